Background: an optimization exercise with open tools, aiming at small area and a short achievable clock period. Do not read the settings as production practice. At most, simulation tests tie the RTL to the original design; equivalence was not proved. Runs are listed by start time; runs that overlapped did not see each other's results, and the first one shown may already differ from the original design. The series may have gaps, and a smaller design here may also do less where the tests do not look. No functional check of the RTL was part of runs 2 to 9, 13 to 15, 18, 25 to 27, 29 to 32 and 38. Power is estimated from default activity; no workload was simulated.

===== design.v =====
`timescale 1ns / 1ps
module fadd_align (a,b,sub,s_is_nan,s_is_inf,inf_nan_frac,sign,temp_exp,
op_sub,large_frac24,small_frac27);  
	input [31:0] a,b;
	input sub;
	output [26:0] small_frac27;
	output [23:0] large_frac24;
	output [22:0] inf_nan_frac;
	output [7:0] temp_exp;
	output s_is_nan;
	output s_is_inf;
	output sign;
	output op_sub;
	wire exchange = (b[30:0] > a[30:0]);
	wire [31:0] fp_large = exchange? b : a;
	wire [31:0] fp_small = exchange? a : b;
	wire fp_large_hidden_bit = |fp_large[30:23];
	wire fp_small_hidden_bit = |fp_small[30:23];
	wire [23:0] large_frac24 = {fp_large_hidden_bit,fp_large[22:0]};
	wire [23:0] small_frac24 = {fp_small_hidden_bit,fp_small[22:0]};
	assign temp_exp = fp_large[30:23];
	assign sign = exchange? sub^b[31] : a[31];
	assign op_sub = sub ^ fp_large[31] ^ fp_small[31];
	wire fp_large_expo_is_ff = &fp_large[30:23];  
	wire fp_small_expo_is_ff = &fp_small[30:23];
	wire fp_large_frac_is_00 = ~|fp_large[22:0];  
	wire fp_small_frac_is_00 = ~|fp_small[22:0];
	wire fp_large_is_inf=fp_large_expo_is_ff & fp_large_frac_is_00;
	wire fp_small_is_inf=fp_small_expo_is_ff & fp_small_frac_is_00;
	wire fp_large_is_nan=fp_large_expo_is_ff & ~fp_large_frac_is_00;
	wire fp_small_is_nan=fp_small_expo_is_ff & ~fp_small_frac_is_00;
	assign s_is_inf = fp_large_is_inf | fp_small_is_inf;
	wire s_is_nan = fp_large_is_nan | fp_small_is_nan | ((sub ^ fp_small[31] ^ fp_large[31]) & fp_large_is_inf & fp_small_is_inf);
	wire [22:0] nan_frac = (a[21:0] > b[21:0])?	{1'b1,a[21:0]} : {1'b1,b[21:0]};
	assign inf_nan_frac = s_is_nan? nan_frac : 23'h0;
	wire [7:0] exp_diff = fp_large[30:23] - fp_small[30:23];
	wire small_den_only = (fp_large[30:23] != 0) & (fp_small[30:23] == 0);
	wire [7:0] shift_amount = small_den_only? exp_diff - 8'h1 : exp_diff;
	wire [49:0] small_frac50 = (shift_amount >= 26)? {26'h0,small_frac24} : {small_frac24,26'h0} >> shift_amount;
	assign small_frac27 = {small_frac50[49:24],|small_frac50[23:0]};
endmodule
`timescale 1ns / 1ps
module reg_align_cal (a_rm,a_is_nan,a_is_inf,a_inf_nan_frac,a_sign,a_exp,
a_op_sub,a_large_frac,a_small_frac,clk,clrn,e,c_rm,
c_is_nan,c_is_inf,c_inf_nan_frac,c_sign,c_exp,
c_op_sub,c_large_frac,c_small_frac);  
	input [26:0] a_small_frac;
	input [23:0] a_large_frac;
	input [22:0] a_inf_nan_frac;
	input [7:0] a_exp;
	input [1:0] a_rm;
	input a_is_nan, a_is_inf, a_sign, a_op_sub;
	input e;  
	input clk, clrn;  
	output reg [26:0] c_small_frac;
	output reg [23:0] c_large_frac;
	output reg [22:0] c_inf_nan_frac;
	output reg [7:0] c_exp;
	output reg [1:0] c_rm;
	output reg c_is_nan,c_is_inf,c_sign,c_op_sub;
	always @ (posedge clk or negedge clrn) begin
		if (!clrn) begin
			c_rm <= 0;
			c_is_nan <= 0;
			c_is_inf <= 0;
			c_inf_nan_frac <= 0;
			c_sign <= 0;
			c_exp <= 0;
			c_op_sub <= 0;
			c_large_frac <= 0;
			c_small_frac <= 0;
		end else if (e) begin
			c_rm <= a_rm;
			c_is_nan <= a_is_nan;
			c_is_inf <= a_is_inf;
			c_inf_nan_frac <= a_inf_nan_frac;
			c_sign <= a_sign;
			c_exp <= a_exp;
			c_op_sub <= a_op_sub;
			c_large_frac <= a_large_frac;
			c_small_frac <= a_small_frac;
		end
	end
endmodule
`timescale 1ns / 1ps
module fadd_cal (op_sub,large_frac24,small_frac27, cal_frac);  
	input [23:0] large_frac24;
	input op_sub;
	input [26:0] small_frac27;
	output [27:0] cal_frac;
	wire [27:0] aligned_large_frac = {1'b0,large_frac24,3'b000};
	wire [27:0] aligned_small_frac = {1'b0,small_frac27};
	assign cal_frac = op_sub?
	aligned_large_frac - aligned_small_frac :
	aligned_large_frac + aligned_small_frac;
endmodule
`timescale 1ns / 1ps
module reg_cal_norm (c_rm,c_is_nan,c_is_inf,c_inf_nan_frac,c_sign,c_exp,
c_frac,clk,clrn,e,n_rm,n_is_nan,n_is_inf,
n_inf_nan_frac,n_sign,n_exp,n_frac);  
	input [27:0] c_frac;
	input [22:0] c_inf_nan_frac;
	input [7:0] c_exp;
	input [1:0] c_rm;
	input c_is_nan, c_is_inf, c_sign;
	input e;  
	input clk, clrn;  
	output reg [27:0] n_frac;
	output reg [22:0] n_inf_nan_frac;
	output reg [7:0] n_exp;
	output reg [1:0] n_rm;
	output reg n_is_nan,n_is_inf,n_sign;
	always @ (posedge clk or negedge clrn) begin
		if (!clrn) begin
			n_rm <= 0;
			n_is_nan <= 0;
			n_is_inf <= 0;
			n_inf_nan_frac <= 0;
			n_sign <= 0;
			n_exp <= 0;
			n_frac <= 0;
		end else if (e) begin
			n_rm <= c_rm;
			n_is_nan <= c_is_nan;
			n_is_inf <= c_is_inf;
			n_inf_nan_frac <= c_inf_nan_frac;
			n_sign <= c_sign;
			n_exp <= c_exp;
			n_frac <= c_frac;
		end
	end
endmodule
`timescale 1ns / 1ps
module fadd_norm (rm,is_nan,is_inf,inf_nan_frac,sign,temp_exp,cal_frac,s);
	input [27:0] cal_frac;
	input [22:0] inf_nan_frac;
	input [7:0] temp_exp;
	input [1:0] rm;
	input is_nan,is_inf;
	input sign;
	output [31:0] s;
	wire [26:0] f4,f3,f2,f1,f0;
	wire [4:0] zeros;
	assign zeros[4] = ~|cal_frac[26:11];  
	assign f4 = zeros[4]? {cal_frac[10:0],16'b0} : cal_frac[26:0];
	assign zeros[3] = ~|f4[26:19];  
	assign f3 = zeros[3]? {f4[18:0], 8'b0} : f4;
	assign zeros[2] = ~|f3[26:23];  
	assign f2 = zeros[2]? {f3[22:0], 4'b0} : f3;
	assign zeros[1] = ~|f2[26:25];  
	assign f1 = zeros[1]? {f2[24:0], 2'b0} : f2;
	assign zeros[0] = ~f1[26];  
	assign f0 = zeros[0]? {f1[25:0], 1'b0} : f1;
	reg [26:0] frac0;
	reg [7:0] exp0;
	always @ * begin
		if (cal_frac[27]) begin
			frac0 = cal_frac[27:1];  
			exp0 = temp_exp + 8'h1;  
		end 
		else begin
			if ((temp_exp > zeros) && (f0[26])) begin  
				exp0 = temp_exp - zeros;
				frac0 = f0;  
			end
			else begin  
				exp0 = 0;
				if (temp_exp != 0)  
					frac0 = cal_frac[26:0] << (temp_exp - 8'h1);
				else frac0 = cal_frac[26:0];
			end
		end
	end
	wire frac_plus_1 =  
	~rm[1] & ~rm[0] & frac0[2] & (frac0[1] | frac0[0]) |
	~rm[1] & ~rm[0] & frac0[2] & ~frac0[1] & ~frac0[0] & frac0[3] |
	~rm[1] & rm[0] & (frac0[2] | frac0[1] | frac0[0]) & sign |
	rm[1] & ~rm[0] & (frac0[2] | frac0[1] | frac0[0]) & ~sign;
	wire [24:0] frac_round = {1'b0,frac0[26:3]} + frac_plus_1;
	wire [7:0] exponent = frac_round[24]? exp0 + 8'h1 : exp0;
	wire overflow = &exp0 | &exponent;
	assign s = final_result(overflow, rm, sign, is_nan, is_inf, exponent, frac_round[22:0], inf_nan_frac);
	function [31:0] final_result;
		input overflow;
		input [1:0] rm;
		input sign, is_nan, is_inf;
		input [7:0] exponent;
		input [22:0] fraction, inf_nan_frac;
		casex ({overflow, rm, sign, is_nan, is_inf})
			6'b1_00_x_0_x : final_result = {sign,8'hff,23'h000000};  
			6'b1_01_0_0_x : final_result = {sign,8'hfe,23'h7fffff};  
			6'b1_01_1_0_x : final_result = {sign,8'hff,23'h000000};  
			6'b1_10_0_0_x : final_result = {sign,8'hff,23'h000000};  
			6'b1_10_1_0_x : final_result = {sign,8'hfe,23'h7fffff};  
			6'b1_11_x_0_x : final_result = {sign,8'hfe,23'h7fffff};  
			6'b0_xx_x_0_0 : final_result = {sign,exponent,fraction};  
			6'bx_xx_x_1_x : final_result = {1'b1,8'hff,inf_nan_frac};  
			6'bx_xx_x_0_1 : final_result = {sign,8'hff,inf_nan_frac};  
			default : final_result = {sign,8'h00,23'h000000};  
		endcase
	endfunction
endmodule
`timescale 1ns / 1ps
module pipelined_fpadder (a,b,sub,rm,s,clk,clrn,e);  
	input clk, clrn;  
	input [31:0] a, b;  
	input [1:0] rm;  
	input sub;  
	input e;  
	output [31:0] s;  
	wire [26:0] a_small_frac;
	wire [23:0] a_large_frac;
	wire [22:0] a_inf_nan_frac; 
	wire [7:0] a_exp; 
	wire a_is_nan,a_is_inf;
	wire a_sign;
	wire a_op_sub;
	fadd_align alignment (a,b,sub,a_is_nan,a_is_inf,a_inf_nan_frac,a_sign,
	a_exp,a_op_sub,a_large_frac,a_small_frac);
	wire [26:0] c_small_frac;
	wire [23:0] c_large_frac;
	wire [22:0] c_inf_nan_frac;
	wire [7:0] c_exp;
	wire [1:0] c_rm;
	wire c_is_nan,c_is_inf;
	wire c_sign;
	wire c_op_sub;
	reg_align_cal reg_ac (rm,a_is_nan,a_is_inf,a_inf_nan_frac,a_sign,a_exp,
	a_op_sub,a_large_frac,a_small_frac,clk,clrn,e,
	c_rm,c_is_nan,c_is_inf,c_inf_nan_frac,c_sign,
	c_exp,c_op_sub,c_large_frac,c_small_frac);
	wire [27:0] c_frac;
	fadd_cal calculation (c_op_sub,c_large_frac,c_small_frac,c_frac);
	wire [27:0] n_frac;
	wire [22:0] n_inf_nan_frac;
	wire [7:0] n_exp;
	wire [1:0] n_rm;
	wire n_is_nan,n_is_inf;
	wire n_sign;
	reg_cal_norm reg_cn (c_rm,c_is_nan,c_is_inf,c_inf_nan_frac,c_sign,c_exp,
	c_frac,clk,clrn,e,n_rm,n_is_nan,n_is_inf,
	n_inf_nan_frac,n_sign,n_exp,n_frac);
	fadd_norm normalization (n_rm,n_is_nan,n_is_inf,n_inf_nan_frac,n_sign,
	n_exp,n_frac,s);
endmodule

===== run.sh =====
#!/bin/bash
# synth_recipe.tcl (not shown) runs the flow's synth.tcl, then flattens the netlist and writes it again
# the make line also repeats each setting of config.mk as NAME=value (left out here)
make -C /OpenROAD-flow-scripts/flow DESIGN_CONFIG=/design/flow/config.mk WORK_HOME=/design/flow/orfs CLKGATE_MAP_FILE= SYNTH_SCRIPT=/design/flow/synth_recipe.tcl finish

===== config.mk =====
export PLATFORM = sky130hd
export DESIGN_NAME = pipelined_fpadder
export DESIGN_NICKNAME = pipelined_fpadder
export VERILOG_FILES = /design/flow/design.v
export SDC_FILE = /design/flow/constraint.sdc
export NUM_CORES = 4
export LEC_CHECK = 0
export CAP_MARGIN = 20
export CORE_MARGIN = 2
export CORE_UTILIZATION = 40
export SETUP_SLACK_MARGIN = 0.3
export SLEW_MARGIN = 20

===== constraint.sdc =====
create_clock -name core_clock -period 10.0 [get_ports {clk}]
set_input_delay 2.0000 -clock core_clock [delete_from_list [all_inputs] [get_ports {clk}]]
set_output_delay 2.0000 -clock core_clock [all_outputs]
set_load 0.01 [all_outputs]

==> impl_metrics.yaml, run 1 <==
die:
  rows: 78
  die_y_um: 218.5
  die-area_mm2: 0.04776
  num_io_pins: 102
  initial_core_util_pct: 40.57
  coreArea_mm2: 0.04538
  die_w_um: 218.5
synth:
  synth_ff_type: "dfrtp_1"
  synth-edff-count: 0
  syn_area_per_cell_um2: 7.640
  synth_cells: 2410
  yosysSeqAreaShare_pct: 20.39
  ys_ff_latch: 150
  yosysMostFrequentCell: "nand2_1"
  yosysUniqueCellTypes: 100
  synth_area_mm2: 0.01841
  yosysTopAreaCellShare_pct: 20.39
  async_reset_ff_share_pct: 100.0
  synth_commonest_cells: "nand2_1 (285), nor2_1 (180), a21oi_1 (152), dfrtp_1 (150), inv_1 (146)"
  synthTopCellsByArea: "dfrtp_1 (20%), ha_1 (7.8%), mux2i_1 (7.4%), nand2_1 (5.8%), a21oi_1 (4.1%)"
  ys_warn_count: 3
  yosysTopAreaCell: "dfrtp_1"
setup_path:
  startpoint_type: "flop"
  worstPathMaxFanout: 24
  crit_required_ns: 8.00
  critPathCaptureType: "output pin"
  path_common_cell: "buf_4"
  cp_slowest_cell: "or4_4"
  reg2reg_depth: 16
  worstSetupStartpoint: "reg_cn.n_frac[25]"
  cp_num_buf_inv: 8
  cp-endpoint: "s[15]"
  r2r_start: "reg_ac.c_large_frac[0]"
  r2r_setup_slack_ns: 5.32
  cp_top_family: "simple AND/OR/NAND/NOR gates"
  slowest_delay_ns: 0.61
  cp_num_cells: 31
  cp.arrival_ns: 7.44
  r2r-end: "reg_cn.n_frac[26]"
  worstSetupPathType: "flop to output pin"
clock_network:
  path_clk_slew_ns: 0.08
  clock_latency_ns: 0.46
  clock_sinks: 150
  cts_root_buffer: "clkbuf_16"
  cts.path.max_buffers: 2
  cts_tree: "built"
  htree_levels: 4
  cts_made_buffers: 17
timing:
  maxSlewViolCount: 0
  hold_ws_ns: 0.4852
  finClkSkew_ns: 0.01653
  finalSetupTns_ns: 0
  finalHoldViolations: 0
  finalSetupViolations: 0
  max_slew_margin_pct: 19.56
  grt_setup_unrepaired: "false"
  finalCriticalPeriod_ns: 9.438
  fmax_mhz: 106.0
  fin_crit_sh_pct: 94.38
  tightestPinTransition_ns: 1.207
drt:
  wl_um: 79990
  wl_per_cell_um: 26.02
  postRouteAntennaNets: 0
  dr.pass1.iters: 7
  drtIter0Drc: 2361
  vias: 19660
  route.detailed.drc: 0
  avgViaCountPerCell: 6.395
power_and_ir_drop:
  ir_drop_v: 0.0001345
  power_density_mw_per_mm2: 208.9
  cellLeakagePower_nw: 9.101
grt:
  antenna_found_initial: 1
  grt_max_degree: 99
  grt_usage_pct: 33.36
  gr-total-overflow: 0
  grt_pass1_vias: 18900
  grt_pass1_wl_um: 120000
min_path:
  hp-class: "flop to flop"
  hold_path.startpoint: "reg_ac.c_is_inf"
placement:
  gp_congestion: 1.027
  place_hpwl_um: 61290
  io_buffer_count: 101
run:
  cap_violations: 0
finish:
  nets: 2647
  drive_gt1_share_pct: 13.02
  areaGrowthSynthToFinish_pct: 14.11
status:
  status: "finished clean"
==> cells by family (layout without fill, tap and decap cells) <==
family / count (synthesis) / in the layout / synth area share [%]
AO/OA/AOI/OAI: 686 / 686 / 25.50
adder cells (fa/ha/maj): 117 / 117 / 8.033
AND/OR/NAND/NOR: 838 / 838 / 21.97
XOR/XNOR: 77 / 77 / 3.663
buffers and inverters: 324 / 387 / 7.068
other: 0 / 1 / 0
flip-flops: 150 / 150 / 20.39
multiplexers: 218 / 218 / 13.38
==> area by class of cell <==
| type | count | area (µm²) |
|---|---|---|
| clock buffer | 17 | 425.4 |
| fill | 4595 | 24370 |
| antenna | 1 | 2.502 |
| timing repair buffer | 203 | 1804 |
| sequential | 150 | 3756 |
| tap | 600 | 750.7 |
| inverter | 152 | 573.1 |
| clock inverter | 15 | 171.4 |
| multi-input combinational | 1936 | 13530 |
==> through the flow <==
stage,setup slack (ns),power [mW],utilization (%),cell area (µm²),instances
5_1_grt,0.2893,4.623,46.29,21010,3073
6_report,0.5619,4.389,46.29,21010,3074
4_1_cts,0.3213,4.320,45.99,20870,3067
3_5_place_dp,0.3498,3.646,44.48,20180,3028
2_1_floorplan,0.8863,2.602,-,18410,2410
3_3_place_gp,0.4582,3.671,44.48,20180,3028
==> layer usage <==
metal	up-vias	wire [µm]	GRT usage [%]
li1	8990	-	-
met4	2	4832	18.53
met5	-	12	0
met3	236	5340	4.830
met2	976	37800	55.57
met1	9453	32000	41.32
==> how the worst min path moves through the flow <==
stage	end	slack [ns]	cells past startpoint
after floorplan	reg_ac.c_is_inf	0.45	1
after global placement	reg_ac.c_is_inf	0.48	1
after detailed placement	reg_ac.c_is_inf	0.47	1
after CTS	reg_ac.c_is_inf	0.49	1
after global routing	reg_cn.n_inf_nan_frac[0]	0.52	1
final	reg_ac.c_is_inf	0.49	1
==> cells in the final DEF, fill, tap and decap left out, types with 33 or more instances in the layout <==
cell type        Yosys  layout
buf_4                3      98
nand2_1            285     283
nor3_1              60      59
mux2_2              64      64
o21ai_0            129     125
mux2i_1            137     137
xnor2_1             48      42
a21oi_1            152     149
inv_1              146     146
ha_1               115     113
nor2_1             180     179
dfrtp_1            150     148
a31oi_1             50      50
nand3_1            102     101
nand4_1             33      33
clkdlybuf4s50_1      0      74
==> power by group <==
part | switching (mW) | leakage [nW] | internal [mW] | total, mW
Clock | 0.325 | 0.292 | 0.337 | 0.662
Combinational | 1.83 | 6.93 | 1.08 | 2.91
Sequential | 0.115 | 1.87 | 0.705 | 0.820
Total | 2.27 | 9.10 | 2.12 | 4.39
==> worst register-to-register path, cell delays in order, from the launching register on <==
cell       delay [ns]
dfrtp_1          0.45
ha_1             0.37
and3b_1          0.20
o21a_1           0.15
o21ai_0          0.13
a21oi_1          0.18
o21ai_0          0.18
a2111oi_0        0.69
nor3_1           0.18
o41ai_1          0.61
a31o_2           0.26
a41o_1           0.22
a21oi_1          0.08
o21ai_0          0.23
a31oi_1          0.14
xnor2_1          0.21
mux2_2           0.29
==> timing repair <==
| action | 4_1_cts | 5_1_grt |
|---|---|---|
| pin swaps | 6 | 8 |
| hold buffers | 0 | 0 |
| setup buffers | 7 | 5 |
| setup endpoints to repair | 31 | 31 |
| gates resized for setup | 29 | 44 |
| gates cloned | 0 | 0 |
==> sequential cells by signal, summed over array words and instances, names as in the netlist <==
name / flops
reg_cn.n_frac: 28
reg_ac.c_small_frac: 27
reg_ac.c_large_frac: 24
reg_cn.n_inf_nan_frac: 23
reg_ac.c_inf_nan_frac: 22
reg_ac.c_exp: 8
reg_cn.n_exp: 8
reg_ac.c_rm: 2
reg_cn.n_rm: 2
reg_ac.c_is_inf: 1
reg_ac.c_is_nan: 1
reg_ac.c_op_sub: 1
reg_ac.c_sign: 1
reg_cn.n_is_inf: 1
reg_cn.n_sign: 1
==> inputs of run 2 (changes only) <==
==> design.v (replaced) <==
`timescale 1ns / 1ps
module fadd_align #(parameter J = 3) (a,b,sub,s_is_nan,s_is_inf,sign,temp_exp,
op_sub,large_frac23,small_win,small_sticky,shift_lo);
	input [31:0] a,b;
	input sub;
	output s_is_nan, s_is_inf, sign, op_sub;
	output [7:0] temp_exp;
	output [22:0] large_frac23;
	output [25:0] small_win;      
	output small_sticky;          
	output [J-1:0] shift_lo;      
	wire [7:0] ea = a[30:23], eb = b[30:23];
	wire a_ff = &ea, b_ff = &eb;
	wire a_f0 = ~|a[22:0], b_f0 = ~|b[22:0];
	wire a_inf = a_ff & a_f0, b_inf = b_ff & b_f0;
	wire a_nan = a_ff & ~a_f0, b_nan = b_ff & ~b_f0;
	assign op_sub = sub ^ a[31] ^ b[31];
	assign s_is_inf = a_inf | b_inf;
	assign s_is_nan = a_nan | b_nan | (op_sub & a_inf & b_inf);
	wire exchange = b[30:0] > a[30:0];
	wire pay_b = b[21:0] > a[21:0];
	wire x = s_is_nan ? pay_b : exchange;
	wire [30:0] fp_large = x ? b[30:0] : a[30:0];
	wire [30:0] fp_small = x ? a[30:0] : b[30:0];
	assign sign = x ? sub ^ b[31] : a[31];
	assign temp_exp = s_is_nan ? 8'd1 : fp_large[30:23];
	assign large_frac23 = fp_large[22:0];
	wire [23:0] small24 = s_is_nan ? 24'h0 : {|fp_small[30:23], fp_small[22:0]};
	wire [7:0] fa = {ea[7:1], ea[0] | ~|ea};
	wire [7:0] fb = {eb[7:1], eb[0] | ~|eb};
	wire [7:0] d = (fa >= fb) ? fa - fb : fb - fa;
	wire [4:0] k = (d >= 8'd26) ? 5'd26 : d[4:0];
	wire [4:0] k_hi = k & ~((5'd1 << J) - 5'd1);
	wire [49:0] y = {small24, 26'h0} >> k_hi;
	assign small_win = y[49:24];
	assign small_sticky = |y[23:0];
	assign shift_lo = k[J-1:0];
endmodule
`timescale 1ns / 1ps
module reg_align_cal #(parameter J = 3) (a_rm,a_is_nan,a_is_inf,a_sign,a_exp,
a_op_sub,a_large_frac,a_small_win,a_small_sticky,a_shift_lo,clk,clrn,e,
c_rm,c_is_nan,c_is_inf,c_sign,c_exp,c_op_sub,c_large_frac,c_small_win,
c_small_sticky,c_shift_lo);  
	input [25:0] a_small_win;
	input [22:0] a_large_frac;
	input [7:0] a_exp;
	input [1:0] a_rm;
	input [J-1:0] a_shift_lo;
	input a_is_nan, a_is_inf, a_sign, a_op_sub, a_small_sticky;
	input e;  
	input clk, clrn;  
	output reg [25:0] c_small_win;
	output reg [22:0] c_large_frac;
	output reg [7:0] c_exp;
	output reg [1:0] c_rm;
	output reg [J-1:0] c_shift_lo;
	output reg c_is_nan,c_is_inf,c_sign,c_op_sub,c_small_sticky;
	always @ (posedge clk or negedge clrn) begin
		if (!clrn) begin
			c_rm <= 0;
			c_is_nan <= 0;
			c_is_inf <= 0;
			c_sign <= 0;
			c_exp <= 0;
			c_op_sub <= 0;
			c_large_frac <= 0;
			c_small_win <= 0;
			c_small_sticky <= 0;
			c_shift_lo <= 0;
		end else if (e) begin
			c_rm <= a_rm;
			c_is_nan <= a_is_nan;
			c_is_inf <= a_is_inf;
			c_sign <= a_sign;
			c_exp <= a_exp;
			c_op_sub <= a_op_sub;
			c_large_frac <= a_large_frac;
			c_small_win <= a_small_win;
			c_small_sticky <= a_small_sticky;
			c_shift_lo <= a_shift_lo;
		end
	end
endmodule
`timescale 1ns / 1ps
module fadd_cal #(parameter J = 3) (op_sub,temp_exp,large_frac23,small_win,
small_sticky,shift_lo,frac,grs,exp0);
	input op_sub;
	input [7:0] temp_exp;
	input [22:0] large_frac23;
	input [25:0] small_win;
	input small_sticky;
	input [J-1:0] shift_lo;
	output [23:0] frac;     
	output [1:0] grs;       
	output [7:0] exp0;      
	wire [25:0] win = small_win >> shift_lo;
	wire [25:0] lost = small_win & ~({26{1'b1}} << shift_lo);
	wire [26:0] small27 = {win, small_sticky | (|lost)};
	wire [27:0] large28 = {1'b0, |temp_exp, large_frac23, 3'b000};
	wire [27:0] cal = op_sub ? large28 - {1'b0, small27} : large28 + {1'b0, small27};
	wire [7:0] ee = {temp_exp[7:1], temp_exp[0] | ~|temp_exp};
	wire [27:0] marker = (ee <= 8'd27) ? (28'h8000000 >> ee) : 28'h0;
	wire [27:0] m = cal | marker;
	reg [4:0] sh;
	integer i;
	always @* begin
		sh = 5'd0;
		for (i = 0; i < 28; i = i + 1)
			if (m[i]) sh = 5'd27 - i;
	end
	wire [27:0] nrm = cal << sh;
	assign frac = nrm[27:4];
	assign grs = {nrm[3], |nrm[2:1]};
	assign exp0 = temp_exp + 8'd1 - {3'b0, sh};
endmodule
`timescale 1ns / 1ps
module reg_cal_norm (c_rm,c_is_nan,c_is_inf,c_sign,c_exp,c_frac,c_grs,
clk,clrn,e,n_rm,n_is_nan,n_is_inf,n_sign,n_exp,n_frac,n_grs);  
	input [23:0] c_frac;
	input [1:0] c_grs;
	input [7:0] c_exp;
	input [1:0] c_rm;
	input c_is_nan, c_is_inf, c_sign;
	input e;  
	input clk, clrn;  
	output reg [23:0] n_frac;
	output reg [1:0] n_grs;
	output reg [7:0] n_exp;
	output reg [1:0] n_rm;
	output reg n_is_nan,n_is_inf,n_sign;
	always @ (posedge clk or negedge clrn) begin
		if (!clrn) begin
			n_rm <= 0;
			n_is_nan <= 0;
			n_is_inf <= 0;
			n_sign <= 0;
			n_exp <= 0;
			n_frac <= 0;
			n_grs <= 0;
		end else if (e) begin
			n_rm <= c_rm;
			n_is_nan <= c_is_nan;
			n_is_inf <= c_is_inf;
			n_sign <= c_sign;
			n_exp <= c_exp;
			n_frac <= c_frac;
			n_grs <= c_grs;
		end
	end
endmodule
`timescale 1ns / 1ps
module fadd_norm (rm,is_nan,is_inf,sign,exp0,frac,grs,s);
	input [1:0] rm;
	input is_nan, is_inf, sign;
	input [7:0] exp0;
	input [23:0] frac;
	input [1:0] grs;
	output [31:0] s;
	wire g = grs[1], st = grs[0];
	wire frac_plus_1 =
		~rm[1] & ~rm[0] & g & (st | frac[0]) |
		~rm[1] &  rm[0] & (g | st) & sign |
		 rm[1] & ~rm[0] & (g | st) & ~sign;
	wire [30:0] inc = {exp0, frac[22:0]} + {30'h0, frac_plus_1};
	wire [7:0] exponent = frac[23] ? inc[30:23] : 8'h00;
	wire overflow = frac[23] & (&exp0 | &inc[30:23]);
	wire to_max = rm[1] & rm[0] | ~rm[1] & rm[0] & ~sign | rm[1] & ~rm[0] & sign;
	assign s = is_nan   ? {1'b1, 8'hff, 1'b1, inc[21:0]} :
	           overflow ? (to_max ? {sign, 8'hfe, 23'h7fffff} : {sign, 8'hff, 23'h0}) :
	           is_inf   ? {sign, 8'hff, 23'h0} :
	                      {sign, exponent, inc[22:0]};
endmodule
`timescale 1ns / 1ps
module pipelined_fpadder (a,b,sub,rm,s,clk,clrn,e);  
	input clk, clrn;  
	input [31:0] a, b;  
	input [1:0] rm;  
	input sub;  
	input e;  
	output [31:0] s;  
	localparam J = 3;  
	wire a_is_nan, a_is_inf, a_sign, a_op_sub, a_small_sticky;
	wire [7:0] a_exp;
	wire [22:0] a_large_frac;
	wire [25:0] a_small_win;
	wire [J-1:0] a_shift_lo;
	fadd_align #(J) alignment (a,b,sub,a_is_nan,a_is_inf,a_sign,a_exp,a_op_sub,
	a_large_frac,a_small_win,a_small_sticky,a_shift_lo);
	wire c_is_nan, c_is_inf, c_sign, c_op_sub, c_small_sticky;
	wire [7:0] c_exp;
	wire [1:0] c_rm;
	wire [22:0] c_large_frac;
	wire [25:0] c_small_win;
	wire [J-1:0] c_shift_lo;
	reg_align_cal #(J) reg_ac (rm,a_is_nan,a_is_inf,a_sign,a_exp,a_op_sub,
	a_large_frac,a_small_win,a_small_sticky,a_shift_lo,clk,clrn,e,
	c_rm,c_is_nan,c_is_inf,c_sign,c_exp,c_op_sub,c_large_frac,c_small_win,
	c_small_sticky,c_shift_lo);
	wire [23:0] c_frac;
	wire [1:0] c_grs;
	wire [7:0] c_exp0;
	fadd_cal #(J) calculation (c_op_sub,c_exp,c_large_frac,c_small_win,
	c_small_sticky,c_shift_lo,c_frac,c_grs,c_exp0);
	wire [23:0] n_frac;
	wire [1:0] n_grs;
	wire [7:0] n_exp;
	wire [1:0] n_rm;
	wire n_is_nan, n_is_inf, n_sign;
	reg_cal_norm reg_cn (c_rm,c_is_nan,c_is_inf,c_sign,c_exp0,c_frac,c_grs,
	clk,clrn,e,n_rm,n_is_nan,n_is_inf,n_sign,n_exp,n_frac,n_grs);
	fadd_norm normalization (n_rm,n_is_nan,n_is_inf,n_sign,n_exp,n_frac,n_grs,s);
endmodule
==> run 2 against run 1 <==
Synthesized cell count fell by 24%. Non-clock buffer count down 88. Via count down 28%. Die area shrank 23%. Synthesized area is 24% lower. Combinational power is 26% lower. Final area decreased by 25%. Maximum frequency increased by 14%. First-iteration DRC count decreased by 43%. Critical path depth down 7. Largest cell class unchanged.
==> impl_metrics.yaml, run 2 <==
status:
  status: "finished clean"
timing:
  setup_ws_ns: 1.702
  maxSlewViolCount: 0
  fin_crit_sh_pct: 82.98
  finalCriticalPeriod_ns: 8.298
  fmax_mhz: 120.5
  finClkSkew_ns: 0.01068
  hold_ws_ns: 0.4773
  tightestPinTransition_ns: 0.9697
  finalSetupTns_ns: 0
  max_slew_margin_pct: 34.85
  finalSetupViolations: 0
  grt_setup_unrepaired: "false"
  finalHoldViolations: 0
setup_path:
  startpoint_type: "flop"
  reg2reg_depth: 24
  cp.arrival_ns: 8.55
  worstPathMaxFanout: 25
  worstSetupPathType: "flop to flop"
  crit_required_ns: 10.25
  critPathCaptureType: "flop"
placement:
  dp_slack_ns: 1.880
  gp_congestion: 0.9584
  place_hpwl_um: 37690
  io_buffer_count: 101
power_and_ir_drop:
  cellLeakagePower_nw: 6.748
  finalPower_mw: 3.204
  pwr-share-comb_pct: 67.1
  p_clk_share_pct: 12.2
  switching_share_pct: 48.70
  p_seq_share_pct: 20.7
  power_density_mw_per_mm2: 204.7
  internal-power_mw: 1.644
  ir_drop_v: 0.00009009
  p_sw_mw: 1.561
die:
  num_io_pins: 102
  coreArea_mm2: 0.03454
  die_w_um: 191.3
  rows: 68
  die_y_um: 191.3
  initial_core_util_pct: 40.63
  die-area_mm2: 0.03660
clock_network:
  clock_latency_ns: 0.37
  cts_tree: "built"
  cts_made_buffers: 9
  post_cts_resized: 0
  cts_hold_buf: 0
  htree_levels: 3
  clock_sinks: 106
  path_clk_slew_ns: 0.08
  cts_root_buffer: "clkbuf_16"
  cts.path.max_buffers: 2
  cts_post_setup_buffers_inserted: 0
synth:
  async_reset_ff_share_pct: 100.0
  synth_commonest_cells: "nor2_1 (173), a21oi_1 (150), nand2_1 (140), inv_1 (118), mux2i_1 (108)"
  yosysMostFrequentCell: "nor2_1"
  syn_area_per_cell_um2: 7.706
  yosysSeqAreaShare_pct: 18.90
  synth_cells: 1821
  synthTopCellsByArea: "dfrtp_1 (19%), ha_1 (9.3%), mux2i_1 (7.7%), a21oi_1 (5.3%), nor2_1 (4.6%)"
  yosysUniqueCellTypes: 96
  ys_warn_count: 3
  yosysTopAreaCellShare_pct: 18.90
  synth_area_mm2: 0.01403
  yosysTopAreaCell: "dfrtp_1"
  ys_ff_latch: 106
  synth_ff_type: "dfrtp_1"
  synth-edff-count: 0
finish:
  largest_register_ffs: 26
  areaGrowthSynthToFinish_pct: 11.55
  drive_gt1_share_pct: 6.774
  diodes: 0
  top_register: "reg_ac.c_small_win"
  final_util_pct: 45.32
  final_common_cell: "nor2_1"
  nets: 2033
  largest_registers: "reg_ac.c_small_win (26), reg_cn.n_frac (24), reg_ac.c_large_frac (23)"
  layout_common_cells: "nor2_1 (173), a21oi_1 (150), nand2_1 (140)"
drt:
  met3_length_um: 2762
  met2_length_um: 19440
  vias: 14070
  met1_length_um: 23060
  drtIter0Drc: 1345
  postRouteAntennaNets: 0
  wl_per_cell_um: 20.16
  top_layer: "met4"
  wl_um: 46670
  dr.pass1.iters: 7
  route.detailed.drc: 0
  avgViaCountPerCell: 6.076
min_path:
  hold_depth: 1
  hp-class: "flop to flop"
grt:
  grt_usage_pct: 25.48
  grt_pass1_wl_um: 73700
  antenna_found_initial: 0
  grt_max_degree: 72
  grt_pass1_vias: 13120
  gr-total-overflow: 0
run:
  cap_violations: 0
run 2: worst paths after layout:
kind | startpoint | endpoint | slack (ns)
setup / recovery | reg_ac.c_shift_lo[0] | reg_cn.n_exp[6] | 1.70
hold / removal | reg_ac.c_is_nan | reg_ac.c_is_nan | 0.48
setup reg to reg | reg_ac.c_shift_lo[0] | reg_cn.n_exp[6] | 1.70
hold reg to reg | reg_ac.c_is_nan | reg_ac.c_is_nan | 0.48
max in group asynchronous | clrn | reg_cn.n_frac[8] | 7.11
min in group asynchronous | clrn | reg_ac.c_large_frac[0] | 1.59
run 2: logic make-up after synthesis:
| group | share of synthesized area (%) |
|---|---|
| XOR/XNOR | 3.620 |
| adder cells (fa/ha/maj) | 9.843 |
| AND/OR/NAND/NOR | 20.88 |
| buffers and inverters | 6.045 |
| flip-flops | 18.90 |
| multiplexers | 13.35 |
| AO/OA/AOI/OAI | 27.36 |
run 2: worst max-delay path, cell delays in order, from the launching register on:
cell and delay (ns):
dfrtp_1 0.89, inv_1 0.48, and2_1 0.27, a211oi_1 0.20, a21oi_1 0.10, ha_1 0.44, and2_1 0.27, o32ai_1 0.18
or4_1 0.53, and3_1 0.25, or2_1 0.30, o21a_1 0.21, o21a_1 0.19, a311o_1 0.42, nor4_1 0.59, o31a_1 0.74
inv_2 0.38, ha_1 0.41, ha_1 0.30, a21o_1 0.15, a21o_1 0.19, a21o_1 0.17, a21oi_1 0.17, xnor2_1 0.08
mux2_2 0.26
run 2: area by class of cell:
type | instances | area [µm²]
clock inverters | 7 | 100.1
well taps | 455 | 569.3
inverters | 120 | 450.4
clock buffers | 9 | 225.2
multi-input cells | 1503 | 10550
fillers | 3563 | 18890
flip-flops and latches | 106 | 2653
repair buffers | 115 | 1111
run 2: stage by stage:
step / area [µm²] / std cells
detailed placement: 15330 / 2299
global route: 15650 / 2315
finish: 15650 / 2315
CTS: 15650 / 2315
global placement: 15330 / 2299
floorplan: 14030 / 1821
run 2: power groups by stage:
stage          registers, mW  clock network [mW]  logic [mW]
6_report               0.662               0.392        2.15
3_5_place_dp           0.667                   0        2.10
5_1_grt                0.678               0.414        2.34
2_1_floorplan          0.615                   0        1.50
3_3_place_gp           0.665                   0        2.10
4_1_cts                0.659               0.396        2.12
run 2: layer usage:
metal	vias up	global-route usage, %
met5	-	0
met4	0	8.254
met3	60	3.084
met2	482	37.67
met1	6714	38.06
li1	6810	-
==> inputs of run 3 (changes only) <==
--- a/config.mk
+++ b/config.mk
@@ -8,5 +8,5 @@
 export CAP_MARGIN = 20
 export CORE_MARGIN = 2
 export CORE_UTILIZATION = 40
-export SETUP_SLACK_MARGIN = 0.3
+export SETUP_SLACK_MARGIN = 5
 export SLEW_MARGIN = 20
==> run 3 against run 2 <==
Register-to-register slack improved by 2.1 ns. Via count increased by 13%. Final area increased by 31%. Die area unchanged. Largest cell class unchanged. Critical endpoint is now reg_cn.n_frac[20]. Synthesized area unchanged. Still clean.
==> impl_metrics.yaml, run 3 <==
finish:
  final_util_pct: 59.58
  stdcell_count: 2541
  final_common_cell: "nor2_1"
  largest_register_ffs: 26
  drive_gt1_share_pct: 35.71
  nets: 2260
  layout_common_cells: "nor2_1 (153), buf_4 (149), nand2_1 (128)"
  largest_registers: "reg_ac.c_small_win (26), reg_cn.n_frac (24), reg_ac.c_large_frac (23)"
  areaGrowthSynthToFinish_pct: 46.65
  top_register: "reg_ac.c_small_win"
  diodes: 0
setup_path:
  crit_required_ns: 10.25
  r2r_start: "reg_ac.c_shift_lo[1]"
  reg2reg_depth: 24
  cp_slowest_cell: "or4b_4"
  worstPathMaxFanout: 8
  r2r_setup_slack_ns: 3.80
  r2r-end: "reg_cn.n_frac[20]"
  worstSetupPathType: "flop to flop"
  path_common_cell: "mux2_4"
  cp.arrival_ns: 6.45
  critPathCaptureType: "flop"
  slowest_delay_ns: 0.58
  crit_chain: "buf_6 > buf_16 > mux2_4 > o21ai_1 > o21a_2 > inv_1 > ha_4 > o211ai_1 > nand2_1 > a41oi_2 > mux2_4 > a31o_4 > or4b_4 > a21o_1 > o31ai_4 > o31ai_4 > o311a_1 > buf_12 > buf_12 > mux2_4 > mux2_4 > mux2_4 > mux2_4 > a211o_1"
  startpoint_type: "flop"
drt:
  wl_per_cell_um: 21.89
  met2_length_um: 25310
  route.detailed.drc: 0
  postRouteAntennaNets: 0
  wl_um: 55640
  top_layer: "met4"
  vias: 15920
  met1_length_um: 24250
  avgViaCountPerCell: 6.264
  drtIter0Drc: 1469
  dr.pass1.iters: 6
  met3_length_um: 3856
die:
  coreArea_mm2: 0.03454
  die_y_um: 191.3
  initial_core_util_pct: 40.63
  die_w_um: 191.3
  die-area_mm2: 0.03660
  num_io_pins: 102
  rows: 68
power_and_ir_drop:
  internal-power_mw: 2.244
  cellLeakagePower_nw: 8.692
  p_clk_share_pct: 8.1
  finalPower_mw: 4.251
  p_sw_mw: 2.008
  switching_share_pct: 47.22
  ir_drop_v: 0.0001328
  power_density_mw_per_mm2: 206.6
  p_seq_share_pct: 15.9
  pwr-share-comb_pct: 76.1
timing:
  finalSetupTns_ns: 0
  tightestPinTransition_ns: 1.082
  fmax_mhz: 161.3
  maxSlewViolCount: 0
  max_slew_margin_pct: 27.79
  grt_setup_unrepaired: "true"
  fin_crit_sh_pct: 62.02
  finClkSkew_ns: 0.01784
  finalSetupViolations: 0
  finalCriticalPeriod_ns: 6.202
  finalHoldViolations: 0
placement:
  place_hpwl_um: 37150
  io_buffer_count: 101
  gp_congestion: 0.9472
  dp_cells: 2298
clock_network:
  cts_tree: "built"
  path_clk_slew_ns: 0.07
  htree_levels: 3
  cts_root_buffer: "clkbuf_16"
  cts.path.max_buffers: 2
  cts_hold_buf: 0
  cts_made_buffers: 9
  clock_sinks: 106
  clock_latency_ns: 0.37
synth:
  yosysTopAreaCell: "dfrtp_1"
  synth_ff_type: "dfrtp_1"
  synthTopCellsByArea: "dfrtp_1 (19%), ha_1 (9.3%), mux2i_1 (7.7%), a21oi_1 (5.3%), nor2_1 (4.6%)"
  yosysMostFrequentCell: "nor2_1"
  synth_area_mm2: 0.01403
  yosysUniqueCellTypes: 96
  yosysTopAreaCellShare_pct: 18.90
  yosysSeqAreaShare_pct: 18.90
  ys_ff_latch: 106
  synth-edff-count: 0
  synth_commonest_cells: "nor2_1 (173), a21oi_1 (150), nand2_1 (140), inv_1 (118), mux2i_1 (108)"
  syn_area_per_cell_um2: 7.706
  synth_cells: 1821
  ys_warn_count: 3
  async_reset_ff_share_pct: 100.0
grt:
  gr-total-overflow: 0
  antenna_found_initial: 0
  grt_pass1_vias: 14950
  grt_usage_pct: 28.65
  grt_max_degree: 71
  grt_pass1_wl_um: 83060
status:
  status: "finished clean"
min_path:
  hold_path.startpoint: "reg_ac.c_is_nan"
  hp-class: "flop to flop"
  hold_depth: 1
  hold_end: "reg_ac.c_is_nan"
run:
  cap_violations: 0
## run 3: cell counts after synthesis
No cell type changed its count.
## run 3: how the worst max path moves through the flow
| stage | start | end | slack (ns) | cells past startpoint |
|---|---|---|---|---|
| 2_1_floorplan | reg_ac.c_shift_lo[1] | reg_cn.n_exp[7] | 3.84 | 32 |
| 3_3_place_gp | b[27] | reg_ac.c_small_sticky | 2.91 | 21 |
| 3_5_place_dp | reg_ac.c_shift_lo[0] | reg_cn.n_exp[6] | 2.77 | 23 |
| 4_1_cts | reg_ac.c_shift_lo[0] | reg_cn.n_exp[7] | 3.91 | 27 |
| 5_1_grt | reg_ac.c_shift_lo[0] | reg_cn.n_exp[7] | 3.68 | 28 |
| 6_report | reg_ac.c_shift_lo[1] | reg_cn.n_frac[20] | 3.80 | 24 |
## run 3: metal layers
layer	vias to the layer above	GRT usage (%)
met5	-	0
met4	0	10.71
met3	126	2.974
met2	756	44.93
met1	7734	40.50
li1	7301	-
## run 3: per-stage QoR
step           setup slack [ns]  area [µm²]  hold WS, ns
2_1_floorplan             3.844       14680       0.4456
3_3_place_gp              2.910       15780       0.4627
3_5_place_dp              2.766       15780       0.4695
4_1_cts                   3.912       18890       0.4860
5_1_grt                   3.681       20580       0.5047
6_report                  3.798       20580       0.4810
## run 3: logic make-up after synthesis
kind of cell,after synthesis,share of synthesized area [%]
adders and majority gates,108,9.843
and+or+nand+nor,601,20.88
buffers and inverters,212,6.045
xor gates and xnor gates,58,3.620
AOI/OAI and AO/OA,564,27.36
muxes,172,13.35
DFF,106,18.90
## run 3: worst max-delay path: cells and delay by family (launching register included)
| family | cells | cell delay, ns |
|---|---|---|
| DFF | 1 | 0.45 |
| and+or+nand+nor | 2 | 0.75 |
| muxes | 6 | 1.85 |
| AOI/OAI and AO/OA | 10 | 2.18 |
| buffers and inverters | 5 | 0.64 |
| adders and majority gates | 1 | 0.24 |
## run 3: repair_timing
action,CTS,global route
gates resized for setup,509,225
cloned,17,4
pin swaps,94,109
setup endpoints to repair,127,127
setup buffers,135,72
## run 3: final cells by class
cell class              instances  area, µm²
inverters                     120      496.7
flip-flops and latches        106       2654
well taps                     455      569.3
repair buffers                334       3392
clock buffers                  11      242.7
multi-input cells            1511      13200
fillers                      2974      13960
clock inverters                 4      27.53
## run 3: power by group through the flow
stage	combinational [mW]	clock, mW	sequential (mW)
floorplan	1.63	0	0.618
global placement	2.20	0	0.661
detailed placement	2.20	0	0.664
CTS	2.81	0.348	0.666
global route	3.41	0.364	0.690
finish	3.23	0.342	0.675
==> inputs of run 4 (changes only) <==
--- a/config.mk
+++ b/config.mk
@@ -5,8 +5,9 @@
 export SDC_FILE = /design/flow/constraint.sdc
 export NUM_CORES = 4
 export LEC_CHECK = 0
+export ABC_AREA = 1
 export CAP_MARGIN = 20
 export CORE_MARGIN = 2
 export CORE_UTILIZATION = 40
-export SETUP_SLACK_MARGIN = 5
+export SETUP_SLACK_MARGIN = 3
 export SLEW_MARGIN = 20
==> run 4 against run 3 <==
Non-clock buffer count decreased by 194. Combinational power decreased by about 30%. Clock power is 21% higher. Largest cell class unchanged. Cell count rose by 6.9%. Largest power group unchanged. Synthesized cell count grew 21%.
==> impl_metrics.yaml, run 4 <==
clock_network:
  clock_latency_ns: 0.37
  htree_levels: 3
  cts_made_buffers: 9
  clock_sinks: 106
  cts_hold_buf: 0
  path_clk_slew_ns: 0.08
  cts_root_buffer: "clkbuf_16"
  cts.path.max_buffers: 2
  cts_tree: "built"
drt:
  drtIter0Drc: 1314
  postRouteAntennaNets: 0
  wl_per_cell_um: 17.83
  avgViaCountPerCell: 5.653
  wl_um: 48440
  dr.pass1.iters: 6
  route.detailed.drc: 0
  vias: 15360
placement:
  io_buffer_count: 101
  place_hpwl_um: 38170
  gp_congestion: 0.9810
die:
  initial_core_util_pct: 40.39
  rows: 67
  die_y_um: 187.3
  num_io_pins: 102
  die-area_mm2: 0.03509
  coreArea_mm2: 0.03328
  die_w_um: 187.3
setup_path:
  path_common_cell: "nor2_4"
  worstPathMaxFanout: 5
  startpoint_type: "flop"
  crit_required_ns: 8.00
  critPathCaptureType: "output pin"
  worstSetupPathType: "flop to output pin"
  slowest_delay_ns: 0.46
  cp.arrival_ns: 4.95
  cp_slowest_cell: "dfrtp_2"
power_and_ir_drop:
  cellLeakagePower_nw: 7.625
  ir_drop_v: 0.0001174
  finalPower_mw: 3.345
  power_density_mw_per_mm2: 214.9
synth:
  ys_ff_latch: 106
  ys_warn_count: 3
  yosysMostFrequentCell: "nand2_1"
  synthTopCellsByArea: "dfrtp_1 (20%), nand2_1 (14%), ha_1 (9.7%), nand3_1 (9.5%), o21ai_0 (8.2%)"
  yosysTopAreaCellShare_pct: 19.73
  yosysUniqueCellTypes: 65
  synth_area_mm2: 0.01344
  yosysTopAreaCell: "dfrtp_1"
  yosysSeqAreaShare_pct: 19.73
  async_reset_ff_share_pct: 100.0
  synth_cells: 2195
  synth_ff_type: "dfrtp_1"
  synth_commonest_cells: "nand2_1 (514), inv_1 (265), nand3_1 (255), o21ai_0 (221), nor2_1 (173)"
  syn_area_per_cell_um2: 6.124
  synth-edff-count: 0
run:
  cap_violations: 0
timing:
  finalSetupViolations: 0
  finalHoldViolations: 0
  finalSetupTns_ns: 0
  fmax_mhz: 143.9
  finalCriticalPeriod_ns: 6.948
  grt_setup_unrepaired: "true"
  fin_crit_sh_pct: 69.48
  finClkSkew_ns: 0.01301
  maxSlewViolCount: 0
  max_slew_margin_pct: 37.99
  tightestPinTransition_ns: 0.9302
finish:
  layout_common_cells: "nand2_1 (506), inv_1 (259), nand3_1 (250)"
  largest_registers: "reg_ac.c_small_win (26), reg_cn.n_frac (24), reg_ac.c_large_frac (23)"
  largest_register_ffs: 26
  top_register: "reg_ac.c_small_win"
  final_common_cell: "nand2_1"
  nets: 2442
  drive_gt1_share_pct: 9.740
  areaGrowthSynthToFinish_pct: 15.77
  diodes: 0
grt:
  grt_pass1_wl_um: 76970
  grt_usage_pct: 27.07
  gr-total-overflow: 0
  grt_pass1_vias: 14480
  antenna_found_initial: 0
  grt_max_degree: 70
min_path:
  hp-class: "flop to flop"
status:
  status: "finished clean"
run 4: repair_timing:
action,4_1_cts,5_1_grt
setup buffers,6,19
resized for setup,55,155
hold endpoints to repair,0,0
setup endpoints to repair,37,75
pin swaps,4,29
gates cloned,4,3
run 4: path summary, 6_finish.rpt:
check	start	end	slack, ns	cells after the start
max	reg_cn.n_sign	s[13]	3.05	34
min	reg_ac.c_rm[0]	reg_ac.c_rm[0]	0.48	2
max reg2reg	reg_ac.c_shift_lo[2]	reg_cn.n_exp[7]	3.57	41
min reg2reg	reg_ac.c_rm[0]	reg_ac.c_rm[0]	0.48	2
max in group asynchronous	clrn	reg_ac.c_small_win[8]	7.06	2
min in group asynchronous	clrn	reg_cn.n_frac[11]	1.59	1
run 4: worst max-delay path: cells and delay by family (launching register included):
family          cells  cell delay (ns)
compound gates      4             0.62
xor+xnor            1             0.16
fa+ha+maj           1             0.22
buf+inv             7             0.65
flops               1             0.46
simple gates       21             2.47
run 4: logic make-up (layout without fill, tap and decap cells):
family	after synthesis	count (layout)	synth area share, %
AO/OA/AOI/OAI	459	460	18.84
buffers and inverters	367	437	11.05
multiplexers	11	11	0.8285
flip-flops	106	106	19.73
adder cells (fa/ha/maj)	108	108	10.28
AND/OR/NAND/NOR	1107	1110	36.86
XOR/XNOR	37	37	2.411
run 4: through the flow:
stage	worst slack, ns	hold WS (ns)	cells	utilization [%]	instance area (µm²)
after global placement	2.547	0.4599	2669	44.13	14690
final	3.052	0.4777	2717	46.76	15560
after global routing	2.684	0.5092	2717	46.76	15560
after floorplan	4.064	0.4422	2195	-	13440
after CTS	2.826	0.4806	2695	45.68	15200
after detailed placement	2.493	0.4613	2669	44.13	14690
run 4: area by class of cell:
cell class / count / area (µm²)
clock buffer: 9 / 225.2
clock inverter: 7 / 107.6
fill: 3555 / 17720
inverter: 278 / 1090
multi-input combinational: 1726 / 9673
sequential: 106 / 2654
tap: 448 / 560.5
timing repair buffer: 140 / 1234
timing repair inverter: 3 / 17.52
run 4: metal layers:
metal / vias up / track usage (%) / wire [µm]
li1: 7545 / - / -
met1: 7174 / 38.14 / 22450
met2: 571 / 43.91 / 21970
met3: 70 / 3.265 / 2904
met4: 0 / 6.868 / 1119
met5: - / 0 / 0
run 4: report_power, final:
group | switching [mW] | internal (mW)
logic | 1.49 | 0.784
registers | 0.130 | 0.530
clock network | 0.188 | 0.225
total | 1.81 | 1.54
==> inputs of run 5 (changes only) <==
--- a/config.mk
+++ b/config.mk
@@ -9,5 +9,5 @@
 export CAP_MARGIN = 20
 export CORE_MARGIN = 2
 export CORE_UTILIZATION = 40
-export SETUP_SLACK_MARGIN = 3
+export SETUP_SLACK_MARGIN = 0.3
 export SLEW_MARGIN = 20
==> run 5 against run 4 <==
Maximum frequency down 8.9%. Sequential cell count unchanged. Sequential power down 2%. Power down 1.8%. First-iteration DRC count down 0.68%. Still clean on timing, DRC and antenna. Clock-buffer cell count unchanged. Hold slack about the same. Clock skew down 0.0012 ns. Worst setup slack worse by 0.68 ns. Sequential share of layout area up 0.61 points. Largest cell class unchanged. Global-route usage down 0.41 points. Combinational power down 2%.
==> impl_metrics.yaml, run 5 <==
timing:
  maxSlewViolCount: 0
  finalSetupViolations: 0
  fmax_mhz: 131.1
  finClkSkew_ns: 0.01180
  setup_ws_ns: 2.373
  tightestPinTransition_ns: 0.9673
  fin_crit_sh_pct: 76.27
  finalHoldViolations: 0
  max_slew_margin_pct: 35.36
  grt_setup_unrepaired: "false"
  finalCriticalPeriod_ns: 7.627
  finalSetupTns_ns: 0
finish:
  diodes: 0
  ff_latch_area_mm2: 0.002653
  layout_common_cells: "nand2_1 (514), inv_1 (264), nand3_1 (255)"
  largest_register_ffs: 26
  drive_gt1_share_pct: 4.873
  stdcell_count: 2685
  multiInputGateArea_mm2: 0.009318
  final_util_pct: 45.13
  areaGrowthSynthToFinish_pct: 11.75
  top_register: "reg_ac.c_small_win"
  nets: 2410
  largest_registers: "reg_ac.c_small_win (26), reg_cn.n_frac (24), reg_ac.c_large_frac (23)"
  fill_cells: 3623
  final_common_cell: "nand2_1"
setup_path:
  critPathCaptureType: "output pin"
  path_common_cell: "inv_1"
  worstSetupPathType: "flop to output pin"
  crit_required_ns: 8.00
  reg2reg_depth: 37
  startpoint_type: "flop"
  slowest_delay_ns: 0.60
  cp.arrival_ns: 5.63
  worstPathMaxFanout: 22
  cp_slowest_cell: "clkdlybuf4s50_1"
drt:
  vias: 15100
  postRouteAntennaNets: 0
  wl_per_cell_um: 17.47
  dr.pass1.iters: 6
  avgViaCountPerCell: 5.623
  drtIter0Drc: 1305
  wl_um: 46890
  route.detailed.drc: 0
clock_network:
  cts_root_buffer: "clkbuf_16"
  cts.path.max_buffers: 2
  post_cts_resized: 0
  htree_levels: 3
  path_clk_slew_ns: 0.08
  clock_latency_ns: 0.37
  clock_sinks: 106
  cts_made_buffers: 9
  cts_tree: "built"
  cts_hold_buf: 0
  cts_post_setup_buffers_inserted: 0
die:
  die-area_mm2: 0.03509
  rows: 67
  num_io_pins: 102
  die_y_um: 187.3
  die_w_um: 187.3
  initial_core_util_pct: 40.39
  coreArea_mm2: 0.03328
synth:
  async_reset_ff_share_pct: 100.0
  yosysTopAreaCell: "dfrtp_1"
  synth_ff_type: "dfrtp_1"
  yosysTopAreaCellShare_pct: 19.73
  synth_commonest_cells: "nand2_1 (514), inv_1 (265), nand3_1 (255), o21ai_0 (221), nor2_1 (173)"
  synthTopCellsByArea: "dfrtp_1 (20%), nand2_1 (14%), ha_1 (9.7%), nand3_1 (9.5%), o21ai_0 (8.2%)"
  ys_warn_count: 3
  syn_area_per_cell_um2: 6.124
  yosysMostFrequentCell: "nand2_1"
  ys_ff_latch: 106
  synth_cells: 2195
  yosysSeqAreaShare_pct: 19.73
  synth-edff-count: 0
  yosysUniqueCellTypes: 65
  synth_area_mm2: 0.01344
status:
  status: "finished clean"
placement:
  io_buffer_count: 101
  dp_slack_ns: 2.493
  dp_cells: 2669
  gp_congestion: 0.9810
  place_hpwl_um: 38170
grt:
  gr-total-overflow: 0
  grt_pass1_vias: 14310
  antenna_found_initial: 0
  grt_max_degree: 70
  grt_usage_pct: 26.66
  grt_pass1_wl_um: 75890
power_and_ir_drop:
  ir_drop_v: 0.0001195
  power_density_mw_per_mm2: 218.6
  cellLeakagePower_nw: 7.326
  finalPower_mw: 3.284
min_path:
  hold_depth: 2
  hp-class: "flop to flop"
run:
  cap_violations: 0
run 5: cell counts after synthesis:
Identical to the previous run, type by type.
run 5: final timing paths:
check,from,to,slack [ns]
worst max-delay path,reg_cn.n_sign,s[13],2.37
worst min-delay path,reg_ac.c_rm[0],reg_ac.c_rm[0],0.48
worst max register to register,reg_ac.c_shift_lo[2],reg_cn.n_exp[7],2.45
worst min register to register,reg_ac.c_rm[0],reg_ac.c_rm[0],0.48
max in group asynchronous,clrn,reg_ac.c_small_win[3],7.07
min in group asynchronous,clrn,reg_cn.n_frac[11],1.59
run 5: worst max-delay path, delay by kind of cell (launching register included):
family                   cells  cell delay (ns)
buffers and inverters        8             1.31
flip-flops                   1             0.44
XOR/XNOR                     1             0.15
adder cells (fa/ha/maj)      2             0.36
AND/OR/NAND/NOR             16             2.38
AO/OA/AOI/OAI                4             0.59
run 5: cells by family (layout without fill, tap and decap cells):
| group | Yosys count | count (layout) | synth area share (%) |
|---|---|---|---|
| AOI/OAI and AO/OA | 459 | 459 | 18.84 |
| xor gates and xnor gates | 37 | 37 | 2.411 |
| adders and majority gates | 108 | 108 | 10.28 |
| buffers and inverters | 367 | 409 | 11.05 |
| DFF | 106 | 106 | 19.73 |
| muxes | 11 | 11 | 0.8285 |
| and+or+nand+nor | 1107 | 1107 | 36.86 |
run 5: final cells by class:
class	instances	share of cell area, %
Tap cell	448	3.732
Clock inverter	7	0.7164
Inverter	278	6.980
Clock buffer	9	1.499
Timing Repair Buffer	115	7.380
Sequential cell	106	17.66
Multi-Input combinational cell	1722	62.03
run 5: per-layer routing:
metal  wire length [µm]  global-route usage (%)  vias to the layer above
met3               2748                   3.152                       62
li1                   -                       -                     7460
met4               1062                   6.807                        0
met2              20990                   43.19                      536
met5                  0                       0                        -
met1              22090                   37.63                     7039
run 5: report_power, final:
group	switching, mW	total (mW)	internal, mW	leakage (nW)
clock network	0.188	0.413	0.225	0.160
logic	1.43	2.22	0.793	5.84
registers	0.118	0.649	0.531	1.33
total	1.74	3.28	1.55	7.33
run 5: per-stage QoR:
step | area [µm²] | hold slack, ns
finish | 15020 | 0.4780
global route | 15020 | 0.5091
floorplan | 13440 | 0.4422
CTS | 15020 | 0.4806
detailed placement | 14690 | 0.4613
global placement | 14690 | 0.4599
==> inputs of run 6 (changes only) <==
--- a/config.mk
+++ b/config.mk
@@ -9,5 +9,5 @@
 export CAP_MARGIN = 20
 export CORE_MARGIN = 2
 export CORE_UTILIZATION = 40
-export SETUP_SLACK_MARGIN = 0.3
+export SETUP_SLACK_MARGIN = 4
 export SLEW_MARGIN = 20
==> run 6 against run 5 <==
Final area rose by 22%. Cell count rose by 9.0%. Still clean. Wire length rose by 18%. Sequential power rose by 3.9%. Synthesized cell count did not move.
==> impl_metrics.yaml, run 6 <==
setup_path:
  r2r_start: "reg_ac.c_shift_lo[0]"
  cp.arrival_ns: 4.97
  critPathCaptureType: "output pin"
  crit_required_ns: 8.00
  r2r-end: "reg_cn.n_exp[7]"
  cp_top_family: "buffers and inverters"
  worstSetupPathType: "flop to output pin"
  startpoint_type: "flop"
  worstPathMaxFanout: 5
  r2r_setup_slack_ns: 4.02
  reg2reg_depth: 42
  path_common_cell: "buf_4"
  cp_num_buf_inv: 22
  slowest_delay_ns: 0.47
  cp_slowest_cell: "dfrtp_2"
placement:
  place_hpwl_um: 38170
  place_area_mm2: 0.01469
  io_buffer_count: 101
  gp_congestion: 0.9810
timing:
  fin_crit_sh_pct: 69.66
  tightestPinTransition_ns: 0.9299
  finalCriticalPeriod_ns: 6.966
  finalSetupViolations: 0
  maxSlewViolCount: 0
  finalHoldViolations: 0
  finalSetupTns_ns: 0
  grt_setup_unrepaired: "true"
  fmax_mhz: 143.6
  finClkSkew_ns: 0.01727
  max_slew_margin_pct: 38.00
die:
  coreArea_mm2: 0.03328
  initial_core_util_pct: 40.39
  die_y_um: 187.3
  die-area_mm2: 0.03509
  num_io_pins: 102
  rows: 67
  die_w_um: 187.3
synth:
  synthAdderAreaFrac_pct: 10.28
  ys_warn_count: 3
  yosysMostFrequentCell: "nand2_1"
  synth_commonest_cells: "nand2_1 (514), inv_1 (265), nand3_1 (255), o21ai_0 (221), nor2_1 (173)"
  async_reset_ff_share_pct: 100.0
  synthXorXnorAreaFrac_pct: 2.411
  synth_cells: 2195
  yosysUniqueCellTypes: 65
  synth-edff-count: 0
  synth_area_mm2: 0.01344
  yosys.area_share.simple_pct: 36.86
  synth_compound_area_share_pct: 18.84
  synthTopCellsByArea: "dfrtp_1 (20%), nand2_1 (14%), ha_1 (9.7%), nand3_1 (9.5%), o21ai_0 (8.2%)"
  yosysTopAreaCell: "dfrtp_1"
  synth_ff_type: "dfrtp_1"
  ys_ff_latch: 106
  synth_top_family_by_area: "simple AND/OR/NAND/NOR gates"
  synthMuxAreaShare_pct: 0.8284
  syn_area_per_cell_um2: 6.124
  yosysSeqAreaShare_pct: 19.73
  yosysTopAreaCellShare_pct: 19.73
grt:
  grt_pass1_wl_um: 84410
  grt_max_degree: 70
  grt_pass1_vias: 15800
  gr-total-overflow: 0
  grt_usage_pct: 29.81
  antenna_found_initial: 0
power_and_ir_drop:
  cellLeakagePower_nw: 8.847
  ir_drop_v: 0.0001256
  power_density_mw_per_mm2: 215.0
finish:
  areaGrowthSynthToFinish_pct: 36.35
  final_area_mm2: 0.01833
  largest_register_ffs: 26
  drive_gt1_share_pct: 25.50
  final_util_pct: 55.07
  final_common_cell: "nand2_1"
  layout_common_cells: "nand2_1 (470), inv_1 (231), nand3_1 (229)"
  nets: 2651
  fill_cells: 3214
  largest_registers: "reg_ac.c_small_win (26), reg_cn.n_frac (24), reg_ac.c_large_frac (23)"
  diodes: 0
  top_register: "reg_ac.c_small_win"
clock_network:
  clock_latency_ns: 0.38
  htree_levels: 3
  cts_tree: "built"
  cts_root_buffer: "clkbuf_16"
  cts.path.max_buffers: 2
  clock_sinks: 106
  cts_made_buffers: 9
  path_clk_slew_ns: 0.08
min_path:
  hold_path.startpoint: "reg_ac.c_rm[0]"
  hp-class: "flop to flop"
  hold_depth: 2
  hold_end: "reg_ac.c_rm[0]"
drt:
  vias: 16790
  route.detailed.drc: 0
  wl_um: 55380
  wl_per_cell_um: 18.93
  avgViaCountPerCell: 5.737
  postRouteAntennaNets: 0
  drtIter0Drc: 1487
  dr.pass1.iters: 6
status:
  status: "finished clean"
run:
  cap_violations: 0
-- run 6: per-layer routing --
layer,routed length (µm),vias to the layer above,global-route usage (%)
li1,-,7975,-
met1,23530,7858,40.37
met2,25430,779,49.26
met3,4046,173,3.565
met4,2373,0,9.951
met5,0,-,0
-- run 6: worst max-delay path by stage --
stage / depth (start not counted) / end / from
final: 34 / s[14] / reg_cn.n_sign
after CTS: 32 / s[20] / reg_cn.n_sign
after global routing: 34 / s[9] / reg_cn.n_sign
after global placement: 37 / reg_cn.n_exp[7] / reg_ac.c_shift_lo[2]
after floorplan: 31 / s[13] / reg_cn.n_sign
after detailed placement: 30 / s[17] / reg_cn.n_sign
-- run 6: worst reg2reg max path, delay by kind of cell (launching register included) --
kind | cells | cell delay [ns]
simple gates | 14 | 1.68
compound gates | 12 | 1.39
fa+ha+maj | 4 | 0.98
buf+inv | 10 | 0.94
flops | 1 | 0.52
mux | 1 | 0.19
xor+xnor | 1 | 0.14
-- run 6: logic make-up (layout without fill, tap and decap cells) --
logic type,Yosys count,in the layout
simple gates,1107,1113
compound gates,459,460
buf+inv,367,643
fa+ha+maj,108,108
flops,106,106
xor+xnor,37,37
mux,11,11
-- run 6: final cells by class --
class	count	area, µm²	area share, %
multi-input cells	1729	10650	58.08
clock buffers	9	225.2	1.229
repair buffers	344	2978	16.25
clock inverters	7	107.6	0.5871
inverters	278	1121	6.117
flip-flops and latches	106	2656	14.49
well taps	448	560.5	3.058
repair inverters	5	33.78	0.1843
-- run 6: metrics by stage --
step / hold slack, ns / std cells / worst slack [ns] / total power [mW]
2_1_floorplan: 0.4422 / 2195 / 4.064 / 2.202
4_1_cts: 0.4806 / 2856 / 3.038 / 3.500
3_3_place_gp: 0.4599 / 2669 / 2.547 / 2.825
6_report: 0.4798 / 2926 / 3.034 / 3.940
3_5_place_dp: 0.4613 / 2669 / 2.493 / 2.841
5_1_grt: 0.5094 / 2926 / 2.729 / 4.241
-- run 6: power by group --
group          switching [mW]  internal (mW)
Clock                   0.193          0.225
Sequential              0.143          0.530
Combinational            1.74           1.11
Total                    2.08           1.86
-- run 6: timing repair --
action | 4_1_cts | 5_1_grt
gates resized for setup | 281 | 292
setup buffers | 157 | 66
hold buffers | 0 | 0
pin swaps | 66 | 116
endpoints found under the setup margin | 92 | 82
gates cloned | 14 | 4
==> inputs of run 7 (changes only) <==
--- a/config.mk
+++ b/config.mk
@@ -9,5 +9,5 @@
 export CAP_MARGIN = 20
 export CORE_MARGIN = 2
 export CORE_UTILIZATION = 40
-export SETUP_SLACK_MARGIN = 4
+export SETUP_SLACK_MARGIN = 4.5
 export SLEW_MARGIN = 20
==> run 7 against run 6 <==
Worst setup slack got worse by 0.17 ns. Critical path depth rose by 2. Sequential power barely moved. First-iteration DRC count up 15%. Global-route usage rose by 0.92 points. Power is 7.1% higher. Final area up 8.3%. Sequential share of layout area down 1.1 points. Maximum frequency is 2.4% lower. Wire length increased by 2.5%.
==> impl_metrics.yaml, run 7 <==
status:
  status: "finished clean"
power_and_ir_drop:
  power_density_mw_per_mm2: 212.7
  ir_drop_v: 0.0001257
  cellLeakagePower_nw: 9.449
synth:
  yosysUniqueCellTypes: 65
  synth_cells: 2195
  ys_warn_count: 3
  async_reset_ff_share_pct: 100.0
  synth_area_mm2: 0.01344
  yosysTopAreaCell: "dfrtp_1"
  syn_area_per_cell_um2: 6.124
  synthMuxAreaShare_pct: 0.8284
  ys_ff_latch: 106
  yosys.area_share.simple_pct: 36.86
  yosysMostFrequentCell: "nand2_1"
  synth_ff_type: "dfrtp_1"
  synth_commonest_cells: "nand2_1 (514), inv_1 (265), nand3_1 (255), o21ai_0 (221), nor2_1 (173)"
  synthAdderAreaFrac_pct: 10.28
  synthTopCellsByArea: "dfrtp_1 (20%), nand2_1 (14%), ha_1 (9.7%), nand3_1 (9.5%), o21ai_0 (8.2%)"
  synth_compound_area_share_pct: 18.84
  yosysSeqAreaShare_pct: 19.73
  synth-edff-count: 0
  yosysTopAreaCellShare_pct: 19.73
  synthXorXnorAreaFrac_pct: 2.411
  synth_top_family_by_area: "simple AND/OR/NAND/NOR gates"
placement:
  dp_cells: 2671
  dp_slack_ns: 2.106
  gp_congestion: 0.9804
  io_buffer_count: 101
  place_hpwl_um: 38450
setup_path:
  slowest_delay_ns: 0.45
  worstSetupPathType: "flop to output pin"
  cp_slowest_cell: "dfrtp_1"
  cp_num_buf_inv: 10
  startpoint_type: "flop"
  cp.arrival_ns: 5.13
  worstPathMaxFanout: 5
  path_common_cell: "nor2_4"
  cp_top_family: "simple AND/OR/NAND/NOR gates"
  critPathCaptureType: "output pin"
  crit_required_ns: 8.00
finish:
  layout_common_cells: "nand2_1 (438), buf_4 (232), nand3_1 (228)"
  nets: 2708
  areaGrowthSynthToFinish_pct: 47.61
  diodes: 0
  final_common_cell: "nand2_1"
  ff_latch_area_mm2: 0.002655
  drive_gt1_share_pct: 32.50
  multiInputGateArea_mm2: 0.01138
  fill_cells: 3075
  largest_register_ffs: 26
  largest_registers: "reg_ac.c_small_win (26), reg_cn.n_frac (24), reg_ac.c_large_frac (23)"
  stdcell_count: 2983
  top_register: "reg_ac.c_small_win"
die:
  die_w_um: 187.3
  rows: 67
  num_io_pins: 102
  initial_core_util_pct: 40.39
  die-area_mm2: 0.03509
  coreArea_mm2: 0.03328
  die_y_um: 187.3
timing:
  hold_ws_ns: 0.4811
  maxSlewViolCount: 0
  finalCriticalPeriod_ns: 7.133
  setup_ws_ns: 2.867
  fin_crit_sh_pct: 71.33
  fmax_mhz: 140.2
  tightestPinTransition_ns: 0.9266
  finalSetupTns_ns: 0
  grt_setup_unrepaired: "true"
  max_slew_margin_pct: 38.22
  finalHoldViolations: 0
  finClkSkew_ns: 0.01301
  finalSetupViolations: 0
clock_network:
  cts_made_buffers: 9
  htree_levels: 3
  cts.path.max_buffers: 2
  path_clk_slew_ns: 0.07
  cts_hold_buf: 0
  cts_root_buffer: "clkbuf_16"
  clock_latency_ns: 0.39
  clock_sinks: 106
  cts_tree: "built"
grt:
  grt_usage_pct: 30.73
  grt_max_degree: 72
  grt_pass1_vias: 15800
  gr-total-overflow: 0
  antenna_found_initial: 0
  grt_pass1_wl_um: 86040
drt:
  wl_per_cell_um: 19.03
  met1_length_um: 25350
  top_layer: "met4"
  route.detailed.drc: 0
  dr.pass1.iters: 7
  wl_um: 56770
  vias: 16920
  met2_length_um: 25800
  met3_length_um: 3989
  avgViaCountPerCell: 5.672
  drtIter0Drc: 1714
  postRouteAntennaNets: 0
run:
  cap_violations: 0
min_path:
  hp-class: "flop to flop"
run 7: final timing paths:
kind                                 startpoint                 endpoint  slack (ns)  depth (start not counted)
min reg2reg                       reg_ac.c_sign            reg_ac.c_sign        0.48                          2
min                               reg_ac.c_sign            reg_ac.c_sign        0.48                          2
max reg2reg                reg_ac.c_shift_lo[0]          reg_cn.n_exp[7]        4.24                         44
max                              reg_cn.n_rm[1]                    s[13]        2.87                         36
max in group asynchronous                  clrn            reg_cn.n_sign        7.07                          2
min in group asynchronous                  clrn  reg_ac.c_large_frac[16]        1.60                          1
run 7: through the flow:
stage	power [mW]	util, %	area, µm²
CTS	3.716	53.72	17880
finish	4.220	59.62	19840
detailed placement	2.924	45.11	15010
global route	4.529	59.62	19840
global placement	2.909	45.11	15010
floorplan	2.283	-	13810
run 7: area by class of cell:
type / instances / area share (%)
tap: 448 / 2.825
inverter: 278 / 5.820
multi-input combinational: 1728 / 57.34
timing repair buffer: 400 / 18.80
timing repair inverter: 7 / 0.2712
sequential: 106 / 13.38
clock buffer: 9 / 1.135
clock inverter: 7 / 0.4225
run 7: cell families (layout without fill, tap and decap cells):
group,after synthesis,in the layout
xor gates and xnor gates,37,37
DFF,106,106
muxes,11,11
AOI/OAI and AO/OA,459,460
and+or+nand+nor,1107,1112
adders and majority gates,108,108
buffers and inverters,367,701
run 7: power breakdown:
group | internal [mW] | total [mW] | switching (mW)
combinational | 1.31 | 3.16 | 1.85
clock | 0.199 | 0.383 | 0.185
sequential | 0.530 | 0.675 | 0.145
run 7: timing repair:
item	CTS	global route
cloned	18	7
buffers inserted	185	86
setup endpoints to repair	94	87
gates resized for setup	429	382
endpoints found under the hold margin	0	0
pin swaps	96	133
run 7: layer usage:
layer / GRT usage [%] / vias up
met1: 43.82 / 7950
met2: 48.66 / 753
met4: 8.700 / 0
met3: 3.846 / 125
li1: - / 8091
met5: 0 / -
run 7: worst reg2reg max path, delay by kind of cell, from the launching register on:
family                   cells  cell delay [ns]
buffers and inverters        7             0.61
flip-flops                   1             0.51
AND/OR/NAND/NOR             21             2.17
AO/OA/AOI/OAI               10             1.05
XOR/XNOR                     2             0.29
adder cells (fa/ha/maj)      4             0.99
==> inputs of run 8 (changes only) <==
--- a/design.v
+++ b/design.v
@@ -28,7 +28,9 @@
 	wire [23:0] small24 = s_is_nan ? 24'h0 : {|fp_small[30:23], fp_small[22:0]};
 	wire [7:0] fa = {ea[7:1], ea[0] | ~|ea};
 	wire [7:0] fb = {eb[7:1], eb[0] | ~|eb};
-	wire [7:0] d = (fa >= fb) ? fa - fb : fb - fa;
+	wire [8:0] d1 = {1'b0, fa} - {1'b0, fb};
+	wire [7:0] d2 = fb - fa;
+	wire [7:0] d = d1[8] ? d2 : d1[7:0];
 	wire [4:0] k = (d >= 8'd26) ? 5'd26 : d[4:0];
 	wire [4:0] k_hi = k & ~((5'd1 << J) - 5'd1);
 	wire [49:0] y = {small24, 26'h0} >> k_hi;
@@ -111,7 +113,10 @@
 	wire [27:0] nrm = cal << sh;
 	assign frac = nrm[27:4];
 	assign grs = {nrm[3], |nrm[2:1]};
-	assign exp0 = temp_exp + 8'd1 - {3'b0, sh};
+	wire [7:0] e1 = temp_exp + 8'd1;
+	wire [5:0] lo = {1'b0, e1[4:0]} - {1'b0, sh};
+	wire [2:0] hi_m1 = e1[7:5] - 3'd1;
+	assign exp0 = {lo[5] ? hi_m1 : e1[7:5], lo[4:0]};
 endmodule
 `timescale 1ns / 1ps
 module reg_cal_norm (c_rm,c_is_nan,c_is_inf,c_sign,c_exp,c_frac,c_grs,
@@ -161,14 +166,40 @@
 		~rm[1] & ~rm[0] & g & (st | frac[0]) |
 		~rm[1] &  rm[0] & (g | st) & sign |
 		 rm[1] & ~rm[0] & (g | st) & ~sign;
-	wire [30:0] inc = {exp0, frac[22:0]} + {30'h0, frac_plus_1};
-	wire [7:0] exponent = frac[23] ? inc[30:23] : 8'h00;
-	wire overflow = frac[23] & (&exp0 | &inc[30:23]);
+	wire [31:0] pa [0:5];
+	assign pa[0] = {9'h0, frac[22:0]};
+	genvar l, i;
+	generate
+		for (l = 0; l < 5; l = l + 1) begin : lv
+			for (i = 0; i < 32; i = i + 1) begin : nd
+				if ((i >> l) & 1) begin : c
+					assign pa[l+1][i] = pa[l][i] & pa[l][((i >> l) << l) - 1];
+				end else begin : p
+					assign pa[l+1][i] = pa[l][i];
+				end
+			end
+		end
+	endgenerate
+	wire [22:0] ones = pa[5][22:0];
+	wire [22:0] fr_inc = frac[22:0] ^ ({ones[21:0], 1'b1} & {23{frac_plus_1}});
+	wire carry = frac_plus_1 & ones[22];
+	wire e_ff = &exp0;
+	wire e_fe = &exp0[7:1] & ~exp0[0];
+	wire [7:0] eo;   
+	assign eo[0] = 1'b1;
+	generate
+		for (i = 1; i < 8; i = i + 1) begin : eon
+			assign eo[i] = &exp0[i-1:0];
+		end
+	endgenerate
+	wire [7:0] exp_inc = exp0 ^ (eo & {8{carry}});
+	wire [7:0] exponent = frac[23] ? exp_inc : 8'h00;
+	wire overflow = frac[23] & (e_ff | e_fe & carry);
 	wire to_max = rm[1] & rm[0] | ~rm[1] & rm[0] & ~sign | rm[1] & ~rm[0] & sign;
-	assign s = is_nan   ? {1'b1, 8'hff, 1'b1, inc[21:0]} :
+	assign s = is_nan   ? {1'b1, 8'hff, 1'b1, fr_inc[21:0]} :
 	           overflow ? (to_max ? {sign, 8'hfe, 23'h7fffff} : {sign, 8'hff, 23'h0}) :
 	           is_inf   ? {sign, 8'hff, 23'h0} :
-	                      {sign, exponent, inc[22:0]};
+	                      {sign, exponent, fr_inc};
 endmodule
 `timescale 1ns / 1ps
 module pipelined_fpadder (a,b,sub,rm,s,clk,clrn,e);  
--- a/config.mk
+++ b/config.mk
@@ -9,5 +9,5 @@
 export CAP_MARGIN = 20
 export CORE_MARGIN = 2
 export CORE_UTILIZATION = 40
-export SETUP_SLACK_MARGIN = 4.5
+export SETUP_SLACK_MARGIN = 3
 export SLEW_MARGIN = 20
==> run 8 against run 7 <==
Still clean. First-iteration DRC count shrank 14%. Global-route usage shrank 4.8 points. Worst setup slack gained 0.45 ns. Clock power shrank 5%. Sequential share of layout area grew 4.0 points. Die area grew 0.39%. Non-clock buffer count shrank 278. Sequential cell count is the same. Wire length shrank 19%. Combinational power shrank 27%. Utilization shrank 14 points. Highest routed layer unchanged.
==> impl_metrics.yaml, run 8 <==
grt:
  grt_max_degree: 79
  met3_usage_pct: 2.302
  busiest_layer: "met1"
  gr-total-overflow: 0
  grt_pass1_wl_um: 73860
  met2_usage_pct: 38.62
  grtUsageMet1_pct: 39.53
  grt_pass1_vias: 13890
  grt_usage_pct: 25.92
  antenna_found_initial: 0
run:
  cap_violations: 0
finish:
  final_area_mm2: 0.01527
  top_register: "reg_ac.c_small_win"
  layout_common_cells: "nand2_1 (538), nand3_1 (292), inv_1 (287)"
  final_util_pct: 45.75
  nets: 2434
  drive_gt1_share_pct: 5.293
  areaGrowthSynthToFinish_pct: 13.12
  diodes: 0
  largest_registers: "reg_ac.c_small_win (26), reg_cn.n_frac (24), reg_ac.c_large_frac (23)"
  stdcell_count: 2715
  final_common_cell: "nand2_1"
  largest_register_ffs: 26
setup_path:
  worstPathMaxFanout: 22
  cp_slowest_cell: "clkdlybuf4s50_1"
  worstSetupPathType: "flop to output pin"
  critPathCaptureType: "output pin"
  slowest_delay_ns: 0.54
  cp_num_cells: 29
  path_common_cell: "nor2_4"
  cp_num_buf_inv: 2
  crit_required_ns: 8.00
  reg2reg_depth: 37
  cp.arrival_ns: 4.68
  startpoint_type: "flop"
  cp_top_family: "simple AND/OR/NAND/NOR gates"
clock_network:
  cts_tree: "built"
  clock_sinks: 106
  cts_hold_buf: 0
  cts.path.max_buffers: 2
  cts_made_buffers: 9
  htree_levels: 3
  cts_root_buffer: "clkbuf_16"
  clock_latency_ns: 0.37
  path_clk_slew_ns: 0.08
die:
  num_io_pins: 102
  initial_core_util_pct: 40.45
  die_y_um: 187.7
  coreArea_mm2: 0.03336
  die-area_mm2: 0.03522
  rows: 67
  die_w_um: 187.7
synth:
  synth_cells: 2227
  synthTopCellsByArea: "dfrtp_1 (20%), nand2_1 (15%), nand3_1 (11%), ha_1 (9.1%), inv_1 (8.0%)"
  yosysUniqueCellTypes: 60
  ys_ff_latch: 106
  yosysTopAreaCell: "dfrtp_1"
  synth_commonest_cells: "nand2_1 (543), nand3_1 (292), inv_1 (288), o21ai_0 (198), nor2_1 (168)"
  yosysMostFrequentCell: "nand2_1"
  synth-edff-count: 0
  async_reset_ff_share_pct: 100.0
  synth_ff_type: "dfrtp_1"
  yosysSeqAreaShare_pct: 19.66
  synth_area_mm2: 0.01350
  ys_warn_count: 4
  yosysTopAreaCellShare_pct: 19.66
  syn_area_per_cell_um2: 6.060
power_and_ir_drop:
  p_seq_share_pct: 19.9
  p_clk_share_pct: 11.0
  cellLeakagePower_nw: 7.757
  switching_share_pct: 54.99
  internal-power_mw: 1.499
  ir_drop_v: 0.0001032
  pwr-share-comb_pct: 69.1
  power_density_mw_per_mm2: 218.1
  p_sw_mw: 1.831
  finalPower_mw: 3.330
drt:
  vias: 14970
  route.detailed.drc: 0
  dr.pass1.iters: 5
  drtIter0Drc: 1477
  wl_um: 45810
  avgViaCountPerCell: 5.514
  wl_per_cell_um: 16.87
  postRouteAntennaNets: 0
placement:
  dp_slack_ns: 2.592
  gp_congestion: 0.9259
  place_hpwl_um: 37100
  dp_cells: 2687
  place_area_mm2: 0.01470
  io_buffer_count: 101
timing:
  max_slew_margin_pct: 37.85
  grt_setup_unrepaired: "true"
  finalCriticalPeriod_ns: 6.681
  maxSlewViolCount: 0
  hold_ws_ns: 0.4806
  finalSetupViolations: 0
  setup_ws_ns: 3.319
  finalSetupTns_ns: 0
  fin_crit_sh_pct: 66.81
  tightestPinTransition_ns: 0.9323
  finClkSkew_ns: 0.01098
  fmax_mhz: 149.7
  finalHoldViolations: 0
min_path:
  hold_depth: 2
  hp-class: "flop to flop"
status:
  status: "finished clean"
run 8: changes by cell type in the layout (fill, tap and decap cells not counted), moves of 44 or more:
cell,change
buf_4,-215
buf_6,-54
inv_1,+73
nand2_1,+100
nand2_2,-61
nand3_1,+64
o21ai_0,+76
o21ai_1,-44
run 8: worst min-delay path, delay by kind of cell (launching register included):
| kind | cells | cell delay, ns |
|---|---|---|
| DFF | 1 | 0.35 |
| and+or+nand+nor | 2 | 0.11 |
run 8: what timing repair did:
| item | 4_1_cts | 5_1_grt |
|---|---|---|
| buffers inserted | 0 | 9 |
| pin swaps | 2 | 5 |
| gates resized for setup | 4 | 51 |
| endpoints found under the setup margin | 49 | 82 |
| gates cloned | 1 | 2 |
| endpoints found under the hold margin | 0 | 0 |
run 8: power groups by stage:
stage | registers (mW) | clock network (mW) | logic (mW)
5_1_grt | 0.679 | 0.391 | 2.60
3_3_place_gp | 0.663 | 0 | 2.23
4_1_cts | 0.658 | 0.371 | 2.26
3_5_place_dp | 0.664 | 0 | 2.24
6_report | 0.662 | 0.365 | 2.30
2_1_floorplan | 0.609 | 0 | 1.61
run 8: worst paths after layout:
path | start | to | slack, ns
setup / recovery | reg_cn.n_grs[1] | s[4] | 3.32
hold reg to reg | reg_ac.c_rm[0] | reg_ac.c_rm[0] | 0.48
setup reg to reg | reg_ac.c_shift_lo[1] | reg_cn.n_exp[6] | 3.74
min in group asynchronous | clrn | reg_ac.c_large_frac[0] | 1.60
hold / removal | reg_ac.c_rm[0] | reg_ac.c_rm[0] | 0.48
max in group asynchronous | clrn | reg_ac.c_shift_lo[1] | 7.12
run 8: logic make-up after synthesis:
group / share of synthesized area, %
AOI/OAI and AO/OA: 18.17
xor gates and xnor gates: 3.310
muxes: 0.5934
and+or+nand+nor: 37.05
buffers and inverters: 11.54
DFF: 19.66
adders and majority gates: 9.679
run 8: routing by layer:
metal / share of wire [%] / vias to the layer above
met5: 0 / -
li1: - / 7463
met4: 2.5 / 0
met3: 6.1 / 46
met2: 41 / 477
met1: 50 / 6985
run 8: layout make-up:
type                       count  area (µm²)
fill                        3648       18100
multi-input combinational   1725        9373
sequential                   106        2654
timing repair buffer         122        1246
inverter                     298        1137
tap                          448       560.5
clock buffer                  10       239.0
clock inverter                 6       56.30
==> inputs of run 9 (changes only) <==
--- a/config.mk
+++ b/config.mk
@@ -9,5 +9,5 @@
 export CAP_MARGIN = 20
 export CORE_MARGIN = 2
 export CORE_UTILIZATION = 40
-export SETUP_SLACK_MARGIN = 3
+export SETUP_SLACK_MARGIN = 3.5
 export SLEW_MARGIN = 20
==> run 9 against run 8 <==
Via count grew 1.5%. Combinational power about the same. Hold slack worse by 0.0016 ns.
==> impl_metrics.yaml, run 9 <==
die:
  initial_core_util_pct: 40.45
  die_y_um: 187.7
  coreArea_mm2: 0.03336
  die_w_um: 187.7
  die-area_mm2: 0.03522
  rows: 67
  num_io_pins: 102
power_and_ir_drop:
  internal-power_mw: 1.488
  power_density_mw_per_mm2: 216.1
  p_clk_share_pct: 10.9
  cellLeakagePower_nw: 7.723
  pwr-share-comb_pct: 69.3
  p_seq_share_pct: 19.9
  switching_share_pct: 55.67
  p_sw_mw: 1.869
  finalPower_mw: 3.357
  ir_drop_v: 0.0001031
timing:
  finalSetupTns_ns: 0
  finClkSkew_ns: 0.007882
  maxSlewViolCount: 0
  fmax_mhz: 151.9
  tightestPinTransition_ns: 0.9213
  finalSetupViolations: 0
  fin_crit_sh_pct: 65.85
  max_slew_margin_pct: 38.58
  grt_setup_unrepaired: "true"
  finalHoldViolations: 0
  finalCriticalPeriod_ns: 6.585
finish:
  layout_common_cells: "nand2_1 (535), nand3_1 (291), inv_1 (283)"
  drive_gt1_share_pct: 8.718
  final_common_cell: "nand2_1"
  fill_cells: 3634
  largest_registers: "reg_ac.c_small_win (26), reg_cn.n_frac (24), reg_ac.c_large_frac (23)"
  areaGrowthSynthToFinish_pct: 15.10
  top_register: "reg_ac.c_small_win"
  diodes: 0
  nets: 2461
  largest_register_ffs: 26
grt:
  gr-total-overflow: 0
  grt_usage_pct: 26.09
  grt_pass1_vias: 13990
  grt_pass1_wl_um: 74400
  grt_max_degree: 79
  antenna_found_initial: 0
setup_path:
  crit_required_ns: 8.00
  cp.arrival_ns: 4.59
  r2r-end: "reg_cn.n_exp[4]"
  worstPathMaxFanout: 6
  cp_top_family: "simple AND/OR/NAND/NOR gates"
  r2r_setup_slack_ns: 4.10
  path_common_cell: "nor2_4"
  cp_slowest_cell: "dfrtp_1"
  critPathCaptureType: "output pin"
  slowest_delay_ns: 0.43
  startpoint_type: "flop"
  r2r_start: "reg_ac.c_shift_lo[0]"
  reg2reg_depth: 44
  cp_num_buf_inv: 3
  worstSetupPathType: "flop to output pin"
synth:
  synth_compound_area_share_pct: 18.17
  synth_commonest_cells: "nand2_1 (543), nand3_1 (292), inv_1 (288), o21ai_0 (198), nor2_1 (168)"
  async_reset_ff_share_pct: 100.0
  synth_cells: 2227
  ys_warn_count: 4
  yosysUniqueCellTypes: 60
  synthXorXnorAreaFrac_pct: 3.310
  synth_ff_type: "dfrtp_1"
  synthMuxAreaShare_pct: 0.5934
  synthTopCellsByArea: "dfrtp_1 (20%), nand2_1 (15%), nand3_1 (11%), ha_1 (9.1%), inv_1 (8.0%)"
  synth_area_mm2: 0.01350
  yosys.area_share.simple_pct: 37.05
  syn_area_per_cell_um2: 6.060
  synth_top_family_by_area: "simple AND/OR/NAND/NOR gates"
  yosysTopAreaCellShare_pct: 19.66
  synth-edff-count: 0
  yosysTopAreaCell: "dfrtp_1"
  yosysSeqAreaShare_pct: 19.66
  ys_ff_latch: 106
  yosysMostFrequentCell: "nand2_1"
  synthAdderAreaFrac_pct: 9.679
status:
  status: "finished clean"
drt:
  wl_um: 47100
  top_layer: "met4"
  drtIter0Drc: 1578
  route.detailed.drc: 0
  met3_length_um: 3226
  dr.pass1.iters: 6
  met2_length_um: 19550
  wl_per_cell_um: 17.18
  postRouteAntennaNets: 0
  met1_length_um: 23160
  vias: 15190
  avgViaCountPerCell: 5.539
placement:
  gp_congestion: 0.9259
  place_hpwl_um: 37100
  io_buffer_count: 101
clock_network:
  cts.path.max_buffers: 2
  path_clk_slew_ns: 0.08
  htree_levels: 3
  clock_sinks: 106
  cts_tree: "built"
  cts_root_buffer: "clkbuf_16"
  cts_made_buffers: 9
  cts_hold_buf: 0
  clock_latency_ns: 0.36
min_path:
  hold_depth: 2
  hp-class: "flop to flop"
  hold_end: "reg_ac.c_rm[0]"
  hold_path.startpoint: "reg_ac.c_rm[0]"
run:
  cap_violations: 0
## run 9: stage by stage
step	area [µm²]	util (%)	cells	setup WS (ns)	hold slack (ns)
finish	15530	46.56	2742	3.415	0.4790
global route	15530	46.56	2742	3.123	0.5168
CTS	15100	45.25	2710	3.311	0.4848
detailed placement	14700	44.07	2687	2.592	0.4643
global placement	14700	44.07	2687	2.840	0.4617
floorplan	13500	-	2227	4.180	0.4417
## run 9: metal layers
layer  vias up  GRT usage, %
met3        51         2.340
li1       7520             -
met5         -             0
met2       508         38.95
met1      7110         39.69
met4         0         7.480
## run 9: worst max path at each step
stage | from | endpoint | cells past startpoint
after floorplan | b[24] | reg_ac.c_small_sticky | 24
after global placement | b[24] | reg_ac.c_small_sticky | 25
after detailed placement | reg_ac.c_shift_lo[2] | reg_cn.n_exp[4] | 39
after CTS | reg_cn.n_grs[1] | s[16] | 29
after global routing | reg_cn.n_sign | s[3] | 32
final | reg_cn.n_frac[0] | s[18] | 29
## run 9: cells by family after synthesis
family	after synthesis
mux	8
xor+xnor	51
fa+ha+maj	102
flops	106
buf+inv	398
simple gates	1135
compound gates	427
## run 9: power groups by stage
stage | logic (mW) | clock network (mW) | registers, mW
after floorplan | 1.61 | 0 | 0.609
after global placement | 2.23 | 0 | 0.663
after detailed placement | 2.24 | 0 | 0.664
after CTS | 2.24 | 0.371 | 0.659
after global routing | 2.61 | 0.391 | 0.682
final | 2.32 | 0.365 | 0.667
## run 9: cell type report
cell class	count	area, µm²	share of cell area, %
timing repair buffer	144	1300	8.369
clock inverter	6	56.30	0.3625
sequential	106	2655	17.09
clock buffer	10	239.0	1.538
tap	448	560.5	3.609
timing repair inverter	4	43.79	0.2819
inverter	298	1151	7.410
multi-input combinational	1726	9528	61.34
## run 9: repair_timing
action,in CTS,in global routing
endpoints found under the setup margin,82,92
resized for setup,43,143
pin swaps,2,23
gates cloned,3,7
setup buffers,4,25
## run 9: worst min-delay path, stage by stage (launching register included)
cell	delay, ns
dfrtp_1	0.35
nand2_1	0.06
nand2_1	0.05
==> inputs of run 10 (changes only) <==
--- a/design.v
+++ b/design.v
@@ -17,8 +17,8 @@
 	assign op_sub = sub ^ a[31] ^ b[31];
 	assign s_is_inf = a_inf | b_inf;
 	assign s_is_nan = a_nan | b_nan | (op_sub & a_inf & b_inf);
-	wire exchange = b[30:0] > a[30:0];
 	wire pay_b = b[21:0] > a[21:0];
+	wire exchange = (b[30:22] > a[30:22]) | (b[30:22] == a[30:22]) & pay_b;
 	wire x = s_is_nan ? pay_b : exchange;
 	wire [30:0] fp_large = x ? b[30:0] : a[30:0];
 	wire [30:0] fp_small = x ? a[30:0] : b[30:0];
--- a/config.mk
+++ b/config.mk
@@ -5,7 +5,7 @@
 export SDC_FILE = /design/flow/constraint.sdc
 export NUM_CORES = 4
 export LEC_CHECK = 0
-export ABC_AREA = 1
+export ABC_AREA = 0
 export CAP_MARGIN = 20
 export CORE_MARGIN = 2
 export CORE_UTILIZATION = 40
==> run 10 against run 9 <==
Sequential power grew 4.0%. Register-to-register slack lost 0.45 ns. Non-clock buffer count grew 28. Clock power shrank 4%. Sequential cell count is the same. Wire length grew 13%. Utilization grew 1.6 points. Maximum frequency grew 3.1%. Clock skew grew 0.0048 ns. Critical path depth shrank 13. Hold slack lost 0.0017 ns. Largest power group unchanged. Highest routed layer is now met5.
==> impl_metrics.yaml, run 10 <==
status:
  status: "finished clean"
timing:
  tightestPinTransition_ns: 1.076
  hold_ws_ns: 0.4772
  fin_crit_sh_pct: 63.86
  finalHoldViolations: 0
  setup_ws_ns: 3.614
  maxSlewViolCount: 0
  finalSetupViolations: 0
  max_slew_margin_pct: 27.81
  finalSetupTns_ns: 0
  finClkSkew_ns: 0.01267
  grt_setup_unrepaired: "true"
  finalCriticalPeriod_ns: 6.386
  fmax_mhz: 156.6
power_and_ir_drop:
  finalPower_mw: 3.259
  power_density_mw_per_mm2: 189.8
  ir_drop_v: 0.00007844
  cellLeakagePower_nw: 7.421
synth:
  yosysTopAreaCell: "dfrtp_1"
  synth_ff_type: "dfrtp_1"
  synth-edff-count: 0
  ys_ff_latch: 106
  async_reset_ff_share_pct: 100.0
  yosysTopAreaCellShare_pct: 18.30
  synth_area_mm2: 0.01449
  yosysMostFrequentCell: "nor2_1"
  yosysSeqAreaShare_pct: 18.30
  ys_warn_count: 4
  synth_cells: 1841
  synth_commonest_cells: "nor2_1 (182), a21oi_1 (150), nand2_1 (135), inv_1 (120), dfrtp_1 (106)"
  yosysUniqueCellTypes: 113
  syn_area_per_cell_um2: 7.873
  synthTopCellsByArea: "dfrtp_1 (18%), ha_1 (8.5%), mux2i_1 (7.2%), a21oi_1 (5.2%), nor2_1 (4.7%)"
placement:
  gp_congestion: 0.9154
  place_area_mm2: 0.01566
  place_hpwl_um: 40200
  dp_slack_ns: 2.013
  io_buffer_count: 101
die:
  num_io_pins: 102
  rows: 69
  die_y_um: 194.4
  coreArea_mm2: 0.03566
  initial_core_util_pct: 40.65
  die_w_um: 194.4
  die-area_mm2: 0.03777
drt:
  dr.pass1.iters: 6
  wl_um: 53160
  avgViaCountPerCell: 6.332
  vias: 15190
  route.detailed.drc: 0
  wl_per_cell_um: 22.16
  postRouteAntennaNets: 0
  drtIter0Drc: 1494
grt:
  gr-total-overflow: 0
  grt_max_degree: 85
  grt_usage_pct: 26.91
  antenna_found_initial: 2
  grt_pass1_wl_um: 81080
  grt_pass1_vias: 13920
setup_path:
  worstSetupPathType: "input pin to flop"
  worstSetupStartpoint: "b[10]"
  startpoint_type: "input pin"
  critPathCaptureType: "flop"
  crit_required_ns: 10.24
  worstPathMaxFanout: 24
  cp.arrival_ns: 6.63
  r2r_setup_slack_ns: 3.65
  cp-endpoint: "reg_ac.c_small_sticky"
  r2r-end: "reg_cn.n_exp[7]"
  reg2reg_depth: 23
  r2r_start: "reg_ac.c_shift_lo[0]"
finish:
  top_register: "reg_ac.c_small_win"
  largest_register_ffs: 26
  layout_common_cells: "nor2_1 (177), a21oi_1 (137), nand2_1 (132)"
  drive_gt1_share_pct: 16.51
  diodes: 0
  areaGrowthSynthToFinish_pct: 18.47
  final_area_mm2: 0.01717
  nets: 2106
  largest_registers: "reg_ac.c_small_win (26), reg_cn.n_frac (24), reg_ac.c_large_frac (23)"
  final_common_cell: "nor2_1"
run:
  cap_violations: 0
clock_network:
  clock_sinks: 106
  htree_levels: 3
  cts_made_buffers: 9
  cts_root_buffer: "clkbuf_16"
  path_clk_slew_ns: 0.07
  cts_tree: "built"
  clock_latency_ns: 0.37
  cts.path.max_buffers: 2
min_path:
  hp-class: "flop to flop"
==> run 10: changes by cell type after synthesis, sizes merged, moves of 24 or more <==
| cell | before | now |
|---|---|---|
| nand2 | 552 | 137 |
| nand3 | 292 | 62 |
| inv | 295 | 124 |
| o21ai | 226 | 105 |
| mux2i | 8 | 106 |
| mux2 | 0 | 48 |
| a21oi | 112 | 151 |
| o21a | 0 | 31 |
| o2bb2ai | 0 | 29 |
| a211oi | 6 | 32 |
| a21o | 7 | 31 |
==> run 10: critical path, stage by stage <==
cell	delay, ns
clkdlybuf4s50_1	0.53
or4_1	0.57
nor4_1	0.28
nand4_1	0.21
a21oi_1	0.20
o22ai_1	0.10
buf_4	0.21
a41oi_2	0.35
nor3_1	0.21
a21o_4	0.37
mux2i_4	0.31
nor3_1	0.09
nor2_2	0.21
or4b_1	0.48
a2111oi_2	0.36
a31oi_1	0.12
==> run 10: stage by stage <==
stage	cells	util (%)
final	2399	48.16
after global routing	2399	48.16
after CTS	2363	46.13
after detailed placement	2319	43.92
after global placement	2319	43.92
after floorplan	1841	-
==> run 10: timing repair <==
| action | in CTS | in global routing |
|---|---|---|
| hold buffers | 0 | 0 |
| gates cloned | 5 | 5 |
| setup endpoints to repair | 91 | 86 |
| pin swaps | 18 | 32 |
| gates resized for setup | 71 | 127 |
| setup buffers | 23 | 31 |
==> run 10: per-layer routing <==
metal | GRT usage, % | part of all wire, % | vias to the layer above
li1 | - | - | 7096
met1 | 39.69 | 46 | 7364
met2 | 41.58 | 44 | 648
met3 | 2.915 | 7.0 | 80
met4 | 7.265 | 2.5 | 2
met5 | 0 | 0.024 | -
==> run 10: how the worst min path moves through the flow <==
stage	slack (ns)	end	startpoint	cells after the start
3_3_place_gp	0.46	reg_ac.c_is_nan	reg_ac.c_is_nan	1
5_1_grt	0.52	reg_ac.c_is_nan	reg_ac.c_is_nan	1
2_1_floorplan	0.45	reg_ac.c_is_nan	reg_ac.c_is_nan	1
3_5_place_dp	0.46	reg_ac.c_is_nan	reg_ac.c_is_nan	1
6_report	0.48	reg_ac.c_is_nan	reg_ac.c_is_nan	1
4_1_cts	0.48	reg_ac.c_is_nan	reg_ac.c_is_nan	1
==> run 10: cell type report <==
class                      instances  area, µm²
fill                            3524      18480
multi-input combinational       1518      11450
sequential                       106       2663
timing repair buffer             172       1709
tap                              461      576.8
inverter                         125      484.2
clock buffer                      10      239.0
clock inverter                     6      47.55
timing repair inverter             1      5.005
==> run 10: kinds of logic after synthesis <==
family          Yosys count  synth area share (%)
buf+inv                 224                 7.035
fa+ha+maj               103                 9.099
mux                     169                 13.56
simple gates            606                 20.90
xor+xnor                 58                 3.505
compound gates          575                 27.60
flops                   106                 18.30
==> run 10: power breakdown <==
part,switching (mW),internal (mW)
Combinational,1.29,0.920
Clock,0.173,0.179
Sequential,0.167,0.527
==> inputs of run 11 (changes only) <==
--- a/config.mk
+++ b/config.mk
@@ -5,9 +5,9 @@
 export SDC_FILE = /design/flow/constraint.sdc
 export NUM_CORES = 4
 export LEC_CHECK = 0
-export ABC_AREA = 0
+export ABC_AREA = 1
 export CAP_MARGIN = 20
 export CORE_MARGIN = 2
 export CORE_UTILIZATION = 40
-export SETUP_SLACK_MARGIN = 3.5
+export SETUP_SLACK_MARGIN = 4
 export SLEW_MARGIN = 20
==> run 11 against run 10 <==
Sequential share of layout area up 1.2 points. Global-route usage is 1.0 points higher. Combinational power rose by 7%. Cell count up 13%. Worst setup slack improved by 0.32 ns. Power grew 3.6%. Critical path depth rose by 14. Die area is 8.5% lower. Clock power increased by 4%. Still clean. Register-to-register slack better by 0.74 ns. Critical endpoint is now s[19]. Sequential cell count did not move. Hold slack gained 0.0071 ns.
==> impl_metrics.yaml, run 11 <==
status:
  status: "finished clean"
synth:
  synth_ff_type: "dfrtp_1"
  synthAdderAreaFrac_pct: 9.966
  synth_area_mm2: 0.01323
  synth-edff-count: 0
  synth_commonest_cells: "nand2_1 (531), inv_1 (262), nand3_1 (223), o21ai_0 (219), nor2_1 (163)"
  synth_top_family_by_area: "simple AND/OR/NAND/NOR gates"
  synth_cells: 2150
  yosysMostFrequentCell: "nand2_1"
  yosysTopAreaCell: "dfrtp_1"
  syn_area_per_cell_um2: 6.155
  yosysSeqAreaShare_pct: 20.05
  synth_compound_area_share_pct: 20.58
  yosysUniqueCellTypes: 61
  ys_ff_latch: 106
  synthTopCellsByArea: "dfrtp_1 (20%), nand2_1 (15%), ha_1 (9.4%), nand3_1 (8.4%), o21ai_0 (8.3%)"
  synthXorXnorAreaFrac_pct: 1.976
  yosysTopAreaCellShare_pct: 20.05
  yosys.area_share.simple_pct: 35.32
  ys_warn_count: 4
  synthMuxAreaShare_pct: 0.7753
  async_reset_ff_share_pct: 100.0
setup_path:
  path_common_cell: "nor2_4"
  cp.arrival_ns: 4.06
  critPathCaptureType: "output pin"
  crit_required_ns: 8.00
  cp_slowest_cell: "dfrtp_1"
  slowest_delay_ns: 0.40
  worstSetupPathType: "flop to output pin"
  worstPathMaxFanout: 11
  startpoint_type: "flop"
drt:
  postRouteAntennaNets: 0
  vias: 15200
  route.detailed.drc: 0
  dr.pass1.iters: 6
  avgViaCountPerCell: 5.588
  wl_per_cell_um: 17.81
  wl_um: 48450
  drtIter0Drc: 1440
grt:
  grt_max_degree: 74
  grt_usage_pct: 27.93
  grt_pass1_vias: 13980
  gr-total-overflow: 0
  antenna_found_initial: 0
  grt_pass1_wl_um: 76020
clock_network:
  path_clk_slew_ns: 0.07
  cts.path.max_buffers: 2
  htree_levels: 3
  cts_made_buffers: 9
  clock_sinks: 106
  cts_hold_buf: 0
  cts_tree: "built"
  cts_root_buffer: "clkbuf_16"
  clock_latency_ns: 0.38
timing:
  finalSetupViolations: 0
  finalSetupTns_ns: 0
  tightestPinTransition_ns: 0.9478
  fmax_mhz: 164.9
  finClkSkew_ns: 0.01548
  hold_ws_ns: 0.4843
  finalHoldViolations: 0
  grt_setup_unrepaired: "true"
  maxSlewViolCount: 0
  fin_crit_sh_pct: 60.64
  max_slew_margin_pct: 36.81
  finalCriticalPeriod_ns: 6.064
finish:
  final_common_cell: "nand2_1"
  drive_gt1_share_pct: 14.93
  diodes: 0
  nets: 2446
  largest_registers: "reg_ac.c_small_win (26), reg_cn.n_frac (24), reg_ac.c_large_frac (23)"
  layout_common_cells: "nand2_1 (519), inv_1 (248), nand3_1 (223)"
  stdcell_count: 2720
  final_area_mm2: 0.01586
  top_register: "reg_ac.c_small_win"
  final_util_pct: 48.73
  largest_register_ffs: 26
  areaGrowthSynthToFinish_pct: 19.82
power_and_ir_drop:
  cellLeakagePower_nw: 7.878
  power_density_mw_per_mm2: 213.0
  ir_drop_v: 0.00008178
die:
  die_w_um: 185.9
  initial_core_util_pct: 40.67
  num_io_pins: 102
  coreArea_mm2: 0.03254
  rows: 66
  die-area_mm2: 0.03455
  die_y_um: 185.9
placement:
  io_buffer_count: 101
  place_hpwl_um: 36090
  gp_congestion: 0.8978
  place_area_mm2: 0.01442
  dp_cells: 2614
min_path:
  hp-class: "flop to flop"
run:
  cap_violations: 0
## run 11: changes by cell type in the layout (fill, tap and decap cells not counted), sizes merged, moves of 20 or more
cell / previous run / this run
o2bb2ai: 29 / 0
o21ai: 105 / 253
a21o: 33 / 7
mux2i: 106 / 8
o21a: 31 / 2
nand3: 63 / 230
a21oi: 151 / 129
inv: 124 / 273
buf: 71 / 119
dlymetal6s2s: 33 / 13
mux2: 48 / 2
nand2: 137 / 554
a211oi: 32 / 7
## run 11: per-stage QoR
stage | setup WS (ns) | total power [mW]
4_1_cts | 3.733 | 3.205
5_1_grt | 3.706 | 3.693
6_report | 3.936 | 3.377
2_1_floorplan | 4.240 | 2.197
3_3_place_gp | 2.356 | 2.770
3_5_place_dp | 2.345 | 2.792
## run 11: repair_timing
action                                  4_1_cts  5_1_grt
cloned                                        8        3
setup buffers                                41       38
pin swaps                                    29       48
endpoints found under the setup margin       92       90
gates resized for setup                     199      115
## run 11: kinds of logic after synthesis
kind of cell,count (synthesis)
AOI/OAI and AO/OA,478
xor gates and xnor gates,29
adders and majority gates,103
buffers and inverters,367
DFF,106
muxes,10
and+or+nand+nor,1057
## run 11: worst paths after layout
| path | startpoint | to | slack, ns | cells after the start |
|---|---|---|---|---|
| min in group asynchronous | clrn | reg_ac.c_small_win[21] | 1.60 | 1 |
| max | reg_cn.n_sign | s[19] | 3.94 | 30 |
| max in group asynchronous | clrn | reg_cn.n_rm[0] | 6.98 | 2 |
| max reg2reg | reg_ac.c_shift_lo[1] | reg_cn.n_frac[16] | 4.39 | 34 |
| min | reg_ac.c_rm[1] | reg_ac.c_rm[1] | 0.48 | 2 |
| min reg2reg | reg_ac.c_rm[1] | reg_ac.c_rm[1] | 0.48 | 2 |
## run 11: critical path: cells and delay by family (launching register included)
kind / cells / cell delay, ns
buffers and inverters: 5 / 0.59
flip-flops: 1 / 0.40
AO/OA/AOI/OAI: 3 / 0.40
AND/OR/NAND/NOR: 22 / 2.29
## run 11: layer usage
| metal | up-vias | share of wire, % | global-route usage, % |
|---|---|---|---|
| met5 | - | 0 | 0 |
| met4 | 0 | 2.9 | 8.756 |
| met1 | 7092 | 48 | 41.07 |
| met2 | 583 | 43 | 42.63 |
| met3 | 87 | 6.2 | 2.915 |
| li1 | 7437 | - | - |
## run 11: cell type report
cell class / instances / area [µm²]
multi-input combinational: 1683 / 9553
clock inverter: 4 / 35.03
fill: 3466 / 16680
clock buffer: 12 / 256.5
tap: 442 / 553.0
timing repair buffer: 191 / 1688
timing repair inverter: 4 / 31.28
sequential: 106 / 2655
inverter: 278 / 1084
## run 11: power by group
group          leakage [nW]  switching [mW]  internal [mW]
Clock                 0.143           0.180          0.185
Combinational          6.41            1.51          0.842
Sequential             1.32           0.124          0.532
==> inputs of run 12 (changes only) <==
--- a/config.mk
+++ b/config.mk
@@ -11,3 +11,4 @@
 export CORE_UTILIZATION = 40
 export SETUP_SLACK_MARGIN = 4
 export SLEW_MARGIN = 20
+export SYNTH_HIERARCHICAL = 1
==> run 12 against run 11 <==
Hold slack got worse by 0.0073 ns. Largest power group unchanged. Power is 15% higher. Die area increased by 14%. Synthesized cell count is 22% higher. Still clean. Non-clock buffer count shrank 44. Synthesized area increased by 14%. First-iteration DRC count shrank 18%. Maximum frequency increased by 7.5%. Wire length up 2.8%. Clock skew grew 0.0011 ns.
==> impl_metrics.yaml, run 12 <==
synth:
  async_reset_ff_share_pct: 100.0
  yosysSeqAreaShare_pct: 17.56
  ys_warn_count: 10
  synthTopCellsByArea: "nand2_1 (25%), dfrtp_1 (18%), nand3_1 (9.1%), ha_1 (8.2%), inv_1 (7.1%)"
  synth-edff-count: 0
  yosysTopAreaCellShare_pct: 25.47
  ys_ff_latch: 106
  yosysTopAreaCell: "nand2_1"
  yosysMostFrequentCell: "nand2_1"
  synth_ff_type: "dfrtp_1"
  synth_cells: 2624
  synth_commonest_cells: "nand2_1 (1025), inv_1 (284), nand3_1 (274), nor2_1 (197), o21ai_0 (129)"
  syn_area_per_cell_um2: 5.757
  synth_area_mm2: 0.01511
  yosysUniqueCellTypes: 60
finish:
  areaGrowthSynthToFinish_pct: 13.86
  final_common_cell: "nand2_1"
  top_register: "reg_ac.c_small_win"
  drive_gt1_share_pct: 8.531
  largest_register_ffs: 26
  layout_common_cells: "nand2_1 (1019), inv_1 (281), nand3_1 (274)"
  diodes: 0
  nets: 2864
  fill_cells: 4089
  largest_registers: "reg_ac.c_small_win (26), reg_cn.n_frac (24), reg_ac.c_large_frac (23)"
power_and_ir_drop:
  internal-power_mw: 1.740
  power_density_mw_per_mm2: 226.6
  switching_share_pct: 55.35
  pwr-share-comb_pct: 72.9
  p_seq_share_pct: 17.3
  p_clk_share_pct: 9.8
  p_sw_mw: 2.157
  ir_drop_v: 0.0001066
  cellLeakagePower_nw: 9.356
grt:
  busiest_layer: "met2"
  antenna_found_initial: 0
  grt_usage_pct: 25.36
  met2_usage_pct: 44.60
  grt_pass1_vias: 15910
  grt_max_degree: 89
  met3_usage_pct: 2.521
  grtUsageMet1_pct: 33.22
  grt_pass1_wl_um: 80450
  gr-total-overflow: 0
status:
  status: "finished clean"
clock_network:
  cts_tree: "built"
  cts.path.max_buffers: 2
  clock_sinks: 106
  htree_levels: 3
  path_clk_slew_ns: 0.09
  clock_latency_ns: 0.38
  cts_root_buffer: "clkbuf_16"
  cts_made_buffers: 9
die:
  initial_core_util_pct: 40.39
  rows: 71
  die_y_um: 198.3
  die_w_um: 198.3
  die-area_mm2: 0.03934
  coreArea_mm2: 0.03740
  num_io_pins: 102
drt:
  wl_um: 49790
  postRouteAntennaNets: 0
  dr.pass1.iters: 5
  drtIter0Drc: 1182
  wl_per_cell_um: 15.53
  route.detailed.drc: 0
  vias: 16800
  avgViaCountPerCell: 5.239
timing:
  hold_ws_ns: 0.4770
  finalSetupTns_ns: 0
  grt_setup_unrepaired: "true"
  finClkSkew_ns: 0.01662
  fin_crit_sh_pct: 56.40
  tightestPinTransition_ns: 0.9309
  fmax_mhz: 177.3
  finalSetupViolations: 0
  max_slew_margin_pct: 37.94
  maxSlewViolCount: 0
  finalCriticalPeriod_ns: 5.640
  finalHoldViolations: 0
placement:
  place_hpwl_um: 39400
  io_buffer_count: 101
  gp_congestion: 0.9270
setup_path:
  path_common_cell: "nand2_1"
  worstPathMaxFanout: 7
  critPathCaptureType: "flop"
  cp_slowest_cell: "dfrtp_4"
  worstSetupPathType: "flop to flop"
  cp.arrival_ns: 5.91
  slowest_delay_ns: 0.56
  startpoint_type: "flop"
  crit_required_ns: 10.27
run:
  cap_violations: 0
min_path:
  hp-class: "flop to flop"
[run 12: cell count changes after synthesis, sizes merged, moves of 28 or more]
cell,delta
inv,+28
buf,+33
nor2,+35
o21ai,-91
nand2,+503
a21oi,-28
nand3,+66
[run 12: repair_timing]
action,CTS,global route
gates resized for setup,20,75
hold buffers,0,0
setup endpoints to repair,35,35
buffers inserted,9,28
pin swaps,3,16
cloned,6,5
[run 12: critical path, delay by kind of cell (launching register included)]
kind            cells  cell delay, ns
flops               1            0.56
buf+inv             8            0.93
fa+ha+maj           2            0.58
xor+xnor            2            0.30
simple gates       15            1.33
compound gates     10            1.81
[run 12: layout make-up]
type                    count  area (µm²)  share of cell area [%]
repair inverters            4       28.78                  0.1673
clock buffers               9       225.2                   1.309
inverters                 306        1190                   6.918
repair buffers            147        1380                   8.024
clock inverters             7       91.34                  0.5310
multi-input cells        2117       10990                   63.87
well taps                 511       639.4                   3.717
flip-flops and latches    106        2660                   15.47
[run 12: stage by stage]
step | cell area [µm²] | setup slack, ns | utilization, % | instances | power (mW)
6_report | 17200 | 4.360 | 45.99 | 3207 | 3.897
5_1_grt | 17200 | 3.916 | 45.99 | 3207 | 4.312
4_1_cts | 16670 | 3.993 | 44.59 | 3174 | 3.745
3_5_place_dp | 16180 | 2.486 | 43.27 | 3143 | 3.305
3_3_place_gp | 16180 | 2.653 | 43.27 | 3143 | 3.291
2_1_floorplan | 15110 | 4.321 | - | 2624 | 2.621
[run 12: per-layer routing]
metal / part of all wire, % / vias up
met5: 0 / -
met4: 2.0 / 0
met3: 4.5 / 59
met2: 48 / 440
met1: 45 / 7756
li1: - / 8545
[run 12: logic make-up (layout without fill, tap and decap cells)]
logic type,Yosys count,in the layout,share of synthesized area (%)
and+or+nand+nor,1660,1665,47.70
buffers and inverters,407,473,11.81
AOI/OAI and AO/OA,302,303,11.51
DFF,106,106,17.56
adders and majority gates,103,103,8.730
xor gates and xnor gates,43,43,2.493
muxes,3,3,0.1988
[run 12: path summary, 6_finish.rpt]
kind | slack, ns | startpoint | cells past startpoint | to
worst max-delay path | 4.36 | reg_ac.c_shift_lo[0] | 37 | reg_cn.n_exp[7]
worst min-delay path | 0.48 | reg_ac.c_rm[1] | 2 | reg_ac.c_rm[1]
worst max register to register | 4.36 | reg_ac.c_shift_lo[0] | 37 | reg_cn.n_exp[7]
worst min register to register | 0.48 | reg_ac.c_rm[1] | 2 | reg_ac.c_rm[1]
max in group asynchronous | 7.16 | clrn | 2 | reg_cn.n_frac[20]
min in group asynchronous | 1.63 | clrn | 1 | reg_ac.c_large_frac[16]
[run 12: Yosys stat by module (local to each module, per instance), a selection]
module / copies in the design / area [µm²]
fadd_norm: 1 / 1404
reg_cal_norm: 1 / 1466
[run 12: power by group through the flow]
stage / logic, mW / clock network [mW] / registers (mW)
finish: 2.84 / 0.381 / 0.674
global placement: 2.61 / 0 / 0.680
floorplan: 2.01 / 0 / 0.616
detailed placement: 2.62 / 0 / 0.681
global route: 3.21 / 0.410 / 0.690
CTS: 2.68 / 0.392 / 0.673
==> inputs of run 13 (changes only) <==
--- a/design.v
+++ b/design.v
@@ -1,6 +1,6 @@
 `timescale 1ns / 1ps
-module fadd_align #(parameter J = 3) (a,b,sub,s_is_nan,s_is_inf,sign,temp_exp,
-op_sub,large_frac23,small_win,small_sticky,shift_lo);
+module fadd_align (a,b,sub,s_is_nan,s_is_inf,sign,temp_exp,
+op_sub,large_frac23,small_win,small_sticky);
 	input [31:0] a,b;
 	input sub;
 	output s_is_nan, s_is_inf, sign, op_sub;
@@ -8,7 +8,6 @@
 	output [22:0] large_frac23;
 	output [25:0] small_win;      
 	output small_sticky;          
-	output [J-1:0] shift_lo;      
 	wire [7:0] ea = a[30:23], eb = b[30:23];
 	wire a_ff = &ea, b_ff = &eb;
 	wire a_f0 = ~|a[22:0], b_f0 = ~|b[22:0];
@@ -31,23 +30,27 @@
 	wire [8:0] d1 = {1'b0, fa} - {1'b0, fb};
 	wire [7:0] d2 = fb - fa;
 	wire [7:0] d = d1[8] ? d2 : d1[7:0];
-	wire [4:0] k = (d >= 8'd26) ? 5'd26 : d[4:0];
-	wire [4:0] k_hi = k & ~((5'd1 << J) - 5'd1);
-	wire [49:0] y = {small24, 26'h0} >> k_hi;
-	assign small_win = y[49:24];
-	assign small_sticky = |y[23:0];
-	assign shift_lo = k[J-1:0];
-endmodule
-`timescale 1ns / 1ps
-module reg_align_cal #(parameter J = 3) (a_rm,a_is_nan,a_is_inf,a_sign,a_exp,
-a_op_sub,a_large_frac,a_small_win,a_small_sticky,a_shift_lo,clk,clrn,e,
+	wire sat = |d[7:5] | d[4] & d[3] & (d[2] | d[1]);
+	wire [49:0] y = {small24, 26'h0} >> d[4:0];
+	assign small_win = sat ? 26'h0 : y[49:24];
+	wire [23:0] below;
+	genvar i;
+	generate
+		for (i = 0; i < 24; i = i + 1) begin : stk
+			assign below[i] = d[4:0] > i + 2;
+		end
+	endgenerate
+	assign small_sticky = sat ? |small24 : |(small24 & below);
+endmodule
+`timescale 1ns / 1ps
+module reg_align_cal (a_rm,a_is_nan,a_is_inf,a_sign,a_exp,
+a_op_sub,a_large_frac,a_small_win,a_small_sticky,clk,clrn,e,
 c_rm,c_is_nan,c_is_inf,c_sign,c_exp,c_op_sub,c_large_frac,c_small_win,
-c_small_sticky,c_shift_lo);  
+c_small_sticky);  
 	input [25:0] a_small_win;
 	input [22:0] a_large_frac;
 	input [7:0] a_exp;
 	input [1:0] a_rm;
-	input [J-1:0] a_shift_lo;
 	input a_is_nan, a_is_inf, a_sign, a_op_sub, a_small_sticky;
 	input e;  
 	input clk, clrn;  
@@ -55,7 +58,6 @@
 	output reg [22:0] c_large_frac;
 	output reg [7:0] c_exp;
 	output reg [1:0] c_rm;
-	output reg [J-1:0] c_shift_lo;
 	output reg c_is_nan,c_is_inf,c_sign,c_op_sub,c_small_sticky;
 	always @ (posedge clk or negedge clrn) begin
 		if (!clrn) begin
@@ -68,7 +70,6 @@
 			c_large_frac <= 0;
 			c_small_win <= 0;
 			c_small_sticky <= 0;
-			c_shift_lo <= 0;
 		end else if (e) begin
 			c_rm <= a_rm;
 			c_is_nan <= a_is_nan;
@@ -79,25 +80,21 @@
 			c_large_frac <= a_large_frac;
 			c_small_win <= a_small_win;
 			c_small_sticky <= a_small_sticky;
-			c_shift_lo <= a_shift_lo;
 		end
 	end
 endmodule
 `timescale 1ns / 1ps
-module fadd_cal #(parameter J = 3) (op_sub,temp_exp,large_frac23,small_win,
-small_sticky,shift_lo,frac,grs,exp0);
+module fadd_cal (op_sub,temp_exp,large_frac23,small_win,
+small_sticky,frac,grs,exp0);
 	input op_sub;
 	input [7:0] temp_exp;
 	input [22:0] large_frac23;
 	input [25:0] small_win;
 	input small_sticky;
-	input [J-1:0] shift_lo;
 	output [23:0] frac;     
 	output [1:0] grs;       
 	output [7:0] exp0;      
-	wire [25:0] win = small_win >> shift_lo;
-	wire [25:0] lost = small_win & ~({26{1'b1}} << shift_lo);
-	wire [26:0] small27 = {win, small_sticky | (|lost)};
+	wire [26:0] small27 = {small_win, small_sticky};
 	wire [27:0] large28 = {1'b0, |temp_exp, large_frac23, 3'b000};
 	wire [27:0] cal = op_sub ? large28 - {1'b0, small27} : large28 + {1'b0, small27};
 	wire [7:0] ee = {temp_exp[7:1], temp_exp[0] | ~|temp_exp};
@@ -209,29 +206,26 @@
 	input sub;  
 	input e;  
 	output [31:0] s;  
-	localparam J = 3;  
 	wire a_is_nan, a_is_inf, a_sign, a_op_sub, a_small_sticky;
 	wire [7:0] a_exp;
 	wire [22:0] a_large_frac;
 	wire [25:0] a_small_win;
-	wire [J-1:0] a_shift_lo;
-	fadd_align #(J) alignment (a,b,sub,a_is_nan,a_is_inf,a_sign,a_exp,a_op_sub,
-	a_large_frac,a_small_win,a_small_sticky,a_shift_lo);
+	fadd_align alignment (a,b,sub,a_is_nan,a_is_inf,a_sign,a_exp,a_op_sub,
+	a_large_frac,a_small_win,a_small_sticky);
 	wire c_is_nan, c_is_inf, c_sign, c_op_sub, c_small_sticky;
 	wire [7:0] c_exp;
 	wire [1:0] c_rm;
 	wire [22:0] c_large_frac;
 	wire [25:0] c_small_win;
-	wire [J-1:0] c_shift_lo;
-	reg_align_cal #(J) reg_ac (rm,a_is_nan,a_is_inf,a_sign,a_exp,a_op_sub,
-	a_large_frac,a_small_win,a_small_sticky,a_shift_lo,clk,clrn,e,
+	reg_align_cal reg_ac (rm,a_is_nan,a_is_inf,a_sign,a_exp,a_op_sub,
+	a_large_frac,a_small_win,a_small_sticky,clk,clrn,e,
 	c_rm,c_is_nan,c_is_inf,c_sign,c_exp,c_op_sub,c_large_frac,c_small_win,
-	c_small_sticky,c_shift_lo);
+	c_small_sticky);
 	wire [23:0] c_frac;
 	wire [1:0] c_grs;
 	wire [7:0] c_exp0;
-	fadd_cal #(J) calculation (c_op_sub,c_exp,c_large_frac,c_small_win,
-	c_small_sticky,c_shift_lo,c_frac,c_grs,c_exp0);
+	fadd_cal calculation (c_op_sub,c_exp,c_large_frac,c_small_win,
+	c_small_sticky,c_frac,c_grs,c_exp0);
 	wire [23:0] n_frac;
 	wire [1:0] n_grs;
 	wire [7:0] n_exp;
--- a/config.mk
+++ b/config.mk
@@ -9,6 +9,6 @@
 export CAP_MARGIN = 20
 export CORE_MARGIN = 2
 export CORE_UTILIZATION = 40
-export SETUP_SLACK_MARGIN = 4
+export SETUP_SLACK_MARGIN = 4.5
 export SLEW_MARGIN = 20
 export SYNTH_HIERARCHICAL = 1
==> run 13 against run 12 <==
Wire length rose by 13%. Utilization did not move. Sequential share of layout area fell by 0.47 points. Register-to-register slack improved by 0.57 ns. Non-clock buffer count fell by 3. Via count rose by 1.9%. Clock-buffer cell count rose by 1. Synthesized area barely moved. Power fell by 18%.
==> impl_metrics.yaml, run 13 <==
clock_network:
  clock_sinks: 103
  cts_made_buffers: 9
  cts_tree: "built"
  cts.path.max_buffers: 2
  cts_hold_buf: 0
  cts_root_buffer: "clkbuf_16"
  path_clk_slew_ns: 0.08
  htree_levels: 3
  clock_latency_ns: 0.36
timing:
  finalSetupViolations: 0
  finClkSkew_ns: 0.01642
  maxSlewViolCount: 0
  fmax_mhz: 187.9
  finalCriticalPeriod_ns: 5.321
  grt_setup_unrepaired: "true"
  setup_ws_ns: 4.679
  finalHoldViolations: 0
  finalSetupTns_ns: 0
  fin_crit_sh_pct: 53.21
  max_slew_margin_pct: 33.94
  tightestPinTransition_ns: 0.9899
synth:
  synth_ff_type: "dfrtp_1"
  synth_area_mm2: 0.01511
  yosysSeqAreaShare_pct: 17.05
  synth_cells: 2594
  yosysUniqueCellTypes: 67
  ys_ff_latch: 103
  yosysTopAreaCellShare_pct: 24.64
  ys_warn_count: 10
  synth_commonest_cells: "nand2_1 (992), nand3_1 (293), inv_1 (245), nor2_1 (191), a21oi_1 (109)"
  yosysMostFrequentCell: "nand2_1"
  synthTopCellsByArea: "nand2_1 (25%), dfrtp_1 (17%), nand3_1 (9.7%), ha_1 (8.2%), inv_1 (6.1%)"
  async_reset_ff_share_pct: 100.0
  yosysTopAreaCell: "nand2_1"
  syn_area_per_cell_um2: 5.827
  synth-edff-count: 0
die:
  die-area_mm2: 0.03936
  num_io_pins: 102
  die_y_um: 198.4
  die_w_um: 198.4
  coreArea_mm2: 0.03740
  rows: 71
  initial_core_util_pct: 40.41
setup_path:
  critPathCaptureType: "flop"
  slowest_delay_ns: 0.53
  cp_slowest_cell: "clkdlybuf4s50_1"
  path_common_cell: "nand2_1"
  worstPathMaxFanout: 24
  startpoint_type: "input pin"
  worstSetupPathType: "input pin to flop"
  cp_top_family: "simple AND/OR/NAND/NOR gates"
  r2r_setup_slack_ns: 4.93
  crit_required_ns: 10.25
  cp.arrival_ns: 5.57
  cp_num_buf_inv: 5
grt:
  antenna_found_initial: 0
  grt_usage_pct: 28.67
  gr-total-overflow: 0
  grt_max_degree: 65
  grt_pass1_vias: 16310
  grt_pass1_wl_um: 88700
finish:
  nets: 2829
  drive_gt1_share_pct: 9.320
  largest_register_ffs: 26
  areaGrowthSynthToFinish_pct: 13.80
  final_common_cell: "nand2_1"
  fill_cells: 4086
  largest_registers: "reg_ac.c_small_win (26), reg_cn.n_frac (24), reg_ac.c_large_frac (23)"
  top_register: "reg_ac.c_small_win"
  diodes: 0
  stdcell_count: 3172
  layout_common_cells: "nand2_1 (988), nand3_1 (293), inv_1 (239)"
placement:
  dp_slack_ns: 3.366
  place_hpwl_um: 43910
  dp_cells: 3112
  gp_congestion: 0.9827
  io_buffer_count: 101
power_and_ir_drop:
  pwr-share-comb_pct: 68.8
  internal-power_mw: 1.477
  switching_share_pct: 53.98
  cellLeakagePower_nw: 9.160
  p_clk_share_pct: 11.1
  finalPower_mw: 3.208
  p_sw_mw: 1.732
  power_density_mw_per_mm2: 186.5
  p_seq_share_pct: 20.1
  ir_drop_v: 0.00008571
drt:
  met3_length_um: 2343
  postRouteAntennaNets: 0
  avgViaCountPerCell: 5.397
  drtIter0Drc: 1317
  vias: 17120
  wl_per_cell_um: 17.72
  wl_um: 56210
  met1_length_um: 24310
  route.detailed.drc: 0
  met2_length_um: 27160
  dr.pass1.iters: 5
  top_layer: "met4"
min_path:
  hp-class: "flop to flop"
status:
  status: "finished clean"
run:
  cap_violations: 0
## run 13: layout make-up
class	count	area, µm²	area share [%]
clock inverters	6	57.56	0.3346
multi-input cells	2116	11120	64.68
well taps	511	639.4	3.717
flip-flops and latches	103	2579	14.99
inverters	282	1104	6.416
clock buffers	10	239.0	1.389
repair buffers	144	1458	8.475
## run 13: kinds of logic (layout without fill, tap and decap cells)
kind of cell,after synthesis,in the layout,synth area share [%]
compound gates,288,289,11.28
flops,103,103,17.05
mux,2,2,0.1325
simple gates,1670,1677,48.98
fa+ha+maj,103,103,8.725
buf+inv,383,442,11.22
xor+xnor,45,45,2.608
## run 13: through the flow
step           hold slack (ns)  utilization, %  cell area (µm²)
2_1_floorplan           0.4366               -            15110
3_3_place_gp            0.4539           43.27            16180
3_5_place_dp            0.4590           43.27            16180
4_1_cts                 0.4781           44.77            16740
5_1_grt                 0.5050           45.99            17200
6_report                0.4761           45.99            17200
## run 13: per-layer routing
metal	vias up	track usage, %
li1	8511	-
met1	7987	36.15
met2	517	50.44
met3	103	2.458
met4	0	11.47
met5	-	0
## run 13: worst min-delay path, stage by stage (launching register included)
cell and delay, ns:
dfrtp_1 0.35, nand2_1 0.05, nand2_1 0.05
## run 13: what timing repair did
action                     4_1_cts  5_1_grt
gates cloned                     5        5
buffers inserted                 9       25
pin swaps                        9       16
resized for setup               28       49
setup endpoints to repair       30       57
## run 13: modules after synthesis, one instance, submodules excluded, excerpt
module         times used  cell area [µm²]
fadd_cal                1             5186
fadd_align              1             4612
reg_align_cal           1             2446
reg_cal_norm            1             1466
fadd_norm               1             1404
## run 13: power groups by stage
stage	combinational, mW	sequential [mW]	clock, mW
2_1_floorplan	1.50	0.591	0
3_3_place_gp	2.05	0.651	0
3_5_place_dp	2.06	0.652	0
4_1_cts	2.12	0.645	0.371
5_1_grt	2.47	0.658	0.385
6_report	2.21	0.644	0.358
## run 13: final timing paths
kind	from	cells after the start	endpoint
max	a[27]	25	reg_ac.c_small_sticky
min	reg_ac.c_is_inf	2	reg_ac.c_is_inf
max reg2reg	reg_ac.c_small_win[4]	38	reg_cn.n_frac[9]
min reg2reg	reg_ac.c_is_inf	2	reg_ac.c_is_inf
max in group asynchronous	clrn	2	reg_ac.c_small_sticky
min in group asynchronous	clrn	1	reg_cn.n_frac[3]
==> inputs of run 14 (changes only) <==
--- a/config.mk
+++ b/config.mk
@@ -9,6 +9,6 @@
 export CAP_MARGIN = 20
 export CORE_MARGIN = 2
 export CORE_UTILIZATION = 40
-export SETUP_SLACK_MARGIN = 4.5
+export SETUP_SLACK_MARGIN = 5
 export SLEW_MARGIN = 20
 export SYNTH_HIERARCHICAL = 1
==> run 14 against run 13 <==
Hold slack lost 0.0013 ns. Critical path type unchanged. Worst setup slack better by 0.27 ns. Via count is 2.7% higher. Critical path depth is 1 higher. Clock-buffer cell count unchanged. Largest power group unchanged. Die area did not move. Critical endpoint unchanged. Still clean. Wire length grew 4.2%. Power grew 7.0%.
==> impl_metrics.yaml, run 14 <==
status:
  status: "finished clean"
setup_path:
  r2r_start: "reg_ac.c_small_win[3]"
  r2r_setup_slack_ns: 5.29
  startpoint_type: "input pin"
  worstSetupPathType: "input pin to flop"
  cp.arrival_ns: 5.30
  reg2reg_depth: 38
  r2r-end: "reg_cn.n_exp[7]"
  crit_required_ns: 10.25
  worstPathMaxFanout: 8
  critPathCaptureType: "flop"
timing:
  finalHoldViolations: 0
  finClkSkew_ns: 0.01543
  grt_setup_unrepaired: "true"
  fmax_mhz: 198.1
  tightestPinTransition_ns: 0.9241
  finalSetupTns_ns: 0
  maxSlewViolCount: 0
  fin_crit_sh_pct: 50.49
  max_slew_margin_pct: 38.39
  finalSetupViolations: 0
  finalCriticalPeriod_ns: 5.049
clock_network:
  clock_sinks: 103
  cts_tree: "built"
  cts_made_buffers: 9
  cts_root_buffer: "clkbuf_16"
  cts.path.max_buffers: 2
  clock_latency_ns: 0.36
  htree_levels: 3
  path_clk_slew_ns: 0.08
placement:
  io_buffer_count: 101
  gp_congestion: 0.9827
  dp_cells: 3112
  place_hpwl_um: 43910
finish:
  largest_register_ffs: 26
  fill_cells: 3970
  layout_common_cells: "nand2_1 (967), nand3_1 (271), inv_1 (226)"
  largest_registers: "reg_ac.c_small_win (26), reg_cn.n_frac (24), reg_ac.c_large_frac (23)"
  final_common_cell: "nand2_1"
  top_register: "reg_ac.c_small_win"
  drive_gt1_share_pct: 16.05
  areaGrowthSynthToFinish_pct: 22.99
  nets: 2890
  ff_latch_area_mm2: 0.002582
  diodes: 0
  multiInputGateArea_mm2: 0.01186
  stdcell_count: 3233
min_path:
  hold_end: "reg_ac.c_is_inf"
  hp-class: "flop to flop"
  hold_depth: 2
  hold_path.startpoint: "reg_ac.c_is_inf"
grt:
  antenna_found_initial: 0
  gr-total-overflow: 0
  grt_pass1_wl_um: 90400
  grt_max_degree: 65
  grt_pass1_vias: 16580
  grt_usage_pct: 29.30
drt:
  drtIter0Drc: 1472
  postRouteAntennaNets: 0
  wl_um: 58580
  avgViaCountPerCell: 5.439
  route.detailed.drc: 0
  wl_per_cell_um: 18.12
  dr.pass1.iters: 8
  vias: 17580
synth:
  async_reset_ff_share_pct: 100.0
  syn_area_per_cell_um2: 5.827
  ys_ff_latch: 103
  synth_commonest_cells: "nand2_1 (992), nand3_1 (293), inv_1 (245), nor2_1 (191), a21oi_1 (109)"
  synth_ff_type: "dfrtp_1"
  yosysTopAreaCell: "nand2_1"
  synth_cells: 2594
  yosysTopAreaCellShare_pct: 24.64
  synth_area_mm2: 0.01511
  yosysSeqAreaShare_pct: 17.05
  synth-edff-count: 0
  yosysUniqueCellTypes: 67
  yosysMostFrequentCell: "nand2_1"
  synthTopCellsByArea: "nand2_1 (25%), dfrtp_1 (17%), nand3_1 (9.7%), ha_1 (8.2%), inv_1 (6.1%)"
  ys_warn_count: 10
power_and_ir_drop:
  cellLeakagePower_nw: 9.603
  ir_drop_v: 0.00008791
  power_density_mw_per_mm2: 184.6
die:
  initial_core_util_pct: 40.41
  die-area_mm2: 0.03936
  die_w_um: 198.4
  coreArea_mm2: 0.03740
  die_y_um: 198.4
  rows: 71
  num_io_pins: 102
run:
  cap_violations: 0
-- run 14: layout make-up --
cell class / count / share of cell area [%]
Tap cell: 511 / 3.439
Clock inverter: 6 / 0.3096
Sequential cell: 103 / 13.89
Inverter: 282 / 6.293
Multi-Input combinational cell: 2119 / 63.77
Timing Repair Buffer: 199 / 10.87
Timing Repair inverter: 3 / 0.1346
Clock buffer: 10 / 1.286
-- run 14: kinds of logic after synthesis --
kind of cell,share of synthesized area (%)
flops,17.05
mux,0.1325
fa+ha+maj,8.725
simple gates,48.98
compound gates,11.28
xor+xnor,2.608
buf+inv,11.22
-- run 14: where the power goes --
group          total, mW  switching (mW)  internal (mW)
Combinational       2.42            1.54          0.889
Clock              0.359           0.177          0.183
Sequential         0.649           0.135          0.513
-- run 14: worst max-delay path by stage --
stage	start	endpoint	depth (start not counted)
floorplan	b[27]	reg_ac.c_small_sticky	26
global placement	b[28]	reg_ac.c_small_win[7]	24
detailed placement	b[27]	reg_ac.c_small_win[7]	24
CTS	b[29]	reg_ac.c_small_win[7]	26
global route	b[28]	reg_ac.c_small_sticky	27
finish	b[28]	reg_ac.c_small_sticky	26
-- run 14: critical path, cell delays in order --
cell and delay [ns]:
buf_8 0.10, nor4_4 0.25, nand4_1 0.16, inv_1 0.10
nor2_2 0.05, inv_1 0.06, ha_2 0.16, inv_2 0.04
fa_2 0.36, a21oi_4 0.16, o21ai_4 0.08, nand2_4 0.11
nand2_8 0.13, inv_6 0.10, nor2_2 0.04, o22ai_2 0.16
xor2_1 0.20, nand3_2 0.17, nor2_4 0.19, buf_12 0.15
clkinvlp_4 0.13, buf_4 0.16, nand2_1 0.07, nand2_1 0.05
nand2_1 0.06, nand2_1 0.05
-- run 14: modules after synthesis, one instance, submodules excluded, excerpt --
module / copies in the design / flip-flops and latches
reg_align_cal: 1 / 64
fadd_align: 1 / 0
fadd_norm: 1 / 0
fadd_cal: 1 / 0
reg_cal_norm: 1 / 39
-- run 14: metrics by stage --
stage	setup WS, ns	cell area (µm²)	utilization (%)	power, mW	hold WS, ns
2_1_floorplan	5.121	15110	-	2.090	0.4366
3_3_place_gp	3.483	16180	43.27	2.698	0.4539
3_5_place_dp	3.366	16180	43.27	2.710	0.4590
4_1_cts	4.937	17350	46.40	3.215	0.4781
5_1_grt	4.765	18590	49.70	3.730	0.5050
6_report	4.951	18590	49.70	3.432	0.4747
-- run 14: repair_timing --
action	in CTS	in global routing
setup buffers	39	48
cloned	11	7
setup endpoints to repair	89	86
gates resized for setup	117	192
hold buffers	0	0
hold endpoints to repair	0	0
pin swaps	29	94
-- run 14: metal layers --
metal	vias up	track usage (%)	part of all wire [%]
met5	-	0	0
met1	8246	36.71	43
met2	577	50.99	48
met3	128	2.967	4.6
met4	0	12.75	4.6
li1	8632	-	-
==> inputs of run 15 (changes only) <==
==> flow/run.sh (new file) <==
#!/bin/bash
# The standard layout, with plain buffers on the ports in place of the
# delay cells buffer_ports picks by default. Every port still gets a buffer.
set -euo pipefail
export BUFFER_PORTS_ARGS="-buffer_cell sky130_fd_sc_hd__buf_2"
bash standard.sh finish > standard_make.log 2>&1
==> standard.sh (new file) <==
#!/bin/bash
# synth_recipe.tcl (not shown) runs the flow's synth.tcl, then flattens the netlist and writes it again
# the make line also repeats each setting of config.mk as NAME=value (left out here)
make -C /OpenROAD-flow-scripts/flow DESIGN_CONFIG=/design/flow/config.mk WORK_HOME=/design/flow/orfs CLKGATE_MAP_FILE= SYNTH_SCRIPT=/design/flow/synth_recipe.tcl "${@:-finish}"
--- a/config.mk
+++ b/config.mk
@@ -9,6 +9,6 @@
 export CAP_MARGIN = 20
 export CORE_MARGIN = 2
 export CORE_UTILIZATION = 40
-export SETUP_SLACK_MARGIN = 5
+export SETUP_SLACK_MARGIN = 4.5
 export SLEW_MARGIN = 20
 export SYNTH_HIERARCHICAL = 1
removed: run.sh
==> run 15 against run 14 <==
Via count is 3.4% lower. Die area unchanged. Sequential share of layout area rose by 1.7 points. Hold slack improved by 0.0058 ns. Utilization fell by 5.6 points. Register-to-register slack got worse by 0.42 ns. Synthesized area unchanged. First-iteration DRC count decreased by 23%. Clock-buffer cell count is 1 higher. Power is 10% lower. Critical path type unchanged. Largest cell class unchanged.
==> impl_metrics.yaml, run 15 <==
setup_path:
  reg2reg_depth: 27
  path_common_cell: "nand2_1"
  cp_num_buf_inv: 6
  slowest_delay_ns: 0.41
  r2r-end: "reg_cn.n_exp[7]"
  worstSetupPathType: "input pin to flop"
  cp_slowest_cell: "fa_1"
  startpoint_type: "input pin"
  r2r_start: "reg_ac.c_exp[1]"
  worstPathMaxFanout: 13
  critPathCaptureType: "flop"
  r2r_setup_slack_ns: 4.87
  cp.arrival_ns: 5.65
  crit_required_ns: 10.30
  cp_top_family: "simple AND/OR/NAND/NOR gates"
placement:
  place_hpwl_um: 42740
  gp_congestion: 0.9478
  dp_cells: 3112
  io_buffer_count: 101
  place_area_mm2: 0.01569
  dp_slack_ns: 3.831
finish:
  multiInputGateArea_mm2: 0.01101
  largest_register_ffs: 26
  final_common_cell: "nand2_1"
  fill_cells: 4168
  final_util_pct: 44.08
  diodes: 0
  layout_common_cells: "nand2_1 (990), nand3_1 (292), inv_1 (243)"
  areaGrowthSynthToFinish_pct: 9.065
  drive_gt1_share_pct: 12.47
  top_register: "reg_ac.c_small_win"
  final_area_mm2: 0.01648
  stdcell_count: 3166
  largest_registers: "reg_ac.c_small_win (26), reg_cn.n_frac (24), reg_ac.c_large_frac (23)"
  nets: 2823
  ff_latch_area_mm2: 0.002577
grt:
  gr-total-overflow: 0
  grt_pass1_wl_um: 83970
  grt_usage_pct: 26.96
  grt_max_degree: 87
  grt_pass1_vias: 15890
  antenna_found_initial: 0
synth:
  synth_area_mm2: 0.01511
  ys_ff_latch: 103
  yosysUniqueCellTypes: 67
  synth-edff-count: 0
  synthTopCellsByArea: "nand2_1 (25%), dfrtp_1 (17%), nand3_1 (9.7%), ha_1 (8.2%), inv_1 (6.1%)"
  yosysTopAreaCell: "nand2_1"
  syn_area_per_cell_um2: 5.827
  synth_cells: 2594
  yosysSeqAreaShare_pct: 17.05
  synth_commonest_cells: "nand2_1 (992), nand3_1 (293), inv_1 (245), nor2_1 (191), a21oi_1 (109)"
  async_reset_ff_share_pct: 100.0
  synth_ff_type: "dfrtp_1"
  yosysMostFrequentCell: "nand2_1"
  yosysTopAreaCellShare_pct: 24.64
  ys_warn_count: 10
die:
  coreArea_mm2: 0.03740
  die_w_um: 198.4
  initial_core_util_pct: 40.41
  num_io_pins: 102
  rows: 71
  die_y_um: 198.4
  die-area_mm2: 0.03936
run:
  cap_violations: 0
drt:
  vias: 16990
  route.detailed.drc: 0
  postRouteAntennaNets: 0
  dr.pass1.iters: 6
  drtIter0Drc: 1128
  wl_um: 53930
  wl_per_cell_um: 17.03
  avgViaCountPerCell: 5.366
clock_network:
  path_clk_slew_ns: 0.07
  cts_made_buffers: 9
  cts_tree: "built"
  clock_latency_ns: 0.36
  clock_sinks: 103
  htree_levels: 3
  cts.path.max_buffers: 2
  cts_root_buffer: "clkbuf_16"
timing:
  max_slew_margin_pct: 35.78
  finalCriticalPeriod_ns: 5.359
  tightestPinTransition_ns: 0.9632
  finalHoldViolations: 0
  grt_setup_unrepaired: "true"
  finalSetupViolations: 0
  setup_ws_ns: 4.641
  finClkSkew_ns: 0.01025
  fmax_mhz: 186.6
  maxSlewViolCount: 0
  fin_crit_sh_pct: 53.59
  finalSetupTns_ns: 0
power_and_ir_drop:
  power_density_mw_per_mm2: 186.6
  cellLeakagePower_nw: 9.032
  ir_drop_v: 0.00008472
min_path:
  hold_path.startpoint: "reg_ac.c_rm[1]"
  hold_end: "reg_ac.c_rm[1]"
  hp-class: "flop to flop"
  hold_depth: 2
status:
  status: "finished clean"
run 15: cell counts after synthesis:
Identical to the previous run, type by type.
run 15: where the power goes:
| part | leakage, nW | switching [mW] | internal [mW] |
|---|---|---|---|
| Sequential | 1.31 | 0.114 | 0.513 |
| Combinational | 7.59 | 1.40 | 0.707 |
| Clock | 0.128 | 0.167 | 0.172 |
run 15: through the flow:
step / hold WS, ns / power [mW]
2_1_floorplan: 0.4366 / 2.090
3_3_place_gp: 0.4604 / 2.598
3_5_place_dp: 0.4655 / 2.611
4_1_cts: 0.4825 / 2.967
5_1_grt: 0.5069 / 3.372
6_report: 0.4805 / 3.076
run 15: tightest hold or removal path, delay by kind of cell (launching register included):
kind / cells / cell delay (ns)
and+or+nand+nor: 2 / 0.09
DFF: 1 / 0.35
run 15: kinds of logic (layout without fill, tap and decap cells):
logic type                 Yosys count  count (layout)  share of synthesized area [%]
AOI/OAI and AO/OA                  288             289                          11.28
muxes                                2               2                         0.1325
DFF                                103             103                          17.05
buffers and inverters              383             439                          11.22
and+or+nand+nor                   1670            1674                          48.98
adders and majority gates          103             103                          8.725
xor gates and xnor gates            45              45                          2.608
run 15: modules after synthesis (local to each module, per instance), excerpt:
module	flops+latches	cell area (µm²)	cells
reg_align_cal	64	2446	270
fadd_cal	0	5186	995
reg_cal_norm	39	1466	165
fadd_align	0	4612	883
fadd_norm	0	1404	281
run 15: what timing repair did:
action	in CTS	in global routing
hold endpoints to repair	0	0
gates cloned	1	5
setup endpoints to repair	28	38
gates resized for setup	4	41
buffers inserted	0	32
pin swaps	1	9
hold buffers	0	0
run 15: how the worst max path moves through the flow:
| stage | depth (start not counted) | from | endpoint |
|---|---|---|---|
| after floorplan | 26 | b[27] | reg_ac.c_small_sticky |
| after global placement | 29 | b[27] | reg_ac.c_small_sticky |
| after detailed placement | 29 | b[27] | reg_ac.c_small_sticky |
| after CTS | 30 | b[27] | reg_ac.c_small_sticky |
| after global routing | 30 | b[27] | reg_ac.c_small_sticky |
| final | 27 | b[27] | reg_ac.c_small_win[5] |
run 15: cell type report:
class	count	share of cell area, %
well taps	511	3.879
repair buffers	141	5.442
clock buffers	11	1.412
inverters	282	6.588
multi-input cells	2113	66.78
flip-flops and latches	103	15.64
clock inverters	5	0.2657
run 15: metal layers:
metal,routed length (µm),global-route usage (%),vias up
met5,0,0,-
met3,2435,2.408,128
met1,23070,33.39,7894
li1,-,-,8479
met4,2663,12.42,0
met2,25760,47.36,488
==> inputs of run 16 (changes only) <==
--- a/design.v
+++ b/design.v
@@ -96,7 +96,8 @@
 	output [7:0] exp0;      
 	wire [26:0] small27 = {small_win, small_sticky};
 	wire [27:0] large28 = {1'b0, |temp_exp, large_frac23, 3'b000};
-	wire [27:0] cal = op_sub ? large28 - {1'b0, small27} : large28 + {1'b0, small27};
+	wire [28:0] sum29 = {large28, 1'b1} + {{1'b0, small27} ^ {28{op_sub}}, op_sub};
+	wire [27:0] cal = sum29[28:1];
 	wire [7:0] ee = {temp_exp[7:1], temp_exp[0] | ~|temp_exp};
 	wire [27:0] marker = (ee <= 8'd27) ? (28'h8000000 >> ee) : 28'h0;
 	wire [27:0] m = cal | marker;
==> run.sh (new file) <==
#!/bin/bash
# synth_recipe.tcl (not shown) runs the flow's synth.tcl, then flattens the netlist and writes it again
# the make line also repeats each setting of config.mk as NAME=value (left out here)
make -C /OpenROAD-flow-scripts/flow DESIGN_CONFIG=/design/flow/config.mk WORK_HOME=/design/flow/orfs CLKGATE_MAP_FILE= SYNTH_SCRIPT=/design/flow/synth_recipe.tcl finish
removed: flow/run.sh
removed: standard.sh
==> run 16 against run 15 <==
Still clean on timing, DRC and antenna. Global-route usage about the same. Synthesized cell count decreased by 7.9%. Utilization increased by 2.3 points. Critical path depth decreased by 1. Critical endpoint is now reg_ac.c_small_sticky. Largest cell class unchanged. Largest power group unchanged.
==> impl_metrics.yaml, run 16 <==
die:
  die_w_um: 191.5
  rows: 68
  coreArea_mm2: 0.03454
  initial_core_util_pct: 40.69
  num_io_pins: 102
  die_y_um: 191.5
  die-area_mm2: 0.03665
grt:
  gr-total-overflow: 0
  grt_max_degree: 79
  grt_pass1_wl_um: 78270
  antenna_found_initial: 0
  grt_usage_pct: 26.93
  grt_pass1_vias: 14790
timing:
  tightestPinTransition_ns: 1.035
  fmax_mhz: 188.4
  finalCriticalPeriod_ns: 5.308
  grt_setup_unrepaired: "false"
  max_slew_margin_pct: 31.02
  fin_crit_sh_pct: 53.08
  finalHoldViolations: 0
  maxSlewViolCount: 0
  setup_ws_ns: 4.692
  finalSetupTns_ns: 0
  finalSetupViolations: 0
  finClkSkew_ns: 0.01185
finish:
  diodes: 0
  fill_cells: 3780
  multiInputGateArea_mm2: 0.01026
  areaGrowthSynthToFinish_pct: 13.94
  top_register: "reg_ac.c_small_win"
  final_util_pct: 46.36
  largest_registers: "reg_ac.c_small_win (26), reg_cn.n_frac (24), reg_ac.c_large_frac (23)"
  ff_latch_area_mm2: 0.002577
  largest_register_ffs: 26
  final_common_cell: "nand2_1"
  final_area_mm2: 0.01601
  layout_common_cells: "nand2_1 (926), nand3_1 (302), inv_1 (197)"
  nets: 2600
  drive_gt1_share_pct: 9.239
synth:
  syn_area_per_cell_um2: 5.881
  yosysUniqueCellTypes: 59
  yosysSeqAreaShare_pct: 18.34
  yosysTopAreaCellShare_pct: 24.84
  synth_commonest_cells: "nand2_1 (930), nand3_1 (304), inv_1 (202), nor2_1 (167), dfrtp_1 (103)"
  yosys.area_share.simple_pct: 49.03
  synthAdderAreaFrac_pct: 7.104
  synth-edff-count: 0
  synthXorXnorAreaFrac_pct: 5.101
  synth_compound_area_share_pct: 9.721
  synthTopCellsByArea: "nand2_1 (25%), dfrtp_1 (18%), nand3_1 (11%), ha_1 (6.7%), inv_1 (5.4%)"
  synth_cells: 2390
  yosysMostFrequentCell: "nand2_1"
  synth_ff_type: "dfrtp_1"
  synth_top_family_by_area: "simple AND/OR/NAND/NOR gates"
  ys_ff_latch: 103
  yosysTopAreaCell: "nand2_1"
  ys_warn_count: 10
  async_reset_ff_share_pct: 100.0
  synthMuxAreaShare_pct: 0.07122
  synth_area_mm2: 0.01405
clock_network:
  clock_latency_ns: 0.36
  cts_made_buffers: 9
  cts_tree: "built"
  clock_sinks: 103
  path_clk_slew_ns: 0.08
  htree_levels: 3
  cts.path.max_buffers: 2
  cts_root_buffer: "clkbuf_16"
placement:
  place_area_mm2: 0.01505
  gp_congestion: 0.9768
  place_hpwl_um: 38170
  io_buffer_count: 101
  dp_slack_ns: 3.241
drt:
  wl_um: 49370
  wl_per_cell_um: 16.96
  avgViaCountPerCell: 5.434
  postRouteAntennaNets: 0
  drtIter0Drc: 1450
  dr.pass1.iters: 6
  route.detailed.drc: 0
  vias: 15820
setup_path:
  crit_required_ns: 10.25
  critPathCaptureType: "flop"
  startpoint_type: "input pin"
  worstSetupPathType: "input pin to flop"
  path_common_cell: "nand2_1"
  cp.arrival_ns: 5.56
  cp_slowest_cell: "clkdlybuf4s50_1"
  worstPathMaxFanout: 19
  slowest_delay_ns: 0.52
power_and_ir_drop:
  power_density_mw_per_mm2: 240.4
  ir_drop_v: 0.0001239
  cellLeakagePower_nw: 8.597
status:
  status: "finished clean"
run:
  cap_violations: 0
min_path:
  hp-class: "flop to flop"
[run 16: cell types whose count changed in the layout (fill, tap and decap cells not counted), moves of 10 or more]
| cell | before | now |
|---|---|---|
| xor2_1 | 34 | 58 |
| ha_1 | 98 | 73 |
| nand2_1 | 990 | 926 |
| clkdlybuf4s50_1 | 0 | 92 |
| nand3_1 | 292 | 302 |
| o21ai_1 | 32 | 21 |
| buf_2 | 99 | 0 |
| nor2_1 | 190 | 160 |
| inv_1 | 243 | 197 |
[run 16: path summary, 6_finish.rpt]
check                           startpoint                      end  slack, ns  cells past startpoint
setup / recovery                     a[28]    reg_ac.c_small_sticky       4.69                     26
hold / removal             reg_ac.c_is_inf          reg_ac.c_is_inf       0.48                      2
setup reg to reg           reg_ac.c_op_sub          reg_cn.n_exp[7]       4.91                     25
hold reg to reg            reg_ac.c_is_inf          reg_ac.c_is_inf       0.48                      2
max in group asynchronous             clrn  reg_ac.c_large_frac[10]       7.18                      2
min in group asynchronous             clrn         reg_cn.n_frac[5]       1.61                      1
[run 16: cell type report]
type,instances,share of cell area [%]
Sequential cell,103,16.10
Inverter,230,5.586
Tap cell,455,3.555
Multi-Input combinational cell,1969,64.08
Timing Repair Buffer,138,8.634
Clock inverter,7,0.5938
Clock buffer,9,1.406
Timing Repair inverter,1,0.04688
[run 16: what timing repair did]
action / CTS / global route
hold buffers: 0 / 0
gates cloned: 7 / 4
setup endpoints to repair: 42 / 58
pin swaps: 8 / 11
gates resized for setup: 33 / 47
setup buffers: 11 / 18
[run 16: per-stage QoR]
stage                     hold WS [ns]  cells  power [mW]
after floorplan                 0.4366   2390       2.575
after global routing            0.5032   2912       4.223
final                           0.4782   2912       3.850
after global placement          0.4569   2856       3.278
after CTS                       0.4815   2890       3.763
after detailed placement        0.4620   2856       3.286
[run 16: logic make-up (layout without fill, tap and decap cells)]
kind of cell / Yosys count / after routing
AO/OA/AOI/OAI: 238 / 240
XOR/XNOR: 78 / 78
adder cells (fa/ha/maj): 78 / 78
buffers and inverters: 326 / 385
flip-flops: 103 / 103
multiplexers: 1 / 1
AND/OR/NAND/NOR: 1566 / 1572
[run 16: layer usage]
layer  part of all wire (%)  vias up  global-route usage, %
met4                    4.4        0                  10.95
li1                       -     7852                      -
met3                    4.9      135                  2.846
met2                     48      597                  46.64
met1                     43     7239                  34.03
met5                      0        -                      0
[run 16: report_power, final]
group	total [mW]	switching, mW	internal, mW
logic	2.82	1.84	0.979
clock network	0.387	0.184	0.203
registers	0.648	0.128	0.520
[run 16: worst max-delay path, delay by kind of cell]
family	cells	cell delay, ns
compound gates	3	0.32
fa+ha+maj	2	0.54
buf+inv	6	1.07
simple gates	15	1.61
[run 16: Yosys stat by module, one instance, submodules excluded, excerpt]
module	cells inside	times used	area (µm²)
fadd_cal	797	1	4213
reg_align_cal	270	1	2446
reg_cal_norm	165	1	1466
fadd_align	877	1	4526
fadd_norm	281	1	1404
==> inputs of run 17 (changes only) <==
==> flow/run.sh (new file) <==
#!/bin/bash
# The standard layout, with plain buffers on the ports in place of the
# delay cells buffer_ports picks by default. Every port still gets a buffer.
set -euo pipefail
export BUFFER_PORTS_ARGS="-buffer_cell sky130_fd_sc_hd__buf_2"
bash standard.sh finish > standard_make.log 2>&1
==> standard.sh (new file) <==
#!/bin/bash
# synth_recipe.tcl (not shown) runs the flow's synth.tcl, then flattens the netlist and writes it again
# the make line also repeats each setting of config.mk as NAME=value (left out here)
make -C /OpenROAD-flow-scripts/flow DESIGN_CONFIG=/design/flow/config.mk WORK_HOME=/design/flow/orfs CLKGATE_MAP_FILE= SYNTH_SCRIPT=/design/flow/synth_recipe.tcl "${@:-finish}"
removed: run.sh
==> run 17 against run 16 <==
Global-route usage grew 0.056 points. Clock skew rose by 0.0023 ns. Critical path depth down 3. Synthesized area did not move. Worst setup slack improved by 0.027 ns. Sequential share of layout area increased by 0.79 points. Wire length fell by 0.64%. Utilization shrank 2.2 points. Via count shrank 1.5%. Highest routed layer unchanged.
==> impl_metrics.yaml, run 17 <==
finish:
  layout_common_cells: "nand2_1 (927), nand3_1 (302), inv_1 (199)"
  areaGrowthSynthToFinish_pct: 8.626
  final_common_cell: "nand2_1"
  largest_register_ffs: 26
  fill_cells: 3852
  largest_registers: "reg_ac.c_small_win (26), reg_cn.n_frac (24), reg_ac.c_large_frac (23)"
  top_register: "reg_ac.c_small_win"
  drive_gt1_share_pct: 12.12
  diodes: 0
  nets: 2585
min_path:
  hp-class: "flop to flop"
synth:
  ys_warn_count: 10
  synthTopCellsByArea: "nand2_1 (25%), dfrtp_1 (18%), nand3_1 (11%), ha_1 (6.7%), inv_1 (5.4%)"
  syn_area_per_cell_um2: 5.881
  yosysMostFrequentCell: "nand2_1"
  yosysSeqAreaShare_pct: 18.34
  synth_area_mm2: 0.01405
  ys_ff_latch: 103
  synth_commonest_cells: "nand2_1 (930), nand3_1 (304), inv_1 (202), nor2_1 (167), dfrtp_1 (103)"
  synth-edff-count: 0
  yosysUniqueCellTypes: 59
  synth_ff_type: "dfrtp_1"
  synth_cells: 2390
  yosysTopAreaCell: "nand2_1"
  yosysTopAreaCellShare_pct: 24.84
  async_reset_ff_share_pct: 100.0
setup_path:
  worstPathMaxFanout: 12
  startpoint_type: "input pin"
  crit_required_ns: 10.30
  critPathCaptureType: "flop"
  cp.arrival_ns: 5.58
  path_common_cell: "inv_1"
  cp_num_buf_inv: 7
  slowest_delay_ns: 0.39
  worstSetupPathType: "input pin to flop"
  cp_top_family: "simple AND/OR/NAND/NOR gates"
  crit_chain: "buf_2 > nor4_2 > nand4_1 > inv_1 > nor2_1 > inv_1 > ha_1 > inv_1 > fa_1 > inv_1 > o21ai_2 > nand2_1 > nand3_4 > inv_2 > nor2_1 > o22ai_1 > xor2_1 > nand3_4 > inv_2 > nand2_2 > a21oi_1 > nand2_1 > nand2_1"
  cp_slowest_cell: "fa_1"
clock_network:
  cts_made_buffers: 9
  cts_root_buffer: "clkbuf_16"
  clock_latency_ns: 0.37
  cts_hold_buf: 0
  htree_levels: 3
  path_clk_slew_ns: 0.08
  cts_tree: "built"
  cts.path.max_buffers: 2
  clock_sinks: 103
drt:
  vias: 15590
  avgViaCountPerCell: 5.380
  wl_per_cell_um: 16.93
  drtIter0Drc: 1224
  route.detailed.drc: 0
  dr.pass1.iters: 6
  wl_um: 49060
  postRouteAntennaNets: 0
timing:
  finalSetupTns_ns: 0
  finalCriticalPeriod_ns: 5.281
  tightestPinTransition_ns: 0.9450
  max_slew_margin_pct: 36.91
  fmax_mhz: 189.4
  finalSetupViolations: 0
  finalHoldViolations: 0
  fin_crit_sh_pct: 52.81
  finClkSkew_ns: 0.01419
  maxSlewViolCount: 0
  grt_setup_unrepaired: "false"
  setup_ws_ns: 4.719
die:
  die-area_mm2: 0.03665
  die_y_um: 191.5
  rows: 68
  die_w_um: 191.5
  num_io_pins: 102
  initial_core_util_pct: 40.69
  coreArea_mm2: 0.03454
placement:
  gp_congestion: 0.9479
  place_hpwl_um: 38790
  io_buffer_count: 101
  dp_slack_ns: 3.311
grt:
  grt_pass1_wl_um: 77910
  antenna_found_initial: 0
  grt_pass1_vias: 14480
  gr-total-overflow: 0
  grt_usage_pct: 26.98
  grt_max_degree: 87
power_and_ir_drop:
  power_density_mw_per_mm2: 244.0
  cellLeakagePower_nw: 8.485
  ir_drop_v: 0.0001272
status:
  status: "finished clean"
run:
  cap_violations: 0
[run 17: Yosys stat by module, one instance, submodules excluded, excerpt]
module | flops+latches | cell area [µm²] | times used
fadd_align | 0 | 4526 | 1
fadd_cal | 0 | 4213 | 1
reg_align_cal | 64 | 2446 | 1
reg_cal_norm | 39 | 1466 | 1
fadd_norm | 0 | 1404 | 1
[run 17: final timing paths]
kind,slack (ns),start,cells past startpoint,to
min in group asynchronous,1.57,clrn,1,reg_cn.n_frac[8]
max in group asynchronous,7.14,clrn,2,reg_ac.c_small_win[23]
setup / recovery,4.72,b[27],23,reg_ac.c_small_win[17]
setup reg to reg,4.86,reg_ac.c_op_sub,27,reg_cn.n_exp[4]
hold reg to reg,0.48,reg_ac.c_exp[7],2,reg_ac.c_exp[7]
hold / removal,0.48,reg_ac.c_exp[7],2,reg_ac.c_exp[7]
[run 17: what timing repair did]
action | CTS | global route
pin swaps | 3 | 5
cloned | 4 | 1
setup endpoints to repair | 41 | 40
gates resized for setup | 16 | 27
setup buffers | 2 | 17
[run 17: worst min-delay path: cells and delay by family, from the launching register on]
| kind | cells | cell delay [ns] |
|---|---|---|
| flops | 1 | 0.35 |
| simple gates | 2 | 0.09 |
[run 17: cell families (layout without fill, tap and decap cells)]
group                    count (synthesis)  in the layout  synth area share (%)
flip-flops                             103            103                 18.34
buffers and inverters                  326            374                 10.64
adder cells (fa/ha/maj)                 78             78                 7.104
XOR/XNOR                                78             78                 5.101
AND/OR/NAND/NOR                       1566           1567                 49.03
multiplexers                             1              1               0.07122
AO/OA/AOI/OAI                          238            241                 9.721
[run 17: cell type report]
class | count | area, µm² | area share, %
clock buffers | 10 | 239.0 | 1.565
clock inverters | 6 | 82.58 | 0.5409
inverters | 230 | 882.1 | 5.778
multi-input cells | 1965 | 10150 | 66.51
flip-flops and latches | 103 | 2577 | 16.88
well taps | 455 | 569.3 | 3.729
repair buffers | 127 | 754.5 | 4.942
repair inverters | 1 | 7.507 | 0.04917
[run 17: report_power, final]
group	switching, mW	internal, mW
clock network	0.180	0.207
logic	1.81	0.877
registers	0.126	0.520
[run 17: metrics by stage]
step	instances	power (mW)	utilization, %	cell area (µm²)	hold WS [ns]
after detailed placement	2855	3.215	42.10	14540	0.4606
after floorplan	2390	2.575	-	14050	0.4366
after global routing	2897	4.098	44.20	15270	0.5040
after CTS	2877	3.656	43.39	14990	0.4806
after global placement	2855	3.219	42.10	14540	0.4572
final	2897	3.725	44.20	15270	0.4802
[run 17: metal layers]
metal,vias to the layer above,wire length (µm),track usage (%)
li1,7817,-,-
met1,7145,20960,34.21
met3,110,2515,2.901
met5,-,0,0
met2,514,23510,46.45
met4,0,2074,11.24
==> inputs of run 18 (changes only) <==
--- a/design.v
+++ b/design.v
@@ -1,6 +1,6 @@
 `timescale 1ns / 1ps
-module fadd_align (a,b,sub,s_is_nan,s_is_inf,sign,temp_exp,
-op_sub,large_frac23,small_win,small_sticky);
+module fadd_align #(parameter J = 3) (a,b,sub,s_is_nan,s_is_inf,sign,temp_exp,
+op_sub,large_frac23,small_win,small_sticky,shift_lo);
 	input [31:0] a,b;
 	input sub;
 	output s_is_nan, s_is_inf, sign, op_sub;
@@ -8,6 +8,7 @@
 	output [22:0] large_frac23;
 	output [25:0] small_win;      
 	output small_sticky;          
+	output [J-1:0] shift_lo;      
 	wire [7:0] ea = a[30:23], eb = b[30:23];
 	wire a_ff = &ea, b_ff = &eb;
 	wire a_f0 = ~|a[22:0], b_f0 = ~|b[22:0];
@@ -31,8 +32,10 @@
 	wire [7:0] d2 = fb - fa;
 	wire [7:0] d = d1[8] ? d2 : d1[7:0];
 	wire sat = |d[7:5] | d[4] & d[3] & (d[2] | d[1]);
-	wire [49:0] y = {small24, 26'h0} >> d[4:0];
+	wire [4:0] k_hi = d[4:0] & ~((5'd1 << J) - 5'd1);
+	wire [49:0] y = {small24, 26'h0} >> k_hi;
 	assign small_win = sat ? 26'h0 : y[49:24];
+	assign shift_lo = d[J-1:0];
 	wire [23:0] below;
 	genvar i;
 	generate
@@ -43,14 +46,15 @@
 	assign small_sticky = sat ? |small24 : |(small24 & below);
 endmodule
 `timescale 1ns / 1ps
-module reg_align_cal (a_rm,a_is_nan,a_is_inf,a_sign,a_exp,
-a_op_sub,a_large_frac,a_small_win,a_small_sticky,clk,clrn,e,
+module reg_align_cal #(parameter J = 3) (a_rm,a_is_nan,a_is_inf,a_sign,a_exp,
+a_op_sub,a_large_frac,a_small_win,a_small_sticky,a_shift_lo,clk,clrn,e,
 c_rm,c_is_nan,c_is_inf,c_sign,c_exp,c_op_sub,c_large_frac,c_small_win,
-c_small_sticky);  
+c_small_sticky,c_shift_lo);  
 	input [25:0] a_small_win;
 	input [22:0] a_large_frac;
 	input [7:0] a_exp;
 	input [1:0] a_rm;
+	input [J-1:0] a_shift_lo;
 	input a_is_nan, a_is_inf, a_sign, a_op_sub, a_small_sticky;
 	input e;  
 	input clk, clrn;  
@@ -58,6 +62,7 @@
 	output reg [22:0] c_large_frac;
 	output reg [7:0] c_exp;
 	output reg [1:0] c_rm;
+	output reg [J-1:0] c_shift_lo;
 	output reg c_is_nan,c_is_inf,c_sign,c_op_sub,c_small_sticky;
 	always @ (posedge clk or negedge clrn) begin
 		if (!clrn) begin
@@ -70,6 +75,7 @@
 			c_large_frac <= 0;
 			c_small_win <= 0;
 			c_small_sticky <= 0;
+			c_shift_lo <= 0;
 		end else if (e) begin
 			c_rm <= a_rm;
 			c_is_nan <= a_is_nan;
@@ -80,28 +86,30 @@
 			c_large_frac <= a_large_frac;
 			c_small_win <= a_small_win;
 			c_small_sticky <= a_small_sticky;
+			c_shift_lo <= a_shift_lo;
 		end
 	end
 endmodule
 `timescale 1ns / 1ps
-module fadd_cal (op_sub,temp_exp,large_frac23,small_win,
-small_sticky,frac,grs,exp0);
+module fadd_cal #(parameter J = 3) (op_sub,temp_exp,large_frac23,small_win,
+small_sticky,shift_lo,frac,grs,sh);
 	input op_sub;
 	input [7:0] temp_exp;
 	input [22:0] large_frac23;
 	input [25:0] small_win;
 	input small_sticky;
+	input [J-1:0] shift_lo;
 	output [23:0] frac;     
 	output [1:0] grs;       
-	output [7:0] exp0;      
-	wire [26:0] small27 = {small_win, small_sticky};
+	output reg [4:0] sh;    
+	wire [25:0] win = small_win >> shift_lo;
+	wire [26:0] small27 = {win, small_sticky};
 	wire [27:0] large28 = {1'b0, |temp_exp, large_frac23, 3'b000};
 	wire [28:0] sum29 = {large28, 1'b1} + {{1'b0, small27} ^ {28{op_sub}}, op_sub};
 	wire [27:0] cal = sum29[28:1];
 	wire [7:0] ee = {temp_exp[7:1], temp_exp[0] | ~|temp_exp};
 	wire [27:0] marker = (ee <= 8'd27) ? (28'h8000000 >> ee) : 28'h0;
 	wire [27:0] m = cal | marker;
-	reg [4:0] sh;
 	integer i;
 	always @* begin
 		sh = 5'd0;
@@ -111,17 +119,14 @@
 	wire [27:0] nrm = cal << sh;
 	assign frac = nrm[27:4];
 	assign grs = {nrm[3], |nrm[2:1]};
-	wire [7:0] e1 = temp_exp + 8'd1;
-	wire [5:0] lo = {1'b0, e1[4:0]} - {1'b0, sh};
-	wire [2:0] hi_m1 = e1[7:5] - 3'd1;
-	assign exp0 = {lo[5] ? hi_m1 : e1[7:5], lo[4:0]};
-endmodule
-`timescale 1ns / 1ps
-module reg_cal_norm (c_rm,c_is_nan,c_is_inf,c_sign,c_exp,c_frac,c_grs,
-clk,clrn,e,n_rm,n_is_nan,n_is_inf,n_sign,n_exp,n_frac,n_grs);  
+endmodule
+`timescale 1ns / 1ps
+module reg_cal_norm (c_rm,c_is_nan,c_is_inf,c_sign,c_exp,c_sh,c_frac,c_grs,
+clk,clrn,e,n_rm,n_is_nan,n_is_inf,n_sign,n_exp,n_sh,n_frac,n_grs);  
 	input [23:0] c_frac;
 	input [1:0] c_grs;
 	input [7:0] c_exp;
+	input [4:0] c_sh;
 	input [1:0] c_rm;
 	input c_is_nan, c_is_inf, c_sign;
 	input e;  
@@ -129,6 +134,7 @@
 	output reg [23:0] n_frac;
 	output reg [1:0] n_grs;
 	output reg [7:0] n_exp;
+	output reg [4:0] n_sh;
 	output reg [1:0] n_rm;
 	output reg n_is_nan,n_is_inf,n_sign;
 	always @ (posedge clk or negedge clrn) begin
@@ -138,6 +144,7 @@
 			n_is_inf <= 0;
 			n_sign <= 0;
 			n_exp <= 0;
+			n_sh <= 0;
 			n_frac <= 0;
 			n_grs <= 0;
 		end else if (e) begin
@@ -146,20 +153,23 @@
 			n_is_inf <= c_is_inf;
 			n_sign <= c_sign;
 			n_exp <= c_exp;
+			n_sh <= c_sh;
 			n_frac <= c_frac;
 			n_grs <= c_grs;
 		end
 	end
 endmodule
 `timescale 1ns / 1ps
-module fadd_norm (rm,is_nan,is_inf,sign,exp0,frac,grs,s);
+module fadd_norm (rm,is_nan,is_inf,sign,temp_exp,sh,frac,grs,s);
 	input [1:0] rm;
 	input is_nan, is_inf, sign;
-	input [7:0] exp0;
+	input [7:0] temp_exp;
+	input [4:0] sh;
 	input [23:0] frac;
 	input [1:0] grs;
 	output [31:0] s;
 	wire g = grs[1], st = grs[0];
+	wire [7:0] exp0 = temp_exp + 8'd1 - {3'b0, sh};  
 	wire frac_plus_1 =
 		~rm[1] & ~rm[0] & g & (st | frac[0]) |
 		~rm[1] &  rm[0] & (g | st) & sign |
@@ -207,32 +217,36 @@
 	input sub;  
 	input e;  
 	output [31:0] s;  
+	localparam J = 1;  
 	wire a_is_nan, a_is_inf, a_sign, a_op_sub, a_small_sticky;
 	wire [7:0] a_exp;
 	wire [22:0] a_large_frac;
 	wire [25:0] a_small_win;
-	fadd_align alignment (a,b,sub,a_is_nan,a_is_inf,a_sign,a_exp,a_op_sub,
-	a_large_frac,a_small_win,a_small_sticky);
+	wire [J-1:0] a_shift_lo;
+	fadd_align #(J) alignment (a,b,sub,a_is_nan,a_is_inf,a_sign,a_exp,a_op_sub,
+	a_large_frac,a_small_win,a_small_sticky,a_shift_lo);
 	wire c_is_nan, c_is_inf, c_sign, c_op_sub, c_small_sticky;
 	wire [7:0] c_exp;
 	wire [1:0] c_rm;
 	wire [22:0] c_large_frac;
 	wire [25:0] c_small_win;
-	reg_align_cal reg_ac (rm,a_is_nan,a_is_inf,a_sign,a_exp,a_op_sub,
-	a_large_frac,a_small_win,a_small_sticky,clk,clrn,e,
+	wire [J-1:0] c_shift_lo;
+	reg_align_cal #(J) reg_ac (rm,a_is_nan,a_is_inf,a_sign,a_exp,a_op_sub,
+	a_large_frac,a_small_win,a_small_sticky,a_shift_lo,clk,clrn,e,
 	c_rm,c_is_nan,c_is_inf,c_sign,c_exp,c_op_sub,c_large_frac,c_small_win,
-	c_small_sticky);
+	c_small_sticky,c_shift_lo);
 	wire [23:0] c_frac;
 	wire [1:0] c_grs;
-	wire [7:0] c_exp0;
-	fadd_cal calculation (c_op_sub,c_exp,c_large_frac,c_small_win,
-	c_small_sticky,c_frac,c_grs,c_exp0);
+	wire [4:0] c_sh;
+	fadd_cal #(J) calculation (c_op_sub,c_exp,c_large_frac,c_small_win,
+	c_small_sticky,c_shift_lo,c_frac,c_grs,c_sh);
 	wire [23:0] n_frac;
 	wire [1:0] n_grs;
 	wire [7:0] n_exp;
+	wire [4:0] n_sh;
 	wire [1:0] n_rm;
 	wire n_is_nan, n_is_inf, n_sign;
-	reg_cal_norm reg_cn (c_rm,c_is_nan,c_is_inf,c_sign,c_exp0,c_frac,c_grs,
-	clk,clrn,e,n_rm,n_is_nan,n_is_inf,n_sign,n_exp,n_frac,n_grs);
-	fadd_norm normalization (n_rm,n_is_nan,n_is_inf,n_sign,n_exp,n_frac,n_grs,s);
-endmodule
+	reg_cal_norm reg_cn (c_rm,c_is_nan,c_is_inf,c_sign,c_exp,c_sh,c_frac,c_grs,
+	clk,clrn,e,n_rm,n_is_nan,n_is_inf,n_sign,n_exp,n_sh,n_frac,n_grs);
+	fadd_norm normalization (n_rm,n_is_nan,n_is_inf,n_sign,n_exp,n_sh,n_frac,n_grs,s);
+endmodule
==> run 18 against run 17 <==
Synthesized area grew 4.8%. Critical path depth grew 2. Still clean on timing, DRC and antenna. Non-clock buffer count grew 6. Utilization shrank 0.22 points. Largest power group unchanged. Global-route usage grew 0.97 points. Wire length grew 9.5%. Sequential cell count grew 6. Synthesized cell count grew 7.0%. Power grew 3.7%.
==> impl_metrics.yaml, run 18 <==
die:
  num_io_pins: 102
  rows: 70
  coreArea_mm2: 0.03643
  die_w_um: 195.9
  die-area_mm2: 0.03837
  initial_core_util_pct: 40.43
  die_y_um: 195.9
timing:
  hold_ws_ns: 0.4745
  maxSlewViolCount: 0
  max_slew_margin_pct: 32.82
  finalSetupViolations: 0
  fin_crit_sh_pct: 52.77
  finClkSkew_ns: 0.009114
  finalHoldViolations: 0
  finalSetupTns_ns: 0
  fmax_mhz: 189.5
  setup_ws_ns: 4.723
  tightestPinTransition_ns: 1.008
  grt_setup_unrepaired: "true"
  finalCriticalPeriod_ns: 5.277
clock_network:
  cts_root_buffer: "clkbuf_16"
  clock_sinks: 109
  clock_latency_ns: 0.37
  path_clk_slew_ns: 0.09
  cts_made_buffers: 9
  cts.path.max_buffers: 2
  cts_tree: "built"
  htree_levels: 3
  cts_hold_buf: 0
grt:
  antenna_found_initial: 2
  gr-total-overflow: 0
  grt_pass1_vias: 15720
  grt_usage_pct: 27.95
  grt_max_degree: 96
  grt_pass1_wl_um: 84810
finish:
  drive_gt1_share_pct: 11.51
  final_common_cell: "nand2_1"
  layout_common_cells: "nand2_1 (1018), nand3_1 (315), inv_1 (251)"
  largest_register_ffs: 26
  top_register: "reg_ac.c_small_win"
  areaGrowthSynthToFinish_pct: 8.784
  final_area_mm2: 0.01602
  fill_cells: 4144
  largest_registers: "reg_ac.c_small_win (26), reg_cn.n_frac (24), reg_ac.c_large_frac (23)"
  nets: 2753
  diodes: 0
synth:
  yosysTopAreaCellShare_pct: 26.07
  synth_commonest_cells: "nand2_1 (1023), nand3_1 (315), inv_1 (252), nor2_1 (186), dfrtp_1 (109)"
  synth-edff-count: 0
  yosysUniqueCellTypes: 59
  synth_cells: 2558
  synthTopCellsByArea: "nand2_1 (26%), dfrtp_1 (19%), nand3_1 (11%), ha_1 (6.6%), inv_1 (6.4%)"
  async_reset_ff_share_pct: 100.0
  ys_warn_count: 10
  yosysTopAreaCell: "nand2_1"
  synth_ff_type: "dfrtp_1"
  yosysMostFrequentCell: "nand2_1"
  yosysSeqAreaShare_pct: 18.52
  synth_area_mm2: 0.01473
  ys_ff_latch: 109
  syn_area_per_cell_um2: 5.758
setup_path:
  crit_required_ns: 10.26
  cp_slowest_cell: "fa_1"
  cp_top_family: "simple AND/OR/NAND/NOR gates"
  cp_num_buf_inv: 4
  cp.arrival_ns: 5.54
  slowest_delay_ns: 0.46
  startpoint_type: "input pin"
  path_common_cell: "nand2_1"
  worstSetupPathType: "input pin to flop"
  worstPathMaxFanout: 19
  critPathCaptureType: "flop"
placement:
  dp_slack_ns: 3.555
  io_buffer_count: 101
  place_hpwl_um: 42060
  place_area_mm2: 0.01518
  gp_congestion: 0.9563
drt:
  drtIter0Drc: 1207
  avgViaCountPerCell: 5.393
  route.detailed.drc: 0
  wl_per_cell_um: 17.47
  wl_um: 53730
  dr.pass1.iters: 5
  vias: 16580
  postRouteAntennaNets: 0
power_and_ir_drop:
  ir_drop_v: 0.0001090
  p_seq_share_pct: 17.2
  pwr-share-comb_pct: 72.7
  finalPower_mw: 3.864
  internal-power_mw: 1.641
  p_sw_mw: 2.223
  power_density_mw_per_mm2: 241.1
  cellLeakagePower_nw: 9.036
  p_clk_share_pct: 10.1
  switching_share_pct: 57.52
status:
  status: "finished clean"
run:
  cap_violations: 0
min_path:
  hp-class: "flop to flop"
-- run 18: Yosys stat by module (local to each module, per instance), excerpt --
module        times used  flops+latches
reg_cal_norm           1             44
fadd_norm              1              0
-- run 18: cell type report --
type | count | area [µm²] | share of cell area [%]
inverter | 277 | 1075 | 6.708
clock buffer | 9 | 225.2 | 1.406
multi-input combinational | 2071 | 10530 | 65.69
timing repair inverter | 1 | 5.005 | 0.03124
tap | 468 | 585.6 | 3.655
sequential | 109 | 2728 | 17.02
clock inverter | 7 | 96.34 | 0.6013
timing repair buffer | 133 | 783.3 | 4.888
-- run 18: repair_timing --
action	CTS	global route
setup buffers	7	19
gates cloned	4	1
resized for setup	20	34
pin swaps	6	12
endpoints found under the setup margin	53	64
-- run 18: cell families after synthesis --
family	Yosys count	share of synthesized area (%)
simple gates	1721	50.97
buf+inv	382	11.90
compound gates	207	8.028
flops	109	18.52
fa+ha+maj	81	7.034
xor+xnor	58	3.551
-- run 18: per-stage QoR --
step	cells	utilization, %
finish	3075	43.98
global route	3075	43.98
detailed placement	3028	41.66
global placement	3028	41.64
CTS	3055	43.01
floorplan	2558	-
-- run 18: power groups by stage --
stage	registers (mW)	clock network, mW	logic, mW
2_1_floorplan	0.616	0	2.07
3_3_place_gp	0.672	0	2.65
3_5_place_dp	0.672	0	2.67
4_1_cts	0.666	0.400	2.72
5_1_grt	0.678	0.417	3.16
6_report	0.666	0.389	2.81
-- run 18: worst reg2reg max path: cells and delay by family (launching register included) --
family | cells | cell delay (ns)
simple gates | 25 | 2.79
buf+inv | 4 | 0.79
compound gates | 3 | 0.54
fa+ha+maj | 1 | 0.38
flops | 1 | 0.35
xor+xnor | 1 | 0.14
-- run 18: per-layer routing --
layer | GRT usage (%) | share of wire, % | vias to the layer above
li1 | - | - | 8287
met1 | 34.47 | 43 | 7678
met2 | 49.18 | 48 | 496
met3 | 3.043 | 4.4 | 117
met4 | 12.40 | 4.7 | 4
met5 | 0 | 0.052 | -
-- run 18: worst paths after layout --
| path | startpoint | endpoint | slack, ns | depth (start not counted) |
|---|---|---|---|---|
| min in group asynchronous | clrn | reg_cn.n_rm[0] | 1.65 | 1 |
| setup / recovery | a[24] | reg_ac.c_small_sticky | 4.72 | 25 |
| hold / removal | reg_ac.c_is_inf | reg_cn.n_is_inf | 0.47 | 2 |
| hold reg to reg | reg_ac.c_is_inf | reg_cn.n_is_inf | 0.47 | 2 |
| max in group asynchronous | clrn | reg_ac.c_large_frac[0] | 7.13 | 2 |
| setup reg to reg | reg_ac.c_shift_lo | reg_cn.n_frac[22] | 4.96 | 34 |
==> inputs of run 19 (changes only) <==
==> design.v (replaced) <==
`timescale 1ns / 1ps
module fadd_align (a,b,sub,s_is_nan,s_is_inf,sign,temp_exp,
op_sub,large_frac23,small_win,small_sticky);
	input [31:0] a,b;
	input sub;
	output s_is_nan, s_is_inf, sign, op_sub;
	output [7:0] temp_exp;
	output [22:0] large_frac23;
	output [25:0] small_win;      
	output small_sticky;          
	wire [7:0] ea = a[30:23], eb = b[30:23];
	wire a_ff = &ea, b_ff = &eb;
	wire a_f0 = ~|a[22:0], b_f0 = ~|b[22:0];
	wire a_inf = a_ff & a_f0, b_inf = b_ff & b_f0;
	wire a_nan = a_ff & ~a_f0, b_nan = b_ff & ~b_f0;
	assign op_sub = sub ^ a[31] ^ b[31];
	assign s_is_inf = a_inf | b_inf;
	assign s_is_nan = a_nan | b_nan | (op_sub & a_inf & b_inf);
	wire pay_b = b[21:0] > a[21:0];
	wire exchange = (b[30:22] > a[30:22]) | (b[30:22] == a[30:22]) & pay_b;
	wire x = s_is_nan ? pay_b : exchange;
	wire [30:0] fp_large = x ? b[30:0] : a[30:0];
	wire [30:0] fp_small = x ? a[30:0] : b[30:0];
	assign sign = x ? sub ^ b[31] : a[31];
	assign temp_exp = s_is_nan ? 8'd1 : fp_large[30:23];
	assign large_frac23 = fp_large[22:0];
	wire [23:0] small24 = s_is_nan ? 24'h0 : {|fp_small[30:23], fp_small[22:0]};
	wire [7:0] fa = {ea[7:1], ea[0] | ~|ea};
	wire [7:0] fb = {eb[7:1], eb[0] | ~|eb};
	wire [8:0] d1 = {1'b0, fa} - {1'b0, fb};
	wire [7:0] d2 = fb - fa;
	wire [7:0] d = d1[8] ? d2 : d1[7:0];
	wire sat = |d[7:5] | d[4] & d[3] & (d[2] | d[1]);
	wire [49:0] y = {small24, 26'h0} >> d[4:0];
	assign small_win = sat ? 26'h0 : y[49:24];
	wire [23:0] below;
	genvar i;
	generate
		for (i = 0; i < 24; i = i + 1) begin : stk
			assign below[i] = d[4:0] > i + 2;
		end
	endgenerate
	assign small_sticky = sat ? |small24 : |(small24 & below);
endmodule
`timescale 1ns / 1ps
module reg_align_cal (a_rm,a_is_nan,a_is_inf,a_sign,a_exp,
a_op_sub,a_large_frac,a_small_win,a_small_sticky,clk,clrn,e,
c_rm,c_is_nan,c_is_inf,c_sign,c_exp,c_op_sub,c_large_frac,c_small_win,
c_small_sticky,c_valid);  
	input [25:0] a_small_win;
	input [22:0] a_large_frac;
	input [7:0] a_exp;
	input [1:0] a_rm;
	input a_is_nan, a_is_inf, a_sign, a_op_sub, a_small_sticky;
	input e;  
	input clk, clrn;  
	output reg [25:0] c_small_win;
	output reg [22:0] c_large_frac;
	output reg [7:0] c_exp;
	output reg [1:0] c_rm;
	output reg c_is_nan,c_is_inf,c_sign,c_op_sub,c_small_sticky;
	output reg c_valid;
	always @ (posedge clk or negedge clrn) begin
		if (!clrn) c_valid <= 0;
		else if (e) c_valid <= 1'b1;
	end
	always @ (posedge clk) begin
		if (e) begin
			c_rm <= a_rm;
			c_is_nan <= a_is_nan;
			c_is_inf <= a_is_inf;
			c_sign <= a_sign;
			c_exp <= a_exp;
			c_op_sub <= a_op_sub;
			c_large_frac <= a_large_frac;
			c_small_win <= a_small_win;
			c_small_sticky <= a_small_sticky;
		end
	end
endmodule
`timescale 1ns / 1ps
module fadd_cal (op_sub,temp_exp,large_frac23,small_win,
small_sticky,valid,frac,grs,exp0);
	input op_sub;
	input [7:0] temp_exp;
	input [22:0] large_frac23;
	input [25:0] small_win;
	input small_sticky;
	input valid;            
	output [23:0] frac;     
	output [1:0] grs;       
	output [7:0] exp0;      
	wire [26:0] small27 = {small_win, small_sticky};
	wire [27:0] large28 = {1'b0, |temp_exp, large_frac23, 3'b000};
	wire [28:0] sum29 = {large28, 1'b1} + {{1'b0, small27} ^ {28{op_sub}}, op_sub};
	wire [27:0] cal = sum29[28:1];
	wire [7:0] ee = {temp_exp[7:1], temp_exp[0] | ~|temp_exp};
	wire [27:0] marker = (ee <= 8'd27) ? (28'h8000000 >> ee) : 28'h0;
	wire [27:0] m = cal | marker;
	reg [4:0] lz;
	integer i;
	always @* begin
		lz = 5'd0;
		for (i = 0; i < 28; i = i + 1)
			if (m[i]) lz = 5'd27 - i;
	end
	wire [4:0] sh = valid ? lz : 5'd31;
	wire [27:0] nrm = cal << sh;
	assign frac = nrm[27:4];
	assign grs = {nrm[3], |nrm[2:1]};
	wire [7:0] e1 = temp_exp + 8'd1;
	wire [5:0] lo = {1'b0, e1[4:0]} - {1'b0, sh};
	wire [2:0] hi_m1 = e1[7:5] - 3'd1;
	assign exp0 = {lo[5] ? hi_m1 : e1[7:5], lo[4:0]};
endmodule
`timescale 1ns / 1ps
module reg_cal_norm (c_rm,c_is_nan,c_is_inf,c_sign,c_exp,c_frac,c_grs,c_valid,
clk,clrn,e,n_rm,n_is_nan,n_is_inf,n_sign,n_exp,n_frac,n_grs);  
	input [23:0] c_frac;
	input [1:0] c_grs;
	input [7:0] c_exp;
	input [1:0] c_rm;
	input c_is_nan, c_is_inf, c_sign, c_valid;
	input e;  
	input clk, clrn;  
	output reg [23:0] n_frac;
	output reg [1:0] n_grs;
	output reg [7:0] n_exp;
	output reg [1:0] n_rm;
	output reg n_is_nan,n_is_inf,n_sign;
	always @ (posedge clk or negedge clrn) begin
		if (!clrn) begin
			n_is_nan <= 0;
			n_is_inf <= 0;
			n_sign <= 0;
			n_frac <= 0;
			n_grs <= 0;
		end else if (e) begin
			n_is_nan <= c_is_nan & c_valid;
			n_is_inf <= c_is_inf & c_valid;
			n_sign <= c_sign & c_valid;
			n_frac <= c_frac;
			n_grs <= c_grs;
		end
	end
	always @ (posedge clk) begin
		if (e) begin
			n_rm <= c_rm;
			n_exp <= c_exp;
		end
	end
endmodule
`timescale 1ns / 1ps
module fadd_norm (rm,is_nan,is_inf,sign,exp0,frac,grs,s);
	input [1:0] rm;
	input is_nan, is_inf, sign;
	input [7:0] exp0;
	input [23:0] frac;
	input [1:0] grs;
	output [31:0] s;
	wire g = grs[1], st = grs[0];
	wire frac_plus_1 =
		~rm[1] & ~rm[0] & g & (st | frac[0]) |
		~rm[1] &  rm[0] & (g | st) & sign |
		 rm[1] & ~rm[0] & (g | st) & ~sign;
	wire [31:0] pa [0:5];
	assign pa[0] = {9'h0, frac[22:0]};
	genvar l, i;
	generate
		for (l = 0; l < 5; l = l + 1) begin : lv
			for (i = 0; i < 32; i = i + 1) begin : nd
				if ((i >> l) & 1) begin : c
					assign pa[l+1][i] = pa[l][i] & pa[l][((i >> l) << l) - 1];
				end else begin : p
					assign pa[l+1][i] = pa[l][i];
				end
			end
		end
	endgenerate
	wire [22:0] ones = pa[5][22:0];
	wire [22:0] fr_inc = frac[22:0] ^ ({ones[21:0], 1'b1} & {23{frac_plus_1}});
	wire carry = frac_plus_1 & ones[22];
	wire e_ff = &exp0;
	wire e_fe = &exp0[7:1] & ~exp0[0];
	wire [7:0] eo;   
	assign eo[0] = 1'b1;
	generate
		for (i = 1; i < 8; i = i + 1) begin : eon
			assign eo[i] = &exp0[i-1:0];
		end
	endgenerate
	wire [7:0] exp_inc = exp0 ^ (eo & {8{carry}});
	wire [7:0] exponent = frac[23] ? exp_inc : 8'h00;
	wire overflow = frac[23] & (e_ff | e_fe & carry);
	wire to_max = rm[1] & rm[0] | ~rm[1] & rm[0] & ~sign | rm[1] & ~rm[0] & sign;
	assign s = is_nan   ? {1'b1, 8'hff, 1'b1, fr_inc[21:0]} :
	           overflow ? (to_max ? {sign, 8'hfe, 23'h7fffff} : {sign, 8'hff, 23'h0}) :
	           is_inf   ? {sign, 8'hff, 23'h0} :
	                      {sign, exponent, fr_inc};
endmodule
`timescale 1ns / 1ps
module pipelined_fpadder (a,b,sub,rm,s,clk,clrn,e);  
	input clk, clrn;  
	input [31:0] a, b;  
	input [1:0] rm;  
	input sub;  
	input e;  
	output [31:0] s;  
	wire a_is_nan, a_is_inf, a_sign, a_op_sub, a_small_sticky;
	wire [7:0] a_exp;
	wire [22:0] a_large_frac;
	wire [25:0] a_small_win;
	fadd_align alignment (a,b,sub,a_is_nan,a_is_inf,a_sign,a_exp,a_op_sub,
	a_large_frac,a_small_win,a_small_sticky);
	wire c_is_nan, c_is_inf, c_sign, c_op_sub, c_small_sticky;
	wire [7:0] c_exp;
	wire c_valid;
	wire [1:0] c_rm;
	wire [22:0] c_large_frac;
	wire [25:0] c_small_win;
	reg_align_cal reg_ac (rm,a_is_nan,a_is_inf,a_sign,a_exp,a_op_sub,
	a_large_frac,a_small_win,a_small_sticky,clk,clrn,e,
	c_rm,c_is_nan,c_is_inf,c_sign,c_exp,c_op_sub,c_large_frac,c_small_win,
	c_small_sticky,c_valid);
	wire [23:0] c_frac;
	wire [1:0] c_grs;
	wire [7:0] c_exp0;
	fadd_cal calculation (c_op_sub,c_exp,c_large_frac,c_small_win,
	c_small_sticky,c_valid,c_frac,c_grs,c_exp0);
	wire [23:0] n_frac;
	wire [1:0] n_grs;
	wire [7:0] n_exp;
	wire [1:0] n_rm;
	wire n_is_nan, n_is_inf, n_sign;
	reg_cal_norm reg_cn (c_rm,c_is_nan,c_is_inf,c_sign,c_exp0,c_frac,c_grs,c_valid,
	clk,clrn,e,n_rm,n_is_nan,n_is_inf,n_sign,n_exp,n_frac,n_grs);
	fadd_norm normalization (n_rm,n_is_nan,n_is_inf,n_sign,n_exp,n_frac,n_grs,s);
endmodule
==> run 19 against run 18 <==
Critical path depth increased by 1. Highest routed layer is now met4. Synthesized area decreased by 6.6%. Power decreased by 4.0%. Worst setup slack improved by 0.041 ns. Register-to-register slack got worse by 0.16 ns. First-iteration DRC count increased by 19%. Largest cell class unchanged. Sequential power increased by 4.7%.
==> impl_metrics.yaml, run 19 <==
status:
  status: "finished clean"
synth:
  synth_ff_type: "edfxtp_1"
  yosysTopAreaCellShare_pct: 19.43
  yosysMostFrequentCell: "nand2_1"
  yosysUniqueCellTypes: 61
  ys_ff_latch: 104
  async_reset_ff_share_pct: 28.85
  yosysTopAreaCell: "nand2_1"
  synth_cells: 2187
  syn_area_per_cell_um2: 6.288
  synth_area_mm2: 0.01375
  synth-edff-count: 74
  ys_warn_count: 10
  yosysSeqAreaShare_pct: 21.62
  synth_commonest_cells: "nand2_1 (712), nand3_1 (320), inv_1 (205), nor2_1 (171), a21oi_1 (88)"
  synthTopCellsByArea: "nand2_1 (19%), edfxtp_1 (16%), nand3_1 (12%), ha_1 (6.8%), inv_1 (5.6%)"
setup_path:
  worstSetupStartpoint: "b[27]"
  worstPathMaxFanout: 15
  worstSetupPathType: "input pin to flop"
  reg2reg_depth: 31
  critPathCaptureType: "flop"
  crit_required_ns: 10.13
  startpoint_type: "input pin"
  r2r_start: "reg_ac.c_op_sub"
  r2r_setup_slack_ns: 4.80
  cp.arrival_ns: 5.36
timing:
  finalSetupViolations: 0
  finalCriticalPeriod_ns: 5.236
  tightestPinTransition_ns: 0.9871
  grt_setup_unrepaired: "false"
  finClkSkew_ns: 0.01237
  finalHoldViolations: 0
  fin_crit_sh_pct: 52.36
  finalSetupTns_ns: 0
  fmax_mhz: 191.0
  maxSlewViolCount: 0
  max_slew_margin_pct: 34.10
drt:
  route.detailed.drc: 0
  dr.pass1.iters: 6
  wl_um: 47270
  drtIter0Drc: 1437
  postRouteAntennaNets: 0
  wl_per_cell_um: 17.63
  vias: 14750
  avgViaCountPerCell: 5.499
placement:
  io_buffer_count: 101
  place_area_mm2: 0.01430
  gp_congestion: 0.9569
  place_hpwl_um: 37280
die:
  die_y_um: 189.4
  die-area_mm2: 0.03588
  initial_core_util_pct: 40.81
  rows: 67
  coreArea_mm2: 0.03370
  num_io_pins: 102
  die_w_um: 189.4
run:
  cap_violations: 0
finish:
  top_register: "reg_ac.c_small_win"
  layout_common_cells: "nand2_1 (707), nand3_1 (318), inv_1 (202)"
  largest_register_ffs: 26
  areaGrowthSynthToFinish_pct: 9.417
  diodes: 0
  largest_registers: "reg_ac.c_small_win (26), reg_cn.n_frac (24), reg_ac.c_large_frac (23)"
  final_area_mm2: 0.01505
  nets: 2377
  drive_gt1_share_pct: 13.29
  final_common_cell: "nand2_1"
grt:
  grt_max_degree: 87
  antenna_found_initial: 0
  gr-total-overflow: 0
  grt_pass1_wl_um: 74030
  grt_usage_pct: 26.02
  grt_pass1_vias: 13920
power_and_ir_drop:
  finalPower_mw: 3.707
  ir_drop_v: 0.0001090
  cellLeakagePower_nw: 7.643
  power_density_mw_per_mm2: 246.4
min_path:
  hold_depth: 0
  hold_path.startpoint: "reg_ac.c_rm[0]"
  hp-class: "flop to flop"
clock_network:
  cts_made_buffers: 9
  htree_levels: 3
  cts_tree: "built"
  cts_root_buffer: "clkbuf_16"
  clock_sinks: 104
  clock_latency_ns: 0.37
  cts_hold_buf: 0
  path_clk_slew_ns: 0.07
  cts.path.max_buffers: 2
==> run 19: cells by family after synthesis <==
logic type	count (synthesis)	synth area share (%)
xor+xnor	76	5.004
compound gates	218	9.490
buf+inv	321	10.46
mux	1	0.07279
fa+ha+maj	78	7.261
flops	104	21.62
simple gates	1389	46.09
==> run 19: power by group <==
group / switching, mW / internal [mW] / total (mW)
Sequential: 0.116 / 0.582 / 0.697
Combinational: 1.78 / 0.860 / 2.64
Clock: 0.173 / 0.201 / 0.374
Total: 2.06 / 1.64 / 3.71
==> run 19: layout make-up <==
type                       count  area, µm²
clock buffer                  12      279.0
clock inverter                 4      30.03
fill                        3621      18650
inverter                     230      898.4
multi-input combinational   1764       9583
sequential                   104       2973
tap                          448      560.5
timing repair buffer         119      715.7
timing repair inverter         1      7.507
==> run 19: critical path: stages <==
cell and delay (ns):
buf_2 0.13, nor4_2 0.29, nand4_1 0.14, inv_1 0.08, nor2_1 0.05, inv_1 0.06
ha_1 0.16, inv_1 0.05, fa_1 0.39, inv_1 0.11, o21ai_2 0.08, nand2_1 0.13
nand3_4 0.18, o21ai_4 0.24, buf_12 0.18, nand2_1 0.12, inv_2 0.14, nand2_1 0.10
a21oi_1 0.21, o22ai_1 0.10, nor2_1 0.09, nand2_1 0.07, nor2_1 0.08, nand2_1 0.06
nand2_1 0.06, nand2_1 0.04
==> run 19: path summary, 6_finish.rpt <==
path / end
max in group asynchronous: reg_ac.c_valid
hold reg to reg: reg_cn.n_rm[0]
setup / recovery: reg_ac.c_small_sticky
hold / removal: reg_cn.n_rm[0]
min in group asynchronous: reg_cn.n_frac[12]
setup reg to reg: reg_cn.n_exp[7]
==> run 19: modules after synthesis, one instance, submodules excluded, excerpt <==
module / cells inside / flops+latches / copies in the design
fadd_norm: 281 / 0 / 1
reg_cal_norm: 133 / 39 / 1
fadd_align: 877 / 0 / 1
fadd_cal: 828 / 0 / 1
reg_align_cal: 68 / 65 / 1
==> run 19: routing by layer <==
| layer | up-vias | track usage [%] | wire (µm) |
|---|---|---|---|
| li1 | 7275 | - | - |
| met3 | 93 | 2.243 | 2351 |
| met1 | 6872 | 32.21 | 19690 |
| met5 | - | 0 | 0 |
| met4 | 0 | 10.94 | 2064 |
| met2 | 507 | 46.29 | 23170 |
==> run 19: metrics by stage <==
step           setup slack (ns)  cells  hold WS (ns)  util, %
2_1_floorplan             4.916   2187        0.4003        -
3_3_place_gp              3.504   2652        0.4023    42.44
3_5_place_dp              3.363   2652        0.4080    42.44
4_1_cts                   4.503   2670        0.4239    43.66
5_1_grt                   4.499   2682        0.4324    44.65
6_report                  4.764   2682        0.4219    44.65
==> run 19: repair_timing <==
action,4_1_cts,5_1_grt
hold endpoints to repair,0,0
gates resized for setup,19,45
cloned,2,3
setup endpoints to repair,33,60
buffers inserted,0,9
pin swaps,1,8
==> inputs of run 20 (changes only) <==
--- a/config.mk
+++ b/config.mk
@@ -8,7 +8,7 @@
 export ABC_AREA = 1
 export CAP_MARGIN = 20
 export CORE_MARGIN = 2
-export CORE_UTILIZATION = 40
+export CORE_UTILIZATION = 60
 export SETUP_SLACK_MARGIN = 4.5
 export SLEW_MARGIN = 20
 export SYNTH_HIERARCHICAL = 1
==> run 20 against run 19 <==
Utilization increased by 22 points. Cell count decreased by 5.6%. Maximum frequency fell by 0.61%. Combinational power is essentially flat. Sequential power fell by 2%. Non-clock buffer count is 11 higher. Final area shrank 0.76%. Hold slack improved by 0.0014 ns. Synthesized area did not move. Still clean. Largest power group unchanged. Clock-buffer cell count fell by 3. First-iteration DRC count grew 26%.
==> impl_metrics.yaml, run 20 <==
status:
  status: "finished clean"
synth:
  synth_cells: 2187
  synth_ff_type: "edfxtp_1"
  synthTopCellsByArea: "nand2_1 (19%), edfxtp_1 (16%), nand3_1 (12%), ha_1 (6.8%), inv_1 (5.6%)"
  yosysTopAreaCell: "nand2_1"
  synth_area_mm2: 0.01375
  yosysSeqAreaShare_pct: 21.62
  synth-edff-count: 74
  synth_commonest_cells: "nand2_1 (712), nand3_1 (320), inv_1 (205), nor2_1 (171), a21oi_1 (88)"
  syn_area_per_cell_um2: 6.288
  async_reset_ff_share_pct: 28.85
  ys_warn_count: 10
  yosysTopAreaCellShare_pct: 19.43
  yosysUniqueCellTypes: 61
  ys_ff_latch: 104
  yosysMostFrequentCell: "nand2_1"
setup_path:
  worstPathMaxFanout: 22
  cp.arrival_ns: 5.40
  reg2reg_depth: 36
  worstSetupPathType: "input pin to flop"
  crit_required_ns: 10.13
  critPathCaptureType: "flop"
  startpoint_type: "input pin"
grt:
  grt_max_degree: 87
  grt_pass1_vias: 14230
  gr-total-overflow: 0
  antenna_found_initial: 1
  grt_pass1_wl_um: 71140
  grt_usage_pct: 36.82
die:
  die_w_um: 155.4
  coreArea_mm2: 0.02257
  die-area_mm2: 0.02415
  die_y_um: 155.4
  num_io_pins: 102
  rows: 55
  initial_core_util_pct: 60.93
clock_network:
  htree_levels: 3
  cts_root_buffer: "clkbuf_16"
  cts.path.max_buffers: 2
  clock_sinks: 104
  cts_tree: "built"
  path_clk_slew_ns: 0.08
  cts_made_buffers: 9
  cts_hold_buf: 0
  clock_latency_ns: 0.37
timing:
  finalSetupTns_ns: 0
  fmax_mhz: 189.8
  finClkSkew_ns: 0.008775
  tightestPinTransition_ns: 1.002
  finalHoldViolations: 0
  grt_setup_unrepaired: "false"
  setup_ws_ns: 4.732
  finalCriticalPeriod_ns: 5.268
  finalSetupViolations: 0
  max_slew_margin_pct: 33.13
  fin_crit_sh_pct: 52.68
  maxSlewViolCount: 0
finish:
  largest_registers: "reg_ac.c_small_win (26), reg_cn.n_frac (24), reg_ac.c_large_frac (23)"
  areaGrowthSynthToFinish_pct: 8.580
  multiInputGateArea_mm2: 0.009583
  fill_cells: 2094
  largest_register_ffs: 26
  ff_latch_area_mm2: 0.002973
  top_register: "reg_ac.c_small_win"
  layout_common_cells: "nand2_1 (702), nand3_1 (317), inv_1 (201)"
  drive_gt1_share_pct: 13.97
  final_common_cell: "nand2_1"
  nets: 2390
placement:
  dp_slack_ns: 3.619
  gp_congestion: 1.066
  io_buffer_count: 101
  place_hpwl_um: 35000
drt:
  wl_per_cell_um: 17.86
  route.detailed.drc: 0
  dr.pass1.iters: 10
  wl_um: 45230
  vias: 15340
  postRouteAntennaNets: 0
  drtIter0Drc: 1817
  avgViaCountPerCell: 6.058
power_and_ir_drop:
  ir_drop_v: 0.0001382
  power_density_mw_per_mm2: 247.4
  cellLeakagePower_nw: 7.717
min_path:
  hp-class: "flop to flop"
  hold_depth: 0
run:
  cap_violations: 0
[run 20: cell counts after synthesis]
Identical to the previous run, type by type.
[run 20: layout make-up]
class / count / share of cell area, %
antenna: 1 / 0.01676
timing repair buffer: 130 / 5.313
timing repair inverter: 1 / 0.03352
tap: 285 / 2.388
clock inverter: 7 / 0.5614
inverter: 230 / 6.092
sequential: 104 / 19.91
clock buffer: 9 / 1.508
multi-input combinational: 1766 / 64.18
[run 20: metrics by stage]
step,power (mW),util [%],hold slack (ns),std cells,area (µm²)
finish,3.695,66.15,0.4233,2533,14930
global route,4.010,66.14,0.4337,2532,14930
CTS,3.537,64.11,0.4254,2506,14470
detailed placement,3.146,62.42,0.4054,2488,14090
global placement,3.110,62.42,0.4010,2488,14090
floorplan,2.584,-,0.4003,2187,13750
[run 20: cells by family after synthesis]
family,after synthesis,share of synthesized area [%]
and+or+nand+nor,1389,46.09
buffers and inverters,321,10.46
AOI/OAI and AO/OA,218,9.490
DFF,104,21.62
adders and majority gates,78,7.261
xor gates and xnor gates,76,5.004
muxes,1,0.07279
[run 20: path summary, 6_finish.rpt]
kind                                 start               endpoint  slack (ns)
min in group asynchronous             clrn      reg_cn.n_frac[23]        1.65
max reg2reg                reg_ac.c_op_sub        reg_cn.n_exp[7]        4.84
min reg2reg                 reg_ac.c_rm[1]         reg_cn.n_rm[1]        0.42
max                                  b[27]  reg_ac.c_small_win[8]        4.73
max in group asynchronous             clrn        reg_cn.n_is_inf        7.91
min                         reg_ac.c_rm[1]         reg_cn.n_rm[1]        0.42
[run 20: worst max-delay path, stage by stage]
cell	delay, ns
buf_2	0.14
nor4_2	0.28
nand4_1	0.13
inv_1	0.08
nor2_1	0.05
inv_1	0.06
ha_1	0.18
inv_1	0.06
fa_1	0.39
inv_1	0.10
o21ai_2	0.09
nand2_2	0.11
nand3_4	0.14
o21ai_4	0.23
buf_12	0.19
clkinvlp_4	0.40
nand3_1	0.28
nand3_1	0.14
a21oi_1	0.29
nor3_2	0.05
[run 20: per-layer routing]
layer	GRT usage, %	up-vias	share of wire, %
li1	-	7310	-
met1	44.99	6957	39
met2	63.30	888	47
met3	4.513	189	8.2
met4	19.92	0	6.4
met5	0	-	0
[run 20: where the power goes]
group | switching, mW | leakage, nW | internal [mW] | total [mW]
registers | 0.101 | 1.08 | 0.581 | 0.683
logic | 1.78 | 6.49 | 0.858 | 2.64
clock network | 0.191 | 0.152 | 0.182 | 0.373
[run 20: Yosys stat by module, one instance, submodules excluded, a selection]
module,cells,times used,area [µm²],flops+latches
reg_cal_norm,133,1,1408,39
fadd_norm,281,1,1404,0
reg_align_cal,68,1,1958,65
fadd_cal,828,1,4457,0
fadd_align,877,1,4526,0
[run 20: what timing repair did]
action                     4_1_cts  5_1_grt
setup buffers                    1       20
setup endpoints to repair       39       59
pin swaps                        0        8
gates cloned                     1        6
gates resized for setup         15       54
==> inputs of run 21 (changes only) <==
==> flow/run.sh (replaced) <==
#!/bin/bash
# The standard layout (standard.sh, its own synthesis script and
# registers), with two changes to how the layout is made:
# - plain buffers on the ports in place of the delay cells buffer_ports picks
#   by default (every port still gets its buffer);
# - no full/half adder cells in synthesis (ADDER_MAP_FILE empty), so abc maps
#   the arithmetic as plain logic and can restructure it.
set -euo pipefail
export BUFFER_PORTS_ARGS="-buffer_cell sky130_fd_sc_hd__buf_2"
bash standard.sh ADDER_MAP_FILE= finish > standard_make.log 2>&1
--- a/config.mk
+++ b/config.mk
@@ -8,7 +8,7 @@
 export ABC_AREA = 1
 export CAP_MARGIN = 20
 export CORE_MARGIN = 2
-export CORE_UTILIZATION = 60
+export CORE_UTILIZATION = 40
 export SETUP_SLACK_MARGIN = 4.5
 export SLEW_MARGIN = 20
 export SYNTH_HIERARCHICAL = 1
==> run 21 against run 20 <==
Synthesized area grew 2.0%. Die area grew 52%. Utilization shrank 23 points. Maximum frequency grew 3.8%. Sequential share of layout area is essentially flat. Global-route usage shrank 11 points. Sequential cell count is the same. Clock power shrank 3%.
==> impl_metrics.yaml, run 21 <==
synth:
  synth-edff-count: 74
  ys_warn_count: 10
  synth_ff_type: "edfxtp_1"
  syn_area_per_cell_um2: 5.838
  async_reset_ff_share_pct: 28.85
  yosysTopAreaCellShare_pct: 22.55
  yosysUniqueCellTypes: 60
  synth_cells: 2404
  yosysTopAreaCell: "nand2_1"
  synth_commonest_cells: "nand2_1 (843), nand3_1 (332), inv_1 (259), nor2_1 (257), edfxtp_1 (74)"
  yosysMostFrequentCell: "nand2_1"
  synth_area_mm2: 0.01403
  synthTopCellsByArea: "nand2_1 (23%), edfxtp_1 (16%), nand3_1 (12%), inv_1 (6.9%), nor2_1 (6.9%)"
  ys_ff_latch: 104
  yosysSeqAreaShare_pct: 21.18
grt:
  grt_usage_pct: 26.19
  grt_pass1_wl_um: 74910
  grt_pass1_vias: 14130
  antenna_found_initial: 0
  grt_max_degree: 88
  gr-total-overflow: 0
timing:
  finalHoldViolations: 0
  fmax_mhz: 197.1
  finClkSkew_ns: 0.02358
  tightestPinTransition_ns: 0.9876
  hold_ws_ns: 0.4263
  finalSetupViolations: 0
  maxSlewViolCount: 0
  fin_crit_sh_pct: 50.75
  grt_setup_unrepaired: "true"
  max_slew_margin_pct: 34.09
  finalSetupTns_ns: 0
  finalCriticalPeriod_ns: 5.075
die:
  die_y_um: 191.3
  coreArea_mm2: 0.03454
  die-area_mm2: 0.03660
  rows: 68
  num_io_pins: 102
  die_w_um: 191.3
  initial_core_util_pct: 40.63
finish:
  diodes: 0
  largest_registers: "reg_ac.c_small_win (26), reg_cn.n_frac (24), reg_ac.c_large_frac (23)"
  top_register: "reg_ac.c_small_win"
  nets: 2515
  areaGrowthSynthToFinish_pct: 6.464
  layout_common_cells: "nand2_1 (843), nand3_1 (332), inv_1 (259)"
  stdcell_count: 2905
  final_common_cell: "nand2_1"
  largest_register_ffs: 26
  drive_gt1_share_pct: 13.39
  final_area_mm2: 0.01494
placement:
  place_hpwl_um: 39070
  dp_cells: 2887
  gp_congestion: 0.9486
  place_area_mm2: 0.01460
  io_buffer_count: 101
drt:
  dr.pass1.iters: 6
  avgViaCountPerCell: 5.283
  wl_per_cell_um: 16.69
  vias: 15350
  wl_um: 48490
  drtIter0Drc: 1195
  postRouteAntennaNets: 0
  route.detailed.drc: 0
setup_path:
  cp.arrival_ns: 5.32
  crit_required_ns: 10.25
  startpoint_type: "input pin"
  worstSetupPathType: "input pin to flop"
  worstPathMaxFanout: 44
  critPathCaptureType: "flop"
clock_network:
  clock_sinks: 104
  cts_tree: "built"
  cts.path.max_buffers: 2
  cts_root_buffer: "clkbuf_16"
  path_clk_slew_ns: 0.09
  cts_made_buffers: 9
  cts_post_setup_buffers_inserted: 0
  cts_hold_buf: 0
  clock_latency_ns: 0.38
  htree_levels: 3
power_and_ir_drop:
  cellLeakagePower_nw: 7.709
  finalPower_mw: 3.193
  ir_drop_v: 0.00009789
  power_density_mw_per_mm2: 213.7
run:
  cap_violations: 0
min_path:
  hp-class: "flop to flop"
status:
  status: "finished clean"
run 21: metal layers:
metal | routed length [µm] | up-vias | share of wire (%) | GRT usage, %
met4 | 2353 | 0 | 4.9 | 12.60
met5 | 0 | - | 0 | 0
met1 | 20370 | 6932 | 42 | 31.50
met2 | 23350 | 512 | 48 | 46.36
met3 | 2419 | 103 | 5.0 | 2.846
li1 | - | 7801 | - | -
run 21: per-module statistics from Yosys, one instance, submodules excluded, excerpt:
module / times used / cell area, µm² / flops+latches / cells
reg_align_cal: 1 / 1958 / 65 / 68
fadd_align: 1 / 4672 / 0 / 1000
fadd_norm: 1 / 1369 / 0 / 277
reg_cal_norm: 1 / 1408 / 39 / 133
fadd_cal: 1 / 4627 / 0 / 926
run 21: logic make-up after synthesis:
family	share of synthesized area [%]
flops	21.18
simple gates	54.98
xor+xnor	4.458
compound gates	7.356
mux	0.08024
buf+inv	11.94
run 21: path summary, 6_finish.rpt:
path | start | end | slack, ns | cells past startpoint
max | b[23] | reg_ac.c_small_win[3] | 4.93 | 17
min | reg_ac.c_rm[0] | reg_cn.n_rm[0] | 0.43 | 0
max reg2reg | reg_ac.c_op_sub | reg_cn.n_frac[3] | 4.94 | 40
min reg2reg | reg_ac.c_rm[0] | reg_cn.n_rm[0] | 0.43 | 0
max in group asynchronous | clrn | reg_cn.n_grs[0] | 7.90 | 1
min in group asynchronous | clrn | reg_cn.n_frac[18] | 1.65 | 1
run 21: critical path: stages:
cell     delay [ns]
buf_2          0.15
nand4_1        0.09
nor2_1         0.35
nand2_1        0.21
o31ai_2        0.20
nand2_4        0.36
nand3_4        0.39
nand2_8        0.27
nand2_1        0.16
nand3_2        0.17
nor2_1         0.25
nand2_1        0.11
nand3_1        0.13
nand3_1        0.17
nand2_1        0.12
inv_1          0.07
nor2_1         0.11
run 21: per-stage QoR:
stage | setup slack (ns) | utilization [%]
floorplan | 5.969 | -
global placement | 3.523 | 42.26
detailed placement | 3.565 | 42.26
CTS | 4.580 | 43.15
global route | 4.462 | 43.25
finish | 4.925 | 43.25
run 21: power breakdown:
group          internal [mW]  leakage [nW]  switching (mW)  total, mW
Clock                  0.174         0.137           0.187      0.362
Combinational          0.691          6.49            1.48       2.17
Sequential             0.570          1.08          0.0909      0.661
Total                   1.44          7.71            1.76       3.19
run 21: cell type report:
| type | instances | area, µm² |
|---|---|---|
| Fill cell | 3776 | 19600 |
| Multi-Input combinational cell | 1929 | 9432 |
| Sequential cell | 104 | 2973 |
| Inverter | 292 | 1104 |
| Timing Repair Buffer | 109 | 571.8 |
| Tap cell | 455 | 569.3 |
| Clock buffer | 9 | 225.2 |
| Clock inverter | 7 | 66.31 |
run 21: timing repair:
item	4_1_cts	5_1_grt
pin swaps	0	2
gates cloned	0	2
endpoints found under the setup margin	30	53
resized for setup	3	5
==> inputs of run 22 (changes only) <==
--- a/config.mk
+++ b/config.mk
@@ -9,6 +9,6 @@
 export CAP_MARGIN = 20
 export CORE_MARGIN = 2
 export CORE_UTILIZATION = 40
-export SETUP_SLACK_MARGIN = 4.5
+export SETUP_SLACK_MARGIN = 5
 export SLEW_MARGIN = 20
 export SYNTH_HIERARCHICAL = 1
==> run 22 against run 21 <==
Sequential power is essentially flat. Via count grew 0.83%. Worst setup slack gained 0.30 ns. Final area grew 1.2%. Global-route usage grew 0.31 points. Wire length grew 1.9%. Clock-buffer cell count is the same. Hold slack is essentially flat. Cell count grew 0.24%. Non-clock buffer count grew 1. First-iteration DRC count grew 2.4%. Synthesized area is the same.
==> impl_metrics.yaml, run 22 <==
status:
  status: "finished clean"
setup_path:
  r2r-end: "reg_cn.n_frac[7]"
  startpoint_type: "input pin"
  slowest_delay_ns: 0.26
  reg2reg_depth: 39
  cp_top_family: "simple AND/OR/NAND/NOR gates"
  worstSetupPathType: "input pin to flop"
  crit_chain: "buf_2 > inv_1 > nand3_1 > nor2_1 > nand3_1 > nand2_1 > o31ai_2 > nand2_4 > nand3_4 > nand2_8 > nand2_1 > nand3_2 > nand2_1 > nand2_1 > nand2_1 > nand3_1 > nand2_1 > o21ai_0 > nor2_1"
  crit_required_ns: 10.14
  critPathCaptureType: "flop"
  cp_slowest_cell: "nand2_4"
  path_common_cell: "nand2_1"
  cp_num_buf_inv: 2
  r2r_setup_slack_ns: 5.35
  r2r_start: "reg_ac.c_op_sub"
  cp.arrival_ns: 4.91
  worstPathMaxFanout: 22
clock_network:
  clock_latency_ns: 0.38
  cts_tree: "built"
  cts_hold_buf: 0
  cts_root_buffer: "clkbuf_16"
  htree_levels: 3
  path_clk_slew_ns: 0.09
  cts_made_buffers: 9
  cts.path.max_buffers: 2
  clock_sinks: 104
grt:
  grt_usage_pct: 26.49
  gr-total-overflow: 0
  grt_pass1_wl_um: 75710
  grt_pass1_vias: 14210
  grt_max_degree: 45
  antenna_found_initial: 0
finish:
  layout_common_cells: "nand2_1 (841), nand3_1 (331), inv_1 (259)"
  largest_registers: "reg_ac.c_small_win (26), reg_cn.n_frac (24), reg_ac.c_large_frac (23)"
  final_common_cell: "nand2_1"
  top_register: "reg_ac.c_small_win"
  stdcell_count: 2912
  nets: 2522
  ff_latch_area_mm2: 0.002973
  diodes: 0
  multiInputGateArea_mm2: 0.009575
  drive_gt1_share_pct: 13.92
  fill_cells: 3754
  largest_register_ffs: 26
  areaGrowthSynthToFinish_pct: 7.766
synth:
  synth_cells: 2404
  yosysTopAreaCell: "nand2_1"
  synth_area_mm2: 0.01403
  synth-edff-count: 74
  async_reset_ff_share_pct: 28.85
  yosysTopAreaCellShare_pct: 22.55
  yosysMostFrequentCell: "nand2_1"
  ys_ff_latch: 104
  yosysSeqAreaShare_pct: 21.18
  syn_area_per_cell_um2: 5.838
  synth_ff_type: "edfxtp_1"
  synth_commonest_cells: "nand2_1 (843), nand3_1 (332), inv_1 (259), nor2_1 (257), edfxtp_1 (74)"
  yosysUniqueCellTypes: 60
  synthTopCellsByArea: "nand2_1 (23%), edfxtp_1 (16%), nand3_1 (12%), inv_1 (6.9%), nor2_1 (6.9%)"
  ys_warn_count: 10
placement:
  place_hpwl_um: 39070
  dp_slack_ns: 3.565
  dp_cells: 2887
  io_buffer_count: 101
  gp_congestion: 0.9486
min_path:
  hp-class: "flop to flop"
  hold_path.startpoint: "reg_ac.c_rm[0]"
  hold_end: "reg_cn.n_rm[0]"
  hold_depth: 0
timing:
  finClkSkew_ns: 0.02494
  grt_setup_unrepaired: "true"
  fin_crit_sh_pct: 47.71
  setup_ws_ns: 5.229
  max_slew_margin_pct: 33.45
  finalCriticalPeriod_ns: 4.771
  finalSetupTns_ns: 0
  finalSetupViolations: 0
  fmax_mhz: 209.6
  maxSlewViolCount: 0
  tightestPinTransition_ns: 0.9971
  finalHoldViolations: 0
die:
  rows: 68
  die_w_um: 191.3
  num_io_pins: 102
  coreArea_mm2: 0.03454
  die-area_mm2: 0.03660
  initial_core_util_pct: 40.63
  die_y_um: 191.3
run:
  cap_violations: 0
power_and_ir_drop:
  p_clk_share_pct: 11.1
  p_sw_mw: 1.788
  switching_share_pct: 55.15
  pwr-share-comb_pct: 68.5
  p_seq_share_pct: 20.4
  power_density_mw_per_mm2: 214.4
  cellLeakagePower_nw: 7.759
  ir_drop_v: 0.0001127
  internal-power_mw: 1.454
drt:
  wl_um: 49410
  postRouteAntennaNets: 0
  dr.pass1.iters: 6
  vias: 15480
  wl_per_cell_um: 16.97
  avgViaCountPerCell: 5.315
  drtIter0Drc: 1224
  route.detailed.drc: 0
==> run 22: Yosys stat by module (local to each module, per instance), excerpt <==
module,cells inside,area [µm²],flip-flops and latches,times used
fadd_align,1000,4672,0,1
fadd_norm,277,1369,0,1
reg_cal_norm,133,1408,39,1
fadd_cal,926,4627,0,1
reg_align_cal,68,1958,65,1
==> run 22: how the worst max path moves through the flow <==
| stage | startpoint | to | slack [ns] | depth (start not counted) |
|---|---|---|---|---|
| after floorplan | a[21] | reg_ac.c_small_sticky | 5.97 | 19 |
| after global placement | b[22] | reg_ac.c_small_win[6] | 3.52 | 19 |
| after detailed placement | b[22] | reg_ac.c_small_win[6] | 3.56 | 19 |
| after CTS | reg_ac.c_op_sub | reg_cn.n_frac[3] | 5.03 | 40 |
| after global routing | reg_ac.c_op_sub | reg_cn.n_frac[3] | 4.96 | 40 |
| final | b[22] | reg_ac.c_small_win[6] | 5.23 | 19 |
==> run 22: stage by stage <==
step | hold slack, ns | total power, mW | utilization, % | cell area, µm²
6_report | 0.4262 | 3.243 | 43.78 | 15120
5_1_grt | 0.4286 | 3.548 | 43.78 | 15120
4_1_cts | 0.4268 | 3.183 | 43.29 | 14950
3_5_place_dp | 0.4081 | 2.807 | 42.26 | 14600
3_3_place_gp | 0.4036 | 2.807 | 42.26 | 14600
2_1_floorplan | 0.4003 | 2.345 | - | 14030
==> run 22: power groups by stage <==
stage                     clock, mW  sequential [mW]  combinational [mW]
after floorplan                   0            0.634                1.71
after global placement            0            0.668                2.14
after detailed placement          0            0.668                2.14
after CTS                     0.370            0.659                2.15
after global routing          0.385            0.673                2.49
final                         0.361            0.661                2.22
==> run 22: final cells by class <==
cell class	instances	area share (%)
sequential	104	19.66
multi-input combinational	1935	63.32
clock inverter	7	0.4385
tap	455	3.764
inverter	292	7.429
clock buffer	9	1.489
timing repair buffer	110	3.905
==> run 22: cells by family (layout without fill, tap and decap cells) <==
| kind of cell | count (synthesis) | after routing | synth area share [%] |
|---|---|---|---|
| AND/OR/NAND/NOR | 1682 | 1690 | 54.98 |
| buffers and inverters | 373 | 418 | 11.94 |
| AO/OA/AOI/OAI | 176 | 176 | 7.356 |
| flip-flops | 104 | 104 | 21.18 |
| XOR/XNOR | 68 | 68 | 4.458 |
| multiplexers | 1 | 1 | 0.08024 |
==> run 22: routing by layer <==
layer / GRT usage (%) / share of wire (%) / up-vias
met5: 0 / 0 / -
met4: 12.87 / 5.1 / 0
met3: 2.864 / 5.5 / 120
met2: 47.00 / 49 / 590
met1: 31.75 / 41 / 6948
li1: - / - / 7818
==> run 22: repair_timing <==
item | 4_1_cts | 5_1_grt
gates cloned | 3 | 5
endpoints found under the setup margin | 93 | 55
buffers inserted | 0 | 1
resized for setup | 8 | 27
pin swaps | 3 | 6
==> inputs of run 23 (changes only) <==
==> flow/run.sh (replaced) <==
#!/bin/bash
# The standard layout (standard.sh, its own synthesis script and
# registers), with two changes to how the layout is made:
# - plain buffers on the ports in place of the delay cells buffer_ports picks
#   by default (every port still gets its buffer);
# - no full/half adder cells in synthesis (ADDER_MAP_FILE empty), so abc maps
#   the arithmetic as plain logic and can restructure it;
# - timing repair aims at 5.5 ns of setup slack.
set -euo pipefail
export BUFFER_PORTS_ARGS="-buffer_cell sky130_fd_sc_hd__buf_2"
bash standard.sh ADDER_MAP_FILE= SETUP_SLACK_MARGIN=5.5 finish > standard_make.log 2>&1
--- a/config.mk
+++ b/config.mk
@@ -9,6 +9,5 @@
 export CAP_MARGIN = 20
 export CORE_MARGIN = 2
 export CORE_UTILIZATION = 40
-export SETUP_SLACK_MARGIN = 5
 export SLEW_MARGIN = 20
 export SYNTH_HIERARCHICAL = 1
==> run 23 against run 22 <==
Power rose by 19%. Via count rose by 6.5%. Synthesized area is the same. Synthesized cell count unchanged. Clock-buffer cell count stayed put. Worst setup slack better by 0.34 ns. Utilization grew 7.3 points. Sequential power about the same. Highest routed layer unchanged.
==> impl_metrics.yaml, run 23 <==
power_and_ir_drop:
  ir_drop_v: 0.0001098
  power_density_mw_per_mm2: 218.5
  cellLeakagePower_nw: 8.766
setup_path:
  startpoint_type: "flop"
  r2r-end: "reg_cn.n_frac[12]"
  reg2reg_depth: 34
  path_common_cell: "nand2_1"
  worstSetupPathType: "flop to flop"
  r2r_setup_slack_ns: 5.57
  r2r_start: "reg_ac.c_op_sub"
  worstSetupStartpoint: "reg_ac.c_op_sub"
  crit_required_ns: 10.26
  cp.arrival_ns: 4.69
  cp_slowest_cell: "edfxtp_1"
  critPathCaptureType: "flop"
  worstPathMaxFanout: 7
  slowest_delay_ns: 0.47
synth:
  yosysUniqueCellTypes: 60
  synth-edff-count: 74
  synth_cells: 2404
  ys_ff_latch: 104
  yosysSeqAreaShare_pct: 21.18
  yosysTopAreaCellShare_pct: 22.55
  yosysTopAreaCell: "nand2_1"
  synth_area_mm2: 0.01403
  synth_ff_type: "edfxtp_1"
  synthTopCellsByArea: "nand2_1 (23%), edfxtp_1 (16%), nand3_1 (12%), inv_1 (6.9%), nor2_1 (6.9%)"
  synth_commonest_cells: "nand2_1 (843), nand3_1 (332), inv_1 (259), nor2_1 (257), edfxtp_1 (74)"
  ys_warn_count: 10
  async_reset_ff_share_pct: 28.85
  yosysMostFrequentCell: "nand2_1"
  syn_area_per_cell_um2: 5.838
placement:
  io_buffer_count: 101
  gp_congestion: 0.9486
  dp_slack_ns: 3.565
  place_hpwl_um: 39070
  place_area_mm2: 0.01460
drt:
  route.detailed.drc: 0
  wl_um: 54300
  drtIter0Drc: 1550
  dr.pass1.iters: 6
  wl_per_cell_um: 17.88
  vias: 16480
  avgViaCountPerCell: 5.425
  postRouteAntennaNets: 0
clock_network:
  path_clk_slew_ns: 0.09
  cts_hold_buf: 0
  clock_sinks: 104
  cts_tree: "built"
  cts_root_buffer: "clkbuf_16"
  cts.path.max_buffers: 2
  clock_latency_ns: 0.38
  cts_made_buffers: 9
  htree_levels: 3
die:
  coreArea_mm2: 0.03454
  initial_core_util_pct: 40.63
  die-area_mm2: 0.03660
  die_y_um: 191.3
  rows: 68
  die_w_um: 191.3
  num_io_pins: 102
timing:
  setup_ws_ns: 5.567
  finalCriticalPeriod_ns: 4.433
  finalSetupTns_ns: 0
  maxSlewViolCount: 0
  finalHoldViolations: 0
  tightestPinTransition_ns: 0.9078
  grt_setup_unrepaired: "true"
  fmax_mhz: 225.6
  fin_crit_sh_pct: 44.33
  max_slew_margin_pct: 39.48
  finClkSkew_ns: 0.02364
  finalSetupViolations: 0
status:
  status: "finished clean"
min_path:
  hold_depth: 0
  hold_path.startpoint: "reg_ac.c_rm[0]"
  hold_end: "reg_cn.n_rm[0]"
  hp-class: "flop to flop"
finish:
  drive_gt1_share_pct: 26.53
  largest_registers: "reg_ac.c_small_win (26), reg_cn.n_frac (24), reg_ac.c_large_frac (23)"
  top_register: "reg_ac.c_small_win"
  nets: 2647
  diodes: 0
  areaGrowthSynthToFinish_pct: 25.78
  largest_register_ffs: 26
  final_area_mm2: 0.01765
  final_common_cell: "nand2_1"
  layout_common_cells: "nand2_1 (768), nand3_1 (267), inv_1 (250)"
grt:
  grt_pass1_wl_um: 77060
  grt_max_degree: 44
  grt_usage_pct: 26.99
  gr-total-overflow: 0
  grt_pass1_vias: 14480
  antenna_found_initial: 0
run:
  cap_violations: 0
==> run 23: cell families (layout without fill, tap and decap cells) <==
logic type                count (synthesis)  count (layout)  synth area share, %
and+or+nand+nor                        1682            1700                54.98
DFF                                     104             104                21.18
buffers and inverters                   373             533                11.94
AOI/OAI and AO/OA                       176             176                7.356
xor gates and xnor gates                 68              68                4.458
muxes                                     1               1              0.08024
==> run 23: cell type report <==
cell class	count	area (µm²)
inverters	292	1182
multi-input cells	1945	10950
clock inverters	7	66.31
repair buffers	223	1665
clock buffers	9	225.2
well taps	455	569.3
fillers	3527	16890
repair inverters	2	18.77
flip-flops and latches	104	2974
==> run 23: how the worst max path moves through the flow <==
| stage | to | slack [ns] | depth (start not counted) |
|---|---|---|---|
| 6_report | reg_cn.n_frac[12] | 5.57 | 34 |
| 5_1_grt | reg_cn.n_frac[12] | 5.32 | 40 |
| 4_1_cts | reg_cn.n_frac[3] | 5.50 | 40 |
| 3_5_place_dp | reg_ac.c_small_win[6] | 3.56 | 19 |
| 3_3_place_gp | reg_ac.c_small_win[6] | 3.52 | 19 |
| 2_1_floorplan | reg_ac.c_small_sticky | 5.97 | 19 |
==> run 23: power by group <==
| group | internal [mW] | total [mW] | leakage (nW) | switching, mW |
|---|---|---|---|---|
| clock | 0.174 | 0.364 | 0.137 | 0.190 |
| combinational | 1.03 | 2.83 | 7.55 | 1.80 |
| sequential | 0.570 | 0.663 | 1.08 | 0.0921 |
==> run 23: layer usage <==
layer / GRT usage, % / wire length (µm) / vias up
li1: - / - / 8077
met1: 31.80 / 21200 / 7463
met2: 47.63 / 26330 / 730
met3: 2.901 / 2952 / 207
met4: 15.15 / 3813 / 0
met5: 0 / 0 / -
==> run 23: critical path, delay by kind of cell (launching register included) <==
kind	cells	cell delay, ns
xor gates and xnor gates	2	0.39
buffers and inverters	6	0.90
DFF	1	0.47
AOI/OAI and AO/OA	5	0.66
and+or+nand+nor	21	1.88
==> run 23: repair_timing <==
item / 4_1_cts / 5_1_grt
setup endpoints to repair: 100 / 85
pin swaps: 8 / 80
gates resized for setup: 51 / 316
gates cloned: 10 / 15
buffers inserted: 12 / 97
==> run 23: modules after synthesis, one instance, submodules excluded, excerpt <==
module,copies in the design,cells inside
fadd_cal,1,926
reg_align_cal,1,68
fadd_align,1,1000
fadd_norm,1,277
reg_cal_norm,1,133
==> run 23: metrics by stage <==
| step | util [%] | hold WS, ns | total power, mW | cells |
|---|---|---|---|---|
| global route | 51.10 | 0.4286 | 4.142 | 3037 |
| CTS | 44.33 | 0.4268 | 3.254 | 2925 |
| global placement | 42.26 | 0.4036 | 2.807 | 2887 |
| finish | 51.10 | 0.4262 | 3.857 | 3037 |
| detailed placement | 42.26 | 0.4081 | 2.807 | 2887 |
| floorplan | - | 0.4003 | 2.345 | 2404 |
==> inputs of run 24 (changes only) <==
--- a/flow/run.sh
+++ b/flow/run.sh
@@ -5,7 +5,7 @@
 #   by default (every port still gets its buffer);
 # - no full/half adder cells in synthesis (ADDER_MAP_FILE empty), so abc maps
 #   the arithmetic as plain logic and can restructure it;
-# - timing repair aims at 5.5 ns of setup slack.
+# - timing repair aims at 6 ns of setup slack.
 set -euo pipefail
 export BUFFER_PORTS_ARGS="-buffer_cell sky130_fd_sc_hd__buf_2"
-bash standard.sh ADDER_MAP_FILE= SETUP_SLACK_MARGIN=5.5 finish > standard_make.log 2>&1
+bash standard.sh ADDER_MAP_FILE= SETUP_SLACK_MARGIN=6 finish > standard_make.log 2>&1
==> run 24 against run 23 <==
Synthesized cell count unchanged. Utilization increased by 13 points. Largest power group unchanged. Via count increased by 12%. Sequential cell count unchanged. Non-clock buffer count increased by 119. Clock skew decreased by 0.0046 ns. Critical path type unchanged. Sequential share of layout area decreased by 3.4 points. Largest cell class unchanged.
==> impl_metrics.yaml, run 24 <==
synth:
  synth-edff-count: 74
  ys_warn_count: 10
  synth_cells: 2404
  yosysUniqueCellTypes: 60
  synth_area_mm2: 0.01403
  async_reset_ff_share_pct: 28.85
  synth_ff_type: "edfxtp_1"
  yosysSeqAreaShare_pct: 21.18
  yosysMostFrequentCell: "nand2_1"
  ys_ff_latch: 104
  syn_area_per_cell_um2: 5.838
  synthTopCellsByArea: "nand2_1 (23%), edfxtp_1 (16%), nand3_1 (12%), inv_1 (6.9%), nor2_1 (6.9%)"
  yosysTopAreaCell: "nand2_1"
  synth_commonest_cells: "nand2_1 (843), nand3_1 (332), inv_1 (259), nor2_1 (257), edfxtp_1 (74)"
  yosysTopAreaCellShare_pct: 22.55
finish:
  nets: 2782
  top_register: "reg_ac.c_small_win"
  largest_register_ffs: 26
  drive_gt1_share_pct: 46.04
  diodes: 0
  areaGrowthSynthToFinish_pct: 57.77
  layout_common_cells: "nand2_1 (586), inv_1 (227), nand2_2 (208)"
  final_common_cell: "nand2_1"
  largest_registers: "reg_ac.c_small_win (26), reg_cn.n_frac (24), reg_ac.c_large_frac (23)"
clock_network:
  cts_tree: "built"
  path_clk_slew_ns: 0.08
  htree_levels: 3
  cts_root_buffer: "clkbuf_16"
  cts_made_buffers: 9
  cts.path.max_buffers: 2
  clock_latency_ns: 0.37
  clock_sinks: 104
grt:
  grt_usage_pct: 30.98
  gr-total-overflow: 0
  grt_max_degree: 61
  grt_pass1_wl_um: 89380
  antenna_found_initial: 1
  grt_pass1_vias: 17040
setup_path:
  critPathCaptureType: "flop"
  worstPathMaxFanout: 8
  cp_num_buf_inv: 5
  worstSetupStartpoint: "reg_ac.c_op_sub"
  slowest_delay_ns: 0.42
  cp_top_family: "simple AND/OR/NAND/NOR gates"
  path_common_cell: "nand2_1"
  cp_slowest_cell: "edfxtp_1"
  cp.arrival_ns: 4.76
  r2r_setup_slack_ns: 5.53
  startpoint_type: "flop"
  worstSetupPathType: "flop to flop"
  reg2reg_depth: 32
  crit_required_ns: 10.29
  r2r-end: "reg_cn.n_frac[16]"
  r2r_start: "reg_ac.c_op_sub"
min_path:
  hp-class: "flop to flop"
  hold_depth: 0
  hold_path.startpoint: "reg_ac.c_rm[1]"
  hold_end: "reg_cn.n_rm[1]"
die:
  initial_core_util_pct: 40.63
  die-area_mm2: 0.03660
  die_w_um: 191.3
  coreArea_mm2: 0.03454
  num_io_pins: 102
  rows: 68
  die_y_um: 191.3
power_and_ir_drop:
  p_seq_share_pct: 14.0
  cellLeakagePower_nw: 10.34
  pwr-share-comb_pct: 78.5
  p_clk_share_pct: 7.5
  internal-power_mw: 2.152
  switching_share_pct: 54.58
  power_density_mw_per_mm2: 214.0
  p_sw_mw: 2.585
  ir_drop_v: 0.0001330
timing:
  finalSetupTns_ns: 0
  tightestPinTransition_ns: 0.9860
  setup_ws_ns: 5.530
  fmax_mhz: 223.7
  fin_crit_sh_pct: 44.70
  grt_setup_unrepaired: "true"
  finalSetupViolations: 0
  max_slew_margin_pct: 34.27
  maxSlewViolCount: 0
  finalHoldViolations: 0
  finClkSkew_ns: 0.01904
  finalCriticalPeriod_ns: 4.470
drt:
  dr.pass1.iters: 6
  avgViaCountPerCell: 5.812
  vias: 18440
  wl_um: 62750
  wl_per_cell_um: 19.78
  drtIter0Drc: 1890
  postRouteAntennaNets: 0
  route.detailed.drc: 0
placement:
  dp_slack_ns: 3.502
  io_buffer_count: 101
  gp_congestion: 0.9419
  place_hpwl_um: 36690
status:
  status: "finished clean"
run:
  cap_violations: 0
==> run 24: cell types whose count changed in the layout (fill, tap and decap cells not counted), sizes merged <==
cell      change
buf         +123
bufbuf        +1
clkbuf        -4
clkinvlp      +4
inv           -1
nand2         +8
nand3         +2
nand4         +1
nor2          +1
==> run 24: how the worst max path moves through the flow <==
| stage | endpoint | slack [ns] | cells past startpoint |
|---|---|---|---|
| 2_1_floorplan | reg_ac.c_small_sticky | 6.00 | 19 |
| 3_3_place_gp | reg_ac.c_small_win[0] | 3.54 | 19 |
| 3_5_place_dp | reg_ac.c_small_win[0] | 3.50 | 19 |
| 4_1_cts | reg_cn.n_grs[0] | 5.76 | 33 |
| 5_1_grt | reg_cn.n_frac[16] | 5.28 | 37 |
| 6_report | reg_cn.n_frac[16] | 5.53 | 32 |
==> run 24: through the flow <==
| stage | hold slack, ns | cells | util, % | total power, mW | cell area, µm² |
|---|---|---|---|---|---|
| after global placement | 0.4013 | 2885 | 42.23 | 2.761 | 14590 |
| after floorplan | 0.4003 | 2404 | - | 2.345 | 14040 |
| after CTS | 0.4233 | 3095 | 56.87 | 4.107 | 19640 |
| after detailed placement | 0.4054 | 2885 | 42.23 | 2.779 | 14590 |
| after global routing | 0.4307 | 3172 | 64.09 | 5.023 | 22140 |
| final | 0.4235 | 3172 | 64.09 | 4.737 | 22140 |
==> run 24: layer usage <==
| layer | track usage (%) | vias to the layer above | wire [µm] |
|---|---|---|---|
| met5 | 0 | - | 13 |
| met4 | 20.38 | 2 | 5868 |
| met3 | 2.827 | 406 | 4840 |
| met2 | 55.46 | 1121 | 30270 |
| met1 | 35.02 | 8518 | 21760 |
| li1 | - | 8388 | - |
==> run 24: final cells by class <==
| class | count | area, µm² |
|---|---|---|
| repair buffers | 342 | 3152 |
| multi-input cells | 1957 | 13890 |
| clock buffers | 10 | 229.0 |
| well taps | 455 | 569.3 |
| repair inverters | 6 | 51.30 |
| clock inverters | 6 | 51.30 |
| flip-flops and latches | 104 | 2975 |
| inverters | 292 | 1222 |
| fillers | 2888 | 12400 |
==> run 24: cell families (layout without fill, tap and decap cells) <==
kind of cell | count (synthesis) | after routing | synth area share, %
AO/OA/AOI/OAI | 176 | 176 | 7.356
XOR/XNOR | 68 | 68 | 4.458
buffers and inverters | 373 | 656 | 11.94
flip-flops | 104 | 104 | 21.18
multiplexers | 1 | 1 | 0.08024
AND/OR/NAND/NOR | 1682 | 1712 | 54.98
==> run 24: timing repair <==
action | 4_1_cts | 5_1_grt
setup buffers | 156 | 71
setup endpoints to repair | 125 | 122
gates resized for setup | 691 | 437
gates cloned | 38 | 6
hold buffers | 0 | 0
pin swaps | 255 | 251
==> run 24: power groups by stage <==
stage	Clock (mW)	Combinational (mW)	Sequential, mW
2_1_floorplan	0	1.71	0.634
3_3_place_gp	0	2.10	0.665
3_5_place_dp	0	2.11	0.667
4_1_cts	0.356	3.09	0.660
5_1_grt	0.375	3.97	0.675
6_report	0.355	3.72	0.664
==> run 24: per-module statistics from Yosys, one instance, submodules excluded, excerpt <==
module         cell area (µm²)  cells inside  copies in the design  flip-flops and latches
fadd_norm                 1369           277                     1                       0
fadd_cal                  4627           926                     1                       0
reg_cal_norm              1408           133                     1                      39
reg_align_cal             1958            68                     1                      65
fadd_align                4672          1000                     1                       0
==> inputs of run 25 (changes only) <==
--- a/design.v
+++ b/design.v
@@ -92,8 +92,8 @@
 	output [7:0] exp0;      
 	wire [26:0] small27 = {small_win, small_sticky};
 	wire [27:0] large28 = {1'b0, |temp_exp, large_frac23, 3'b000};
-	wire [28:0] sum29 = {large28, 1'b1} + {{1'b0, small27} ^ {28{op_sub}}, op_sub};
-	wire [27:0] cal = sum29[28:1];
+	wire [27:0] cal;
+	fadd_add28 adder (large28, {1'b0, small27} ^ {28{op_sub}}, op_sub, cal);
 	wire [7:0] ee = {temp_exp[7:1], temp_exp[0] | ~|temp_exp};
 	wire [27:0] marker = (ee <= 8'd27) ? (28'h8000000 >> ee) : 28'h0;
 	wire [27:0] m = cal | marker;
@@ -112,6 +112,30 @@
 	wire [5:0] lo = {1'b0, e1[4:0]} - {1'b0, sh};
 	wire [2:0] hi_m1 = e1[7:5] - 3'd1;
 	assign exp0 = {lo[5] ? hi_m1 : e1[7:5], lo[4:0]};
+endmodule
+module fadd_add28 (x, y, ci, sum);
+	input [27:0] x, y;
+	input ci;
+	output [27:0] sum;
+	wire [31:0] g [0:5];
+	wire [31:0] p [0:5];
+	assign g[0] = {3'b0, x & y, ci};
+	assign p[0] = {3'b0, x ^ y, 1'b0};
+	genvar l, i;
+	generate
+		for (l = 0; l < 5; l = l + 1) begin : lv
+			for (i = 0; i < 32; i = i + 1) begin : nd
+				if ((i >> l) & 1) begin : c
+					assign g[l+1][i] = g[l][i] | p[l][i] & g[l][((i >> l) << l) - 1];
+					assign p[l+1][i] = p[l][i] & p[l][((i >> l) << l) - 1];
+				end else begin : k
+					assign g[l+1][i] = g[l][i];
+					assign p[l+1][i] = p[l][i];
+				end
+			end
+		end
+	endgenerate
+	assign sum = (x ^ y) ^ g[5][27:0];
 endmodule
 `timescale 1ns / 1ps
 module reg_cal_norm (c_rm,c_is_nan,c_is_inf,c_sign,c_exp,c_frac,c_grs,c_valid,
==> flow/run.sh (replaced) <==
#!/bin/bash
# The standard layout (standard.sh, its own synthesis script and
# registers), with two changes to how the layout is made:
# - plain buffers on the ports in place of the delay cells buffer_ports picks
#   by default (every port still gets its buffer);
# - no full/half adder cells in synthesis (ADDER_MAP_FILE empty), so abc maps
#   the arithmetic as plain logic and can restructure it.
set -euo pipefail
export BUFFER_PORTS_ARGS="-buffer_cell sky130_fd_sc_hd__buf_2"
bash standard.sh ADDER_MAP_FILE= finish > standard_make.log 2>&1
--- a/config.mk
+++ b/config.mk
@@ -9,5 +9,6 @@
 export CAP_MARGIN = 20
 export CORE_MARGIN = 2
 export CORE_UTILIZATION = 40
+export SETUP_SLACK_MARGIN = 5
 export SLEW_MARGIN = 20
 export SYNTH_HIERARCHICAL = 1
==> run 25 against run 24 <==
Still clean on timing, DRC and antenna. Hold slack lost 0.0046 ns. First-iteration DRC count is 35% lower. Sequential share of layout area increased by 6.3 points. Wire length is 24% lower. Maximum frequency is 7.3% lower. Critical path type is now input pin to flop. Critical endpoint is now reg_ac.c_small_win[6]. Highest routed layer is now met4.
==> impl_metrics.yaml, run 25 <==
synth:
  synthTopCellsByArea: "nand2_1 (23%), edfxtp_1 (16%), nand3_1 (13%), inv_1 (7.0%), nor2_1 (6.4%)"
  ys_ff_latch: 104
  synth-edff-count: 74
  synth_commonest_cells: "nand2_1 (841), nand3_1 (360), inv_1 (255), nor2_1 (233), a21oi_1 (89)"
  syn_area_per_cell_um2: 5.738
  synth_area_mm2: 0.01375
  yosysSeqAreaShare_pct: 21.62
  yosysUniqueCellTypes: 52
  ys_warn_count: 11
  async_reset_ff_share_pct: 28.85
  synth_cells: 2396
  yosysTopAreaCell: "nand2_1"
  yosysTopAreaCellShare_pct: 22.96
  synth_ff_type: "edfxtp_1"
  yosysMostFrequentCell: "nand2_1"
setup_path:
  critPathCaptureType: "flop"
  r2r_start: "reg_ac.c_op_sub"
  reg2reg_depth: 30
  crit_required_ns: 10.20
  worstPathMaxFanout: 22
  worstSetupPathType: "input pin to flop"
  r2r-end: "reg_cn.n_exp[7]"
  r2r_setup_slack_ns: 5.36
  cp.arrival_ns: 5.02
  startpoint_type: "input pin"
min_path:
  hp-class: "flop to flop"
  hold_depth: 0
  hold_end: "reg_cn.n_rm[0]"
  hold_path.startpoint: "reg_ac.c_rm[0]"
finish:
  layout_common_cells: "nand2_1 (838), nand3_1 (359), inv_1 (253)"
  diodes: 0
  multiInputGateArea_mm2: 0.009435
  ff_latch_area_mm2: 0.002973
  final_util_pct: 44.67
  drive_gt1_share_pct: 13.20
  largest_register_ffs: 26
  fill_cells: 3771
  largest_registers: "reg_ac.c_small_win (26), reg_cn.n_frac (24), reg_ac.c_large_frac (23)"
  top_register: "reg_ac.c_small_win"
  nets: 2534
  final_common_cell: "nand2_1"
  areaGrowthSynthToFinish_pct: 9.501
power_and_ir_drop:
  p_sw_mw: 1.760
  ir_drop_v: 0.0001006
  pwr-share-comb_pct: 69.3
  cellLeakagePower_nw: 7.953
  p_clk_share_pct: 10.1
  switching_share_pct: 54.51
  internal-power_mw: 1.469
  p_seq_share_pct: 20.6
  power_density_mw_per_mm2: 214.5
die:
  initial_core_util_pct: 40.80
  die_y_um: 189.4
  coreArea_mm2: 0.03370
  die_w_um: 189.4
  rows: 67
  die-area_mm2: 0.03587
  num_io_pins: 102
drt:
  wl_um: 47410
  vias: 15320
  postRouteAntennaNets: 0
  drtIter0Drc: 1228
  wl_per_cell_um: 16.25
  avgViaCountPerCell: 5.252
  dr.pass1.iters: 6
  route.detailed.drc: 0
clock_network:
  cts_tree: "built"
  htree_levels: 3
  path_clk_slew_ns: 0.06
  clock_latency_ns: 0.37
  clock_sinks: 104
  cts_made_buffers: 9
  cts.path.max_buffers: 2
  cts_root_buffer: "clkbuf_16"
timing:
  tightestPinTransition_ns: 0.7026
  finClkSkew_ns: 0.01398
  grt_setup_unrepaired: "false"
  finalSetupTns_ns: 0
  finalHoldViolations: 0
  fin_crit_sh_pct: 48.23
  setup_ws_ns: 5.177
  max_slew_margin_pct: 53.16
  finalCriticalPeriod_ns: 4.823
  fmax_mhz: 207.3
  finalSetupViolations: 0
  maxSlewViolCount: 0
grt:
  grt_max_degree: 64
  antenna_found_initial: 0
  grt_usage_pct: 26.23
  grt_pass1_wl_um: 74640
  gr-total-overflow: 0
  grt_pass1_vias: 14230
placement:
  dp_slack_ns: 4.134
  gp_congestion: 0.9438
  place_hpwl_um: 37200
  io_buffer_count: 101
status:
  status: "finished clean"
run:
  cap_violations: 0
run 25: cell count changes after synthesis, moves of 8 or more:
cell      change
a21oi_1      +26
buf_1         +8
buf_4         -8
clkbuf_1     +13
nand3_1      +28
nand3_2      -23
nand4_1      -13
nor2_1       -24
o21ai_0      +17
o21ai_1      -13
xnor2_1      -22
xor2_1       +35
run 25: stage by stage:
stage               hold slack [ns]  cells  cell area, µm²  total power [mW]
floorplan                    0.4003   2403           13770             2.320
global placement             0.4016   2880           14430             2.814
detailed placement           0.4057   2880           14430             2.821
CTS                          0.4208   2901           14780             3.173
global route                 0.4308   2917           15050             3.578
finish                       0.4189   2917           15050             3.229
run 25: worst max path at each step:
stage	from	to	slack [ns]
final	b[23]	reg_ac.c_small_win[6]	5.18
after detailed placement	reg_ac.c_op_sub	reg_cn.n_exp[7]	4.13
after global placement	sub	reg_ac.c_small_win[9]	4.16
after floorplan	reg_ac.c_op_sub	reg_cn.n_exp[7]	5.48
after global routing	reg_ac.c_op_sub	reg_cn.n_exp[4]	4.98
after CTS	b[29]	reg_ac.c_small_sticky	5.01
run 25: modules after synthesis (local to each module, per instance), a selection:
module         times used  cells  cell area (µm²)
reg_align_cal           1     68             1958
fadd_align              1    987             4603
fadd_norm               1    277             1369
reg_cal_norm            1    133             1408
fadd_add28              1    319             1478
fadd_cal                1    612             2933
run 25: logic make-up after synthesis:
kind of cell              after synthesis  synth area share [%]
and+or+nand+nor                      1638                 53.98
buffers and inverters                 370                 11.35
AOI/OAI and AO/OA                     206                 8.118
DFF                                   104                 21.62
xor gates and xnor gates               77                 4.905
other                                   1               0.02728
run 25: cell type report:
cell class / count / area share, %
multi-input cells: 1934 / 62.67
flip-flops and latches: 104 / 19.75
repair inverters: 1 / 0.04987
repair buffers: 124 / 4.712
well taps: 448 / 3.723
clock inverters: 4 / 0.1496
clock buffers: 12 / 1.571
inverters: 290 / 7.372
run 25: power by group through the flow:
stage	registers (mW)	clock network, mW	logic, mW
2_1_floorplan	0.639	0	1.68
3_3_place_gp	0.671	0	2.14
3_5_place_dp	0.673	0	2.15
4_1_cts	0.665	0.338	2.17
5_1_grt	0.682	0.352	2.54
6_report	0.665	0.327	2.24
run 25: timing repair:
| action | 4_1_cts | 5_1_grt |
|---|---|---|
| resized for setup | 10 | 31 |
| hold endpoints to repair | 0 | 0 |
| hold buffers | 0 | 0 |
| setup endpoints to repair | 58 | 60 |
| pin swaps | 1 | 5 |
| gates cloned | 4 | 2 |
| buffers inserted | 1 | 14 |
run 25: critical path: stages:
cell	delay (ns)
buf_2	0.16
nand4_1	0.11
nor2_1	0.47
inv_1	0.12
nor2_1	0.13
nand3_1	0.16
nand2_4	0.17
inv_2	0.10
nand3_4	0.21
nand2_8	0.19
nand2_1	0.10
nand3_1	0.19
nand2_1	0.16
nand2_1	0.08
nand2_1	0.10
nand3_1	0.17
a21oi_1	0.17
nand2_1	0.07
nor2_1	0.14
run 25: metal layers:
| layer | vias up | routed length, µm | GRT usage (%) |
|---|---|---|---|
| li1 | 7806 | - | - |
| met5 | - | 0 | 0 |
| met4 | 0 | 2195 | 11.87 |
| met1 | 6911 | 20140 | 32.49 |
| met2 | 506 | 22950 | 46.38 |
| met3 | 98 | 2123 | 2.095 |
==> inputs of run 26 (changes only) <==
--- a/design.v
+++ b/design.v
@@ -30,17 +30,19 @@
 	wire [8:0] d1 = {1'b0, fa} - {1'b0, fb};
 	wire [7:0] d2 = fb - fa;
 	wire [7:0] d = d1[8] ? d2 : d1[7:0];
-	wire sat = |d[7:5] | d[4] & d[3] & (d[2] | d[1]);
+	wire sat = |d[7:5];
 	wire [49:0] y = {small24, 26'h0} >> d[4:0];
 	assign small_win = sat ? 26'h0 : y[49:24];
-	wire [23:0] below;
+	wire [23:0] po;
+	assign po[0] = small24[0];
 	genvar i;
 	generate
-		for (i = 0; i < 24; i = i + 1) begin : stk
-			assign below[i] = d[4:0] > i + 2;
-		end
-	endgenerate
-	assign small_sticky = sat ? |small24 : |(small24 & below);
+		for (i = 1; i < 24; i = i + 1) begin : por
+			assign po[i] = po[i-1] | small24[i];
+		end
+	endgenerate
+	wire [31:0] q = {{6{po[23]}}, po[22:0], 3'b000};
+	assign small_sticky = sat ? po[23] : q[d[4:0]];
 endmodule
 `timescale 1ns / 1ps
 module reg_align_cal (a_rm,a_is_nan,a_is_inf,a_sign,a_exp,
@@ -97,13 +99,8 @@
 	wire [7:0] ee = {temp_exp[7:1], temp_exp[0] | ~|temp_exp};
 	wire [27:0] marker = (ee <= 8'd27) ? (28'h8000000 >> ee) : 28'h0;
 	wire [27:0] m = cal | marker;
-	reg [4:0] lz;
-	integer i;
-	always @* begin
-		lz = 5'd0;
-		for (i = 0; i < 28; i = i + 1)
-			if (m[i]) lz = 5'd27 - i;
-	end
+	wire [4:0] lz;
+	fadd_lzc32 lzc ({m, 4'h0}, lz);
 	wire [4:0] sh = valid ? lz : 5'd31;
 	wire [27:0] nrm = cal << sh;
 	assign frac = nrm[27:4];
@@ -136,6 +133,31 @@
 		end
 	endgenerate
 	assign sum = (x ^ y) ^ g[5][27:0];
+endmodule
+module fadd_lzc32 (x, lz);
+	input [31:0] x;
+	output [4:0] lz;
+	wire [31:0] v [0:5];
+	wire [4:0] c [0:5][0:31];
+	genvar l, i;
+	generate
+		for (i = 0; i < 32; i = i + 1) begin : leaf
+			assign v[0][i] = x[i];
+			assign c[0][i] = 5'd0;
+		end
+		for (l = 1; l <= 5; l = l + 1) begin : lv
+			for (i = 0; i < (32 >> l); i = i + 1) begin : nd
+				wire hv = v[l-1][2*i+1];
+				assign v[l][i] = hv | v[l-1][2*i];
+				assign c[l][i] = hv ? c[l-1][2*i+1] : (c[l-1][2*i] | (5'd1 << (l-1)));
+			end
+			for (i = (32 >> l); i < 32; i = i + 1) begin : pad
+				assign v[l][i] = 1'b0;
+				assign c[l][i] = 5'd0;
+			end
+		end
+	endgenerate
+	assign lz = c[5][0];
 endmodule
 `timescale 1ns / 1ps
 module reg_cal_norm (c_rm,c_is_nan,c_is_inf,c_sign,c_exp,c_frac,c_grs,c_valid,
==> run 26 against run 25 <==
Worst setup slack got worse by 0.055 ns. Synthesized cell count decreased by 5.4%. Via count shrank 5.0%. Synthesized area is 3.4% lower. Clock skew shrank 0.0016 ns. Clock power increased by 18%. Global-route usage fell by 2.1 points.
==> impl_metrics.yaml, run 26 <==
timing:
  finalCriticalPeriod_ns: 4.878
  fmax_mhz: 205.0
  max_slew_margin_pct: 52.17
  finalSetupTns_ns: 0
  grt_setup_unrepaired: "true"
  fin_crit_sh_pct: 48.78
  finClkSkew_ns: 0.01236
  tightestPinTransition_ns: 0.7174
  maxSlewViolCount: 0
  finalSetupViolations: 0
  finalHoldViolations: 0
setup_path:
  r2r-end: "reg_cn.n_exp[5]"
  r2r_setup_slack_ns: 5.41
  worstPathMaxFanout: 8
  startpoint_type: "input pin"
  crit_required_ns: 10.19
  critPathCaptureType: "flop"
  cp.arrival_ns: 5.06
  reg2reg_depth: 35
  r2r_start: "reg_ac.c_op_sub"
  worstSetupPathType: "input pin to flop"
run:
  cap_violations: 0
synth:
  syn_area_per_cell_um2: 5.859
  synth_compound_area_share_pct: 12.85
  synthTopCellsByArea: "nand2_1 (23%), edfxtp_1 (17%), nand3_1 (7.3%), inv_1 (7.2%), nor2_1 (6.1%)"
  yosys.area_share.simple_pct: 46.48
  ys_warn_count: 11
  synth_area_mm2: 0.01328
  synthXorXnorAreaFrac_pct: 5.417
  yosysTopAreaCellShare_pct: 22.84
  synth_ff_type: "edfxtp_1"
  synth-edff-count: 74
  synthMuxAreaShare_pct: 0.4522
  yosysSeqAreaShare_pct: 22.38
  async_reset_ff_share_pct: 28.85
  yosysUniqueCellTypes: 62
  ys_ff_latch: 104
  yosysMostFrequentCell: "nand2_1"
  synthAdderAreaFrac_pct: 0
  yosysTopAreaCell: "nand2_1"
  synth_top_family_by_area: "simple AND/OR/NAND/NOR gates"
  synth_cells: 2267
  synth_commonest_cells: "nand2_1 (808), inv_1 (256), nor2_1 (217), nand3_1 (195), o21ai_0 (117)"
placement:
  place_hpwl_um: 32750
  io_buffer_count: 101
  place_area_mm2: 0.01396
  gp_congestion: 0.9396
drt:
  drtIter0Drc: 1097
  vias: 14550
  avgViaCountPerCell: 5.189
  postRouteAntennaNets: 0
  dr.pass1.iters: 8
  route.detailed.drc: 0
  wl_per_cell_um: 14.85
  wl_um: 41640
finish:
  top_register: "reg_ac.c_small_win"
  fill_cells: 3514
  final_common_cell: "nand2_1"
  drive_gt1_share_pct: 15.71
  nets: 2427
  layout_common_cells: "nand2_1 (803), inv_1 (249), nor2_1 (213)"
  largest_register_ffs: 26
  areaGrowthSynthToFinish_pct: 12.24
  largest_registers: "reg_ac.c_small_win (26), reg_cn.n_frac (24), reg_ac.c_large_frac (23)"
  final_area_mm2: 0.01491
  diodes: 0
power_and_ir_drop:
  ir_drop_v: 0.0001172
  cellLeakagePower_nw: 7.669
  power_density_mw_per_mm2: 219.7
clock_network:
  cts.path.max_buffers: 2
  cts_made_buffers: 9
  cts_tree: "built"
  cts_hold_buf: 0
  clock_latency_ns: 0.37
  htree_levels: 3
  cts_root_buffer: "clkbuf_16"
  clock_sinks: 104
  path_clk_slew_ns: 0.08
grt:
  grt_pass1_vias: 12960
  grt_pass1_wl_um: 66190
  grt_max_degree: 62
  grt_usage_pct: 24.11
  antenna_found_initial: 0
  gr-total-overflow: 0
die:
  initial_core_util_pct: 40.72
  die-area_mm2: 0.03468
  num_io_pins: 102
  die_y_um: 186.2
  coreArea_mm2: 0.03262
  die_w_um: 186.2
  rows: 66
min_path:
  hold_depth: 0
  hold_path.startpoint: "reg_ac.c_rm[0]"
  hp-class: "flop to flop"
  hold_end: "reg_cn.n_rm[0]"
status:
  status: "finished clean"
## run 26: cell count changes in the layout (fill, tap and decap cells not counted), moves of 12 or more
cell / change
nor2_1: -19
buf_4: +12
o21ai_2: +17
nand3_1: -166
nand2_1: -35
o21ai_1: +58
nand4_1: -15
a21oi_1: -30
inv_2: +12
nand2_2: -17
o21ai_0: +20
## run 26: logic make-up after synthesis
| kind of cell | Yosys count |
|---|---|
| xor+xnor | 80 |
| simple gates | 1386 |
| compound gates | 303 |
| other cells | 1 |
| buf+inv | 387 |
| flops | 104 |
| mux | 6 |
## run 26: what timing repair did
| item | in CTS | in global routing |
|---|---|---|
| resized for setup | 21 | 71 |
| setup buffers | 3 | 25 |
| pin swaps | 2 | 10 |
| setup endpoints to repair | 59 | 56 |
| cloned | 5 | 5 |
## run 26: cell type report
cell class | instances | area, µm² | share of cell area, %
Clock buffer | 9 | 225.2 | 1.511
Clock inverter | 7 | 95.09 | 0.6379
Inverter | 309 | 1211 | 8.125
Multi-Input combinational cell | 1796 | 9057 | 60.76
Sequential cell | 104 | 2973 | 19.94
Tap cell | 442 | 553.0 | 3.710
Timing Repair Buffer | 135 | 779.5 | 5.229
Timing Repair inverter | 2 | 12.51 | 0.08393
## run 26: per-layer routing
metal,track usage (%),vias up,part of all wire [%]
li1,-,7393,-
met1,33.30,6624,46
met2,39.39,478,45
met3,2.940,55,6.1
met4,7.307,0,3.1
met5,0,-,0
## run 26: worst max-delay path by stage
stage / startpoint / endpoint / slack (ns) / cells after the start
2_1_floorplan: a[21] / reg_ac.c_small_sticky / 5.63 / 25
3_3_place_gp: b[25] / reg_ac.c_small_win[1] / 3.51 / 22
3_5_place_dp: b[25] / reg_ac.c_small_win[1] / 3.56 / 22
4_1_cts: b[25] / reg_ac.c_small_win[1] / 5.00 / 22
5_1_grt: b[24] / reg_ac.c_small_win[14] / 4.96 / 21
6_report: b[25] / reg_ac.c_small_win[1] / 5.12 / 23
## run 26: power breakdown
group | internal [mW] | switching (mW)
Sequential | 0.572 | 0.0925
Clock | 0.202 | 0.183
Combinational | 0.730 | 1.50
Total | 1.50 | 1.77
## run 26: per-stage QoR
stage               cells  utilization [%]  setup WS (ns)  power [mW]  hold WS, ns
finish               2804            45.70          5.122       3.276       0.4234
CTS                  2774            44.28          4.996       3.154       0.4261
floorplan            2279                -          5.633       2.268       0.4003
global route         2804            45.70          4.958       3.618       0.4503
detailed placement   2750            42.80          3.565       2.738       0.4056
global placement     2750            42.80          3.511       2.721       0.4005
## run 26: worst max-delay path, cell delays in order
cell and delay [ns]:
buf_2 0.12, inv_1 0.11, nand4_1 0.16, nor4_4 0.32, nor2_1 0.11, inv_2 0.08, nand2_2 0.09, nand2_1 0.09
nand2_2 0.08, nand2_2 0.09, nand2_4 0.06, nand2_4 0.08, nand2_8 0.08, inv_4 0.13, nand2_2 0.19, nand2_8 0.18
clkinvlp_4 0.10, buf_4 0.16, nand2_2 0.13, o22ai_1 0.11, o21ai_1 0.21, o21ai_0 0.15, o22ai_1 0.22
## run 26: per-module statistics from Yosys, one instance, submodules excluded, excerpt
module	cells	copies in the design	cell area (µm²)	flip-flops and latches
fadd_cal	539	1	2564	0
fadd_align	831	1	4033	0
fadd_add28	319	1	1478	0
fadd_norm	277	1	1369	0
reg_align_cal	68	1	1958	65
fadd_lzc32	100	1	473.0	0
reg_cal_norm	133	1	1408	39
==> inputs of run 27 (changes only) <==
--- a/design.v
+++ b/design.v
@@ -33,16 +33,14 @@
 	wire sat = |d[7:5];
 	wire [49:0] y = {small24, 26'h0} >> d[4:0];
 	assign small_win = sat ? 26'h0 : y[49:24];
-	wire [23:0] po;
-	assign po[0] = small24[0];
+	wire [23:0] below;
 	genvar i;
 	generate
-		for (i = 1; i < 24; i = i + 1) begin : por
-			assign po[i] = po[i-1] | small24[i];
-		end
-	endgenerate
-	wire [31:0] q = {{6{po[23]}}, po[22:0], 3'b000};
-	assign small_sticky = sat ? po[23] : q[d[4:0]];
+		for (i = 0; i < 24; i = i + 1) begin : stk
+			assign below[i] = d[4:0] > i + 2;
+		end
+	endgenerate
+	assign small_sticky = sat ? |small24 : |(small24 & below);
 endmodule
 `timescale 1ns / 1ps
 module reg_align_cal (a_rm,a_is_nan,a_is_inf,a_sign,a_exp,
==> run 27 against run 26 <==
Still clean. Synthesized cell count is 7.6% higher. Clock-buffer cell count stayed put. Final area is 1.7% higher. Register-to-register slack worse by 0.07 ns. Wire length is 16% higher. Sequential power hardly changed. Power is 0.90% higher. Via count is 8.0% higher. Cell count is 5.5% higher. Clock skew is 0.0021 ns higher. Global-route usage is 2.3 points higher. Critical path type unchanged. Critical endpoint is now reg_ac.c_small_win[13].
==> impl_metrics.yaml, run 27 <==
status:
  status: "finished clean"
finish:
  largest_registers: "reg_ac.c_small_win (26), reg_cn.n_frac (24), reg_ac.c_large_frac (23)"
  top_register: "reg_ac.c_small_win"
  final_util_pct: 43.99
  areaGrowthSynthToFinish_pct: 8.791
  final_area_mm2: 0.01516
  drive_gt1_share_pct: 13.43
  nets: 2567
  final_common_cell: "nand2_1"
  largest_register_ffs: 26
  stdcell_count: 2958
  layout_common_cells: "nand2_1 (901), nand3_1 (304), inv_1 (257)"
drt:
  dr.pass1.iters: 6
  drtIter0Drc: 1375
  vias: 15710
  postRouteAntennaNets: 0
  avgViaCountPerCell: 5.311
  wl_per_cell_um: 16.37
  route.detailed.drc: 0
  wl_um: 48430
timing:
  tightestPinTransition_ns: 0.8451
  maxSlewViolCount: 0
  fmax_mhz: 206.2
  hold_ws_ns: 0.4268
  finalSetupViolations: 0
  finalCriticalPeriod_ns: 4.850
  finalHoldViolations: 0
  finClkSkew_ns: 0.01443
  grt_setup_unrepaired: "true"
  max_slew_margin_pct: 43.66
  fin_crit_sh_pct: 48.50
  finalSetupTns_ns: 0
  setup_ws_ns: 5.150
setup_path:
  worstPathMaxFanout: 49
  crit_required_ns: 10.17
  startpoint_type: "input pin"
  reg2reg_depth: 32
  worstSetupPathType: "input pin to flop"
  r2r_setup_slack_ns: 5.34
  r2r-end: "reg_cn.n_frac[23]"
  critPathCaptureType: "flop"
  cp.arrival_ns: 5.02
  r2r_start: "reg_ac.c_op_sub"
die:
  die_w_um: 190.6
  num_io_pins: 102
  die_y_um: 190.6
  rows: 68
  initial_core_util_pct: 40.44
  coreArea_mm2: 0.03446
  die-area_mm2: 0.03634
grt:
  gr-total-overflow: 0
  grt_max_degree: 73
  grt_pass1_vias: 14340
  antenna_found_initial: 0
  grt_pass1_wl_um: 75790
  grt_usage_pct: 26.42
power_and_ir_drop:
  p_sw_mw: 1.851
  internal-power_mw: 1.454
  p_clk_share_pct: 10.9
  switching_share_pct: 56.01
  power_density_mw_per_mm2: 218.0
  pwr-share-comb_pct: 69.0
  cellLeakagePower_nw: 8.004
  ir_drop_v: 0.0001060
  p_seq_share_pct: 20.1
  finalPower_mw: 3.305
clock_network:
  cts_tree: "built"
  path_clk_slew_ns: 0.09
  htree_levels: 3
  cts.path.max_buffers: 2
  cts_hold_buf: 0
  clock_latency_ns: 0.37
  clock_sinks: 104
  cts_root_buffer: "clkbuf_16"
  cts_made_buffers: 9
run:
  cap_violations: 0
placement:
  place_hpwl_um: 38770
  gp_congestion: 0.9714
  place_area_mm2: 0.01458
  dp_cells: 2934
  io_buffer_count: 101
  dp_slack_ns: 4.225
synth:
  async_reset_ff_share_pct: 28.85
  ys_warn_count: 11
  yosysUniqueCellTypes: 61
  syn_area_per_cell_um2: 5.710
  synth-edff-count: 74
  yosysSeqAreaShare_pct: 21.34
  yosysMostFrequentCell: "nand2_1"
  synth_commonest_cells: "nand2_1 (902), nand3_1 (305), inv_1 (259), nor2_1 (236), o21ai_0 (106)"
  synth_cells: 2440
  ys_ff_latch: 104
  synth_area_mm2: 0.01393
  yosysTopAreaCellShare_pct: 24.30
  synthTopCellsByArea: "nand2_1 (24%), edfxtp_1 (16%), nand3_1 (11%), inv_1 (7.0%), nor2_1 (6.4%)"
  yosysTopAreaCell: "nand2_1"
  synth_ff_type: "edfxtp_1"
min_path:
  hold_end: "reg_cn.n_rm[1]"
  hold_path.startpoint: "reg_ac.c_rm[1]"
  hold_depth: 0
  hp-class: "flop to flop"
run 27: power by group through the flow:
stage	clock, mW	combinational (mW)	sequential (mW)
final	0.361	2.28	0.663
after detailed placement	0	2.16	0.672
after floorplan	0	1.67	0.634
after global placement	0	2.15	0.670
after CTS	0.366	2.18	0.663
after global routing	0.380	2.56	0.677
run 27: area by class of cell:
cell class                 count  area, µm²
antenna                        1      2.502
clock inverter                 7      72.57
fill                        3806      19300
timing repair inverter         1      5.005
sequential                   104       2973
multi-input combinational   1963       9550
tap                          455      569.3
clock buffer                   9      225.2
timing repair buffer         108      576.8
inverter                     310       1184
run 27: kinds of logic (layout without fill, tap and decap cells):
kind of cell / count (synthesis) / in the layout / share of synthesized area (%)
other: 1 / 14 / 0.02691
buffers and inverters: 390 / 435 / 12.18
multiplexers: 1 / 1 / 0.08081
AO/OA/AOI/OAI: 234 / 234 / 9.339
AND/OR/NAND/NOR: 1638 / 1643 / 52.51
flip-flops: 104 / 104 / 21.34
XOR/XNOR: 72 / 72 / 4.526
run 27: critical path, cell delays in order:
cell and delay [ns]:
buf_2 0.10, inv_1 0.15, nand3_1 0.15, nor2_1 0.25, nand3_1 0.18, nand2_1 0.09, nand2_1 0.06, inv_2 0.06
nand2_1 0.23, inv_1 0.11, buf_4 0.44, nand3_1 0.29, nand2_1 0.17, nand3_1 0.11, nand3_1 0.13, nand3_1 0.13
a21oi_1 0.33
run 27: routing by layer:
layer	GRT usage (%)	part of all wire, %	wire [µm]	vias to the layer above
met1	35.37	45	21880	7260
met4	7.513	2.5	1219	0
li1	-	-	-	7857
met5	0	0	0	-
met3	3.589	5.9	2860	76
met2	44.34	46	22460	516
run 27: Yosys stat by module, one instance, submodules excluded, excerpt:
module | flip-flops and latches | cells | copies in the design | area, µm²
fadd_lzc32 | 0 | 100 | 1 | 473.0
reg_cal_norm | 39 | 133 | 1 | 1408
fadd_add28 | 0 | 319 | 1 | 1478
fadd_align | 0 | 1004 | 1 | 4684
reg_align_cal | 65 | 68 | 1 | 1958
fadd_norm | 0 | 277 | 1 | 1369
fadd_cal | 0 | 539 | 1 | 2564
run 27: what timing repair did:
action	4_1_cts	5_1_grt
endpoints found under the setup margin	59	48
buffers inserted	1	0
gates cloned	2	4
gates resized for setup	8	51
endpoints found under the hold margin	0	0
pin swaps	2	1
run 27: how the worst max path moves through the flow:
stage	from	end	slack (ns)	depth (start not counted)
floorplan	b[25]	reg_ac.c_small_sticky	5.92	22
global placement	a[7]	reg_ac.c_small_win[1]	4.29	19
detailed placement	a[6]	reg_ac.c_small_win[3]	4.23	19
CTS	reg_ac.c_op_sub	reg_cn.n_frac[23]	5.05	30
global route	a[9]	reg_ac.c_small_win[2]	4.99	22
finish	a[6]	reg_ac.c_small_win[13]	5.15	17
==> inputs of run 28 (changes only) <==
==> design.v: back to that of run 19 <==
==> flow/run.sh (replaced) <==
#!/bin/bash
# The standard layout (standard.sh, its own synthesis script and
# registers), with two changes to how the layout is made:
# - plain buffers on the ports in place of the delay cells buffer_ports picks
#   by default (every port still gets its buffer);
# - no full/half adder cells in synthesis (ADDER_MAP_FILE empty), so abc maps
#   the arithmetic as plain logic and can restructure it;
# - timing repair aims at 5.2 ns of setup slack.
set -euo pipefail
export BUFFER_PORTS_ARGS="-buffer_cell sky130_fd_sc_hd__buf_2"
bash standard.sh ADDER_MAP_FILE= SETUP_SLACK_MARGIN=5.2 finish > standard_make.log 2>&1
--- a/config.mk
+++ b/config.mk
@@ -9,6 +9,5 @@
 export CAP_MARGIN = 20
 export CORE_MARGIN = 2
 export CORE_UTILIZATION = 40
-export SETUP_SLACK_MARGIN = 5
 export SLEW_MARGIN = 20
 export SYNTH_HIERARCHICAL = 1
==> run 28 against run 27 <==
Register-to-register slack better by 0.13 ns. Largest power group unchanged. Sequential share of layout area shrank 0.38 points. Critical endpoint is now reg_ac.c_small_sticky. Global-route usage up 0.21 points. Sequential power barely moved. Non-clock buffer count up 22. Clock skew is 0.0061 ns higher. Hold slack hardly changed. Wire length grew 3.5%. Highest routed layer unchanged. Final area grew 2.0%. First-iteration DRC count fell by 1.6%. Worst setup slack improved by 0.24 ns.
==> impl_metrics.yaml, run 28 <==
grt:
  antenna_found_initial: 0
  grt_usage_pct: 26.63
  met2_usage_pct: 46.95
  grt_pass1_wl_um: 76020
  busiest_layer: "met2"
  grt_max_degree: 44
  grt_pass1_vias: 14270
  grtUsageMet1_pct: 31.72
  gr-total-overflow: 0
  met3_usage_pct: 2.992
die:
  die_w_um: 191.3
  coreArea_mm2: 0.03454
  initial_core_util_pct: 40.63
  die-area_mm2: 0.03660
  rows: 68
  num_io_pins: 102
  die_y_um: 191.3
drt:
  route.detailed.drc: 0
  vias: 15670
  avgViaCountPerCell: 5.335
  wl_um: 50110
  drtIter0Drc: 1353
  dr.pass1.iters: 7
  postRouteAntennaNets: 0
  wl_per_cell_um: 17.07
finish:
  drive_gt1_share_pct: 15.60
  final_area_mm2: 0.01546
  layout_common_cells: "nand2_1 (837), nand3_1 (325), inv_1 (258)"
  final_common_cell: "nand2_1"
  areaGrowthSynthToFinish_pct: 10.15
  largest_registers: "reg_ac.c_small_win (26), reg_cn.n_frac (24), reg_ac.c_large_frac (23)"
  nets: 2546
  diodes: 0
  largest_register_ffs: 26
  top_register: "reg_ac.c_small_win"
timing:
  finClkSkew_ns: 0.02055
  fin_crit_sh_pct: 46.11
  grt_setup_unrepaired: "true"
  max_slew_margin_pct: 47.09
  tightestPinTransition_ns: 0.7890
  finalHoldViolations: 0
  finalCriticalPeriod_ns: 4.611
  finalSetupTns_ns: 0
  maxSlewViolCount: 0
  fmax_mhz: 216.9
  finalSetupViolations: 0
  hold_ws_ns: 0.4263
synth:
  yosysUniqueCellTypes: 60
  async_reset_ff_share_pct: 28.85
  synth-edff-count: 74
  yosysSeqAreaShare_pct: 21.18
  synth_ff_type: "edfxtp_1"
  yosysTopAreaCell: "nand2_1"
  synth_commonest_cells: "nand2_1 (843), nand3_1 (332), inv_1 (259), nor2_1 (257), edfxtp_1 (74)"
  yosysMostFrequentCell: "nand2_1"
  syn_area_per_cell_um2: 5.838
  ys_ff_latch: 104
  synth_cells: 2404
  ys_warn_count: 10
  synthTopCellsByArea: "nand2_1 (23%), edfxtp_1 (16%), nand3_1 (12%), inv_1 (6.9%), nor2_1 (6.9%)"
  synth_area_mm2: 0.01403
  yosysTopAreaCellShare_pct: 22.55
power_and_ir_drop:
  p_clk_share_pct: 11.0
  power_density_mw_per_mm2: 212.6
  pwr-share-comb_pct: 68.9
  internal-power_mw: 1.483
  p_seq_share_pct: 20.1
  p_sw_mw: 1.804
  cellLeakagePower_nw: 7.898
  ir_drop_v: 0.0001145
  switching_share_pct: 54.88
setup_path:
  worstPathMaxFanout: 11
  startpoint_type: "input pin"
  r2r_setup_slack_ns: 5.47
  worstSetupPathType: "input pin to flop"
  r2r-end: "reg_cn.n_frac[7]"
  critPathCaptureType: "flop"
  cp.arrival_ns: 4.75
  reg2reg_depth: 39
  crit_required_ns: 10.14
  r2r_start: "reg_ac.c_op_sub"
clock_network:
  htree_levels: 3
  cts_hold_buf: 0
  cts_made_buffers: 9
  clock_latency_ns: 0.38
  path_clk_slew_ns: 0.09
  cts_tree: "built"
  clock_sinks: 104
  cts.path.max_buffers: 2
  cts_root_buffer: "clkbuf_16"
placement:
  io_buffer_count: 101
  place_hpwl_um: 39070
  place_area_mm2: 0.01460
  gp_congestion: 0.9486
min_path:
  hp-class: "flop to flop"
  hold_path.startpoint: "reg_ac.c_rm[0]"
  hold_end: "reg_cn.n_rm[0]"
  hold_depth: 0
run:
  cap_violations: 0
status:
  status: "finished clean"
run 28: changes by cell type after synthesis, moves of 7 or more:
cell,delta
xor2_1,-33
nor3_1,+7
nand4_1,+16
nand2_4,-9
nand3_2,+22
inv_2,-19
nor2_1,+21
nand2_1,-59
xnor2_1,+25
nand3_1,+27
o21ai_0,-47
run 28: kinds of logic (layout without fill, tap and decap cells):
kind of cell / count (synthesis) / in the layout / synth area share, %
AOI/OAI and AO/OA: 176 / 176 / 7.356
xor gates and xnor gates: 68 / 68 / 4.458
buffers and inverters: 373 / 439 / 11.94
DFF: 104 / 104 / 21.18
muxes: 1 / 1 / 0.08024
and+or+nand+nor: 1682 / 1693 / 54.98
run 28: worst max-delay path by stage:
stage	startpoint	end	depth (start not counted)	slack [ns]
2_1_floorplan	a[21]	reg_ac.c_small_sticky	19	5.97
3_3_place_gp	b[22]	reg_ac.c_small_win[6]	19	3.52
3_5_place_dp	b[22]	reg_ac.c_small_win[6]	19	3.56
4_1_cts	a[27]	reg_ac.c_small_win[3]	19	5.20
5_1_grt	reg_ac.c_op_sub	reg_cn.n_frac[3]	40	5.13
6_report	a[27]	reg_ac.c_small_sticky	19	5.39
run 28: metal layers:
metal  part of all wire (%)  routed length (µm)  vias up
met2                     48               24160      578
li1                       -                   -     7865
met3                    5.1                2554      143
met1                     41               20480     7079
met5                      0                   0        -
met4                    5.8                2905        0
run 28: final cells by class:
| class | count | area, µm² |
|---|---|---|
| repair buffers | 130 | 758.2 |
| fillers | 3732 | 19090 |
| inverters | 292 | 1137 |
| repair inverters | 1 | 5.005 |
| clock buffers | 9 | 225.2 |
| flip-flops and latches | 104 | 2973 |
| well taps | 455 | 569.3 |
| multi-input cells | 1938 | 9723 |
| clock inverters | 7 | 66.31 |
run 28: worst max-delay path: stages:
cell and delay (ns):
buf_2 0.14, inv_1 0.09, nor2_1 0.09, nor2_2 0.26, nand2_1 0.15, nor2_2 0.15, nand3_2 0.20, nand3_2 0.23
nand3_4 0.21, nand2_8 0.18, nand2_1 0.08, nand3_2 0.13, nand2_1 0.07, nor3_1 0.31, nand2_1 0.12, nor2_1 0.13
nand2_1 0.05, nor2_1 0.10, nor2_1 0.05
run 28: per-module statistics from Yosys (local to each module, per instance), a selection:
module / times used / flip-flops and latches / cell area (µm²) / cells inside
fadd_norm: 1 / 0 / 1369 / 277
fadd_align: 1 / 0 / 4672 / 1000
fadd_cal: 1 / 0 / 4627 / 926
reg_cal_norm: 1 / 39 / 1408 / 133
reg_align_cal: 1 / 65 / 1958 / 68
run 28: timing repair:
action                                  4_1_cts  5_1_grt
pin swaps                                     3        9
endpoints found under the setup margin       93       59
gates cloned                                  5        7
setup buffers                                 0       21
gates resized for setup                      17       50
run 28: metrics by stage:
| step | worst slack (ns) | total power, mW | cells | utilization (%) |
|---|---|---|---|---|
| 2_1_floorplan | 5.969 | 2.345 | 2404 | - |
| 3_3_place_gp | 3.523 | 2.807 | 2887 | 42.26 |
| 3_5_place_dp | 3.565 | 2.807 | 2887 | 42.26 |
| 4_1_cts | 5.197 | 3.196 | 2908 | 43.47 |
| 5_1_grt | 5.133 | 3.597 | 2936 | 44.75 |
| 6_report | 5.389 | 3.287 | 2936 | 44.75 |
run 28: power by group through the flow:
| stage | registers (mW) | clock network (mW) | logic, mW |
|---|---|---|---|
| 3_3_place_gp | 0.668 | 0 | 2.14 |
| 6_report | 0.661 | 0.361 | 2.27 |
| 3_5_place_dp | 0.668 | 0 | 2.14 |
| 2_1_floorplan | 0.634 | 0 | 1.71 |
| 4_1_cts | 0.659 | 0.370 | 2.17 |
| 5_1_grt | 0.673 | 0.385 | 2.54 |
==> inputs of run 29 (changes only) <==
--- a/design.v
+++ b/design.v
@@ -1,12 +1,13 @@
 `timescale 1ns / 1ps
 module fadd_align (a,b,sub,s_is_nan,s_is_inf,sign,temp_exp,
-op_sub,large_frac23,small_win,small_sticky);
+op_sub,large_frac23,small_win,small_sticky,shift_lo);
 	input [31:0] a,b;
 	input sub;
 	output s_is_nan, s_is_inf, sign, op_sub;
 	output [7:0] temp_exp;
 	output [22:0] large_frac23;
 	output [25:0] small_win;      
+	output shift_lo;              
 	output small_sticky;          
 	wire [7:0] ea = a[30:23], eb = b[30:23];
 	wire a_ff = &ea, b_ff = &eb;
@@ -30,28 +31,31 @@
 	wire [8:0] d1 = {1'b0, fa} - {1'b0, fb};
 	wire [7:0] d2 = fb - fa;
 	wire [7:0] d = d1[8] ? d2 : d1[7:0];
-	wire sat = |d[7:5] | d[4] & d[3] & (d[2] | d[1]);
-	wire [49:0] y = {small24, 26'h0} >> d[4:0];
+	wire sat = |d[7:5];
+	wire [49:0] y = {small24, 26'h0} >> {d[4:1], 1'b0};
+	assign shift_lo = d[0];
 	assign small_win = sat ? 26'h0 : y[49:24];
-	wire [23:0] below;
+	wire [23:0] po;
+	assign po[0] = small24[0];
 	genvar i;
 	generate
-		for (i = 0; i < 24; i = i + 1) begin : stk
-			assign below[i] = d[4:0] > i + 2;
-		end
-	endgenerate
-	assign small_sticky = sat ? |small24 : |(small24 & below);
+		for (i = 1; i < 24; i = i + 1) begin : por
+			assign po[i] = po[i-1] | small24[i];
+		end
+	endgenerate
+	wire [31:0] q = {{6{po[23]}}, po[22:0], 3'b000};
+	assign small_sticky = sat ? po[23] : q[d[4:0]];
 endmodule
 `timescale 1ns / 1ps
 module reg_align_cal (a_rm,a_is_nan,a_is_inf,a_sign,a_exp,
 a_op_sub,a_large_frac,a_small_win,a_small_sticky,clk,clrn,e,
 c_rm,c_is_nan,c_is_inf,c_sign,c_exp,c_op_sub,c_large_frac,c_small_win,
-c_small_sticky,c_valid);  
+c_small_sticky,c_valid,a_shift_lo,c_shift_lo);  
 	input [25:0] a_small_win;
 	input [22:0] a_large_frac;
 	input [7:0] a_exp;
 	input [1:0] a_rm;
-	input a_is_nan, a_is_inf, a_sign, a_op_sub, a_small_sticky;
+	input a_is_nan, a_is_inf, a_sign, a_op_sub, a_small_sticky, a_shift_lo;
 	input e;  
 	input clk, clrn;  
 	output reg [25:0] c_small_win;
@@ -60,6 +64,7 @@
 	output reg [1:0] c_rm;
 	output reg c_is_nan,c_is_inf,c_sign,c_op_sub,c_small_sticky;
 	output reg c_valid;
+	output reg c_shift_lo;
 	always @ (posedge clk or negedge clrn) begin
 		if (!clrn) c_valid <= 0;
 		else if (e) c_valid <= 1'b1;
@@ -75,50 +80,93 @@
 			c_large_frac <= a_large_frac;
 			c_small_win <= a_small_win;
 			c_small_sticky <= a_small_sticky;
+			c_shift_lo <= a_shift_lo;
 		end
 	end
 endmodule
 `timescale 1ns / 1ps
 module fadd_cal (op_sub,temp_exp,large_frac23,small_win,
-small_sticky,valid,frac,grs,exp0);
+small_sticky,shift_lo,valid,frac,grs,sh);
 	input op_sub;
 	input [7:0] temp_exp;
 	input [22:0] large_frac23;
 	input [25:0] small_win;
 	input small_sticky;
+	input shift_lo;
 	input valid;            
 	output [23:0] frac;     
 	output [1:0] grs;       
-	output [7:0] exp0;      
-	wire [26:0] small27 = {small_win, small_sticky};
+	output [4:0] sh;        
+	wire [26:0] small27 = {shift_lo ? {1'b0, small_win[25:1]} : small_win, small_sticky};
 	wire [27:0] large28 = {1'b0, |temp_exp, large_frac23, 3'b000};
-	wire [28:0] sum29 = {large28, 1'b1} + {{1'b0, small27} ^ {28{op_sub}}, op_sub};
-	wire [27:0] cal = sum29[28:1];
+	wire [27:0] cal;
+	fadd_add28 adder (large28, {1'b0, small27} ^ {28{op_sub}}, op_sub, cal);
 	wire [7:0] ee = {temp_exp[7:1], temp_exp[0] | ~|temp_exp};
 	wire [27:0] marker = (ee <= 8'd27) ? (28'h8000000 >> ee) : 28'h0;
 	wire [27:0] m = cal | marker;
-	reg [4:0] lz;
-	integer i;
-	always @* begin
-		lz = 5'd0;
-		for (i = 0; i < 28; i = i + 1)
-			if (m[i]) lz = 5'd27 - i;
-	end
+	wire [4:0] lz;
+	fadd_lzc32 lzc ({m, 4'h0}, lz);
 	wire [4:0] sh = valid ? lz : 5'd31;
 	wire [27:0] nrm = cal << sh;
 	assign frac = nrm[27:4];
 	assign grs = {nrm[3], |nrm[2:1]};
-	wire [7:0] e1 = temp_exp + 8'd1;
-	wire [5:0] lo = {1'b0, e1[4:0]} - {1'b0, sh};
-	wire [2:0] hi_m1 = e1[7:5] - 3'd1;
-	assign exp0 = {lo[5] ? hi_m1 : e1[7:5], lo[4:0]};
-endmodule
-`timescale 1ns / 1ps
-module reg_cal_norm (c_rm,c_is_nan,c_is_inf,c_sign,c_exp,c_frac,c_grs,c_valid,
-clk,clrn,e,n_rm,n_is_nan,n_is_inf,n_sign,n_exp,n_frac,n_grs);  
+endmodule
+module fadd_add28 (x, y, ci, sum);
+	input [27:0] x, y;
+	input ci;
+	output [27:0] sum;
+	wire [31:0] g [0:5];
+	wire [31:0] p [0:5];
+	assign g[0] = {3'b0, x & y, ci};
+	assign p[0] = {3'b0, x ^ y, 1'b0};
+	genvar l, i;
+	generate
+		for (l = 0; l < 5; l = l + 1) begin : lv
+			for (i = 0; i < 32; i = i + 1) begin : nd
+				if ((i >> l) & 1) begin : c
+					assign g[l+1][i] = g[l][i] | p[l][i] & g[l][((i >> l) << l) - 1];
+					assign p[l+1][i] = p[l][i] & p[l][((i >> l) << l) - 1];
+				end else begin : k
+					assign g[l+1][i] = g[l][i];
+					assign p[l+1][i] = p[l][i];
+				end
+			end
+		end
+	endgenerate
+	assign sum = (x ^ y) ^ g[5][27:0];
+endmodule
+module fadd_lzc32 (x, lz);
+	input [31:0] x;
+	output [4:0] lz;
+	wire [31:0] v [0:5];
+	wire [4:0] c [0:5][0:31];
+	genvar l, i;
+	generate
+		for (i = 0; i < 32; i = i + 1) begin : leaf
+			assign v[0][i] = x[i];
+			assign c[0][i] = 5'd0;
+		end
+		for (l = 1; l <= 5; l = l + 1) begin : lv
+			for (i = 0; i < (32 >> l); i = i + 1) begin : nd
+				wire hv = v[l-1][2*i+1];
+				assign v[l][i] = hv | v[l-1][2*i];
+				assign c[l][i] = hv ? c[l-1][2*i+1] : (c[l-1][2*i] | (5'd1 << (l-1)));
+			end
+			for (i = (32 >> l); i < 32; i = i + 1) begin : pad
+				assign v[l][i] = 1'b0;
+				assign c[l][i] = 5'd0;
+			end
+		end
+	endgenerate
+	assign lz = c[5][0];
+endmodule
+`timescale 1ns / 1ps
+module reg_cal_norm (c_rm,c_is_nan,c_is_inf,c_sign,c_exp,c_sh,c_frac,c_grs,c_valid,
+clk,clrn,e,n_rm,n_is_nan,n_is_inf,n_sign,n_exp,n_sh,n_frac,n_grs);  
 	input [23:0] c_frac;
 	input [1:0] c_grs;
 	input [7:0] c_exp;
+	input [4:0] c_sh;
 	input [1:0] c_rm;
 	input c_is_nan, c_is_inf, c_sign, c_valid;
 	input e;  
@@ -126,6 +174,7 @@
 	output reg [23:0] n_frac;
 	output reg [1:0] n_grs;
 	output reg [7:0] n_exp;
+	output reg [4:0] n_sh;
 	output reg [1:0] n_rm;
 	output reg n_is_nan,n_is_inf,n_sign;
 	always @ (posedge clk or negedge clrn) begin
@@ -147,18 +196,21 @@
 		if (e) begin
 			n_rm <= c_rm;
 			n_exp <= c_exp;
-		end
-	end
-endmodule
-`timescale 1ns / 1ps
-module fadd_norm (rm,is_nan,is_inf,sign,exp0,frac,grs,s);
+			n_sh <= c_sh;
+		end
+	end
+endmodule
+`timescale 1ns / 1ps
+module fadd_norm (rm,is_nan,is_inf,sign,temp_exp,sh,frac,grs,s);
 	input [1:0] rm;
 	input is_nan, is_inf, sign;
-	input [7:0] exp0;
+	input [7:0] temp_exp;
+	input [4:0] sh;
 	input [23:0] frac;
 	input [1:0] grs;
 	output [31:0] s;
 	wire g = grs[1], st = grs[0];
+	wire [7:0] exp0 = temp_exp + 8'd1 - {3'b0, sh};  
 	wire frac_plus_1 =
 		~rm[1] & ~rm[0] & g & (st | frac[0]) |
 		~rm[1] &  rm[0] & (g | st) & sign |
@@ -206,13 +258,13 @@
 	input sub;  
 	input e;  
 	output [31:0] s;  
-	wire a_is_nan, a_is_inf, a_sign, a_op_sub, a_small_sticky;
+	wire a_is_nan, a_is_inf, a_sign, a_op_sub, a_small_sticky, a_shift_lo;
 	wire [7:0] a_exp;
 	wire [22:0] a_large_frac;
 	wire [25:0] a_small_win;
 	fadd_align alignment (a,b,sub,a_is_nan,a_is_inf,a_sign,a_exp,a_op_sub,
-	a_large_frac,a_small_win,a_small_sticky);
-	wire c_is_nan, c_is_inf, c_sign, c_op_sub, c_small_sticky;
+	a_large_frac,a_small_win,a_small_sticky,a_shift_lo);
+	wire c_is_nan, c_is_inf, c_sign, c_op_sub, c_small_sticky, c_shift_lo;
 	wire [7:0] c_exp;
 	wire c_valid;
 	wire [1:0] c_rm;
@@ -221,18 +273,19 @@
 	reg_align_cal reg_ac (rm,a_is_nan,a_is_inf,a_sign,a_exp,a_op_sub,
 	a_large_frac,a_small_win,a_small_sticky,clk,clrn,e,
 	c_rm,c_is_nan,c_is_inf,c_sign,c_exp,c_op_sub,c_large_frac,c_small_win,
-	c_small_sticky,c_valid);
+	c_small_sticky,c_valid,a_shift_lo,c_shift_lo);
 	wire [23:0] c_frac;
 	wire [1:0] c_grs;
-	wire [7:0] c_exp0;
+	wire [4:0] c_sh;
 	fadd_cal calculation (c_op_sub,c_exp,c_large_frac,c_small_win,
-	c_small_sticky,c_valid,c_frac,c_grs,c_exp0);
+	c_small_sticky,c_shift_lo,c_valid,c_frac,c_grs,c_sh);
 	wire [23:0] n_frac;
 	wire [1:0] n_grs;
 	wire [7:0] n_exp;
+	wire [4:0] n_sh;
 	wire [1:0] n_rm;
 	wire n_is_nan, n_is_inf, n_sign;
-	reg_cal_norm reg_cn (c_rm,c_is_nan,c_is_inf,c_sign,c_exp0,c_frac,c_grs,c_valid,
-	clk,clrn,e,n_rm,n_is_nan,n_is_inf,n_sign,n_exp,n_frac,n_grs);
-	fadd_norm normalization (n_rm,n_is_nan,n_is_inf,n_sign,n_exp,n_frac,n_grs,s);
-endmodule
+	reg_cal_norm reg_cn (c_rm,c_is_nan,c_is_inf,c_sign,c_exp,c_sh,c_frac,c_grs,c_valid,
+	clk,clrn,e,n_rm,n_is_nan,n_is_inf,n_sign,n_exp,n_sh,n_frac,n_grs);
+	fadd_norm normalization (n_rm,n_is_nan,n_is_inf,n_sign,n_exp,n_sh,n_frac,n_grs,s);
+endmodule
--- a/flow/run.sh
+++ b/flow/run.sh
@@ -5,7 +5,7 @@
 #   by default (every port still gets its buffer);
 # - no full/half adder cells in synthesis (ADDER_MAP_FILE empty), so abc maps
 #   the arithmetic as plain logic and can restructure it;
-# - timing repair aims at 5.2 ns of setup slack.
+# - timing repair aims at 5 ns of setup slack.
 set -euo pipefail
 export BUFFER_PORTS_ARGS="-buffer_cell sky130_fd_sc_hd__buf_2"
-bash standard.sh ADDER_MAP_FILE= SETUP_SLACK_MARGIN=5.2 finish > standard_make.log 2>&1
+bash standard.sh ADDER_MAP_FILE= SETUP_SLACK_MARGIN=5 finish > standard_make.log 2>&1
==> run 29 against run 28 <==
Critical endpoint is now reg_ac.c_small_win[12]. Critical path type unchanged. Global-route usage shrank 2.7 points. Worst setup slack worse by 0.19 ns. Final area fell by 2.6%. Wire length shrank 15%. Still clean. Largest power group unchanged.
==> impl_metrics.yaml, run 29 <==
status:
  status: "finished clean"
setup_path:
  cp_num_buf_inv: 4
  cp.arrival_ns: 4.99
  worstSetupStartpoint: "b[29]"
  cp_slowest_cell: "o31ai_1"
  worstSetupPathType: "input pin to flop"
  cp_top_family: "compound AO/OA/AOI/OAI gates"
  crit_chain: "buf_2 > inv_1 > nand4_1 > o21bai_2 > nand2_1 > a21oi_2 > o21ai_2 > nand2_2 > nand2_4 > inv_2 > o21ai_1 > nand2_4 > inv_2 > o31ai_1 > nor2_1 > nor3_1"
  startpoint_type: "input pin"
  slowest_delay_ns: 0.56
  worstPathMaxFanout: 32
  r2r_setup_slack_ns: 5.30
  r2r_start: "reg_ac.c_shift_lo"
  critPathCaptureType: "flop"
  crit_required_ns: 10.19
grt:
  grt_max_degree: 64
  grt_pass1_wl_um: 67500
  grt_pass1_vias: 13460
  grt_usage_pct: 23.88
  antenna_found_initial: 0
  gr-total-overflow: 0
clock_network:
  clock_sinks: 110
  cts.path.max_buffers: 2
  cts_hold_buf: 0
  htree_levels: 3
  cts_root_buffer: "clkbuf_16"
  path_clk_slew_ns: 0.08
  cts_made_buffers: 9
  cts_tree: "built"
  clock_latency_ns: 0.37
synth:
  ys_ff_latch: 110
  synth_commonest_cells: "nand2_1 (837), nand3_1 (271), inv_1 (258), nor2_1 (211), o21ai_0 (93)"
  synth_ff_type: "edfxtp_1"
  syn_area_per_cell_um2: 5.844
  yosysTopAreaCellShare_pct: 23.42
  async_reset_ff_share_pct: 27.27
  synth-edff-count: 80
  yosysSeqAreaShare_pct: 23.51
  synth_cells: 2295
  yosysUniqueCellTypes: 62
  synth_area_mm2: 0.01341
  ys_warn_count: 11
  yosysTopAreaCell: "nand2_1"
  synthTopCellsByArea: "nand2_1 (23%), edfxtp_1 (18%), nand3_1 (10%), inv_1 (7.2%), nor2_1 (5.9%)"
  yosysMostFrequentCell: "nand2_1"
placement:
  io_buffer_count: 101
  place_hpwl_um: 33650
  dp_slack_ns: 3.515
  gp_congestion: 0.9585
timing:
  maxSlewViolCount: 0
  finClkSkew_ns: 0.008239
  grt_setup_unrepaired: "false"
  finalCriticalPeriod_ns: 4.801
  setup_ws_ns: 5.199
  finalSetupTns_ns: 0
  max_slew_margin_pct: 44.16
  finalSetupViolations: 0
  tightestPinTransition_ns: 0.8377
  hold_ws_ns: 0.4240
  fin_crit_sh_pct: 48.01
  finalHoldViolations: 0
  fmax_mhz: 208.3
finish:
  largest_register_ffs: 26
  areaGrowthSynthToFinish_pct: 12.20
  final_util_pct: 45.22
  largest_registers: "reg_ac.c_small_win (26), reg_cn.n_frac (24), reg_ac.c_large_frac (23)"
  diodes: 0
  top_register: "reg_ac.c_small_win"
  layout_common_cells: "nand2_1 (828), nand3_1 (266), inv_1 (253)"
  drive_gt1_share_pct: 15.71
  final_common_cell: "nand2_1"
  nets: 2445
min_path:
  hp-class: "flop to flop"
  hold_path.startpoint: "reg_ac.c_rm[0]"
drt:
  wl_um: 42440
  vias: 14340
  route.detailed.drc: 0
  dr.pass1.iters: 5
  avgViaCountPerCell: 5.069
  postRouteAntennaNets: 0
  wl_per_cell_um: 15.01
  drtIter0Drc: 1129
die:
  initial_core_util_pct: 40.30
  num_io_pins: 102
  die_y_um: 187.1
  rows: 67
  die-area_mm2: 0.03501
  die_w_um: 187.1
  coreArea_mm2: 0.03328
power_and_ir_drop:
  p_sw_mw: 2.012
  p_clk_share_pct: 10.6
  ir_drop_v: 0.0001105
  cellLeakagePower_nw: 7.957
  p_seq_share_pct: 19.0
  switching_share_pct: 54.98
  pwr-share-comb_pct: 70.4
  internal-power_mw: 1.648
  power_density_mw_per_mm2: 243.2
run:
  cap_violations: 0
==> run 29: cell types whose count changed after synthesis, sizes merged, moves of 13 or more <==
| cell | before | now |
|---|---|---|
| xnor2 | 43 | 20 |
| nand3 | 372 | 285 |
| o21ai | 84 | 122 |
| nand4 | 56 | 22 |
| xor2 | 25 | 59 |
| buf | 71 | 58 |
| nor2 | 292 | 255 |
| nand2 | 910 | 884 |
| inv | 289 | 307 |
==> run 29: worst register-to-register path, delay by kind of cell (launching register included) <==
family	cells	cell delay [ns]
AO/OA/AOI/OAI	2	0.33
XOR/XNOR	1	0.15
buffers and inverters	7	0.86
flip-flops	1	0.44
AND/OR/NAND/NOR	28	2.82
==> run 29: per-module statistics from Yosys (local to each module, per instance), excerpt <==
module | cells inside | flops+latches | cell area, µm² | times used
fadd_align | 787 | 0 | 3762 | 1
fadd_cal | 562 | 0 | 2587 | 1
fadd_add28 | 319 | 0 | 1478 | 1
reg_align_cal | 69 | 66 | 1988 | 1
fadd_norm | 320 | 0 | 1567 | 1
reg_cal_norm | 138 | 44 | 1558 | 1
fadd_lzc32 | 100 | 0 | 473.0 | 1
==> run 29: cell families (layout without fill, tap and decap cells) <==
| group | after synthesis | in the layout | synth area share (%) |
|---|---|---|---|
| flip-flops | 110 | 110 | 23.51 |
| XOR/XNOR | 79 | 79 | 5.215 |
| other | 1 | 13 | 0.02796 |
| multiplexers | 4 | 4 | 0.3918 |
| AND/OR/NAND/NOR | 1478 | 1485 | 48.62 |
| AO/OA/AOI/OAI | 232 | 232 | 9.888 |
| buffers and inverters | 391 | 457 | 12.35 |
==> run 29: cell type report <==
| cell class | instances | area, µm² |
|---|---|---|
| Tap cell | 448 | 560.5 |
| Multi-Input combinational cell | 1813 | 8986 |
| Sequential cell | 110 | 3154 |
| Inverter | 313 | 1235 |
| Clock inverter | 7 | 102.6 |
| Fill cell | 3642 | 18230 |
| Timing Repair inverter | 2 | 12.51 |
| Timing Repair Buffer | 126 | 773.2 |
| Clock buffer | 9 | 225.2 |
==> run 29: worst paths after layout <==
check	endpoint	cells after the start
max in group asynchronous	reg_ac.c_valid	1
max reg2reg	reg_cn.n_frac[20]	38
min in group asynchronous	reg_cn.n_is_inf	1
min reg2reg	reg_cn.n_rm[0]	0
min	reg_cn.n_rm[0]	0
max	reg_ac.c_small_win[12]	16
==> run 29: power by group through the flow <==
stage	clock network, mW	registers, mW	logic, mW
after global routing	0.414	0.710	2.90
after detailed placement	0	0.704	2.34
after CTS	0.398	0.694	2.38
after floorplan	0	0.672	1.80
final	0.388	0.694	2.58
after global placement	0	0.703	2.33
==> run 29: stage by stage <==
step / power [mW] / cells / instance area (µm²)
floorplan: 2.473 / 2307 / 13460
global placement: 3.037 / 2782 / 14090
global route: 4.023 / 2828 / 15050
CTS: 3.472 / 2801 / 14540
detailed placement: 3.045 / 2782 / 14090
finish: 3.660 / 2828 / 15050
==> run 29: timing repair <==
| item | 4_1_cts | 5_1_grt |
|---|---|---|
| buffers inserted | 0 | 20 |
| gates resized for setup | 25 | 60 |
| cloned | 3 | 7 |
| endpoints found under the setup margin | 54 | 77 |
| pin swaps | 2 | 13 |
==> run 29: metal layers <==
metal / share of wire, % / track usage (%) / routed length (µm) / up-vias
met2: 48 / 42.21 / 20490 / 435
met1: 41 / 28.41 / 17530 / 6369
met3: 4.7 / 2.139 / 1982 / 119
met5: 0 / 0 / 0 / -
met4: 5.8 / 13.64 / 2443 / 0
li1: - / - / - / 7412
==> inputs of run 30 (changes only) <==
--- a/flow/run.sh
+++ b/flow/run.sh
@@ -5,7 +5,7 @@
 #   by default (every port still gets its buffer);
 # - no full/half adder cells in synthesis (ADDER_MAP_FILE empty), so abc maps
 #   the arithmetic as plain logic and can restructure it;
-# - timing repair aims at 5 ns of setup slack.
+# - timing repair aims at 5.2 ns of setup slack.
 set -euo pipefail
 export BUFFER_PORTS_ARGS="-buffer_cell sky130_fd_sc_hd__buf_2"
-bash standard.sh ADDER_MAP_FILE= SETUP_SLACK_MARGIN=5 finish > standard_make.log 2>&1
+bash standard.sh ADDER_MAP_FILE= SETUP_SLACK_MARGIN=5.2 finish > standard_make.log 2>&1
==> run 30 against run 29 <==
Hold slack is essentially flat. Global-route usage grew 0.33 points. Largest cell class unchanged. Critical path type is now flop to output pin. Utilization grew 3.7 points. Wire length grew 7.7%. First-iteration DRC count grew 1.2%. Synthesized cell count is the same. Critical path depth shrank 2. Critical endpoint is now s[19]. Worst setup slack gained 0.084 ns. Clock power is essentially flat.
==> impl_metrics.yaml, run 30 <==
synth:
  syn_area_per_cell_um2: 5.844
  yosysTopAreaCell: "nand2_1"
  yosysUniqueCellTypes: 62
  synth-edff-count: 80
  synth_ff_type: "edfxtp_1"
  ys_ff_latch: 110
  yosysTopAreaCellShare_pct: 23.42
  async_reset_ff_share_pct: 27.27
  synthTopCellsByArea: "nand2_1 (23%), edfxtp_1 (18%), nand3_1 (10%), inv_1 (7.2%), nor2_1 (5.9%)"
  synth_cells: 2295
  synth_area_mm2: 0.01341
  yosysMostFrequentCell: "nand2_1"
  ys_warn_count: 11
  synth_commonest_cells: "nand2_1 (837), nand3_1 (271), inv_1 (258), nor2_1 (211), o21ai_0 (93)"
  yosysSeqAreaShare_pct: 23.51
timing:
  grt_setup_unrepaired: "true"
  finalSetupViolations: 0
  finalCriticalPeriod_ns: 4.717
  tightestPinTransition_ns: 1.137
  finalSetupTns_ns: 0
  fmax_mhz: 212.0
  fin_crit_sh_pct: 47.17
  finClkSkew_ns: 0.009166
  finalHoldViolations: 0
  max_slew_margin_pct: 24.23
  maxSlewViolCount: 0
drt:
  wl_um: 45730
  dr.pass1.iters: 6
  avgViaCountPerCell: 5.179
  route.detailed.drc: 0
  vias: 14930
  wl_per_cell_um: 15.87
  drtIter0Drc: 1142
  postRouteAntennaNets: 0
grt:
  gr-total-overflow: 0
  antenna_found_initial: 0
  grt_max_degree: 64
  grt_usage_pct: 24.22
  grt_pass1_wl_um: 68410
  grt_pass1_vias: 13540
setup_path:
  r2r_start: "reg_ac.c_shift_lo"
  slowest_delay_ns: 0.49
  cp_slowest_cell: "edfxtp_1"
  worstSetupPathType: "flop to output pin"
  critPathCaptureType: "output pin"
  cp.arrival_ns: 2.72
  crit_chain: "nand2_1 > nand2_2 > nor2_4 > nand2_4 > nor2_8 > nand3_4 > nor2_4 > nand3_2 > a21oi_4 > nand3_4 > nor2_4 > nand2_4 > nand2_1 > buf_2"
  path_common_cell: "nor2_4"
  worstSetupStartpoint: "reg_cn.n_rm[1]"
  startpoint_type: "flop"
  crit_required_ns: 8.00
  worstPathMaxFanout: 6
finish:
  diodes: 0
  drive_gt1_share_pct: 23.13
  areaGrowthSynthToFinish_pct: 21.43
  final_common_cell: "nand2_1"
  multiInputGateArea_mm2: 0.009774
  ff_latch_area_mm2: 0.003156
  top_register: "reg_ac.c_small_win"
  largest_register_ffs: 26
  layout_common_cells: "nand2_1 (790), inv_1 (243), nand3_1 (218)"
  largest_registers: "reg_ac.c_small_win (26), reg_cn.n_frac (24), reg_ac.c_large_frac (23)"
  fill_cells: 3528
  nets: 2499
power_and_ir_drop:
  cellLeakagePower_nw: 8.374
  ir_drop_v: 0.0001316
  power_density_mw_per_mm2: 252.6
  finalPower_mw: 4.114
die:
  coreArea_mm2: 0.03328
  num_io_pins: 102
  die_w_um: 187.1
  die_y_um: 187.1
  die-area_mm2: 0.03501
  rows: 67
  initial_core_util_pct: 40.30
placement:
  place_hpwl_um: 33650
  gp_congestion: 0.9585
  io_buffer_count: 101
clock_network:
  cts_made_buffers: 9
  cts_hold_buf: 0
  path_clk_slew_ns: 0.08
  htree_levels: 3
  clock_latency_ns: 0.37
  cts.path.max_buffers: 2
  cts_root_buffer: "clkbuf_16"
  cts_tree: "built"
  clock_sinks: 110
min_path:
  hold_path.startpoint: "reg_ac.c_rm[0]"
  hp-class: "flop to flop"
status:
  status: "finished clean"
run:
  cap_violations: 0
-- run 30: cell counts after synthesis --
Identical to the previous run, type by type.
-- run 30: worst paths after layout --
check,endpoint,slack [ns],cells after the start
setup / recovery,s[19],5.28,14
hold / removal,reg_cn.n_rm[0],0.42,0
setup reg to reg,reg_cn.n_frac[20],5.39,38
hold reg to reg,reg_cn.n_rm[0],0.42,0
max in group asynchronous,reg_ac.c_valid,7.89,1
min in group asynchronous,reg_cn.n_is_inf,1.64,1
-- run 30: Yosys stat by module (local to each module, per instance), a selection --
module	cell area [µm²]	flip-flops and latches	copies in the design	cells
fadd_align	3762	0	1	787
fadd_add28	1478	0	1	319
fadd_norm	1567	0	1	320
fadd_lzc32	473.0	0	1	100
reg_cal_norm	1558	44	1	138
reg_align_cal	1988	66	1	69
fadd_cal	2587	0	1	562
-- run 30: kinds of logic after synthesis --
family | count (synthesis) | share of synthesized area (%)
compound gates | 232 | 9.888
buf+inv | 391 | 12.35
mux | 4 | 0.3918
xor+xnor | 79 | 5.215
flops | 110 | 23.51
other cells | 1 | 0.02796
simple gates | 1478 | 48.62
-- run 30: critical path: cells and delay by family, from the launching register on --
kind / cells / cell delay (ns)
flip-flops: 1 / 0.49
AND/OR/NAND/NOR: 12 / 1.57
buffers and inverters: 1 / 0.13
AO/OA/AOI/OAI: 1 / 0.15
-- run 30: layer usage --
metal	track usage (%)	share of wire, %	vias to the layer above
met5	0	0	-
met4	13.74	7.3	0
met3	2.045	5.6	179
met2	42.94	48	576
met1	28.81	39	6639
li1	-	-	7531
-- run 30: metrics by stage --
step / area [µm²] / hold WS (ns) / utilization (%) / setup WS (ns) / instances
after floorplan: 13460 / 0.4003 / - / 5.778 / 2307
after global placement: 14090 / 0.4052 / 42.32 / 3.530 / 2782
after detailed placement: 14090 / 0.4084 / 42.32 / 3.515 / 2782
after CTS: 14630 / 0.4282 / 43.97 / 5.191 / 2808
after global routing: 16290 / 0.4318 / 48.94 / 5.113 / 2882
final: 16290 / 0.4240 / 48.94 / 5.283 / 2882
-- run 30: area by class of cell --
type | instances | share of cell area, %
clock inverters | 7 | 0.6299
clock buffers | 9 | 1.383
repair buffers | 166 | 7.098
inverters | 313 | 7.751
well taps | 448 | 3.442
flip-flops and latches | 110 | 19.37
multi-input cells | 1824 | 60.01
repair inverters | 5 | 0.3073
-- run 30: report_power, final --
part / leakage [nW] / switching, mW / internal, mW
Sequential: 1.14 / 0.0946 / 0.600
Clock: 0.160 / 0.185 / 0.203
Combinational: 7.08 / 1.99 / 1.04
Total: 8.37 / 2.27 / 1.85
-- run 30: timing repair --
| item | 4_1_cts | 5_1_grt |
|---|---|---|
| pin swaps | 4 | 64 |
| endpoints found under the setup margin | 57 | 83 |
| gates resized for setup | 34 | 244 |
| cloned | 8 | 17 |
| setup buffers | 2 | 57 |
==> inputs of run 31 (changes only) <==
--- a/design.v
+++ b/design.v
@@ -1,13 +1,12 @@
 `timescale 1ns / 1ps
 module fadd_align (a,b,sub,s_is_nan,s_is_inf,sign,temp_exp,
-op_sub,large_frac23,small_win,small_sticky,shift_lo);
+op_sub,large_frac23,small_win,small_sticky);
 	input [31:0] a,b;
 	input sub;
 	output s_is_nan, s_is_inf, sign, op_sub;
 	output [7:0] temp_exp;
 	output [22:0] large_frac23;
 	output [25:0] small_win;      
-	output shift_lo;              
 	output small_sticky;          
 	wire [7:0] ea = a[30:23], eb = b[30:23];
 	wire a_ff = &ea, b_ff = &eb;
@@ -23,17 +22,16 @@
 	wire [30:0] fp_large = x ? b[30:0] : a[30:0];
 	wire [30:0] fp_small = x ? a[30:0] : b[30:0];
 	assign sign = x ? sub ^ b[31] : a[31];
-	assign temp_exp = s_is_nan ? 8'd1 : fp_large[30:23];
+	assign temp_exp = fp_large[30:23];
 	assign large_frac23 = fp_large[22:0];
-	wire [23:0] small24 = s_is_nan ? 24'h0 : {|fp_small[30:23], fp_small[22:0]};
+	wire [23:0] small24 = {|fp_small[30:23], fp_small[22:0]};
 	wire [7:0] fa = {ea[7:1], ea[0] | ~|ea};
 	wire [7:0] fb = {eb[7:1], eb[0] | ~|eb};
 	wire [8:0] d1 = {1'b0, fa} - {1'b0, fb};
 	wire [7:0] d2 = fb - fa;
 	wire [7:0] d = d1[8] ? d2 : d1[7:0];
-	wire sat = |d[7:5];
-	wire [49:0] y = {small24, 26'h0} >> {d[4:1], 1'b0};
-	assign shift_lo = d[0];
+	wire sat = |d[7:5] | s_is_nan;
+	wire [49:0] y = {small24, 26'h0} >> d[4:0];
 	assign small_win = sat ? 26'h0 : y[49:24];
 	wire [23:0] po;
 	assign po[0] = small24[0];
@@ -44,18 +42,18 @@
 		end
 	endgenerate
 	wire [31:0] q = {{6{po[23]}}, po[22:0], 3'b000};
-	assign small_sticky = sat ? po[23] : q[d[4:0]];
+	assign small_sticky = ~s_is_nan & (sat ? po[23] : q[d[4:0]]);
 endmodule
 `timescale 1ns / 1ps
 module reg_align_cal (a_rm,a_is_nan,a_is_inf,a_sign,a_exp,
 a_op_sub,a_large_frac,a_small_win,a_small_sticky,clk,clrn,e,
 c_rm,c_is_nan,c_is_inf,c_sign,c_exp,c_op_sub,c_large_frac,c_small_win,
-c_small_sticky,c_valid,a_shift_lo,c_shift_lo);  
+c_small_sticky,c_valid);  
 	input [25:0] a_small_win;
 	input [22:0] a_large_frac;
 	input [7:0] a_exp;
 	input [1:0] a_rm;
-	input a_is_nan, a_is_inf, a_sign, a_op_sub, a_small_sticky, a_shift_lo;
+	input a_is_nan, a_is_inf, a_sign, a_op_sub, a_small_sticky;
 	input e;  
 	input clk, clrn;  
 	output reg [25:0] c_small_win;
@@ -64,7 +62,6 @@
 	output reg [1:0] c_rm;
 	output reg c_is_nan,c_is_inf,c_sign,c_op_sub,c_small_sticky;
 	output reg c_valid;
-	output reg c_shift_lo;
 	always @ (posedge clk or negedge clrn) begin
 		if (!clrn) c_valid <= 0;
 		else if (e) c_valid <= 1'b1;
@@ -80,24 +77,22 @@
 			c_large_frac <= a_large_frac;
 			c_small_win <= a_small_win;
 			c_small_sticky <= a_small_sticky;
-			c_shift_lo <= a_shift_lo;
 		end
 	end
 endmodule
 `timescale 1ns / 1ps
 module fadd_cal (op_sub,temp_exp,large_frac23,small_win,
-small_sticky,shift_lo,valid,frac,grs,sh);
+small_sticky,valid,frac,grs,exp0);
 	input op_sub;
 	input [7:0] temp_exp;
 	input [22:0] large_frac23;
 	input [25:0] small_win;
 	input small_sticky;
-	input shift_lo;
 	input valid;            
 	output [23:0] frac;     
 	output [1:0] grs;       
-	output [4:0] sh;        
-	wire [26:0] small27 = {shift_lo ? {1'b0, small_win[25:1]} : small_win, small_sticky};
+	output [7:0] exp0;      
+	wire [26:0] small27 = {small_win, small_sticky};
 	wire [27:0] large28 = {1'b0, |temp_exp, large_frac23, 3'b000};
 	wire [27:0] cal;
 	fadd_add28 adder (large28, {1'b0, small27} ^ {28{op_sub}}, op_sub, cal);
@@ -110,6 +105,10 @@
 	wire [27:0] nrm = cal << sh;
 	assign frac = nrm[27:4];
 	assign grs = {nrm[3], |nrm[2:1]};
+	wire [7:0] e1 = temp_exp + 8'd1;
+	wire [5:0] lo = {1'b0, e1[4:0]} - {1'b0, sh};
+	wire [2:0] hi_m1 = e1[7:5] - 3'd1;
+	assign exp0 = {lo[5] ? hi_m1 : e1[7:5], lo[4:0]};
 endmodule
 module fadd_add28 (x, y, ci, sum);
 	input [27:0] x, y;
@@ -161,12 +160,11 @@
 	assign lz = c[5][0];
 endmodule
 `timescale 1ns / 1ps
-module reg_cal_norm (c_rm,c_is_nan,c_is_inf,c_sign,c_exp,c_sh,c_frac,c_grs,c_valid,
-clk,clrn,e,n_rm,n_is_nan,n_is_inf,n_sign,n_exp,n_sh,n_frac,n_grs);  
+module reg_cal_norm (c_rm,c_is_nan,c_is_inf,c_sign,c_exp,c_frac,c_grs,c_valid,
+clk,clrn,e,n_rm,n_is_nan,n_is_inf,n_sign,n_exp,n_frac,n_grs);  
 	input [23:0] c_frac;
 	input [1:0] c_grs;
 	input [7:0] c_exp;
-	input [4:0] c_sh;
 	input [1:0] c_rm;
 	input c_is_nan, c_is_inf, c_sign, c_valid;
 	input e;  
@@ -174,7 +172,6 @@
 	output reg [23:0] n_frac;
 	output reg [1:0] n_grs;
 	output reg [7:0] n_exp;
-	output reg [4:0] n_sh;
 	output reg [1:0] n_rm;
 	output reg n_is_nan,n_is_inf,n_sign;
 	always @ (posedge clk or negedge clrn) begin
@@ -196,21 +193,18 @@
 		if (e) begin
 			n_rm <= c_rm;
 			n_exp <= c_exp;
-			n_sh <= c_sh;
-		end
-	end
-endmodule
-`timescale 1ns / 1ps
-module fadd_norm (rm,is_nan,is_inf,sign,temp_exp,sh,frac,grs,s);
+		end
+	end
+endmodule
+`timescale 1ns / 1ps
+module fadd_norm (rm,is_nan,is_inf,sign,exp0,frac,grs,s);
 	input [1:0] rm;
 	input is_nan, is_inf, sign;
-	input [7:0] temp_exp;
-	input [4:0] sh;
+	input [7:0] exp0;
 	input [23:0] frac;
 	input [1:0] grs;
 	output [31:0] s;
 	wire g = grs[1], st = grs[0];
-	wire [7:0] exp0 = temp_exp + 8'd1 - {3'b0, sh};  
 	wire frac_plus_1 =
 		~rm[1] & ~rm[0] & g & (st | frac[0]) |
 		~rm[1] &  rm[0] & (g | st) & sign |
@@ -258,13 +252,13 @@
 	input sub;  
 	input e;  
 	output [31:0] s;  
-	wire a_is_nan, a_is_inf, a_sign, a_op_sub, a_small_sticky, a_shift_lo;
+	wire a_is_nan, a_is_inf, a_sign, a_op_sub, a_small_sticky;
 	wire [7:0] a_exp;
 	wire [22:0] a_large_frac;
 	wire [25:0] a_small_win;
 	fadd_align alignment (a,b,sub,a_is_nan,a_is_inf,a_sign,a_exp,a_op_sub,
-	a_large_frac,a_small_win,a_small_sticky,a_shift_lo);
-	wire c_is_nan, c_is_inf, c_sign, c_op_sub, c_small_sticky, c_shift_lo;
+	a_large_frac,a_small_win,a_small_sticky);
+	wire c_is_nan, c_is_inf, c_sign, c_op_sub, c_small_sticky;
 	wire [7:0] c_exp;
 	wire c_valid;
 	wire [1:0] c_rm;
@@ -273,19 +267,18 @@
 	reg_align_cal reg_ac (rm,a_is_nan,a_is_inf,a_sign,a_exp,a_op_sub,
 	a_large_frac,a_small_win,a_small_sticky,clk,clrn,e,
 	c_rm,c_is_nan,c_is_inf,c_sign,c_exp,c_op_sub,c_large_frac,c_small_win,
-	c_small_sticky,c_valid,a_shift_lo,c_shift_lo);
+	c_small_sticky,c_valid);
 	wire [23:0] c_frac;
 	wire [1:0] c_grs;
-	wire [4:0] c_sh;
+	wire [7:0] c_exp0;
 	fadd_cal calculation (c_op_sub,c_exp,c_large_frac,c_small_win,
-	c_small_sticky,c_shift_lo,c_valid,c_frac,c_grs,c_sh);
+	c_small_sticky,c_valid,c_frac,c_grs,c_exp0);
 	wire [23:0] n_frac;
 	wire [1:0] n_grs;
 	wire [7:0] n_exp;
-	wire [4:0] n_sh;
 	wire [1:0] n_rm;
 	wire n_is_nan, n_is_inf, n_sign;
-	reg_cal_norm reg_cn (c_rm,c_is_nan,c_is_inf,c_sign,c_exp,c_sh,c_frac,c_grs,c_valid,
-	clk,clrn,e,n_rm,n_is_nan,n_is_inf,n_sign,n_exp,n_sh,n_frac,n_grs);
-	fadd_norm normalization (n_rm,n_is_nan,n_is_inf,n_sign,n_exp,n_sh,n_frac,n_grs,s);
-endmodule
+	reg_cal_norm reg_cn (c_rm,c_is_nan,c_is_inf,c_sign,c_exp0,c_frac,c_grs,c_valid,
+	clk,clrn,e,n_rm,n_is_nan,n_is_inf,n_sign,n_exp,n_frac,n_grs);
+	fadd_norm normalization (n_rm,n_is_nan,n_is_inf,n_sign,n_exp,n_frac,n_grs,s);
+endmodule
--- a/flow/run.sh
+++ b/flow/run.sh
@@ -5,7 +5,7 @@
 #   by default (every port still gets its buffer);
 # - no full/half adder cells in synthesis (ADDER_MAP_FILE empty), so abc maps
 #   the arithmetic as plain logic and can restructure it;
-# - timing repair aims at 5.2 ns of setup slack.
+# - timing repair aims at 5 ns of setup slack.
 set -euo pipefail
 export BUFFER_PORTS_ARGS="-buffer_cell sky130_fd_sc_hd__buf_2"
-bash standard.sh ADDER_MAP_FILE= SETUP_SLACK_MARGIN=5.2 finish > standard_make.log 2>&1
+bash standard.sh ADDER_MAP_FILE= SETUP_SLACK_MARGIN=5 finish > standard_make.log 2>&1
==> run 31 against run 30 <==
Still clean. Critical path depth increased by 7. Synthesized cell count down 0.61%. Clock skew up 0.0048 ns. First-iteration DRC count increased by 9.9%. Global-route usage shrank 1.2 points. Worst setup slack got worse by 0.021 ns. Synthesized area is 0.92% lower. Via count fell by 4.5%. Combinational power down 28%. Clock power fell by 8.8%. Register-to-register slack better by 0.04 ns. Utilization shrank 4.4 points. Critical path type is now input pin to flop. Largest cell class unchanged.
==> impl_metrics.yaml, run 31 <==
die:
  coreArea_mm2: 0.03262
  die-area_mm2: 0.03470
  die_y_um: 186.3
  num_io_pins: 102
  initial_core_util_pct: 40.74
  die_w_um: 186.3
  rows: 66
timing:
  grt_setup_unrepaired: "true"
  finalSetupTns_ns: 0
  finalHoldViolations: 0
  finalCriticalPeriod_ns: 4.738
  finalSetupViolations: 0
  maxSlewViolCount: 0
  fin_crit_sh_pct: 47.38
  tightestPinTransition_ns: 0.7404
  fmax_mhz: 211.0
  max_slew_margin_pct: 50.64
  finClkSkew_ns: 0.01397
clock_network:
  cts_root_buffer: "clkbuf_16"
  clock_latency_ns: 0.37
  cts_hold_buf: 0
  cts_tree: "built"
  cts.path.max_buffers: 2
  clock_sinks: 104
  htree_levels: 3
  cts_made_buffers: 9
  path_clk_slew_ns: 0.08
setup_path:
  critPathCaptureType: "flop"
  worstSetupPathType: "input pin to flop"
  cp.arrival_ns: 4.96
  cp_top_family: "simple AND/OR/NAND/NOR gates"
  cp_slowest_cell: "inv_2"
  worstPathMaxFanout: 27
  crit_chain: "buf_2 > inv_1 > nand4_1 > nor2_1 > nor2_1 > nand2_1 > nand2_1 > nand2_1 > nand3_1 > nand2_1 > nand2_1 > nand2_2 > inv_2 > o21ai_1 > nand2_4 > inv_2 > nor2_1 > nand3_1 > nand2_1 > a211oi_1 > o21a_1"
  slowest_delay_ns: 0.40
  cp_num_buf_inv: 4
  crit_required_ns: 10.22
  startpoint_type: "input pin"
  path_common_cell: "nand2_1"
synth:
  ys_ff_latch: 104
  yosysMostFrequentCell: "nand2_1"
  syn_area_per_cell_um2: 5.826
  synth_ff_type: "edfxtp_1"
  yosysTopAreaCell: "nand2_1"
  synth_area_mm2: 0.01329
  yosysSeqAreaShare_pct: 22.37
  synthTopCellsByArea: "nand2_1 (24%), edfxtp_1 (17%), inv_1 (7.1%), nand3_1 (7.1%), nor2_1 (6.0%)"
  yosysTopAreaCellShare_pct: 24.40
  synth_commonest_cells: "nand2_1 (864), inv_1 (253), nor2_1 (211), nand3_1 (188), o21ai_0 (114)"
  synth-edff-count: 74
  yosysUniqueCellTypes: 61
  synth_cells: 2281
  async_reset_ff_share_pct: 28.85
  ys_warn_count: 11
finish:
  largest_registers: "reg_ac.c_small_win (26), reg_cn.n_frac (24), reg_ac.c_large_frac (23)"
  final_common_cell: "nand2_1"
  nets: 2418
  diodes: 0
  top_register: "reg_ac.c_small_win"
  largest_register_ffs: 26
  drive_gt1_share_pct: 14.07
  areaGrowthSynthToFinish_pct: 9.443
  layout_common_cells: "nand2_1 (861), inv_1 (251), nor2_1 (207)"
drt:
  avgViaCountPerCell: 5.099
  drtIter0Drc: 1255
  route.detailed.drc: 0
  wl_um: 40050
  wl_per_cell_um: 14.33
  dr.pass1.iters: 6
  vias: 14250
  postRouteAntennaNets: 0
grt:
  gr-total-overflow: 0
  grt_pass1_wl_um: 63700
  antenna_found_initial: 0
  grt_max_degree: 112
  grt_usage_pct: 22.98
  grt_pass1_vias: 12570
min_path:
  hp-class: "flop to flop"
power_and_ir_drop:
  finalPower_mw: 3.194
  ir_drop_v: 0.0001149
  cellLeakagePower_nw: 7.522
  power_density_mw_per_mm2: 219.6
run:
  cap_violations: 0
placement:
  place_hpwl_um: 31690
  io_buffer_count: 101
  gp_congestion: 0.9451
status:
  status: "finished clean"
==> run 31: cell count changes after synthesis, sizes merged, moves of 13 or more <==
cell,change
inv,-20
o21ai,+63
a21oi,-13
nand2,+31
nand3,-87
==> run 31: worst paths after layout <==
path | slack (ns) | cells after the start | to | startpoint
worst max register to register | 5.43 | 34 | reg_cn.n_frac[22] | reg_ac.c_op_sub
worst min register to register | 0.43 | 0 | reg_cn.n_rm[1] | reg_ac.c_rm[1]
max in group asynchronous | 7.86 | 1 | reg_cn.n_frac[0] | clrn
min in group asynchronous | 1.69 | 1 | reg_cn.n_frac[17] | clrn
worst min-delay path | 0.43 | 0 | reg_cn.n_rm[1] | reg_ac.c_rm[1]
worst max-delay path | 5.26 | 21 | reg_ac.c_small_win[3] | a[28]
==> run 31: final cells by class <==
| type | instances | area [µm²] |
|---|---|---|
| clock inverter | 6 | 57.56 |
| fill | 3509 | 18070 |
| timing repair inverter | 1 | 7.507 |
| multi-input combinational | 1831 | 9025 |
| sequential | 104 | 2973 |
| clock buffer | 10 | 229.0 |
| tap | 442 | 553.0 |
| timing repair buffer | 110 | 588.1 |
| inverter | 291 | 1111 |
==> run 31: kinds of logic (layout without fill, tap and decap cells) <==
logic type | count (synthesis) | in the layout | share of synthesized area (%)
AOI/OAI and AO/OA | 289 | 289 | 12.33
xor gates and xnor gates | 79 | 79 | 5.207
buffers and inverters | 364 | 418 | 11.83
DFF | 104 | 104 | 22.37
muxes | 6 | 6 | 0.4614
other | 1 | 13 | 0.02822
and+or+nand+nor | 1438 | 1444 | 47.77
==> run 31: layer usage <==
layer	vias to the layer above	global-route usage, %	wire length [µm]
met5	-	0	0
met4	0	4.189	580
met3	36	2.629	2285
met2	409	36.49	17490
met1	6459	33.80	19700
li1	7347	-	-
==> run 31: timing repair <==
action	CTS	global route
resized for setup	8	57
setup endpoints to repair	58	59
buffers inserted	1	4
pin swaps	2	2
gates cloned	1	6
==> run 31: Yosys stat by module, one instance, submodules excluded, excerpt <==
module	area (µm²)	flops+latches	times used
reg_align_cal	1958	65	1
fadd_norm	1369	0	1
fadd_cal	2564	0	1
fadd_lzc32	473.0	0	1
reg_cal_norm	1408	39	1
fadd_add28	1478	0	1
fadd_align	4040	0	1
==> run 31: stage by stage <==
step	utilization, %	hold slack (ns)	std cells	cell area, µm²	setup slack, ns
floorplan	-	0.4003	2293	13330	5.726
global placement	42.78	0.4013	2767	13960	4.316
detailed placement	42.78	0.4071	2767	13960	4.308
CTS	43.81	0.4278	2785	14290	5.002
global route	44.59	0.4343	2795	14540	4.999
finish	44.59	0.4280	2795	14540	5.262
==> run 31: power by group <==
part	switching (mW)	leakage [nW]	internal, mW
Combinational	1.47	6.30	0.706
Sequential	0.0904	1.08	0.573
Clock	0.178	0.142	0.176
Total	1.74	7.52	1.45
==> inputs of run 32 (changes only) <==
--- a/config.mk
+++ b/config.mk
@@ -9,5 +9,6 @@
 export CAP_MARGIN = 20
 export CORE_MARGIN = 2
 export CORE_UTILIZATION = 40
+export GPL_TIMING_DRIVEN = 1
 export SLEW_MARGIN = 20
 export SYNTH_HIERARCHICAL = 1
==> run 32 against run 31 <==
Sequential cell count stayed put. Register-to-register slack hardly changed. Cell count is the same. Clock skew did not move. Worst setup slack stayed put. Synthesized area stayed put. Wire length did not move. Critical path depth unchanged. Synthesized cell count unchanged. Combinational power about the same. Final area did not move. Clock-buffer cell count is the same.
==> impl_metrics.yaml, run 32 <==
die:
  die-area_mm2: 0.03470
  die_y_um: 186.3
  num_io_pins: 102
  initial_core_util_pct: 40.74
  rows: 66
  die_w_um: 186.3
  coreArea_mm2: 0.03262
finish:
  drive_gt1_share_pct: 14.07
  nets: 2418
  largest_registers: "reg_ac.c_small_win (26), reg_cn.n_frac (24), reg_ac.c_large_frac (23)"
  areaGrowthSynthToFinish_pct: 9.443
  final_common_cell: "nand2_1"
  diodes: 0
  top_register: "reg_ac.c_small_win"
  fill_cells: 3509
  layout_common_cells: "nand2_1 (861), inv_1 (251), nor2_1 (207)"
  largest_register_ffs: 26
setup_path:
  cp-endpoint: "reg_ac.c_small_win[3]"
  r2r_start: "reg_ac.c_op_sub"
  startpoint_type: "input pin"
  reg2reg_depth: 34
  worstSetupPathType: "input pin to flop"
  worstPathMaxFanout: 27
  worstSetupStartpoint: "a[28]"
  critPathCaptureType: "flop"
  crit_required_ns: 10.22
  r2r-end: "reg_cn.n_frac[22]"
  cp.arrival_ns: 4.96
  r2r_setup_slack_ns: 5.43
drt:
  route.detailed.drc: 0
  avgViaCountPerCell: 5.099
  wl_per_cell_um: 14.33
  wl_um: 40050
  postRouteAntennaNets: 0
  vias: 14250
  drtIter0Drc: 1255
  dr.pass1.iters: 6
synth:
  yosysMostFrequentCell: "nand2_1"
  synthAdderAreaFrac_pct: 0
  synth_cells: 2281
  synthTopCellsByArea: "nand2_1 (24%), edfxtp_1 (17%), inv_1 (7.1%), nand3_1 (7.1%), nor2_1 (6.0%)"
  yosys.area_share.simple_pct: 47.77
  ys_ff_latch: 104
  yosysTopAreaCellShare_pct: 24.40
  async_reset_ff_share_pct: 28.85
  yosysSeqAreaShare_pct: 22.37
  synth_area_mm2: 0.01329
  synth_top_family_by_area: "simple AND/OR/NAND/NOR gates"
  synthXorXnorAreaFrac_pct: 5.207
  synth_compound_area_share_pct: 12.33
  synth_ff_type: "edfxtp_1"
  syn_area_per_cell_um2: 5.826
  yosysTopAreaCell: "nand2_1"
  yosysUniqueCellTypes: 61
  ys_warn_count: 11
  synthMuxAreaShare_pct: 0.4614
  synth_commonest_cells: "nand2_1 (864), inv_1 (253), nor2_1 (211), nand3_1 (188), o21ai_0 (114)"
  synth-edff-count: 74
grt:
  antenna_found_initial: 0
  gr-total-overflow: 0
  grt_max_degree: 112
  grt_usage_pct: 22.98
  grt_pass1_wl_um: 63700
  grt_pass1_vias: 12570
run:
  cap_violations: 0
timing:
  finalHoldViolations: 0
  finClkSkew_ns: 0.01397
  fmax_mhz: 211.0
  finalSetupViolations: 0
  grt_setup_unrepaired: "true"
  fin_crit_sh_pct: 47.38
  finalCriticalPeriod_ns: 4.738
  tightestPinTransition_ns: 0.7404
  max_slew_margin_pct: 50.64
  hold_ws_ns: 0.4280
  finalSetupTns_ns: 0
  maxSlewViolCount: 0
clock_network:
  cts_tree: "built"
  clock_latency_ns: 0.37
  cts_hold_buf: 0
  clock_sinks: 104
  cts_made_buffers: 9
  cts.path.max_buffers: 2
  path_clk_slew_ns: 0.08
  cts_root_buffer: "clkbuf_16"
  htree_levels: 3
placement:
  place_hpwl_um: 31690
  io_buffer_count: 101
  gp_congestion: 0.9451
min_path:
  hp-class: "flop to flop"
  hold_path.startpoint: "reg_ac.c_rm[1]"
status:
  status: "finished clean"
power_and_ir_drop:
  finalPower_mw: 3.194
  cellLeakagePower_nw: 7.522
  power_density_mw_per_mm2: 219.6
  ir_drop_v: 0.0001149
-- run 32: kinds of logic after synthesis --
group	Yosys count
buffers and inverters	364
XOR/XNOR	79
AO/OA/AOI/OAI	289
AND/OR/NAND/NOR	1438
flip-flops	104
multiplexers	6
other	1
-- run 32: metrics by stage --
stage / util [%] / cell area [µm²] / setup WS (ns) / cells
after global placement: 42.78 / 13960 / 4.316 / 2767
final: 44.59 / 14540 / 5.262 / 2795
after CTS: 43.81 / 14290 / 5.002 / 2785
after detailed placement: 42.78 / 13960 / 4.308 / 2767
after global routing: 44.59 / 14540 / 4.999 / 2795
after floorplan: - / 13330 / 5.726 / 2293
-- run 32: layout make-up --
class | instances | area, µm² | share of cell area, %
flip-flops and latches | 104 | 2973 | 20.44
repair inverters | 1 | 7.507 | 0.05162
clock inverters | 6 | 57.56 | 0.3957
well taps | 442 | 553.0 | 3.802
multi-input cells | 1831 | 9025 | 62.05
clock buffers | 10 | 229.0 | 1.574
inverters | 291 | 1111 | 7.639
repair buffers | 110 | 588.1 | 4.043
-- run 32: modules after synthesis, one instance, submodules excluded, a selection --
module | times used | flops+latches
fadd_add28 | 1 | 0
fadd_align | 1 | 0
fadd_cal | 1 | 0
fadd_lzc32 | 1 | 0
fadd_norm | 1 | 0
reg_align_cal | 1 | 65
reg_cal_norm | 1 | 39
-- run 32: worst max-delay path: stages --
cell,delay (ns)
buf_2,0.12
inv_1,0.09
nand4_1,0.11
nor2_1,0.15
nor2_1,0.07
nand2_1,0.11
nand2_1,0.08
nand2_1,0.09
nand3_1,0.07
nand2_1,0.12
nand2_1,0.08
nand2_2,0.14
inv_2,0.09
o21ai_1,0.14
nand2_4,0.23
inv_2,0.40
nor2_1,0.17
nand3_1,0.10
nand2_1,0.06
a211oi_1,0.36
o21a_1,0.18
-- run 32: worst min-delay path by stage --
| stage | to | slack (ns) | depth (start not counted) |
|---|---|---|---|
| 2_1_floorplan | reg_cn.n_rm[0] | 0.40 | 0 |
| 3_3_place_gp | reg_cn.n_rm[0] | 0.40 | 0 |
| 3_5_place_dp | reg_cn.n_rm[0] | 0.41 | 0 |
| 4_1_cts | reg_cn.n_rm[1] | 0.43 | 0 |
| 5_1_grt | reg_cn.n_rm[1] | 0.43 | 0 |
| 6_report | reg_cn.n_rm[1] | 0.43 | 0 |
-- run 32: metal layers --
layer | share of wire [%] | track usage, %
met1 | 49 | 33.80
met4 | 1.4 | 4.189
met2 | 44 | 36.49
met3 | 5.7 | 2.629
met5 | 0 | 0
-- run 32: timing repair --
| item | in CTS | in global routing |
|---|---|---|
| endpoints found under the setup margin | 58 | 59 |
| pin swaps | 2 | 2 |
| gates cloned | 1 | 6 |
| buffers inserted | 1 | 4 |
| gates resized for setup | 8 | 57 |
-- run 32: report_power, final --
group          total, mW  internal [mW]  switching [mW]
Clock              0.354          0.176           0.178
Sequential         0.663          0.573          0.0904
Combinational       2.18          0.706            1.47
Total               3.19           1.45            1.74
==> inputs of run 33 (changes only) <==
--- a/design.v
+++ b/design.v
@@ -82,13 +82,12 @@
 endmodule
 `timescale 1ns / 1ps
 module fadd_cal (op_sub,temp_exp,large_frac23,small_win,
-small_sticky,valid,frac,grs,exp0);
+small_sticky,frac,grs,exp0);
 	input op_sub;
 	input [7:0] temp_exp;
 	input [22:0] large_frac23;
 	input [25:0] small_win;
 	input small_sticky;
-	input valid;            
 	output [23:0] frac;     
 	output [1:0] grs;       
 	output [7:0] exp0;      
@@ -101,7 +100,7 @@
 	wire [27:0] m = cal | marker;
 	wire [4:0] lz;
 	fadd_lzc32 lzc ({m, 4'h0}, lz);
-	wire [4:0] sh = valid ? lz : 5'd31;
+	wire [4:0] sh = lz;
 	wire [27:0] nrm = cal << sh;
 	assign frac = nrm[27:4];
 	assign grs = {nrm[3], |nrm[2:1]};
@@ -161,7 +160,7 @@
 endmodule
 `timescale 1ns / 1ps
 module reg_cal_norm (c_rm,c_is_nan,c_is_inf,c_sign,c_exp,c_frac,c_grs,c_valid,
-clk,clrn,e,n_rm,n_is_nan,n_is_inf,n_sign,n_exp,n_frac,n_grs);  
+clk,clrn,e,n_rm,n_is_nan,n_is_inf,n_sign,n_exp,n_frac,n_grs,n_valid);  
 	input [23:0] c_frac;
 	input [1:0] c_grs;
 	input [7:0] c_exp;
@@ -174,35 +173,31 @@
 	output reg [7:0] n_exp;
 	output reg [1:0] n_rm;
 	output reg n_is_nan,n_is_inf,n_sign;
+	output reg n_valid;
 	always @ (posedge clk or negedge clrn) begin
-		if (!clrn) begin
-			n_is_nan <= 0;
-			n_is_inf <= 0;
-			n_sign <= 0;
-			n_frac <= 0;
-			n_grs <= 0;
-		end else if (e) begin
-			n_is_nan <= c_is_nan & c_valid;
-			n_is_inf <= c_is_inf & c_valid;
-			n_sign <= c_sign & c_valid;
-			n_frac <= c_frac;
-			n_grs <= c_grs;
-		end
+		if (!clrn) n_valid <= 0;
+		else if (e) n_valid <= c_valid;
 	end
 	always @ (posedge clk) begin
 		if (e) begin
 			n_rm <= c_rm;
+			n_is_nan <= c_is_nan;
+			n_is_inf <= c_is_inf;
+			n_sign <= c_sign;
 			n_exp <= c_exp;
-		end
-	end
-endmodule
-`timescale 1ns / 1ps
-module fadd_norm (rm,is_nan,is_inf,sign,exp0,frac,grs,s);
+			n_frac <= c_frac;
+			n_grs <= c_grs;
+		end
+	end
+endmodule
+`timescale 1ns / 1ps
+module fadd_norm (rm,is_nan,is_inf,sign,exp0,frac,grs,valid,s);
 	input [1:0] rm;
 	input is_nan, is_inf, sign;
 	input [7:0] exp0;
 	input [23:0] frac;
 	input [1:0] grs;
+	input valid;            
 	output [31:0] s;
 	wire g = grs[1], st = grs[0];
 	wire frac_plus_1 =
@@ -239,7 +234,8 @@
 	wire [7:0] exponent = frac[23] ? exp_inc : 8'h00;
 	wire overflow = frac[23] & (e_ff | e_fe & carry);
 	wire to_max = rm[1] & rm[0] | ~rm[1] & rm[0] & ~sign | rm[1] & ~rm[0] & sign;
-	assign s = is_nan   ? {1'b1, 8'hff, 1'b1, fr_inc[21:0]} :
+	assign s = ~valid   ? 32'h0 :
+	           is_nan   ? {1'b1, 8'hff, 1'b1, fr_inc[21:0]} :
 	           overflow ? (to_max ? {sign, 8'hfe, 23'h7fffff} : {sign, 8'hff, 23'h0}) :
 	           is_inf   ? {sign, 8'hff, 23'h0} :
 	                      {sign, exponent, fr_inc};
@@ -272,13 +268,13 @@
 	wire [1:0] c_grs;
 	wire [7:0] c_exp0;
 	fadd_cal calculation (c_op_sub,c_exp,c_large_frac,c_small_win,
-	c_small_sticky,c_valid,c_frac,c_grs,c_exp0);
+	c_small_sticky,c_frac,c_grs,c_exp0);
 	wire [23:0] n_frac;
 	wire [1:0] n_grs;
 	wire [7:0] n_exp;
 	wire [1:0] n_rm;
-	wire n_is_nan, n_is_inf, n_sign;
+	wire n_is_nan, n_is_inf, n_sign, n_valid;
 	reg_cal_norm reg_cn (c_rm,c_is_nan,c_is_inf,c_sign,c_exp0,c_frac,c_grs,c_valid,
-	clk,clrn,e,n_rm,n_is_nan,n_is_inf,n_sign,n_exp,n_frac,n_grs);
-	fadd_norm normalization (n_rm,n_is_nan,n_is_inf,n_sign,n_exp,n_frac,n_grs,s);
-endmodule
+	clk,clrn,e,n_rm,n_is_nan,n_is_inf,n_sign,n_exp,n_frac,n_grs,n_valid);
+	fadd_norm normalization (n_rm,n_is_nan,n_is_inf,n_sign,n_exp,n_frac,n_grs,n_valid,s);
+endmodule
--- a/flow/run.sh
+++ b/flow/run.sh
@@ -5,7 +5,7 @@
 #   by default (every port still gets its buffer);
 # - no full/half adder cells in synthesis (ADDER_MAP_FILE empty), so abc maps
 #   the arithmetic as plain logic and can restructure it;
-# - timing repair aims at 5 ns of setup slack.
+# - timing repair aims at 5.2 ns of setup slack.
 set -euo pipefail
 export BUFFER_PORTS_ARGS="-buffer_cell sky130_fd_sc_hd__buf_2"
-bash standard.sh ADDER_MAP_FILE= SETUP_SLACK_MARGIN=5 finish > standard_make.log 2>&1
+bash standard.sh ADDER_MAP_FILE= SETUP_SLACK_MARGIN=5.2 finish > standard_make.log 2>&1
--- a/config.mk
+++ b/config.mk
@@ -9,6 +9,5 @@
 export CAP_MARGIN = 20
 export CORE_MARGIN = 2
 export CORE_UTILIZATION = 40
-export GPL_TIMING_DRIVEN = 1
 export SLEW_MARGIN = 20
 export SYNTH_HIERARCHICAL = 1
==> run 33 against run 32 <==
Die area decreased by 2.4%. Combinational power grew 4%. Still clean. Critical path type unchanged. Synthesized cell count decreased by 7.0%. Power up 5.0%. Final area rose by 2.4%. Register-to-register slack improved by 0.03 ns.
==> impl_metrics.yaml, run 33 <==
status:
  status: "finished clean"
synth:
  yosysMostFrequentCell: "nand2_1"
  yosysUniqueCellTypes: 60
  synth_commonest_cells: "nand2_1 (678), inv_1 (255), nor2_1 (210), nand3_1 (177), o21ai_0 (126)"
  synth_area_mm2: 0.01296
  yosys.area_share.simple_pct: 43.41
  synth_cells: 2121
  synth_top_family_by_area: "simple AND/OR/NAND/NOR gates"
  ys_warn_count: 11
  synth_ff_type: "edfxtp_1"
  synth-edff-count: 103
  yosysTopAreaCellShare_pct: 23.87
  syn_area_per_cell_um2: 6.110
  ys_ff_latch: 105
  synthAdderAreaFrac_pct: 0
  yosysSeqAreaShare_pct: 24.25
  yosysTopAreaCell: "edfxtp_1"
  synthTopCellsByArea: "edfxtp_1 (24%), nand2_1 (20%), inv_1 (7.4%), nand3_1 (6.8%), nor2_1 (6.1%)"
  synthMuxAreaShare_pct: 0.5504
  async_reset_ff_share_pct: 1.905
  synth_compound_area_share_pct: 15.61
  synthXorXnorAreaFrac_pct: 4.461
min_path:
  hp-class: "flop to flop"
clock_network:
  htree_levels: 3
  clock_latency_ns: 0.38
  cts_tree: "built"
  path_clk_slew_ns: 0.08
  clock_sinks: 105
  cts_root_buffer: "clkbuf_16"
  cts_made_buffers: 9
  cts.path.max_buffers: 2
finish:
  final_common_cell: "nand2_1"
  top_register: "reg_ac.c_small_win"
  nets: 2302
  drive_gt1_share_pct: 19.36
  fill_cells: 3389
  layout_common_cells: "nand2_1 (666), inv_1 (250), nor2_1 (201)"
  areaGrowthSynthToFinish_pct: 14.98
  largest_registers: "reg_ac.c_small_win (26), reg_cn.n_frac (24), reg_ac.c_large_frac (23)"
  diodes: 0
  largest_register_ffs: 26
setup_path:
  critPathCaptureType: "flop"
  crit_chain: "buf_2 > inv_1 > nor2_1 > nor2_2 > inv_2 > nor2_2 > nand4_2 > nand3_1 > nand3_4 > nand2_4 > nand2_1 > o21ai_2 > nand2_1 > nor2_1 > nand4_1 > nor2_2 > nand3b_1 > nand2_1 > nand2_1 > nand2_1 > a21oi_1"
  path_common_cell: "nand2_1"
  cp_num_buf_inv: 3
  worstPathMaxFanout: 14
  worstSetupPathType: "input pin to flop"
  cp_top_family: "simple AND/OR/NAND/NOR gates"
  startpoint_type: "input pin"
  r2r_setup_slack_ns: 5.46
  cp.arrival_ns: 4.71
  crit_required_ns: 10.12
  slowest_delay_ns: 0.28
  cp_slowest_cell: "nand2_4"
power_and_ir_drop:
  finalPower_mw: 3.352
  p_seq_share_pct: 21.6
  pwr-share-comb_pct: 67.3
  p_clk_share_pct: 11.1
  cellLeakagePower_nw: 7.185
  internal-power_mw: 1.603
  power_density_mw_per_mm2: 225.0
  switching_share_pct: 52.18
  ir_drop_v: 0.0001021
  p_sw_mw: 1.749
drt:
  wl_um: 40810
  vias: 13910
  avgViaCountPerCell: 5.272
  dr.pass1.iters: 6
  route.detailed.drc: 0
  postRouteAntennaNets: 0
  drtIter0Drc: 1175
  wl_per_cell_um: 15.46
die:
  die-area_mm2: 0.03385
  initial_core_util_pct: 40.86
  die_y_um: 184.0
  coreArea_mm2: 0.03172
  num_io_pins: 102
  die_w_um: 184.0
  rows: 65
grt:
  grt_max_degree: 81
  grt_pass1_wl_um: 62950
  grt_pass1_vias: 12270
  grt_usage_pct: 23.18
  antenna_found_initial: 0
  gr-total-overflow: 0
timing:
  tightestPinTransition_ns: 1.035
  max_slew_margin_pct: 30.97
  fin_crit_sh_pct: 45.86
  finalHoldViolations: 0
  finalSetupViolations: 0
  finalCriticalPeriod_ns: 4.586
  grt_setup_unrepaired: "true"
  maxSlewViolCount: 0
  fmax_mhz: 218.0
  finClkSkew_ns: 0.01644
  finalSetupTns_ns: 0
placement:
  place_hpwl_um: 31190
  io_buffer_count: 101
  gp_congestion: 0.9665
run:
  cap_violations: 0
==> run 33: per-layer routing <==
metal | vias up | track usage (%) | wire (µm)
li1 | 7038 | - | -
met5 | - | 0 | 0
met4 | 0 | 6.912 | 1160
met2 | 459 | 39.43 | 18890
met3 | 61 | 1.624 | 2211
met1 | 6355 | 31.50 | 18550
==> run 33: final timing paths <==
kind | from | endpoint | cells past startpoint
setup / recovery | a[25] | reg_ac.c_small_sticky | 21
hold reg to reg | reg_ac.c_sign | reg_cn.n_sign | 0
setup reg to reg | reg_ac.c_op_sub | reg_cn.n_frac[12] | 33
max in group asynchronous | clrn | reg_cn.n_valid | 1
hold / removal | reg_ac.c_sign | reg_cn.n_sign | 0
min in group asynchronous | clrn | reg_ac.c_valid | 1
==> run 33: logic make-up after synthesis <==
| logic type | count (synthesis) |
|---|---|
| muxes | 7 |
| other | 1 |
| DFF | 105 |
| buffers and inverters | 359 |
| and+or+nand+nor | 1238 |
| xor gates and xnor gates | 66 |
| AOI/OAI and AO/OA | 345 |
==> run 33: cell type report <==
type	instances	area, µm²	share of cell area (%)
Clock buffer	9	225.2	1.512
Clock inverter	7	80.08	0.5375
Inverter	292	1142	7.667
Multi-Input combinational cell	1675	8778	58.92
Sequential cell	105	3143	21.10
Tap cell	402	503.0	3.376
Timing Repair Buffer	145	999.7	6.710
Timing Repair inverter	4	27.53	0.1847
==> run 33: repair_timing <==
item | in CTS | in global routing
setup buffers | 2 | 30
endpoints found under the hold margin | 0 | 0
cloned | 4 | 11
hold buffers | 0 | 0
gates resized for setup | 27 | 100
setup endpoints to repair | 60 | 61
pin swaps | 1 | 23
==> run 33: stage by stage <==
stage	area, µm²	hold slack (ns)	setup WS [ns]	utilization [%]	cells
5_1_grt	14900	0.4450	5.121	46.97	2639
4_1_cts	14110	0.4256	5.203	44.50	2598
3_3_place_gp	13670	0.4015	4.355	43.08	2576
6_report	14900	0.4288	5.414	46.97	2639
3_5_place_dp	13670	0.4056	4.364	43.08	2576
2_1_floorplan	13000	0.4003	5.726	-	2133
==> run 33: per-module statistics from Yosys, one instance, submodules excluded, a selection <==
| module | times used | cells | flops+latches | cell area [µm²] |
|---|---|---|---|---|
| reg_align_cal | 1 | 68 | 65 | 1958 |
| fadd_align | 1 | 845 | 0 | 4040 |
| reg_cal_norm | 1 | 44 | 40 | 1211 |
| fadd_lzc32 | 1 | 100 | 0 | 473.0 |
| fadd_norm | 1 | 260 | 0 | 1409 |
| fadd_cal | 1 | 485 | 0 | 2390 |
| fadd_add28 | 1 | 319 | 0 | 1478 |
==> run 33: power groups by stage <==
stage	sequential, mW	clock (mW)	combinational (mW)
6_report	0.725	0.371	2.26
4_1_cts	0.725	0.374	2.01
5_1_grt	0.742	0.390	2.52
3_3_place_gp	0.733	0	1.94
2_1_floorplan	0.702	0	1.51
3_5_place_dp	0.735	0	1.95
==> inputs of run 34 (changes only) <==
--- a/flow/run.sh
+++ b/flow/run.sh
@@ -5,7 +5,7 @@
 #   by default (every port still gets its buffer);
 # - no full/half adder cells in synthesis (ADDER_MAP_FILE empty), so abc maps
 #   the arithmetic as plain logic and can restructure it;
-# - timing repair aims at 5.2 ns of setup slack.
+# - timing repair aims at 5 ns of setup slack.
 set -euo pipefail
 export BUFFER_PORTS_ARGS="-buffer_cell sky130_fd_sc_hd__buf_2"
-bash standard.sh ADDER_MAP_FILE= SETUP_SLACK_MARGIN=5.2 finish > standard_make.log 2>&1
+bash standard.sh ADDER_MAP_FILE= SETUP_SLACK_MARGIN=5 finish > standard_make.log 2>&1
==> run 34 against run 33 <==
Synthesized cell count is the same. Worst setup slack lost 0.19 ns. Wire length shrank 4.2%.
==> impl_metrics.yaml, run 34 <==
drt:
  postRouteAntennaNets: 0
  drtIter0Drc: 1085
  dr.pass1.iters: 7
  route.detailed.drc: 0
  wl_um: 39080
  avgViaCountPerCell: 5.211
  vias: 13570
  wl_per_cell_um: 15.00
die:
  initial_core_util_pct: 40.86
  coreArea_mm2: 0.03172
  num_io_pins: 102
  die-area_mm2: 0.03385
  die_y_um: 184.0
  rows: 65
  die_w_um: 184.0
setup_path:
  worstSetupPathType: "input pin to flop"
  cp_num_buf_inv: 4
  crit_chain: "buf_2 > inv_1 > nand4_1 > nor2_2 > nor2_1 > nand2_1 > nand2_1 > nand2_1 > nand3_1 > nand2_1 > nand2_1 > nand2_2 > inv_2 > nand2_1 > nand2_1 > inv_2 > nand2_2 > nor2_1"
  cp.arrival_ns: 4.93
  slowest_delay_ns: 0.39
  worstPathMaxFanout: 15
  cp_top_family: "simple AND/OR/NAND/NOR gates"
  startpoint_type: "input pin"
  r2r_setup_slack_ns: 5.37
  critPathCaptureType: "flop"
  crit_required_ns: 10.15
  cp_slowest_cell: "nand2_1"
  path_common_cell: "nand2_1"
synth:
  synth_ff_type: "edfxtp_1"
  synth_commonest_cells: "nand2_1 (678), inv_1 (255), nor2_1 (210), nand3_1 (177), o21ai_0 (126)"
  yosysSeqAreaShare_pct: 24.25
  synth-edff-count: 103
  ys_warn_count: 11
  yosysTopAreaCell: "edfxtp_1"
  ys_ff_latch: 105
  syn_area_per_cell_um2: 6.110
  synthTopCellsByArea: "edfxtp_1 (24%), nand2_1 (20%), inv_1 (7.4%), nand3_1 (6.8%), nor2_1 (6.1%)"
  synth_area_mm2: 0.01296
  yosysMostFrequentCell: "nand2_1"
  async_reset_ff_share_pct: 1.905
  synth_cells: 2121
  yosysTopAreaCellShare_pct: 23.87
  yosysUniqueCellTypes: 60
run:
  cap_violations: 0
finish:
  drive_gt1_share_pct: 16.43
  top_register: "reg_ac.c_small_win"
  final_common_cell: "nand2_1"
  diodes: 0
  largest_registers: "reg_ac.c_small_win (26), reg_cn.n_frac (24), reg_ac.c_large_frac (23)"
  layout_common_cells: "nand2_1 (676), inv_1 (250), nor2_1 (207)"
  largest_register_ffs: 26
  nets: 2268
  areaGrowthSynthToFinish_pct: 10.03
  final_util_pct: 44.95
grt:
  gr-total-overflow: 0
  antenna_found_initial: 0
  grt_pass1_vias: 12130
  grt_usage_pct: 22.91
  grt_pass1_wl_um: 62270
  grt_max_degree: 112
clock_network:
  cts_hold_buf: 0
  htree_levels: 3
  clock_sinks: 105
  cts_made_buffers: 9
  cts.path.max_buffers: 2
  path_clk_slew_ns: 0.08
  cts_root_buffer: "clkbuf_16"
  clock_latency_ns: 0.37
  cts_tree: "built"
timing:
  finClkSkew_ns: 0.01729
  finalSetupTns_ns: 0
  finalSetupViolations: 0
  finalHoldViolations: 0
  grt_setup_unrepaired: "false"
  fmax_mhz: 209.2
  maxSlewViolCount: 0
  tightestPinTransition_ns: 1.046
  finalCriticalPeriod_ns: 4.780
  fin_crit_sh_pct: 47.80
  max_slew_margin_pct: 30.29
placement:
  io_buffer_count: 101
  gp_congestion: 0.9665
  place_hpwl_um: 31190
power_and_ir_drop:
  ir_drop_v: 0.00008868
  cellLeakagePower_nw: 6.917
  power_density_mw_per_mm2: 221.2
min_path:
  hp-class: "flop to flop"
status:
  status: "finished clean"
==> run 34: cell counts after synthesis <==
Identical to the previous run, type by type.
==> run 34: per-stage QoR <==
| step | instance area (µm²) | cells | worst slack [ns] | hold WS, ns | total power [mW] |
|---|---|---|---|---|---|
| global route | 14260 | 2605 | 4.987 | 0.4450 | 3.460 |
| CTS | 14010 | 2593 | 4.966 | 0.4256 | 3.073 |
| global placement | 13670 | 2576 | 4.355 | 0.4015 | 2.676 |
| finish | 14260 | 2605 | 5.220 | 0.4229 | 3.154 |
| floorplan | 13000 | 2133 | 5.726 | 0.4003 | 2.212 |
| detailed placement | 13670 | 2576 | 4.364 | 0.4056 | 2.688 |
==> run 34: layout make-up <==
class                      instances  area, µm²
clock buffer                       9      225.2
tap                              402      503.0
fill                            3447      17460
sequential                       105       3143
timing repair buffer             115      649.4
multi-input combinational       1672       8508
inverter                         292       1127
timing repair inverter             3      22.52
clock inverter                     7      80.08
==> run 34: cells by family (layout without fill, tap and decap cells) <==
| family | after synthesis | after routing | share of synthesized area [%] |
|---|---|---|---|
| other | 1 | 13 | 0.02894 |
| buffers and inverters | 359 | 426 | 11.68 |
| DFF | 105 | 105 | 24.25 |
| muxes | 7 | 7 | 0.5504 |
| xor gates and xnor gates | 66 | 66 | 4.461 |
| AOI/OAI and AO/OA | 345 | 345 | 15.61 |
| and+or+nand+nor | 1238 | 1241 | 43.41 |
==> run 34: modules after synthesis, one instance, submodules excluded, a selection <==
module         flops+latches  copies in the design
fadd_add28                 0                     1
reg_align_cal             65                     1
fadd_cal                   0                     1
fadd_norm                  0                     1
fadd_align                 0                     1
fadd_lzc32                 0                     1
reg_cal_norm              40                     1
==> run 34: per-layer routing <==
metal | vias to the layer above | part of all wire (%) | track usage [%]
met1 | 6175 | 47 | 31.45
met5 | - | 0 | 0
met3 | 46 | 4.7 | 1.208
li1 | 6967 | - | -
met2 | 386 | 46 | 39.17
met4 | 0 | 2.2 | 6.240
==> run 34: final timing paths <==
kind                                 start                      to  depth (start not counted)
min reg2reg                  reg_ac.c_sign           reg_cn.n_sign                          0
min                          reg_ac.c_sign           reg_cn.n_sign                          0
max reg2reg                reg_ac.c_op_sub       reg_cn.n_frac[12]                         31
min in group asynchronous             clrn          reg_ac.c_valid                          1
max in group asynchronous             clrn          reg_cn.n_valid                          1
max                                  a[28]  reg_ac.c_small_win[18]                         18
==> run 34: timing repair <==
item | CTS | global route
gates cloned | 1 | 5
setup endpoints to repair | 57 | 60
pin swaps | 0 | 3
gates resized for setup | 8 | 54
buffers inserted | 0 | 7
==> run 34: where the power goes <==
group	total, mW	leakage, nW	internal, mW	switching (mW)
Combinational	2.06	5.75	0.668	1.40
Sequential	0.724	1.02	0.645	0.0793
Clock	0.366	0.146	0.179	0.187
Total	3.15	6.92	1.49	1.66
==> inputs of run 35 (changes only) <==
--- a/flow/run.sh
+++ b/flow/run.sh
@@ -7,5 +7,5 @@
 #   the arithmetic as plain logic and can restructure it;
 # - timing repair aims at 5 ns of setup slack.
 set -euo pipefail
-export BUFFER_PORTS_ARGS="-buffer_cell sky130_fd_sc_hd__buf_2"
+export BUFFER_PORTS_ARGS="-buffer_cell sky130_fd_sc_hd__buf_1"
 bash standard.sh ADDER_MAP_FILE= SETUP_SLACK_MARGIN=5 finish > standard_make.log 2>&1
==> run 35 against run 34 <==
Sequential share of layout area barely moved. Combinational power about the same. Wire length grew 0.74%. Worst setup slack got worse by 0.093 ns. First-iteration DRC count grew 3.8%.
==> impl_metrics.yaml, run 35 <==
finish:
  drive_gt1_share_pct: 12.12
  areaGrowthSynthToFinish_pct: 9.897
  top_register: "reg_ac.c_small_win"
  largest_register_ffs: 26
  nets: 2277
  largest_registers: "reg_ac.c_small_win (26), reg_cn.n_frac (24), reg_ac.c_large_frac (23)"
  diodes: 0
  final_common_cell: "nand2_1"
  layout_common_cells: "nand2_1 (675), inv_1 (252), nor2_1 (206)"
grt:
  grt_pass1_wl_um: 63670
  antenna_found_initial: 1
  gr-total-overflow: 0
  grt_pass1_vias: 12540
  grt_max_degree: 80
  grt_usage_pct: 23.41
clock_network:
  clock_sinks: 105
  cts_made_buffers: 9
  path_clk_slew_ns: 0.08
  cts_root_buffer: "clkbuf_16"
  cts_hold_buf: 0
  clock_latency_ns: 0.36
  htree_levels: 3
  cts_tree: "built"
  cts.path.max_buffers: 2
placement:
  place_hpwl_um: 31130
  gp_congestion: 0.9390
  io_buffer_count: 101
  dp_slack_ns: 4.077
die:
  num_io_pins: 102
  coreArea_mm2: 0.03172
  initial_core_util_pct: 40.86
  die-area_mm2: 0.03385
  rows: 65
  die_w_um: 184.0
  die_y_um: 184.0
synth:
  ys_warn_count: 11
  yosysTopAreaCell: "edfxtp_1"
  ys_ff_latch: 105
  synth_area_mm2: 0.01296
  yosysSeqAreaShare_pct: 24.25
  synthTopCellsByArea: "edfxtp_1 (24%), nand2_1 (20%), inv_1 (7.4%), nand3_1 (6.8%), nor2_1 (6.1%)"
  yosysTopAreaCellShare_pct: 23.87
  async_reset_ff_share_pct: 1.905
  syn_area_per_cell_um2: 6.110
  synth-edff-count: 103
  synth_cells: 2121
  yosysMostFrequentCell: "nand2_1"
  synth_ff_type: "edfxtp_1"
  yosysUniqueCellTypes: 60
  synth_commonest_cells: "nand2_1 (678), inv_1 (255), nor2_1 (210), nand3_1 (177), o21ai_0 (126)"
timing:
  grt_setup_unrepaired: "true"
  max_slew_margin_pct: 31.08
  finClkSkew_ns: 0.01265
  finalCriticalPeriod_ns: 4.873
  setup_ws_ns: 5.127
  maxSlewViolCount: 0
  finalSetupViolations: 0
  fmax_mhz: 205.2
  finalSetupTns_ns: 0
  fin_crit_sh_pct: 48.73
  finalHoldViolations: 0
  tightestPinTransition_ns: 1.034
drt:
  avgViaCountPerCell: 5.181
  vias: 13540
  route.detailed.drc: 0
  wl_um: 39370
  wl_per_cell_um: 15.06
  dr.pass1.iters: 5
  postRouteAntennaNets: 0
  drtIter0Drc: 1126
setup_path:
  worstSetupPathType: "input pin to flop"
  slowest_delay_ns: 0.41
  cp_num_buf_inv: 3
  cp_slowest_cell: "a211oi_1"
  r2r_start: "reg_ac.c_op_sub"
  startpoint_type: "input pin"
  crit_required_ns: 10.12
  path_common_cell: "nand2_1"
  worstPathMaxFanout: 14
  crit_chain: "buf_1 > inv_1 > nand2_1 > nand2_1 > nor2_1 > nand4_2 > nand3_1 > nand3_4 > buf_12 > nand2_8 > nand2_1 > o21ai_1 > a21oi_1 > nand2_1 > o21ai_1 > nand2_1 > nand2_1 > a211oi_1"
  critPathCaptureType: "flop"
  worstSetupStartpoint: "a[30]"
  cp.arrival_ns: 4.99
  cp_top_family: "simple AND/OR/NAND/NOR gates"
power_and_ir_drop:
  ir_drop_v: 0.0001107
  cellLeakagePower_nw: 6.680
  power_density_mw_per_mm2: 221.6
  finalPower_mw: 3.155
status:
  status: "finished clean"
min_path:
  hold_path.startpoint: "reg_ac.c_sign"
  hp-class: "flop to flop"
run:
  cap_violations: 0
==> run 35: routing by layer <==
layer / track usage [%] / vias to the layer above / wire length, µm
met1: 32.58 / 6132 / 18430
met3: 2.278 / 59 / 1996
met2: 38.29 / 383 / 17910
li1: - / 6967 / -
met4: 7.168 / 2 / 1020
met5: 0 / - / 13
==> run 35: path summary, 6_finish.rpt <==
| path | to | slack, ns | cells after the start |
|---|---|---|---|
| worst max-delay path | reg_ac.c_small_win[11] | 5.13 | 18 |
| worst min register to register | reg_cn.n_sign | 0.42 | 0 |
| max in group asynchronous | reg_cn.n_valid | 8.47 | 1 |
| worst max register to register | reg_cn.n_frac[9] | 5.37 | 30 |
| min in group asynchronous | reg_ac.c_valid | 1.40 | 1 |
| worst min-delay path | reg_cn.n_sign | 0.42 | 0 |
==> run 35: timing repair <==
| item | in CTS | in global routing |
|---|---|---|
| cloned | 2 | 6 |
| setup buffers | 3 | 12 |
| pin swaps | 1 | 4 |
| endpoints found under the hold margin | 0 | 0 |
| resized for setup | 8 | 48 |
| setup endpoints to repair | 59 | 60 |
==> run 35: area by class of cell <==
| type | instances | area [µm²] |
|---|---|---|
| fillers | 3409 | 17480 |
| multi-input cells | 1674 | 8537 |
| flip-flops and latches | 105 | 3143 |
| inverters | 292 | 1120 |
| repair buffers | 122 | 603.1 |
| well taps | 402 | 503.0 |
| clock buffers | 9 | 225.2 |
| clock inverters | 7 | 87.58 |
| repair inverters | 3 | 22.52 |
==> run 35: power by group <==
| group | switching (mW) | internal, mW |
|---|---|---|
| sequential | 0.0788 | 0.645 |
| combinational | 1.40 | 0.662 |
| clock | 0.174 | 0.199 |
| total | 1.65 | 1.50 |
==> run 35: cells by family after synthesis <==
kind of cell	count (synthesis)	synth area share, %
AO/OA/AOI/OAI	345	15.61
buffers and inverters	359	11.68
multiplexers	7	0.5504
XOR/XNOR	66	4.461
flip-flops	105	24.25
other	1	0.02894
AND/OR/NAND/NOR	1238	43.41
==> run 35: per-module statistics from Yosys (local to each module, per instance), a selection <==
module,flops+latches,area [µm²],times used
fadd_norm,0,1409,1
fadd_cal,0,2390,1
fadd_lzc32,0,473.0,1
reg_cal_norm,40,1211,1
fadd_add28,0,1478,1
reg_align_cal,65,1958,1
fadd_align,0,4040,1
==> run 35: per-stage QoR <==
stage | cells | hold WS [ns] | instance area (µm²) | utilization [%]
2_1_floorplan | 2133 | 0.4003 | 13000 | -
3_3_place_gp | 2575 | 0.4010 | 13530 | 42.67
3_5_place_dp | 2575 | 0.4057 | 13530 | 42.67
4_1_cts | 2596 | 0.4255 | 13910 | 43.87
5_1_grt | 2614 | 0.4304 | 14240 | 44.90
6_report | 2614 | 0.4241 | 14240 | 44.90
==> inputs of run 36 (changes only) <==
--- a/flow/run.sh
+++ b/flow/run.sh
@@ -7,5 +7,5 @@
 #   the arithmetic as plain logic and can restructure it;
 # - timing repair aims at 5 ns of setup slack.
 set -euo pipefail
-export BUFFER_PORTS_ARGS="-buffer_cell sky130_fd_sc_hd__buf_1"
+export BUFFER_PORTS_ARGS="-buffer_cell sky130_fd_sc_hd__buf_2"
 bash standard.sh ADDER_MAP_FILE= SETUP_SLACK_MARGIN=5 finish > standard_make.log 2>&1
--- a/config.mk
+++ b/config.mk
@@ -8,6 +8,6 @@
 export ABC_AREA = 1
 export CAP_MARGIN = 20
 export CORE_MARGIN = 2
-export CORE_UTILIZATION = 40
+export CORE_UTILIZATION = 50
 export SLEW_MARGIN = 20
 export SYNTH_HIERARCHICAL = 1
==> run 36 against run 35 <==
Combinational power about the same. Largest power group unchanged. Largest cell class unchanged. Power decreased by 1.7%. Non-clock buffer count decreased by 8. Final area decreased by 0.99%. Critical endpoint is now reg_ac.c_small_sticky.
==> impl_metrics.yaml, run 36 <==
drt:
  route.detailed.drc: 0
  drtIter0Drc: 1088
  postRouteAntennaNets: 0
  wl_per_cell_um: 15.02
  wl_um: 38010
  avgViaCountPerCell: 5.267
  vias: 13330
  dr.pass1.iters: 6
synth:
  ys_ff_latch: 105
  yosysTopAreaCellShare_pct: 23.87
  synth_ff_type: "edfxtp_1"
  synth_area_mm2: 0.01296
  synth-edff-count: 103
  synth_commonest_cells: "nand2_1 (678), inv_1 (255), nor2_1 (210), nand3_1 (177), o21ai_0 (126)"
  yosysTopAreaCell: "edfxtp_1"
  ys_warn_count: 11
  yosysMostFrequentCell: "nand2_1"
  synth_cells: 2121
  yosysUniqueCellTypes: 60
  async_reset_ff_share_pct: 1.905
  synthTopCellsByArea: "edfxtp_1 (24%), nand2_1 (20%), inv_1 (7.4%), nand3_1 (6.8%), nor2_1 (6.1%)"
  yosysSeqAreaShare_pct: 24.25
  syn_area_per_cell_um2: 6.110
setup_path:
  critPathCaptureType: "flop"
  startpoint_type: "input pin"
  cp.arrival_ns: 4.91
  crit_required_ns: 10.12
  r2r_setup_slack_ns: 5.31
  worstPathMaxFanout: 27
  worstSetupPathType: "input pin to flop"
finish:
  top_register: "reg_ac.c_small_win"
  multiInputGateArea_mm2: 0.008478
  diodes: 0
  ff_latch_area_mm2: 0.003143
  areaGrowthSynthToFinish_pct: 8.806
  drive_gt1_share_pct: 15.90
  final_common_cell: "nand2_1"
  nets: 2266
  largest_registers: "reg_ac.c_small_win (26), reg_cn.n_frac (24), reg_ac.c_large_frac (23)"
  layout_common_cells: "nand2_1 (675), inv_1 (252), nor2_1 (209)"
  largest_register_ffs: 26
  fill_cells: 2614
die:
  coreArea_mm2: 0.02533
  die_w_um: 165.0
  die_y_um: 165.0
  num_io_pins: 102
  rows: 58
  die-area_mm2: 0.02722
  initial_core_util_pct: 51.17
status:
  status: "finished clean"
placement:
  place_hpwl_um: 30560
  gp_congestion: 0.9365
  io_buffer_count: 101
timing:
  finClkSkew_ns: 0.01038
  grt_setup_unrepaired: "true"
  finalCriticalPeriod_ns: 4.793
  fmax_mhz: 208.6
  max_slew_margin_pct: 36.03
  maxSlewViolCount: 0
  finalHoldViolations: 0
  finalSetupViolations: 0
  finalSetupTns_ns: 0
  fin_crit_sh_pct: 47.93
  tightestPinTransition_ns: 0.9595
power_and_ir_drop:
  p_clk_share_pct: 11.2
  finalPower_mw: 3.103
  power_density_mw_per_mm2: 220.1
  switching_share_pct: 52.49
  p_sw_mw: 1.629
  internal-power_mw: 1.474
  p_seq_share_pct: 23.4
  pwr-share-comb_pct: 65.3
  ir_drop_v: 0.0001644
  cellLeakagePower_nw: 6.910
clock_network:
  cts_root_buffer: "clkbuf_16"
  path_clk_slew_ns: 0.08
  cts.path.max_buffers: 2
  htree_levels: 3
  cts_tree: "built"
  clock_sinks: 105
  clock_latency_ns: 0.36
  cts_made_buffers: 9
grt:
  grt_pass1_vias: 11970
  grt_pass1_wl_um: 60370
  grt_max_degree: 78
  antenna_found_initial: 0
  gr-total-overflow: 0
  grt_usage_pct: 28.03
min_path:
  hp-class: "flop to flop"
run:
  cap_violations: 0
-- run 36: changes by cell type in the layout (fill, tap and decap cells not counted), sizes merged, moves of 2 or more --
cell	delta
buf	-6
clkinvlp	-4
clkbuf	-2
nand3	-2
clkinv	+2
inv	+2
-- run 36: through the flow --
step / util [%] / hold WS (ns) / instance area (µm²) / std cells / worst slack, ns
floorplan: - / 0.4003 / 13000 / 2133 / 5.726
global placement: 53.57 / 0.4006 / 13570 / 2503 / 4.321
detailed placement: 53.57 / 0.4205 / 13570 / 2503 / 4.281
CTS: 54.92 / 0.4392 / 13910 / 2523 / 5.019
global route: 55.67 / 0.4412 / 14100 / 2531 / 4.946
finish: 55.67 / 0.4335 / 14100 / 2531 / 5.207
-- run 36: path summary, 6_finish.rpt --
kind | from | endpoint | depth (start not counted)
max | b[28] | reg_ac.c_small_sticky | 23
min reg2reg | reg_ac.c_sign | reg_cn.n_sign | 0
max reg2reg | reg_ac.c_op_sub | reg_cn.n_frac[14] | 29
min | reg_ac.c_sign | reg_cn.n_sign | 0
max in group asynchronous | clrn | reg_ac.c_valid | 1
min in group asynchronous | clrn | reg_cn.n_valid | 1
-- run 36: Yosys stat by module, one instance, submodules excluded, excerpt --
module	copies in the design	cells	flip-flops and latches	cell area, µm²
fadd_add28	1	319	0	1478
fadd_align	1	845	0	4040
fadd_cal	1	485	0	2390
fadd_lzc32	1	100	0	473.0
fadd_norm	1	260	0	1409
reg_cal_norm	1	44	40	1211
-- run 36: cells by family (layout without fill, tap and decap cells) --
logic type      Yosys count  in the layout  share of synthesized area (%)
xor+xnor                 66             66                          4.461
flops                   105            105                          24.25
mux                       7              7                         0.5504
compound gates          345            345                          15.61
buf+inv                 359            424                          11.68
simple gates           1238           1241                          43.41
other cells               1             13                        0.02894
-- run 36: power by group through the flow --
stage               sequential [mW]  combinational, mW  clock (mW)
floorplan                     0.702               1.51           0
global placement              0.735               1.94           0
detailed placement            0.737               1.95           0
CTS                           0.727               1.97       0.353
global route                  0.742               2.29       0.367
finish                        0.727               2.03       0.348
-- run 36: repair_timing --
| action | CTS | global route |
|---|---|---|
| pin swaps | 1 | 1 |
| endpoints found under the hold margin | 0 | 0 |
| cloned | 2 | 3 |
| hold buffers | 0 | 0 |
| gates resized for setup | 5 | 34 |
| buffers inserted | 2 | 5 |
| endpoints found under the setup margin | 59 | 60 |
-- run 36: worst max-delay path, stage by stage --
cell      delay, ns
buf_2          0.13
inv_1          0.09
nand4_1        0.14
o21bai_1       0.17
nand2_1        0.15
nand2_1        0.12
nand2_1        0.09
nand3_1        0.08
nand2_1        0.10
nand2_1        0.09
nand2_2        0.13
inv_2          0.17
o21ai_1        0.13
nand2_4        0.29
nand2_1        0.23
inv_1          0.16
o21ai_0        0.10
a21oi_1        0.15
nand4_1        0.10
nand2_1        0.07
inv_1          0.05
nand2_1        0.08
a21oi_1        0.07
-- run 36: cell type report --
type                            instances  area share [%]
Tap cell                              330           2.928
Clock inverter                          7          0.4792
Clock buffer                            9           1.597
Multi-Input combinational cell       1672           60.13
Inverter                              292           8.022
Timing Repair inverter                  2         0.08874
Timing Repair Buffer                  114           4.464
Sequential cell                       105           22.29
-- run 36: layer usage --
layer | vias to the layer above | part of all wire [%] | global-route usage, %
met5 | - | 0 | 0
met2 | 325 | 47 | 47.20
met3 | 39 | 3.9 | 1.909
li1 | 6980 | - | -
met4 | 0 | 1.6 | 7.075
met1 | 5988 | 47 | 39.07
==> inputs of run 37 (changes only) <==
--- a/design.v
+++ b/design.v
@@ -98,9 +98,8 @@
 	wire [7:0] ee = {temp_exp[7:1], temp_exp[0] | ~|temp_exp};
 	wire [27:0] marker = (ee <= 8'd27) ? (28'h8000000 >> ee) : 28'h0;
 	wire [27:0] m = cal | marker;
-	wire [4:0] lz;
-	fadd_lzc32 lzc ({m, 4'h0}, lz);
-	wire [4:0] sh = lz;
+	wire [4:0] sh;
+	fadd_lzc32 lzc ({m, 4'h0}, sh);
 	wire [27:0] nrm = cal << sh;
 	assign frac = nrm[27:4];
 	assign grs = {nrm[3], |nrm[2:1]};
==> flow/run.sh (replaced) <==
#!/bin/bash
# The standard layout (standard.sh, with its own synthesis script and
# the settings in config.mk), with two changes to how the layout is made:
# - plain buffers on the ports in place of the delay cells buffer_ports picks
#   by default (every port still gets its buffer);
# - no full/half adder cells in synthesis (ADDER_MAP_FILE empty), so abc maps
#   the arithmetic as plain logic and can restructure it.
# The make output goes to standard_make.log; ORFS keeps each step's own log
# under orfs/logs.
set -euo pipefail
export BUFFER_PORTS_ARGS="-buffer_cell sky130_fd_sc_hd__buf_2"
bash standard.sh ADDER_MAP_FILE= finish > standard_make.log 2>&1
--- a/config.mk
+++ b/config.mk
@@ -8,6 +8,7 @@
 export ABC_AREA = 1
 export CAP_MARGIN = 20
 export CORE_MARGIN = 2
-export CORE_UTILIZATION = 50
+export CORE_UTILIZATION = 40
+export SETUP_SLACK_MARGIN = 5
 export SLEW_MARGIN = 20
 export SYNTH_HIERARCHICAL = 1
==> run 37 against run 36 <==
Sequential power barely moved. Non-clock buffer count rose by 1. Wire length rose by 2.7%. Synthesized cell count did not move. Final area rose by 1.1%. Sequential cell count did not move. Clock power rose by 5%. Hold slack got worse by 0.010 ns. Largest power group unchanged.
==> impl_metrics.yaml, run 37 <==
setup_path:
  r2r-end: "reg_cn.n_frac[12]"
  cp_num_cells: 19
  crit_chain: "buf_2 > nand4_1 > nor2_1 > inv_1 > nor2_1 > nand3_1 > and2_1 > nand3_4 > nand2_4 > o21ai_1 > nand2_1 > nor2_2 > nand4_1 > nor2_2 > nand3b_1 > nand2_1 > nand2_1 > nand2_1 > a21oi_1"
  cp_top_family: "simple AND/OR/NAND/NOR gates"
  r2r_setup_slack_ns: 5.35
  worstSetupPathType: "input pin to flop"
  worstSetupStartpoint: "a[29]"
  slowest_delay_ns: 0.37
  cp_num_buf_inv: 2
  crit_required_ns: 10.12
  cp_slowest_cell: "nor2_1"
  cp.arrival_ns: 4.89
  worstPathMaxFanout: 28
  startpoint_type: "input pin"
  path_common_cell: "nand2_1"
  reg2reg_depth: 27
  critPathCaptureType: "flop"
  r2r_start: "reg_ac.c_op_sub"
synth:
  syn_area_per_cell_um2: 6.110
  synth_commonest_cells: "nand2_1 (678), inv_1 (255), nor2_1 (210), nand3_1 (177), o21ai_0 (126)"
  yosysUniqueCellTypes: 60
  yosysTopAreaCellShare_pct: 23.87
  yosysSeqAreaShare_pct: 24.25
  async_reset_ff_share_pct: 1.905
  synthTopCellsByArea: "edfxtp_1 (24%), nand2_1 (20%), inv_1 (7.4%), nand3_1 (6.8%), nor2_1 (6.1%)"
  synth_area_mm2: 0.01296
  ys_ff_latch: 105
  ys_warn_count: 11
  synth_ff_type: "edfxtp_1"
  yosysMostFrequentCell: "nand2_1"
  synth-edff-count: 103
  yosysTopAreaCell: "edfxtp_1"
  synth_cells: 2121
grt:
  grt_pass1_vias: 12130
  antenna_found_initial: 0
  grt_usage_pct: 22.91
  grt_max_degree: 112
  grt_pass1_wl_um: 62270
  gr-total-overflow: 0
timing:
  finClkSkew_ns: 0.01432
  grt_setup_unrepaired: "false"
  finalHoldViolations: 0
  finalSetupViolations: 0
  setup_ws_ns: 5.224
  finalSetupTns_ns: 0
  maxSlewViolCount: 0
  fin_crit_sh_pct: 47.76
  max_slew_margin_pct: 29.87
  fmax_mhz: 209.4
  tightestPinTransition_ns: 1.052
  finalCriticalPeriod_ns: 4.776
finish:
  largest_registers: "reg_ac.c_small_win (26), reg_cn.n_frac (24), reg_ac.c_large_frac (23)"
  final_common_cell: "nand2_1"
  drive_gt1_share_pct: 16.43
  fill_cells: 3447
  diodes: 0
  top_register: "reg_ac.c_small_win"
  areaGrowthSynthToFinish_pct: 10.03
  nets: 2268
  largest_register_ffs: 26
  final_util_pct: 44.95
  layout_common_cells: "nand2_1 (676), inv_1 (250), nor2_1 (207)"
power_and_ir_drop:
  cellLeakagePower_nw: 6.917
  ir_drop_v: 0.00008885
  power_density_mw_per_mm2: 221.3
drt:
  wl_per_cell_um: 14.99
  avgViaCountPerCell: 5.211
  vias: 13580
  route.detailed.drc: 0
  postRouteAntennaNets: 0
  dr.pass1.iters: 5
  wl_um: 39040
  drtIter0Drc: 1057
clock_network:
  clock_latency_ns: 0.37
  cts_root_buffer: "clkbuf_16"
  cts_tree: "built"
  path_clk_slew_ns: 0.08
  cts_made_buffers: 9
  cts.path.max_buffers: 2
  htree_levels: 3
  clock_sinks: 105
die:
  die_w_um: 184.0
  die-area_mm2: 0.03385
  num_io_pins: 102
  rows: 65
  die_y_um: 184.0
  initial_core_util_pct: 40.86
  coreArea_mm2: 0.03172
placement:
  io_buffer_count: 101
  dp_slack_ns: 4.364
  gp_congestion: 0.9665
  place_hpwl_um: 31190
run:
  cap_violations: 0
min_path:
  hold_end: "reg_cn.n_sign"
  hp-class: "flop to flop"
  hold_path.startpoint: "reg_ac.c_sign"
  hold_depth: 0
status:
  status: "finished clean"
run 37: cell counts after synthesis:
No cell type changed its count.
run 37: what timing repair did:
action,CTS,global route
gates resized for setup,8,54
cloned,1,5
setup endpoints to repair,57,60
hold buffers,0,0
pin swaps,0,3
hold endpoints to repair,0,0
setup buffers,0,7
run 37: through the flow:
| step | total power [mW] | instances | area [µm²] | hold WS, ns |
|---|---|---|---|---|
| 5_1_grt | 3.460 | 2605 | 14260 | 0.4450 |
| 2_1_floorplan | 2.212 | 2133 | 13000 | 0.4003 |
| 4_1_cts | 3.073 | 2593 | 14010 | 0.4256 |
| 3_5_place_dp | 2.688 | 2576 | 13670 | 0.4056 |
| 6_report | 3.155 | 2605 | 14260 | 0.4230 |
| 3_3_place_gp | 2.676 | 2576 | 13670 | 0.4015 |
run 37: how the worst max path moves through the flow:
stage	endpoint
after floorplan	reg_ac.c_small_sticky
after global placement	reg_ac.c_small_win[5]
after detailed placement	reg_ac.c_small_win[5]
after CTS	reg_cn.n_frac[11]
after global routing	reg_cn.n_frac[12]
final	reg_ac.c_small_sticky
run 37: per-layer routing:
layer  global-route usage, %  vias to the layer above  routed length (µm)  share of wire [%]
li1                        -                     6961                   -                  -
met5                       0                        -                   0                  0
met1                   31.45                     6163               18140                 46
met4                   6.240                        0                 855                2.2
met3                   1.208                       47                1899                4.9
met2                   39.17                      404               18140                 46
run 37: area by class of cell:
| type | instances | area [µm²] | area share, % |
|---|---|---|---|
| multi-input cells | 1672 | 8508 | 59.67 |
| flip-flops and latches | 105 | 3143 | 22.04 |
| inverters | 292 | 1127 | 7.906 |
| repair buffers | 115 | 649.4 | 4.554 |
| well taps | 402 | 503.0 | 3.528 |
| clock buffers | 9 | 225.2 | 1.579 |
| clock inverters | 7 | 80.08 | 0.5616 |
| repair inverters | 3 | 22.52 | 0.1579 |
run 37: cell families after synthesis:
group                     count (synthesis)  share of synthesized area [%]
AOI/OAI and AO/OA                       345                          15.61
muxes                                     7                         0.5504
DFF                                     105                          24.25
other                                     1                        0.02894
buffers and inverters                   359                          11.68
and+or+nand+nor                        1238                          43.41
xor gates and xnor gates                 66                          4.461
run 37: modules after synthesis, one instance, submodules excluded, a selection:
module	copies in the design	cells	cell area, µm²
fadd_align	1	845	4040
fadd_add28	1	319	1478
fadd_lzc32	1	100	473.0
reg_cal_norm	1	44	1211
fadd_norm	1	260	1409
reg_align_cal	1	68	1958
fadd_cal	1	485	2390
run 37: where the power goes:
part / switching (mW) / leakage, nW / internal, mW
registers: 0.0790 / 1.02 / 0.645
logic: 1.40 / 5.75 / 0.668
clock network: 0.188 / 0.146 / 0.179
==> inputs of run 38 (changes only) <==
--- a/design.v
+++ b/design.v
@@ -1,12 +1,13 @@
 `timescale 1ns / 1ps
 module fadd_align (a,b,sub,s_is_nan,s_is_inf,sign,temp_exp,
-op_sub,large_frac23,small_win,small_sticky);
+op_sub,large_frac23,small_win,small_zero,small_sticky);
 	input [31:0] a,b;
 	input sub;
 	output s_is_nan, s_is_inf, sign, op_sub;
 	output [7:0] temp_exp;
 	output [22:0] large_frac23;
 	output [25:0] small_win;      
+	output small_zero;            
 	output small_sticky;          
 	wire [7:0] ea = a[30:23], eb = b[30:23];
 	wire a_ff = &ea, b_ff = &eb;
@@ -31,8 +32,9 @@
 	wire [7:0] d2 = fb - fa;
 	wire [7:0] d = d1[8] ? d2 : d1[7:0];
 	wire sat = |d[7:5] | s_is_nan;
+	assign small_zero = sat;
 	wire [49:0] y = {small24, 26'h0} >> d[4:0];
-	assign small_win = sat ? 26'h0 : y[49:24];
+	assign small_win = y[49:24];
 	wire [23:0] po;
 	assign po[0] = small24[0];
 	genvar i;
@@ -48,12 +50,12 @@
 module reg_align_cal (a_rm,a_is_nan,a_is_inf,a_sign,a_exp,
 a_op_sub,a_large_frac,a_small_win,a_small_sticky,clk,clrn,e,
 c_rm,c_is_nan,c_is_inf,c_sign,c_exp,c_op_sub,c_large_frac,c_small_win,
-c_small_sticky,c_valid);  
+c_small_sticky,c_valid,a_small_zero,c_small_zero);  
 	input [25:0] a_small_win;
 	input [22:0] a_large_frac;
 	input [7:0] a_exp;
 	input [1:0] a_rm;
-	input a_is_nan, a_is_inf, a_sign, a_op_sub, a_small_sticky;
+	input a_is_nan, a_is_inf, a_sign, a_op_sub, a_small_sticky, a_small_zero;
 	input e;  
 	input clk, clrn;  
 	output reg [25:0] c_small_win;
@@ -62,6 +64,7 @@
 	output reg [1:0] c_rm;
 	output reg c_is_nan,c_is_inf,c_sign,c_op_sub,c_small_sticky;
 	output reg c_valid;
+	output reg c_small_zero;
 	always @ (posedge clk or negedge clrn) begin
 		if (!clrn) c_valid <= 0;
 		else if (e) c_valid <= 1'b1;
@@ -77,21 +80,23 @@
 			c_large_frac <= a_large_frac;
 			c_small_win <= a_small_win;
 			c_small_sticky <= a_small_sticky;
+			c_small_zero <= a_small_zero;
 		end
 	end
 endmodule
 `timescale 1ns / 1ps
 module fadd_cal (op_sub,temp_exp,large_frac23,small_win,
-small_sticky,frac,grs,exp0);
+small_zero,small_sticky,frac,grs,exp0);
 	input op_sub;
 	input [7:0] temp_exp;
 	input [22:0] large_frac23;
 	input [25:0] small_win;
+	input small_zero;
 	input small_sticky;
 	output [23:0] frac;     
 	output [1:0] grs;       
 	output [7:0] exp0;      
-	wire [26:0] small27 = {small_win, small_sticky};
+	wire [26:0] small27 = {small_zero ? 26'h0 : small_win, small_sticky};
 	wire [27:0] large28 = {1'b0, |temp_exp, large_frac23, 3'b000};
 	wire [27:0] cal;
 	fadd_add28 adder (large28, {1'b0, small27} ^ {28{op_sub}}, op_sub, cal);
@@ -247,13 +252,13 @@
 	input sub;  
 	input e;  
 	output [31:0] s;  
-	wire a_is_nan, a_is_inf, a_sign, a_op_sub, a_small_sticky;
+	wire a_is_nan, a_is_inf, a_sign, a_op_sub, a_small_sticky, a_small_zero;
 	wire [7:0] a_exp;
 	wire [22:0] a_large_frac;
 	wire [25:0] a_small_win;
 	fadd_align alignment (a,b,sub,a_is_nan,a_is_inf,a_sign,a_exp,a_op_sub,
-	a_large_frac,a_small_win,a_small_sticky);
-	wire c_is_nan, c_is_inf, c_sign, c_op_sub, c_small_sticky;
+	a_large_frac,a_small_win,a_small_zero,a_small_sticky);
+	wire c_is_nan, c_is_inf, c_sign, c_op_sub, c_small_sticky, c_small_zero;
 	wire [7:0] c_exp;
 	wire c_valid;
 	wire [1:0] c_rm;
@@ -262,12 +267,12 @@
 	reg_align_cal reg_ac (rm,a_is_nan,a_is_inf,a_sign,a_exp,a_op_sub,
 	a_large_frac,a_small_win,a_small_sticky,clk,clrn,e,
 	c_rm,c_is_nan,c_is_inf,c_sign,c_exp,c_op_sub,c_large_frac,c_small_win,
-	c_small_sticky,c_valid);
+	c_small_sticky,c_valid,a_small_zero,c_small_zero);
 	wire [23:0] c_frac;
 	wire [1:0] c_grs;
 	wire [7:0] c_exp0;
 	fadd_cal calculation (c_op_sub,c_exp,c_large_frac,c_small_win,
-	c_small_sticky,c_frac,c_grs,c_exp0);
+	c_small_zero,c_small_sticky,c_frac,c_grs,c_exp0);
 	wire [23:0] n_frac;
 	wire [1:0] n_grs;
 	wire [7:0] n_exp;
==> run 38 against run 37 <==
Still clean on timing, DRC and antenna. Utilization increased by 0.44 points. Cell count stayed put. Final area is 0.98% higher. Non-clock buffer count increased by 8. Synthesized cell count is 0.47% lower. Synthesized area fell by 0.26%. First-iteration DRC count is 8.3% higher. Critical endpoint is now reg_ac.c_small_win[11]. Largest power group unchanged. Highest routed layer unchanged.
==> impl_metrics.yaml, run 38 <==
drt:
  wl_per_cell_um: 14.93
  avgViaCountPerCell: 5.153
  vias: 13420
  postRouteAntennaNets: 0
  dr.pass1.iters: 6
  drtIter0Drc: 1145
  route.detailed.drc: 0
  wl_um: 38900
finish:
  layout_common_cells: "nand2_1 (653), inv_1 (263), nor2_1 (211)"
  nets: 2268
  top_register: "reg_ac.c_small_win"
  largest_registers: "reg_ac.c_small_win (26), reg_cn.n_frac (24), reg_ac.c_large_frac (23)"
  areaGrowthSynthToFinish_pct: 11.40
  drive_gt1_share_pct: 16.93
  final_common_cell: "nand2_1"
  largest_register_ffs: 26
  diodes: 0
  fill_cells: 3352
synth:
  async_reset_ff_share_pct: 1.887
  yosysTopAreaCell: "edfxtp_1"
  yosysTopAreaCellShare_pct: 24.16
  yosysUniqueCellTypes: 65
  ys_ff_latch: 106
  synth_area_mm2: 0.01292
  yosysSeqAreaShare_pct: 24.55
  synth_commonest_cells: "nand2_1 (656), inv_1 (266), nor2_1 (215), nand3_1 (162), o21ai_0 (146)"
  synth_ff_type: "edfxtp_1"
  syn_area_per_cell_um2: 6.123
  yosysMostFrequentCell: "nand2_1"
  synth_cells: 2111
  ys_warn_count: 11
  synth-edff-count: 104
  synthTopCellsByArea: "edfxtp_1 (24%), nand2_1 (19%), inv_1 (7.7%), nand3_1 (6.3%), nor2_1 (6.2%)"
timing:
  finalSetupTns_ns: 0
  tightestPinTransition_ns: 0.9808
  finClkSkew_ns: 0.006295
  maxSlewViolCount: 0
  finalHoldViolations: 0
  grt_setup_unrepaired: "true"
  finalCriticalPeriod_ns: 4.770
  max_slew_margin_pct: 34.62
  fin_crit_sh_pct: 47.70
  finalSetupViolations: 0
  fmax_mhz: 209.7
clock_network:
  clock_sinks: 106
  cts_root_buffer: "clkbuf_16"
  htree_levels: 3
  cts_made_buffers: 9
  cts.path.max_buffers: 2
  clock_latency_ns: 0.36
  cts_tree: "built"
  cts_hold_buf: 0
  path_clk_slew_ns: 0.07
status:
  status: "finished clean"
die:
  num_io_pins: 102
  die_w_um: 183.8
  coreArea_mm2: 0.03172
  rows: 65
  initial_core_util_pct: 40.75
  die_y_um: 183.8
  die-area_mm2: 0.03377
power_and_ir_drop:
  ir_drop_v: 0.0001227
  finalPower_mw: 3.492
  power_density_mw_per_mm2: 242.5
  cellLeakagePower_nw: 7.017
run:
  cap_violations: 0
setup_path:
  critPathCaptureType: "flop"
  crit_chain: "buf_2 > inv_2 > nor2_2 > nor2_4 > nand2_4 > nor2_1 > nand4_1 > nand3_1 > nand3_4 > buf_12 > nand2_8 > or3b_1 > nand2_1 > nor2_1 > o21ai_1 > o21ai_1 > o21ai_0 > nor2_1"
  cp_slowest_cell: "or3b_1"
  path_common_cell: "nor2_1"
  worstSetupPathType: "input pin to flop"
  startpoint_type: "input pin"
  r2r_setup_slack_ns: 5.31
  cp.arrival_ns: 4.87
  r2r_start: "reg_ac.c_small_zero"
  crit_required_ns: 10.10
  worstPathMaxFanout: 26
  slowest_delay_ns: 0.43
  cp_top_family: "simple AND/OR/NAND/NOR gates"
  cp_num_buf_inv: 3
  r2r-end: "reg_cn.n_frac[21]"
  reg2reg_depth: 34
grt:
  grt_pass1_vias: 12030
  grt_pass1_wl_um: 61470
  antenna_found_initial: 0
  grt_usage_pct: 22.78
  gr-total-overflow: 0
  grt_max_degree: 78
placement:
  gp_congestion: 0.9664
  io_buffer_count: 101
  place_hpwl_um: 30680
min_path:
  hold_path.startpoint: "reg_ac.c_sign"
  hold_end: "reg_cn.n_sign"
  hold_depth: 0
  hp-class: "flop to flop"
==> run 38: changes by cell type after synthesis, sizes merged, moves of 6 or more <==
cell    previous run  this run
o21ai            196       202
inv              287       302
o211ai            10        17
o21a              11         3
clkbuf            21        28
nand2            731       714
buf               46        38
nand3            191       174
==> run 38: where the power goes <==
| group | switching (mW) | internal (mW) | leakage (nW) | total (mW) |
|---|---|---|---|---|
| combinational | 1.61 | 0.765 | 5.84 | 2.37 |
| clock | 0.161 | 0.201 | 0.149 | 0.362 |
| sequential | 0.0800 | 0.677 | 1.03 | 0.757 |
| total | 1.85 | 1.64 | 7.02 | 3.49 |
==> run 38: per-layer routing <==
layer  share of wire [%]  up-vias  global-route usage (%)
met1                  46     6045                   31.15
met5                   0        -                       0
li1                    -     6953                       -
met3                 5.0       62                   2.318
met2                  46      363                   37.81
met4                 2.9        0                   7.200
==> run 38: cell type report <==
class	instances	area, µm²	share of cell area (%)
clock inverters	6	65.06	0.4519
multi-input cells	1643	8424	58.51
clock buffers	10	239.0	1.660
well taps	402	503.0	3.493
repair inverters	4	26.28	0.1825
flip-flops and latches	106	3173	22.04
repair buffers	123	752.0	5.222
inverters	311	1216	8.446
==> run 38: how the worst max path moves through the flow <==
stage,startpoint,end,slack [ns],depth (start not counted)
2_1_floorplan,b[24],reg_ac.c_small_sticky,5.64,24
5_1_grt,reg_ac.c_op_sub,reg_cn.n_frac[20],4.95,32
4_1_cts,reg_ac.c_op_sub,reg_cn.n_frac[21],5.00,32
3_3_place_gp,b[21],reg_ac.c_small_sticky,4.34,26
6_report,a[26],reg_ac.c_small_win[11],5.23,18
3_5_place_dp,sub,reg_ac.c_small_sticky,4.21,20
==> run 38: worst reg2reg max path, delay by kind of cell, from the launching register on <==
kind	cells	cell delay, ns
AO/OA/AOI/OAI	4	0.78
XOR/XNOR	1	0.17
AND/OR/NAND/NOR	21	2.12
flip-flops	1	0.44
buffers and inverters	8	0.91
==> run 38: timing repair <==
| action | CTS | global route |
|---|---|---|
| endpoints found under the setup margin | 59 | 56 |
| resized for setup | 9 | 63 |
| cloned | 1 | 7 |
| pin swaps | 1 | 4 |
| buffers inserted | 0 | 13 |
==> run 38: cells by family (layout without fill, tap and decap cells) <==
| family | Yosys count | after routing | synth area share, % |
|---|---|---|---|
| other | 1 | 13 | 0.02901 |
| flip-flops | 106 | 106 | 24.55 |
| multiplexers | 9 | 9 | 0.7067 |
| buffers and inverters | 377 | 454 | 12.05 |
| XOR/XNOR | 59 | 59 | 4.056 |
| AO/OA/AOI/OAI | 355 | 355 | 15.77 |
| AND/OR/NAND/NOR | 1204 | 1207 | 42.84 |
==> run 38: per-module statistics from Yosys (local to each module, per instance), excerpt <==
| module | cell area (µm²) | flip-flops and latches | times used |
|---|---|---|---|
| fadd_align | 3860 | 0 | 1 |
| fadd_cal | 2506 | 0 | 1 |
| reg_align_cal | 1988 | 66 | 1 |
| fadd_add28 | 1478 | 0 | 1 |
| fadd_norm | 1409 | 0 | 1 |
| reg_cal_norm | 1211 | 40 | 1 |
| fadd_lzc32 | 473.0 | 0 | 1 |
==> run 38: stage by stage <==
stage	area (µm²)	std cells	utilization, %	setup slack, ns	hold WS (ns)
finish	14400	2605	45.40	5.230	0.4218
global route	14400	2605	45.40	4.953	0.4434
CTS	14020	2585	44.19	5.003	0.4220
detailed placement	13670	2568	43.10	4.215	0.4045
global placement	13670	2568	43.10	4.342	0.4011
floorplan	12970	2123	-	5.644	0.4003

-- port drivers added, routing unchanged --
The results above use ideal ports. As a check the final layouts listed here were re-extracted and re-timed, cells and wires unchanged.
Step 1 assumes that a clkbuf_16 drives the clock port and a buf_2 every other input.
Step 2 moves the port delays by t, midway between the first and last clock arrival at a register: inputs arrive t later, outputs are due t later. That takes back most of the time a late clock gives input paths.
a / b / c = no drivers / after step 1 / after step 2; a / b = the first two.
| run | t (ns) | setup WS [ns] | worst slew at a driven data input, ns | cell pins on the clock port's net |
|---|---|---|---|---|
| run 1 | 0.506 | 0.562 / 0.506 / 1.012 | 0.07 | 1 |
| run 2 | 0.400 | 1.702 / 1.702 / 1.702 | 0.04 | 1 |
| run 3 | 0.416 | 3.798 / 3.798 / 3.798 | 0.05 | 1 |
| run 4 | 0.421 | 3.052 / 2.999 / 3.064 | 0.06 | 1 |
| run 5 | 0.420 | 2.373 / 2.319 / 2.446 | 0.05 | 1 |
| run 6 | 0.425 | 3.034 / 2.980 / 3.406 | 0.05 | 1 |
| run 7 | 0.434 | 2.867 / 2.813 / 3.247 | 0.06 | 1 |
| run 8 | 0.409 | 3.319 / 3.273 / 3.018 | 0.05 | 1 |
| run 9 | 0.407 | 3.415 / 3.369 / 3.373 | 0.05 | 1 |
| run 10 | 0.415 | 3.614 / 3.645 / 3.229 | 0.04 | 1 |
| run 11 | 0.424 | 3.936 / 3.883 / 3.860 | 0.06 | 1 |
| run 12 | 0.422 | 4.360 / 4.360 / 3.969 | 0.07 | 1 |
| run 13 | 0.398 | 4.679 / 4.700 / 4.301 | 0.06 | 1 |
| run 14 | 0.400 | 4.951 / 4.956 / 4.555 | 0.06 | 1 |
| run 15 | 0.402 | 4.641 / 4.668 / 4.266 | 0.05 | 1 |
| run 16 | 0.411 | 4.692 / 4.719 / 4.308 | 0.05 | 1 |
| run 17 | 0.418 | 4.719 / 4.753 / 4.334 | 0.06 | 1 |
| run 18 | 0.421 | 4.723 / 4.720 / 4.335 | 0.06 | 1 |
| run 19 | 0.409 | 4.764 / 4.791 / 4.381 | 0.04 | 1 |
| run 20 | 0.414 | 4.732 / 4.756 / 4.341 | 0.05 | 1 |
| run 21 | 0.420 | 4.925 / 4.940 / 4.526 | 0.05 | 1 |
| run 22 | 0.415 | 5.229 / 5.258 / 4.842 | 0.05 | 1 |
| run 23 | 0.420 | 5.567 / 5.567 / 5.196 | 0.05 | 1 |
| run 24 | 0.398 | 5.530 / 5.530 / 5.144 | 0.06 | 1 |
| run 25 | 0.405 | 5.177 / 5.194 / 4.789 | 0.06 | 1 |
| run 26 | 0.411 | 5.122 / 5.149 / 4.737 | 0.07 | 1 |
| run 27 | 0.417 | 5.150 / 5.169 / 4.752 | 0.07 | 1 |
| run 28 | 0.416 | 5.389 / 5.418 / 5.002 | 0.05 | 1 |
| run 29 | 0.416 | 5.199 / 5.232 / 4.815 | 0.04 | 1 |
| run 30 | 0.418 | 5.283 / 5.231 / 5.016 | 0.04 | 1 |
| run 31 | 0.402 | 5.262 / 5.286 / 4.884 | 0.05 | 1 |
| run 32 | 0.402 | 5.262 / 5.286 / 4.884 | 0.05 | 1 |
| run 33 | 0.410 | 5.414 / 5.432 / 5.021 | 0.06 | 1 |
| run 34 | 0.401 | 5.220 / 5.235 / 4.834 | 0.06 | 1 |
| run 35 | 0.399 | 5.127 / 5.093 / 4.694 | 0.08 | 1 |
| run 36 | 0.401 | 5.207 / 5.230 / 4.830 | 0.05 | 1 |
| run 37 | 0.403 | 5.224 / 5.230 / 4.826 | 0.06 | 1 |
| run 38 | 0.403 | 5.230 / 5.252 / 4.849 | 0.04 | 1 |
After both steps setup and hold are still met in every run listed. The setup slack of run 35, which loses most, moves by -0.034 ns with the drivers and by -0.433 ns with both steps.
